This design comes from an exercise in tuning for a short achievable clock period and few clock cycles on the open sky130 flow, not from production work.
The RTL was checked by simulation tests, not by an equivalence proof against the original design.
The runs stand in the order in which they began. Some may have run side by side, so a run need not build on the results above it, and the first need not be the original design.
The series may have gaps, and a smaller design here may also do less where the tests do not look.
Power figures rest on the tool's default switching activity, not on a simulated workload.

--- flow/design.v ---
`timescale 1ns / 1ps
module control(
    input [5:0] OP,
    input [5:0]FUNC,
    output wire  [3:0]ALU_OP,
    output wire  Memtoreg, Memwrite, Alu_src, Regwrite, Syscall, Signedext, Regdst, Beq, Bne, Jr, Jmp, Jal, Shift,  Bgtz, 
    output wire[1:0]Mode
    );
    reg SLL, SRA, SRL, ADD, ADDU, SUB, AND, OR, NOR, SLT, SLTU, JR, SYSCALL, SRLV, SUBU;
    reg R_type;
	wire J,JAL,BEQ,BNE,BGTZ,ADDI,ADDIU,SLTI,ANDI,ORI,LW,SW,SB;
	assign  Mode = (SB)? 2'b00 : 2'b10;
	assign  Memtoreg = LW ;
    assign  Memwrite = SW || SB;
    assign  Alu_src = ADDI || ANDI || ADDIU || SLTI || ORI || LW || SW || SB;
    assign  Regwrite = R_type || JAL || ADDI || ANDI || ADDIU || SLTI || ORI || LW;
    assign  Syscall = SYSCALL;
    assign  Signedext = ADDI || ADDIU || SLTI || LW || SW || SB || BNE || Beq || SUBU || BGTZ;
    assign  Regdst = R_type;
    assign  Beq = BEQ;
    assign  Bne = BNE;
    assign  Jr = JR;
    assign  Jmp = J;
    assign  Jal = JAL;
    assign  Shift = SRLV ;
    assign  Bgtz = BGTZ;
	assign  ALU_OP = (ADD || ADDU || ADDI || ADDIU || LW || SW ||SB) ? 5 :
                (SLL) ? 0 :
                (SRA ) ? 1 :
                (SRL || SRLV) ? 2 :
                (SUB || SUBU) ? 6 :
                (AND || ANDI) ? 7 :
                (OR || ORI) ? 8 :
                (SLT || SLTI) ? 11 :
                (SLTU) ? 12 : 
                NOR ? 10 : 13;
    assign  J = (OP == 2);
    assign  JAL = (OP == 3);
    assign  BEQ = (OP == 4);
    assign  BNE = (OP == 5);
    assign  BGTZ = (OP == 7);
    assign  ADDI = (OP == 8);
    assign  ADDIU = (OP == 9);
    assign  SLTI = (OP == 10);
    assign  ANDI = (OP == 12);
    assign  ORI = (OP == 13);
    assign  LW = (OP == 35);
    assign  SB = (OP == 40);
    assign  SW = (OP == 43);
	always @(*) begin	
        if (OP == 0 && SYSCALL == 0)begin
            R_type = 1;
        end
        else R_type = 0;
	end
	always @(*) begin
		if(OP!=0)begin
			SLL = 0;
			SRA = 0;
			SRL = 0;
			ADD = 0;
			ADDU = 0;
			SUB = 0;
			AND = 0;
			OR = 0;
			NOR = 0;
			SLT = 0;
			SLTU = 0;
			JR = 0;
			SYSCALL = 0;
			SRLV = 0;
			SUBU = 0;
		end		
		else begin
		SLL = (FUNC == 0);
		SRL = (FUNC == 2);
		SRA = (FUNC == 3);
		SRLV = (FUNC == 6);
		JR = (FUNC == 8);
		SYSCALL = (FUNC == 12);
		ADD = (FUNC == 32);
		SUB = (FUNC == 34);
		ADDU = (FUNC == 33);
		SUBU = (FUNC == 35);
		AND = (FUNC == 36);
		OR = (FUNC == 37);
		NOR = (FUNC == 39);
		SLT = (FUNC == 42);
		SLTU = (FUNC == 43);
		end
	end
endmodule
`timescale 1ns / 1ps
module ALU(
	input [31:0] x,
	input [31:0] y,
	input [3:0] aluop,
	input [4:0] shamt,
	output reg [31:0] res1,
	output reg equ
    );
always @(*)
	begin
	equ = (x == y);
	case(aluop)
	0: res1 = y << shamt;
	1: res1 = $signed(y) >>> shamt;
	2: res1 = y >> shamt;
	5: res1 = x + y;
	6: res1 = x - y;
	7: res1 = x & y;
	8: res1 = x | y;
	9: res1 = x ^ y;
	10: res1 = ~(x | y);
	11: res1 = ($signed(x) < $signed(y)) ? 32'd1 : 32'd0;
	12: res1 = (x < y) ? 32'd1 : 32'd0;
	default: res1 = 0;
	endcase  
end
endmodule
`timescale 1ns / 1ps
module DataRelate(
	input [5:0] OP, F,
	input [4:0] EX_WriteNo, MEM_WriteNo, ID_R1No, ID_R2No,
	input EX_Write, MEM_Write,
	output R1_EX, R1_MEM, R2_EX, R2_MEM
    );
wire R1_Used, R2_Used;
assign R1_Used = ~OP[5] & ~OP[4] & ~OP[3] & ~OP[2] & ~OP[1] & ~OP[0] &  F[5] & ~F[4] & ~F[3] & ~F[2] & ~F[1] & ~F[0] |
~OP[5] & ~OP[4] & ~OP[3] & ~OP[2] & ~OP[1] & ~OP[0] &  F[5] & ~F[4] & ~F[3] & ~F[2] & ~F[1] &  F[0] |
~OP[5] & ~OP[4] & ~OP[3] & ~OP[2] & ~OP[1] & ~OP[0] &  F[5] & ~F[4] & ~F[3] & ~F[2] &  F[1] & ~F[0] |
~OP[5] & ~OP[4] & ~OP[3] & ~OP[2] & ~OP[1] & ~OP[0] &  F[5] & ~F[4] & ~F[3] &  F[2] & ~F[1] & ~F[0] |
~OP[5] & ~OP[4] & ~OP[3] & ~OP[2] & ~OP[1] & ~OP[0] &  F[5] & ~F[4] & ~F[3] &  F[2] & ~F[1] &  F[0] |
~OP[5] & ~OP[4] & ~OP[3] & ~OP[2] & ~OP[1] & ~OP[0] &  F[5] & ~F[4] & ~F[3] &  F[2] &  F[1] &  F[0] |
~OP[5] & ~OP[4] & ~OP[3] & ~OP[2] & ~OP[1] & ~OP[0] &  F[5] & ~F[4] &  F[3] & ~F[2] &  F[1] & ~F[0] |
~OP[5] & ~OP[4] & ~OP[3] & ~OP[2] & ~OP[1] & ~OP[0] &  F[5] & ~F[4] &  F[3] & ~F[2] &  F[1] &  F[0] |
~OP[5] & ~OP[4] & ~OP[3] & ~OP[2] & ~OP[1] & ~OP[0] & ~F[5] & ~F[4] &  F[3] & ~F[2] & ~F[1] & ~F[0] |
~OP[5] & ~OP[4] & ~OP[3] & ~OP[2] & ~OP[1] & ~OP[0] & ~F[5] & ~F[4] &  F[3] &  F[2] & ~F[1] & ~F[0] |
~OP[5] & ~OP[4] & ~OP[3] &  OP[2] & ~OP[1] & ~OP[0] |
~OP[5] & ~OP[4] & ~OP[3] &  OP[2] & ~OP[1] &  OP[0] |
~OP[5] & ~OP[4] &  OP[3] & ~OP[2] & ~OP[1] & ~OP[0] |
~OP[5] & ~OP[4] &  OP[3] &  OP[2] & ~OP[1] & ~OP[0] |
~OP[5] & ~OP[4] &  OP[3] & ~OP[2] & ~OP[1] &  OP[0] |
~OP[5] & ~OP[4] &  OP[3] & ~OP[2] &  OP[1] & ~OP[0] |
~OP[5] & ~OP[4] &  OP[3] &  OP[2] & ~OP[1] &  OP[0] |
 OP[5] & ~OP[4] & ~OP[3] & ~OP[2] &  OP[1] &  OP[0] |
 OP[5] & ~OP[4] &  OP[3] & ~OP[2] &  OP[1] &  OP[0] |
~OP[5] & ~OP[4] & ~OP[3] & ~OP[2] & ~OP[1] & ~OP[0] & ~F[5] & ~F[4] & ~F[3] &  F[2] &  F[1] & ~F[0] |
~OP[5] & ~OP[4] & ~OP[3] & ~OP[2] & ~OP[1] & ~OP[0] &  F[5] & ~F[4] & ~F[3] & ~F[2] &  F[1] &  F[0] |
 OP[5] & ~OP[4] &  OP[3] & ~OP[2] & ~OP[1] & ~OP[0] |
~OP[5] & ~OP[4] & ~OP[3] &  OP[2] &  OP[1] &  OP[0];
assign R2_Used = ~OP[5] & ~OP[4] & ~OP[3] & ~OP[2] & ~OP[1] & ~OP[0] & ~F[5] & ~F[4] & ~F[3] & ~F[2] & ~F[1] & ~F[0] |
~OP[5] & ~OP[4] & ~OP[3] & ~OP[2] & ~OP[1] & ~OP[0] & ~F[5] & ~F[4] & ~F[3] & ~F[2] &  F[1] &  F[0] |
~OP[5] & ~OP[4] & ~OP[3] & ~OP[2] & ~OP[1] & ~OP[0] & ~F[5] & ~F[4] & ~F[3] & ~F[2] &  F[1] & ~F[0] |
~OP[5] & ~OP[4] & ~OP[3] & ~OP[2] & ~OP[1] & ~OP[0] &  F[5] & ~F[4] & ~F[3] & ~F[2] & ~F[1] & ~F[0] |
~OP[5] & ~OP[4] & ~OP[3] & ~OP[2] & ~OP[1] & ~OP[0] &  F[5] & ~F[4] & ~F[3] & ~F[2] & ~F[1] &  F[0] |
~OP[5] & ~OP[4] & ~OP[3] & ~OP[2] & ~OP[1] & ~OP[0] &  F[5] & ~F[4] & ~F[3] & ~F[2] &  F[1] & ~F[0] |
~OP[5] & ~OP[4] & ~OP[3] & ~OP[2] & ~OP[1] & ~OP[0] &  F[5] & ~F[4] & ~F[3] &  F[2] & ~F[1] & ~F[0] |
~OP[5] & ~OP[4] & ~OP[3] & ~OP[2] & ~OP[1] & ~OP[0] &  F[5] & ~F[4] & ~F[3] &  F[2] & ~F[1] &  F[0] |
~OP[5] & ~OP[4] & ~OP[3] & ~OP[2] & ~OP[1] & ~OP[0] &  F[5] & ~F[4] & ~F[3] &  F[2] &  F[1] &  F[0] |
~OP[5] & ~OP[4] & ~OP[3] & ~OP[2] & ~OP[1] & ~OP[0] &  F[5] & ~F[4] &  F[3] & ~F[2] &  F[1] & ~F[0] |
~OP[5] & ~OP[4] & ~OP[3] & ~OP[2] & ~OP[1] & ~OP[0] &  F[5] & ~F[4] &  F[3] & ~F[2] &  F[1] &  F[0] |
~OP[5] & ~OP[4] & ~OP[3] & ~OP[2] & ~OP[1] & ~OP[0] & ~F[5] & ~F[4] &  F[3] &  F[2] & ~F[1] & ~F[0] |
~OP[5] & ~OP[4] & ~OP[3] &  OP[2] & ~OP[1] & ~OP[0] |
~OP[5] & ~OP[4] & ~OP[3] &  OP[2] & ~OP[1] &  OP[0] |
 OP[5] & ~OP[4] &  OP[3] & ~OP[2] &  OP[1] &  OP[0] |
~OP[5] & ~OP[4] & ~OP[3] & ~OP[2] & ~OP[1] & ~OP[0] & ~F[5] & ~F[4] & ~F[3] &  F[2] &  F[1] & ~F[0] |
~OP[5] & ~OP[4] & ~OP[3] & ~OP[2] & ~OP[1] & ~OP[0] &  F[5] & ~F[4] & ~F[3] & ~F[2] &  F[1] &  F[0] |
 OP[5] & ~OP[4] &  OP[3] & ~OP[2] & ~OP[1] & ~OP[0];
assign R1_EX = (ID_R1No != 5'h0) & ((ID_R1No == EX_WriteNo) & R1_Used & EX_Write);
assign R1_MEM = (ID_R1No != 5'h0) & ((ID_R1No == MEM_WriteNo) & R1_Used & MEM_Write);
assign R2_EX = (ID_R2No != 5'h0) & ((ID_R2No == EX_WriteNo) & R2_Used & EX_Write);
assign R2_MEM = (ID_R2No != 5'h0) & ((ID_R2No == MEM_WriteNo) & R2_Used & MEM_Write);
endmodule
`timescale 1ns / 1ps
module IF_ID(
	input clk,
	input rst,
	input en,
	input bubble,
	input [31:0] I_PC,
	input [31:0]I_IR,
	output reg [31:0]O_PC,
	output reg [31:0]O_IR
    );
always @(posedge clk or posedge rst)
begin
	if(rst)
	begin
		O_PC <= 0;
		O_IR <= 0;
	end
	else if(bubble)
	begin
		O_PC <= 0;
		O_IR <= 0;
	end
	else if(~en)
	begin
		O_PC <= I_PC;
		O_IR <= I_IR;
	end
end
endmodule
`timescale 1ns / 1ps
module ID_EX(
	input clk,
	input rst,
	input en,
	input bubble,
	input [31:0] I_PC, I_IR,
	input I_RegWrite, I_MemtoReg, I_MemWrite, 
	input [1:0] I_Mode,
	input I_ALU_SRC, I_BEQ, I_BNE, I_JR, I_JMP, I_JAL, I_BGTZ, I_Shamt,
	input [3:0] I_ALU_OP,
	input I_syscall, 
	input [4:0] I_Wnum,
	input [31:0] I_R1, I_R2, I_Imm,
	input I_R1_EX, I_R1_MEM, I_R2_EX, I_R2_MEM,
	output reg [31:0] O_PC, O_IR,
	output reg O_RegWrite, O_MemtoReg, O_MemWrite,
	output reg [1:0] O_Mode,
	output reg O_ALU_SRC, O_BEQ, O_BNE, O_JR, O_JMP, O_JAL, O_BGTZ, O_Shamt,
	output reg [3:0] O_ALU_OP,
	output reg O_syscall, 
	output reg [4:0] O_Wnum,
	output reg [31:0] O_R1, O_R2, O_Imm,
	output reg R1_EX, R1_MEM, R2_EX, R2_MEM
	);
always @(posedge clk or posedge rst)
begin
	if(rst)
	begin
		O_PC <= 0; O_IR <= 0;
		O_RegWrite <= 0; O_MemtoReg <= 0; O_MemWrite <= 0; O_Mode <= 0;
		O_ALU_SRC <= 0; O_BEQ <= 0; O_BNE <= 0; O_JR <= 0; O_JMP <= 0; O_JAL <= 0; O_BGTZ <= 0; O_Shamt <= 0;
		O_ALU_OP <= 0;
		O_syscall <= 0; 
		O_Wnum <= 0;
		O_R1 <= 0; O_R2 <= 0; O_Imm <= 0;	
		R1_EX <= 0; R1_MEM <= 0; R2_EX <= 0; R2_MEM <= 0;
	end
	else if(bubble)
	begin
		O_PC <= 0; O_IR <= 0;
		O_RegWrite <= 0; O_MemtoReg <= 0; O_MemWrite <= 0; O_Mode <= 0;
		O_ALU_SRC <= 0; O_BEQ <= 0; O_BNE <= 0; O_JR <= 0; O_JMP <= 0; O_JAL <= 0; O_BGTZ <= 0; O_Shamt <= 0;
		O_ALU_OP <= 0;
		O_syscall <= 0; 
		O_Wnum <= 0;
		O_R1 <= 0; O_R2 <= 0; O_Imm <= 0;
		R1_EX <= 0; R1_MEM <= 0; R2_EX <= 0; R2_MEM <= 0;
	end
	else if(~en)
	begin
		O_PC <= I_PC; O_IR <= I_IR;
		O_RegWrite <= I_RegWrite; O_MemtoReg <= I_MemtoReg; O_MemWrite <= I_MemWrite; O_Mode <= I_Mode;
		O_ALU_SRC <= I_ALU_SRC; O_BEQ <= I_BEQ; O_BNE <= I_BNE; O_JR <= I_JR; O_JMP <= I_JMP; O_JAL <= I_JAL; O_BGTZ <= I_BGTZ; O_Shamt <= I_Shamt;
		O_ALU_OP <= I_ALU_OP;
		O_syscall <= I_syscall; 
		O_Wnum <= I_Wnum;
		O_R1 <= I_R1; O_R2 <= I_R2; O_Imm <= I_Imm;
		R1_EX <= I_R1_EX; R1_MEM <= I_R1_MEM; R2_EX <= I_R2_EX; R2_MEM <= I_R2_MEM;
	end
end
endmodule
`timescale 1ns / 1ps
module EX_MEM(
	input clk,
	input rst,
	input en,
	input bubble,
	input [31:0] I_PC, I_IR,
	input I_RegWrite, I_MemtoReg, I_MemWrite, I_JAL, I_Halt,
	input [31:0] I_res1, I_mem_din,
	input [4:0] I_Wnum,
	input [1:0] I_mode,
	output reg [31:0] O_PC, O_IR, 
	output reg O_RegWrite, O_MemtoReg, O_MemWrite, O_JAL, O_Halt,
	output reg [31:0] O_res1, O_mem_din,
	output reg [4:0] O_Wnum,
	output reg [1:0] O_mode
    );
always @(posedge clk or posedge rst)
begin
	if(rst)
	begin
	O_PC <= 0; O_IR <= 0; 
	O_RegWrite <= 0; O_MemtoReg <= 0; O_MemWrite <= 0; O_JAL <= 0; O_Halt <= 0; 
	O_res1 <= 0; O_mem_din <= 0; 
	O_Wnum <= 0; 
	O_mode <= 0; 
	end
	else if(bubble)
	begin
	O_PC <= 0; O_IR <= 0; 
	O_RegWrite <= 0; O_MemtoReg <= 0; O_MemWrite <= 0; O_JAL <= 0; O_Halt <= 0; 
	O_res1 <= 0; O_mem_din <= 0; 
	O_Wnum <= 0; 
	O_mode <= 0; 
	end
	else if(~en)
	begin
	O_PC <= I_PC; O_IR <= I_IR; 
	O_RegWrite <= I_RegWrite; O_MemtoReg <= I_MemtoReg; O_MemWrite <= I_MemWrite; O_JAL <= I_JAL; O_Halt <= I_Halt; 
	O_res1 <= I_res1; O_mem_din <= I_mem_din; 
	O_Wnum <= I_Wnum; 
	O_mode <= I_mode; 
	end
end
endmodule
`timescale 1ns / 1ps
module MEM_WB(
	input clk,
	input rst,
	input en,
	input bubble,
	input [31:0] I_PC, I_IR,
	input I_RegWrite, I_MemtoReg, I_jal, 
	input [31:0] I_res1, I_MemOut,
	input [4:0] I_Wnum,
	output reg [31:0] O_PC, O_IR,
	output reg O_RegWrite, O_MemtoReg, O_jal, 
	output reg [31:0] O_res1, O_MemOut,
	output reg [4:0] O_Wnum
    );
always @(posedge clk or posedge rst)
begin
	if(rst)
	begin
	O_PC <= 0; O_IR <= 0;
	O_RegWrite <= 0; O_MemtoReg <= 0; O_jal <= 0; 
	O_res1 <= 0; O_MemOut <= 0;
	O_Wnum <= 0;
	end
	else if(bubble)
	begin
	O_PC <= 0; O_IR <= 0;
	O_RegWrite <= 0; O_MemtoReg <= 0; O_jal <= 0; 
	O_res1 <= 0; O_MemOut <= 0;
	O_Wnum <= 0;
	end
	else if(~en)
	begin
	O_PC <= I_PC; O_IR <= I_IR;
	O_RegWrite <= I_RegWrite; O_MemtoReg <= I_MemtoReg; O_jal <= I_jal; 
	O_res1 <= I_res1; O_MemOut <= I_MemOut;
	O_Wnum <= I_Wnum;
	end
end
endmodule
`timescale 1ns / 1ps
module RegFile(
	input [4:0] R1_num,
	input [4:0] R2_num,
	input [4:0] W_num,
	input [31:0] Din,
	input WE,
	input clk,
	output [31:0] R1_data,
	output [31:0] R2_data
    );
reg [31:0] Reg [1:31];
always @(posedge clk)
begin
	if(WE && W_num != 5'd0) Reg[W_num] <= Din;
end
assign R1_data = (R1_num == 5'd0) ? 32'd0 :
                 (WE && W_num == R1_num) ? Din : Reg[R1_num];
assign R2_data = (R2_num == 5'd0) ? 32'd0 :
                 (WE && W_num == R2_num) ? Din : Reg[R2_num];
endmodule
`timescale 1ns / 1ps
module LedData(Syscall, R1, R2, clk, clr, data);
    input Syscall, clk, clr;
    input [31:0] R1, R2;
    output reg [31:0]data;
    wire show;
    assign show = Syscall & (R1 == 34);
    always @(posedge clr or posedge clk) begin
		if(clr == 1) begin
			data <= 0;
		end
		else if(show == 1) begin
			data <= R2;
		end
	end
endmodule
`timescale 1ns / 1ps
module Counter(running, clk, clr, count);
    input running,clk,clr;
    output reg [31:0] count;
    always @(posedge clk) begin
     if(clr) count <= 0;
      else  if(running) count <= count+1;
    end
endmodule
`timescale 1ns / 1ps
module RAM
    (Addr, data_in, Mode, memWrite,  clk, clr, data_out,mem_probe,probe);
    parameter
        byte_mode       = 2'b00,
        dbyte_mode      = 2'b01,
        word_mode       = 2'b10,
        Addr_Width      = 7;
    input [31:0] data_in;
    input [Addr_Width - 1 : 0] Addr;
    input [1:0] Mode;
    input memWrite,  clk, clr;
    output wire [31:0] data_out;
    output wire [31:0] mem_probe ;
    input  wire [Addr_Width - 3:0] probe;
    wire [31:0] words [0:2**(Addr_Width - 2)-1];
    wire [31:0] select;
    wire [Addr_Width - 3:0]index;
    assign index = Addr[Addr_Width - 1:2];
    assign select = words[index];
    assign mem_probe = words[probe];
    reg [31:0] merged;
    always @(*) begin
        merged = select;
        case(Mode)
            dbyte_mode: begin
                if(Addr[1:1]==0) merged[15:0] = data_in[15:0];
                else merged[31:16] = data_in[15:0];
            end
            word_mode: merged = data_in;
            byte_mode: begin
                case(Addr[1:0])
                    2'd0: merged[7:0] = data_in[7:0];
                    2'd1: merged[15:8] = data_in[7:0];
                    2'd2: merged[23:16] = data_in[7:0];
                    default: merged[31:24] = data_in[7:0];
                endcase
            end
            default: merged = select;
        endcase
    end
    genvar w;
    generate
        for (w = 0; w < 2**(Addr_Width - 2); w = w + 1) begin : g_word
            reg [31:0] word;
            always @(posedge clk or posedge clr) begin
                if(clr) word <= 32'h0;
                else if(memWrite && index == w) word <= merged;
            end
            assign words[w] = word;
        end
    endgenerate
    wire [15:0] out_31_16;
    wire [7:0] out_7_0, out_15_8;
    assign out_7_0 = (Mode == byte_mode)?(
                 (Addr[1:0] == 2'b00)?select[7:0]:
                            ((Addr[1:0] == 2'b01)?select[15:8]:
                                ((Addr[1:0] == 2'b10)?select[23:16]:select[31:24]))):
                            ((Mode == dbyte_mode)?
                            ((Addr[1] == 0)?select[7:0]:select[23:16]):select[7:0]);
    assign out_15_8 = (Mode == byte_mode)?(8'b0):
                            ((Mode == dbyte_mode)?
                            ((Addr[1] == 1)?select[31:24]:select[15:8]):select[15:8]);
    assign out_31_16 = (Mode == word_mode)?select[31:16]:16'b0;
    assign data_out = {out_31_16, out_15_8, out_7_0};
endmodule
`timescale 1ns / 1ps
module MIPS_CPU(
	input rst, Go, clk,
	output [31:0] Leddata, Count_cycle, Count_branch, Count_jmp,
	input [4:0] probe,
	output [31:0] mem_probe,
	output [9:0] imem_addr,
	input [31:0] imem_data,
	output halted
    );
wire Memtoreg, Memwrite, Alu_src, Regwrite, Syscall, Signedext,
 Regdst, Beq, Bne, Jr, Jmp, Jal, Shift,  Bgtz;
reg [31:0] PC;
wire [31:0] ID_PC, EX_PC, MEM_PC, WB_PC;
wire [31:0] ID_IR, EX_IR, MEM_IR, WB_IR;
wire [5:0] OP, Func;
wire [3:0] ALU_OP;
wire [31:0] instr;
wire [1:0] Mode;
assign OP = ID_IR[31:26];
assign Func = ID_IR[5:0];
control control1(OP, Func, ALU_OP, Memtoreg, Memwrite, Alu_src, 
	Regwrite, Syscall, Signedext, Regdst, Beq, Bne, Jr, Jmp, 
    Jal, Shift, Bgtz, Mode);
wire [15:0]high = ID_IR[15] ? 16'hFFFF : 16'h0;
wire [31:0]imm = (Signedext) ? {high, ID_IR[15:0]} : {16'h0, ID_IR[15:0]};
wire LoadUse;
wire branch;
reg run;
wire EN1, EN2, EN3, EN4;
assign EN1 = LoadUse | ~run;
assign EN2 = ~run;
assign EN3 = ~run;
assign EN4 = ~run;
wire bubble1, bubble2, bubble3, bubble4;
assign bubble1 = branch;
assign bubble2 = branch | LoadUse;
assign bubble3 = 0;
assign bubble4 = 0;
assign imem_addr = PC[11:2];
assign instr = imem_data;
IF_ID IF_ID1(clk, rst, EN1, bubble1, PC, instr, ID_PC, ID_IR);
wire [4:0] R1_in, R2_in, W_in;
wire [31:0] R1_out, R2_out, Din;
assign R1_in = (Syscall == 1) ? 5'b00010 : ID_IR[25:21];
assign R2_in = (Syscall == 1) ? 5'b00100 : ID_IR[20:16];
assign W_in = (Jal == 1) ? 5'b11111 : 
			  (Regdst == 0) ? ID_IR[20:16] : ID_IR[15:11];
wire EX_RegWrite, EX_MemtoReg, EX_MemWrite;
wire [1:0]EX_Mode;
wire EX_ALU_SRC, EX_BEQ, EX_BNE, EX_JR, EX_JMP, EX_JAL, EX_BGTZ;
wire [3:0] EX_ALU_OP;
wire EX_syscall, EX_Shamt;
wire [4:0] EX_Wnum;
wire [31:0] EX_R1, EX_R2, EX_Imm;
wire R1_EX, R1_MEM, R2_EX, R2_MEM;
wire I_R1_EX, I_R1_MEM, I_R2_EX, I_R2_MEM;
assign LoadUse = (I_R1_EX | I_R2_EX) & EX_MemtoReg & ~EX_JAL;
ID_EX ID_EX1(clk, rst, EN2, bubble2, ID_PC, ID_IR, Regwrite, 
	Memtoreg, Memwrite, Mode, Alu_src, Beq, Bne, Jr, Jmp, Jal, 
	Bgtz, Shift, ALU_OP, Syscall, W_in, R1_out, R2_out, imm, 
	I_R1_EX, I_R1_MEM, I_R2_EX, I_R2_MEM,
	EX_PC, EX_IR, EX_RegWrite, EX_MemtoReg, EX_MemWrite, EX_Mode,
	EX_ALU_SRC, EX_BEQ, EX_BNE, EX_JR, EX_JMP, EX_JAL, EX_BGTZ, 
	EX_Shamt, EX_ALU_OP, EX_syscall, EX_Wnum, EX_R1, EX_R2, EX_Imm,
	R1_EX, R1_MEM, R2_EX, R2_MEM);
wire [31:0] EX_O_R1, EX_O_R2;
wire [31:0] X, Y;
wire [4:0] shamt;
wire [31:0] EX_res1;
wire equal;
assign X = EX_O_R1;
assign Y = EX_ALU_SRC ? EX_Imm : EX_O_R2;
assign shamt = (EX_Shamt == 1) ? EX_O_R1 : EX_IR[10:6];
ALU alu1 (X, Y, EX_ALU_OP, shamt, EX_res1, equal);
LedData led(EX_syscall, EX_O_R1, EX_O_R2, clk, rst, Leddata);
wire EX_Halt = EX_syscall & (EX_O_R1 != 32'h22);
wire MEM_RegWrite, MEM_MemtoReg, MEM_MemWrite, MEM_JAL, MEM_Halt;
wire [31:0] MEM_res1, MEM_MemDin;
wire [4:0] MEM_Wnum;
wire [1:0] MEM_mode;
wire [31:0] EX_MemDin = EX_O_R2;
EX_MEM EX_MEM1(
	clk, rst, EN3, bubble3, EX_PC, EX_IR, EX_RegWrite, EX_MemtoReg,
	EX_MemWrite, EX_JAL, EX_Halt, EX_res1, EX_MemDin, 
	EX_Wnum, EX_Mode,
	MEM_PC, MEM_IR, 
	MEM_RegWrite, MEM_MemtoReg, MEM_MemWrite, MEM_JAL, MEM_Halt,
	MEM_res1, MEM_MemDin,
	MEM_Wnum, 
	MEM_mode
	);
assign halted = ~run;
always @(posedge clk or posedge rst) begin : proc_run
	if(rst) begin
		run <= 1;
	end else if(Go) begin
		run <= 1;
	end else if(MEM_Halt) begin
		run <= 0;
	end 
end
wire [31:0]MEM_MemOut;
parameter RAM_Width = 7;
RAM RAM1(MEM_res1[RAM_Width - 1:0], MEM_MemDin, MEM_mode, 
	MEM_MemWrite, clk, rst, MEM_MemOut, mem_probe, probe);
wire WB_RegWrite, WB_MemtoReg, WB_jal; 
wire [31:0] WB_res1, WB_MemOut;
wire [4:0] WB_Wnum;
MEM_WB MEM_WB1(
	clk, rst, EN4, bubble4, MEM_PC, MEM_IR,
	MEM_RegWrite,  MEM_MemtoReg, MEM_JAL, 
	MEM_res1, MEM_MemOut, MEM_Wnum,
	WB_PC, WB_IR,
	WB_RegWrite, WB_MemtoReg, WB_jal, 
	WB_res1, WB_MemOut,
	WB_Wnum
	);
wire [31:0] WB_NPC;
assign WB_NPC = WB_PC + 4;
assign Din = (WB_jal == 1) ? WB_NPC : 
			  (WB_MemtoReg == 1) ? WB_MemOut : WB_res1;
RegFile regFile1(R1_in, R2_in, WB_Wnum, Din, WB_RegWrite, clk,
	R1_out, R2_out);
DataRelate DataRelate1(OP, Func, EX_Wnum, MEM_Wnum, R1_in, R2_in, 
	EX_RegWrite, MEM_RegWrite, I_R1_EX, I_R1_MEM, I_R2_EX, I_R2_MEM);
wire Branch_Rel = (EX_BNE & ~equal) | (EX_BEQ & equal) | 
	(EX_BGTZ & ~EX_O_R1[31] & (EX_O_R1 != 0));
wire Branch_Abs = EX_JMP | EX_JAL;
wire Branch_Reg = EX_JR;
assign branch = Branch_Rel | Branch_Abs | Branch_Reg;
wire [31:0]RelateAddr = EX_PC + 32'h4 + (EX_Imm << 2);
wire [31:0]AbsoluteAddr = {EX_PC[31:28], EX_IR[25:0], 2'b00};
wire [31:0]RegAddr = EX_O_R1;
assign EX_O_R1 = R1_EX ? MEM_res1 : R1_MEM ? Din : EX_R1;
assign EX_O_R2 = R2_EX ? MEM_res1 : R2_MEM ? Din : EX_R2;
always @(posedge clk or posedge rst) begin : proc_PC
	if(rst) begin
		PC <= 0;
	end else if(run & ~LoadUse) begin
		PC <= Branch_Reg ? RegAddr : 
			  Branch_Abs ? AbsoluteAddr : 
			  Branch_Rel ? RelateAddr : PC + 4;
	end
end
Counter count1(run, clk, rst, Count_cycle);
Counter count2(run & Branch_Rel, clk, rst, Count_branch);
Counter count3(run & (Branch_Abs | Branch_Reg), 
				clk, rst, Count_jmp);
endmodule
--- flow/run.sh ---
#!/bin/bash
# synth_recipe.tcl (not shown) runs the flow's synth.tcl, then flattens the netlist and writes it again
# the make line also repeats each setting of config.mk as NAME=value (left out here)
make -C /OpenROAD-flow-scripts/flow DESIGN_CONFIG=/design/flow/config.mk WORK_HOME=/design/flow/orfs CLKGATE_MAP_FILE= SYNTH_SCRIPT=/design/flow/synth_recipe.tcl finish
--- flow/config.mk ---
export PLATFORM = sky130hd
export DESIGN_NAME = MIPS_CPU
export DESIGN_NICKNAME = MIPS_CPU
export VERILOG_FILES = /design/flow/design.v
export SDC_FILE = /design/flow/constraint.sdc
export NUM_CORES = 8
export LEC_CHECK = 0
export CAP_MARGIN = 20
export CORE_MARGIN = 2
export CORE_UTILIZATION = 40
export PLACE_DENSITY = 0.6
export SLEW_MARGIN = 20
--- flow/constraint.sdc ---
create_clock -name core_clock -period 10.0 [get_ports {clk}]
set_input_delay 2.0000 -clock core_clock [delete_from_list [all_inputs] [get_ports {clk}]]
set_output_delay 2.0000 -clock core_clock [all_outputs]
set_load 0.01 [all_outputs]
==> results of run 1 <==
==> Yosys cell counts, types with 76 or more instances <==
cell,count
a22oi_1,689
nor3_1,192
buf_1,114
mux2_2,306
clkbuf_1,1081
inv_1,174
a21oi_1,634
nor2b_1,198
o22ai_1,117
a311oi_1,140
a22o_1,294
a211oi_1,228
mux2i_1,434
nor4_1,76
o21ai_0,1357
a31oi_1,126
nor2_1,681
and3_1,76
ha_1,158
a221oi_1,281
edfxtp_1,992
nand3_1,300
o211ai_1,139
dfrtp_1,1512
nand4_1,153
dfxtp_1,96
nand2_1,2448
==> metal layers <==
layer	track usage	vias to the layer above	part of all wire
li1	-	52400	-
met1	0.487	61900	0.39
met2	0.503	9919	0.40
met3	0.122	2482	0.14
met4	0.200	36	0.069
met5	0.000958	-	0.00043
==> kinds of logic (layout without fill, tap and decap cells) <==
family,count (synthesis),in the layout
flip-flops,2601,2601
adder cells (fa/ha/maj),161,161
XOR/XNOR,141,141
multiplexers,743,743
buffers and inverters,1445,1335
AO/OA/AOI/OAI,4677,4677
other,0,34
AND/OR/NAND/NOR,4435,4435
==> worst max-delay path, cell delays in order (launching register included) <==
cell and delay (ns):
dfrtp_1 0.56, ha_1 0.57, nand4_1 0.59, mux2_2 0.50
and2_1 0.14, buf_4 0.26, mux2i_1 0.21, nor2_1 0.07
a21oi_1 0.83, ha_1 0.53, or4_1 0.51, or2_1 0.27
nor2_1 0.34, nand3_1 0.37, mux2i_1 0.30, nand3_1 0.09
or3_4 0.46, o21ai_4 0.24, and4_4 0.97, a22o_1 0.27
==> worst min-delay path by stage <==
| stage | from | to | slack, ns | cells after the start |
|---|---|---|---|---|
| floorplan | EX_MEM1.O_PC[25] | MEM_WB1.O_PC[25] | 0.45 | 2 |
| detailed placement | EX_MEM1.O_PC[28] | MEM_WB1.O_PC[28] | 0.47 | 2 |
| finish | IF_ID1.O_IR[8] | ID_EX1.O_Imm[8] | 0.48 | 1 |
| CTS | IF_ID1.O_IR[8] | ID_EX1.O_Imm[8] | 0.48 | 1 |
| global placement | count2.count[31] | count2.count[31] | 0.46 | 2 |
| global route | IF_ID1.O_PC[7] | ID_EX1.O_PC[7] | 0.50 | 1 |
==> area by class of cell <==
cell class | instances | area (µm²) | area share
Multi-Input combinational cell | 10200 | 64000 | 0.410
Clock inverter | 139 | 1810 | 0.0116
Clock buffer | 395 | 8530 | 0.0547
Timing Repair Buffer | 621 | 5600 | 0.0359
Antenna cell | 34 | 85.1 | 0.000545
Inverter | 180 | 682 | 0.00437
Tap cell | 4557 | 5700 | 0.0366
Sequential cell | 2601 | 69600 | 0.446
==> cells in the final DEF (no fill, tap or decap), types with 61 or more instances in the layout <==
| cell | Yosys | routed |
|---|---|---|
| nand2_1 | 2448 | 2405 |
| dfrtp_1 | 1512 | 1497 |
| o21ai_0 | 1357 | 1350 |
| edfxtp_1 | 992 | 992 |
| a22oi_1 | 689 | 689 |
| a21oi_1 | 634 | 601 |
| nor2_1 | 681 | 576 |
| mux2i_1 | 434 | 422 |
| buf_4 | 18 | 380 |
| clkbuf_16 | 0 | 317 |
| mux2_2 | 306 | 306 |
| nand3_1 | 300 | 299 |
| a22o_1 | 294 | 294 |
| a221oi_1 | 281 | 279 |
| a211oi_1 | 228 | 228 |
| clkdlybuf4s50_1 | 0 | 209 |
| nor2b_1 | 198 | 197 |
| nor3_1 | 192 | 188 |
| inv_1 | 174 | 172 |
| ha_1 | 158 | 158 |
| nand4_1 | 153 | 153 |
| a311oi_1 | 140 | 140 |
| o211ai_1 | 139 | 139 |
| a31oi_1 | 126 | 120 |
| o22ai_1 | 117 | 115 |
| nor2_4 | 0 | 97 |
| dfxtp_1 | 96 | 96 |
| and3_1 | 76 | 76 |
| nor4_1 | 76 | 73 |
| xor2_1 | 71 | 71 |
| xnor2_1 | 70 | 70 |
| o31ai_1 | 74 | 70 |
| or3_1 | 69 | 69 |
| a2bb2oi_1 | 61 | 61 |
==> report_power, final <==
part | internal [mW] | switching, mW | leakage [nW]
clock network | 7.00 | 4.81 | 5.02
registers | 12.0 | 1.06 | 30.3
logic | 2.42 | 5.71 | 25.9
total | 21.4 | 11.6 | 61.1
==> impl_metrics.py, run 1 <==
metrics = {
    "status": {
        "outcome": "timing/DRC/antenna clean",
    },
    "finish": {
        "final_cells": 18700,
        "final_util": 0.456,
        "largest_register_ffs": 1024,
        "drive_above_1_share": 0.108,
        "area_delta_synth_final_pct": 13.5,
        "finalInstanceArea_um2": 156000,
        "final_nets": 14100,
        "fill_cells": 32200,
    },
    "floorplan": {
        "rows": 215,
        "initial_core_util": 0.401,
        "fp.dieH_um": 590,
        "ios": 211,
        "core_area_um2": 342000,
        "die_w_um": 590,
        "die-area_um2": 348000,
    },
    "synthesis": {
        "synthMuxAreaShare": 0.0572,
        "synth_ff_type": "dfrtp_1",
        "synth_area_per_cell_um2": 9.67,
        "synthArstFlopShare": 0.582,
        "yosys.area.top_type": "dfrtp_1",
        "synth_edf_count": 992,
        "synth_cell_type_count": 101,
        "synth_area_leaders": "dfrtp_1 28%, edfxtp_1 22%, nand2_1 6.7%",
        "yosysSeqAreaShare": 0.506,
        "synth-compound-area-share": 0.229,
        "yosysTopAreaCellShare": 0.275,
        "synth_seq_cells": 2601,
        "syn-cell-area_um2": 137000,
        "synth-adder-area-share": 0.0148,
        "ys_warn_count": 11,
        "synth-simple-area-share": 0.143,
        "synth_xor_xnor_area_share": 0.00899,
        "synthCells": 14200,
        "synth_top_family_by_area": "compound AO/OA/AOI/OAI gates",
    },
    "drt": {
        "first_iter_violations": 20900,
        "via_per_inst": 6.78,
        "antenna_left": 0,
        "wl_per_cell_um": 34.9,
        "drtPass1Iterations": 8,
        "vias": 127000,
        "wirelength_um": 651000,
        "route.detailed.drc": 0,
    },
    "critical_path": {
        "timing.rr.end": "ID_EX1.O_PC[17]",
        "path_class": "register to register",
        "reg2reg_slack_ns": 1.78,
        "crit_start": "MEM_WB1.O_PC[2]",
        "critical_path.max_fanout": 81,
        "startpoint_type": "register",
        "cp.arrival_ns": 9.05,
        "crit_path_end_kind": "register",
        "crit-reg2reg-launch": "MEM_WB1.O_PC[2]",
        "worstPathRequired_ns": 10.83,
        "r2r_cells": 19,
        "cp-endpoint": "ID_EX1.O_PC[17]",
    },
    "global_routing": {
        "grt_max_degree": 155,
        "grt_antenna_before_repair": 52,
        "grt_pass1_wl_um": 905000,
        "grt_pass1_vias": 117000,
        "track_usage": 0.360,
        "grt-ovfl-total": 0,
    },
    "placement": {
        "dp_slack_ns": 2.22,
        "dpl_cell_area_um2": 145000,
        "port_buffers": 210,
        "dpl.hpwl_um": 398000,
        "finalWeightedCongestion": 1.02,
        "dp_cells": 18100,
    },
    "sta": {
        "slew_headroom": 0.135,
        "worstMarginPinSlew_ns": 1.29,
        "hold_viol": 0,
        "finalMaxSlewViolations": 0,
        "setup_ws_ns": 1.78,
        "rsz0062_at_grt": "no",
        "holdWs_ns": 0.478,
        "setup_viol": 0,
        "fmax_ghz": 0.122,
        "post-route-min-period_ns": 8.22,
        "setup_tns_ns": 0,
        "post-route-period-util": 0.822,
        "finClkSkew_ns": 0.115,
    },
    "pwr": {
        "vdd_drop_max_v": 0.000156,
        "powerDensity_nw_per_um2": 212,
        "p_total_mw": 33.0,
        "leakagePower_nw": 61.1,
    },
    "cts": {
        "cts_setup_buffers": 0,
        "cts_tree": "built",
        "clk_latency_ns": 0.98,
        "cts-resized-gates": 0,
        "clock-root-buffer": "clkbuf_16",
        "cts_hold_buf": 0,
        "cts_max_level": 5,
        "cts.sinks": 2601,
        "clk_pin_slew_ns": 0.07,
        "cts_buffer_depth": 4,
        "cts_buffers": 300,
    },
    "job": {
        "max_cap_violations": 0,
    },
    "hold_path": {
        "hp-class": "register to register",
    },
}
Testbench counts, summed over its fixed seeds: cycles 108,070.
==> inputs of run 2 (changes only) <==
==> flow/design.v (replaced) <==
`timescale 1ns / 1ps
module control(
    input  [31:0] ir,
    output [3:0]  alu_op,
    output        memtoreg, memwrite, sb, alu_src, regwrite, syscall, signext,
    output        beq, bne, bgtz, jr, j, jal, srlv,
    output [4:0]  wnum
    );
    wire [5:0] op = ir[31:26];
    wire [5:0] fn = ir[5:0];
    wire rt0 = (op == 6'd0);
    wire SLL  = rt0 & (fn == 6'd0);
    wire SRL  = rt0 & (fn == 6'd2);
    wire SRA  = rt0 & (fn == 6'd3);
    wire SRLV = rt0 & (fn == 6'd6);
    wire JR   = rt0 & (fn == 6'd8);
    wire SYSC = rt0 & (fn == 6'd12);
    wire ADD  = rt0 & (fn == 6'd32);
    wire ADDU = rt0 & (fn == 6'd33);
    wire SUB  = rt0 & (fn == 6'd34);
    wire SUBU = rt0 & (fn == 6'd35);
    wire AND  = rt0 & (fn == 6'd36);
    wire OR   = rt0 & (fn == 6'd37);
    wire NOR  = rt0 & (fn == 6'd39);
    wire SLT  = rt0 & (fn == 6'd42);
    wire SLTU = rt0 & (fn == 6'd43);
    wire RT   = rt0 & ~SYSC;
    wire J     = (op == 6'd2);
    wire JAL   = (op == 6'd3);
    wire BEQ   = (op == 6'd4);
    wire BNE   = (op == 6'd5);
    wire BGTZ  = (op == 6'd7);
    wire ADDI  = (op == 6'd8);
    wire ADDIU = (op == 6'd9);
    wire SLTI  = (op == 6'd10);
    wire ANDI  = (op == 6'd12);
    wire ORI   = (op == 6'd13);
    wire LW    = (op == 6'd35);
    wire SB    = (op == 6'd40);
    wire SW    = (op == 6'd43);
    assign memtoreg = LW;
    assign memwrite = SW | SB;
    assign sb       = SB;
    assign alu_src  = ADDI | ANDI | ADDIU | SLTI | ORI | LW | SW | SB;
    assign regwrite = RT | JAL | ADDI | ANDI | ADDIU | SLTI | ORI | LW;
    assign syscall  = SYSC;
    assign signext  = ~(ANDI | ORI);
    assign beq = BEQ; assign bne = BNE; assign bgtz = BGTZ;
    assign jr = JR; assign j = J; assign jal = JAL; assign srlv = SRLV;
    assign wnum = JAL ? 5'd31 : RT ? ir[15:11] : ir[20:16];
    assign alu_op = (ADD | ADDU | ADDI | ADDIU | LW | SW | SB) ? 4'd5 :
                    SLL ? 4'd0 :
                    SRA ? 4'd1 :
                    (SRL | SRLV) ? 4'd2 :
                    (SUB | SUBU) ? 4'd6 :
                    (AND | ANDI) ? 4'd7 :
                    (OR | ORI) ? 4'd8 :
                    (SLT | SLTI) ? 4'd11 :
                    SLTU ? 4'd12 :
                    NOR ? 4'd10 : 4'd13;
endmodule
`timescale 1ns / 1ps
module ALU(
	input [31:0] x,
	input [31:0] y,
	input [3:0] aluop,
	input [4:0] shamt,
	output reg [31:0] res1
    );
always @(*)
	begin
	case(aluop)
	0: res1 = y << shamt;
	1: res1 = $signed(y) >>> shamt;
	2: res1 = y >> shamt;
	5: res1 = x + y;
	6: res1 = x - y;
	7: res1 = x & y;
	8: res1 = x | y;
	9: res1 = x ^ y;
	10: res1 = ~(x | y);
	11: res1 = ($signed(x) < $signed(y)) ? 32'd1 : 32'd0;
	12: res1 = (x < y) ? 32'd1 : 32'd0;
	default: res1 = 0;
	endcase  
end
endmodule
`timescale 1ns / 1ps
module RegFile(
	input [4:0] R1_num,
	input [4:0] R2_num,
	input [4:0] W_num,
	input [31:0] Din,
	input WE,
	input clk,
	output [31:0] R1_data,
	output [31:0] R2_data,
	output [31:0] V0_data,
	output [31:0] A0_data
    );
reg [31:0] Reg [1:31];
always @(posedge clk)
begin
	if(WE && W_num != 5'd0) Reg[W_num] <= Din;
end
assign R1_data = (R1_num == 5'd0) ? 32'd0 : Reg[R1_num];
assign R2_data = (R2_num == 5'd0) ? 32'd0 : Reg[R2_num];
assign V0_data = Reg[2];
assign A0_data = Reg[4];
endmodule
`timescale 1ns / 1ps
module LedData(show, R2, clk, clr, data);
    input show, clk, clr;
    input [31:0] R2;
    output reg [31:0]data;
    always @(posedge clr or posedge clk) begin
		if(clr == 1) begin
			data <= 0;
		end
		else if(show == 1) begin
			data <= R2;
		end
	end
endmodule
`timescale 1ns / 1ps
module Counter(running, clk, clr, count);
    input running,clk,clr;
    output reg [31:0] count;
    always @(posedge clk) begin
     if(clr) count <= 0;
      else  if(running) count <= count+1;
    end
endmodule
`timescale 1ns / 1ps
module RAM(Addr, data_in, sb, memWrite, clk, clr, data_out, mem_probe, probe);
    input [6:0] Addr;
    input [31:0] data_in;
    input sb, memWrite, clk, clr;
    output wire [31:0] data_out;
    output wire [31:0] mem_probe;
    input wire [4:0] probe;
    wire [31:0] words [0:31];
    wire [4:0] index = Addr[6:2];
    assign data_out = words[index];
    assign mem_probe = words[probe];
    genvar w, b;
    generate
        for (w = 0; w < 32; w = w + 1) begin : g_word
            for (b = 0; b < 4; b = b + 1) begin : g_byte
                reg [7:0] byte_q;
                always @(posedge clk or posedge clr) begin
                    if(clr) byte_q <= 8'h0;
                    else if(memWrite && index == w && (!sb || Addr[1:0] == b))
                        byte_q <= sb ? data_in[7:0] : data_in[8*b+7:8*b];
                end
                assign words[w][8*b+7:8*b] = byte_q;
            end
        end
    endgenerate
endmodule
`timescale 1ns / 1ps
module MIPS_CPU(
	input rst, Go, clk,
	output [31:0] Leddata, Count_cycle, Count_branch, Count_jmp,
	input [4:0] probe,
	output [31:0] mem_probe,
	output [9:0] imem_addr,
	input [31:0] imem_data,
	output halted
    );
reg run;
reg [31:0] PC;
assign imem_addr = PC[11:2];
assign halted = ~run;
wire [31:0] IR = imem_data;
wire [3:0] alu_op;
wire memtoreg, memwrite, sb, alu_src, regwrite, syscall, signext;
wire beq, bne, bgtz, jr, j, jal, srlv;
wire [4:0] wnum;
control ctl(IR, alu_op, memtoreg, memwrite, sb, alu_src, regwrite, syscall, signext,
	beq, bne, bgtz, jr, j, jal, srlv, wnum);
wire [4:0] rs = IR[25:21];
wire [4:0] rt = IR[20:16];
wire [31:0] imm = {{16{signext & IR[15]}}, IR[15:0]};
reg        B_regwrite, B_memtoreg, B_memwrite, B_sb, B_jal;
reg [4:0]  B_wnum;
reg [3:0]  B_aluop;
reg [4:0]  B_shamt;
reg [31:0] B_x, B_y, B_sd, B_pc4;
wire [31:0] B_din;
wire B_fwd_ok = B_regwrite & (B_wnum != 5'd0);
wire [31:0] rf_a, rf_b, rf_v0, rf_a0;
RegFile regFile1(rs, rt, B_wnum, B_din, B_regwrite, clk, rf_a, rf_b, rf_v0, rf_a0);
wire [31:0] A = (B_fwd_ok && B_wnum == rs) ? B_din : rf_a;
wire [31:0] Bv = (B_fwd_ok && B_wnum == rt) ? B_din : rf_b;
wire [31:0] V0 = (B_fwd_ok && B_wnum == 5'd2) ? B_din : rf_v0;
wire [31:0] A0 = (B_fwd_ok && B_wnum == 5'd4) ? B_din : rf_a0;
wire show = syscall & (V0 == 32'd34);
wire halt = syscall & (V0 != 32'd34);
wire equal = (A == Bv);
wire br_taken = (beq & equal) | (bne & ~equal) | (bgtz & ~A[31] & (A != 32'd0));
wire [31:0] PC4 = PC + 32'd4;
wire [31:0] br_target = PC4 + {imm[29:0], 2'b00};
wire [31:0] j_target = {PC[31:28], IR[25:0], 2'b00};
wire [31:0] nextPC = jr ? A : (j | jal) ? j_target : br_taken ? br_target : PC4;
always @(posedge clk or posedge rst) begin
	if (rst) run <= 1'b1;
	else if (Go) run <= 1'b1;
	else if (run & halt) run <= 1'b0;
end
always @(posedge clk or posedge rst) begin
	if (rst) PC <= 32'd0;
	else if (run) PC <= nextPC;
end
always @(posedge clk or posedge rst) begin
	if (rst) begin
		B_regwrite <= 1'b0; B_memwrite <= 1'b0;
	end else if (run) begin
		B_regwrite <= regwrite; B_memwrite <= memwrite;
	end else begin
		B_regwrite <= 1'b0; B_memwrite <= 1'b0;
	end
end
always @(posedge clk) begin
	if (run) begin
		B_memtoreg <= memtoreg; B_sb <= sb; B_jal <= jal;
		B_wnum <= wnum; B_aluop <= alu_op;
		B_shamt <= srlv ? A[4:0] : IR[10:6];
		B_x <= A;
		B_y <= alu_src ? imm : Bv;
		B_sd <= Bv;
		B_pc4 <= PC4;
	end
end
LedData led(run & show, A0, clk, rst, Leddata);
wire [31:0] alu_res;
ALU alu1(B_x, B_y, B_aluop, B_shamt, alu_res);
wire [31:0] mem_out;
RAM RAM1(alu_res[6:0], B_sd, B_sb, B_memwrite, clk, rst, mem_out, mem_probe, probe);
assign B_din = B_jal ? B_pc4 : B_memtoreg ? mem_out : alu_res;
Counter count1(run, clk, rst, Count_cycle);
Counter count2(run & br_taken, clk, rst, Count_branch);
Counter count3(run & (j | jal | jr), clk, rst, Count_jmp);
endmodule
--- a/flow/config.mk
+++ b/flow/config.mk
@@ -5,8 +5,11 @@
 export SDC_FILE = /design/flow/constraint.sdc
 export NUM_CORES = 8
 export LEC_CHECK = 0
+export ABC_CLOCK_PERIOD_IN_PS = 5000
 export CAP_MARGIN = 20
 export CORE_MARGIN = 2
 export CORE_UTILIZATION = 40
 export PLACE_DENSITY = 0.6
+export SETUP_SLACK_MARGIN = 4.5
 export SLEW_MARGIN = 20
+export TNS_END_PERCENT = 100
==> run 2 against run 1 <==
Non-clock buffer count rose by 856; still clean; sequential power fell by 12%; critical endpoint is now count2.count[30]; synthesized cell count fell by 24%; fmax rose by 7.6%; clock power fell by 12%; critical path type unchanged; combinational power fell by 2%.
==> impl_metrics.py, run 2 <==
metrics = {
    "sta": {
        "worstMarginPinSlew_ns": 1.38,
        "post-route-period-util": 0.764,
        "rsz0062_at_grt": "yes",
        "slew_headroom": 0.0757,
        "finClkSkew_ns": 0.111,
        "finalMaxSlewViolations": 0,
        "setup_ws_ns": 2.36,
        "post-route-min-period_ns": 7.64,
        "setup_tns_ns": 0,
        "hold_viol": 0,
        "fmax_ghz": 0.131,
        "setup_viol": 0,
    },
    "placement": {
        "dpl_cell_area_um2": 134000,
        "dp_cells": 14800,
        "dpl.hpwl_um": 420000,
        "dp_slack_ns": 0.784,
        "finalWeightedCongestion": 1.06,
        "port_buffers": 210,
    },
    "cts": {
        "clk_pin_slew_ns": 0.06,
        "clock-root-buffer": "clkbuf_16",
        "clk_latency_ns": 0.99,
        "cts_buffer_depth": 4,
        "cts.sinks": 2324,
        "cts_buffers": 273,
        "cts_max_level": 5,
        "cts_tree": "built",
        "cts_hold_buf": 0,
    },
    "global_routing": {
        "grt-ovfl-total": 0,
        "grt_pass1_wl_um": 922000,
        "grt_pass1_vias": 108000,
        "grt_antenna_before_repair": 77,
        "grt_max_degree": 166,
        "track_usage": 0.423,
    },
    "synthesis": {
        "yosysTopAreaCellShare": 0.275,
        "synth_cell_type_count": 115,
        "synth_area_leaders": "edfxtp_1 28%, dfrtp_1 22%, mux4_2 9.9%",
        "synth_area_per_cell_um2": 11.4,
        "yosys.area.top_type": "edfxtp_1",
        "syn-cell-area_um2": 124000,
        "synth_ff_type": "edfxtp_1",
        "synth.most_common_cell": "nor2_1",
        "synth_seq_cells": 2324,
        "yosysSeqAreaShare": 0.511,
        "synthTopCellsByCount": "1,189 x nor2_1, 1,137 x edfxtp_1, 1,090 x dfrtp_1",
        "synth_edf_count": 1137,
        "synthArstFlopShare": 0.469,
        "synthCells": 10900,
        "ys_warn_count": 6,
    },
    "finish": {
        "final_cells": 16100,
        "drive_above_1_share": 0.300,
        "final_nets": 11900,
        "final_cell_mix": "1,137 x edfxtp_1, 1,089 x dfrtp_1, 1,023 x nor2_1",
        "largest_register_ffs": 1024,
        "finalInstanceArea_um2": 159000,
        "mostFrequentLayoutCell": "edfxtp_1",
        "area_delta_synth_final_pct": 27.8,
        "fill_cells": 26600,
    },
    "floorplan": {
        "core_area_um2": 309000,
        "initial_core_util": 0.402,
        "fp.dieH_um": 561,
        "die-area_um2": 315000,
        "die_w_um": 561,
        "ios": 211,
        "rows": 204,
    },
    "pwr": {
        "vdd_drop_max_v": 0.000145,
        "powerDensity_nw_per_um2": 189,
        "leakagePower_nw": 61.4,
        "p_total_mw": 29.9,
    },
    "critical_path": {
        "crit_path_end_kind": "register",
        "critical_path.max_fanout": 7,
        "path_class": "register to register",
        "startpoint_type": "register",
        "cp.arrival_ns": 8.43,
        "crit_slowest_cell": "a222oi_1",
        "worstPathRequired_ns": 10.80,
        "crit_path_frequent_cell": "buf_12",
        "slowest_delay_ns": 0.60,
    },
    "drt": {
        "via_per_inst": 7.24,
        "route.detailed.drc": 0,
        "vias": 117000,
        "first_iter_violations": 21400,
        "antenna_left": 0,
        "wl_per_cell_um": 43.1,
        "wirelength_um": 695000,
        "drtPass1Iterations": 12,
    },
    "job": {
        "max_cap_violations": 0,
    },
    "status": {
        "outcome": "timing/DRC/antenna clean",
    },
    "hold_path": {
        "hp-class": "register to register",
    },
}
run 2: stage by stage:
stage	hold WS (ns)	util
after floorplan	0.425	-
after global placement	0.473	0.433
after detailed placement	0.469	0.434
after CTS	0.483	0.498
after global routing	0.530	0.513
final	0.493	0.514
run 2: kinds of logic after synthesis:
| logic type | Yosys count | synth area share |
|---|---|---|
| AO/OA/AOI/OAI | 3176 | 0.175 |
| AND/OR/NAND/NOR | 2798 | 0.102 |
| flip-flops | 2324 | 0.511 |
| multiplexers | 1187 | 0.154 |
| buffers and inverters | 1090 | 0.0352 |
| XOR/XNOR | 150 | 0.0106 |
| adder cells (fa/ha/maj) | 133 | 0.0136 |
run 2: routing by layer:
layer  up-vias  part of all wire  wire, µm  global-route usage
met5         -            0.0016      1140              0.0143
met4        60             0.095     66300               0.311
met3      3339              0.15    107000               0.194
met2     11000              0.40    278000               0.582
met1     58300              0.35    243000               0.518
li1      44000                 -         -                   -
run 2: report_power, final:
part | internal (mW) | switching, mW
Combinational | 2.79 | 5.22
Sequential | 10.7 | 0.849
Clock | 5.96 | 4.44
run 2: worst paths after layout:
| check | slack, ns | start | end | depth (start not counted) |
|---|---|---|---|---|
| max | 2.36 | B_x[1] | count2.count[30] | 29 |
| min | 0.49 | count3.count[31] | count3.count[31] | 2 |
| max reg2reg | 2.36 | B_x[1] | count2.count[30] | 29 |
| min reg2reg | 0.49 | count3.count[31] | count3.count[31] | 2 |
| max in group asynchronous | 6.32 | rst | RAM1.g_word[2].g_byte[3].byte_q[5] | 4 |
| min in group asynchronous | 1.18 | rst | RAM1.g_word[23].g_byte[2].byte_q[4] | 2 |
run 2: area by class of cell:
cell class / count / area (µm²) / share of cell area
repair inverters: 12 / 91.3 / 0.000576
repair buffers: 1477 / 17200 / 0.109
inverters: 176 / 733 / 0.00462
flip-flops and latches: 2324 / 63400 / 0.400
clock inverters: 127 / 1350 / 0.00849
diodes: 70 / 175 / 0.00110
multi-input cells: 7449 / 62800 / 0.396
clock buffers: 365 / 7730 / 0.0487
well taps: 4120 / 5150 / 0.0325
run 2: timing repair:
item,4_1_cts,5_1_grt
buffers inserted,473,182
cloned,67,22
pin swaps,294,331
resized for setup,1185,600
setup endpoints to repair,2273,1584
run 2: critical path: cells and delay by family (launching register included):
family	cells	cell delay, ns
DFF	1	0.55
muxes	2	0.45
AOI/OAI and AO/OA	8	2.01
adders and majority gates	1	0.42
buffers and inverters	8	1.37
and+or+nand+nor	10	2.56
Testbench counts for the RTL of run 2, summed over its fixed seeds: cycles 81,580.
==> inputs of run 3 (changes only) <==
--- a/flow/design.v
+++ b/flow/design.v
@@ -93,20 +93,33 @@
 	input [31:0] Din,
 	input WE,
 	input clk,
-	output [31:0] R1_data,
-	output [31:0] R2_data,
+	output reg [31:0] R1_data,
+	output reg [31:0] R2_data,
 	output [31:0] V0_data,
 	output [31:0] A0_data
     );
-reg [31:0] Reg [1:31];
-always @(posedge clk)
-begin
-	if(WE && W_num != 5'd0) Reg[W_num] <= Din;
-end
-assign R1_data = (R1_num == 5'd0) ? 32'd0 : Reg[R1_num];
-assign R2_data = (R2_num == 5'd0) ? 32'd0 : Reg[R2_num];
-assign V0_data = Reg[2];
-assign A0_data = Reg[4];
+wire [31:0] q [0:31];
+assign q[0] = 32'd0;
+genvar k;
+generate
+	for (k = 1; k < 32; k = k + 1) begin : g_reg
+		reg [31:0] r;
+		always @(posedge clk)
+			if (WE && W_num == k) r <= Din;
+		assign q[k] = r;
+	end
+endgenerate
+integer i;
+always @(*) begin
+	R1_data = 32'd0;
+	R2_data = 32'd0;
+	for (i = 1; i < 32; i = i + 1) begin
+		R1_data = R1_data | ({32{R1_num == i}} & q[i]);
+		R2_data = R2_data | ({32{R2_num == i}} & q[i]);
+	end
+end
+assign V0_data = q[2];
+assign A0_data = q[4];
 endmodule
 `timescale 1ns / 1ps
 module LedData(show, R2, clk, clr, data);
@@ -132,17 +145,24 @@
     end
 endmodule
 `timescale 1ns / 1ps
-module RAM(Addr, data_in, sb, memWrite, clk, clr, data_out, mem_probe, probe);
-    input [6:0] Addr;
+module RAM(wsel, lane, data_in, sb, memWrite, clk, clr, data_out, mem_probe, probe);
+    input [31:0] wsel;
+    input [1:0] lane;
     input [31:0] data_in;
     input sb, memWrite, clk, clr;
-    output wire [31:0] data_out;
-    output wire [31:0] mem_probe;
+    output reg [31:0] data_out;
+    output reg [31:0] mem_probe;
     input wire [4:0] probe;
     wire [31:0] words [0:31];
-    wire [4:0] index = Addr[6:2];
-    assign data_out = words[index];
-    assign mem_probe = words[probe];
+    integer i;
+    always @(*) begin
+        data_out = 32'd0;
+        mem_probe = 32'd0;
+        for (i = 0; i < 32; i = i + 1) begin
+            data_out = data_out | ({32{wsel[i]}} & words[i]);
+            mem_probe = mem_probe | ({32{probe == i}} & words[i]);
+        end
+    end
     genvar w, b;
     generate
         for (w = 0; w < 32; w = w + 1) begin : g_word
@@ -150,7 +170,7 @@
                 reg [7:0] byte_q;
                 always @(posedge clk or posedge clr) begin
                     if(clr) byte_q <= 8'h0;
-                    else if(memWrite && index == w && (!sb || Addr[1:0] == b))
+                    else if(memWrite && wsel[w] && (!sb || lane == b))
                         byte_q <= sb ? data_in[7:0] : data_in[8*b+7:8*b];
                 end
                 assign words[w][8*b+7:8*b] = byte_q;
@@ -191,18 +211,35 @@
 wire B_fwd_ok = B_regwrite & (B_wnum != 5'd0);
 wire [31:0] rf_a, rf_b, rf_v0, rf_a0;
 RegFile regFile1(rs, rt, B_wnum, B_din, B_regwrite, clk, rf_a, rf_b, rf_v0, rf_a0);
-wire [31:0] A = (B_fwd_ok && B_wnum == rs) ? B_din : rf_a;
-wire [31:0] Bv = (B_fwd_ok && B_wnum == rt) ? B_din : rf_b;
+wire fa  = B_fwd_ok & (B_wnum == rs);
+wire fb  = B_fwd_ok & (B_wnum == rt);
+wire [31:0] A  = fa ? B_din : rf_a;
+wire [31:0] Bv = fb ? B_din : rf_b;
 wire [31:0] V0 = (B_fwd_ok && B_wnum == 5'd2) ? B_din : rf_v0;
 wire [31:0] A0 = (B_fwd_ok && B_wnum == 5'd4) ? B_din : rf_a0;
 wire show = syscall & (V0 == 32'd34);
 wire halt = syscall & (V0 != 32'd34);
-wire equal = (A == Bv);
-wire br_taken = (beq & equal) | (bne & ~equal) | (bgtz & ~A[31] & (A != 32'd0));
+wire eq_rr = (rf_a == rf_b);
+wire eq_dr = (B_din == rf_b);
+wire eq_rd = (rf_a == B_din);
+wire equal = fa ? (fb ? 1'b1 : eq_dr) : (fb ? eq_rd : eq_rr);
+wire gtz_r = ~rf_a[31] & (rf_a != 32'd0);
+wire gtz_d = ~B_din[31] & (B_din != 32'd0);
+wire gtz = fa ? gtz_d : gtz_r;
+wire br_taken = (beq & equal) | (bne & ~equal) | (bgtz & gtz);
 wire [31:0] PC4 = PC + 32'd4;
 wire [31:0] br_target = PC4 + {imm[29:0], 2'b00};
 wire [31:0] j_target = {PC[31:28], IR[25:0], 2'b00};
-wire [31:0] nextPC = jr ? A : (j | jal) ? j_target : br_taken ? br_target : PC4;
+wire [31:0] seqPC = jr ? A : (j | jal) ? j_target : PC4;
+wire [31:0] nextPC = br_taken ? br_target : seqPC;
+wire [6:0] addr7 = A[6:0] + imm[6:0];
+wire [31:0] wsel;
+genvar gi;
+generate
+	for (gi = 0; gi < 32; gi = gi + 1) begin : g_wsel
+		assign wsel[gi] = (addr7[6:2] == gi);
+	end
+endgenerate
 always @(posedge clk or posedge rst) begin
 	if (rst) run <= 1'b1;
 	else if (Go) run <= 1'b1;
@@ -212,6 +249,8 @@
 	if (rst) PC <= 32'd0;
 	else if (run) PC <= nextPC;
 end
+reg [31:0] B_wsel;
+reg [1:0]  B_lane;
 always @(posedge clk or posedge rst) begin
 	if (rst) begin
 		B_regwrite <= 1'b0; B_memwrite <= 1'b0;
@@ -230,15 +269,22 @@
 		B_y <= alu_src ? imm : Bv;
 		B_sd <= Bv;
 		B_pc4 <= PC4;
+		B_wsel <= wsel;
+		B_lane <= addr7[1:0];
 	end
 end
 LedData led(run & show, A0, clk, rst, Leddata);
 wire [31:0] alu_res;
 ALU alu1(B_x, B_y, B_aluop, B_shamt, alu_res);
 wire [31:0] mem_out;
-RAM RAM1(alu_res[6:0], B_sd, B_sb, B_memwrite, clk, rst, mem_out, mem_probe, probe);
+RAM RAM1(B_wsel, B_lane, B_sd, B_sb, B_memwrite, clk, rst, mem_out, mem_probe, probe);
 assign B_din = B_jal ? B_pc4 : B_memtoreg ? mem_out : alu_res;
 Counter count1(run, clk, rst, Count_cycle);
-Counter count2(run & br_taken, clk, rst, Count_branch);
-Counter count3(run & (j | jal | jr), clk, rst, Count_jmp);
-endmodule
+reg br_pend, jmp_pend;
+always @(posedge clk or posedge rst) begin
+	if (rst) begin br_pend <= 1'b0; jmp_pend <= 1'b0; end
+	else begin br_pend <= run & br_taken; jmp_pend <= run & (j | jal | jr); end
+end
+Counter count2(br_pend, clk, rst, Count_branch);
+Counter count3(jmp_pend, clk, rst, Count_jmp);
+endmodule
==> run 3 against run 2 <==
Still clean; worst hold slack got worse by 0.044 ns; combinational power fell by 12%; worst setup slack improved by 0.77 ns; first-iteration DRC count rose by 17%; area after synthesis fell by 1.8%; largest cell class unchanged; sequential cell count rose by 36; clock skew fell by 0.031 ns.
==> impl_metrics.py, run 3 <==
metrics = {
    "status": {
        "outcome": "timing/DRC/antenna clean",
    },
    "critical_path": {
        "worstPathRequired_ns": 10.79,
        "cp_cell_sequence": "buf_16 -> buf_4 -> nor2_1 -> a21oi_1 -> o32a_1 -> nand4_1 -> or4_4 -> mux2i_1 -> or4_4 -> a2111oi_4 -> nand4_1 -> nor4b_2 -> nand4_1 -> or4_1 -> or4_4 -> a31o_4 -> o211ai_1 -> bufbuf_16 -> mux2i_1 -> mux2_4",
        "crit_slowest_cell": "nor2_1",
        "cp.arrival_ns": 7.66,
        "path_class": "input port to register",
        "crit_path_end_kind": "register",
        "crit_start": "imem_data[17]",
        "startpoint_type": "input port",
        "critical_path.max_fanout": 8,
        "slowest_delay_ns": 0.81,
        "crit-reg2reg-launch": "B_wsel[9]",
    },
    "floorplan": {
        "ios": 211,
        "rows": 202,
        "die-area_um2": 309000,
        "fp.dieH_um": 556,
        "initial_core_util": 0.402,
        "core_area_um2": 303000,
        "die_w_um": 556,
    },
    "drt": {
        "vias": 125000,
        "via_per_inst": 7.56,
        "first_iter_violations": 25000,
        "antenna_left": 0,
        "route.detailed.drc": 0,
        "wirelength_um": 743000,
        "drtPass1Iterations": 19,
        "wl_per_cell_um": 44.9,
    },
    "sta": {
        "post-route-period-util": 0.687,
        "worstMarginPinSlew_ns": 1.30,
        "finClkSkew_ns": 0.0805,
        "fmax_ghz": 0.146,
        "rsz0062_at_grt": "yes",
        "slew_headroom": 0.131,
        "holdWs_ns": 0.449,
        "finalMaxSlewViolations": 0,
        "setup_tns_ns": 0,
        "setup_viol": 0,
        "post-route-min-period_ns": 6.87,
        "hold_viol": 0,
    },
    "cts": {
        "clk_latency_ns": 0.95,
        "cts.sinks": 2360,
        "clock-root-buffer": "clkbuf_16",
        "cts_hold_buf": 0,
        "cts_buffers": 274,
        "clk_pin_slew_ns": 0.06,
        "cts_buffer_depth": 4,
        "cts_max_level": 5,
        "cts_tree": "built",
    },
    "hold_path": {
        "hp-class": "register to register",
        "min_from": "PC[1]",
    },
    "global_routing": {
        "track_usage": 0.461,
        "grt_antenna_before_repair": 69,
        "grt-ovfl-total": 0,
        "grt_max_degree": 181,
        "grt_pass1_vias": 115000,
        "grt_pass1_wl_um": 986000,
    },
    "synthesis": {
        "synth.most_common_cell": "edfxtp_1",
        "synthArstFlopShare": 0.463,
        "syn-cell-area_um2": 122000,
        "synth_area_leaders": "edfxtp_1 29%, dfrtp_1 22%, a22oi_1 7.0%",
        "synth_seq_cells": 2360,
        "synth_edf_count": 1171,
        "yosys.area.top_type": "edfxtp_1",
        "synth_area_per_cell_um2": 10.6,
        "synth_ff_type": "edfxtp_1",
        "synthTopCellsByCount": "1,171 x edfxtp_1, 1,139 x a22oi_1, 1,137 x nor2_1",
        "yosysSeqAreaShare": 0.529,
        "yosysTopAreaCellShare": 0.289,
        "synth_cell_type_count": 104,
        "ys_warn_count": 6,
        "synthCells": 11500,
    },
    "placement": {
        "dpl_cell_area_um2": 131000,
        "dp_cells": 15300,
        "finalWeightedCongestion": 1.05,
        "port_buffers": 210,
        "dpl.hpwl_um": 460000,
    },
    "pwr": {
        "vdd_drop_max_v": 0.000147,
        "p_total_mw": 29.9,
        "powerDensity_nw_per_um2": 195,
        "leakagePower_nw": 61.0,
    },
    "finish": {
        "mostFrequentLayoutCell": "edfxtp_1",
        "final_cells": 16500,
        "final_cell_mix": "1,171 x edfxtp_1, 1,105 x a22oi_1, 1,091 x dfrtp_1",
        "final_nets": 12500,
        "finalInstanceArea_um2": 153000,
        "drive_above_1_share": 0.240,
        "area_delta_synth_final_pct": 26.0,
        "largest_register_ffs": 1024,
    },
    "job": {
        "max_cap_violations": 0,
    },
}
## run 3: cell types whose count changed after synthesis, moves of 96 or more
cell       delta
a22oi_1     +805
mux4_2      -471
and3_1      +324
a21oi_1     -272
mux2i_1     -209
nand4_1     +200
nand2_1     +108
clkbuf_1    +102
a2111oi_0    +96
## run 3: worst paths after layout
| check | end | slack (ns) | depth (start not counted) |
|---|---|---|---|
| worst max-delay path | PC[15] | 3.13 | 20 |
| worst min-delay path | B_pc4[1] | 0.45 | 0 |
| worst max register to register | PC[15] | 3.16 | 20 |
| worst min register to register | B_pc4[1] | 0.45 | 0 |
| max in group asynchronous | RAM1.g_word[25].g_byte[3].byte_q[1] | 6.13 | 4 |
| min in group asynchronous | RAM1.g_word[10].g_byte[0].byte_q[4] | 1.62 | 2 |
## run 3: report_power, final
| part | internal [mW] | switching (mW) | leakage [nW] |
|---|---|---|---|
| registers | 11.3 | 1.06 | 26.8 |
| logic | 2.42 | 4.66 | 29.7 |
| clock network | 5.98 | 4.44 | 4.47 |
| total | 19.7 | 10.2 | 61.0 |
## run 3: layout make-up
class / instances / area, µm²
timing repair inverter: 3 / 18.8
tap: 3978 / 4980
clock inverter: 128 / 1430
inverter: 162 / 674
antenna: 65 / 163
timing repair buffer: 1450 / 15400
multi-input combinational: 8034 / 58600
sequential: 2360 / 64400
fill: 26500 / 149000
clock buffer: 367 / 7710
## run 3: per-layer routing
layer / vias to the layer above / GRT usage / routed length [µm]
li1: 46200 / - / -
met1: 61100 / 0.567 / 256000
met5: - / 0.00609 / 985
met2: 13600 / 0.619 / 285000
met3: 4248 / 0.218 / 126000
met4: 42 / 0.351 / 74500
## run 3: cells by family (layout without fill, tap and decap cells)
| logic type | Yosys count | after routing | synth area share |
|---|---|---|---|
| mux | 537 | 537 | 0.0553 |
| other cells | 0 | 65 | 0 |
| fa+ha+maj | 139 | 139 | 0.0145 |
| xor+xnor | 234 | 234 | 0.0168 |
| flops | 2360 | 2360 | 0.529 |
| buf+inv | 1120 | 2110 | 0.0361 |
| simple gates | 3609 | 3614 | 0.144 |
| compound gates | 3509 | 3510 | 0.204 |
## run 3: stage by stage
stage | worst slack (ns) | utilization
after global routing | 3.21 | 0.506
after floorplan | -7.56 | -
after global placement | 0.940 | 0.433
after detailed placement | 0.940 | 0.434
final | 3.13 | 0.507
after CTS | 3.49 | 0.498
## run 3: repair_timing
action | CTS | global route
pin swaps | 290 | 125
setup buffers | 547 | 97
gates cloned | 48 | 2
setup endpoints to repair | 372 | 130
gates resized for setup | 1196 | 257
## run 3: worst max-delay path: cells and delay by family
kind                   cells  cell delay (ns)
buffers and inverters      3             0.63
AOI/OAI and AO/OA          5             1.40
muxes                      3             0.46
and+or+nand+nor            9             3.12
Testbench counts for the RTL of run 3, summed over its fixed seeds: cycles 81,580.
==> inputs of run 4 (changes only) <==
--- a/flow/design.v
+++ b/flow/design.v
@@ -4,7 +4,8 @@
     output [3:0]  alu_op,
     output        memtoreg, memwrite, sb, alu_src, regwrite, syscall, signext,
     output        beq, bne, bgtz, jr, j, jal, srlv,
-    output [4:0]  wnum
+    output [4:0]  wnum,
+    output        use_rs, use_rt, is_mem, is_jump
     );
     wire [5:0] op = ir[31:26];
     wire [5:0] fn = ir[5:0];
@@ -48,6 +49,10 @@
     assign beq = BEQ; assign bne = BNE; assign bgtz = BGTZ;
     assign jr = JR; assign j = J; assign jal = JAL; assign srlv = SRLV;
     assign wnum = JAL ? 5'd31 : RT ? ir[15:11] : ir[20:16];
+    assign use_rs = ~(SLL | SRL | SRA | J | JAL);
+    assign use_rt = rt0 | BEQ | BNE | SW | SB;
+    assign is_mem = LW | SW | SB;
+    assign is_jump = J | JAL | JR;
     assign alu_op = (ADD | ADDU | ADDI | ADDIU | LW | SW | SB) ? 4'd5 :
                     SLL ? 4'd0 :
                     SRA ? 4'd1 :
@@ -87,14 +92,12 @@
 endmodule
 `timescale 1ns / 1ps
 module RegFile(
-	input [4:0] R1_num,
-	input [4:0] R2_num,
-	input [4:0] W_num,
-	input [31:0] Din,
-	input WE,
+	input [4:0] Ra0, Rb0, Ra1, Rb1,
+	input [4:0] W0_num, W1_num,
+	input [31:0] Din0, Din1,
+	input WE0, WE1,
 	input clk,
-	output reg [31:0] R1_data,
-	output reg [31:0] R2_data,
+	output reg [31:0] Qa0, Qb0, Qa1, Qb1,
 	output [31:0] V0_data,
 	output [31:0] A0_data
     );
@@ -105,17 +108,19 @@
 	for (k = 1; k < 32; k = k + 1) begin : g_reg
 		reg [31:0] r;
 		always @(posedge clk)
-			if (WE && W_num == k) r <= Din;
+			if (WE1 && W1_num == k) r <= Din1;
+			else if (WE0 && W0_num == k) r <= Din0;
 		assign q[k] = r;
 	end
 endgenerate
 integer i;
 always @(*) begin
-	R1_data = 32'd0;
-	R2_data = 32'd0;
+	Qa0 = 32'd0; Qb0 = 32'd0; Qa1 = 32'd0; Qb1 = 32'd0;
 	for (i = 1; i < 32; i = i + 1) begin
-		R1_data = R1_data | ({32{R1_num == i}} & q[i]);
-		R2_data = R2_data | ({32{R2_num == i}} & q[i]);
+		Qa0 = Qa0 | ({32{Ra0 == i}} & q[i]);
+		Qb0 = Qb0 | ({32{Rb0 == i}} & q[i]);
+		Qa1 = Qa1 | ({32{Ra1 == i}} & q[i]);
+		Qb1 = Qb1 | ({32{Rb1 == i}} & q[i]);
 	end
 end
 assign V0_data = q[2];
@@ -192,54 +197,105 @@
 reg [31:0] PC;
 assign imem_addr = PC[11:2];
 assign halted = ~run;
-wire [31:0] IR = imem_data;
-wire [3:0] alu_op;
-wire memtoreg, memwrite, sb, alu_src, regwrite, syscall, signext;
-wire beq, bne, bgtz, jr, j, jal, srlv;
-wire [4:0] wnum;
-control ctl(IR, alu_op, memtoreg, memwrite, sb, alu_src, regwrite, syscall, signext,
-	beq, bne, bgtz, jr, j, jal, srlv, wnum);
-wire [4:0] rs = IR[25:21];
-wire [4:0] rt = IR[20:16];
-wire [31:0] imm = {{16{signext & IR[15]}}, IR[15:0]};
-reg        B_regwrite, B_memtoreg, B_memwrite, B_sb, B_jal;
-reg [4:0]  B_wnum;
-reg [3:0]  B_aluop;
-reg [4:0]  B_shamt;
-reg [31:0] B_x, B_y, B_sd, B_pc4;
-wire [31:0] B_din;
-wire B_fwd_ok = B_regwrite & (B_wnum != 5'd0);
-wire [31:0] rf_a, rf_b, rf_v0, rf_a0;
-RegFile regFile1(rs, rt, B_wnum, B_din, B_regwrite, clk, rf_a, rf_b, rf_v0, rf_a0);
-wire fa  = B_fwd_ok & (B_wnum == rs);
-wire fb  = B_fwd_ok & (B_wnum == rt);
-wire [31:0] A  = fa ? B_din : rf_a;
-wire [31:0] Bv = fb ? B_din : rf_b;
-wire [31:0] V0 = (B_fwd_ok && B_wnum == 5'd2) ? B_din : rf_v0;
-wire [31:0] A0 = (B_fwd_ok && B_wnum == 5'd4) ? B_din : rf_a0;
-wire show = syscall & (V0 == 32'd34);
-wire halt = syscall & (V0 != 32'd34);
-wire eq_rr = (rf_a == rf_b);
-wire eq_dr = (B_din == rf_b);
-wire eq_rd = (rf_a == B_din);
-wire equal = fa ? (fb ? 1'b1 : eq_dr) : (fb ? eq_rd : eq_rr);
-wire gtz_r = ~rf_a[31] & (rf_a != 32'd0);
-wire gtz_d = ~B_din[31] & (B_din != 32'd0);
-wire gtz = fa ? gtz_d : gtz_r;
-wire br_taken = (beq & equal) | (bne & ~equal) | (bgtz & gtz);
+localparam NE = 16;
+reg [NE-1:0] c_valid;
+reg [25:0]   c_tag  [0:NE-1];
+reg [31:0]   c_word [0:NE-1];
+wire [3:0]   c_idx = PC[5:2];
+wire         c_hit = c_valid[c_idx] && (c_tag[c_idx] == PC[31:6]);
+wire [31:0]  IR1 = c_word[c_idx];
+wire [31:0]  IR0 = imem_data;
+wire [3:0] alu_op0, alu_op1;
+wire memtoreg0, memwrite0, sb0, alu_src0, regwrite0, syscall0, signext0;
+wire beq0, bne0, bgtz0, jr0, j0, jal0, srlv0;
+wire [4:0] wnum0;
+wire use_rs0, use_rt0, is_mem0, is_jump0;
+control ctl0(IR0, alu_op0, memtoreg0, memwrite0, sb0, alu_src0, regwrite0, syscall0, signext0,
+	beq0, bne0, bgtz0, jr0, j0, jal0, srlv0, wnum0, use_rs0, use_rt0, is_mem0, is_jump0);
+wire memtoreg1, memwrite1, sb1, alu_src1, regwrite1, syscall1, signext1;
+wire beq1, bne1, bgtz1, jr1, j1, jal1, srlv1;
+wire [4:0] wnum1;
+wire use_rs1, use_rt1, is_mem1, is_jump1;
+control ctl1(IR1, alu_op1, memtoreg1, memwrite1, sb1, alu_src1, regwrite1, syscall1, signext1,
+	beq1, bne1, bgtz1, jr1, j1, jal1, srlv1, wnum1, use_rs1, use_rt1, is_mem1, is_jump1);
+wire [4:0] rs0 = IR0[25:21], rt0 = IR0[20:16];
+wire [4:0] rs1 = IR1[25:21], rt1 = IR1[20:16];
+wire [31:0] imm0 = {{16{signext0 & IR0[15]}}, IR0[15:0]};
+wire [31:0] imm1 = {{16{signext1 & IR1[15]}}, IR1[15:0]};
+reg        B0_regwrite, B1_regwrite, B_memwrite;
+reg        B0_memtoreg, B1_memtoreg, B0_jal, B1_jal, B_sb;
+reg [4:0]  B0_wnum, B1_wnum;
+reg [3:0]  B0_aluop, B1_aluop;
+reg [4:0]  B0_shamt, B1_shamt;
+reg [31:0] B0_x, B0_y, B1_x, B1_y, B_sd, B0_pc4, B1_pc4;
+reg [31:0] B_wsel;
+reg [1:0]  B_lane;
+wire [31:0] B0_din, B1_din;
+wire B0_ok = B0_regwrite & (B0_wnum != 5'd0);
+wire B1_ok = B1_regwrite & (B1_wnum != 5'd0);
+wire [31:0] rf_a0, rf_b0, rf_a1, rf_b1, rf_v0, rf_a0r;
+RegFile regFile1(rs0, rt0, rs1, rt1, B0_wnum, B1_wnum, B0_din, B1_din,
+	B0_regwrite, B1_regwrite, clk, rf_a0, rf_b0, rf_a1, rf_b1, rf_v0, rf_a0r);
+function [31:0] fwd;
+	input [4:0] r;
+	input [31:0] rf;
+	input b1ok, b0ok;
+	input [4:0] w1, w0;
+	input [31:0] d1, d0;
+	begin
+		fwd = (b1ok && w1 == r) ? d1 : (b0ok && w0 == r) ? d0 : rf;
+	end
+endfunction
+wire [31:0] A0 = fwd(rs0, rf_a0, B1_ok, B0_ok, B1_wnum, B0_wnum, B1_din, B0_din);
+wire [31:0] Bv0 = fwd(rt0, rf_b0, B1_ok, B0_ok, B1_wnum, B0_wnum, B1_din, B0_din);
+wire [31:0] A1 = fwd(rs1, rf_a1, B1_ok, B0_ok, B1_wnum, B0_wnum, B1_din, B0_din);
+wire [31:0] Bv1 = fwd(rt1, rf_b1, B1_ok, B0_ok, B1_wnum, B0_wnum, B1_din, B0_din);
+wire [31:0] V0 = fwd(5'd2, rf_v0, B1_ok, B0_ok, B1_wnum, B0_wnum, B1_din, B0_din);
+wire [31:0] A0r = fwd(5'd4, rf_a0r, B1_ok, B0_ok, B1_wnum, B0_wnum, B1_din, B0_din);
+wire show = syscall0 & (V0 == 32'd34);
+wire halt = syscall0 & (V0 != 32'd34);
+wire eq0 = (A0 == Bv0);
+wire taken0 = (beq0 & eq0) | (bne0 & ~eq0) | (bgtz0 & ~A0[31] & (A0 != 32'd0));
+wire eq1 = (A1 == Bv1);
+wire taken1 = (beq1 & eq1) | (bne1 & ~eq1) | (bgtz1 & ~A1[31] & (A1 != 32'd0));
+wire dep = regwrite0 & (wnum0 != 5'd0) &
+	((use_rs1 & (rs1 == wnum0)) | (use_rt1 & (rt1 == wnum0)));
+wire pair = c_hit & ~syscall0 & ~is_jump0 & ~syscall1 & ~(is_mem0 & is_mem1) & ~dep;
+wire ex1 = pair & ~taken0;    
 wire [31:0] PC4 = PC + 32'd4;
-wire [31:0] br_target = PC4 + {imm[29:0], 2'b00};
-wire [31:0] j_target = {PC[31:28], IR[25:0], 2'b00};
-wire [31:0] seqPC = jr ? A : (j | jal) ? j_target : PC4;
-wire [31:0] nextPC = br_taken ? br_target : seqPC;
-wire [6:0] addr7 = A[6:0] + imm[6:0];
-wire [31:0] wsel;
-genvar gi;
-generate
-	for (gi = 0; gi < 32; gi = gi + 1) begin : g_wsel
-		assign wsel[gi] = (addr7[6:2] == gi);
+wire [31:0] PC8 = PC + 32'd8;
+wire [31:0] bt0 = PC4 + {imm0[29:0], 2'b00};
+wire [31:0] bt1 = PC8 + {imm1[29:0], 2'b00};
+wire [31:0] jt0 = {PC[31:28], IR0[25:0], 2'b00};
+wire [31:0] jt1 = {PC4[31:28], IR1[25:0], 2'b00};
+wire [31:0] seq0 = jr0 ? A0 : (j0 | jal0) ? jt0 : PC4;
+wire [31:0] seq1 = jr1 ? A1 : (j1 | jal1) ? jt1 : taken1 ? bt1 : PC8;
+wire [31:0] nextPC = taken0 ? bt0 : pair ? seq1 : seq0;
+reg        f_seq;
+reg [31:0] f_addr;
+wire [3:0] f_idx = f_addr[5:2];
+integer ci;
+always @(posedge clk or posedge rst) begin
+	if (rst) begin
+		c_valid <= {NE{1'b0}};
+		f_seq <= 1'b0;
+	end else if (run) begin
+		if (halt) c_valid <= {NE{1'b0}};
+		else if (f_seq) c_valid[f_idx] <= 1'b1;
+		f_seq <= ~halt & ~taken0 & ~is_jump0 & (~pair | (~taken1 & ~is_jump1));
+	end else begin
+		f_seq <= 1'b0;
 	end
-endgenerate
+end
+always @(posedge clk) begin
+	if (run) begin
+		if (f_seq) begin
+			c_tag[f_idx] <= f_addr[31:6];
+			c_word[f_idx] <= IR0;
+		end
+		f_addr <= pair ? PC4 : PC;
+	end
+end
 always @(posedge clk or posedge rst) begin
 	if (rst) run <= 1'b1;
 	else if (Go) run <= 1'b1;
@@ -249,42 +305,64 @@
 	if (rst) PC <= 32'd0;
 	else if (run) PC <= nextPC;
 end
-reg [31:0] B_wsel;
-reg [1:0]  B_lane;
+wire [6:0] addr0 = A0[6:0] + imm0[6:0];
+wire [6:0] addr1 = A1[6:0] + imm1[6:0];
+wire [6:0] addr7 = is_mem0 ? addr0 : addr1;
+wire [31:0] wsel;
+genvar gi;
+generate
+	for (gi = 0; gi < 32; gi = gi + 1) begin : g_wsel
+		assign wsel[gi] = (addr7[6:2] == gi);
+	end
+endgenerate
 always @(posedge clk or posedge rst) begin
 	if (rst) begin
-		B_regwrite <= 1'b0; B_memwrite <= 1'b0;
+		B0_regwrite <= 1'b0; B1_regwrite <= 1'b0; B_memwrite <= 1'b0;
 	end else if (run) begin
-		B_regwrite <= regwrite; B_memwrite <= memwrite;
+		B0_regwrite <= regwrite0;
+		B1_regwrite <= ex1 & regwrite1;
+		B_memwrite <= memwrite0 | (ex1 & memwrite1);
 	end else begin
-		B_regwrite <= 1'b0; B_memwrite <= 1'b0;
+		B0_regwrite <= 1'b0; B1_regwrite <= 1'b0; B_memwrite <= 1'b0;
 	end
 end
 always @(posedge clk) begin
 	if (run) begin
-		B_memtoreg <= memtoreg; B_sb <= sb; B_jal <= jal;
-		B_wnum <= wnum; B_aluop <= alu_op;
-		B_shamt <= srlv ? A[4:0] : IR[10:6];
-		B_x <= A;
-		B_y <= alu_src ? imm : Bv;
-		B_sd <= Bv;
-		B_pc4 <= PC4;
+		B0_memtoreg <= memtoreg0; B0_jal <= jal0;
+		B0_wnum <= wnum0; B0_aluop <= alu_op0;
+		B0_shamt <= srlv0 ? A0[4:0] : IR0[10:6];
+		B0_x <= A0;
+		B0_y <= alu_src0 ? imm0 : Bv0;
+		B0_pc4 <= PC4;
+		B1_memtoreg <= memtoreg1; B1_jal <= jal1;
+		B1_wnum <= wnum1; B1_aluop <= alu_op1;
+		B1_shamt <= srlv1 ? A1[4:0] : IR1[10:6];
+		B1_x <= A1;
+		B1_y <= alu_src1 ? imm1 : Bv1;
+		B1_pc4 <= PC8;
+		B_sb <= is_mem0 ? sb0 : sb1;
+		B_sd <= is_mem0 ? Bv0 : Bv1;
 		B_wsel <= wsel;
 		B_lane <= addr7[1:0];
 	end
 end
-LedData led(run & show, A0, clk, rst, Leddata);
-wire [31:0] alu_res;
-ALU alu1(B_x, B_y, B_aluop, B_shamt, alu_res);
+LedData led(run & show, A0r, clk, rst, Leddata);
+wire [31:0] alu0, alu1;
+ALU alu_0(B0_x, B0_y, B0_aluop, B0_shamt, alu0);
+ALU alu_1(B1_x, B1_y, B1_aluop, B1_shamt, alu1);
 wire [31:0] mem_out;
 RAM RAM1(B_wsel, B_lane, B_sd, B_sb, B_memwrite, clk, rst, mem_out, mem_probe, probe);
-assign B_din = B_jal ? B_pc4 : B_memtoreg ? mem_out : alu_res;
-Counter count1(run, clk, rst, Count_cycle);
+assign B0_din = B0_jal ? B0_pc4 : B0_memtoreg ? mem_out : alu0;
+assign B1_din = B1_jal ? B1_pc4 : B1_memtoreg ? mem_out : alu1;
 reg br_pend, jmp_pend;
 always @(posedge clk or posedge rst) begin
 	if (rst) begin br_pend <= 1'b0; jmp_pend <= 1'b0; end
-	else begin br_pend <= run & br_taken; jmp_pend <= run & (j | jal | jr); end
+	else begin
+		br_pend <= run & (taken0 | (ex1 & taken1));
+		jmp_pend <= run & (is_jump0 | (ex1 & is_jump1));
+	end
 end
+Counter count1(run, clk, rst, Count_cycle);
 Counter count2(br_pend, clk, rst, Count_branch);
 Counter count3(jmp_pend, clk, rst, Count_jmp);
 endmodule
==> run 4 against run 3 <==
Synthesized cell count grew 82%; the run now fails in 5_1_grt; area after synthesis grew 72%.
==> impl_metrics.py, run 4 <==
metrics = {
    "status": {
        "outcome": "aborted with a tool error",
        "stop_stage": "5_1_grt",
        "toolErrorMsg": "[ERROR GRT-0116] Global routing finished with congestion. Check the congestion regions in the DRC Viewer.",
    },
    "synthesis": {
        "yosysSeqAreaShare": 0.463,
        "yosysTopAreaCellShare": 0.321,
        "synthArstFlopShare": 0.322,
        "synth_cell_type_count": 127,
        "synth_edf_count": 2239,
        "ys_warn_count": 6,
        "synthCells": 21000,
        "synth_seq_cells": 3446,
        "synth.most_common_cell": "edfxtp_1",
        "synth_area_per_cell_um2": 9.99,
        "synthTopCellsByCount": "2,239 x edfxtp_1, 2,023 x nand2_1, 1,816 x a22oi_1",
        "synth_ff_type": "edfxtp_1",
        "synth_area_leaders": "edfxtp_1 32%, dfrtp_1 13%, a22oi_1 6.5%",
        "yosys.area.top_type": "edfxtp_1",
        "syn-cell-area_um2": 209000,
    },
    "cts": {
        "cts.sinks": 3446,
        "cts_max_level": 5,
        "cts_hold_buf": 0,
        "cts_buffers": 376,
        "clock-root-buffer": "clkbuf_16",
        "cts_buffer_depth": 4,
    },
    "placement": {
        "dp_slack_ns": 0.143,
        "port_buffers": 210,
        "dpl.hpwl_um": 1400000,
        "finalWeightedCongestion": 1.26,
    },
    "global_routing": {
        "grt_pass1_vias": 263000,
        "grt_max_degree": 182,
        "track_usage": 0.820,
        "grt-ovfl-total": 2348,
        "grt_pass1_wl_um": 2900000,
    },
    "floorplan": {
        "die_w_um": 727,
        "initial_core_util": 0.402,
        "rows": 265,
        "fp.dieH_um": 727,
        "ios": 211,
    },
}
## run 4: how the worst min path moves through the flow
stage / from / endpoint / slack [ns]
after CTS: led.data[23] / led.data[23] / 0.48
after floorplan: PC[0] / B0_pc4[0] / 0.42
after detailed placement: led.data[23] / led.data[23] / 0.47
after global placement: led.data[23] / led.data[23] / 0.47
## run 4: kinds of logic after synthesis
group	Yosys count	synth area share
compound gates	6976	0.229
simple gates	6220	0.139
flops	3446	0.463
buf+inv	2240	0.0423
mux	1410	0.0932
xor+xnor	376	0.0157
fa+ha+maj	283	0.0172
## run 4: metal layers
layer  track usage  overflow
met4         0.764       757
met2         0.925      1093
met1         0.844       235
met5         0.512        17
met3         0.720       246
## run 4: stage by stage
stage	instances	hold slack (ns)	setup TNS (ns)	cell area, µm²
after detailed placement	28100	0.469	0	232000
after CTS	29800	0.482	0	265000
after global placement	28000	0.466	-17.86	231000
after floorplan	21000	0.421	-8670.11	209000
## run 4: repair_timing
item	in CTS
buffers inserted	981
cloned	60
setup endpoints to repair	598
resized for setup	2155
pin swaps	537
Testbench counts for the RTL of run 4, summed over its fixed seeds: cycles 65,765.
==> inputs of run 5 (changes only) <==
==> flow/design.v: back to that of run 3 <==
--- a/flow/config.mk
+++ b/flow/config.mk
@@ -5,11 +5,12 @@
 export SDC_FILE = /design/flow/constraint.sdc
 export NUM_CORES = 8
 export LEC_CHECK = 0
-export ABC_CLOCK_PERIOD_IN_PS = 5000
 export CAP_MARGIN = 20
 export CORE_MARGIN = 2
 export CORE_UTILIZATION = 40
 export PLACE_DENSITY = 0.6
 export SETUP_SLACK_MARGIN = 4.5
 export SLEW_MARGIN = 20
+export SYNTH_HIERARCHICAL = 1
+export SYNTH_MINIMUM_KEEP_SIZE = 0
 export TNS_END_PERCENT = 100
==> run 5 against run 4 <==
The run now finishes clean; area after synthesis is 42% lower; synthesized cell count is 44% lower.
==> impl_metrics.py, run 5 <==
metrics = {
    "finish": {
        "area_delta_synth_final_pct": 23.7,
        "largest_register_ffs": 1024,
        "final_nets": 12500,
        "mostFrequentLayoutCell": "a22oi_1",
        "final_cell_mix": "1,213 x a22oi_1, 1,171 x edfxtp_1, 1,091 x dfrtp_1",
        "regArea_um2": 64400,
        "multi_input_comb_area_um2": 58000,
        "final_util": 0.496,
        "fill_cells": 27100,
        "drive_above_1_share": 0.223,
        "finalInstanceArea_um2": 151000,
    },
    "placement": {
        "dpl_cell_area_um2": 131000,
        "dpl.hpwl_um": 467000,
        "port_buffers": 210,
        "finalWeightedCongestion": 1.05,
    },
    "synthesis": {
        "synth_cell_type_count": 131,
        "synth.most_common_cell": "a22oi_1",
        "synth_area_per_cell_um2": 10.5,
        "ys_warn_count": 12,
        "synth_ff_type": "edfxtp_1",
        "synth_edf_count": 1171,
        "yosysTopAreaCellShare": 0.287,
        "yosys.area.top_type": "edfxtp_1",
        "synthArstFlopShare": 0.463,
        "synthCells": 11700,
        "yosysSeqAreaShare": 0.527,
        "synth_seq_cells": 2360,
        "syn-cell-area_um2": 122000,
        "synth_area_leaders": "edfxtp_1 29%, dfrtp_1 22%, a22oi_1 7.6%",
        "synthTopCellsByCount": "1,232 x a22oi_1, 1,171 x edfxtp_1, 1,092 x dfrtp_1",
    },
    "floorplan": {
        "core_area_um2": 305000,
        "die-area_um2": 310000,
        "ios": 211,
        "die_w_um": 557,
        "fp.dieH_um": 557,
        "initial_core_util": 0.401,
        "rows": 203,
    },
    "drt": {
        "wl_per_cell_um": 45.2,
        "via_per_inst": 7.45,
        "first_iter_violations": 25200,
        "wirelength_um": 754000,
        "vias": 124000,
        "drtPass1Iterations": 17,
        "route.detailed.drc": 0,
        "antenna_left": 0,
    },
    "critical_path": {
        "cp-endpoint": "mem_probe[2]",
        "crit_slowest_cell": "or4_4",
        "cp.depth": 10,
        "slowest_delay_ns": 0.69,
        "path_class": "input port to primary output",
        "timing.rr.end": "PC[23]",
        "critical_path.max_fanout": 7,
        "cpLargestDelayFamily": "simple AND/OR/NAND/NOR gates",
        "cp_cell_sequence": "buf_16 -> buf_8 -> and3b_4 -> buf_12 -> buf_8 -> and3_4 -> a2111oi_4 -> nand4_1 -> or4_4 -> buf_6",
        "worstPathRequired_ns": 8.00,
        "crit_path_end_kind": "primary output",
        "cp.arrival_ns": 4.37,
        "r2r_cells": 19,
        "reg2reg_slack_ns": 3.76,
        "startpoint_type": "input port",
        "crit_start": "probe[4]",
        "crit-reg2reg-launch": "B_wsel[3]",
        "crit_path_frequent_cell": "buf_8",
        "crit_buf_inv": 5,
    },
    "sta": {
        "rsz0062_at_grt": "yes",
        "fmax_ghz": 0.157,
        "post-route-min-period_ns": 6.37,
        "finalMaxSlewViolations": 0,
        "setup_tns_ns": 0,
        "setup_viol": 0,
        "finClkSkew_ns": 0.0815,
        "hold_viol": 0,
        "slew_headroom": 0.109,
        "worstMarginPinSlew_ns": 1.33,
        "post-route-period-util": 0.637,
    },
    "global_routing": {
        "grt-ovfl-total": 0,
        "grt_pass1_vias": 114000,
        "grt_max_degree": 175,
        "grt_pass1_wl_um": 995000,
        "grt_antenna_before_repair": 90,
        "track_usage": 0.469,
    },
    "pwr": {
        "leakagePower_nw": 60.6,
        "vdd_drop_max_v": 0.000132,
        "powerDensity_nw_per_um2": 204,
        "p_total_mw": 30.8,
    },
    "cts": {
        "cts.sinks": 2360,
        "clock-root-buffer": "clkbuf_16",
        "clk_latency_ns": 0.98,
        "cts_tree": "built",
        "cts_max_level": 5,
        "cts_buffer_depth": 4,
        "clk_pin_slew_ns": 0.06,
        "cts_buffers": 274,
    },
    "job": {
        "max_cap_violations": 0,
    },
    "hold_path": {
        "hp-class": "register to register",
        "whs_path_depth": 0,
    },
    "status": {
        "outcome": "timing/DRC/antenna clean",
    },
}
[run 5: how the worst min path moves through the flow]
stage,start,end
2_1_floorplan,PC[0],B_pc4[0]
3_3_place_gp,PC[0],B_pc4[0]
3_5_place_dp,PC[1],B_pc4[1]
4_1_cts,PC[1],B_pc4[1]
5_1_grt,PC[1],B_pc4[1]
6_report,PC[1],B_pc4[1]
[run 5: cell type report]
| cell class | count | area share |
|---|---|---|
| Antenna cell | 103 | 0.00170 |
| Clock buffer | 360 | 0.0505 |
| Clock inverter | 134 | 0.0113 |
| Inverter | 205 | 0.00547 |
| Multi-Input combinational cell | 8142 | 0.384 |
| Sequential cell | 2360 | 0.426 |
| Tap cell | 4100 | 0.0339 |
| Timing Repair Buffer | 1297 | 0.0878 |
| Timing Repair inverter | 1 | 0.0000331 |
[run 5: power by group]
group | leakage [nW] | switching, mW | internal (mW) | total, mW
sequential | 26.9 | 0.959 | 11.4 | 12.3
clock | 4.56 | 4.53 | 6.20 | 10.7
combinational | 29.1 | 5.32 | 2.46 | 7.78
total | 60.6 | 10.8 | 20.0 | 30.8
[run 5: cells by family (layout without fill, tap and decap cells)]
logic type,Yosys count,count (layout),synth area share
other cells,0,103,0
buf+inv,1198,1997,0.0396
xor+xnor,153,153,0.0109
mux,580,581,0.0552
compound gates,3476,3476,0.196
flops,2360,2360,0.527
simple gates,3769,3783,0.156
fa+ha+maj,149,149,0.0155
[run 5: worst register-to-register path: cells and delay by family (launching register included)]
kind	cells	cell delay, ns
compound gates	6	1.77
mux	1	0.39
flops	1	0.61
buf+inv	7	1.89
simple gates	5	1.45
[run 5: modules after synthesis, one instance, submodules excluded]
| module | flops+latches | times used | cells inside | area (µm²) |
|---|---|---|---|---|
| RAM | 1024 | 1 | 5075 | 49300 |
| ALU | 0 | 1 | 1354 | 9190 |
| Counter | 32 | 3 | 174 | 1490 |
| MIPS_CPU | 216 | 1 | 1466 | 14300 |
| LedData | 32 | 1 | 69 | 1350 |
| control | 0 | 1 | 98 | 607 |
| RegFile | 992 | 1 | 3101 | 43200 |
[run 5: routing by layer]
| metal | routed length (µm) | track usage |
|---|---|---|
| met1 | 256000 | 0.563 |
| met2 | 296000 | 0.641 |
| met3 | 115000 | 0.201 |
| met4 | 86600 | 0.400 |
| met5 | 757 | 0.00617 |
[run 5: what timing repair did]
| action | 4_1_cts | 5_1_grt |
|---|---|---|
| buffers inserted | 335 | 147 |
| hold buffers | 0 | 0 |
| gates resized for setup | 1022 | 331 |
| setup endpoints to repair | 307 | 130 |
| cloned | 44 | 8 |
| pin swaps | 212 | 190 |
[run 5: stage by stage]
step	setup WS, ns	hold slack [ns]	instances
floorplan	-6.11	0.425	11700
global placement	1.22	0.445	15600
detailed placement	1.21	0.440	15600
CTS	3.79	0.454	16400
global route	3.68	0.471	16600
finish	3.63	0.459	16700
Testbench counts for the RTL of run 5, summed over its fixed seeds: cycles 81,580.
==> inputs of run 6 (changes only) <==
--- a/flow/design.v
+++ b/flow/design.v
@@ -4,7 +4,8 @@
     output [3:0]  alu_op,
     output        memtoreg, memwrite, sb, alu_src, regwrite, syscall, signext,
     output        beq, bne, bgtz, jr, j, jal, srlv,
-    output [4:0]  wnum
+    output [4:0]  wnum,
+    output        use_rs, use_rt, is_mem, is_jump
     );
     wire [5:0] op = ir[31:26];
     wire [5:0] fn = ir[5:0];
@@ -48,6 +49,10 @@
     assign beq = BEQ; assign bne = BNE; assign bgtz = BGTZ;
     assign jr = JR; assign j = J; assign jal = JAL; assign srlv = SRLV;
     assign wnum = JAL ? 5'd31 : RT ? ir[15:11] : ir[20:16];
+    assign use_rs = ~(SLL | SRL | SRA | J | JAL);
+    assign use_rt = rt0 | BEQ | BNE | SW | SB;
+    assign is_mem = LW | SW | SB;
+    assign is_jump = J | JAL | JR;
     assign alu_op = (ADD | ADDU | ADDI | ADDIU | LW | SW | SB) ? 4'd5 :
                     SLL ? 4'd0 :
                     SRA ? 4'd1 :
@@ -86,15 +91,70 @@
 end
 endmodule
 `timescale 1ns / 1ps
+module BrUnit(
+	input [31:0] ra, rb, d0, d1,
+	input [2:0] sa, sb,
+	input beq, bne, bgtz,
+	output taken
+    );
+wire eq_rr = (ra == rb);
+wire eq_r0 = (ra == d0);
+wire eq_r1 = (ra == d1);
+wire eq_0r = (d0 == rb);
+wire eq_1r = (d1 == rb);
+wire eq_01 = (d0 == d1);
+wire equal = (sa[0] & sb[0] & eq_rr) | (sa[0] & sb[1] & eq_r0) | (sa[0] & sb[2] & eq_r1) |
+             (sa[1] & sb[0] & eq_0r) | (sa[2] & sb[0] & eq_1r) |
+             (sa[1] & sb[1]) | (sa[2] & sb[2]) | (((sa[1] & sb[2]) | (sa[2] & sb[1])) & eq_01);
+wire gtz = (sa[0] & ~ra[31] & (ra != 32'd0)) | (sa[1] & ~d0[31] & (d0 != 32'd0)) |
+           (sa[2] & ~d1[31] & (d1 != 32'd0));
+assign taken = (beq & equal) | (bne & ~equal) | (bgtz & gtz);
+endmodule
+`timescale 1ns / 1ps
+module SuccCache(
+	input clk, rst, clear,
+	input we,
+	input [31:0] wkey,
+	input [31:0] wword,
+	input [31:0] k0, k1, k2, k3, k4, k5,
+	output h0, h1, h2, h3, h4, h5,
+	output [31:0] w0, w1, w2, w3, w4, w5
+    );
+reg [15:0] valid;
+reg [25:0] tag  [0:15];
+reg [31:0] word [0:15];
+always @(posedge clk or posedge rst) begin
+	if (rst) valid <= 16'd0;
+	else if (clear) valid <= 16'd0;
+	else if (we) valid[wkey[5:2]] <= 1'b1;
+end
+always @(posedge clk) begin
+	if (we) begin
+		tag[wkey[5:2]] <= wkey[31:6];
+		word[wkey[5:2]] <= wword;
+	end
+end
+assign h0 = valid[k0[5:2]] & (tag[k0[5:2]] == k0[31:6]);
+assign h1 = valid[k1[5:2]] & (tag[k1[5:2]] == k1[31:6]);
+assign h2 = valid[k2[5:2]] & (tag[k2[5:2]] == k2[31:6]);
+assign h3 = valid[k3[5:2]] & (tag[k3[5:2]] == k3[31:6]);
+assign h4 = valid[k4[5:2]] & (tag[k4[5:2]] == k4[31:6]);
+assign h5 = valid[k5[5:2]] & (tag[k5[5:2]] == k5[31:6]);
+assign w0 = word[k0[5:2]];
+assign w1 = word[k1[5:2]];
+assign w2 = word[k2[5:2]];
+assign w3 = word[k3[5:2]];
+assign w4 = word[k4[5:2]];
+assign w5 = word[k5[5:2]];
+endmodule
+`timescale 1ns / 1ps
 module RegFile(
-	input [4:0] R1_num,
-	input [4:0] R2_num,
-	input [4:0] W_num,
-	input [31:0] Din,
-	input WE,
+	input [4:0] Ra0, Rb0, Ra1, Rb1,
+	input [4:0] W0_num, W1_num,
+	input [31:0] Din0, Din1,
+	input WE0, WE1,
 	input clk,
-	output reg [31:0] R1_data,
-	output reg [31:0] R2_data,
+	output reg [31:0] Qa0, Qb0, Qa1, Qb1,
 	output [31:0] V0_data,
 	output [31:0] A0_data
     );
@@ -105,17 +165,19 @@
 	for (k = 1; k < 32; k = k + 1) begin : g_reg
 		reg [31:0] r;
 		always @(posedge clk)
-			if (WE && W_num == k) r <= Din;
+			if (WE1 && W1_num == k) r <= Din1;
+			else if (WE0 && W0_num == k) r <= Din0;
 		assign q[k] = r;
 	end
 endgenerate
 integer i;
 always @(*) begin
-	R1_data = 32'd0;
-	R2_data = 32'd0;
+	Qa0 = 32'd0; Qb0 = 32'd0; Qa1 = 32'd0; Qb1 = 32'd0;
 	for (i = 1; i < 32; i = i + 1) begin
-		R1_data = R1_data | ({32{R1_num == i}} & q[i]);
-		R2_data = R2_data | ({32{R2_num == i}} & q[i]);
+		Qa0 = Qa0 | ({32{Ra0 == i}} & q[i]);
+		Qb0 = Qb0 | ({32{Rb0 == i}} & q[i]);
+		Qa1 = Qa1 | ({32{Ra1 == i}} & q[i]);
+		Qb1 = Qb1 | ({32{Rb1 == i}} & q[i]);
 	end
 end
 assign V0_data = q[2];
@@ -192,54 +254,121 @@
 reg [31:0] PC;
 assign imem_addr = PC[11:2];
 assign halted = ~run;
-wire [31:0] IR = imem_data;
-wire [3:0] alu_op;
-wire memtoreg, memwrite, sb, alu_src, regwrite, syscall, signext;
-wire beq, bne, bgtz, jr, j, jal, srlv;
-wire [4:0] wnum;
-control ctl(IR, alu_op, memtoreg, memwrite, sb, alu_src, regwrite, syscall, signext,
-	beq, bne, bgtz, jr, j, jal, srlv, wnum);
-wire [4:0] rs = IR[25:21];
-wire [4:0] rt = IR[20:16];
-wire [31:0] imm = {{16{signext & IR[15]}}, IR[15:0]};
-reg        B_regwrite, B_memtoreg, B_memwrite, B_sb, B_jal;
-reg [4:0]  B_wnum;
-reg [3:0]  B_aluop;
-reg [4:0]  B_shamt;
-reg [31:0] B_x, B_y, B_sd, B_pc4;
-wire [31:0] B_din;
-wire B_fwd_ok = B_regwrite & (B_wnum != 5'd0);
-wire [31:0] rf_a, rf_b, rf_v0, rf_a0;
-RegFile regFile1(rs, rt, B_wnum, B_din, B_regwrite, clk, rf_a, rf_b, rf_v0, rf_a0);
-wire fa  = B_fwd_ok & (B_wnum == rs);
-wire fb  = B_fwd_ok & (B_wnum == rt);
-wire [31:0] A  = fa ? B_din : rf_a;
-wire [31:0] Bv = fb ? B_din : rf_b;
-wire [31:0] V0 = (B_fwd_ok && B_wnum == 5'd2) ? B_din : rf_v0;
-wire [31:0] A0 = (B_fwd_ok && B_wnum == 5'd4) ? B_din : rf_a0;
-wire show = syscall & (V0 == 32'd34);
-wire halt = syscall & (V0 != 32'd34);
-wire eq_rr = (rf_a == rf_b);
-wire eq_dr = (B_din == rf_b);
-wire eq_rd = (rf_a == B_din);
-wire equal = fa ? (fb ? 1'b1 : eq_dr) : (fb ? eq_rd : eq_rr);
-wire gtz_r = ~rf_a[31] & (rf_a != 32'd0);
-wire gtz_d = ~B_din[31] & (B_din != 32'd0);
-wire gtz = fa ? gtz_d : gtz_r;
-wire br_taken = (beq & equal) | (bne & ~equal) | (bgtz & gtz);
+reg        I1_valid;
+reg [31:0] I1_word;
+wire [31:0] IR0 = imem_data;
+wire [31:0] IR1 = I1_word;
+wire [3:0] alu_op0, alu_op1;
+wire memtoreg0, memwrite0, sb0, alu_src0, regwrite0, syscall0, signext0;
+wire beq0, bne0, bgtz0, jr0, j0, jal0, srlv0;
+wire [4:0] wnum0;
+wire use_rs0, use_rt0, is_mem0, is_jump0;
+control ctl0(IR0, alu_op0, memtoreg0, memwrite0, sb0, alu_src0, regwrite0, syscall0, signext0,
+	beq0, bne0, bgtz0, jr0, j0, jal0, srlv0, wnum0, use_rs0, use_rt0, is_mem0, is_jump0);
+wire memtoreg1, memwrite1, sb1, alu_src1, regwrite1, syscall1, signext1;
+wire beq1, bne1, bgtz1, jr1, j1, jal1, srlv1;
+wire [4:0] wnum1;
+wire use_rs1, use_rt1, is_mem1, is_jump1;
+control ctl1(IR1, alu_op1, memtoreg1, memwrite1, sb1, alu_src1, regwrite1, syscall1, signext1,
+	beq1, bne1, bgtz1, jr1, j1, jal1, srlv1, wnum1, use_rs1, use_rt1, is_mem1, is_jump1);
+wire [4:0] rs0 = IR0[25:21], rt0 = IR0[20:16];
+wire [4:0] rs1 = IR1[25:21], rt1 = IR1[20:16];
+wire [31:0] imm0 = {{16{signext0 & IR0[15]}}, IR0[15:0]};
+wire [31:0] imm1 = {{16{signext1 & IR1[15]}}, IR1[15:0]};
+reg        B0_regwrite, B1_regwrite, B_memwrite;
+reg        B0_memtoreg, B1_memtoreg, B0_jal, B1_jal, B_sb;
+reg [4:0]  B0_wnum, B1_wnum;
+reg [3:0]  B0_aluop, B1_aluop;
+reg [4:0]  B0_shamt, B1_shamt;
+reg [31:0] B0_x, B0_y, B1_x, B1_y, B_sd, B0_pc4, B1_pc4;
+reg [31:0] B_wsel;
+reg [1:0]  B_lane;
+wire [31:0] B0_din, B1_din;
+wire B0_ok = B0_regwrite & (B0_wnum != 5'd0);
+wire B1_ok = B1_regwrite & (B1_wnum != 5'd0);
+wire [31:0] rf_a0, rf_b0, rf_a1, rf_b1, rf_v0, rf_a0r;
+RegFile regFile1(rs0, rt0, rs1, rt1, B0_wnum, B1_wnum, B0_din, B1_din,
+	B0_regwrite, B1_regwrite, clk, rf_a0, rf_b0, rf_a1, rf_b1, rf_v0, rf_a0r);
+function [2:0] srcsel;
+	input [4:0] r;
+	input b1ok, b0ok;
+	input [4:0] w1, w0;
+	reg m1, m0;
+	begin
+		m1 = b1ok & (w1 == r);
+		m0 = b0ok & (w0 == r);
+		srcsel = {m1, ~m1 & m0, ~m1 & ~m0};
+	end
+endfunction
+function [31:0] pick;
+	input [2:0] s;
+	input [31:0] rf, d0, d1;
+	begin
+		pick = ({32{s[0]}} & rf) | ({32{s[1]}} & d0) | ({32{s[2]}} & d1);
+	end
+endfunction
+wire [2:0] sa0 = srcsel(rs0, B1_ok, B0_ok, B1_wnum, B0_wnum);
+wire [2:0] tb0 = srcsel(rt0, B1_ok, B0_ok, B1_wnum, B0_wnum);
+wire [2:0] sa1 = srcsel(rs1, B1_ok, B0_ok, B1_wnum, B0_wnum);
+wire [2:0] tb1 = srcsel(rt1, B1_ok, B0_ok, B1_wnum, B0_wnum);
+wire [2:0] sv0 = srcsel(5'd2, B1_ok, B0_ok, B1_wnum, B0_wnum);
+wire [2:0] sa0r = srcsel(5'd4, B1_ok, B0_ok, B1_wnum, B0_wnum);
+wire [31:0] A0  = pick(sa0, rf_a0, B0_din, B1_din);
+wire [31:0] Bv0 = pick(tb0, rf_b0, B0_din, B1_din);
+wire [31:0] A1  = pick(sa1, rf_a1, B0_din, B1_din);
+wire [31:0] Bv1 = pick(tb1, rf_b1, B0_din, B1_din);
+wire [31:0] V0  = pick(sv0, rf_v0, B0_din, B1_din);
+wire [31:0] A0r = pick(sa0r, rf_a0r, B0_din, B1_din);
+wire show = syscall0 & (V0 == 32'd34);
+wire halt = syscall0 & (V0 != 32'd34);
+wire taken0, taken1;
+BrUnit bru0(rf_a0, rf_b0, B0_din, B1_din, sa0, tb0, beq0, bne0, bgtz0, taken0);
+BrUnit bru1(rf_a1, rf_b1, B0_din, B1_din, sa1, tb1, beq1, bne1, bgtz1, taken1);
+wire dep = regwrite0 & (wnum0 != 5'd0) &
+	((use_rs1 & (rs1 == wnum0)) | (use_rt1 & (rt1 == wnum0)));
+wire pair = I1_valid & ~syscall0 & ~is_jump0 & ~syscall1 & ~(is_mem0 & is_mem1) & ~dep;
+wire ex1 = pair & ~taken0;    
 wire [31:0] PC4 = PC + 32'd4;
-wire [31:0] br_target = PC4 + {imm[29:0], 2'b00};
-wire [31:0] j_target = {PC[31:28], IR[25:0], 2'b00};
-wire [31:0] seqPC = jr ? A : (j | jal) ? j_target : PC4;
-wire [31:0] nextPC = br_taken ? br_target : seqPC;
-wire [6:0] addr7 = A[6:0] + imm[6:0];
-wire [31:0] wsel;
-genvar gi;
-generate
-	for (gi = 0; gi < 32; gi = gi + 1) begin : g_wsel
-		assign wsel[gi] = (addr7[6:2] == gi);
+wire [31:0] PC8 = PC + 32'd8;
+wire [31:0] bt0 = PC4 + {imm0[29:0], 2'b00};
+wire [31:0] bt1 = PC8 + {imm1[29:0], 2'b00};
+wire [31:0] jt0 = {PC[31:28], IR0[25:0], 2'b00};
+wire [31:0] jt1 = {PC4[31:28], IR1[25:0], 2'b00};
+wire [31:0] seq0 = jr0 ? A0 : (j0 | jal0) ? jt0 : PC4;
+wire [31:0] seq1 = jr1 ? A1 : (j1 | jal1) ? jt1 : taken1 ? bt1 : PC8;
+wire [31:0] nextPC = taken0 ? bt0 : pair ? seq1 : seq0;
+reg        f_seq;
+reg [31:0] f_addr;
+wire hp4, hp8, hbt0, hjt0, hbt1, hjt1;
+wire [31:0] wp4, wp8, wbt0, wjt0, wbt1, wjt1;
+SuccCache cache(clk, rst, run & halt, run & f_seq, f_addr, IR0,
+	PC4, PC8, bt0, jt0, bt1, jt1,
+	hp4, hp8, hbt0, hjt0, hbt1, hjt1,
+	wp4, wp8, wbt0, wjt0, wbt1, wjt1);
+wire        n1_v0 = ~jr0 & ((j0 | jal0) ? hjt0 : hp4);
+wire [31:0] n1_w0 = (j0 | jal0) ? wjt0 : wp4;
+wire        n1_v1 = ~jr1 & ((j1 | jal1) ? hjt1 : taken1 ? hbt1 : hp8);
+wire [31:0] n1_w1 = (j1 | jal1) ? wjt1 : taken1 ? wbt1 : wp8;
+wire        n1_v = taken0 ? hbt0 : pair ? n1_v1 : n1_v0;
+wire [31:0] n1_w = taken0 ? wbt0 : pair ? n1_w1 : n1_w0;
+always @(posedge clk or posedge rst) begin
+	if (rst) begin
+		f_seq <= 1'b0;
+		I1_valid <= 1'b0;
+	end else if (run) begin
+		f_seq <= ~halt & ~taken0 & ~is_jump0 & (~pair | (~taken1 & ~is_jump1));
+		I1_valid <= ~halt & n1_v;
+	end else begin
+		f_seq <= 1'b0;
+		I1_valid <= 1'b0;
 	end
-endgenerate
+end
+always @(posedge clk) begin
+	if (run) begin
+		f_addr <= pair ? PC4 : PC;
+		I1_word <= n1_w;
+	end
+end
 always @(posedge clk or posedge rst) begin
 	if (rst) run <= 1'b1;
 	else if (Go) run <= 1'b1;
@@ -249,42 +378,64 @@
 	if (rst) PC <= 32'd0;
 	else if (run) PC <= nextPC;
 end
-reg [31:0] B_wsel;
-reg [1:0]  B_lane;
+wire [6:0] addr0 = A0[6:0] + imm0[6:0];
+wire [6:0] addr1 = A1[6:0] + imm1[6:0];
+wire [6:0] addr7 = is_mem0 ? addr0 : addr1;
+wire [31:0] wsel;
+genvar gi;
+generate
+	for (gi = 0; gi < 32; gi = gi + 1) begin : g_wsel
+		assign wsel[gi] = (addr7[6:2] == gi);
+	end
+endgenerate
 always @(posedge clk or posedge rst) begin
 	if (rst) begin
-		B_regwrite <= 1'b0; B_memwrite <= 1'b0;
+		B0_regwrite <= 1'b0; B1_regwrite <= 1'b0; B_memwrite <= 1'b0;
 	end else if (run) begin
-		B_regwrite <= regwrite; B_memwrite <= memwrite;
+		B0_regwrite <= regwrite0;
+		B1_regwrite <= ex1 & regwrite1;
+		B_memwrite <= memwrite0 | (ex1 & memwrite1);
 	end else begin
-		B_regwrite <= 1'b0; B_memwrite <= 1'b0;
+		B0_regwrite <= 1'b0; B1_regwrite <= 1'b0; B_memwrite <= 1'b0;
 	end
 end
 always @(posedge clk) begin
 	if (run) begin
-		B_memtoreg <= memtoreg; B_sb <= sb; B_jal <= jal;
-		B_wnum <= wnum; B_aluop <= alu_op;
-		B_shamt <= srlv ? A[4:0] : IR[10:6];
-		B_x <= A;
-		B_y <= alu_src ? imm : Bv;
-		B_sd <= Bv;
-		B_pc4 <= PC4;
+		B0_memtoreg <= memtoreg0; B0_jal <= jal0;
+		B0_wnum <= wnum0; B0_aluop <= alu_op0;
+		B0_shamt <= srlv0 ? A0[4:0] : IR0[10:6];
+		B0_x <= A0;
+		B0_y <= alu_src0 ? imm0 : Bv0;
+		B0_pc4 <= PC4;
+		B1_memtoreg <= memtoreg1; B1_jal <= jal1;
+		B1_wnum <= wnum1; B1_aluop <= alu_op1;
+		B1_shamt <= srlv1 ? A1[4:0] : IR1[10:6];
+		B1_x <= A1;
+		B1_y <= alu_src1 ? imm1 : Bv1;
+		B1_pc4 <= PC8;
+		B_sb <= is_mem0 ? sb0 : sb1;
+		B_sd <= is_mem0 ? Bv0 : Bv1;
 		B_wsel <= wsel;
 		B_lane <= addr7[1:0];
 	end
 end
-LedData led(run & show, A0, clk, rst, Leddata);
-wire [31:0] alu_res;
-ALU alu1(B_x, B_y, B_aluop, B_shamt, alu_res);
+LedData led(run & show, A0r, clk, rst, Leddata);
+wire [31:0] alu0, alu1;
+ALU alu_0(B0_x, B0_y, B0_aluop, B0_shamt, alu0);
+ALU alu_1(B1_x, B1_y, B1_aluop, B1_shamt, alu1);
 wire [31:0] mem_out;
 RAM RAM1(B_wsel, B_lane, B_sd, B_sb, B_memwrite, clk, rst, mem_out, mem_probe, probe);
-assign B_din = B_jal ? B_pc4 : B_memtoreg ? mem_out : alu_res;
-Counter count1(run, clk, rst, Count_cycle);
+assign B0_din = B0_jal ? B0_pc4 : B0_memtoreg ? mem_out : alu0;
+assign B1_din = B1_jal ? B1_pc4 : B1_memtoreg ? mem_out : alu1;
 reg br_pend, jmp_pend;
 always @(posedge clk or posedge rst) begin
 	if (rst) begin br_pend <= 1'b0; jmp_pend <= 1'b0; end
-	else begin br_pend <= run & br_taken; jmp_pend <= run & (j | jal | jr); end
+	else begin
+		br_pend <= run & (taken0 | (ex1 & taken1));
+		jmp_pend <= run & (is_jump0 | (ex1 & is_jump1));
+	end
 end
+Counter count1(run, clk, rst, Count_cycle);
 Counter count2(br_pend, clk, rst, Count_branch);
 Counter count3(jmp_pend, clk, rst, Count_jmp);
 endmodule
--- a/flow/config.mk
+++ b/flow/config.mk
@@ -7,8 +7,8 @@
 export LEC_CHECK = 0
 export CAP_MARGIN = 20
 export CORE_MARGIN = 2
-export CORE_UTILIZATION = 40
-export PLACE_DENSITY = 0.6
+export CORE_UTILIZATION = 30
+export PLACE_DENSITY = 0.5
 export SETUP_SLACK_MARGIN = 4.5
 export SLEW_MARGIN = 20
 export SYNTH_HIERARCHICAL = 1
==> run 6 against run 5 <==
Still clean; sequential share of layout area shrank 10 points; via count grew 110%; sequential power grew 68%; cell count grew 110%; area after synthesis grew 110%; largest cell class is now multi-input gates.
==> impl_metrics.py, run 6 <==
metrics = {
    "status": {
        "outcome": "timing/DRC/antenna clean",
    },
    "finish": {
        "regArea_um2": 98000,
        "multi_input_comb_area_um2": 151000,
        "mostFrequentLayoutCell": "edfxtp_1",
        "fill_cells": 82300,
        "finalInstanceArea_um2": 302000,
        "area_delta_synth_final_pct": 19.8,
        "final_cell_mix": "2,271 x edfxtp_1, 1,632 x a22oi_1, 1,602 x mux4_2",
        "drive_above_1_share": 0.297,
        "largest_register_ffs": 1024,
        "final_nets": 23800,
    },
    "drt": {
        "routed-wl-met2_um": 698000,
        "route.detailed.drc": 0,
        "via_per_inst": 7.28,
        "wl_met3_um": 272000,
        "vias": 257000,
        "drtPass1Iterations": 17,
        "antenna_left": 0,
        "met1_length_um": 622000,
        "first_iter_violations": 50400,
        "top_layer": "met5",
        "wl_per_cell_um": 50.5,
        "wirelength_um": 1780000,
    },
    "sta": {
        "worstMarginPinSlew_ns": 1.37,
        "finClkSkew_ns": 0.140,
        "post-route-period-util": 0.750,
        "rsz0062_at_grt": "yes",
        "fmax_ghz": 0.133,
        "hold_viol": 0,
        "setup_viol": 0,
        "finalMaxSlewViolations": 0,
        "post-route-min-period_ns": 7.50,
        "slew_headroom": 0.0817,
        "setup_ws_ns": 2.50,
    },
    "hold_path": {
        "min_from": "PC[0]",
        "hold_end": "B0_pc4[0]",
        "hp-class": "register to register",
        "whs_path_depth": 0,
    },
    "floorplan": {
        "fp.dieH_um": 920,
        "core_area_um2": 837000,
        "ios": 211,
        "initial_core_util": 0.301,
        "die_w_um": 920,
        "die-area_um2": 846000,
        "rows": 336,
    },
    "cts": {
        "cts_buffer_depth": 4,
        "clk_latency_ns": 1.19,
        "clk_pin_slew_ns": 0.06,
        "cts.sinks": 3479,
        "cts_max_level": 5,
        "cts_tree": "built",
        "clock-root-buffer": "clkbuf_16",
        "cts_buffers": 429,
    },
    "global_routing": {
        "grt_max_degree": 168,
        "grt-ovfl-total": 0,
        "grt_pass1_vias": 231000,
        "track_usage": 0.399,
        "grt_antenna_before_repair": 243,
        "grt_pass1_wl_um": 2290000,
    },
    "critical_path": {
        "crit_path_end_kind": "register",
        "worstPathRequired_ns": 10.81,
        "path_class": "register to register",
        "timing.rr.end": "I1_word[26]",
        "r2r_cells": 23,
        "startpoint_type": "register",
        "cp.arrival_ns": 8.32,
        "crit-reg2reg-launch": "I1_word[17]",
        "critical_path.max_fanout": 28,
        "reg2reg_slack_ns": 2.50,
    },
    "job": {
        "max_cap_violations": 0,
    },
    "synthesis": {
        "synthCells": 23100,
        "ys_warn_count": 13,
        "synth_area_per_cell_um2": 10.9,
        "syn-cell-area_um2": 252000,
    },
    "placement": {
        "dpl.hpwl_um": 1180000,
        "finalWeightedCongestion": 1.12,
        "port_buffers": 210,
        "dp_slack_ns": 0.584,
        "dpl_cell_area_um2": 272000,
    },
    "pwr": {
        "powerDensity_nw_per_um2": 364,
        "vdd_drop_max_v": 0.000650,
        "leakagePower_nw": 110,
        "p_total_mw": 110,
    },
}
-- run 6: per-stage QoR --
stage | cells | utilization | TNS [ns] | hold slack, ns
after detailed placement | 33500 | 0.325 | 0 | 0.449
after floorplan | 23100 | - | -6260.67 | 0.419
final | 35200 | 0.360 | 0 | 0.465
after global placement | 33500 | 0.325 | 0 | 0.446
after global routing | 35000 | 0.360 | 0 | 0.468
after CTS | 34800 | 0.354 | 0 | 0.464
-- run 6: routing by layer --
metal,global-route usage,up-vias
li1,-,92800
met5,0.0162,-
met2,0.545,26300
met3,0.188,8137
met1,0.478,129000
met4,0.315,126
-- run 6: critical path: stages, from the launching register on --
cell and delay (ns):
edfxtp_1 0.38, buf_4 0.26, nor2_4 0.65, buf_4 0.59, and2_4 0.77, buf_4 0.51
a22oi_1 0.17, nand3_1 0.13, or4_1 0.73, xor2_1 0.15, nor4_1 0.36, nand4_1 0.25
nor4_2 0.34, a41oi_1 0.14, and4_4 0.22, mux2i_4 0.19, buf_6 0.13, buf_12 0.17
buf_16 0.19, buf_16 0.20, mux2i_1 0.20, o21ai_0 0.08, a21oi_1 0.18, o21ai_1 0.09
-- run 6: where the power goes --
| part | switching [mW] | leakage [nW] | internal (mW) |
|---|---|---|---|
| registers | 2.57 | 37.3 | 18.1 |
| clock network | 7.30 | 7.12 | 9.54 |
| logic | 48.0 | 66.0 | 24.2 |
| total | 57.9 | 110 | 51.9 |
-- run 6: cell type report --
class                           count  share of cell area
Multi-Input combinational cell  17000               0.500
Sequential cell                  3479               0.325
Timing Repair Buffer             2178              0.0729
Tap cell                        11200              0.0463
Clock buffer                      554              0.0389
Clock inverter                    247             0.00966
Inverter                          369             0.00480
Antenna cell                      243             0.00202
Timing Repair inverter              1           0.0000249
-- run 6: worst max path at each step --
| stage | endpoint | cells after the start | start |
|---|---|---|---|
| floorplan | RAM1.g_word[0].g_byte[0].byte_q[0] | 1 | rst |
| global placement | PC[19] | 22 | imem_data[25] |
| detailed placement | PC[19] | 22 | imem_data[25] |
| CTS | PC[19] | 28 | B1_y[0] |
| global route | PC[4] | 32 | B1_x[0] |
| finish | I1_word[26] | 23 | I1_word[17] |
-- run 6: timing repair --
item	CTS	global route
gates cloned	31	20
setup endpoints to repair	781	254
hold buffers	0	0
pin swaps	321	287
buffers inserted	480	163
resized for setup	1255	556
Testbench counts for the RTL of run 6, summed over its fixed seeds: cycles 65,854.
==> inputs of run 7 (changes only) <==
--- a/flow/design.v
+++ b/flow/design.v
@@ -68,60 +68,46 @@
 module ALU(
 	input [31:0] x,
 	input [31:0] y,
-	input [3:0] aluop,
+	input [9:0] op,
 	input [4:0] shamt,
-	output reg [31:0] res1
+	output [31:0] res1
     );
-always @(*)
-	begin
-	case(aluop)
-	0: res1 = y << shamt;
-	1: res1 = $signed(y) >>> shamt;
-	2: res1 = y >> shamt;
-	5: res1 = x + y;
-	6: res1 = x - y;
-	7: res1 = x & y;
-	8: res1 = x | y;
-	9: res1 = x ^ y;
-	10: res1 = ~(x | y);
-	11: res1 = ($signed(x) < $signed(y)) ? 32'd1 : 32'd0;
-	12: res1 = (x < y) ? 32'd1 : 32'd0;
-	default: res1 = 0;
-	endcase  
-end
+wire sub = op[1] | op[5] | op[6];
+wire [32:0] sum = {1'b0, x} + {1'b0, y ^ {32{sub}}} + {32'd0, sub};
+wire slt  = (x[31] ^ y[31]) ? x[31] : sum[31];
+wire sltu = ~sum[32];
+wire [31:0] sra = $signed(y) >>> shamt;
+assign res1 = ({32{op[0] | op[1]}} & sum[31:0]) |
+              ({32{op[2]}} & (x & y)) |
+              ({32{op[3]}} & (x | y)) |
+              ({32{op[4]}} & ~(x | y)) |
+              {31'd0, (op[5] & slt) | (op[6] & sltu)} |
+              ({32{op[7]}} & (y << shamt)) |
+              ({32{op[8]}} & (y >> shamt)) |
+              ({32{op[9]}} & sra);
 endmodule
 `timescale 1ns / 1ps
 module BrUnit(
-	input [31:0] ra, rb, d0, d1,
-	input [2:0] sa, sb,
-	input beq, bne, bgtz,
+	input [31:0] x, y,
+	input [2:0] op,
 	output taken
     );
-wire eq_rr = (ra == rb);
-wire eq_r0 = (ra == d0);
-wire eq_r1 = (ra == d1);
-wire eq_0r = (d0 == rb);
-wire eq_1r = (d1 == rb);
-wire eq_01 = (d0 == d1);
-wire equal = (sa[0] & sb[0] & eq_rr) | (sa[0] & sb[1] & eq_r0) | (sa[0] & sb[2] & eq_r1) |
-             (sa[1] & sb[0] & eq_0r) | (sa[2] & sb[0] & eq_1r) |
-             (sa[1] & sb[1]) | (sa[2] & sb[2]) | (((sa[1] & sb[2]) | (sa[2] & sb[1])) & eq_01);
-wire gtz = (sa[0] & ~ra[31] & (ra != 32'd0)) | (sa[1] & ~d0[31] & (d0 != 32'd0)) |
-           (sa[2] & ~d1[31] & (d1 != 32'd0));
-assign taken = (beq & equal) | (bne & ~equal) | (bgtz & gtz);
+wire equal = (x == y);
+wire gtz = ~x[31] & (x != 32'd0);
+assign taken = (op[0] & equal) | (op[1] & ~equal) | (op[2] & gtz);
 endmodule
 `timescale 1ns / 1ps
 module SuccCache(
 	input clk, rst, clear,
 	input we,
-	input [31:0] wkey,
+	input [11:2] wkey,
 	input [31:0] wword,
-	input [31:0] k0, k1, k2, k3, k4, k5,
-	output h0, h1, h2, h3, h4, h5,
-	output [31:0] w0, w1, w2, w3, w4, w5
+	input [11:2] k0, k1, k2, k3, k4, k5, k6, k7,
+	output h0, h1, h2, h3, h4, h5, h6, h7,
+	output [31:0] w0, w1, w2, w3, w4, w5, w6, w7
     );
 reg [15:0] valid;
-reg [25:0] tag  [0:15];
+reg [5:0]  tag  [0:15];
 reg [31:0] word [0:15];
 always @(posedge clk or posedge rst) begin
 	if (rst) valid <= 16'd0;
@@ -130,22 +116,84 @@
 end
 always @(posedge clk) begin
 	if (we) begin
-		tag[wkey[5:2]] <= wkey[31:6];
+		tag[wkey[5:2]] <= wkey[11:6];
 		word[wkey[5:2]] <= wword;
 	end
 end
-assign h0 = valid[k0[5:2]] & (tag[k0[5:2]] == k0[31:6]);
-assign h1 = valid[k1[5:2]] & (tag[k1[5:2]] == k1[31:6]);
-assign h2 = valid[k2[5:2]] & (tag[k2[5:2]] == k2[31:6]);
-assign h3 = valid[k3[5:2]] & (tag[k3[5:2]] == k3[31:6]);
-assign h4 = valid[k4[5:2]] & (tag[k4[5:2]] == k4[31:6]);
-assign h5 = valid[k5[5:2]] & (tag[k5[5:2]] == k5[31:6]);
+assign h0 = valid[k0[5:2]] & (tag[k0[5:2]] == k0[11:6]);
+assign h1 = valid[k1[5:2]] & (tag[k1[5:2]] == k1[11:6]);
+assign h2 = valid[k2[5:2]] & (tag[k2[5:2]] == k2[11:6]);
+assign h3 = valid[k3[5:2]] & (tag[k3[5:2]] == k3[11:6]);
+assign h4 = valid[k4[5:2]] & (tag[k4[5:2]] == k4[11:6]);
+assign h5 = valid[k5[5:2]] & (tag[k5[5:2]] == k5[11:6]);
+assign h6 = valid[k6[5:2]] & (tag[k6[5:2]] == k6[11:6]);
+assign h7 = valid[k7[5:2]] & (tag[k7[5:2]] == k7[11:6]);
 assign w0 = word[k0[5:2]];
 assign w1 = word[k1[5:2]];
 assign w2 = word[k2[5:2]];
 assign w3 = word[k3[5:2]];
 assign w4 = word[k4[5:2]];
 assign w5 = word[k5[5:2]];
+assign w6 = word[k6[5:2]];
+assign w7 = word[k7[5:2]];
+endmodule
+`timescale 1ns / 1ps
+module g_a22oi(input a1, a2, b1, b2, output y); assign y = ~((a1 & a2) | (b1 & b2)); endmodule
+module g_nand4(input a, b, c, d, output y); assign y = ~(a & b & c & d); endmodule
+module g_nor2(input a, b, output y); assign y = ~(a | b); endmodule
+module g_nand2(input a, b, output y); assign y = ~(a & b); endmodule
+module g_and2(input a, b, output y); assign y = a & b; endmodule
+module g_nor3(input a, b, c, output y); assign y = ~(a | b | c); endmodule
+module sel32(input [31:0] sel, input [1023:0] d, output [31:0] y);
+genvar b, k;
+generate for (b = 0; b < 32; b = b + 1) begin : g_bit
+	wire [15:0] t;
+	wire [3:0] u;
+	wire [1:0] v;
+	for (k = 0; k < 16; k = k + 1) begin : g_t
+		g_a22oi x(sel[2*k], d[32*(2*k)+b], sel[2*k+1], d[32*(2*k+1)+b], t[k]);
+	end
+	for (k = 0; k < 4; k = k + 1) begin : g_u
+		g_nand4 x(t[4*k], t[4*k+1], t[4*k+2], t[4*k+3], u[k]);
+	end
+	g_nor2 x0(u[0], u[1], v[0]);
+	g_nor2 x1(u[2], u[3], v[1]);
+	g_nand2 x2(v[0], v[1], y[b]);
+end endgenerate
+endmodule
+module dec32(input [4:0] a, output [31:0] y);
+wire [3:0] lo; wire [7:0] hi;
+genvar i;
+generate
+	for (i = 0; i < 4; i = i + 1) begin : g_lo
+		g_nor2 x(a[0] ^ i[0], a[1] ^ i[1], lo[i]);
+	end
+	for (i = 0; i < 8; i = i + 1) begin : g_hi
+		g_nor3 x(a[2] ^ i[0], a[3] ^ i[1], a[4] ^ i[2], hi[i]);
+	end
+	for (i = 0; i < 32; i = i + 1) begin : g_y
+		g_and2 x(lo[i % 4], hi[i / 4], y[i]);
+	end
+endgenerate
+endmodule
+module psel8(input [4:0] p, input [255:0] d, output [7:0] y);
+wire [31:0] s;
+dec32 dd(p, s);
+genvar b, k;
+generate for (b = 0; b < 8; b = b + 1) begin : g_bit
+	wire [15:0] t;
+	wire [3:0] u;
+	wire [1:0] v;
+	for (k = 0; k < 16; k = k + 1) begin : g_t
+		g_a22oi x(s[2*k], d[8*(2*k)+b], s[2*k+1], d[8*(2*k+1)+b], t[k]);
+	end
+	for (k = 0; k < 4; k = k + 1) begin : g_u
+		g_nand4 x(t[4*k], t[4*k+1], t[4*k+2], t[4*k+3], u[k]);
+	end
+	g_nor2 x0(u[0], u[1], v[0]);
+	g_nor2 x1(u[2], u[3], v[1]);
+	g_nand2 x2(v[0], v[1], y[b]);
+end endgenerate
 endmodule
 `timescale 1ns / 1ps
 module RegFile(
@@ -154,9 +202,10 @@
 	input [31:0] Din0, Din1,
 	input WE0, WE1,
 	input clk,
-	output reg [31:0] Qa0, Qb0, Qa1, Qb1,
+	output [31:0] Qa0, Qb0, Qa1, Qb1,
 	output [31:0] V0_data,
-	output [31:0] A0_data
+	output [31:0] A0_data,
+	output GZa0, GZa1         
     );
 wire [31:0] q [0:31];
 assign q[0] = 32'd0;
@@ -170,16 +219,28 @@
 		assign q[k] = r;
 	end
 endgenerate
-integer i;
-always @(*) begin
-	Qa0 = 32'd0; Qb0 = 32'd0; Qa1 = 32'd0; Qb1 = 32'd0;
-	for (i = 1; i < 32; i = i + 1) begin
-		Qa0 = Qa0 | ({32{Ra0 == i}} & q[i]);
-		Qb0 = Qb0 | ({32{Rb0 == i}} & q[i]);
-		Qa1 = Qa1 | ({32{Ra1 == i}} & q[i]);
-		Qb1 = Qb1 | ({32{Rb1 == i}} & q[i]);
-	end
-end
+wire [1023:0] flat;
+genvar f;
+generate for (f = 0; f < 32; f = f + 1) begin : g_flat
+	assign flat[32*f+31:32*f] = q[f];
+end endgenerate
+wire [31:0] da0, db0, da1, db1;
+dec32 dA0(Ra0, da0);
+dec32 dB0(Rb0, db0);
+dec32 dA1(Ra1, da1);
+dec32 dB1(Rb1, db1);
+sel32 sA0(da0, flat, Qa0);
+sel32 sB0(db0, flat, Qb0);
+sel32 sA1(da1, flat, Qa1);
+sel32 sB1(db1, flat, Qb1);
+wire [31:0] gz;
+assign gz[0] = 1'b0;
+genvar z;
+generate for (z = 1; z < 32; z = z + 1) begin : g_gz
+	assign gz[z] = ~q[z][31] & (q[z] != 32'd0);
+end endgenerate
+assign GZa0 = |(da0 & gz);
+assign GZa1 = |(da1 & gz);
 assign V0_data = q[2];
 assign A0_data = q[4];
 endmodule
@@ -213,16 +274,22 @@
     input [31:0] data_in;
     input sb, memWrite, clk, clr;
     output reg [31:0] data_out;
-    output reg [31:0] mem_probe;
+    output [31:0] mem_probe;
     input wire [4:0] probe;
     wire [31:0] words [0:31];
+    genvar fw, sl;
+    generate for (sl = 0; sl < 4; sl = sl + 1) begin : g_sl
+        wire [255:0] flat;
+        for (fw = 0; fw < 32; fw = fw + 1) begin : g_flat
+            assign flat[8*fw+7:8*fw] = words[fw][8*sl+7:8*sl];
+        end
+        psel8 pm(probe, flat, mem_probe[8*sl+7:8*sl]);
+    end endgenerate
     integer i;
     always @(*) begin
         data_out = 32'd0;
-        mem_probe = 32'd0;
         for (i = 0; i < 32; i = i + 1) begin
             data_out = data_out | ({32{wsel[i]}} & words[i]);
-            mem_probe = mem_probe | ({32{probe == i}} & words[i]);
         end
     end
     genvar w, b;
@@ -278,17 +345,22 @@
 reg        B0_regwrite, B1_regwrite, B_memwrite;
 reg        B0_memtoreg, B1_memtoreg, B0_jal, B1_jal, B_sb;
 reg [4:0]  B0_wnum, B1_wnum;
-reg [3:0]  B0_aluop, B1_aluop;
+reg [9:0]  B0_aluop, B1_aluop;
 reg [4:0]  B0_shamt, B1_shamt;
 reg [31:0] B0_x, B0_y, B1_x, B1_y, B_sd, B0_pc4, B1_pc4;
-reg [31:0] B_wsel;
-reg [1:0]  B_lane;
+reg [6:0]  B_mx, B_my;        
+reg        B_mslot;           
+reg        B0_cb, B1_cb, B0_pt, B1_pt, B0_jmp, B1_jmp;
+reg [2:0]  B0_bop, B1_bop;    
+reg [31:0] B0_alt, B1_alt;    
 wire [31:0] B0_din, B1_din;
 wire B0_ok = B0_regwrite & (B0_wnum != 5'd0);
 wire B1_ok = B1_regwrite & (B1_wnum != 5'd0);
 wire [31:0] rf_a0, rf_b0, rf_a1, rf_b1, rf_v0, rf_a0r;
+wire rf_gz0, rf_gz1;
 RegFile regFile1(rs0, rt0, rs1, rt1, B0_wnum, B1_wnum, B0_din, B1_din,
-	B0_regwrite, B1_regwrite, clk, rf_a0, rf_b0, rf_a1, rf_b1, rf_v0, rf_a0r);
+	B0_regwrite, B1_we, clk, rf_a0, rf_b0, rf_a1, rf_b1, rf_v0, rf_a0r,
+	rf_gz0, rf_gz1);
 function [2:0] srcsel;
 	input [4:0] r;
 	input b1ok, b0ok;
@@ -319,15 +391,44 @@
 wire [31:0] Bv1 = pick(tb1, rf_b1, B0_din, B1_din);
 wire [31:0] V0  = pick(sv0, rf_v0, B0_din, B1_din);
 wire [31:0] A0r = pick(sa0r, rf_a0r, B0_din, B1_din);
-wire show = syscall0 & (V0 == 32'd34);
-wire halt = syscall0 & (V0 != 32'd34);
-wire taken0, taken1;
-BrUnit bru0(rf_a0, rf_b0, B0_din, B1_din, sa0, tb0, beq0, bne0, bgtz0, taken0);
-BrUnit bru1(rf_a1, rf_b1, B0_din, B1_din, sa1, tb1, beq1, bne1, bgtz1, taken1);
+wire show = syscall0 & (V0 == 32'd34) & ~mis;
+wire halt = syscall0 & (V0 != 32'd34) & ~mis;
+function [9:0] aluoh;
+	input [3:0] c;
+	begin
+		case (c)
+			4'd5:  aluoh = 10'b0000000001;
+			4'd6:  aluoh = 10'b0000000010;
+			4'd7:  aluoh = 10'b0000000100;
+			4'd8:  aluoh = 10'b0000001000;
+			4'd10: aluoh = 10'b0000010000;
+			4'd11: aluoh = 10'b0000100000;
+			4'd12: aluoh = 10'b0001000000;
+			4'd0:  aluoh = 10'b0010000000;
+			4'd2:  aluoh = 10'b0100000000;
+			4'd1:  aluoh = 10'b1000000000;
+			default: aluoh = 10'b0000000000;
+		endcase
+	end
+endfunction
+wire cb0 = beq0 | bne0 | bgtz0;
+wire cb1 = beq1 | bne1 | bgtz1;
+wire gzd0 = ~B0_din[31] & (B0_din != 32'd0);
+wire gzd1 = ~B1_din[31] & (B1_din != 32'd0);
+wire gz0 = (sa0[0] & rf_gz0) | (sa0[1] & gzd0) | (sa0[2] & gzd1);
+wire gz1 = (sa1[0] & rf_gz1) | (sa1[1] & gzd0) | (sa1[2] & gzd1);
+wire pt0 = bne0 | (beq0 & IR0[15]) | (bgtz0 & gz0);    
+wire pt1 = bne1 | (beq1 & IR1[15]) | (bgtz1 & gz1);
+wire taken0 = cb0 & pt0;
+wire taken1 = cb1 & pt1;
+wire mis;                   
+wire mis0;
+wire [31:0] redirect;
 wire dep = regwrite0 & (wnum0 != 5'd0) &
 	((use_rs1 & (rs1 == wnum0)) | (use_rt1 & (rt1 == wnum0)));
 wire pair = I1_valid & ~syscall0 & ~is_jump0 & ~syscall1 & ~(is_mem0 & is_mem1) & ~dep;
-wire ex1 = pair & ~taken0;    
+wire ex0 = ~mis;             
+wire ex1 = pair & ~taken0 & ~mis;    
 wire [31:0] PC4 = PC + 32'd4;
 wire [31:0] PC8 = PC + 32'd8;
 wire [31:0] bt0 = PC4 + {imm0[29:0], 2'b00};
@@ -336,27 +437,34 @@
 wire [31:0] jt1 = {PC4[31:28], IR1[25:0], 2'b00};
 wire [31:0] seq0 = jr0 ? A0 : (j0 | jal0) ? jt0 : PC4;
 wire [31:0] seq1 = jr1 ? A1 : (j1 | jal1) ? jt1 : taken1 ? bt1 : PC8;
-wire [31:0] nextPC = taken0 ? bt0 : pair ? seq1 : seq0;
+wire [31:0] nextA = taken0 ? bt0 : pair ? seq1 : seq0;
+wire [31:0] nextPC = mis ? redirect : nextA;
 reg        f_seq;
-reg [31:0] f_addr;
-wire hp4, hp8, hbt0, hjt0, hbt1, hjt1;
-wire [31:0] wp4, wp8, wbt0, wjt0, wbt1, wjt1;
+reg [11:2] f_addr;
+wire [11:2] kp4  = PC[11:2] + 10'd1;
+wire [11:2] kp8  = PC[11:2] + 10'd2;
+wire [11:2] kbt0 = PC[11:2] + 10'd1 + imm0[9:0];
+wire [11:2] kbt1 = PC[11:2] + 10'd2 + imm1[9:0];
+wire hp4, hp8, hbt0, hjt0, hbt1, hjt1, hra0, hra1;
+wire [31:0] wp4, wp8, wbt0, wjt0, wbt1, wjt1, wra0, wra1;
 SuccCache cache(clk, rst, run & halt, run & f_seq, f_addr, IR0,
-	PC4, PC8, bt0, jt0, bt1, jt1,
-	hp4, hp8, hbt0, hjt0, hbt1, hjt1,
-	wp4, wp8, wbt0, wjt0, wbt1, wjt1);
+	kp4, kp8, kbt0, IR0[9:0], kbt1, IR1[9:0], B0_alt[11:2], B1_alt[11:2],
+	hp4, hp8, hbt0, hjt0, hbt1, hjt1, hra0, hra1,
+	wp4, wp8, wbt0, wjt0, wbt1, wjt1, wra0, wra1);
+wire        hrd = mis0 ? hra0 : hra1;
+wire [31:0] wrd = mis0 ? wra0 : wra1;
 wire        n1_v0 = ~jr0 & ((j0 | jal0) ? hjt0 : hp4);
 wire [31:0] n1_w0 = (j0 | jal0) ? wjt0 : wp4;
 wire        n1_v1 = ~jr1 & ((j1 | jal1) ? hjt1 : taken1 ? hbt1 : hp8);
 wire [31:0] n1_w1 = (j1 | jal1) ? wjt1 : taken1 ? wbt1 : wp8;
-wire        n1_v = taken0 ? hbt0 : pair ? n1_v1 : n1_v0;
-wire [31:0] n1_w = taken0 ? wbt0 : pair ? n1_w1 : n1_w0;
+wire        n1_v = mis ? hrd : taken0 ? hbt0 : pair ? n1_v1 : n1_v0;
+wire [31:0] n1_w = mis ? wrd : taken0 ? wbt0 : pair ? n1_w1 : n1_w0;
 always @(posedge clk or posedge rst) begin
 	if (rst) begin
 		f_seq <= 1'b0;
 		I1_valid <= 1'b0;
 	end else if (run) begin
-		f_seq <= ~halt & ~taken0 & ~is_jump0 & (~pair | (~taken1 & ~is_jump1));
+		f_seq <= ~halt & ~mis & ~taken0 & ~is_jump0 & (~pair | (~taken1 & ~is_jump1));
 		I1_valid <= ~halt & n1_v;
 	end else begin
 		f_seq <= 1'b0;
@@ -365,7 +473,7 @@
 end
 always @(posedge clk) begin
 	if (run) begin
-		f_addr <= pair ? PC4 : PC;
+		f_addr <= pair ? kp4 : PC[11:2];
 		I1_word <= n1_w;
 	end
 end
@@ -377,65 +485,75 @@
 always @(posedge clk or posedge rst) begin
 	if (rst) PC <= 32'd0;
 	else if (run) PC <= nextPC;
+	else if (IR0 == 32'd0) PC <= PC4;
 end
-wire [6:0] addr0 = A0[6:0] + imm0[6:0];
-wire [6:0] addr1 = A1[6:0] + imm1[6:0];
-wire [6:0] addr7 = is_mem0 ? addr0 : addr1;
-wire [31:0] wsel;
-genvar gi;
-generate
-	for (gi = 0; gi < 32; gi = gi + 1) begin : g_wsel
-		assign wsel[gi] = (addr7[6:2] == gi);
-	end
-endgenerate
 always @(posedge clk or posedge rst) begin
 	if (rst) begin
 		B0_regwrite <= 1'b0; B1_regwrite <= 1'b0; B_memwrite <= 1'b0;
+		B0_cb <= 1'b0; B1_cb <= 1'b0; B0_jmp <= 1'b0; B1_jmp <= 1'b0;
 	end else if (run) begin
-		B0_regwrite <= regwrite0;
+		B0_regwrite <= ex0 & regwrite0;
 		B1_regwrite <= ex1 & regwrite1;
-		B_memwrite <= memwrite0 | (ex1 & memwrite1);
+		B_memwrite <= (ex0 & memwrite0) | (ex1 & memwrite1);
+		B0_cb <= ex0 & cb0;
+		B1_cb <= ex1 & cb1;
+		B0_jmp <= ex0 & is_jump0;
+		B1_jmp <= ex1 & is_jump1;
 	end else begin
 		B0_regwrite <= 1'b0; B1_regwrite <= 1'b0; B_memwrite <= 1'b0;
+		B0_cb <= 1'b0; B1_cb <= 1'b0; B0_jmp <= 1'b0; B1_jmp <= 1'b0;
 	end
 end
 always @(posedge clk) begin
 	if (run) begin
 		B0_memtoreg <= memtoreg0; B0_jal <= jal0;
-		B0_wnum <= wnum0; B0_aluop <= alu_op0;
+		B0_wnum <= wnum0; B0_aluop <= memtoreg0 ? 10'd0 : aluoh(alu_op0);
 		B0_shamt <= srlv0 ? A0[4:0] : IR0[10:6];
 		B0_x <= A0;
 		B0_y <= alu_src0 ? imm0 : Bv0;
 		B0_pc4 <= PC4;
+		B0_pt <= pt0; B0_bop <= {bgtz0, bne0, beq0};
+		B0_alt <= pt0 ? PC4 : bt0;
 		B1_memtoreg <= memtoreg1; B1_jal <= jal1;
-		B1_wnum <= wnum1; B1_aluop <= alu_op1;
+		B1_wnum <= wnum1; B1_aluop <= memtoreg1 ? 10'd0 : aluoh(alu_op1);
 		B1_shamt <= srlv1 ? A1[4:0] : IR1[10:6];
 		B1_x <= A1;
 		B1_y <= alu_src1 ? imm1 : Bv1;
 		B1_pc4 <= PC8;
+		B1_pt <= pt1; B1_bop <= {bgtz1, bne1, beq1};
+		B1_alt <= pt1 ? PC8 : bt1;
 		B_sb <= is_mem0 ? sb0 : sb1;
 		B_sd <= is_mem0 ? Bv0 : Bv1;
-		B_wsel <= wsel;
-		B_lane <= addr7[1:0];
+		B_mslot <= ~is_mem0;
+		B_mx <= is_mem0 ? A0[6:0] : A1[6:0];
+		B_my <= is_mem0 ? imm0[6:0] : imm1[6:0];
 	end
 end
+wire act0, act1;
+BrUnit bru0(B0_x, B0_y, B0_bop, act0);
+BrUnit bru1(B1_x, B1_y, B1_bop, act1);
+assign mis0 = B0_cb & (act0 != B0_pt);
+wire mis1 = B1_cb & (act1 != B1_pt) & ~mis0;
+assign mis = mis0 | mis1;
+assign redirect = mis0 ? B0_alt : B1_alt;
+wire B1_live = ~mis0;       
+wire B1_we = B1_regwrite & B1_live;
+wire B_mwe = B_memwrite & (~B_mslot | B1_live);
 LedData led(run & show, A0r, clk, rst, Leddata);
 wire [31:0] alu0, alu1;
 ALU alu_0(B0_x, B0_y, B0_aluop, B0_shamt, alu0);
 ALU alu_1(B1_x, B1_y, B1_aluop, B1_shamt, alu1);
+wire [6:0] maddr = B_mx + B_my;
+wire [31:0] B_wsel;
+dec32 mdec(maddr[6:2], B_wsel);
+wire [1:0] B_lane = maddr[1:0];
 wire [31:0] mem_out;
-RAM RAM1(B_wsel, B_lane, B_sd, B_sb, B_memwrite, clk, rst, mem_out, mem_probe, probe);
-assign B0_din = B0_jal ? B0_pc4 : B0_memtoreg ? mem_out : alu0;
-assign B1_din = B1_jal ? B1_pc4 : B1_memtoreg ? mem_out : alu1;
-reg br_pend, jmp_pend;
-always @(posedge clk or posedge rst) begin
-	if (rst) begin br_pend <= 1'b0; jmp_pend <= 1'b0; end
-	else begin
-		br_pend <= run & (taken0 | (ex1 & taken1));
-		jmp_pend <= run & (is_jump0 | (ex1 & is_jump1));
-	end
-end
+RAM RAM1(B_wsel, B_lane, B_sd, B_sb, B_mwe, clk, rst, mem_out, mem_probe, probe);
+assign B0_din = ({32{B0_jal}} & B0_pc4) | ({32{B0_memtoreg}} & mem_out) | alu0;
+assign B1_din = ({32{B1_jal}} & B1_pc4) | ({32{B1_memtoreg}} & mem_out) | alu1;
+wire br_cnt = (B0_cb & act0) | (B1_cb & act1 & B1_live);
+wire jmp_cnt = B0_jmp | (B1_jmp & B1_live);
 Counter count1(run, clk, rst, Count_cycle);
-Counter count2(br_pend, clk, rst, Count_branch);
-Counter count3(jmp_pend, clk, rst, Count_jmp);
+Counter count2(br_cnt, clk, rst, Count_branch);
+Counter count3(jmp_cnt, clk, rst, Count_jmp);
 endmodule
--- a/flow/config.mk
+++ b/flow/config.mk
@@ -5,12 +5,12 @@
 export SDC_FILE = /design/flow/constraint.sdc
 export NUM_CORES = 8
 export LEC_CHECK = 0
-export CAP_MARGIN = 20
+export CAP_MARGIN = 40
 export CORE_MARGIN = 2
 export CORE_UTILIZATION = 30
 export PLACE_DENSITY = 0.5
 export SETUP_SLACK_MARGIN = 4.5
-export SLEW_MARGIN = 20
+export SLEW_MARGIN = 40
 export SYNTH_HIERARCHICAL = 1
 export SYNTH_MINIMUM_KEEP_SIZE = 0
 export TNS_END_PERCENT = 100
==> run 7 against run 6 <==
Global-route usage decreased by 8.3 points; synthesized cell count decreased by 15%; largest cell class unchanged; critical path depth increased by 5; clock skew decreased by 0.020 ns; count of clock-buffer cells in the layout decreased by 30; die area decreased by 3.3%; non-clock buffer count decreased by 536; sequential power increased by 13%; fmax increased by 14%; register-to-register slack improved by 0.90 ns; total power decreased by 14%; sequential share of layout area decreased by 1.3 points.
==> impl_metrics.py, run 7 <==
metrics = {
    "critical_path": {
        "cp.arrival_ns": 7.60,
        "worstPathRequired_ns": 11.00,
        "startpoint_type": "register",
        "crit_slowest_cell": "or4_4",
        "path_class": "register to register",
        "crit_path_end_kind": "register",
        "r2r_cells": 28,
        "critical_path.max_fanout": 8,
        "crit-reg2reg-launch": "B_mx[1]",
        "slowest_delay_ns": 0.80,
        "reg2reg_slack_ns": 3.40,
        "timing.rr.end": "I1_valid",
    },
    "sta": {
        "post-route-min-period_ns": 6.60,
        "hold_viol": 0,
        "rsz0062_at_grt": "yes",
        "holdWs_ns": 0.447,
        "setup_ws_ns": 3.40,
        "finClkSkew_ns": 0.120,
        "fmax_ghz": 0.152,
        "setup_tns_ns": 0,
        "slew_headroom": 0.252,
        "finalMaxSlewViolations": 0,
        "setup_viol": 0,
        "worstMarginPinSlew_ns": 1.11,
        "post-route-period-util": 0.660,
    },
    "global_routing": {
        "grt_pass1_vias": 200000,
        "track_usage": 0.316,
        "grt_antenna_before_repair": 101,
        "grt_max_degree": 156,
        "grt-ovfl-total": 0,
        "grt_pass1_wl_um": 1820000,
    },
    "cts": {
        "cts_tree": "built",
        "cts_buffers": 400,
        "clock-root-buffer": "clkbuf_16",
        "cts_max_level": 5,
        "cts_hold_buf": 0,
        "cts.sinks": 3202,
        "cts_buffer_depth": 4,
        "clk_latency_ns": 1.15,
        "clk_pin_slew_ns": 0.06,
    },
    "floorplan": {
        "ios": 211,
        "die_w_um": 905,
        "rows": 330,
        "initial_core_util": 0.301,
        "die-area_um2": 818000,
        "core_area_um2": 808000,
        "fp.dieH_um": 905,
    },
    "pwr": {
        "power_frac_comb": 0.590,
        "switchingPower_mw": 46.9,
        "vdd_drop_max_v": 0.000787,
        "power_frac_clock": 0.162,
        "internal_power_mw": 47.4,
        "leakagePower_nw": 98.1,
        "seqPwrFrac": 0.248,
        "switching_share": 0.498,
        "powerDensity_nw_per_um2": 328,
    },
    "finish": {
        "mostFrequentLayoutCell": "a22oi_2",
        "final_cell_mix": "2,608 x a22oi_2, 1,992 x edfxtp_1, 1,624 x mux4_2",
        "largest_register_ffs": 1024,
        "finalInstanceArea_um2": 287000,
        "final_nets": 20600,
        "drive_above_1_share": 0.462,
        "final_util": 0.355,
        "area_delta_synth_final_pct": 18.0,
    },
    "drt": {
        "wl_per_cell_um": 43.1,
        "vias": 215000,
        "drtPass1Iterations": 10,
        "route.detailed.drc": 0,
        "first_iter_violations": 36700,
        "antenna_left": 0,
        "wirelength_um": 1360000,
        "via_per_inst": 6.82,
    },
    "hold_path": {
        "hp-class": "register to register",
        "whs_path_depth": 0,
        "hold_end": "B0_pc4[1]",
        "min_from": "PC[1]",
    },
    "placement": {
        "finalWeightedCongestion": 1.03,
        "dp_slack_ns": 0.743,
        "dpl.hpwl_um": 924000,
        "port_buffers": 210,
        "dpl_cell_area_um2": 261000,
    },
    "synthesis": {
        "ys_warn_count": 12,
        "syn-cell-area_um2": 243000,
        "synth_area_per_cell_um2": 12.3,
        "synthCells": 19700,
    },
    "job": {
        "max_cap_violations": 0,
    },
    "status": {
        "outcome": "timing/DRC/antenna clean",
    },
}
run 7: through the flow:
stage / total power, mW / std cells
after global placement: 72.2 / 30100
final: 94.3 / 31600
after CTS: 90.8 / 31300
after floorplan: 50.4 / 19900
after detailed placement: 72.5 / 30100
after global routing: 95.3 / 31500
run 7: final cells by class:
type | count | area [µm²]
Multi-Input combinational cell | 14800 | 152000
Fill cell | 78900 | 521000
Inverter | 310 | 1370
Clock buffer | 524 | 10900
Sequential cell | 3202 | 89600
Antenna cell | 62 | 155
Timing Repair Buffer | 1642 | 16700
Tap cell | 10800 | 13500
Clock inverter | 215 | 2490
Timing Repair inverter | 13 | 246
run 7: what timing repair did:
action | 4_1_cts | 5_1_grt
pin swaps | 382 | 336
cloned | 59 | 9
endpoints found under the hold margin | 0 | 0
endpoints found under the setup margin | 2927 | 536
setup buffers | 414 | 150
gates resized for setup | 1177 | 419
run 7: worst max-delay path: cells and delay by family (launching register included):
family	cells	cell delay, ns
compound gates	11	2.30
simple gates	8	2.14
buf+inv	7	1.08
flops	1	0.39
fa+ha+maj	1	0.31
xor+xnor	1	0.21
run 7: routing by layer:
metal	global-route usage	share of wire	vias up
li1	-	-	82100
met3	0.0898	0.12	4409
met5	0.000694	0.00041	-
met1	0.406	0.37	111000
met4	0.227	0.093	68
met2	0.454	0.41	18000
run 7: worst max-delay path by stage:
stage,slack (ns),to,cells after the start,start
after floorplan,-6.11,RAM1.g_word[0].g_byte[0].byte_q[0],1,rst
after global placement,0.64,PC[29],25,B_mx[0]
after detailed placement,0.74,PC[29],26,B_my[0]
after CTS,3.55,I1_word[30],32,B_my[0]
after global routing,3.37,I1_valid,26,B0_aluop[6]
final,3.40,I1_valid,28,B_mx[1]
run 7: power groups by stage:
stage | clock network [mW] | logic, mW | registers, mW
4_1_cts | 15.4 | 52.3 | 23.0
3_5_place_dp | 0 | 49.3 | 23.2
2_1_floorplan | 0 | 30.4 | 20.0
3_3_place_gp | 0 | 48.8 | 23.4
5_1_grt | 15.8 | 56.1 | 23.4
6_report | 15.3 | 55.6 | 23.4
Testbench counts for the RTL of run 7, summed over its fixed seeds: cycles 65,707.
==> inputs of run 8 (changes only) <==
--- a/flow/design.v
+++ b/flow/design.v
@@ -268,12 +268,12 @@
     end
 endmodule
 `timescale 1ns / 1ps
-module RAM(wsel, lane, data_in, sb, memWrite, clk, clr, data_out, mem_probe, probe);
-    input [31:0] wsel;
+module RAM(rsel0, rsel1, wsel, lane, data_in, sb, memWrite, clk, clr, data_out, data_out1, mem_probe, probe);
+    input [31:0] rsel0, rsel1, wsel;
     input [1:0] lane;
     input [31:0] data_in;
     input sb, memWrite, clk, clr;
-    output reg [31:0] data_out;
+    output reg [31:0] data_out, data_out1;
     output [31:0] mem_probe;
     input wire [4:0] probe;
     wire [31:0] words [0:31];
@@ -288,8 +288,10 @@
     integer i;
     always @(*) begin
         data_out = 32'd0;
+        data_out1 = 32'd0;
         for (i = 0; i < 32; i = i + 1) begin
-            data_out = data_out | ({32{wsel[i]}} & words[i]);
+            data_out = data_out | ({32{rsel0[i]}} & words[i]);
+            data_out1 = data_out1 | ({32{rsel1[i]}} & words[i]);
         end
     end
     genvar w, b;
@@ -348,12 +350,14 @@
 reg [9:0]  B0_aluop, B1_aluop;
 reg [4:0]  B0_shamt, B1_shamt;
 reg [31:0] B0_x, B0_y, B1_x, B1_y, B_sd, B0_pc4, B1_pc4;
-reg [6:0]  B_mx, B_my;        
+reg [6:0]  B0_mx, B0_my, B1_mx, B1_my;   
 reg        B_mslot;           
 reg        B0_cb, B1_cb, B0_pt, B1_pt, B0_jmp, B1_jmp;
+reg        B1_chain;           
 reg [2:0]  B0_bop, B1_bop;    
 reg [31:0] B0_alt, B1_alt;    
 wire [31:0] B0_din, B1_din;
+wire [31:0] alu0, alu1;
 wire B0_ok = B0_regwrite & (B0_wnum != 5'd0);
 wire B1_ok = B1_regwrite & (B1_wnum != 5'd0);
 wire [31:0] rf_a0, rf_b0, rf_a1, rf_b1, rf_v0, rf_a0r;
@@ -418,15 +422,16 @@
 wire gz0 = (sa0[0] & rf_gz0) | (sa0[1] & gzd0) | (sa0[2] & gzd1);
 wire gz1 = (sa1[0] & rf_gz1) | (sa1[1] & gzd0) | (sa1[2] & gzd1);
 wire pt0 = bne0 | (beq0 & IR0[15]) | (bgtz0 & gz0);    
-wire pt1 = bne1 | (beq1 & IR1[15]) | (bgtz1 & gz1);
+wire dep = regwrite0 & (wnum0 != 5'd0) &
+	((use_rs1 & (rs1 == wnum0)) | (use_rt1 & (rt1 == wnum0)));
+wire chain = dep & bgtz1 & ~memtoreg0 & ~jal0;
+wire pt1 = bne1 | (beq1 & IR1[15]) | (bgtz1 & (chain ? IR1[15] : gz1));
 wire taken0 = cb0 & pt0;
 wire taken1 = cb1 & pt1;
 wire mis;                   
 wire mis0;
 wire [31:0] redirect;
-wire dep = regwrite0 & (wnum0 != 5'd0) &
-	((use_rs1 & (rs1 == wnum0)) | (use_rt1 & (rt1 == wnum0)));
-wire pair = I1_valid & ~syscall0 & ~is_jump0 & ~syscall1 & ~(is_mem0 & is_mem1) & ~dep;
+wire pair = I1_valid & ~syscall0 & ~is_jump0 & ~syscall1 & ~(memwrite0 & is_mem1) & (~dep | chain);    
 wire ex0 = ~mis;             
 wire ex1 = pair & ~taken0 & ~mis;    
 wire [31:0] PC4 = PC + 32'd4;
@@ -521,17 +526,19 @@
 		B1_y <= alu_src1 ? imm1 : Bv1;
 		B1_pc4 <= PC8;
 		B1_pt <= pt1; B1_bop <= {bgtz1, bne1, beq1};
+		B1_chain <= chain;
 		B1_alt <= pt1 ? PC8 : bt1;
-		B_sb <= is_mem0 ? sb0 : sb1;
-		B_sd <= is_mem0 ? Bv0 : Bv1;
-		B_mslot <= ~is_mem0;
-		B_mx <= is_mem0 ? A0[6:0] : A1[6:0];
-		B_my <= is_mem0 ? imm0[6:0] : imm1[6:0];
+		B_sb <= memwrite0 ? sb0 : sb1;
+		B_sd <= memwrite0 ? Bv0 : Bv1;
+		B_mslot <= ~memwrite0;
+		B0_mx <= A0[6:0]; B0_my <= imm0[6:0];
+		B1_mx <= A1[6:0]; B1_my <= imm1[6:0];
 	end
 end
 wire act0, act1;
 BrUnit bru0(B0_x, B0_y, B0_bop, act0);
-BrUnit bru1(B1_x, B1_y, B1_bop, act1);
+wire [31:0] B1_bx = B1_chain ? alu0 : B1_x;
+BrUnit bru1(B1_bx, B1_y, B1_bop, act1);
 assign mis0 = B0_cb & (act0 != B0_pt);
 wire mis1 = B1_cb & (act1 != B1_pt) & ~mis0;
 assign mis = mis0 | mis1;
@@ -540,17 +547,19 @@
 wire B1_we = B1_regwrite & B1_live;
 wire B_mwe = B_memwrite & (~B_mslot | B1_live);
 LedData led(run & show, A0r, clk, rst, Leddata);
-wire [31:0] alu0, alu1;
 ALU alu_0(B0_x, B0_y, B0_aluop, B0_shamt, alu0);
 ALU alu_1(B1_x, B1_y, B1_aluop, B1_shamt, alu1);
-wire [6:0] maddr = B_mx + B_my;
-wire [31:0] B_wsel;
-dec32 mdec(maddr[6:2], B_wsel);
-wire [1:0] B_lane = maddr[1:0];
-wire [31:0] mem_out;
-RAM RAM1(B_wsel, B_lane, B_sd, B_sb, B_mwe, clk, rst, mem_out, mem_probe, probe);
-assign B0_din = ({32{B0_jal}} & B0_pc4) | ({32{B0_memtoreg}} & mem_out) | alu0;
-assign B1_din = ({32{B1_jal}} & B1_pc4) | ({32{B1_memtoreg}} & mem_out) | alu1;
+wire [6:0] maddr0 = B0_mx + B0_my;
+wire [6:0] maddr1 = B1_mx + B1_my;
+wire [31:0] wsel0, wsel1;
+dec32 mdec0(maddr0[6:2], wsel0);
+dec32 mdec1(maddr1[6:2], wsel1);
+wire [31:0] B_wsel = B_mslot ? wsel1 : wsel0;       
+wire [1:0]  B_lane = B_mslot ? maddr1[1:0] : maddr0[1:0];
+wire [31:0] mem_out0, mem_out1;
+RAM RAM1(wsel0, wsel1, B_wsel, B_lane, B_sd, B_sb, B_mwe, clk, rst, mem_out0, mem_out1, mem_probe, probe);
+assign B0_din = ({32{B0_jal}} & B0_pc4) | ({32{B0_memtoreg}} & mem_out0) | alu0;
+assign B1_din = ({32{B1_jal}} & B1_pc4) | ({32{B1_memtoreg}} & mem_out1) | alu1;
 wire br_cnt = (B0_cb & act0) | (B1_cb & act1 & B1_live);
 wire jmp_cnt = B0_jmp | (B1_jmp & B1_live);
 Counter count1(run, clk, rst, Count_cycle);
==> run 8 against run 7 <==
Final area is 4.0% higher; global-route usage is 5.4 points higher; non-clock buffer count is 346 higher; still clean on timing, DRC and antenna; cell count is 4.1% higher; critical path depth is 2 lower; worst setup slack worse by 0.38 ns; register-to-register slack worse by 0.38 ns; die area is 2.4% higher; highest routed layer unchanged; via count is 6.7% higher; first-iteration DRC count is 0.17% higher.
==> impl_metrics.py, run 8 <==
metrics = {
    "status": {
        "outcome": "timing/DRC/antenna clean",
    },
    "synthesis": {
        "synth_area_per_cell_um2": 12.1,
        "syn-cell-area_um2": 249000,
        "ys_warn_count": 12,
        "synthCells": 20600,
    },
    "finish": {
        "drive_above_1_share": 0.468,
        "final_nets": 21700,
        "largest_register_ffs": 1024,
        "finalInstanceArea_um2": 298000,
        "final_cells": 32800,
        "mostFrequentLayoutCell": "a22oi_2",
        "area_delta_synth_final_pct": 19.8,
        "fill_cells": 80700,
        "final_cell_mix": "2,627 x a22oi_2, 1,993 x edfxtp_1, 1,633 x mux2_2",
    },
    "cts": {
        "cts_max_level": 5,
        "clk_pin_slew_ns": 0.09,
        "cts.sinks": 3203,
        "clock-root-buffer": "clkbuf_16",
        "cts_buffers": 408,
        "clk_latency_ns": 1.19,
        "cts_tree": "built",
        "cts_buffer_depth": 4,
    },
    "sta": {
        "post-route-period-util": 0.698,
        "post-route-min-period_ns": 6.98,
        "setup_ws_ns": 3.02,
        "fmax_ghz": 0.143,
        "finClkSkew_ns": 0.137,
        "worstMarginPinSlew_ns": 1.14,
        "holdWs_ns": 0.498,
        "slew_headroom": 0.237,
        "hold_viol": 0,
        "rsz0062_at_grt": "yes",
        "setup_viol": 0,
        "finalMaxSlewViolations": 0,
    },
    "placement": {
        "dpl.hpwl_um": 1140000,
        "dp_cells": 31200,
        "finalWeightedCongestion": 1.05,
        "port_buffers": 210,
        "dp_slack_ns": 1.34,
        "dpl_cell_area_um2": 269000,
    },
    "critical_path": {
        "crit-reg2reg-launch": "B1_mx[1]",
        "cp.arrival_ns": 8.02,
        "crit_path_end_kind": "register",
        "worstPathRequired_ns": 11.04,
        "critical_path.max_fanout": 13,
        "path_class": "register to register",
        "crit_start": "B1_mx[1]",
        "startpoint_type": "register",
    },
    "floorplan": {
        "ios": 211,
        "core_area_um2": 827000,
        "rows": 334,
        "initial_core_util": 0.301,
        "die-area_um2": 838000,
        "die_w_um": 915,
        "fp.dieH_um": 915,
    },
    "global_routing": {
        "grt_antenna_before_repair": 149,
        "grt_pass1_vias": 212000,
        "grt_pass1_wl_um": 2120000,
        "grt_max_degree": 160,
        "grt-ovfl-total": 0,
        "track_usage": 0.370,
    },
    "drt": {
        "first_iter_violations": 36800,
        "route.detailed.drc": 0,
        "vias": 230000,
        "wirelength_um": 1630000,
        "drtPass1Iterations": 8,
        "antenna_left": 0,
        "wl_per_cell_um": 49.7,
        "via_per_inst": 6.99,
    },
    "pwr": {
        "vdd_drop_max_v": 0.000647,
        "powerDensity_nw_per_um2": 333,
        "leakagePower_nw": 103,
        "p_total_mw": 99.5,
    },
    "hold_path": {
        "min_from": "count1.count[22]",
        "hp-class": "register to register",
    },
    "job": {
        "max_cap_violations": 0,
    },
}
[run 8: layout make-up]
class	instances	area, µm²	area share
Sequential cell	3203	89700	0.300
Inverter	315	1370	0.00460
Multi-Input combinational cell	15600	159000	0.532
Timing Repair Buffer	1988	20800	0.0698
Timing Repair inverter	3	52.6	0.000176
Tap cell	10900	13700	0.0458
Clock buffer	511	11000	0.0370
Antenna cell	94	235	0.000788
Clock inverter	248	2880	0.00966
[run 8: power breakdown]
| group | total (mW) | internal, mW | switching (mW) | leakage (nW) |
|---|---|---|---|---|
| clock | 15.9 | 9.03 | 6.90 | 6.74 |
| sequential | 24.8 | 17.6 | 7.18 | 35.1 |
| combinational | 58.8 | 21.4 | 37.5 | 60.7 |
[run 8: timing repair]
action | in CTS | in global routing
buffers inserted | 405 | 265
setup endpoints to repair | 1871 | 1583
pin swaps | 390 | 377
hold endpoints to repair | 0 | 0
cloned | 40 | 20
hold buffers | 0 | 0
gates resized for setup | 1412 | 644
[run 8: critical path, stage by stage, from the launching register on]
cell and delay (ns):
edfxtp_1 0.48, ha_1 0.33, a21o_1 0.22, a21oi_4 0.20, o21bai_1 0.10, a21oi_1 0.18
xnor2_1 0.18, buf_6 0.23, nor3_2 0.09, and2_4 0.29, buf_4 0.29, a22oi_1 0.23
nand4_1 0.27, or4_4 0.73, a221oi_2 0.27, buf_4 0.31, nand4_1 0.23, nor4_4 0.35
a21oi_4 0.18, o22ai_4 0.23, o21a_4 0.23, buf_12 0.18, buf_12 0.13, clkbuf_16 0.16
mux2i_1 0.20, a211oi_1 0.09, o311a_1 0.37
[run 8: path summary, 6_finish.rpt]
check,end,slack [ns],depth (start not counted)
max in group asynchronous,RAM1.g_word[2].g_byte[0].byte_q[1],6.96,6
hold / removal,count1.count[22],0.50,2
hold reg to reg,count1.count[22],0.50,2
setup reg to reg,I1_valid,3.02,26
setup / recovery,I1_valid,3.02,26
min in group asynchronous,RAM1.g_word[26].g_byte[1].byte_q[5],1.26,3
[run 8: stage by stage]
stage          setup TNS [ns]  utilization
6_report                    0        0.361
5_1_grt                     0        0.360
4_1_cts                     0        0.353
3_5_place_dp                0        0.326
3_3_place_gp                0        0.324
2_1_floorplan        -6260.67            -
[run 8: per-layer routing]
metal  track usage  wire length, µm
met5       0.00351              786
met4         0.266           156000
met3         0.116           190000
met2         0.545           684000
met1         0.458           601000
Testbench counts for the RTL of run 8, summed over its fixed seeds: cycles 62,213.
==> inputs of run 9 (changes only) <==
--- a/flow/design.v
+++ b/flow/design.v
@@ -273,7 +273,7 @@
     input [1:0] lane;
     input [31:0] data_in;
     input sb, memWrite, clk, clr;
-    output reg [31:0] data_out, data_out1;
+    output [31:0] data_out, data_out1;
     output [31:0] mem_probe;
     input wire [4:0] probe;
     wire [31:0] words [0:31];
@@ -285,15 +285,13 @@
         end
         psel8 pm(probe, flat, mem_probe[8*sl+7:8*sl]);
     end endgenerate
-    integer i;
-    always @(*) begin
-        data_out = 32'd0;
-        data_out1 = 32'd0;
-        for (i = 0; i < 32; i = i + 1) begin
-            data_out = data_out | ({32{rsel0[i]}} & words[i]);
-            data_out1 = data_out1 | ({32{rsel1[i]}} & words[i]);
-        end
-    end
+    wire [1023:0] flatw;
+    genvar fx;
+    generate for (fx = 0; fx < 32; fx = fx + 1) begin : g_flatw
+        assign flatw[32*fx+31:32*fx] = words[fx];
+    end endgenerate
+    sel32 rd0(rsel0, flatw, data_out);
+    sel32 rd1(rsel1, flatw, data_out1);
     genvar w, b;
     generate
         for (w = 0; w < 32; w = w + 1) begin : g_word
@@ -417,10 +415,8 @@
 endfunction
 wire cb0 = beq0 | bne0 | bgtz0;
 wire cb1 = beq1 | bne1 | bgtz1;
-wire gzd0 = ~B0_din[31] & (B0_din != 32'd0);
-wire gzd1 = ~B1_din[31] & (B1_din != 32'd0);
-wire gz0 = (sa0[0] & rf_gz0) | (sa0[1] & gzd0) | (sa0[2] & gzd1);
-wire gz1 = (sa1[0] & rf_gz1) | (sa1[1] & gzd0) | (sa1[2] & gzd1);
+wire gz0 = sa0[0] ? rf_gz0 : IR0[15];
+wire gz1 = sa1[0] ? rf_gz1 : IR1[15];
 wire pt0 = bne0 | (beq0 & IR0[15]) | (bgtz0 & gz0);    
 wire dep = regwrite0 & (wnum0 != 5'd0) &
 	((use_rs1 & (rs1 == wnum0)) | (use_rt1 & (rt1 == wnum0)));
==> run 9 against run 8 <==
Synthesized cell count is 0.18% higher; area after synthesis grew 2.2%; critical path type unchanged; non-clock buffer count is 147 lower; core utilization fell by 0.42 points; highest routed layer unchanged; sequential cell count unchanged; sequential share of layout area decreased by 0.33 points; die area is 2.2% higher; via count fell by 3.6%; still clean; sequential power down 8.9%; routed wire length decreased by 14%; combinational power fell by 4.6%; final area up 1.1%.
==> impl_metrics.py, run 9 <==
metrics = {
    "status": {
        "outcome": "timing/DRC/antenna clean",
    },
    "finish": {
        "mostFrequentLayoutCell": "a22oi_2",
        "final_nets": 21700,
        "drive_above_1_share": 0.507,
        "regArea_um2": 89700,
        "multi_input_comb_area_um2": 165000,
        "area_delta_synth_final_pct": 18.5,
        "largest_register_ffs": 1024,
        "fill_cells": 82600,
        "final_cell_mix": "3,587 x a22oi_2, 1,993 x edfxtp_1, 1,624 x mux4_2",
    },
    "hold_path": {
        "whs_path_depth": 0,
        "hp-class": "register to register",
        "min_from": "PC[0]",
    },
    "critical_path": {
        "timing.rr.end": "led.data[23]",
        "reg2reg_slack_ns": 3.48,
        "cp-endpoint": "led.data[23]",
        "crit_path_frequent_cell": "buf_12",
        "r2r_cells": 29,
        "critical_path.max_fanout": 8,
        "crit-reg2reg-launch": "B0_mx[0]",
        "slowest_delay_ns": 0.39,
        "path_class": "register to register",
        "crit_path_end_kind": "register",
        "startpoint_type": "register",
        "cp.arrival_ns": 7.42,
        "worstPathRequired_ns": 10.90,
        "crit_slowest_cell": "fa_2",
        "crit_start": "B0_mx[0]",
    },
    "global_routing": {
        "track_usage": 0.309,
        "grt_max_degree": 144,
        "grt-ovfl-total": 0,
        "grt_pass1_vias": 209000,
        "grt_pass1_wl_um": 1870000,
        "grt_antenna_before_repair": 124,
    },
    "cts": {
        "clk_pin_slew_ns": 0.07,
        "clock-root-buffer": "clkbuf_16",
        "cts_buffers": 403,
        "cts_hold_buf": 0,
        "clk_latency_ns": 1.17,
        "cts.sinks": 3203,
        "cts_buffer_depth": 4,
        "cts_tree": "built",
        "cts_max_level": 5,
    },
    "floorplan": {
        "initial_core_util": 0.301,
        "core_area_um2": 847000,
        "fp.dieH_um": 925,
        "die_w_um": 925,
        "ios": 211,
        "die-area_um2": 856000,
        "rows": 338,
    },
    "sta": {
        "setup_ws_ns": 3.48,
        "setup_viol": 0,
        "slew_headroom": 0.232,
        "worstMarginPinSlew_ns": 1.13,
        "holdWs_ns": 0.456,
        "finalMaxSlewViolations": 0,
        "hold_viol": 0,
        "rsz0062_at_grt": "yes",
        "fmax_ghz": 0.153,
        "finClkSkew_ns": 0.156,
        "post-route-period-util": 0.652,
        "post-route-min-period_ns": 6.52,
    },
    "drt": {
        "antenna_left": 0,
        "drtPass1Iterations": 7,
        "wirelength_um": 1400000,
        "via_per_inst": 6.68,
        "top_layer": "met5",
        "wl_met3_um": 169000,
        "wl_per_cell_um": 42.1,
        "route.detailed.drc": 0,
        "first_iter_violations": 33300,
        "met1_length_um": 520000,
        "routed-wl-met2_um": 585000,
        "vias": 221000,
    },
    "job": {
        "max_cap_violations": 0,
    },
    "synthesis": {
        "synthCells": 20600,
        "syn-cell-area_um2": 255000,
        "ys_warn_count": 12,
        "synth_area_per_cell_um2": 12.4,
    },
    "placement": {
        "dp_slack_ns": 2.02,
        "port_buffers": 210,
        "finalWeightedCongestion": 1.04,
        "dpl.hpwl_um": 941000,
    },
    "pwr": {
        "internal_power_mw": 47.4,
        "power_frac_comb": 0.594,
        "switchingPower_mw": 47.0,
        "powerDensity_nw_per_um2": 313,
        "seqPwrFrac": 0.239,
        "power_frac_clock": 0.167,
        "vdd_drop_max_v": 0.000676,
        "switching_share": 0.498,
        "leakagePower_nw": 102,
    },
}
[run 9: power groups by stage]
stage	sequential, mW	clock [mW]	combinational (mW)
6_report	22.6	15.7	56.1
5_1_grt	22.9	16.3	56.7
4_1_cts	22.4	15.9	52.7
3_5_place_dp	22.7	0	51.0
3_3_place_gp	22.7	0	50.4
2_1_floorplan	20.6	0	31.4
[run 9: final cells by class]
cell class / instances / share of cell area
Clock buffer: 517 / 0.0367
Antenna cell: 47 / 0.000390
Sequential cell: 3203 / 0.297
Timing Repair Buffer: 1841 / 0.0605
Tap cell: 11200 / 0.0465
Inverter: 333 / 0.00475
Clock inverter: 227 / 0.00886
Multi-Input combinational cell: 15700 / 0.545
[run 9: worst min-delay path by stage]
stage | slack (ns) | endpoint
floorplan | 0.42 | B0_alt[0]
global placement | 0.44 | B0_alt[0]
detailed placement | 0.44 | B0_alt[0]
CTS | 0.46 | B0_alt[0]
global route | 0.46 | B0_alt[0]
finish | 0.46 | B0_alt[0]
[run 9: timing repair]
action | 4_1_cts | 5_1_grt
cloned | 30 | 10
setup endpoints to repair | 2719 | 1364
pin swaps | 369 | 320
gates resized for setup | 1501 | 417
setup buffers | 470 | 223
[run 9: layer usage]
metal,vias up,global-route usage
met1,114000,0.390
met4,46,0.205
met3,3901,0.100
met2,16500,0.453
li1,86600,-
met5,-,0.00238
[run 9: through the flow]
step / area, µm² / TNS [ns] / power [mW] / std cells / util
finish: 302000 / 0 / 94.5 / 33100 / 0.357
global route: 302000 / 0 / 95.9 / 33100 / 0.356
CTS: 297000 / 0 / 91.0 / 32800 / 0.351
detailed placement: 274000 / 0 / 73.7 / 31600 / 0.324
global placement: 273000 / 0 / 73.1 / 31500 / 0.322
floorplan: 255000 / -6260.67 / 52.0 / 20700 / -
[run 9: worst max-delay path, delay by kind of cell, from the launching register on]
kind | cells | cell delay, ns
AND/OR/NAND/NOR | 8 | 2.03
AO/OA/AOI/OAI | 8 | 1.45
buffers and inverters | 9 | 1.35
adder cells (fa/ha/maj) | 2 | 0.59
flip-flops | 1 | 0.38
multiplexers | 1 | 0.30
XOR/XNOR | 1 | 0.19
Testbench counts for the RTL of run 9, summed over its fixed seeds: cycles 62,667.
==> inputs of run 10 (changes only) <==
--- a/flow/design.v
+++ b/flow/design.v
@@ -393,8 +393,10 @@
 wire [31:0] Bv1 = pick(tb1, rf_b1, B0_din, B1_din);
 wire [31:0] V0  = pick(sv0, rf_v0, B0_din, B1_din);
 wire [31:0] A0r = pick(sa0r, rf_a0r, B0_din, B1_din);
-wire show = syscall0 & (V0 == 32'd34) & ~mis;
-wire halt = syscall0 & (V0 != 32'd34) & ~mis;
+reg        B_sys;
+reg [31:0] B_v0, B_a0;
+wire show = B_sys & (B_v0 == 32'd34);
+wire halt = B_sys & (B_v0 != 32'd34);
 function [9:0] aluoh;
 	input [3:0] c;
 	begin
@@ -425,11 +427,12 @@
 wire taken0 = cb0 & pt0;
 wire taken1 = cb1 & pt1;
 wire mis;                   
+wire misx;                  
 wire mis0;
 wire [31:0] redirect;
 wire pair = I1_valid & ~syscall0 & ~is_jump0 & ~syscall1 & ~(memwrite0 & is_mem1) & (~dep | chain);    
-wire ex0 = ~mis;             
-wire ex1 = pair & ~taken0 & ~mis;    
+wire ex0 = ~misx;            
+wire ex1 = pair & ~taken0 & ~misx;   
 wire [31:0] PC4 = PC + 32'd4;
 wire [31:0] PC8 = PC + 32'd8;
 wire [31:0] bt0 = PC4 + {imm0[29:0], 2'b00};
@@ -439,7 +442,7 @@
 wire [31:0] seq0 = jr0 ? A0 : (j0 | jal0) ? jt0 : PC4;
 wire [31:0] seq1 = jr1 ? A1 : (j1 | jal1) ? jt1 : taken1 ? bt1 : PC8;
 wire [31:0] nextA = taken0 ? bt0 : pair ? seq1 : seq0;
-wire [31:0] nextPC = mis ? redirect : nextA;
+wire [31:0] nextPC = halt ? B0_pc4 : mis ? redirect : nextA;
 reg        f_seq;
 reg [11:2] f_addr;
 wire [11:2] kp4  = PC[11:2] + 10'd1;
@@ -465,7 +468,7 @@
 		f_seq <= 1'b0;
 		I1_valid <= 1'b0;
 	end else if (run) begin
-		f_seq <= ~halt & ~mis & ~taken0 & ~is_jump0 & (~pair | (~taken1 & ~is_jump1));
+		f_seq <= ~misx & ~taken0 & ~is_jump0 & (~pair | (~taken1 & ~is_jump1));
 		I1_valid <= ~halt & n1_v;
 	end else begin
 		f_seq <= 1'b0;
@@ -492,17 +495,20 @@
 	if (rst) begin
 		B0_regwrite <= 1'b0; B1_regwrite <= 1'b0; B_memwrite <= 1'b0;
 		B0_cb <= 1'b0; B1_cb <= 1'b0; B0_jmp <= 1'b0; B1_jmp <= 1'b0;
+		B_sys <= 1'b0;
 	end else if (run) begin
 		B0_regwrite <= ex0 & regwrite0;
 		B1_regwrite <= ex1 & regwrite1;
 		B_memwrite <= (ex0 & memwrite0) | (ex1 & memwrite1);
 		B0_cb <= ex0 & cb0;
+		B_sys <= ex0 & syscall0;
 		B1_cb <= ex1 & cb1;
 		B0_jmp <= ex0 & is_jump0;
 		B1_jmp <= ex1 & is_jump1;
 	end else begin
 		B0_regwrite <= 1'b0; B1_regwrite <= 1'b0; B_memwrite <= 1'b0;
 		B0_cb <= 1'b0; B1_cb <= 1'b0; B0_jmp <= 1'b0; B1_jmp <= 1'b0;
+		B_sys <= 1'b0;
 	end
 end
 always @(posedge clk) begin
@@ -514,6 +520,7 @@
 		B0_y <= alu_src0 ? imm0 : Bv0;
 		B0_pc4 <= PC4;
 		B0_pt <= pt0; B0_bop <= {bgtz0, bne0, beq0};
+		B_v0 <= V0; B_a0 <= A0r;
 		B0_alt <= pt0 ? PC4 : bt0;
 		B1_memtoreg <= memtoreg1; B1_jal <= jal1;
 		B1_wnum <= wnum1; B1_aluop <= memtoreg1 ? 10'd0 : aluoh(alu_op1);
@@ -538,11 +545,12 @@
 assign mis0 = B0_cb & (act0 != B0_pt);
 wire mis1 = B1_cb & (act1 != B1_pt) & ~mis0;
 assign mis = mis0 | mis1;
+assign misx = mis | halt;
 assign redirect = mis0 ? B0_alt : B1_alt;
 wire B1_live = ~mis0;       
 wire B1_we = B1_regwrite & B1_live;
 wire B_mwe = B_memwrite & (~B_mslot | B1_live);
-LedData led(run & show, A0r, clk, rst, Leddata);
+LedData led(run & show, B_a0, clk, rst, Leddata);
 ALU alu_0(B0_x, B0_y, B0_aluop, B0_shamt, alu0);
 ALU alu_1(B1_x, B1_y, B1_aluop, B1_shamt, alu1);
 wire [6:0] maddr0 = B0_mx + B0_my;
==> run 10 against run 9 <==
Still clean; clock skew up 0.017 ns; global-route usage down 0.76 points; via count up 0.51%; die area up 1.0%; largest cell class unchanged.
==> impl_metrics.py, run 10 <==
metrics = {
    "synthesis": {
        "synthCells": 20700,
        "ys_warn_count": 12,
        "syn-cell-area_um2": 257000,
        "synth_area_per_cell_um2": 12.4,
    },
    "pwr": {
        "vdd_drop_max_v": 0.000557,
        "leakagePower_nw": 104,
        "p_total_mw": 97.0,
        "power_frac_comb": 0.594,
        "switchingPower_mw": 47.7,
        "seqPwrFrac": 0.237,
        "power_frac_clock": 0.169,
        "switching_share": 0.491,
        "internal_power_mw": 49.3,
        "powerDensity_nw_per_um2": 313,
    },
    "sta": {
        "finClkSkew_ns": 0.173,
        "setup_viol": 0,
        "fmax_ghz": 0.148,
        "post-route-period-util": 0.678,
        "rsz0062_at_grt": "yes",
        "hold_viol": 0,
        "finalMaxSlewViolations": 0,
        "slew_headroom": 0.254,
        "post-route-min-period_ns": 6.78,
        "worstMarginPinSlew_ns": 1.11,
        "setup_tns_ns": 0,
    },
    "floorplan": {
        "initial_core_util": 0.301,
        "fp.dieH_um": 930,
        "die-area_um2": 865000,
        "ios": 211,
        "core_area_um2": 856000,
        "rows": 340,
        "die_w_um": 930,
    },
    "finish": {
        "largest_register_ffs": 1024,
        "final_nets": 22000,
        "final_cell_mix": "3,584 x a22oi_2, 2,057 x edfxtp_1, 1,612 x mux4_2",
        "final_util": 0.362,
        "drive_above_1_share": 0.517,
        "mostFrequentLayoutCell": "a22oi_2",
        "area_delta_synth_final_pct": 20.4,
    },
    "global_routing": {
        "track_usage": 0.302,
        "grt-ovfl-total": 0,
        "grt_max_degree": 147,
        "grt_antenna_before_repair": 97,
        "grt_pass1_vias": 208000,
        "grt_pass1_wl_um": 1840000,
    },
    "critical_path": {
        "crit-reg2reg-launch": "B0_aluop[6]",
        "slowest_delay_ns": 0.44,
        "cp.arrival_ns": 7.73,
        "reg2reg_slack_ns": 3.22,
        "r2r_cells": 29,
        "worstPathRequired_ns": 10.95,
        "critical_path.max_fanout": 6,
        "crit_slowest_cell": "edfxtp_1",
        "path_class": "register to register",
        "timing.rr.end": "count2.count[31]",
        "startpoint_type": "register",
        "crit_buf_inv": 7,
        "crit_path_end_kind": "register",
        "cpLargestDelayFamily": "simple AND/OR/NAND/NOR gates",
        "crit_path_frequent_cell": "buf_6",
    },
    "placement": {
        "port_buffers": 210,
        "finalWeightedCongestion": 1.03,
        "dpl.hpwl_um": 934000,
    },
    "drt": {
        "wirelength_um": 1380000,
        "antenna_left": 0,
        "routed-wl-met2_um": 574000,
        "via_per_inst": 6.61,
        "route.detailed.drc": 0,
        "drtPass1Iterations": 6,
        "first_iter_violations": 33600,
        "vias": 222000,
        "wl_per_cell_um": 41.0,
        "wl_met3_um": 165000,
        "met1_length_um": 520000,
        "top_layer": "met5",
    },
    "hold_path": {
        "whs_path_depth": 0,
        "min_from": "PC[1]",
        "hold_end": "B0_alt[1]",
        "hp-class": "register to register",
    },
    "cts": {
        "clock-root-buffer": "clkbuf_16",
        "clk_pin_slew_ns": 0.06,
        "cts_hold_buf": 0,
        "clk_latency_ns": 1.14,
        "cts.sinks": 3268,
        "cts_tree": "built",
        "cts_max_level": 5,
        "cts_buffers": 411,
        "cts_buffer_depth": 4,
    },
    "status": {
        "outcome": "timing/DRC/antenna clean",
    },
    "job": {
        "max_cap_violations": 0,
    },
}
==> run 10: routing by layer <==
layer / vias to the layer above / GRT usage
met5: - / 0
met3: 3784 / 0.0939
met4: 38 / 0.204
met2: 16200 / 0.438
li1: 87500 / -
met1: 115000 / 0.385
==> run 10: power by group through the flow <==
stage,Combinational (mW),Sequential (mW),Clock (mW)
after floorplan,31.4,21.0,0
after global placement,50.2,23.0,0
after detailed placement,50.9,23.1,0
after CTS,53.6,22.9,16.5
after global routing,58.3,23.4,17.0
final,57.6,23.0,16.4
==> run 10: area by class of cell <==
cell class	instances	area, µm²
Timing Repair Buffer	2018	21200
Fill cell	83200	546000
Antenna cell	81	203
Inverter	291	1330
Tap cell	11500	14300
Sequential cell	3268	91600
Multi-Input combinational cell	15800	167000
Clock inverter	247	3130
Timing Repair inverter	2	17.5
Clock buffer	528	11200
==> run 10: worst max path at each step <==
stage / slack (ns) / startpoint / to / cells after the start
after floorplan: -6.11 / rst / RAM1.g_word[0].g_byte[0].byte_q[0] / 1
after global placement: 0.93 / B0_aluop[6] / PC[25] / 29
after detailed placement: 1.28 / B0_aluop[6] / PC[25] / 29
after CTS: 3.38 / B0_aluop[6] / PC[30] / 30
after global routing: 2.99 / B0_aluop[5] / count2.count[27] / 29
final: 3.22 / B0_aluop[6] / count2.count[31] / 29
==> run 10: through the flow <==
step / setup slack, ns / std cells / area (µm²) / hold WS, ns
4_1_cts: 3.38 / 33200 / 302000 / 0.456
3_5_place_dp: 1.28 / 31800 / 277000 / 0.442
6_report: 3.22 / 33700 / 310000 / 0.455
5_1_grt: 2.99 / 33600 / 310000 / 0.461
3_3_place_gp: 0.933 / 31800 / 275000 / 0.435
2_1_floorplan: -6.11 / 20800 / 258000 / 0.425
==> run 10: what timing repair did <==
item                       4_1_cts  5_1_grt
gates cloned                    21       28
pin swaps                      355      412
setup buffers                  534      398
setup endpoints to repair     2709     1422
resized for setup             1678      868
Testbench counts for the RTL of run 10, summed over its fixed seeds: cycles 63,050.
==> inputs of run 11 (changes only) <==
--- a/flow/design.v
+++ b/flow/design.v
@@ -102,9 +102,9 @@
 	input we,
 	input [11:2] wkey,
 	input [31:0] wword,
-	input [11:2] k0, k1, k2, k3, k4, k5, k6, k7,
-	output h0, h1, h2, h3, h4, h5, h6, h7,
-	output [31:0] w0, w1, w2, w3, w4, w5, w6, w7
+	input [11:2] k0, k1, k2, k3, k4, k5, k6, k7, k8,
+	output h0, h1, h2, h3, h4, h5, h6, h7, h8,
+	output [31:0] w0, w1, w2, w3, w4, w5, w6, w7, w8
     );
 reg [15:0] valid;
 reg [5:0]  tag  [0:15];
@@ -128,6 +128,7 @@
 assign h5 = valid[k5[5:2]] & (tag[k5[5:2]] == k5[11:6]);
 assign h6 = valid[k6[5:2]] & (tag[k6[5:2]] == k6[11:6]);
 assign h7 = valid[k7[5:2]] & (tag[k7[5:2]] == k7[11:6]);
+assign h8 = valid[k8[5:2]] & (tag[k8[5:2]] == k8[11:6]);
 assign w0 = word[k0[5:2]];
 assign w1 = word[k1[5:2]];
 assign w2 = word[k2[5:2]];
@@ -136,6 +137,7 @@
 assign w5 = word[k5[5:2]];
 assign w6 = word[k6[5:2]];
 assign w7 = word[k7[5:2]];
+assign w8 = word[k8[5:2]];
 endmodule
 `timescale 1ns / 1ps
 module g_a22oi(input a1, a2, b1, b2, output y); assign y = ~((a1 & a2) | (b1 & b2)); endmodule
@@ -209,14 +211,24 @@
     );
 wire [31:0] q [0:31];
 assign q[0] = 32'd0;
+function gtz32;
+	input [31:0] v;
+	gtz32 = ~v[31] & (v != 32'd0);
+endfunction
+wire gz1 = gtz32(Din1);
+wire gz0 = gtz32(Din0);
+wire [31:0] gz;
+assign gz[0] = 1'b0;
 genvar k;
 generate
 	for (k = 1; k < 32; k = k + 1) begin : g_reg
 		reg [31:0] r;
+		reg gzq;
 		always @(posedge clk)
-			if (WE1 && W1_num == k) r <= Din1;
-			else if (WE0 && W0_num == k) r <= Din0;
+			if (WE1 && W1_num == k) begin r <= Din1; gzq <= gz1; end
+			else if (WE0 && W0_num == k) begin r <= Din0; gzq <= gz0; end
 		assign q[k] = r;
+		assign gz[k] = gzq;
 	end
 endgenerate
 wire [1023:0] flat;
@@ -233,12 +245,6 @@
 sel32 sB0(db0, flat, Qb0);
 sel32 sA1(da1, flat, Qa1);
 sel32 sB1(db1, flat, Qb1);
-wire [31:0] gz;
-assign gz[0] = 1'b0;
-genvar z;
-generate for (z = 1; z < 32; z = z + 1) begin : g_gz
-	assign gz[z] = ~q[z][31] & (q[z] != 32'd0);
-end endgenerate
 assign GZa0 = |(da0 & gz);
 assign GZa1 = |(da1 & gz);
 assign V0_data = q[2];
@@ -267,6 +273,15 @@
       else  if(running) count <= count+1;
     end
 endmodule
+module Counter2(inc, clk, clr, count);
+    input [1:0] inc;
+    input clk, clr;
+    output reg [31:0] count;
+    always @(posedge clk) begin
+     if(clr) count <= 0;
+      else  if(inc != 2'd0) count <= count + {30'd0, inc};
+    end
+endmodule
 `timescale 1ns / 1ps
 module RAM(rsel0, rsel1, wsel, lane, data_in, sb, memWrite, clk, clr, data_out, data_out1, mem_probe, probe);
     input [31:0] rsel0, rsel1, wsel;
@@ -361,7 +376,7 @@
 wire [31:0] rf_a0, rf_b0, rf_a1, rf_b1, rf_v0, rf_a0r;
 wire rf_gz0, rf_gz1;
 RegFile regFile1(rs0, rt0, rs1, rt1, B0_wnum, B1_wnum, B0_din, B1_din,
-	B0_regwrite, B1_we, clk, rf_a0, rf_b0, rf_a1, rf_b1, rf_v0, rf_a0r,
+	B0_we, B1_we, clk, rf_a0, rf_b0, rf_a1, rf_b1, rf_v0, rf_a0r,
 	rf_gz0, rf_gz1);
 function [2:0] srcsel;
 	input [4:0] r;
@@ -395,8 +410,11 @@
 wire [31:0] A0r = pick(sa0r, rf_a0r, B0_din, B1_din);
 reg        B_sys;
 reg [31:0] B_v0, B_a0;
-wire show = B_sys & (B_v0 == 32'd34);
-wire halt = B_sys & (B_v0 != 32'd34);
+reg        C_v, C_pt, C_act;
+reg [31:0] C_alt;
+wire misC = C_v & (C_act != C_pt);
+wire show = B_sys & (B_v0 == 32'd34) & ~misC;
+wire halt = B_sys & (B_v0 != 32'd34) & ~misC;
 function [9:0] aluoh;
 	input [3:0] c;
 	begin
@@ -442,27 +460,27 @@
 wire [31:0] seq0 = jr0 ? A0 : (j0 | jal0) ? jt0 : PC4;
 wire [31:0] seq1 = jr1 ? A1 : (j1 | jal1) ? jt1 : taken1 ? bt1 : PC8;
 wire [31:0] nextA = taken0 ? bt0 : pair ? seq1 : seq0;
-wire [31:0] nextPC = halt ? B0_pc4 : mis ? redirect : nextA;
+wire [31:0] nextPC = misC ? C_alt : halt ? B0_pc4 : mis ? redirect : nextA;
 reg        f_seq;
 reg [11:2] f_addr;
 wire [11:2] kp4  = PC[11:2] + 10'd1;
 wire [11:2] kp8  = PC[11:2] + 10'd2;
 wire [11:2] kbt0 = PC[11:2] + 10'd1 + imm0[9:0];
 wire [11:2] kbt1 = PC[11:2] + 10'd2 + imm1[9:0];
-wire hp4, hp8, hbt0, hjt0, hbt1, hjt1, hra0, hra1;
-wire [31:0] wp4, wp8, wbt0, wjt0, wbt1, wjt1, wra0, wra1;
+wire hp4, hp8, hbt0, hjt0, hbt1, hjt1, hra0, hra1, hrc;
+wire [31:0] wp4, wp8, wbt0, wjt0, wbt1, wjt1, wra0, wra1, wrc;
 SuccCache cache(clk, rst, run & halt, run & f_seq, f_addr, IR0,
-	kp4, kp8, kbt0, IR0[9:0], kbt1, IR1[9:0], B0_alt[11:2], B1_alt[11:2],
-	hp4, hp8, hbt0, hjt0, hbt1, hjt1, hra0, hra1,
-	wp4, wp8, wbt0, wjt0, wbt1, wjt1, wra0, wra1);
+	kp4, kp8, kbt0, IR0[9:0], kbt1, IR1[9:0], B0_alt[11:2], B1_alt[11:2], C_alt[11:2],
+	hp4, hp8, hbt0, hjt0, hbt1, hjt1, hra0, hra1, hrc,
+	wp4, wp8, wbt0, wjt0, wbt1, wjt1, wra0, wra1, wrc);
 wire        hrd = mis0 ? hra0 : hra1;
 wire [31:0] wrd = mis0 ? wra0 : wra1;
 wire        n1_v0 = ~jr0 & ((j0 | jal0) ? hjt0 : hp4);
 wire [31:0] n1_w0 = (j0 | jal0) ? wjt0 : wp4;
 wire        n1_v1 = ~jr1 & ((j1 | jal1) ? hjt1 : taken1 ? hbt1 : hp8);
 wire [31:0] n1_w1 = (j1 | jal1) ? wjt1 : taken1 ? wbt1 : wp8;
-wire        n1_v = mis ? hrd : taken0 ? hbt0 : pair ? n1_v1 : n1_v0;
-wire [31:0] n1_w = mis ? wrd : taken0 ? wbt0 : pair ? n1_w1 : n1_w0;
+wire        n1_v = misC ? hrc : mis ? hrd : taken0 ? hbt0 : pair ? n1_v1 : n1_v0;
+wire [31:0] n1_w = misC ? wrc : mis ? wrd : taken0 ? wbt0 : pair ? n1_w1 : n1_w0;
 always @(posedge clk or posedge rst) begin
 	if (rst) begin
 		f_seq <= 1'b0;
@@ -540,16 +558,26 @@
 end
 wire act0, act1;
 BrUnit bru0(B0_x, B0_y, B0_bop, act0);
-wire [31:0] B1_bx = B1_chain ? alu0 : B1_x;
-BrUnit bru1(B1_bx, B1_y, B1_bop, act1);
-assign mis0 = B0_cb & (act0 != B0_pt);
-wire mis1 = B1_cb & (act1 != B1_pt) & ~mis0;
+BrUnit bru1(B1_x, B1_y, B1_bop, act1);
+assign mis0 = B0_cb & (act0 != B0_pt) & ~misC;
+wire mis1 = B1_cb & ~B1_chain & (act1 != B1_pt) & ~mis0 & ~misC;
 assign mis = mis0 | mis1;
-assign misx = mis | halt;
+assign misx = mis | halt | misC;
 assign redirect = mis0 ? B0_alt : B1_alt;
 wire B1_live = ~mis0;       
-wire B1_we = B1_regwrite & B1_live;
-wire B_mwe = B_memwrite & (~B_mslot | B1_live);
+wire B0_we = B0_regwrite & ~misC;
+wire B1_we = B1_regwrite & B1_live & ~misC;
+wire B_mwe = B_memwrite & (~B_mslot | B1_live) & ~misC;
+wire C_next = B1_cb & B1_chain & B1_live & ~misC;
+always @(posedge clk or posedge rst) begin
+	if (rst) C_v <= 1'b0;
+	else C_v <= C_next;
+end
+always @(posedge clk) begin
+	C_act <= ~alu0[31] & (alu0 != 32'd0);
+	C_pt <= B1_pt;
+	C_alt <= B1_alt;
+end
 LedData led(run & show, B_a0, clk, rst, Leddata);
 ALU alu_0(B0_x, B0_y, B0_aluop, B0_shamt, alu0);
 ALU alu_1(B1_x, B1_y, B1_aluop, B1_shamt, alu1);
@@ -564,9 +592,10 @@
 RAM RAM1(wsel0, wsel1, B_wsel, B_lane, B_sd, B_sb, B_mwe, clk, rst, mem_out0, mem_out1, mem_probe, probe);
 assign B0_din = ({32{B0_jal}} & B0_pc4) | ({32{B0_memtoreg}} & mem_out0) | alu0;
 assign B1_din = ({32{B1_jal}} & B1_pc4) | ({32{B1_memtoreg}} & mem_out1) | alu1;
-wire br_cnt = (B0_cb & act0) | (B1_cb & act1 & B1_live);
-wire jmp_cnt = B0_jmp | (B1_jmp & B1_live);
+wire br_cntB = ((B0_cb & act0) | (B1_cb & ~B1_chain & act1 & B1_live)) & ~misC;
+wire br_cntC = C_v & C_act;
+wire jmp_cnt = (B0_jmp | (B1_jmp & B1_live)) & ~misC;
 Counter count1(run, clk, rst, Count_cycle);
-Counter count2(br_cnt, clk, rst, Count_branch);
+Counter2 count2({br_cntB & br_cntC, br_cntB ^ br_cntC}, clk, rst, Count_branch);
 Counter count3(jmp_cnt, clk, rst, Count_jmp);
 endmodule
==> run 11 against run 10 <==
Critical path depth down 15; critical endpoint is now mem_probe[29]; die area increased by 1.4%; first-iteration DRC count shrank 7.8%; largest power group unchanged; largest cell class unchanged; register-to-register slack better by 0.83 ns; still clean on timing, DRC and antenna; worst setup slack improved by 0.79 ns; count of clock-buffer cells in the layout fell by 19.
==> impl_metrics.py, run 11 <==
metrics = {
    "global_routing": {
        "grt_pass1_vias": 213000,
        "grt_max_degree": 155,
        "track_usage": 0.305,
        "grt_antenna_before_repair": 98,
        "grt-ovfl-total": 0,
        "grt_pass1_wl_um": 1880000,
    },
    "hold_path": {
        "hp-class": "register to register",
    },
    "synthesis": {
        "ys_warn_count": 13,
        "synthCells": 20600,
        "synth_area_per_cell_um2": 12.6,
        "syn-cell-area_um2": 261000,
    },
    "cts": {
        "clk_pin_slew_ns": 0.06,
        "clk_latency_ns": 1.19,
        "cts_buffer_depth": 4,
        "cts.sinks": 3334,
        "clock-root-buffer": "clkbuf_16",
        "cts_max_level": 5,
        "cts_buffers": 408,
        "cts_hold_buf": 0,
        "cts_tree": "built",
    },
    "placement": {
        "port_buffers": 210,
        "finalWeightedCongestion": 1.01,
        "dpl_cell_area_um2": 282000,
        "dpl.hpwl_um": 939000,
    },
    "floorplan": {
        "core_area_um2": 867000,
        "initial_core_util": 0.301,
        "rows": 342,
        "ios": 211,
        "fp.dieH_um": 936,
        "die_w_um": 936,
        "die-area_um2": 877000,
    },
    "job": {
        "max_cap_violations": 0,
    },
    "finish": {
        "drive_above_1_share": 0.513,
        "finalInstanceArea_um2": 309000,
        "area_delta_synth_final_pct": 18.4,
        "mostFrequentLayoutCell": "a22oi_2",
        "largest_register_ffs": 1024,
        "final_nets": 21800,
        "final_cell_mix": "3,588 x a22oi_2, 2,088 x edfxtp_1, 1,840 x mux4_2",
        "fill_cells": 84500,
    },
    "drt": {
        "vias": 222000,
        "drtPass1Iterations": 10,
        "wl_per_cell_um": 41.8,
        "route.detailed.drc": 0,
        "wirelength_um": 1400000,
        "antenna_left": 0,
        "first_iter_violations": 31000,
        "via_per_inst": 6.63,
    },
    "sta": {
        "setup_tns_ns": 0,
        "post-route-min-period_ns": 5.99,
        "hold_viol": 0,
        "rsz0062_at_grt": "yes",
        "post-route-period-util": 0.599,
        "worstMarginPinSlew_ns": 1.14,
        "fmax_ghz": 0.167,
        "setup_viol": 0,
        "finalMaxSlewViolations": 0,
        "slew_headroom": 0.234,
        "finClkSkew_ns": 0.166,
    },
    "critical_path": {
        "crit_path_frequent_cell": "buf_6",
        "worstPathRequired_ns": 8.00,
        "critical_path.max_fanout": 5,
        "crit_slowest_cell": "nor2_4",
        "slowest_delay_ns": 0.27,
        "cp.arrival_ns": 3.99,
        "path_class": "input port to primary output",
        "crit_path_end_kind": "primary output",
        "startpoint_type": "input port",
        "cp_cell_sequence": "buf_16 -> buf_4 -> clkinvlp_4 -> nor3_4 -> and2_4 -> buf_6 -> buf_6 -> buf_6 -> buf_6 -> a22oi_2 -> nand4_1 -> nor2_4 -> nand2_2 -> buf_6",
    },
    "pwr": {
        "leakagePower_nw": 104,
        "vdd_drop_max_v": 0.000582,
        "powerDensity_nw_per_um2": 324,
    },
    "status": {
        "outcome": "timing/DRC/antenna clean",
    },
}
[run 11: path summary, 6_finish.rpt]
kind | startpoint | endpoint | slack (ns) | depth (start not counted)
min reg2reg | B1_alt[19] | C_alt[19] | 0.35 | 0
min | B1_alt[19] | C_alt[19] | 0.35 | 0
max in group asynchronous | rst | RAM1.g_word[8].g_byte[2].byte_q[7] | 6.79 | 6
min in group asynchronous | rst | RAM1.g_word[5].g_byte[0].byte_q[5] | 1.16 | 2
max reg2reg | B0_mx[0] | regFile1.g_reg[8].gzq | 4.05 | 30
max | probe[2] | mem_probe[29] | 4.01 | 14
[run 11: per-stage QoR]
stage | hold slack (ns) | power, mW | cells | util | setup slack (ns)
finish | 0.349 | 100 | 33500 | 0.356 | 4.01
global route | 0.360 | 102 | 33500 | 0.356 | 3.97
CTS | 0.346 | 95.9 | 33200 | 0.351 | 4.00
detailed placement | 0.357 | 76.9 | 32000 | 0.325 | 2.22
global placement | 0.353 | 76.3 | 31900 | 0.323 | 1.94
floorplan | 0.348 | 54.2 | 20800 | - | -6.11
[run 11: repair_timing]
action / in CTS / in global routing
endpoints found under the setup margin: 2485 / 743
setup buffers: 403 / 262
cloned: 37 / 14
pin swaps: 318 / 368
resized for setup: 1413 / 424
[run 11: layout make-up]
type,count,area [µm²],share of cell area
Inverter,294,1350,0.00437
Multi-Input combinational cell,15600,167000,0.540
Tap cell,11500,14400,0.0467
Clock buffer,509,10900,0.0354
Clock inverter,254,3000,0.00972
Antenna cell,71,178,0.000575
Sequential cell,3334,93300,0.302
Timing Repair Buffer,1895,18900,0.0613
Timing Repair inverter,2,20.0,0.0000648
[run 11: power by group]
group          switching, mW  leakage (nW)  internal [mW]
combinational           37.1          60.6           23.1
sequential              5.44          36.4           18.2
clock                   6.96          6.77           9.13
total                   49.5           104           50.5
[run 11: routing by layer]
layer	wire length (µm)	vias up	track usage	part of all wire
li1	-	87100	-	-
met1	509000	115000	0.370	0.36
met2	594000	15900	0.451	0.42
met3	163000	4234	0.0993	0.12
met4	133000	60	0.227	0.095
met5	1180	-	0.00474	0.00085
[run 11: worst max-delay path: cells and delay by family]
| kind | cells | cell delay, ns |
|---|---|---|
| AOI/OAI and AO/OA | 1 | 0.17 |
| and+or+nand+nor | 5 | 0.86 |
| buffers and inverters | 8 | 0.93 |
Testbench counts for the RTL of run 11, summed over its fixed seeds: cycles 63,517.
==> inputs of run 12 (changes only) <==
==> flow/design.v (replaced) <==
`timescale 1ns / 1ps
module control(
    input  [31:0] ir,
    output [3:0]  alu_op,
    output        memtoreg, memwrite, sb, alu_src, regwrite, syscall, signext,
    output        beq, bne, bgtz, jr, j, jal, srlv,
    output [4:0]  wnum,
    output        use_rs, use_rt, is_mem, is_jump
    );
    wire [5:0] op = ir[31:26];
    wire [5:0] fn = ir[5:0];
    wire rt0 = (op == 6'd0);
    wire SLL  = rt0 & (fn == 6'd0);
    wire SRL  = rt0 & (fn == 6'd2);
    wire SRA  = rt0 & (fn == 6'd3);
    wire SRLV = rt0 & (fn == 6'd6);
    wire JR   = rt0 & (fn == 6'd8);
    wire SYSC = rt0 & (fn == 6'd12);
    wire ADD  = rt0 & (fn == 6'd32);
    wire ADDU = rt0 & (fn == 6'd33);
    wire SUB  = rt0 & (fn == 6'd34);
    wire SUBU = rt0 & (fn == 6'd35);
    wire AND  = rt0 & (fn == 6'd36);
    wire OR   = rt0 & (fn == 6'd37);
    wire NOR  = rt0 & (fn == 6'd39);
    wire SLT  = rt0 & (fn == 6'd42);
    wire SLTU = rt0 & (fn == 6'd43);
    wire RT   = rt0 & ~SYSC;
    wire J     = (op == 6'd2);
    wire JAL   = (op == 6'd3);
    wire BEQ   = (op == 6'd4);
    wire BNE   = (op == 6'd5);
    wire BGTZ  = (op == 6'd7);
    wire ADDI  = (op == 6'd8);
    wire ADDIU = (op == 6'd9);
    wire SLTI  = (op == 6'd10);
    wire ANDI  = (op == 6'd12);
    wire ORI   = (op == 6'd13);
    wire LW    = (op == 6'd35);
    wire SB    = (op == 6'd40);
    wire SW    = (op == 6'd43);
    assign memtoreg = LW;
    assign memwrite = SW | SB;
    assign sb       = SB;
    assign alu_src  = ADDI | ANDI | ADDIU | SLTI | ORI | LW | SW | SB;
    assign regwrite = RT | JAL | ADDI | ANDI | ADDIU | SLTI | ORI | LW;
    assign syscall  = SYSC;
    assign signext  = ~(ANDI | ORI);
    assign beq = BEQ; assign bne = BNE; assign bgtz = BGTZ;
    assign jr = JR; assign j = J; assign jal = JAL; assign srlv = SRLV;
    assign wnum = JAL ? 5'd31 : RT ? ir[15:11] : ir[20:16];
    assign use_rs = ~(SLL | SRL | SRA | J | JAL);
    assign use_rt = rt0 | BEQ | BNE | SW | SB;
    assign is_mem = LW | SW | SB;
    assign is_jump = J | JAL | JR;
    assign alu_op = (ADD | ADDU | ADDI | ADDIU | LW | SW | SB) ? 4'd5 :
                    SLL ? 4'd0 :
                    SRA ? 4'd1 :
                    (SRL | SRLV) ? 4'd2 :
                    (SUB | SUBU) ? 4'd6 :
                    (AND | ANDI) ? 4'd7 :
                    (OR | ORI) ? 4'd8 :
                    (SLT | SLTI) ? 4'd11 :
                    SLTU ? 4'd12 :
                    NOR ? 4'd10 : 4'd13;
endmodule
`timescale 1ns / 1ps
module ALU(
	input [31:0] x,
	input [31:0] y,
	input [9:0] op,
	input [4:0] shamt,
	output [31:0] res1
    );
wire sub = op[1] | op[5] | op[6];
wire [32:0] sum = {1'b0, x} + {1'b0, y ^ {32{sub}}} + {32'd0, sub};
wire slt  = (x[31] ^ y[31]) ? x[31] : sum[31];
wire sltu = ~sum[32];
wire [31:0] sra = $signed(y) >>> shamt;
assign res1 = ({32{op[0] | op[1]}} & sum[31:0]) |
              ({32{op[2]}} & (x & y)) |
              ({32{op[3]}} & (x | y)) |
              ({32{op[4]}} & ~(x | y)) |
              {31'd0, (op[5] & slt) | (op[6] & sltu)} |
              ({32{op[7]}} & (y << shamt)) |
              ({32{op[8]}} & (y >> shamt)) |
              ({32{op[9]}} & sra);
endmodule
`timescale 1ns / 1ps
module BrUnit(
	input [31:0] x, y,
	input [2:0] op,
	output taken
    );
wire equal = (x == y);
wire gtz = ~x[31] & (x != 32'd0);
assign taken = (op[0] & equal) | (op[1] & ~equal) | (op[2] & gtz);
endmodule
`timescale 1ns / 1ps
module WordCache #(parameter NP = 15) (
	input clk, rst,
	input [9:0] wkey,
	input [31:0] wword,
	input [10*NP-1:0] keys,
	output [NP-1:0] hits,
	output [32*NP-1:0] words
    );
reg [31:0] valid;
reg [4:0]  tag  [0:31];
reg [31:0] word [0:31];
always @(posedge clk or posedge rst) begin
	if (rst) valid <= 32'd0;
	else valid[wkey[4:0]] <= 1'b1;
end
always @(posedge clk) begin
	tag[wkey[4:0]] <= wkey[9:5];
	word[wkey[4:0]] <= wword;
end
genvar i;
generate for (i = 0; i < NP; i = i + 1) begin : g_port
	wire [9:0] k = keys[10*i+9:10*i];
	assign hits[i] = valid[k[4:0]] & (tag[k[4:0]] == k[9:5]);
	assign words[32*i+31:32*i] = word[k[4:0]];
end endgenerate
endmodule
`timescale 1ns / 1ps
module g_a22oi(input a1, a2, b1, b2, output y); assign y = ~((a1 & a2) | (b1 & b2)); endmodule
module g_nand4(input a, b, c, d, output y); assign y = ~(a & b & c & d); endmodule
module g_nor2(input a, b, output y); assign y = ~(a | b); endmodule
module g_nand2(input a, b, output y); assign y = ~(a & b); endmodule
module g_and2(input a, b, output y); assign y = a & b; endmodule
module g_nor3(input a, b, c, output y); assign y = ~(a | b | c); endmodule
module sel32(input [31:0] sel, input [1023:0] d, output [31:0] y);
genvar b, k;
generate for (b = 0; b < 32; b = b + 1) begin : g_bit
	wire [15:0] t;
	wire [3:0] u;
	wire [1:0] v;
	for (k = 0; k < 16; k = k + 1) begin : g_t
		g_a22oi x(sel[2*k], d[32*(2*k)+b], sel[2*k+1], d[32*(2*k+1)+b], t[k]);
	end
	for (k = 0; k < 4; k = k + 1) begin : g_u
		g_nand4 x(t[4*k], t[4*k+1], t[4*k+2], t[4*k+3], u[k]);
	end
	g_nor2 x0(u[0], u[1], v[0]);
	g_nor2 x1(u[2], u[3], v[1]);
	g_nand2 x2(v[0], v[1], y[b]);
end endgenerate
endmodule
module dec32(input [4:0] a, output [31:0] y);
wire [3:0] lo; wire [7:0] hi;
genvar i;
generate
	for (i = 0; i < 4; i = i + 1) begin : g_lo
		g_nor2 x(a[0] ^ i[0], a[1] ^ i[1], lo[i]);
	end
	for (i = 0; i < 8; i = i + 1) begin : g_hi
		g_nor3 x(a[2] ^ i[0], a[3] ^ i[1], a[4] ^ i[2], hi[i]);
	end
	for (i = 0; i < 32; i = i + 1) begin : g_y
		g_and2 x(lo[i % 4], hi[i / 4], y[i]);
	end
endgenerate
endmodule
module psel8(input [4:0] p, input [255:0] d, output [7:0] y);
wire [31:0] s;
dec32 dd(p, s);
genvar b, k;
generate for (b = 0; b < 8; b = b + 1) begin : g_bit
	wire [15:0] t;
	wire [3:0] u;
	wire [1:0] v;
	for (k = 0; k < 16; k = k + 1) begin : g_t
		g_a22oi x(s[2*k], d[8*(2*k)+b], s[2*k+1], d[8*(2*k+1)+b], t[k]);
	end
	for (k = 0; k < 4; k = k + 1) begin : g_u
		g_nand4 x(t[4*k], t[4*k+1], t[4*k+2], t[4*k+3], u[k]);
	end
	g_nor2 x0(u[0], u[1], v[0]);
	g_nor2 x1(u[2], u[3], v[1]);
	g_nand2 x2(v[0], v[1], y[b]);
end endgenerate
endmodule
`timescale 1ns / 1ps
module RegFile(
	input [14:0] Ra,           
	input [14:0] Rb,           
	input [14:0] W_num,
	input [95:0] Din,
	input [2:0] WE,
	input clk,
	output [95:0] Qa, Qb,
	output [2:0] GZa,
	output [31:0] V0_data,
	output [31:0] A0_data
    );
wire [31:0] q [0:31];
assign q[0] = 32'd0;
function gtz32;
	input [31:0] v;
	gtz32 = ~v[31] & (v != 32'd0);
endfunction
wire [2:0] gzw = {gtz32(Din[95:64]), gtz32(Din[63:32]), gtz32(Din[31:0])};
wire [31:0] gz;
assign gz[0] = 1'b0;
genvar k;
generate
	for (k = 1; k < 32; k = k + 1) begin : g_reg
		reg [31:0] r;
		reg gzq;
		always @(posedge clk)
			if (WE[2] && W_num[14:10] == k) begin r <= Din[95:64]; gzq <= gzw[2]; end
			else if (WE[1] && W_num[9:5] == k) begin r <= Din[63:32]; gzq <= gzw[1]; end
			else if (WE[0] && W_num[4:0] == k) begin r <= Din[31:0]; gzq <= gzw[0]; end
		assign q[k] = r;
		assign gz[k] = gzq;
	end
endgenerate
wire [1023:0] flat;
genvar f;
generate for (f = 0; f < 32; f = f + 1) begin : g_flat
	assign flat[32*f+31:32*f] = q[f];
end endgenerate
genvar p;
generate for (p = 0; p < 3; p = p + 1) begin : g_port
	wire [31:0] da, db;
	dec32 dA(Ra[5*p+4:5*p], da);
	dec32 dB(Rb[5*p+4:5*p], db);
	sel32 sA(da, flat, Qa[32*p+31:32*p]);
	sel32 sB(db, flat, Qb[32*p+31:32*p]);
	assign GZa[p] = |(da & gz);
end endgenerate
assign V0_data = q[2];
assign A0_data = q[4];
endmodule
`timescale 1ns / 1ps
module LedData(show, R2, clk, clr, data);
    input show, clk, clr;
    input [31:0] R2;
    output reg [31:0]data;
    always @(posedge clr or posedge clk) begin
		if(clr == 1) begin
			data <= 0;
		end
		else if(show == 1) begin
			data <= R2;
		end
	end
endmodule
`timescale 1ns / 1ps
module Counter(running, clk, clr, count);
    input running,clk,clr;
    output reg [31:0] count;
    always @(posedge clk) begin
     if(clr) count <= 0;
      else  if(running) count <= count+1;
    end
endmodule
module Counter2(inc, clk, clr, count);
    input [1:0] inc;
    input clk, clr;
    output reg [31:0] count;
    always @(posedge clk) begin
     if(clr) count <= 0;
      else  if(inc != 2'd0) count <= count + {30'd0, inc};
    end
endmodule
`timescale 1ns / 1ps
module RAM(rsel0, rsel1, rsel2, wsel, lane, data_in, sb, memWrite, clk, clr, data_out, data_out1, data_out2, mem_probe, probe);
    input [31:0] rsel0, rsel1, rsel2, wsel;
    input [1:0] lane;
    input [31:0] data_in;
    input sb, memWrite, clk, clr;
    output [31:0] data_out, data_out1, data_out2;
    output [31:0] mem_probe;
    input wire [4:0] probe;
    wire [31:0] words [0:31];
    genvar fw, sl;
    generate for (sl = 0; sl < 4; sl = sl + 1) begin : g_sl
        wire [255:0] flat;
        for (fw = 0; fw < 32; fw = fw + 1) begin : g_flat
            assign flat[8*fw+7:8*fw] = words[fw][8*sl+7:8*sl];
        end
        psel8 pm(probe, flat, mem_probe[8*sl+7:8*sl]);
    end endgenerate
    wire [1023:0] flatw;
    genvar fx;
    generate for (fx = 0; fx < 32; fx = fx + 1) begin : g_flatw
        assign flatw[32*fx+31:32*fx] = words[fx];
    end endgenerate
    sel32 rd0(rsel0, flatw, data_out);
    sel32 rd1(rsel1, flatw, data_out1);
    sel32 rd2(rsel2, flatw, data_out2);
    genvar w, b;
    generate
        for (w = 0; w < 32; w = w + 1) begin : g_word
            for (b = 0; b < 4; b = b + 1) begin : g_byte
                reg [7:0] byte_q;
                always @(posedge clk or posedge clr) begin
                    if(clr) byte_q <= 8'h0;
                    else if(memWrite && wsel[w] && (!sb || lane == b))
                        byte_q <= sb ? data_in[7:0] : data_in[8*b+7:8*b];
                end
                assign words[w][8*b+7:8*b] = byte_q;
            end
        end
    endgenerate
endmodule
`timescale 1ns / 1ps
module MIPS_CPU(
	input rst, Go, clk,
	output [31:0] Leddata, Count_cycle, Count_branch, Count_jmp,
	input [4:0] probe,
	output [31:0] mem_probe,
	output [9:0] imem_addr,
	input [31:0] imem_data,
	output halted
    );
reg run;
reg [31:0] PC;
reg [9:0] FA;                 
reg       fa_pf;              
reg [9:0] PF;                 
assign imem_addr = FA;
assign halted = ~run;
reg        I0_valid, I1_valid, I2_valid;
reg [31:0] I0_word, I1_word, I2_word;
wire [31:0] IR [0:2];
assign IR[0] = I0_valid ? I0_word : imem_data;
assign IR[1] = I1_word;
assign IR[2] = I2_word;
wire [31:0] PCs [0:3];        
assign PCs[0] = PC;
assign PCs[1] = PC + 32'd4;
assign PCs[2] = PC + 32'd8;
assign PCs[3] = PC + 32'd12;
reg  [2:0]  B_regwrite, B_memtoreg, B_jal, B_cb, B_pt, B_jmp, B_chain;
reg  [4:0]  B_wnum [0:2];
reg  [9:0]  B_aluop [0:2];
reg  [4:0]  B_shamt [0:2];
reg  [31:0] B_x [0:2];
reg  [31:0] B_y [0:2];
reg  [31:0] B_pc4 [0:2];
reg  [2:0]  B_bop [0:2];
reg  [31:0] B_alt [0:2];
reg  [6:0]  B_mx [0:2];
reg  [6:0]  B_my [0:2];
reg         B_memwrite, B_sb;
reg  [1:0]  B_mslot;           
reg  [31:0] B_sd;
wire [31:0] B_din [0:2];
wire [31:0] alu [0:2];
wire [31:0] B_dnl [0:2];
wire [2:0]  B_ok;
genvar gs;
generate for (gs = 0; gs < 3; gs = gs + 1) begin : g_bok
	assign B_ok[gs] = B_regwrite[gs] & (B_wnum[gs] != 5'd0);
end endgenerate
wire mis, mis0, mis1, mis2;   
wire [2:0] live;              
wire [3:0] alu_op [0:2];
wire [2:0] memtoreg, memwrite, sb, alu_src, regwrite, syscall, signext;
wire [2:0] beq, bne, bgtz, jr, j, jal, srlv, use_rs, use_rt, is_mem, is_jump;
wire [4:0] wnum [0:2];
wire [4:0] rs [0:2];
wire [4:0] rt [0:2];
wire [31:0] imm [0:2];
generate for (gs = 0; gs < 3; gs = gs + 1) begin : g_dec
	control ctl(IR[gs], alu_op[gs], memtoreg[gs], memwrite[gs], sb[gs], alu_src[gs],
		regwrite[gs], syscall[gs], signext[gs], beq[gs], bne[gs], bgtz[gs], jr[gs], j[gs],
		jal[gs], srlv[gs], wnum[gs], use_rs[gs], use_rt[gs], is_mem[gs], is_jump[gs]);
	assign rs[gs] = IR[gs][25:21];
	assign rt[gs] = IR[gs][20:16];
	assign imm[gs] = {{16{signext[gs] & IR[gs][15]}}, IR[gs][15:0]};
end endgenerate
wire [95:0] rfa, rfb;
wire [2:0]  rf_gz;
wire [31:0] rf_v0, rf_a0r;
RegFile regFile1({rs[2], rs[1], rs[0]}, {rt[2], rt[1], rt[0]},
	{B_wnum[2], B_wnum[1], B_wnum[0]}, {B_din[2], B_din[1], B_din[0]},
	B_regwrite & live, clk, rfa, rfb, rf_gz, rf_v0, rf_a0r);
function [3:0] srcsel;
	input [4:0] r;
	input [2:0] ok;
	input [4:0] w0, w1, w2;
	reg m2, m1, m0;
	begin
		m2 = ok[2] & (w2 == r);
		m1 = ok[1] & (w1 == r);
		m0 = ok[0] & (w0 == r);
		srcsel = {m2, ~m2 & m1, ~m2 & ~m1 & m0, ~m2 & ~m1 & ~m0};
	end
endfunction
function [31:0] pick;
	input [3:0] s;
	input [31:0] rf, d0, d1, d2;
	begin
		pick = ({32{s[0]}} & rf) | ({32{s[1]}} & d0) | ({32{s[2]}} & d1) | ({32{s[3]}} & d2);
	end
endfunction
wire [3:0]  sa [0:2];
wire [31:0] A [0:2];
wire [31:0] Ajr [0:2];        
wire [2:0]  jr_ld;            
wire [31:0] Bv [0:2];
generate for (gs = 0; gs < 3; gs = gs + 1) begin : g_op
	wire [3:0] sb_ = srcsel(rt[gs], B_ok, B_wnum[0], B_wnum[1], B_wnum[2]);
	assign sa[gs] = srcsel(rs[gs], B_ok, B_wnum[0], B_wnum[1], B_wnum[2]);
	assign A[gs]  = pick(sa[gs], rfa[32*gs+31:32*gs], B_din[0], B_din[1], B_din[2]);
	assign Ajr[gs] = pick(sa[gs], rfa[32*gs+31:32*gs], B_dnl[0], B_dnl[1], B_dnl[2]);
	assign jr_ld[gs] = jr[gs] & |(sa[gs][3:1] & B_memtoreg);
	assign Bv[gs] = pick(sb_, rfb[32*gs+31:32*gs], B_din[0], B_din[1], B_din[2]);
end endgenerate
wire [31:0] V0  = pick(srcsel(5'd2, B_ok, B_wnum[0], B_wnum[1], B_wnum[2]), rf_v0, B_din[0], B_din[1], B_din[2]);
wire [31:0] A0r = pick(srcsel(5'd4, B_ok, B_wnum[0], B_wnum[1], B_wnum[2]), rf_a0r, B_din[0], B_din[1], B_din[2]);
wire [31:0] redirect;
reg        B_sys;
reg [31:0] B_v0, B_a0;
reg        C_v, C_pt, C_act;
reg [31:0] C_alt;
wire misC = C_v & (C_act != C_pt);
wire show = B_sys & (B_v0 == 32'd34) & ~misC;
wire halt = B_sys & (B_v0 != 32'd34) & ~misC;
wire misx = mis | halt | misC;    
wire bub = jr_ld[0] & ~misx;      
function dep;                 
	input rw_i;
	input [4:0] w_i;
	input urs_j, urt_j;
	input [4:0] rs_j, rt_j;
	begin
		dep = rw_i & (w_i != 5'd0) & ((urs_j & (rs_j == w_i)) | (urt_j & (rt_j == w_i)));
	end
endfunction
wire dep01 = dep(regwrite[0], wnum[0], use_rs[1], use_rt[1], rs[1], rt[1]);
wire dep02 = dep(regwrite[0], wnum[0], use_rs[2], use_rt[2], rs[2], rt[2]);
wire dep12 = dep(regwrite[1], wnum[1], use_rs[2], use_rt[2], rs[2], rt[2]);
wire chain1 = dep01 & bgtz[1] & ~memtoreg[0] & ~jal[0];
wire chain2 = dep12 & ~dep02 & bgtz[2] & ~memtoreg[1] & ~jal[1];
wire [2:0] cb, pt, taken, endg;
generate for (gs = 0; gs < 3; gs = gs + 1) begin : g_pred
	wire ch = (gs == 1) ? chain1 : (gs == 2) ? chain2 : 1'b0;
	wire gz = (sa[gs][0] & ~ch) ? rf_gz[gs] : IR[gs][15];
	assign cb[gs] = beq[gs] | bne[gs] | bgtz[gs];
	assign pt[gs] = bne[gs] | (beq[gs] & IR[gs][15]) | (bgtz[gs] & gz);    
	assign taken[gs] = cb[gs] & pt[gs];
	assign endg[gs] = syscall[gs] | is_jump[gs] | taken[gs];    
end endgenerate
wire iss1 = I1_valid & ~jr_ld[1] & ~endg[0] & ~syscall[1] & ~(memwrite[0] & is_mem[1]) & (~dep01 | chain1);
wire iss2 = iss1 & ~jr_ld[2] & ~chain1 & I2_valid & ~endg[1] & ~syscall[2] &
	~((memwrite[0] | memwrite[1]) & is_mem[2]) & ~dep02 & (~dep12 | chain2);
wire [2:0] ex = {iss2, iss1, 1'b1} & {3{~misx & ~bub}};
wire [31:0] bt [0:2];
wire [31:0] seq [0:2];
generate for (gs = 0; gs < 3; gs = gs + 1) begin : g_npc
	assign bt[gs] = PCs[gs+1] + {imm[gs][29:0], 2'b00};
	wire [31:0] jt = {PCs[gs][31:28], IR[gs][25:0], 2'b00};
	assign seq[gs] = jr[gs] ? Ajr[gs] : (j[gs] | jal[gs]) ? jt : taken[gs] ? bt[gs] : PCs[gs+1];
end endgenerate
wire [31:0] nextA = iss2 ? seq[2] : iss1 ? seq[1] : seq[0];
wire [31:0] nextPC = misC ? C_alt : halt ? B_pc4[0] : mis ? redirect : bub ? PC : nextA;
wire [9:0] pcw = PC[11:2];
wire [9:0] kbt0 = pcw + 10'd1 + imm[0][9:0];
wire [9:0] kbt1 = pcw + 10'd2 + imm[1][9:0];
wire [9:0] kbt2 = pcw + 10'd3 + imm[2][9:0];
wire [149:0] keys = {pcw,
	kbt2 + 10'd2, kbt2 + 10'd1, kbt2, kbt1 + 10'd2, kbt1 + 10'd1, kbt1,
	kbt0 + 10'd2, kbt0 + 10'd1, kbt0,
	pcw + 10'd5, pcw + 10'd4, pcw + 10'd3, pcw + 10'd2, pcw + 10'd1};
wire [14:0]  ch_hit;
wire [479:0] ch_word;
WordCache #(15) cache(clk, rst, FA, imem_data, keys, ch_hit, ch_word);
wire [31:0] cw [0:14];
generate for (gs = 0; gs < 15; gs = gs + 1) begin : g_cw
	assign cw[gs] = ch_word[32*gs+31:32*gs];
end endgenerate
reg        n0_v, n1_v, n2_v;
reg [31:0] n0_w, n1_w, n2_w;
task sel3;
	input integer p;
	begin
		n0_v = ch_hit[p]; n0_w = cw[p];
		n1_v = ch_hit[p+1]; n1_w = cw[p+1];
		n2_v = ch_hit[p+2]; n2_w = cw[p+2];
	end
endtask
wire redir = misx;
always @(*) begin
	n0_v = 1'b0; n1_v = 1'b0; n2_v = 1'b0;
	n0_w = cw[0]; n1_w = cw[1]; n2_w = cw[2];
	if (!run || bub) begin
		n0_v = ch_hit[14]; n0_w = cw[14]; n1_v = ch_hit[0]; n1_w = cw[0]; n2_v = ch_hit[1]; n2_w = cw[1];
	end else if (redir) begin
		n0_v = 1'b0; n1_v = 1'b0; n2_v = 1'b0;
	end else if (iss2) begin
		if (taken[2]) sel3(11);
		else if (~is_jump[2]) sel3(2);
	end else if (iss1) begin
		if (taken[1]) sel3(8);
		else if (~is_jump[1]) sel3(1);
	end else begin
		if (taken[0]) sel3(5);
		else if (~is_jump[0]) sel3(0);
	end
end
always @(posedge clk or posedge rst) begin
	if (rst) begin
		I0_valid <= 1'b0; I1_valid <= 1'b0; I2_valid <= 1'b0;
	end else begin
		I0_valid <= n0_v;
		I1_valid <= n1_v;
		I2_valid <= n1_v & n2_v;
	end
end
always @(posedge clk) begin
	I0_word <= n0_w;
	I1_word <= n1_w;
	I2_word <= n2_w;
end
wire [9:0] pf_base = run ? pcw + 10'd3 : pcw;
wire [9:0] pf_diff = PF - pf_base;
wire pf_reset = pf_diff[9] | (pf_diff > 10'd40);
wire [9:0] PF_next = pf_reset ? pf_base : (fa_pf & (pf_diff < (run ? 10'd20 : 10'd31))) ? PF + 10'd1 : PF;
wire go_now = run | Go;         
always @(posedge clk or posedge rst) begin
	if (rst) begin
		PF <= 10'd0; FA <= 10'd0; fa_pf <= 1'b0;
	end else begin
		PF <= PF_next;
		fa_pf <= ~go_now | n0_v;
		FA <= (~go_now | n0_v) ? PF_next : (run ? nextPC[11:2] : pcw);
	end
end
always @(posedge clk or posedge rst) begin
	if (rst) run <= 1'b1;
	else if (Go) run <= 1'b1;
	else if (run & halt) run <= 1'b0;
end
always @(posedge clk or posedge rst) begin
	if (rst) PC <= 32'd0;
	else if (run) PC <= nextPC;
	else if (ch_hit[14] && cw[14] == 32'd0) PC <= PCs[1];
end
function [9:0] aluoh;
	input [3:0] c;
	begin
		case (c)
			4'd5:  aluoh = 10'b0000000001;
			4'd6:  aluoh = 10'b0000000010;
			4'd7:  aluoh = 10'b0000000100;
			4'd8:  aluoh = 10'b0000001000;
			4'd10: aluoh = 10'b0000010000;
			4'd11: aluoh = 10'b0000100000;
			4'd12: aluoh = 10'b0001000000;
			4'd0:  aluoh = 10'b0010000000;
			4'd2:  aluoh = 10'b0100000000;
			4'd1:  aluoh = 10'b1000000000;
			default: aluoh = 10'b0000000000;
		endcase
	end
endfunction
always @(posedge clk or posedge rst) begin
	if (rst) begin
		B_regwrite <= 3'd0; B_memwrite <= 1'b0; B_cb <= 3'd0; B_jmp <= 3'd0;
		B_sys <= 1'b0;
	end else if (run) begin
		B_sys <= ex[0] & syscall[0];
		B_regwrite <= ex & regwrite;
		B_memwrite <= |(ex & memwrite);
		B_cb <= ex & cb;
		B_jmp <= ex & is_jump;
	end else begin
		B_regwrite <= 3'd0; B_memwrite <= 1'b0; B_cb <= 3'd0; B_jmp <= 3'd0;
		B_sys <= 1'b0;
	end
end
integer bs;
always @(posedge clk) begin
	if (run) begin
		for (bs = 0; bs < 3; bs = bs + 1) begin
			B_memtoreg[bs] <= memtoreg[bs];
			B_jal[bs] <= jal[bs];
			B_wnum[bs] <= wnum[bs];
			B_aluop[bs] <= memtoreg[bs] ? 10'd0 : aluoh(alu_op[bs]);
			B_shamt[bs] <= srlv[bs] ? A[bs][4:0] : IR[bs][10:6];
			B_x[bs] <= A[bs];
			B_y[bs] <= alu_src[bs] ? imm[bs] : Bv[bs];
			B_pc4[bs] <= PCs[bs+1];
			B_pt[bs] <= pt[bs];
			B_bop[bs] <= {bgtz[bs], bne[bs], beq[bs]};
			B_alt[bs] <= pt[bs] ? PCs[bs+1] : bt[bs];
			B_mx[bs] <= A[bs][6:0];
			B_my[bs] <= imm[bs][6:0];
		end
		B_chain <= {chain2, chain1, 1'b0};
		B_v0 <= V0; B_a0 <= A0r;
		B_sb <= memwrite[0] ? sb[0] : memwrite[1] ? sb[1] : sb[2];
		B_sd <= memwrite[0] ? Bv[0] : memwrite[1] ? Bv[1] : Bv[2];
		B_mslot <= memwrite[0] ? 2'd0 : memwrite[1] ? 2'd1 : 2'd2;
	end
end
LedData led(run & show, B_a0, clk, rst, Leddata);
generate for (gs = 0; gs < 3; gs = gs + 1) begin : g_alu
	ALU alu_s(B_x[gs], B_y[gs], B_aluop[gs], B_shamt[gs], alu[gs]);
end endgenerate
wire [2:0] act;
generate for (gs = 0; gs < 3; gs = gs + 1) begin : g_br
	BrUnit bru(B_x[gs], B_y[gs], B_bop[gs], act[gs]);
end endgenerate
wire [2:0] bres = B_cb & ~B_chain;      
assign mis0 = bres[0] & (act[0] != B_pt[0]) & ~misC;
assign mis1 = bres[1] & (act[1] != B_pt[1]) & ~mis0 & ~misC;
assign mis2 = bres[2] & (act[2] != B_pt[2]) & ~mis0 & ~mis1 & ~misC;
assign mis = mis0 | mis1 | mis2;
assign redirect = mis0 ? B_alt[0] : mis1 ? B_alt[1] : B_alt[2];
assign live = {~mis0 & ~mis1, ~mis0, 1'b1} & {3{~misC}};
wire C_next = |(B_cb & B_chain & live);
always @(posedge clk or posedge rst) begin
	if (rst) C_v <= 1'b0;
	else C_v <= C_next;
end
wire [31:0] C_src = B_chain[1] ? alu[0] : alu[1];
always @(posedge clk) begin
	C_act <= ~C_src[31] & (C_src != 32'd0);
	C_pt <= B_chain[1] ? B_pt[1] : B_pt[2];
	C_alt <= B_chain[1] ? B_alt[1] : B_alt[2];
end
wire [6:0]  maddr [0:2];
wire [31:0] rsel [0:2];
generate for (gs = 0; gs < 3; gs = gs + 1) begin : g_ma
	assign maddr[gs] = B_mx[gs] + B_my[gs];
	dec32 mdec(maddr[gs][6:2], rsel[gs]);
end endgenerate
wire [31:0] B_wsel = (B_mslot == 2'd0) ? rsel[0] : (B_mslot == 2'd1) ? rsel[1] : rsel[2];
wire [1:0]  B_lane = (B_mslot == 2'd0) ? maddr[0][1:0] : (B_mslot == 2'd1) ? maddr[1][1:0] : maddr[2][1:0];
wire B_mwe = B_memwrite & (((B_mslot == 2'd0) & live[0]) | ((B_mslot == 2'd1) & live[1]) | ((B_mslot == 2'd2) & live[2]));
wire [31:0] mem_out [0:2];
RAM RAM1(rsel[0], rsel[1], rsel[2], B_wsel, B_lane, B_sd, B_sb, B_mwe, clk, rst,
	mem_out[0], mem_out[1], mem_out[2], mem_probe, probe);
generate for (gs = 0; gs < 3; gs = gs + 1) begin : g_din
	assign B_dnl[gs] = ({32{B_jal[gs]}} & B_pc4[gs]) | alu[gs];
	assign B_din[gs] = ({32{B_memtoreg[gs]}} & mem_out[gs]) | B_dnl[gs];
end endgenerate
wire br_cntB = |(bres & act & live);
wire br_cntC = C_v & C_act;
wire jmp_cnt = |(B_jmp & live);
Counter count1(run, clk, rst, Count_cycle);
Counter2 count2({br_cntB & br_cntC, br_cntB ^ br_cntC}, clk, rst, Count_branch);
Counter count3(jmp_cnt, clk, rst, Count_jmp);
endmodule
--- a/flow/config.mk
+++ b/flow/config.mk
@@ -7,8 +7,8 @@
 export LEC_CHECK = 0
 export CAP_MARGIN = 40
 export CORE_MARGIN = 2
-export CORE_UTILIZATION = 30
-export PLACE_DENSITY = 0.5
+export CORE_UTILIZATION = 25
+export PLACE_DENSITY = 0.45
 export SETUP_SLACK_MARGIN = 4.5
 export SLEW_MARGIN = 40
 export SYNTH_HIERARCHICAL = 1
==> run 12 against run 11 <==
Still clean; count of clock-buffer cells in the layout increased by 233; sequential cell count increased by 829; global-route usage increased by 4.5 points; register-to-register slack got worse by 0.83 ns; routed wire length increased by 140%; sequential share of layout area decreased by 9.1 points; first-iteration DRC count increased to 2.6 times the previous value; non-clock buffer count increased by 2630; synthesized cell count increased by 87%; critical path type is now register to register.
==> impl_metrics.py, run 12 <==
metrics = {
    "status": {
        "outcome": "timing/DRC/antenna clean",
    },
    "drt": {
        "wl_per_cell_um": 52.3,
        "wirelength_um": 3370000,
        "route.detailed.drc": 0,
        "vias": 452000,
        "antenna_left": 0,
        "via_per_inst": 7.03,
        "first_iter_violations": 80100,
        "drtPass1Iterations": 10,
    },
    "global_routing": {
        "grt_pass1_vias": 413000,
        "grt_pass1_wl_um": 4290000,
        "grt_antenna_before_repair": 381,
        "grt-ovfl-total": 0,
        "grt_max_degree": 187,
        "track_usage": 0.350,
    },
    "critical_path": {
        "crit_path_frequent_cell": "nor2_1",
        "slowest_delay_ns": 1.09,
        "cp.arrival_ns": 7.88,
        "cpLargestDelayFamily": "simple AND/OR/NAND/NOR gates",
        "critical_path.max_fanout": 13,
        "crit_slowest_cell": "nand2_1",
        "crit_buf_inv": 1,
        "crit_path_end_kind": "register",
        "path_class": "register to register",
        "startpoint_type": "register",
        "worstPathRequired_ns": 11.10,
        "cp_cell_sequence": "nor2_1 -> and2_2 -> buf_4 -> a22oi_2 -> nand4_1 -> nor2_1 -> nand2_1 -> nor2_1 -> a211oi_1 -> o21ai_0 -> o21ai_0 -> a221oi_1 -> o211ai_1 -> a311o_1",
    },
    "sta": {
        "setup_tns_ns": 0,
        "slew_headroom": 0.0663,
        "worstMarginPinSlew_ns": 1.40,
        "setup_ws_ns": 3.22,
        "finalMaxSlewViolations": 0,
        "post-route-period-util": 0.678,
        "holdWs_ns": 0.435,
        "setup_viol": 0,
        "rsz0062_at_grt": "yes",
        "post-route-min-period_ns": 6.78,
        "finClkSkew_ns": 0.221,
        "hold_viol": 0,
        "fmax_ghz": 0.148,
    },
    "finish": {
        "drive_above_1_share": 0.515,
        "mostFrequentLayoutCell": "mux4_2",
        "final_cell_mix": "5,472 x mux4_2, 5,138 x a22oi_2, 2,780 x edfxtp_1",
        "final_nets": 39800,
        "area_delta_synth_final_pct": 23.2,
        "final_cells": 64300,
    },
    "floorplan": {
        "die_w_um": 1350,
        "ios": 211,
        "rows": 493,
        "die-area_um2": 1820000,
        "fp.dieH_um": 1350,
        "initial_core_util": 0.251,
        "core_area_um2": 1800000,
    },
    "cts": {
        "cts_buffer_depth": 5,
        "cts_tree": "built",
        "cts_buffers": 596,
        "cts_max_level": 6,
        "clk_pin_slew_ns": 0.07,
        "clock-root-buffer": "clkbuf_16",
        "clk_latency_ns": 1.38,
        "cts.sinks": 4163,
    },
    "placement": {
        "dp_cells": 60700,
        "port_buffers": 210,
        "finalWeightedCongestion": 1.07,
        "dpl.hpwl_um": 2150000,
        "dp_slack_ns": 0.667,
    },
    "synthesis": {
        "synthCells": 38600,
        "syn-cell-area_um2": 451000,
        "ys_warn_count": 33,
        "synth_area_per_cell_um2": 11.7,
    },
    "hold_path": {
        "hp-class": "register to register",
    },
    "job": {
        "max_cap_violations": 0,
    },
}
## run 12: metal layers
metal	track usage	routed length, µm
met5	0.0129	5380
met4	0.294	365000
met2	0.481	1340000
met1	0.407	1160000
met3	0.168	499000
## run 12: area by class of cell
class                   instances  area [µm²]
well taps                   24000       30000
repair buffers               4525       54100
fillers                    181000     1240000
flip-flops and latches       4163      117000
multi-input cells           29700      331000
clock inverters               341        3790
clock buffers                 742       16000
inverters                     451        3160
diodes                        365         913
repair inverters               17         173
## run 12: worst register-to-register path: cells and delay by family, from the launching register on
family,cells,cell delay [ns]
compound gates,7,1.61
flops,1,0.79
simple gates,6,3.80
buf+inv,1,0.41
## run 12: path summary, 6_finish.rpt
check                                                     endpoint  slack (ns)  cells after the start        start
worst max-delay path                                        PC[30]        3.22                     14  I1_word[21]
worst min-delay path                                   led.data[3]        0.44                      1      B_a0[3]
worst max register to register                              PC[30]        3.22                     14  I1_word[21]
worst min register to register                         led.data[3]        0.44                      1      B_a0[3]
max in group asynchronous       RAM1.g_word[0].g_byte[3].byte_q[5]        6.97                      6          rst
min in group asynchronous                             led.data[11]        0.71                      2          rst
## run 12: repair_timing
action | CTS | global route
setup endpoints to repair | 3349 | 1824
pin swaps | 880 | 1085
endpoints found under the hold margin | 0 | 0
resized for setup | 4003 | 1852
buffers inserted | 1312 | 592
hold buffers | 0 | 0
gates cloned | 182 | 60
## run 12: through the flow
stage | cell area, µm² | util
4_1_cts | 540000 | 0.300
3_5_place_dp | 489000 | 0.271
3_3_place_gp | 485000 | 0.270
2_1_floorplan | 452000 | -
6_report | 556000 | 0.309
5_1_grt | 555000 | 0.308
Testbench counts for the RTL of run 12, summed over its fixed seeds: cycles 52,554.
Power of run 12 is not shown: default switching activity piles up to over one toggle a cycle in this logic, so the estimate is an artifact.
==> inputs of run 13 (changes only) <==
--- a/flow/design.v
+++ b/flow/design.v
@@ -105,22 +105,22 @@
 	output [NP-1:0] hits,
 	output [32*NP-1:0] words
     );
-reg [31:0] valid;
-reg [4:0]  tag  [0:31];
-reg [31:0] word [0:31];
+reg [63:0] valid;
+reg [3:0]  tag  [0:63];
+reg [31:0] word [0:63];
 always @(posedge clk or posedge rst) begin
-	if (rst) valid <= 32'd0;
-	else valid[wkey[4:0]] <= 1'b1;
+	if (rst) valid <= 64'd0;
+	else valid[wkey[5:0]] <= 1'b1;
 end
 always @(posedge clk) begin
-	tag[wkey[4:0]] <= wkey[9:5];
-	word[wkey[4:0]] <= wword;
+	tag[wkey[5:0]] <= wkey[9:6];
+	word[wkey[5:0]] <= wword;
 end
 genvar i;
 generate for (i = 0; i < NP; i = i + 1) begin : g_port
 	wire [9:0] k = keys[10*i+9:10*i];
-	assign hits[i] = valid[k[4:0]] & (tag[k[4:0]] == k[9:5]);
-	assign words[32*i+31:32*i] = word[k[4:0]];
+	assign hits[i] = valid[k[5:0]] & (tag[k[5:0]] == k[9:6]);
+	assign words[32*i+31:32*i] = word[k[5:0]];
 end endgenerate
 endmodule
 `timescale 1ns / 1ps
@@ -519,8 +519,8 @@
 end
 wire [9:0] pf_base = run ? pcw + 10'd3 : pcw;
 wire [9:0] pf_diff = PF - pf_base;
-wire pf_reset = pf_diff[9] | (pf_diff > 10'd40);
-wire [9:0] PF_next = pf_reset ? pf_base : (fa_pf & (pf_diff < (run ? 10'd20 : 10'd31))) ? PF + 10'd1 : PF;
+wire pf_reset = pf_diff[9] | (pf_diff > 10'd80);
+wire [9:0] PF_next = pf_reset ? pf_base : (fa_pf & (pf_diff < (run ? 10'd44 : 10'd63))) ? PF + 10'd1 : PF;
 wire go_now = run | Go;         
 always @(posedge clk or posedge rst) begin
 	if (rst) begin
==> run 13 against run 12 <==
Fmax decreased by 3.3%; core utilization down 1.3 points; final area up 33%; critical path type unchanged; still clean; die area grew 39%.
==> impl_metrics.py, run 13 <==
metrics = {
    "finish": {
        "largest_register_ffs": 2048,
        "finalInstanceArea_um2": 739000,
        "final_util": 0.295,
        "mostFrequentLayoutCell": "mux4_2",
        "final_nets": 47700,
        "area_delta_synth_final_pct": 18.0,
        "drive_above_1_share": 0.554,
        "final_cell_mix": "11,200 x mux4_2, 5,121 x a22oi_2, 3,900 x edfxtp_1",
    },
    "global_routing": {
        "track_usage": 0.328,
        "grt_max_degree": 144,
        "grt_antenna_before_repair": 554,
        "grt_pass1_wl_um": 5570000,
        "grt-ovfl-total": 0,
        "grt_pass1_vias": 533000,
    },
    "sta": {
        "finalMaxSlewViolations": 0,
        "post-route-min-period_ns": 7.01,
        "worstMarginPinSlew_ns": 1.37,
        "slew_headroom": 0.0891,
        "setup_viol": 0,
        "fmax_ghz": 0.143,
        "setup_tns_ns": 0,
        "finClkSkew_ns": 0.137,
        "rsz0062_at_grt": "yes",
        "post-route-period-util": 0.701,
        "setup_ws_ns": 2.99,
        "hold_viol": 0,
    },
    "critical_path": {
        "crit_slowest_cell": "a311oi_1",
        "crit_path_end_kind": "register",
        "critical_path.max_fanout": 26,
        "cp.arrival_ns": 8.43,
        "startpoint_type": "register",
        "cp_cell_sequence": "buf_4 -> buf_4 -> buf_12 -> buf_6 -> inv_8 -> ha_1 -> bufinv_16 -> buf_4 -> nor2b_1 -> a311oi_1 -> a211oi_2 -> or3_1 -> a21oi_1 -> and4_1 -> nand3_1 -> a21oi_1 -> o21ai_0 -> a21oi_1 -> o21a_1",
        "path_class": "register to register",
        "slowest_delay_ns": 0.77,
        "worstPathRequired_ns": 11.42,
    },
    "placement": {
        "port_buffers": 210,
        "finalWeightedCongestion": 1.04,
        "dpl.hpwl_um": 2780000,
        "dpl_cell_area_um2": 673000,
        "dp_slack_ns": 0.720,
    },
    "drt": {
        "vias": 596000,
        "via_per_inst": 7.27,
        "route.detailed.drc": 0,
        "wirelength_um": 4350000,
        "wl_per_cell_um": 53.0,
        "drtPass1Iterations": 10,
        "antenna_left": 0,
        "first_iter_violations": 109000,
    },
    "cts": {
        "cts_hold_buf": 0,
        "cts_buffers": 736,
        "clk_pin_slew_ns": 0.08,
        "cts.sinks": 5315,
        "cts_tree": "built",
        "clock-root-buffer": "clkbuf_16",
        "cts_buffer_depth": 6,
        "cts_max_level": 6,
        "clk_latency_ns": 1.47,
    },
    "synthesis": {
        "synthCells": 48500,
        "syn-cell-area_um2": 626000,
        "synth_area_per_cell_um2": 12.9,
        "ys_warn_count": 33,
    },
    "floorplan": {
        "die-area_um2": 2520000,
        "ios": 211,
        "rows": 581,
        "initial_core_util": 0.250,
        "fp.dieH_um": 1590,
        "die_w_um": 1590,
        "core_area_um2": 2500000,
    },
    "hold_path": {
        "hp-class": "register to register",
    },
    "status": {
        "outcome": "timing/DRC/antenna clean",
    },
    "job": {
        "max_cap_violations": 0,
    },
}
## run 13: cell count changes in the layout (fill, tap and decap cells not counted), moves of 69 or more
cell,change
a211oi_1,+86
a21oi_1,-70
buf_4,+582
buf_6,-154
clkbuf_16,+128
diode_2,+500
edfxtp_1,+1120
mux2_2,-311
mux4_2,+5704
nand2_1,+165
nor2_2,-100
o21ai_0,+652
o21ai_1,-174
o21ai_2,+69
## run 13: area by class of cell
type	instances	area, µm²
fill	251000	1760000
antenna	865	2160
timing repair buffer	4956	57100
timing repair inverter	19	185
inverter	451	2520
clock buffer	927	19900
sequential	5315	152000
tap	33200	41600
clock inverter	370	4000
multi-input combinational	35900	460000
## run 13: metrics by stage
step                hold WS [ns]  std cells
CTS                        0.436      80500
floorplan                  0.425      48700
global route               0.447      81400
detailed placement         0.433      78000
global placement           0.434      77900
finish                     0.430      82100
## run 13: critical path: cells and delay by family (launching register included)
family | cells | cell delay [ns]
buffers and inverters | 7 | 2.48
DFF | 1 | 0.44
adders and majority gates | 1 | 0.40
and+or+nand+nor | 4 | 1.21
AOI/OAI and AO/OA | 7 | 2.18
## run 13: per-layer routing
layer	wire, µm	track usage
met3	713000	0.180
met1	1520000	0.394
met5	5700	0.0131
met2	1690000	0.428
met4	421000	0.259
## run 13: worst paths after layout
| kind | start | to | slack, ns | depth (start not counted) |
|---|---|---|---|---|
| max in group asynchronous | rst | RAM1.g_word[20].g_byte[1].byte_q[2] | 7.01 | 6 |
| min reg2reg | PC[0] | B_pc4[0][0] | 0.43 | 0 |
| min in group asynchronous | rst | RAM1.g_word[17].g_byte[0].byte_q[4] | 0.91 | 2 |
| max | PC[4] | I2_valid | 2.99 | 19 |
| max reg2reg | PC[4] | I2_valid | 2.99 | 19 |
| min | PC[0] | B_pc4[0][0] | 0.43 | 0 |
## run 13: repair_timing
item / 4_1_cts / 5_1_grt
setup endpoints to repair: 3642 / 1519
pin swaps: 784 / 699
setup buffers: 942 / 642
gates resized for setup: 3468 / 1218
cloned: 187 / 38
hold endpoints to repair: 0 / 0
Testbench counts for the RTL of run 13, summed over its fixed seeds: cycles 50,089.
Power of run 13 is left out for the same reason.
==> inputs of run 14 (changes only) <==
--- a/flow/design.v
+++ b/flow/design.v
@@ -105,22 +105,22 @@
 	output [NP-1:0] hits,
 	output [32*NP-1:0] words
     );
-reg [63:0] valid;
-reg [3:0]  tag  [0:63];
-reg [31:0] word [0:63];
+reg [31:0] valid;
+reg [4:0]  tag  [0:31];
+reg [31:0] word [0:31];
 always @(posedge clk or posedge rst) begin
-	if (rst) valid <= 64'd0;
-	else valid[wkey[5:0]] <= 1'b1;
+	if (rst) valid <= 32'd0;
+	else valid[wkey[4:0]] <= 1'b1;
 end
 always @(posedge clk) begin
-	tag[wkey[5:0]] <= wkey[9:6];
-	word[wkey[5:0]] <= wword;
+	tag[wkey[4:0]] <= wkey[9:5];
+	word[wkey[4:0]] <= wword;
 end
 genvar i;
 generate for (i = 0; i < NP; i = i + 1) begin : g_port
 	wire [9:0] k = keys[10*i+9:10*i];
-	assign hits[i] = valid[k[5:0]] & (tag[k[5:0]] == k[9:6]);
-	assign words[32*i+31:32*i] = word[k[5:0]];
+	assign hits[i] = valid[k[4:0]] & (tag[k[4:0]] == k[9:5]);
+	assign words[32*i+31:32*i] = word[k[4:0]];
 end endgenerate
 endmodule
 `timescale 1ns / 1ps
@@ -162,16 +162,16 @@
 	end
 endgenerate
 endmodule
-module psel8(input [4:0] p, input [255:0] d, output [7:0] y);
+module psel4(input [4:0] p, input [127:0] d, output [3:0] y);
 wire [31:0] s;
 dec32 dd(p, s);
 genvar b, k;
-generate for (b = 0; b < 8; b = b + 1) begin : g_bit
+generate for (b = 0; b < 4; b = b + 1) begin : g_bit
 	wire [15:0] t;
 	wire [3:0] u;
 	wire [1:0] v;
 	for (k = 0; k < 16; k = k + 1) begin : g_t
-		g_a22oi x(s[2*k], d[8*(2*k)+b], s[2*k+1], d[8*(2*k+1)+b], t[k]);
+		g_a22oi x(s[2*k], d[4*(2*k)+b], s[2*k+1], d[4*(2*k+1)+b], t[k]);
 	end
 	for (k = 0; k < 4; k = k + 1) begin : g_u
 		g_nand4 x(t[4*k], t[4*k+1], t[4*k+2], t[4*k+3], u[k]);
@@ -188,9 +188,11 @@
 	input [14:0] W_num,
 	input [95:0] Din,
 	input [2:0] WE,
+	input [2:0] GZin, G1in,    
 	input clk,
 	output [95:0] Qa, Qb,
 	output [2:0] GZa,
+	output [2:0] G1a,          
 	output [31:0] V0_data,
 	output [31:0] A0_data
     );
@@ -200,20 +202,28 @@
 	input [31:0] v;
 	gtz32 = ~v[31] & (v != 32'd0);
 endfunction
-wire [2:0] gzw = {gtz32(Din[95:64]), gtz32(Din[63:32]), gtz32(Din[31:0])};
+wire [2:0] gzw = GZin;
+function g1f;
+	input [31:0] v;
+	g1f = (~v[31] & (v[30:1] != 30'd0)) | (v[31] & (v[30:0] == 31'd0));
+endfunction
+wire [2:0] g1w = G1in;
+wire [31:0] g1;
+assign g1[0] = 1'b0;
 wire [31:0] gz;
 assign gz[0] = 1'b0;
 genvar k;
 generate
 	for (k = 1; k < 32; k = k + 1) begin : g_reg
 		reg [31:0] r;
-		reg gzq;
+		reg gzq, g1q;
 		always @(posedge clk)
-			if (WE[2] && W_num[14:10] == k) begin r <= Din[95:64]; gzq <= gzw[2]; end
-			else if (WE[1] && W_num[9:5] == k) begin r <= Din[63:32]; gzq <= gzw[1]; end
-			else if (WE[0] && W_num[4:0] == k) begin r <= Din[31:0]; gzq <= gzw[0]; end
+			if (WE[2] && W_num[14:10] == k) begin r <= Din[95:64]; gzq <= gzw[2]; g1q <= g1w[2]; end
+			else if (WE[1] && W_num[9:5] == k) begin r <= Din[63:32]; gzq <= gzw[1]; g1q <= g1w[1]; end
+			else if (WE[0] && W_num[4:0] == k) begin r <= Din[31:0]; gzq <= gzw[0]; g1q <= g1w[0]; end
 		assign q[k] = r;
 		assign gz[k] = gzq;
+		assign g1[k] = g1q;
 	end
 endgenerate
 wire [1023:0] flat;
@@ -229,6 +239,7 @@
 	sel32 sA(da, flat, Qa[32*p+31:32*p]);
 	sel32 sB(db, flat, Qb[32*p+31:32*p]);
 	assign GZa[p] = |(da & gz);
+	assign G1a[p] = |(da & g1);
 end endgenerate
 assign V0_data = q[2];
 assign A0_data = q[4];
@@ -266,22 +277,23 @@
     end
 endmodule
 `timescale 1ns / 1ps
-module RAM(rsel0, rsel1, rsel2, wsel, lane, data_in, sb, memWrite, clk, clr, data_out, data_out1, data_out2, mem_probe, probe);
+module RAM(rsel0, rsel1, rsel2, wsel, lane, data_in, sb, memWrite, clk, clr, data_out, data_out1, data_out2, mem_probe, probe, gz, g1);
     input [31:0] rsel0, rsel1, rsel2, wsel;
     input [1:0] lane;
     input [31:0] data_in;
     input sb, memWrite, clk, clr;
     output [31:0] data_out, data_out1, data_out2;
+    output [2:0] gz, g1;       
     output [31:0] mem_probe;
     input wire [4:0] probe;
     wire [31:0] words [0:31];
     genvar fw, sl;
-    generate for (sl = 0; sl < 4; sl = sl + 1) begin : g_sl
-        wire [255:0] flat;
+    generate for (sl = 0; sl < 8; sl = sl + 1) begin : g_sl
+        wire [127:0] flat;
         for (fw = 0; fw < 32; fw = fw + 1) begin : g_flat
-            assign flat[8*fw+7:8*fw] = words[fw][8*sl+7:8*sl];
+            assign flat[4*fw+3:4*fw] = words[fw][4*sl+3:4*sl];
         end
-        psel8 pm(probe, flat, mem_probe[8*sl+7:8*sl]);
+        psel4 pm(probe, flat, mem_probe[4*sl+3:4*sl]);
     end endgenerate
     wire [1023:0] flatw;
     genvar fx;
@@ -291,6 +303,13 @@
     sel32 rd0(rsel0, flatw, data_out);
     sel32 rd1(rsel1, flatw, data_out1);
     sel32 rd2(rsel2, flatw, data_out2);
+    wire [31:0] wgz, wg1;
+    generate for (fx = 0; fx < 32; fx = fx + 1) begin : g_wt
+        assign wgz[fx] = ~words[fx][31] & (words[fx] != 32'd0);
+        assign wg1[fx] = (~words[fx][31] & (words[fx][30:1] != 30'd0)) | (words[fx][31] & (words[fx][30:0] == 31'd0));
+    end endgenerate
+    assign gz = {|(rsel2 & wgz), |(rsel1 & wgz), |(rsel0 & wgz)};
+    assign g1 = {|(rsel2 & wg1), |(rsel1 & wg1), |(rsel0 & wg1)};
     genvar w, b;
     generate
         for (w = 0; w < 32; w = w + 1) begin : g_word
@@ -334,7 +353,7 @@
 assign PCs[1] = PC + 32'd4;
 assign PCs[2] = PC + 32'd8;
 assign PCs[3] = PC + 32'd12;
-reg  [2:0]  B_regwrite, B_memtoreg, B_jal, B_cb, B_pt, B_jmp, B_chain;
+reg  [2:0]  B_regwrite, B_memtoreg, B_jal, B_cb, B_pt, B_jmp, B_chain, B_cbA, B_jrv, B_rs31;
 reg  [4:0]  B_wnum [0:2];
 reg  [9:0]  B_aluop [0:2];
 reg  [4:0]  B_shamt [0:2];
@@ -343,6 +362,7 @@
 reg  [31:0] B_pc4 [0:2];
 reg  [2:0]  B_bop [0:2];
 reg  [31:0] B_alt [0:2];
+reg  [31:0] B_jrt [0:2];      
 reg  [6:0]  B_mx [0:2];
 reg  [6:0]  B_my [0:2];
 reg         B_memwrite, B_sb;
@@ -374,11 +394,12 @@
 	assign imm[gs] = {{16{signext[gs] & IR[gs][15]}}, IR[gs][15:0]};
 end endgenerate
 wire [95:0] rfa, rfb;
-wire [2:0]  rf_gz;
+wire [2:0]  rf_gz, rf_g1;
+wire [2:0]  wgz_in, wg1_in;    
 wire [31:0] rf_v0, rf_a0r;
 RegFile regFile1({rs[2], rs[1], rs[0]}, {rt[2], rt[1], rt[0]},
 	{B_wnum[2], B_wnum[1], B_wnum[0]}, {B_din[2], B_din[1], B_din[0]},
-	B_regwrite & live, clk, rfa, rfb, rf_gz, rf_v0, rf_a0r);
+	B_regwrite & live, wgz_in, wg1_in, clk, rfa, rfb, rf_gz, rf_g1, rf_v0, rf_a0r);
 function [3:0] srcsel;
 	input [4:0] r;
 	input [2:0] ok;
@@ -400,15 +421,11 @@
 endfunction
 wire [3:0]  sa [0:2];
 wire [31:0] A [0:2];
-wire [31:0] Ajr [0:2];        
-wire [2:0]  jr_ld;            
 wire [31:0] Bv [0:2];
 generate for (gs = 0; gs < 3; gs = gs + 1) begin : g_op
 	wire [3:0] sb_ = srcsel(rt[gs], B_ok, B_wnum[0], B_wnum[1], B_wnum[2]);
 	assign sa[gs] = srcsel(rs[gs], B_ok, B_wnum[0], B_wnum[1], B_wnum[2]);
 	assign A[gs]  = pick(sa[gs], rfa[32*gs+31:32*gs], B_din[0], B_din[1], B_din[2]);
-	assign Ajr[gs] = pick(sa[gs], rfa[32*gs+31:32*gs], B_dnl[0], B_dnl[1], B_dnl[2]);
-	assign jr_ld[gs] = jr[gs] & |(sa[gs][3:1] & B_memtoreg);
 	assign Bv[gs] = pick(sb_, rfb[32*gs+31:32*gs], B_din[0], B_din[1], B_din[2]);
 end endgenerate
 wire [31:0] V0  = pick(srcsel(5'd2, B_ok, B_wnum[0], B_wnum[1], B_wnum[2]), rf_v0, B_din[0], B_din[1], B_din[2]);
@@ -422,7 +439,6 @@
 wire show = B_sys & (B_v0 == 32'd34) & ~misC;
 wire halt = B_sys & (B_v0 != 32'd34) & ~misC;
 wire misx = mis | halt | misC;    
-wire bub = jr_ld[0] & ~misx;      
 function dep;                 
 	input rw_i;
 	input [4:0] w_i;
@@ -437,28 +453,61 @@
 wire dep12 = dep(regwrite[1], wnum[1], use_rs[2], use_rt[2], rs[2], rt[2]);
 wire chain1 = dep01 & bgtz[1] & ~memtoreg[0] & ~jal[0];
 wire chain2 = dep12 & ~dep02 & bgtz[2] & ~memtoreg[1] & ~jal[1];
+wire [2:0] dec1;
+generate for (gs = 0; gs < 3; gs = gs + 1) begin : g_dec1
+	assign dec1[gs] = (IR[gs][31:27] == 5'b00100) & (IR[gs][15:0] == 16'hffff) & sa[gs][0];
+end endgenerate
+wire resA1 = chain1 & dec1[0];
+wire resA2 = chain2 & dec1[1];
 wire [2:0] cb, pt, taken, endg;
 generate for (gs = 0; gs < 3; gs = gs + 1) begin : g_pred
 	wire ch = (gs == 1) ? chain1 : (gs == 2) ? chain2 : 1'b0;
-	wire gz = (sa[gs][0] & ~ch) ? rf_gz[gs] : IR[gs][15];
+	wire ra = (gs == 1) ? resA1 : (gs == 2) ? resA2 : 1'b0;
+	wire g1 = (gs == 1) ? rf_g1[0] : rf_g1[(gs == 2) ? 1 : 0];
+	wire gz = ra ? g1 : (sa[gs][0] & ~ch) ? rf_gz[gs] : IR[gs][15];
 	assign cb[gs] = beq[gs] | bne[gs] | bgtz[gs];
 	assign pt[gs] = bne[gs] | (beq[gs] & IR[gs][15]) | (bgtz[gs] & gz);    
 	assign taken[gs] = cb[gs] & pt[gs];
 	assign endg[gs] = syscall[gs] | is_jump[gs] | taken[gs];    
 end endgenerate
-wire iss1 = I1_valid & ~jr_ld[1] & ~endg[0] & ~syscall[1] & ~(memwrite[0] & is_mem[1]) & (~dep01 | chain1);
-wire iss2 = iss1 & ~jr_ld[2] & ~chain1 & I2_valid & ~endg[1] & ~syscall[2] &
+wire iss1 = I1_valid & ~endg[0] & ~syscall[1] & ~(memwrite[0] & is_mem[1]) & (~dep01 | chain1);
+wire iss2 = iss1 & ~chain1 & I2_valid & ~endg[1] & ~syscall[2] &
 	~((memwrite[0] | memwrite[1]) & is_mem[2]) & ~dep02 & (~dep12 | chain2);
-wire [2:0] ex = {iss2, iss1, 1'b1} & {3{~misx & ~bub}};
+wire [2:0] ex = {iss2, iss1, 1'b1} & {3{~misx}};
+reg        ras_v, jb_v;
+reg [31:0] ras;
+reg [9:0]  jb_pc;             
+reg [31:0] jb_t;
+wire [31:0] jrp [0:2];
 wire [31:0] bt [0:2];
 wire [31:0] seq [0:2];
 generate for (gs = 0; gs < 3; gs = gs + 1) begin : g_npc
 	assign bt[gs] = PCs[gs+1] + {imm[gs][29:0], 2'b00};
 	wire [31:0] jt = {PCs[gs][31:28], IR[gs][25:0], 2'b00};
-	assign seq[gs] = jr[gs] ? Ajr[gs] : (j[gs] | jal[gs]) ? jt : taken[gs] ? bt[gs] : PCs[gs+1];
+	assign jrp[gs] = (ras_v & (rs[gs] == 5'd31)) ? ras :
+	                 (jb_v & (jb_pc == PCs[gs][11:2])) ? jb_t : PCs[gs+1];
+	assign seq[gs] = jr[gs] ? jrp[gs] : (j[gs] | jal[gs]) ? jt : taken[gs] ? bt[gs] : PCs[gs+1];
 end endgenerate
 wire [31:0] nextA = iss2 ? seq[2] : iss1 ? seq[1] : seq[0];
-wire [31:0] nextPC = misC ? C_alt : halt ? B_pc4[0] : mis ? redirect : bub ? PC : nextA;
+wire [31:0] nextPC = misC ? C_alt : halt ? B_pc4[0] : mis ? redirect : nextA;
+always @(posedge clk or posedge rst) begin
+	if (rst) begin ras_v <= 1'b0; jb_v <= 1'b0; end
+	else begin
+		if (run & |(ex & jal)) ras_v <= 1'b1;
+		if (jbw) jb_v <= 1'b1;
+	end
+end
+wire [2:0] jb_s = B_jrv & ~B_rs31 & live;
+wire jbw = |jb_s & ~misC;
+always @(posedge clk) begin
+	if (jbw) begin
+		jb_pc <= jb_s[0] ? B_pc4[0][11:2] - 10'd1 : jb_s[1] ? B_pc4[1][11:2] - 10'd1 : B_pc4[2][11:2] - 10'd1;
+		jb_t <= jb_s[0] ? B_alt[0] : jb_s[1] ? B_alt[1] : B_alt[2];
+	end
+end
+always @(posedge clk) begin
+	if (run & |(ex & jal)) ras <= (ex[2] & jal[2]) ? PCs[3] : (ex[1] & jal[1]) ? PCs[2] : PCs[1];
+end
 wire [9:0] pcw = PC[11:2];
 wire [9:0] kbt0 = pcw + 10'd1 + imm[0][9:0];
 wire [9:0] kbt1 = pcw + 10'd2 + imm[1][9:0];
@@ -488,7 +537,7 @@
 always @(*) begin
 	n0_v = 1'b0; n1_v = 1'b0; n2_v = 1'b0;
 	n0_w = cw[0]; n1_w = cw[1]; n2_w = cw[2];
-	if (!run || bub) begin
+	if (!run) begin
 		n0_v = ch_hit[14]; n0_w = cw[14]; n1_v = ch_hit[0]; n1_w = cw[0]; n2_v = ch_hit[1]; n2_w = cw[1];
 	end else if (redir) begin
 		n0_v = 1'b0; n1_v = 1'b0; n2_v = 1'b0;
@@ -519,8 +568,8 @@
 end
 wire [9:0] pf_base = run ? pcw + 10'd3 : pcw;
 wire [9:0] pf_diff = PF - pf_base;
-wire pf_reset = pf_diff[9] | (pf_diff > 10'd80);
-wire [9:0] PF_next = pf_reset ? pf_base : (fa_pf & (pf_diff < (run ? 10'd44 : 10'd63))) ? PF + 10'd1 : PF;
+wire pf_reset = pf_diff[9] | (pf_diff > 10'd40);
+wire [9:0] PF_next = pf_reset ? pf_base : (fa_pf & (pf_diff < (run ? 10'd20 : 10'd31))) ? PF + 10'd1 : PF;
 wire go_now = run | Go;         
 always @(posedge clk or posedge rst) begin
 	if (rst) begin
@@ -562,16 +611,18 @@
 always @(posedge clk or posedge rst) begin
 	if (rst) begin
 		B_regwrite <= 3'd0; B_memwrite <= 1'b0; B_cb <= 3'd0; B_jmp <= 3'd0;
-		B_sys <= 1'b0;
+		B_sys <= 1'b0; B_cbA <= 3'd0; B_jrv <= 3'd0;
 	end else if (run) begin
 		B_sys <= ex[0] & syscall[0];
 		B_regwrite <= ex & regwrite;
 		B_memwrite <= |(ex & memwrite);
-		B_cb <= ex & cb;
+		B_cb <= ex & cb & ~{resA2, resA1, 1'b0};
+		B_jrv <= ex & jr;
+		B_cbA <= ex & {resA2, resA1, 1'b0};
 		B_jmp <= ex & is_jump;
 	end else begin
 		B_regwrite <= 3'd0; B_memwrite <= 1'b0; B_cb <= 3'd0; B_jmp <= 3'd0;
-		B_sys <= 1'b0;
+		B_sys <= 1'b0; B_cbA <= 3'd0; B_jrv <= 3'd0;
 	end
 end
 integer bs;
@@ -588,11 +639,13 @@
 			B_pc4[bs] <= PCs[bs+1];
 			B_pt[bs] <= pt[bs];
 			B_bop[bs] <= {bgtz[bs], bne[bs], beq[bs]};
-			B_alt[bs] <= pt[bs] ? PCs[bs+1] : bt[bs];
+			B_alt[bs] <= jr[bs] ? A[bs] : pt[bs] ? PCs[bs+1] : bt[bs];
+			B_jrt[bs] <= jrp[bs];
+			B_rs31[bs] <= (rs[bs] == 5'd31);
 			B_mx[bs] <= A[bs][6:0];
 			B_my[bs] <= imm[bs][6:0];
 		end
-		B_chain <= {chain2, chain1, 1'b0};
+		B_chain <= {chain2 & ~resA2, chain1 & ~resA1, 1'b0};
 		B_v0 <= V0; B_a0 <= A0r;
 		B_sb <= memwrite[0] ? sb[0] : memwrite[1] ? sb[1] : sb[2];
 		B_sd <= memwrite[0] ? Bv[0] : memwrite[1] ? Bv[1] : Bv[2];
@@ -608,9 +661,13 @@
 	BrUnit bru(B_x[gs], B_y[gs], B_bop[gs], act[gs]);
 end endgenerate
 wire [2:0] bres = B_cb & ~B_chain;      
-assign mis0 = bres[0] & (act[0] != B_pt[0]) & ~misC;
-assign mis1 = bres[1] & (act[1] != B_pt[1]) & ~mis0 & ~misC;
-assign mis2 = bres[2] & (act[2] != B_pt[2]) & ~mis0 & ~mis1 & ~misC;
+wire [2:0] jmis;                
+generate for (gs = 0; gs < 3; gs = gs + 1) begin : g_jmis
+	assign jmis[gs] = B_jrv[gs] & (B_alt[gs] != B_jrt[gs]);
+end endgenerate
+assign mis0 = ((bres[0] & (act[0] != B_pt[0])) | jmis[0]) & ~misC;
+assign mis1 = ((bres[1] & (act[1] != B_pt[1])) | jmis[1]) & ~mis0 & ~misC;
+assign mis2 = ((bres[2] & (act[2] != B_pt[2])) | jmis[2]) & ~mis0 & ~mis1 & ~misC;
 assign mis = mis0 | mis1 | mis2;
 assign redirect = mis0 ? B_alt[0] : mis1 ? B_alt[1] : B_alt[2];
 assign live = {~mis0 & ~mis1, ~mis0, 1'b1} & {3{~misC}};
@@ -635,13 +692,18 @@
 wire [1:0]  B_lane = (B_mslot == 2'd0) ? maddr[0][1:0] : (B_mslot == 2'd1) ? maddr[1][1:0] : maddr[2][1:0];
 wire B_mwe = B_memwrite & (((B_mslot == 2'd0) & live[0]) | ((B_mslot == 2'd1) & live[1]) | ((B_mslot == 2'd2) & live[2]));
 wire [31:0] mem_out [0:2];
+wire [2:0] mgz, mg1;
 RAM RAM1(rsel[0], rsel[1], rsel[2], B_wsel, B_lane, B_sd, B_sb, B_mwe, clk, rst,
-	mem_out[0], mem_out[1], mem_out[2], mem_probe, probe);
+	mem_out[0], mem_out[1], mem_out[2], mem_probe, probe, mgz, mg1);
 generate for (gs = 0; gs < 3; gs = gs + 1) begin : g_din
 	assign B_dnl[gs] = ({32{B_jal[gs]}} & B_pc4[gs]) | alu[gs];
 	assign B_din[gs] = ({32{B_memtoreg[gs]}} & mem_out[gs]) | B_dnl[gs];
+	assign wgz_in[gs] = B_memtoreg[gs] ? mgz[gs] :
+		(~B_dnl[gs][31] & (B_dnl[gs] != 32'd0));
+	assign wg1_in[gs] = B_memtoreg[gs] ? mg1[gs] :
+		((~B_dnl[gs][31] & (B_dnl[gs][30:1] != 30'd0)) | (B_dnl[gs][31] & (B_dnl[gs][30:0] == 31'd0)));
 end endgenerate
-wire br_cntB = |(bres & act & live);
+wire br_cntB = |(((bres & act) | (B_cbA & B_pt)) & live);
 wire br_cntC = C_v & C_act;
 wire jmp_cnt = |(B_jmp & live);
 Counter count1(run, clk, rst, Count_cycle);
==> run 14 against run 13 <==
Now fails the layout checks on antenna violations, max-slew violations; register-to-register slack improved by 0.72 ns; sequential cell count fell by 935; final area fell by 23%; global-route usage rose by 2.0 points; clock skew rose by 0.11 ns; area after synthesis fell by 26%; core utilization rose by 1.2 points.
==> impl_metrics.py, run 14 <==
metrics = {
    "sta": {
        "rsz0062_at_grt": "yes",
        "post-route-period-util": 0.629,
        "setup_ws_ns": 3.71,
        "fmax_ghz": 0.159,
        "hold_viol": 0,
        "setup_viol": 0,
        "finalMaxSlewViolations": 16,
        "finClkSkew_ns": 0.252,
        "holdWs_ns": 0.474,
        "post-route-min-period_ns": 6.29,
        "worstMarginPinSlew_ns": 1.50,
        "slew_headroom": -0.00233,
    },
    "drt": {
        "vias": 485000,
        "route.detailed.drc": 0,
        "drtPass1Iterations": 15,
        "via_per_inst": 6.99,
        "wl_per_cell_um": 50.2,
        "wirelength_um": 3480000,
        "antenna_left": 2,
        "first_iter_violations": 89500,
    },
    "job": {
        "max_cap_violations": 0,
    },
    "critical_path": {
        "reg2reg_slack_ns": 3.71,
        "worstPathRequired_ns": 11.14,
        "path_class": "register to register",
        "crit_path_end_kind": "register",
        "critical_path.max_fanout": 16,
        "crit_start": "I1_word[24]",
        "cp.arrival_ns": 7.43,
        "startpoint_type": "register",
        "crit-reg2reg-launch": "I1_word[24]",
    },
    "finish": {
        "final_cells": 69400,
        "multi_input_comb_area_um2": 341000,
        "regArea_um2": 124000,
        "mostFrequentLayoutCell": "mux4_2",
        "final_cell_mix": "5,172 x mux4_2, 5,140 x a22oi_2, 4,510 x nand2_1",
        "final_nets": 44200,
        "finalInstanceArea_um2": 572000,
        "fill_cells": 189000,
        "drive_above_1_share": 0.450,
        "area_delta_synth_final_pct": 22.8,
    },
    "global_routing": {
        "grt_max_degree": 139,
        "grt-ovfl-total": 0,
        "track_usage": 0.348,
        "grt_antenna_before_repair": 342,
        "grt_pass1_vias": 430000,
        "grt_pass1_wl_um": 4410000,
    },
    "floorplan": {
        "rows": 501,
        "die_w_um": 1370,
        "ios": 211,
        "die-area_um2": 1870000,
        "core_area_um2": 1860000,
        "fp.dieH_um": 1370,
        "initial_core_util": 0.250,
    },
    "synthesis": {
        "ys_warn_count": 35,
        "synthCells": 43300,
        "syn-cell-area_um2": 466000,
        "synth_area_per_cell_um2": 10.8,
    },
    "hold_path": {
        "hp-class": "register to register",
        "min_from": "B_a0[31]",
    },
    "cts": {
        "cts_tree": "built",
        "cts_max_level": 6,
        "cts_buffers": 607,
        "clk_latency_ns": 1.45,
        "cts.sinks": 4380,
        "clk_pin_slew_ns": 0.06,
        "cts_buffer_depth": 5,
        "clock-root-buffer": "clkbuf_16",
    },
    "status": {
        "outcome": "finished with violations",
        "failed_checks": "antenna violations, max-slew violations",
    },
    "placement": {
        "dpl_cell_area_um2": 506000,
        "dpl.hpwl_um": 2240000,
        "dp_slack_ns": 0.153,
        "port_buffers": 210,
        "dp_cells": 65900,
        "finalWeightedCongestion": 1.07,
    },
}
-- run 14: final timing paths --
| check | cells after the start | endpoint |
|---|---|---|
| hold / removal | 1 | led.data[31] |
| hold reg to reg | 1 | led.data[31] |
| min in group asynchronous | 2 | RAM1.g_word[8].g_byte[2].byte_q[7] |
| max in group asynchronous | 6 | RAM1.g_word[16].g_byte[1].byte_q[0] |
| setup / recovery | 20 | FA[4] |
| setup reg to reg | 20 | FA[4] |
-- run 14: metal layers --
metal / up-vias / wire length [µm] / GRT usage / part of all wire
li1: 175000 / - / - / -
met1: 248000 / 1200000 / 0.408 / 0.34
met2: 48800 / 1320000 / 0.456 / 0.38
met3: 12700 / 573000 / 0.184 / 0.16
met4: 234 / 391000 / 0.302 / 0.11
met5: - / 7450 / 0.0219 / 0.0021
-- run 14: cell type report --
type                    instances  area share
repair inverters               14    0.000219
flip-flops and latches       4380       0.216
clock inverters               342     0.00743
repair buffers               4486      0.0915
clock buffers                 765      0.0286
inverters                     490     0.00528
multi-input cells           33900       0.595
well taps                   24600      0.0539
diodes                        395     0.00173
-- run 14: worst max-delay path, cell delays in order (launching register included) --
cell and delay, ns:
dfxtp_2 0.31, buf_4 0.53, inv_1 0.30, nor3_2 0.49
and2_2 0.76, a22o_1 0.23, a221oi_1 0.05, nand3_1 0.16
or4_4 0.29, nand4b_1 0.57, a31o_4 0.49, buf_12 0.15
and2_4 0.19, buf_6 0.12, buf_6 0.12, nand3_4 0.18
o221ai_4 0.14, o31ai_4 0.34, buf_4 0.17, o21ai_0 0.07
mux2_4 0.28
-- run 14: metrics by stage --
stage               setup TNS [ns]   util
detailed placement               0  0.272
global placement            -0.101  0.270
floorplan                 -6260.67      -
global route                     0  0.307
CTS                              0  0.297
finish                           0  0.308
-- run 14: what timing repair did --
action | in CTS | in global routing
setup endpoints to repair | 3898 | 1575
pin swaps | 939 | 1092
hold buffers | 0 | 0
endpoints found under the hold margin | 0 | 0
gates cloned | 189 | 91
buffers inserted | 968 | 688
resized for setup | 3362 | 2333
Testbench counts for the RTL of run 14, summed over its fixed seeds: cycles 51,789.
Power of run 14 is left out for the same reason.
==> inputs of run 15 (changes only) <==
--- a/flow/design.v
+++ b/flow/design.v
@@ -471,7 +471,7 @@
 	assign endg[gs] = syscall[gs] | is_jump[gs] | taken[gs];    
 end endgenerate
 wire iss1 = I1_valid & ~endg[0] & ~syscall[1] & ~(memwrite[0] & is_mem[1]) & (~dep01 | chain1);
-wire iss2 = iss1 & ~chain1 & I2_valid & ~endg[1] & ~syscall[2] &
+wire iss2 = 1'b0 & iss1 & ~chain1 & I2_valid & ~endg[1] & ~syscall[2] &
 	~((memwrite[0] | memwrite[1]) & is_mem[2]) & ~dep02 & (~dep12 | chain2);
 wire [2:0] ex = {iss2, iss1, 1'b1} & {3{~misx}};
 reg        ras_v, jb_v;
@@ -558,7 +558,7 @@
 	end else begin
 		I0_valid <= n0_v;
 		I1_valid <= n1_v;
-		I2_valid <= n1_v & n2_v;
+		I2_valid <= 1'b0;
 	end
 end
 always @(posedge clk) begin
==> run 15 against run 14 <==
Critical path depth is 5 higher; critical path type unchanged; register-to-register slack better by 0.06 ns; fmax is 0.96% higher; synthesized cell count is 12% lower; count of clock-buffer cells in the layout increased by 13; fails the layout checks on max-slew violations; die area shrank 12%; global-route usage is 0.93 points higher; via count fell by 13%; routed wire length shrank 10%.
==> impl_metrics.py, run 15 <==
metrics = {
    "cts": {
        "cts_buffer_depth": 5,
        "cts_max_level": 6,
        "clk_latency_ns": 1.30,
        "cts_tree": "built",
        "cts.sinks": 4337,
        "clock-root-buffer": "clkbuf_16",
        "cts_hold_buf": 0,
        "cts_buffers": 619,
        "clk_pin_slew_ns": 0.06,
    },
    "synthesis": {
        "synth_area_per_cell_um2": 10.8,
        "ys_warn_count": 35,
        "synthCells": 37900,
        "syn-cell-area_um2": 410000,
    },
    "floorplan": {
        "initial_core_util": 0.251,
        "ios": 211,
        "fp.dieH_um": 1280,
        "rows": 470,
        "die_w_um": 1280,
        "core_area_um2": 1640000,
        "die-area_um2": 1650000,
    },
    "global_routing": {
        "track_usage": 0.357,
        "grt_antenna_before_repair": 310,
        "grt_max_degree": 140,
        "grt_pass1_vias": 384000,
        "grt-ovfl-total": 0,
        "grt_pass1_wl_um": 3980000,
    },
    "placement": {
        "dp_slack_ns": 0.735,
        "finalWeightedCongestion": 1.05,
        "dpl.hpwl_um": 2050000,
        "port_buffers": 210,
    },
    "sta": {
        "fmax_ghz": 0.160,
        "finClkSkew_ns": 0.140,
        "slew_headroom": -2.51,
        "setup_viol": 0,
        "post-route-period-util": 0.623,
        "holdWs_ns": 0.479,
        "hold_viol": 0,
        "finalMaxSlewViolations": 2170,
        "setup_tns_ns": 0,
        "setup_ws_ns": 3.77,
        "worstMarginPinSlew_ns": 5.26,
        "post-route-min-period_ns": 6.23,
        "rsz0062_at_grt": "yes",
    },
    "hold_path": {
        "whs_path_depth": 1,
        "hp-class": "register to register",
    },
    "critical_path": {
        "crit_path_end_kind": "register",
        "r2r_cells": 25,
        "cp.arrival_ns": 7.15,
        "critical_path.max_fanout": 9,
        "worstPathRequired_ns": 10.92,
        "path_class": "register to register",
        "startpoint_type": "register",
    },
    "drt": {
        "drtPass1Iterations": 10,
        "wl_per_cell_um": 51.4,
        "vias": 420000,
        "route.detailed.drc": 0,
        "first_iter_violations": 72800,
        "via_per_inst": 6.90,
        "antenna_left": 0,
        "wirelength_um": 3130000,
    },
    "finish": {
        "final_cell_mix": "5,124 x a22oi_2, 3,898 x mux4_2, 3,128 x nand2_1",
        "drive_above_1_share": 0.473,
        "fill_cells": 165000,
        "mostFrequentLayoutCell": "a22oi_2",
        "area_delta_synth_final_pct": 24.3,
        "final_nets": 38700,
    },
    "status": {
        "failed_checks": "max-slew violations",
        "outcome": "finished with violations",
    },
    "job": {
        "max_cap_violations": 0,
    },
}
-- run 15: path summary, 6_finish.rpt --
check,start,end,slack (ns)
setup / recovery,B_my[0][0],regFile1.g_reg[26].r[14],3.77
hold / removal,B_a0[5],led.data[5],0.48
setup reg to reg,B_my[0][0],regFile1.g_reg[26].r[14],3.77
hold reg to reg,B_a0[5],led.data[5],0.48
max in group asynchronous,rst,RAM1.g_word[7].g_byte[3].byte_q[2],6.88
min in group asynchronous,rst,RAM1.g_word[29].g_byte[1].byte_q[5],1.08
-- run 15: through the flow --
step                area (µm²)   util  cells
finish                  510000  0.312  60900
global route            510000  0.311  60700
CTS                     494000  0.302  60100
detailed placement      446000  0.273  57800
global placement        442000  0.270  57700
floorplan               411000      -  38100
-- run 15: routing by layer --
layer	share of wire	vias to the layer above	wire (µm)	global-route usage
li1	-	153000	-	-
met1	0.35	216000	1100000	0.423
met2	0.39	40300	1230000	0.491
met3	0.15	10600	459000	0.163
met4	0.11	166	331000	0.296
met5	0.0012	-	3840	0.00652
-- run 15: cell type report --
type | instances | area (µm²) | share of cell area
Timing Repair inverter | 14 | 203 | 0.000397
Tap cell | 21700 | 27200 | 0.0533
Timing Repair Buffer | 3735 | 44600 | 0.0875
Sequential cell | 4337 | 122000 | 0.240
Multi-Input combinational cell | 29100 | 291000 | 0.571
Inverter | 582 | 2850 | 0.00559
Clock buffer | 778 | 16700 | 0.0328
Antenna cell | 245 | 613 | 0.00120
Clock inverter | 349 | 4210 | 0.00825
-- run 15: repair_timing --
item	CTS	global route
setup buffers	980	461
hold endpoints to repair	0	0
resized for setup	3926	2227
pin swaps	1030	1167
setup endpoints to repair	3864	2454
gates cloned	151	53
-- run 15: critical path, cell delays in order, from the launching register on --
cell	delay, ns
edfxtp_1	0.60
ha_2	0.29
inv_2	0.04
fa_2	0.34
buf_4	0.14
buf_4	0.14
xnor2_4	0.44
nor2_2	0.30
and2_4	0.29
buf_6	0.12
buf_6	0.11
buf_12	0.12
buf_8	0.13
a22oi_2	0.15
nand4_1	0.35
nor2_4	0.48
nand2_8	0.18
a221oi_4	0.35
buf_12	0.21
buf_12	0.12
buf_12	0.13
clkinvlp_4	0.16
buf_12	0.21
clkbuf_16	0.19
nand2_2	0.06
a31oi_1	0.11
Testbench counts for the RTL of run 15, summed over its fixed seeds: cycles 58,555.
Power of run 15 is not shown: the default activity estimate is doubtful for this run.
==> inputs of run 16 (changes only) <==
--- a/flow/design.v
+++ b/flow/design.v
@@ -471,7 +471,7 @@
 	assign endg[gs] = syscall[gs] | is_jump[gs] | taken[gs];    
 end endgenerate
 wire iss1 = I1_valid & ~endg[0] & ~syscall[1] & ~(memwrite[0] & is_mem[1]) & (~dep01 | chain1);
-wire iss2 = 1'b0 & iss1 & ~chain1 & I2_valid & ~endg[1] & ~syscall[2] &
+wire iss2 = iss1 & ~chain1 & I2_valid & ~endg[1] & ~syscall[2] &
 	~((memwrite[0] | memwrite[1]) & is_mem[2]) & ~dep02 & (~dep12 | chain2);
 wire [2:0] ex = {iss2, iss1, 1'b1} & {3{~misx}};
 reg        ras_v, jb_v;
@@ -558,7 +558,7 @@
 	end else begin
 		I0_valid <= n0_v;
 		I1_valid <= n1_v;
-		I2_valid <= 1'b0;
+		I2_valid <= n1_v & n2_v;
 	end
 end
 always @(posedge clk) begin
--- a/flow/config.mk
+++ b/flow/config.mk
@@ -5,12 +5,12 @@
 export SDC_FILE = /design/flow/constraint.sdc
 export NUM_CORES = 8
 export LEC_CHECK = 0
-export CAP_MARGIN = 40
+export CAP_MARGIN = 50
 export CORE_MARGIN = 2
 export CORE_UTILIZATION = 25
 export PLACE_DENSITY = 0.45
 export SETUP_SLACK_MARGIN = 4.5
-export SLEW_MARGIN = 40
+export SLEW_MARGIN = 70
 export SYNTH_HIERARCHICAL = 1
 export SYNTH_MINIMUM_KEEP_SIZE = 0
 export TNS_END_PERCENT = 100
==> run 16 against run 15 <==
The run now finishes clean; final area grew 20%; routed wire length rose by 9.6%; sequential cell count increased by 43; non-clock buffer count up 3842; first-iteration DRC count increased by 23%; clock skew up 0.11 ns; critical path depth shrank 2; critical endpoint is now ras[9]; worst hold slack worse by 0.0074 ns.
==> impl_metrics.py, run 16 <==
metrics = {
    "sta": {
        "finalMaxSlewViolations": 0,
        "worstMarginPinSlew_ns": 0.621,
        "finClkSkew_ns": 0.251,
        "fmax_ghz": 0.161,
        "slew_headroom": 0.586,
        "rsz0062_at_grt": "yes",
        "hold_viol": 0,
        "holdWs_ns": 0.472,
        "post-route-min-period_ns": 6.21,
        "setup_viol": 0,
        "setup_tns_ns": 0,
        "post-route-period-util": 0.621,
    },
    "drt": {
        "met1_length_um": 1190000,
        "first_iter_violations": 89700,
        "drtPass1Iterations": 17,
        "routed-wl-met2_um": 1310000,
        "route.detailed.drc": 0,
        "wl_per_cell_um": 47.4,
        "via_per_inst": 6.82,
        "wirelength_um": 3430000,
        "wl_met3_um": 552000,
        "antenna_left": 0,
        "vias": 493000,
        "top_layer": "met5",
    },
    "hold_path": {
        "whs_path_depth": 1,
        "hold_end": "led.data[31]",
        "min_from": "B_a0[31]",
        "hp-class": "register to register",
    },
    "job": {
        "max_cap_violations": 0,
    },
    "cts": {
        "cts.sinks": 4380,
        "cts_buffer_depth": 5,
        "cts_max_level": 6,
        "clk_pin_slew_ns": 0.06,
        "cts_hold_buf": 0,
        "cts_buffers": 602,
        "cts_tree": "built",
        "clock-root-buffer": "clkbuf_16",
        "clk_latency_ns": 1.44,
    },
    "critical_path": {
        "cp.arrival_ns": 7.22,
        "cp_cell_sequence": "buf_12 -> nand2b_4 -> and2_4 -> clkinvlp_4 -> or4b_4 -> o311ai_4 -> buf_6 -> mux2i_2 -> nand2_2 -> or4_4 -> o21ai_4 -> buf_6 -> o311ai_4 -> buf_6 -> buf_12 -> buf_6 -> a311oi_4 -> buf_4 -> buf_6 -> and3_4 -> buf_12 -> mux2i_1 -> a21oi_1",
        "crit_slowest_cell": "or4b_4",
        "reg2reg_slack_ns": 3.84,
        "cpLargestDelayFamily": "simple AND/OR/NAND/NOR gates",
        "startpoint_type": "input port",
        "worstPathRequired_ns": 11.02,
        "crit-reg2reg-launch": "I0_valid",
        "crit_path_frequent_cell": "buf_6",
        "crit_buf_inv": 10,
        "timing.rr.end": "ras[9]",
        "r2r_cells": 23,
        "critical_path.max_fanout": 8,
        "slowest_delay_ns": 0.56,
        "crit_path_end_kind": "register",
        "path_class": "input port to register",
    },
    "finish": {
        "final_nets": 47300,
        "final_cell_mix": "5,172 x mux4_2, 5,145 x a22oi_2, 4,402 x nand2_1",
        "mostFrequentLayoutCell": "mux4_2",
        "final_cells": 72300,
        "area_delta_synth_final_pct": 31.5,
        "drive_above_1_share": 0.504,
    },
    "floorplan": {
        "rows": 501,
        "core_area_um2": 1860000,
        "ios": 211,
        "initial_core_util": 0.250,
        "fp.dieH_um": 1370,
        "die-area_um2": 1870000,
        "die_w_um": 1370,
    },
    "placement": {
        "port_buffers": 210,
        "finalWeightedCongestion": 1.07,
        "dpl.hpwl_um": 2460000,
        "dp_cells": 69100,
    },
    "synthesis": {
        "ys_warn_count": 35,
        "syn-cell-area_um2": 466000,
        "synthCells": 43300,
        "synth_area_per_cell_um2": 10.8,
    },
    "global_routing": {
        "grt-ovfl-total": 0,
        "grt_max_degree": 65,
        "grt_pass1_wl_um": 4420000,
        "grt_pass1_vias": 445000,
        "track_usage": 0.345,
        "grt_antenna_before_repair": 281,
    },
    "status": {
        "outcome": "timing/DRC/antenna clean",
    },
}
## run 16: per-stage QoR
stage	setup slack [ns]	cell area, µm²	util
after floorplan	-6.11	467000	-
after global placement	-0.101	501000	0.270
after detailed placement	1.43	553000	0.297
after CTS	4.02	592000	0.319
after global routing	3.79	612000	0.329
final	3.79	612000	0.329
## run 16: final cells by class
class	instances	area, µm²
fillers	186000	1250000
multi-input cells	33900	346000
flip-flops and latches	4380	124000
repair buffers	7577	88500
well taps	24600	30800
clock buffers	765	16300
clock inverters	332	3590
inverters	490	3090
diodes	256	641
repair inverters	7	63.8
## run 16: timing repair
action	4_1_cts	5_1_grt
resized for setup	2317	2101
endpoints found under the hold margin	0	0
setup buffers	840	590
cloned	142	71
endpoints found under the setup margin	2125	1425
pin swaps	917	1164
## run 16: worst max path at each step
stage	from	endpoint	slack [ns]	cells past startpoint
6_report	imem_data[1]	ras[9]	3.79	23
5_1_grt	imem_data[1]	I2_valid	3.79	25
4_1_cts	imem_data[1]	I2_word[30]	4.02	23
3_5_place_dp	imem_data[0]	FA[8]	1.43	19
3_3_place_gp	imem_data[25]	FA[4]	-0.10	21
2_1_floorplan	rst	RAM1.g_word[0].g_byte[0].byte_q[0]	-6.11	1
## run 16: metal layers
layer / vias to the layer above / GRT usage
met5: - / 0.0163
met4: 200 / 0.285
met2: 47600 / 0.460
li1: 181000 / -
met1: 252000 / 0.409
met3: 12300 / 0.175
Testbench counts for the RTL of run 16, summed over its fixed seeds: cycles 51,789.
Power of run 16 is not shown: default switching activity piles up to over one toggle a cycle in this logic, so the estimate is an artifact.
==> inputs of run 17 (changes only) <==
--- a/flow/design.v
+++ b/flow/design.v
@@ -238,8 +238,10 @@
 	dec32 dB(Rb[5*p+4:5*p], db);
 	sel32 sA(da, flat, Qa[32*p+31:32*p]);
 	sel32 sB(db, flat, Qb[32*p+31:32*p]);
-	assign GZa[p] = |(da & gz);
-	assign G1a[p] = |(da & g1);
+	wire [31:0] dg;
+	dec32 dG(Ra[5*p+4:5*p], dg);
+	assign GZa[p] = |(dg & gz);
+	assign G1a[p] = |(dg & g1);
 end endgenerate
 assign V0_data = q[2];
 assign A0_data = q[4];
@@ -475,7 +477,9 @@
 	~((memwrite[0] | memwrite[1]) & is_mem[2]) & ~dep02 & (~dep12 | chain2);
 wire [2:0] ex = {iss2, iss1, 1'b1} & {3{~misx}};
 reg        ras_v, jb_v;
-reg [31:0] ras;
+reg [31:0] ras;               
+wire       jal_B;             
+wire [31:0] ret_B;
 reg [9:0]  jb_pc;             
 reg [31:0] jb_t;
 wire [31:0] jrp [0:2];
@@ -484,7 +488,7 @@
 generate for (gs = 0; gs < 3; gs = gs + 1) begin : g_npc
 	assign bt[gs] = PCs[gs+1] + {imm[gs][29:0], 2'b00};
 	wire [31:0] jt = {PCs[gs][31:28], IR[gs][25:0], 2'b00};
-	assign jrp[gs] = (ras_v & (rs[gs] == 5'd31)) ? ras :
+	assign jrp[gs] = (rs[gs] == 5'd31) ? (jal_B ? ret_B : ras_v ? ras : PCs[gs+1]) :
 	                 (jb_v & (jb_pc == PCs[gs][11:2])) ? jb_t : PCs[gs+1];
 	assign seq[gs] = jr[gs] ? jrp[gs] : (j[gs] | jal[gs]) ? jt : taken[gs] ? bt[gs] : PCs[gs+1];
 end endgenerate
@@ -493,12 +497,15 @@
 always @(posedge clk or posedge rst) begin
 	if (rst) begin ras_v <= 1'b0; jb_v <= 1'b0; end
 	else begin
-		if (run & |(ex & jal)) ras_v <= 1'b1;
+		if (jal_B) ras_v <= 1'b1;
 		if (jbw) jb_v <= 1'b1;
 	end
 end
 wire [2:0] jb_s = B_jrv & ~B_rs31 & live;
 wire jbw = |jb_s & ~misC;
+wire [2:0] jal_s = B_jal & live & {3{~misC}};
+assign jal_B = |jal_s;
+assign ret_B = jal_s[2] ? B_pc4[2] : jal_s[1] ? B_pc4[1] : B_pc4[0];
 always @(posedge clk) begin
 	if (jbw) begin
 		jb_pc <= jb_s[0] ? B_pc4[0][11:2] - 10'd1 : jb_s[1] ? B_pc4[1][11:2] - 10'd1 : B_pc4[2][11:2] - 10'd1;
@@ -506,7 +513,7 @@
 	end
 end
 always @(posedge clk) begin
-	if (run & |(ex & jal)) ras <= (ex[2] & jal[2]) ? PCs[3] : (ex[1] & jal[1]) ? PCs[2] : PCs[1];
+	if (jal_B) ras <= ret_B;
 end
 wire [9:0] pcw = PC[11:2];
 wire [9:0] kbt0 = pcw + 10'd1 + imm[0][9:0];
==> run 17 against run 16 <==
Worst setup slack worse by 0.35 ns; final area is 0.39% lower; synthesized cell count is 0.49% higher; die area up 0.46%; largest cell class unchanged; critical endpoint is now I1_word[25]; sequential share of layout area is 0.090 points higher; register-to-register slack worse by 0.39 ns; sequential cell count did not move.
==> impl_metrics.py, run 17 <==
metrics = {
    "status": {
        "outcome": "timing/DRC/antenna clean",
    },
    "critical_path": {
        "cp.arrival_ns": 7.71,
        "crit_path_frequent_cell": "buf_16",
        "cp_cell_sequence": "buf_16 -> buf_12 -> mux2_4 -> or4b_4 -> o311ai_4 -> buf_6 -> mux2i_2 -> nand2_2 -> or4_4 -> o21a_4 -> nor2b_4 -> a221o_4 -> nand2b_4 -> or3_4 -> or3_4 -> nor2_4 -> buf_6 -> buf_12 -> buf_16 -> buf_16 -> a221oi_4 -> a31oi_1 -> mux2_4",
        "timing.rr.end": "I1_word[25]",
        "crit_path_end_kind": "register",
        "cpLargestDelayFamily": "simple AND/OR/NAND/NOR gates",
        "path_class": "register to register",
        "startpoint_type": "register",
        "critical_path.max_fanout": 7,
        "worstPathRequired_ns": 11.15,
        "crit-reg2reg-launch": "I0_valid",
        "crit_slowest_cell": "or4b_4",
        "reg2reg_slack_ns": 3.45,
        "slowest_delay_ns": 0.67,
        "crit_buf_inv": 7,
        "r2r_cells": 23,
    },
    "sta": {
        "post-route-min-period_ns": 6.55,
        "finClkSkew_ns": 0.196,
        "post-route-period-util": 0.655,
        "rsz0062_at_grt": "yes",
        "setup_ws_ns": 3.45,
        "setup_tns_ns": 0,
        "holdWs_ns": 0.480,
        "setup_viol": 0,
        "worstMarginPinSlew_ns": 0.550,
        "hold_viol": 0,
        "finalMaxSlewViolations": 0,
        "slew_headroom": 0.623,
        "fmax_ghz": 0.153,
    },
    "drt": {
        "antenna_left": 0,
        "route.detailed.drc": 0,
        "vias": 492000,
        "via_per_inst": 6.77,
        "wl_per_cell_um": 47.6,
        "first_iter_violations": 87500,
        "wirelength_um": 3460000,
        "drtPass1Iterations": 15,
    },
    "synthesis": {
        "synth_area_per_cell_um2": 10.8,
        "synthCells": 43500,
        "ys_warn_count": 35,
        "syn-cell-area_um2": 468000,
    },
    "global_routing": {
        "grt_max_degree": 66,
        "grt_pass1_vias": 447000,
        "grt_pass1_wl_um": 4460000,
        "track_usage": 0.349,
        "grt_antenna_before_repair": 303,
        "grt-ovfl-total": 0,
    },
    "cts": {
        "cts.sinks": 4380,
        "cts_buffers": 615,
        "cts_tree": "built",
        "clk_pin_slew_ns": 0.07,
        "clock-root-buffer": "clkbuf_16",
        "cts_buffer_depth": 5,
        "clk_latency_ns": 1.41,
        "cts_max_level": 6,
    },
    "finish": {
        "mostFrequentLayoutCell": "a22oi_2",
        "final_cells": 72600,
        "final_cell_mix": "5,191 x a22oi_2, 5,172 x mux4_2, 4,304 x nand2_1",
        "final_nets": 47200,
        "area_delta_synth_final_pct": 30.4,
        "fill_cells": 187000,
        "drive_above_1_share": 0.502,
    },
    "hold_path": {
        "hp-class": "register to register",
        "min_from": "B_a0[4]",
        "hold_end": "led.data[4]",
        "whs_path_depth": 1,
    },
    "floorplan": {
        "fp.dieH_um": 1370,
        "initial_core_util": 0.251,
        "die_w_um": 1370,
        "rows": 502,
        "ios": 211,
        "die-area_um2": 1880000,
        "core_area_um2": 1870000,
    },
    "placement": {
        "port_buffers": 210,
        "dp_cells": 69700,
        "dp_slack_ns": 0.975,
        "dpl.hpwl_um": 2520000,
        "finalWeightedCongestion": 1.06,
    },
    "job": {
        "max_cap_violations": 0,
    },
}
-- run 17: routing by layer --
metal,GRT usage,wire (µm),vias up
met5,0.0111,4890,-
met4,0.291,371000,176
met3,0.164,528000,12300
met2,0.471,1340000,47100
met1,0.416,1210000,250000
li1,-,-,182000
-- run 17: repair_timing --
item / CTS / global route
hold buffers: 0 / 0
setup buffers: 797 / 335
pin swaps: 890 / 886
endpoints found under the setup margin: 2498 / 1148
gates resized for setup: 2635 / 1420
cloned: 88 / 42
-- run 17: how the worst max path moves through the flow --
stage / startpoint / endpoint / slack [ns] / depth (start not counted)
after detailed placement: imem_data[0] / FA[5] / 0.97 / 20
after CTS: I0_valid / FA[5] / 3.67 / 22
final: I0_valid / I1_word[25] / 3.45 / 23
after floorplan: rst / RAM1.g_word[0].g_byte[0].byte_q[0] / -6.11 / 1
after global routing: I0_valid / I1_word[21] / 3.47 / 23
after global placement: imem_data[0] / FA[1] / 0.56 / 17
-- run 17: layout make-up --
type,instances,area [µm²],area share
Sequential cell,4380,124000,0.203
Clock buffer,786,16700,0.0274
Multi-Input combinational cell,34100,347000,0.569
Tap cell,24900,31200,0.0512
Timing Repair inverter,9,110,0.000180
Antenna cell,268,671,0.00110
Clock inverter,342,4140,0.00679
Inverter,512,3340,0.00548
Timing Repair Buffer,7305,82800,0.136
-- run 17: metrics by stage --
step	cell area, µm²	util
after floorplan	469000	-
after global placement	505000	0.270
after detailed placement	556000	0.298
after CTS	596000	0.319
after global routing	610000	0.326
final	610000	0.327
Testbench counts for the RTL of run 17, summed over its fixed seeds: cycles 51,948.
Power of run 17 is left out for the same reason.
==> inputs of run 18 (changes only) <==
--- a/flow/design.v
+++ b/flow/design.v
@@ -198,15 +198,7 @@
     );
 wire [31:0] q [0:31];
 assign q[0] = 32'd0;
-function gtz32;
-	input [31:0] v;
-	gtz32 = ~v[31] & (v != 32'd0);
-endfunction
 wire [2:0] gzw = GZin;
-function g1f;
-	input [31:0] v;
-	g1f = (~v[31] & (v[30:1] != 30'd0)) | (v[31] & (v[30:0] == 31'd0));
-endfunction
 wire [2:0] g1w = G1in;
 wire [31:0] g1;
 assign g1[0] = 1'b0;
@@ -279,13 +271,13 @@
     end
 endmodule
 `timescale 1ns / 1ps
-module RAM(rsel0, rsel1, rsel2, wsel, lane, data_in, sb, memWrite, clk, clr, data_out, data_out1, data_out2, mem_probe, probe, gz, g1);
-    input [31:0] rsel0, rsel1, rsel2, wsel;
+module RAM(rsel0, rsel1, wsel, lane, data_in, sb, memWrite, clk, clr, data_out, data_out1, mem_probe, probe, gz, g1);
+    input [31:0] rsel0, rsel1, wsel;
     input [1:0] lane;
     input [31:0] data_in;
     input sb, memWrite, clk, clr;
-    output [31:0] data_out, data_out1, data_out2;
-    output [2:0] gz, g1;       
+    output [31:0] data_out, data_out1;
+    output [1:0] gz, g1;       
     output [31:0] mem_probe;
     input wire [4:0] probe;
     wire [31:0] words [0:31];
@@ -304,14 +296,13 @@
     end endgenerate
     sel32 rd0(rsel0, flatw, data_out);
     sel32 rd1(rsel1, flatw, data_out1);
-    sel32 rd2(rsel2, flatw, data_out2);
     wire [31:0] wgz, wg1;
     generate for (fx = 0; fx < 32; fx = fx + 1) begin : g_wt
         assign wgz[fx] = ~words[fx][31] & (words[fx] != 32'd0);
         assign wg1[fx] = (~words[fx][31] & (words[fx][30:1] != 30'd0)) | (words[fx][31] & (words[fx][30:0] == 31'd0));
     end endgenerate
-    assign gz = {|(rsel2 & wgz), |(rsel1 & wgz), |(rsel0 & wgz)};
-    assign g1 = {|(rsel2 & wg1), |(rsel1 & wg1), |(rsel0 & wg1)};
+    assign gz = {|(rsel1 & wgz), |(rsel0 & wgz)};
+    assign g1 = {|(rsel1 & wg1), |(rsel0 & wg1)};
     genvar w, b;
     generate
         for (w = 0; w < 32; w = w + 1) begin : g_word
@@ -365,8 +356,9 @@
 reg  [2:0]  B_bop [0:2];
 reg  [31:0] B_alt [0:2];
 reg  [31:0] B_jrt [0:2];      
-reg  [6:0]  B_mx [0:2];
-reg  [6:0]  B_my [0:2];
+reg  [6:0]  B_ax [0:1];        
+reg  [6:0]  B_ay [0:1];        
+reg  [6:0]  B_sx, B_sy;        
 reg         B_memwrite, B_sb;
 reg  [1:0]  B_mslot;           
 reg  [31:0] B_sd;
@@ -474,7 +466,7 @@
 end endgenerate
 wire iss1 = I1_valid & ~endg[0] & ~syscall[1] & ~(memwrite[0] & is_mem[1]) & (~dep01 | chain1);
 wire iss2 = iss1 & ~chain1 & I2_valid & ~endg[1] & ~syscall[2] &
-	~((memwrite[0] | memwrite[1]) & is_mem[2]) & ~dep02 & (~dep12 | chain2);
+	~((memwrite[0] | memwrite[1]) & is_mem[2]) & ~(memtoreg[1] & memtoreg[2]) & ~dep02 & (~dep12 | chain2);
 wire [2:0] ex = {iss2, iss1, 1'b1} & {3{~misx}};
 reg        ras_v, jb_v;
 reg [31:0] ras;               
@@ -649,14 +641,17 @@
 			B_alt[bs] <= jr[bs] ? A[bs] : pt[bs] ? PCs[bs+1] : bt[bs];
 			B_jrt[bs] <= jrp[bs];
 			B_rs31[bs] <= (rs[bs] == 5'd31);
-			B_mx[bs] <= A[bs][6:0];
-			B_my[bs] <= imm[bs][6:0];
 		end
 		B_chain <= {chain2 & ~resA2, chain1 & ~resA1, 1'b0};
 		B_v0 <= V0; B_a0 <= A0r;
 		B_sb <= memwrite[0] ? sb[0] : memwrite[1] ? sb[1] : sb[2];
 		B_sd <= memwrite[0] ? Bv[0] : memwrite[1] ? Bv[1] : Bv[2];
 		B_mslot <= memwrite[0] ? 2'd0 : memwrite[1] ? 2'd1 : 2'd2;
+		B_ax[0] <= A[0][6:0]; B_ay[0] <= imm[0][6:0];
+		B_ax[1] <= memtoreg[1] ? A[1][6:0] : A[2][6:0];
+		B_ay[1] <= memtoreg[1] ? imm[1][6:0] : imm[2][6:0];
+		B_sx <= memwrite[0] ? A[0][6:0] : memwrite[1] ? A[1][6:0] : A[2][6:0];
+		B_sy <= memwrite[0] ? imm[0][6:0] : memwrite[1] ? imm[1][6:0] : imm[2][6:0];
 	end
 end
 LedData led(run & show, B_a0, clk, rst, Leddata);
@@ -689,19 +684,24 @@
 	C_pt <= B_chain[1] ? B_pt[1] : B_pt[2];
 	C_alt <= B_chain[1] ? B_alt[1] : B_alt[2];
 end
-wire [6:0]  maddr [0:2];
-wire [31:0] rsel [0:2];
-generate for (gs = 0; gs < 3; gs = gs + 1) begin : g_ma
-	assign maddr[gs] = B_mx[gs] + B_my[gs];
+wire [6:0]  maddr [0:1];
+wire [31:0] rsel [0:1];
+generate for (gs = 0; gs < 2; gs = gs + 1) begin : g_ma
+	assign maddr[gs] = B_ax[gs] + B_ay[gs];
 	dec32 mdec(maddr[gs][6:2], rsel[gs]);
 end endgenerate
-wire [31:0] B_wsel = (B_mslot == 2'd0) ? rsel[0] : (B_mslot == 2'd1) ? rsel[1] : rsel[2];
-wire [1:0]  B_lane = (B_mslot == 2'd0) ? maddr[0][1:0] : (B_mslot == 2'd1) ? maddr[1][1:0] : maddr[2][1:0];
+wire [6:0]  saddr = B_sx + B_sy;
+wire [31:0] B_wsel;
+dec32 sdec(saddr[6:2], B_wsel);
+wire [1:0]  B_lane = saddr[1:0];
 wire B_mwe = B_memwrite & (((B_mslot == 2'd0) & live[0]) | ((B_mslot == 2'd1) & live[1]) | ((B_mslot == 2'd2) & live[2]));
 wire [31:0] mem_out [0:2];
 wire [2:0] mgz, mg1;
-RAM RAM1(rsel[0], rsel[1], rsel[2], B_wsel, B_lane, B_sd, B_sb, B_mwe, clk, rst,
-	mem_out[0], mem_out[1], mem_out[2], mem_probe, probe, mgz, mg1);
+RAM RAM1(rsel[0], rsel[1], B_wsel, B_lane, B_sd, B_sb, B_mwe, clk, rst,
+	mem_out[0], mem_out[1], mem_probe, probe, mgz[1:0], mg1[1:0]);
+assign mem_out[2] = mem_out[1];
+assign mgz[2] = mgz[1];
+assign mg1[2] = mg1[1];
 generate for (gs = 0; gs < 3; gs = gs + 1) begin : g_din
 	assign B_dnl[gs] = ({32{B_jal[gs]}} & B_pc4[gs]) | alu[gs];
 	assign B_din[gs] = ({32{B_memtoreg[gs]}} & mem_out[gs]) | B_dnl[gs];
--- a/flow/config.mk
+++ b/flow/config.mk
@@ -8,7 +8,7 @@
 export CAP_MARGIN = 50
 export CORE_MARGIN = 2
 export CORE_UTILIZATION = 25
-export PLACE_DENSITY = 0.45
+export PLACE_DENSITY = 0.55
 export SETUP_SLACK_MARGIN = 4.5
 export SLEW_MARGIN = 70
 export SYNTH_HIERARCHICAL = 1
==> run 18 against run 17 <==
Count of clock-buffer cells in the layout down 46; worst setup slack better by 0.14 ns; critical endpoint is now FA[6]; fmax up 2.1%; critical path depth up 1; synthesized cell count down 2.2%; non-clock buffer count down 562; core utilization down 0.29 points; sequential cell count up 14; clock skew down 0.024 ns.
==> impl_metrics.py, run 18 <==
metrics = {
    "floorplan": {
        "die-area_um2": 1850000,
        "ios": 211,
        "core_area_um2": 1830000,
        "die_w_um": 1360,
        "fp.dieH_um": 1360,
        "initial_core_util": 0.251,
        "rows": 497,
    },
    "critical_path": {
        "startpoint_type": "register",
        "worstPathRequired_ns": 11.13,
        "crit_start": "I0_valid",
        "critical_path.max_fanout": 5,
        "crit-reg2reg-launch": "I0_valid",
        "reg2reg_slack_ns": 3.58,
        "timing.rr.end": "FA[6]",
        "crit_path_end_kind": "register",
        "r2r_cells": 24,
        "path_class": "register to register",
        "cp.arrival_ns": 7.55,
    },
    "synthesis": {
        "synth_area_per_cell_um2": 10.8,
        "synthCells": 42600,
        "syn-cell-area_um2": 459000,
        "ys_warn_count": 35,
    },
    "sta": {
        "setup_viol": 0,
        "hold_viol": 0,
        "slew_headroom": 0.475,
        "holdWs_ns": 0.480,
        "rsz0062_at_grt": "yes",
        "finalMaxSlewViolations": 0,
        "finClkSkew_ns": 0.172,
        "worstMarginPinSlew_ns": 0.785,
        "fmax_ghz": 0.156,
        "post-route-period-util": 0.642,
        "post-route-min-period_ns": 6.42,
    },
    "cts": {
        "cts_max_level": 6,
        "cts_buffers": 585,
        "cts_buffer_depth": 5,
        "clock-root-buffer": "clkbuf_16",
        "cts_hold_buf": 0,
        "clk_latency_ns": 1.34,
        "cts.sinks": 4394,
        "cts_tree": "built",
        "clk_pin_slew_ns": 0.07,
    },
    "placement": {
        "finalWeightedCongestion": 1.10,
        "port_buffers": 210,
        "dpl.hpwl_um": 2180000,
        "dpl_cell_area_um2": 539000,
    },
    "drt": {
        "via_per_inst": 6.96,
        "drtPass1Iterations": 17,
        "antenna_left": 0,
        "first_iter_violations": 99200,
        "route.detailed.drc": 0,
        "wl_per_cell_um": 44.0,
        "vias": 491000,
        "wirelength_um": 3100000,
    },
    "finish": {
        "final_nets": 45700,
        "finalInstanceArea_um2": 593000,
        "drive_above_1_share": 0.483,
        "mostFrequentLayoutCell": "mux4_2",
        "area_delta_synth_final_pct": 29.2,
        "final_cell_mix": "5,172 x mux4_2, 4,684 x a22oi_2, 4,488 x nand2_1",
        "fill_cells": 182000,
    },
    "global_routing": {
        "track_usage": 0.316,
        "grt_pass1_vias": 439000,
        "grt_max_degree": 90,
        "grt_antenna_before_repair": 292,
        "grt_pass1_wl_um": 4050000,
        "grt-ovfl-total": 0,
    },
    "hold_path": {
        "min_from": "B_a0[5]",
        "whs_path_depth": 1,
        "hp-class": "register to register",
        "hold_end": "led.data[5]",
    },
    "status": {
        "outcome": "timing/DRC/antenna clean",
    },
    "job": {
        "max_cap_violations": 0,
    },
}
==> run 18: cell types whose count changed in the layout (fill, tap and decap cells not counted), sizes merged, moves of 57 or more <==
cell	before	now
nor3	399	528
buf	7019	6402
nand4	1499	1382
and3	171	97
diode	268	344
o211ai	406	209
nand2	5004	4858
inv	523	580
o21ai	1202	1378
a22oi	5720	5217
a221oi	274	180
nand3	381	302
a211oi	353	452
nor2	3831	3724
==> run 18: metrics by stage <==
step           utilization  setup TNS, ns  std cells  setup slack (ns)
6_report             0.324              0      70600              3.58
5_1_grt              0.324              0      70400              3.60
4_1_cts              0.315              0      69500              3.89
3_5_place_dp         0.295              0      67600              1.25
3_3_place_gp         0.269              0      64600             0.364
2_1_floorplan            -       -6260.67      42800             -6.11
==> run 18: how the worst max path moves through the flow <==
stage | end | slack (ns) | cells after the start
floorplan | RAM1.g_word[0].g_byte[0].byte_q[0] | -6.11 | 1
global placement | I1_word[4] | 0.36 | 18
detailed placement | FA[5] | 1.25 | 23
CTS | FA[0] | 3.89 | 26
global route | I1_word[31] | 3.60 | 25
finish | FA[6] | 3.58 | 24
==> run 18: area by class of cell <==
class	count	area (µm²)	area share
diodes	344	861	0.00145
clock buffers	740	15800	0.0267
clock inverters	319	3750	0.00632
inverters	583	3050	0.00515
multi-input cells	33000	336000	0.567
flip-flops and latches	4394	124000	0.209
well taps	24500	30600	0.0516
repair buffers	6743	78600	0.133
repair inverters	10	140	0.000236
==> run 18: timing repair <==
item / in CTS / in global routing
buffers inserted: 683 / 519
setup endpoints to repair: 1812 / 892
cloned: 129 / 53
pin swaps: 798 / 881
resized for setup: 2450 / 1364
==> run 18: layer usage <==
layer,global-route usage,routed length [µm],vias up,part of all wire
li1,-,-,176000,-
met5,0.0330,9410,-,0.0030
met3,0.191,573000,16600,0.18
met1,0.357,1000000,242000,0.32
met2,0.412,1160000,56000,0.37
met4,0.272,360000,271,0.12
==> run 18: critical path: stages (launching register included) <==
cell      delay [ns]
dfrtp_4         0.57
buf_16          0.18
buf_12          0.14
mux2_4          0.32
or4b_4          0.74
o311ai_4        0.48
buf_6           0.19
mux2i_2         0.22
nand2_2         0.15
or4_4           0.58
o21ai_4         0.28
nor2_2          0.10
a221oi_4        0.26
buf_4           0.17
buf_12          0.10
and2_1          0.17
o311ai_4        0.13
buf_6           0.18
a311oi_4        0.39
a311oi_4        0.10
nor3_4          0.31
inv_4           0.08
buf_6           0.13
and2_4          0.13
a31o_1          0.18
Testbench counts for the RTL of run 18, summed over its fixed seeds: cycles 52,048.
Power of run 18 is left out for the same reason.
==> inputs of run 19 (changes only) <==
--- a/flow/config.mk
+++ b/flow/config.mk
@@ -8,7 +8,7 @@
 export CAP_MARGIN = 50
 export CORE_MARGIN = 2
 export CORE_UTILIZATION = 25
-export PLACE_DENSITY = 0.55
+export PLACE_DENSITY = 0.4
 export SETUP_SLACK_MARGIN = 4.5
 export SLEW_MARGIN = 70
 export SYNTH_HIERARCHICAL = 1
==> run 19 against run 18 <==
Count of clock-buffer cells in the layout is 62 higher; clock skew is 0.012 ns higher; cell count is 1.2% higher; area after synthesis stayed put; critical path depth is 7 higher; sequential share of layout area is 0.60 points lower.
==> impl_metrics.py, run 19 <==
metrics = {
    "drt": {
        "drtPass1Iterations": 10,
        "first_iter_violations": 84200,
        "vias": 482000,
        "wirelength_um": 3420000,
        "route.detailed.drc": 0,
        "via_per_inst": 6.74,
        "antenna_left": 0,
        "wl_per_cell_um": 47.9,
    },
    "critical_path": {
        "timing.rr.end": "I0_word[8]",
        "path_class": "register to register",
        "critical_path.max_fanout": 6,
        "crit_buf_inv": 14,
        "crit_path_frequent_cell": "buf_16",
        "crit_slowest_cell": "or4b_4",
        "cpLargestDelayFamily": "buffers and inverters",
        "crit_path_end_kind": "register",
        "r2r_cells": 31,
        "worstPathRequired_ns": 11.13,
        "slowest_delay_ns": 0.58,
        "crit-reg2reg-launch": "I0_valid",
        "reg2reg_slack_ns": 3.58,
        "cp.arrival_ns": 7.55,
        "startpoint_type": "register",
    },
    "hold_path": {
        "min_from": "B_a0[26]",
        "hp-class": "register to register",
        "whs_path_depth": 1,
        "hold_end": "led.data[26]",
    },
    "synthesis": {
        "ys_warn_count": 35,
        "syn-cell-area_um2": 459000,
        "synthCells": 42600,
        "synth_area_per_cell_um2": 10.8,
    },
    "global_routing": {
        "grt_max_degree": 75,
        "grt-ovfl-total": 0,
        "grt_pass1_vias": 447000,
        "track_usage": 0.352,
        "grt_pass1_wl_um": 4430000,
        "grt_antenna_before_repair": 227,
    },
    "sta": {
        "setup_viol": 0,
        "post-route-min-period_ns": 6.42,
        "finClkSkew_ns": 0.184,
        "rsz0062_at_grt": "yes",
        "setup_tns_ns": 0,
        "finalMaxSlewViolations": 0,
        "slew_headroom": 0.543,
        "hold_viol": 0,
        "worstMarginPinSlew_ns": 0.685,
        "fmax_ghz": 0.156,
        "post-route-period-util": 0.642,
    },
    "job": {
        "max_cap_violations": 0,
    },
    "floorplan": {
        "core_area_um2": 1830000,
        "rows": 497,
        "die-area_um2": 1850000,
        "ios": 211,
        "die_w_um": 1360,
        "fp.dieH_um": 1360,
        "initial_core_util": 0.251,
    },
    "status": {
        "outcome": "timing/DRC/antenna clean",
    },
    "cts": {
        "cts_tree": "built",
        "clock-root-buffer": "clkbuf_16",
        "clk_latency_ns": 1.40,
        "cts_hold_buf": 0,
        "cts_buffer_depth": 5,
        "clk_pin_slew_ns": 0.06,
        "cts.sinks": 4394,
        "cts_max_level": 6,
        "cts_buffers": 626,
    },
    "finish": {
        "final_nets": 46600,
        "drive_above_1_share": 0.510,
        "area_delta_synth_final_pct": 33.0,
        "final_cell_mix": "5,172 x mux4_2, 4,686 x a22oi_2, 3,985 x nand2_1",
        "fill_cells": 181000,
        "mostFrequentLayoutCell": "mux4_2",
        "final_util": 0.333,
    },
    "placement": {
        "dpl.hpwl_um": 2470000,
        "finalWeightedCongestion": 1.05,
        "port_buffers": 210,
    },
}
-- run 19: per-stage QoR --
stage	setup WS [ns]	hold slack (ns)	cells	instance area [µm²]
2_1_floorplan	-6.11	0.454	42800	460000
3_3_place_gp	0.216	0.463	64900	495000
3_5_place_dp	1.60	0.472	68300	547000
4_1_cts	3.74	0.482	70600	593000
5_1_grt	3.50	0.504	71300	610000
6_report	3.58	0.478	71500	611000
-- run 19: how the worst max path moves through the flow --
stage,endpoint,slack (ns),from,cells past startpoint
2_1_floorplan,RAM1.g_word[0].g_byte[0].byte_q[0],-6.11,rst,1
3_5_place_dp,I1_word[7],1.60,imem_data[5],23
3_3_place_gp,B_alt[1][19],0.22,B_x[0][1],23
4_1_cts,FA[5],3.74,I0_valid,26
6_report,I0_word[8],3.58,I0_valid,31
5_1_grt,I0_word[23],3.50,I0_valid,30
-- run 19: repair_timing --
item / CTS / global route
gates resized for setup: 3377 / 1960
pin swaps: 1192 / 1031
setup buffers: 964 / 382
cloned: 188 / 52
setup endpoints to repair: 3243 / 1639
-- run 19: cell type report --
class	count	area, µm²	area share
Multi-Input combinational cell	33000	341000	0.558
Sequential cell	4394	124000	0.203
Timing Repair Buffer	7658	89800	0.147
Tap cell	24500	30600	0.0501
Clock buffer	802	17200	0.0282
Clock inverter	338	4070	0.00666
Inverter	583	3280	0.00537
Antenna cell	215	538	0.000881
Timing Repair inverter	16	228	0.000373
-- run 19: routing by layer --
layer  part of all wire  vias to the layer above  wire [µm]  track usage
li1                   -                   178000          -            -
met1               0.36                   248000    1230000        0.432
met2               0.40                    45100    1360000        0.490
met3               0.14                    11000     490000        0.145
met4              0.099                      140     340000        0.266
met5            0.00064                        -       2190     0.000206
Power of run 19 is left out for the same reason.
==> inputs of run 20 (changes only) <==
--- a/flow/design.v
+++ b/flow/design.v
@@ -188,7 +188,6 @@
 	input [14:0] W_num,
 	input [95:0] Din,
 	input [2:0] WE,
-	input [2:0] GZin, G1in,    
 	input clk,
 	output [95:0] Qa, Qb,
 	output [2:0] GZa,
@@ -198,8 +197,6 @@
     );
 wire [31:0] q [0:31];
 assign q[0] = 32'd0;
-wire [2:0] gzw = GZin;
-wire [2:0] g1w = G1in;
 wire [31:0] g1;
 assign g1[0] = 1'b0;
 wire [31:0] gz;
@@ -208,14 +205,12 @@
 generate
 	for (k = 1; k < 32; k = k + 1) begin : g_reg
 		reg [31:0] r;
-		reg gzq, g1q;
 		always @(posedge clk)
-			if (WE[2] && W_num[14:10] == k) begin r <= Din[95:64]; gzq <= gzw[2]; g1q <= g1w[2]; end
-			else if (WE[1] && W_num[9:5] == k) begin r <= Din[63:32]; gzq <= gzw[1]; g1q <= g1w[1]; end
-			else if (WE[0] && W_num[4:0] == k) begin r <= Din[31:0]; gzq <= gzw[0]; g1q <= g1w[0]; end
+			if (WE[2] && W_num[14:10] == k) r <= Din[95:64];
+			else if (WE[1] && W_num[9:5] == k) r <= Din[63:32];
+			else if (WE[0] && W_num[4:0] == k) r <= Din[31:0];
 		assign q[k] = r;
-		assign gz[k] = gzq;
-		assign g1[k] = g1q;
+		sgn s(r, gz[k], g1[k]);
 	end
 endgenerate
 wire [1023:0] flat;
@@ -238,6 +233,11 @@
 assign V0_data = q[2];
 assign A0_data = q[4];
 endmodule
+module sgn(input [31:0] v, output gz, output g1);
+wire z30 = (v[30:1] == 30'd0);
+assign gz = ~v[31] & ~(z30 & ~v[0]);
+assign g1 = (~v[31] & ~z30) | (v[31] & z30 & ~v[0]);
+endmodule
 `timescale 1ns / 1ps
 module LedData(show, R2, clk, clr, data);
     input show, clk, clr;
@@ -271,13 +271,12 @@
     end
 endmodule
 `timescale 1ns / 1ps
-module RAM(rsel0, rsel1, wsel, lane, data_in, sb, memWrite, clk, clr, data_out, data_out1, mem_probe, probe, gz, g1);
+module RAM(rsel0, rsel1, wsel, lane, data_in, sb, memWrite, clk, clr, data_out, data_out1, mem_probe, probe);
     input [31:0] rsel0, rsel1, wsel;
     input [1:0] lane;
     input [31:0] data_in;
     input sb, memWrite, clk, clr;
     output [31:0] data_out, data_out1;
-    output [1:0] gz, g1;       
     output [31:0] mem_probe;
     input wire [4:0] probe;
     wire [31:0] words [0:31];
@@ -296,13 +295,6 @@
     end endgenerate
     sel32 rd0(rsel0, flatw, data_out);
     sel32 rd1(rsel1, flatw, data_out1);
-    wire [31:0] wgz, wg1;
-    generate for (fx = 0; fx < 32; fx = fx + 1) begin : g_wt
-        assign wgz[fx] = ~words[fx][31] & (words[fx] != 32'd0);
-        assign wg1[fx] = (~words[fx][31] & (words[fx][30:1] != 30'd0)) | (words[fx][31] & (words[fx][30:0] == 31'd0));
-    end endgenerate
-    assign gz = {|(rsel1 & wgz), |(rsel0 & wgz)};
-    assign g1 = {|(rsel1 & wg1), |(rsel0 & wg1)};
     genvar w, b;
     generate
         for (w = 0; w < 32; w = w + 1) begin : g_word
@@ -389,11 +381,10 @@
 end endgenerate
 wire [95:0] rfa, rfb;
 wire [2:0]  rf_gz, rf_g1;
-wire [2:0]  wgz_in, wg1_in;    
 wire [31:0] rf_v0, rf_a0r;
 RegFile regFile1({rs[2], rs[1], rs[0]}, {rt[2], rt[1], rt[0]},
 	{B_wnum[2], B_wnum[1], B_wnum[0]}, {B_din[2], B_din[1], B_din[0]},
-	B_regwrite & live, wgz_in, wg1_in, clk, rfa, rfb, rf_gz, rf_g1, rf_v0, rf_a0r);
+	B_regwrite & live, clk, rfa, rfb, rf_gz, rf_g1, rf_v0, rf_a0r);
 function [3:0] srcsel;
 	input [4:0] r;
 	input [2:0] ok;
@@ -696,19 +687,12 @@
 wire [1:0]  B_lane = saddr[1:0];
 wire B_mwe = B_memwrite & (((B_mslot == 2'd0) & live[0]) | ((B_mslot == 2'd1) & live[1]) | ((B_mslot == 2'd2) & live[2]));
 wire [31:0] mem_out [0:2];
-wire [2:0] mgz, mg1;
 RAM RAM1(rsel[0], rsel[1], B_wsel, B_lane, B_sd, B_sb, B_mwe, clk, rst,
-	mem_out[0], mem_out[1], mem_probe, probe, mgz[1:0], mg1[1:0]);
+	mem_out[0], mem_out[1], mem_probe, probe);
 assign mem_out[2] = mem_out[1];
-assign mgz[2] = mgz[1];
-assign mg1[2] = mg1[1];
 generate for (gs = 0; gs < 3; gs = gs + 1) begin : g_din
 	assign B_dnl[gs] = ({32{B_jal[gs]}} & B_pc4[gs]) | alu[gs];
 	assign B_din[gs] = ({32{B_memtoreg[gs]}} & mem_out[gs]) | B_dnl[gs];
-	assign wgz_in[gs] = B_memtoreg[gs] ? mgz[gs] :
-		(~B_dnl[gs][31] & (B_dnl[gs] != 32'd0));
-	assign wg1_in[gs] = B_memtoreg[gs] ? mg1[gs] :
-		((~B_dnl[gs][31] & (B_dnl[gs][30:1] != 30'd0)) | (B_dnl[gs][31] & (B_dnl[gs][30:0] == 31'd0)));
 end endgenerate
 wire br_cntB = |(((bres & act) | (B_cbA & B_pt)) & live);
 wire br_cntC = C_v & C_act;
--- a/flow/config.mk
+++ b/flow/config.mk
@@ -8,7 +8,7 @@
 export CAP_MARGIN = 50
 export CORE_MARGIN = 2
 export CORE_UTILIZATION = 25
-export PLACE_DENSITY = 0.4
+export PLACE_DENSITY = 0.55
 export SETUP_SLACK_MARGIN = 4.5
 export SLEW_MARGIN = 70
 export SYNTH_HIERARCHICAL = 1
==> run 20 against run 19 <==
The run now fails in 5_2_route; global-route usage shrank 3.9 points; area after synthesis shrank 0.25%; synthesized cell count shrank 4.1%.
==> impl_metrics.py, run 20 <==
metrics = {
    "global_routing": {
        "track_usage": 0.313,
        "grt_max_degree": 72,
        "grt_antenna_before_repair": 265,
        "grt-ovfl-total": 0,
        "grt_pass1_wl_um": 3990000,
        "grt_pass1_vias": 429000,
    },
    "floorplan": {
        "rows": 497,
        "die_w_um": 1360,
        "ios": 211,
        "fp.dieH_um": 1360,
        "initial_core_util": 0.250,
    },
    "cts": {
        "cts_buffers": 588,
        "cts.sinks": 4332,
        "cts_max_level": 6,
        "cts_buffer_depth": 5,
        "clock-root-buffer": "clkbuf_16",
    },
    "synthesis": {
        "synthCells": 40800,
        "ys_warn_count": 35,
        "synth_area_per_cell_um2": 11.2,
        "syn-cell-area_um2": 458000,
    },
    "placement": {
        "dpl.hpwl_um": 2200000,
        "finalWeightedCongestion": 1.13,
        "port_buffers": 210,
    },
    "status": {
        "outcome": "aborted with a tool error",
        "stop_stage": "5_2_route",
        "toolErrorMsg": "Error: net5026 1 pin not visited #guides = 42",
    },
    "sta": {
        "worst-ep-kind": "register input",
        "crit_endpoint": "PC[21]$_DFFE_PP0P_/D",
    },
}
[run 20: stage by stage]
stage	util	worst slack, ns	hold WS (ns)	std cells	instance area (µm²)
2_1_floorplan	-	-6.11	0.454	41000	459000
3_3_place_gp	0.269	0.727	0.460	63100	492000
3_5_place_dp	0.295	1.24	0.465	66600	540000
5_1_grt	0.323	3.75	0.474	69500	591000
4_1_cts	0.314	3.95	0.439	68400	574000
[run 20: worst max path at each step]
stage	startpoint	endpoint	slack [ns]	cells past startpoint
global route	imem_data[1]	PC[21]	3.75	25
CTS	imem_data[1]	FA[6]	3.95	23
detailed placement	imem_data[0]	FA[0]	1.24	22
global placement	imem_data[1]	I1_word[22]	0.73	21
floorplan	rst	RAM1.g_word[0].g_byte[0].byte_q[0]	-6.11	1
[run 20: repair_timing]
action,4_1_cts,5_1_grt
cloned,96,56
pin swaps,623,733
gates resized for setup,1897,1450
hold buffers,0,0
endpoints found under the setup margin,2526,1015
setup buffers,603,542
[run 20: layer usage]
metal and track usage:
met1 0.348, met2 0.419, met3 0.178, met4 0.278
met5 0.0256
Testbench counts for the RTL of run 20, summed over its fixed seeds: cycles 52,048.
==> inputs of run 21 (changes only) <==
--- a/flow/config.mk
+++ b/flow/config.mk
@@ -8,8 +8,8 @@
 export CAP_MARGIN = 50
 export CORE_MARGIN = 2
 export CORE_UTILIZATION = 25
-export PLACE_DENSITY = 0.55
-export SETUP_SLACK_MARGIN = 4.5
+export PLACE_DENSITY = 0.45
+export SETUP_SLACK_MARGIN = 5
 export SLEW_MARGIN = 70
 export SYNTH_HIERARCHICAL = 1
 export SYNTH_MINIMUM_KEEP_SIZE = 0
==> run 21 against run 20 <==
Global-route usage up 4.7 points; synthesized cell count did not move; area after synthesis unchanged; now clean on timing, DRC and antenna.
==> impl_metrics.py, run 21 <==
metrics = {
    "sta": {
        "setup_ws_ns": 3.76,
        "slew_headroom": 0.291,
        "finalMaxSlewViolations": 0,
        "hold_viol": 0,
        "worstMarginPinSlew_ns": 1.06,
        "rsz0062_at_grt": "yes",
        "post-route-min-period_ns": 6.24,
        "setup_viol": 0,
        "setup_tns_ns": 0,
        "post-route-period-util": 0.624,
        "finClkSkew_ns": 0.272,
        "fmax_ghz": 0.160,
    },
    "placement": {
        "port_buffers": 210,
        "dpl.hpwl_um": 2500000,
        "dpl_cell_area_um2": 552000,
        "dp_slack_ns": 1.55,
        "finalWeightedCongestion": 1.07,
    },
    "floorplan": {
        "die_w_um": 1360,
        "die-area_um2": 1840000,
        "rows": 497,
        "initial_core_util": 0.250,
        "core_area_um2": 1830000,
        "fp.dieH_um": 1360,
        "ios": 211,
    },
    "finish": {
        "final_cell_mix": "5,486 x mux4_2, 4,731 x a22oi_2, 2,942 x edfxtp_1",
        "fill_cells": 178000,
        "drive_above_1_share": 0.586,
        "mostFrequentLayoutCell": "mux4_2",
        "final_util": 0.347,
        "area_delta_synth_final_pct": 38.4,
        "final_nets": 46400,
        "finalInstanceArea_um2": 634000,
    },
    "drt": {
        "top_layer": "met5",
        "wirelength_um": 3510000,
        "first_iter_violations": 89400,
        "wl_met3_um": 571000,
        "drtPass1Iterations": 14,
        "routed-wl-met2_um": 1340000,
        "vias": 492000,
        "route.detailed.drc": 0,
        "wl_per_cell_um": 49.1,
        "antenna_left": 0,
        "via_per_inst": 6.90,
        "met1_length_um": 1200000,
    },
    "synthesis": {
        "synthCells": 40800,
        "syn-cell-area_um2": 458000,
        "synth_area_per_cell_um2": 11.2,
        "ys_warn_count": 35,
    },
    "critical_path": {
        "path_class": "register to register",
        "crit-reg2reg-launch": "regFile1.g_reg[13].r[25]",
        "worstPathRequired_ns": 11.09,
        "critical_path.max_fanout": 26,
        "reg2reg_slack_ns": 3.76,
        "crit_path_end_kind": "register",
        "startpoint_type": "register",
        "crit_start": "regFile1.g_reg[13].r[25]",
        "r2r_cells": 22,
        "cp.arrival_ns": 7.33,
        "timing.rr.end": "I2_word[8]",
    },
    "global_routing": {
        "grt-ovfl-total": 0,
        "grt_pass1_vias": 452000,
        "grt_max_degree": 78,
        "grt_pass1_wl_um": 4500000,
        "grt_antenna_before_repair": 283,
        "track_usage": 0.360,
    },
    "hold_path": {
        "whs_path_depth": 1,
        "min_from": "B_a0[21]",
        "hold_end": "led.data[21]",
        "hp-class": "register to register",
    },
    "status": {
        "outcome": "timing/DRC/antenna clean",
    },
    "job": {
        "max_cap_violations": 0,
    },
    "cts": {
        "clk_latency_ns": 1.43,
        "clk_pin_slew_ns": 0.06,
        "cts_buffers": 623,
        "cts_buffer_depth": 5,
        "cts_max_level": 6,
        "cts.sinks": 4332,
        "clock-root-buffer": "clkbuf_16",
        "cts_tree": "built",
    },
}
[run 21: stage by stage]
| step | cells | hold slack, ns |
|---|---|---|
| finish | 71300 | 0.478 |
| global route | 71100 | 0.487 |
| CTS | 70000 | 0.479 |
| detailed placement | 67300 | 0.466 |
| global placement | 63000 | 0.465 |
| floorplan | 41000 | 0.454 |
[run 21: metal layers]
| layer | global-route usage | vias to the layer above |
|---|---|---|
| met4 | 0.307 | 242 |
| li1 | - | 176000 |
| met2 | 0.478 | 51100 |
| met1 | 0.418 | 251000 |
| met3 | 0.191 | 13700 |
| met5 | 0.0261 | - |
[run 21: what timing repair did]
action | CTS | global route
gates resized for setup | 4897 | 2690
pin swaps | 1568 | 1395
setup buffers | 1319 | 588
setup endpoints to repair | 3264 | 2454
gates cloned | 238 | 41
hold buffers | 0 | 0
[run 21: worst max-delay path, stage by stage (launching register included)]
cell	delay (ns)
edfxtp_1	0.54
buf_2	0.25
nor4_2	0.33
buf_1	0.23
nand4_1	0.27
buf_4	0.28
nor3_2	0.30
nor2_2	0.08
buf_4	0.23
a22oi_1	0.19
nand4_1	0.14
or4_4	0.58
nand2_1	0.16
or4_4	0.19
and3_4	0.31
inv_16	0.10
buf_12	0.18
buf_12	0.20
buf_16	0.20
buf_16	0.28
a221oi_2	0.30
o21ai_1	0.13
a22o_1	0.20
[run 21: final cells by class]
class,instances,area (µm²),share of cell area
repair inverters,13,138,0.000217
clock buffers,770,16800,0.0265
inverters,478,3480,0.00550
clock inverters,364,4340,0.00684
multi-input cells,31600,348000,0.549
repair buffers,9066,108000,0.170
diodes,316,791,0.00125
well taps,24500,30600,0.0483
flip-flops and latches,4332,122000,0.193
[run 21: worst max path at each step]
stage,to,slack (ns),cells after the start
after floorplan,RAM1.g_word[0].g_byte[0].byte_q[0],-6.11,1
after global placement,B_sd[2],0.84,24
after detailed placement,PC[4],1.55,22
after CTS,PC[31],3.97,24
after global routing,PC[6],3.76,25
final,I2_word[8],3.76,22
Power of run 21 is left out for the same reason.
==> inputs of run 22 (changes only) <==
--- a/flow/config.mk
+++ b/flow/config.mk
@@ -8,8 +8,8 @@
 export CAP_MARGIN = 50
 export CORE_MARGIN = 2
 export CORE_UTILIZATION = 25
-export PLACE_DENSITY = 0.45
-export SETUP_SLACK_MARGIN = 5
+export PLACE_DENSITY = 0.4
+export SETUP_SLACK_MARGIN = 4.5
 export SLEW_MARGIN = 70
 export SYNTH_HIERARCHICAL = 1
 export SYNTH_MINIMUM_KEEP_SIZE = 0
==> run 22 against run 21 <==
Routed wire length is 2.4% lower; highest routed layer unchanged; still clean; fmax rose by 3.0%; clock skew fell by 0.046 ns; synthesized cell count unchanged; cell count shrank 1.0%; critical path type unchanged; non-clock buffer count is 641 lower; worst hold slack worse by 0.027 ns; count of clock-buffer cells in the layout rose by 15; sequential cell count stayed put; global-route usage decreased by 0.57 points; die area stayed put.
==> impl_metrics.py, run 22 <==
metrics = {
    "drt": {
        "first_iter_violations": 80300,
        "drtPass1Iterations": 8,
        "wl_per_cell_um": 48.5,
        "vias": 474000,
        "antenna_left": 0,
        "route.detailed.drc": 0,
        "wirelength_um": 3420000,
        "via_per_inst": 6.72,
    },
    "cts": {
        "cts_max_level": 6,
        "clk_latency_ns": 1.38,
        "cts_tree": "built",
        "cts_buffer_depth": 5,
        "cts_buffers": 621,
        "clk_pin_slew_ns": 0.06,
        "cts.sinks": 4332,
        "clock-root-buffer": "clkbuf_16",
    },
    "finish": {
        "drive_above_1_share": 0.537,
        "final_cell_mix": "5,486 x mux4_2, 4,697 x a22oi_2, 4,022 x nand2_1",
        "final_util": 0.332,
        "regArea_um2": 122000,
        "final_nets": 45700,
        "multi_input_comb_area_um2": 337000,
        "area_delta_synth_final_pct": 32.6,
        "mostFrequentLayoutCell": "mux4_2",
        "fill_cells": 181000,
    },
    "sta": {
        "holdWs_ns": 0.450,
        "fmax_ghz": 0.165,
        "worstMarginPinSlew_ns": 0.759,
        "setup_ws_ns": 3.94,
        "hold_viol": 0,
        "post-route-period-util": 0.606,
        "post-route-min-period_ns": 6.06,
        "slew_headroom": 0.494,
        "rsz0062_at_grt": "yes",
        "finClkSkew_ns": 0.226,
        "setup_viol": 0,
        "finalMaxSlewViolations": 0,
    },
    "synthesis": {
        "synth_area_per_cell_um2": 11.2,
        "synthCells": 40800,
        "ys_warn_count": 35,
        "syn-cell-area_um2": 458000,
    },
    "global_routing": {
        "track_usage": 0.354,
        "grt_pass1_vias": 442000,
        "grt_antenna_before_repair": 277,
        "grt.met2_usage": 0.493,
        "grt-ovfl-total": 0,
        "grt_pass1_wl_um": 4430000,
        "grt_max_degree": 83,
        "grt_busiest_layer": "met2",
        "grt_use_met3": 0.156,
        "gr-usage-met1": 0.426,
    },
    "floorplan": {
        "ios": 211,
        "fp.dieH_um": 1360,
        "die-area_um2": 1840000,
        "rows": 497,
        "core_area_um2": 1830000,
        "die_w_um": 1360,
        "initial_core_util": 0.250,
    },
    "critical_path": {
        "cp.arrival_ns": 7.12,
        "startpoint_type": "register",
        "crit_slowest_cell": "or4_4",
        "critical_path.max_fanout": 13,
        "path_class": "register to register",
        "crit_path_end_kind": "register",
        "slowest_delay_ns": 0.68,
        "cp_cell_sequence": "buf_2 -> nor4_2 -> nand4_1 -> buf_4 -> buf_6 -> o21bai_1 -> a21bo_1 -> a22o_1 -> a221oi_1 -> nand3_1 -> or4_4 -> a2111oi_2 -> or2_4 -> buf_12 -> inv_16 -> buf_12 -> bufbuf_16 -> nand2_1 -> o21ai_1 -> a221oi_2 -> o21ai_2 -> a22o_1",
        "worstPathRequired_ns": 11.07,
    },
    "status": {
        "outcome": "timing/DRC/antenna clean",
    },
    "job": {
        "max_cap_violations": 0,
    },
    "placement": {
        "finalWeightedCongestion": 1.07,
        "dpl.hpwl_um": 2520000,
        "port_buffers": 210,
        "dp_slack_ns": 1.16,
    },
    "hold_path": {
        "hp-class": "register to register",
    },
}
## run 22: final cells by class
class                           instances  share of cell area
Sequential cell                      4332               0.201
Tap cell                            24500              0.0504
Clock buffer                          785              0.0279
Multi-Input combinational cell      31500               0.555
Antenna cell                          214            0.000882
Inverter                              478             0.00467
Clock inverter                        353             0.00733
Timing Repair inverter                 15            0.000330
Timing Repair Buffer                 8425               0.152
## run 22: final timing paths
check                                                       to                     from  slack (ns)  cells after the start
max in group asynchronous   RAM1.g_word[5].g_byte[3].byte_q[6]                      rst        6.93                     10
min                                               led.data[28]                 B_a0[28]        0.45                      1
min reg2reg                                       led.data[28]                 B_a0[28]        0.45                      1
max                                                I2_word[11]  regFile1.g_reg[5].r[24]        3.94                     22
max reg2reg                                        I2_word[11]  regFile1.g_reg[5].r[24]        3.94                     22
min in group asynchronous  RAM1.g_word[11].g_byte[1].byte_q[7]                      rst        0.73                      2
## run 22: worst max-delay path: cells and delay by family, from the launching register on
kind,cells,cell delay [ns]
AND/OR/NAND/NOR,6,1.88
buffers and inverters,7,1.35
flip-flops,1,0.50
AO/OA/AOI/OAI,9,2.04
## run 22: timing repair
| item | 4_1_cts | 5_1_grt |
|---|---|---|
| pin swaps | 801 | 644 |
| hold buffers | 0 | 0 |
| endpoints found under the setup margin | 2116 | 1496 |
| gates resized for setup | 2441 | 1007 |
| buffers inserted | 836 | 364 |
| cloned | 134 | 35 |
## run 22: per-stage QoR
| stage | instance area, µm² | TNS, ns | instances |
|---|---|---|---|
| after detailed placement | 552000 | 0 | 67500 |
| after global placement | 493000 | 0 | 63100 |
| final | 607000 | 0 | 70600 |
| after global routing | 607000 | 0 | 70400 |
| after floorplan | 459000 | -6260.67 | 41000 |
| after CTS | 594000 | 0 | 69700 |
## run 22: metal layers
layer  vias up  wire length [µm]  share of wire
met1    245000           1220000           0.36
met3     10600            493000           0.14
li1     175000                 -              -
met2     44000           1370000           0.40
met5         -              1690        0.00049
met4       162            340000          0.099
Power of run 22 is left out for the same reason.
==> inputs of run 23 (changes only) <==
--- a/flow/config.mk
+++ b/flow/config.mk
@@ -7,8 +7,8 @@
 export LEC_CHECK = 0
 export CAP_MARGIN = 50
 export CORE_MARGIN = 2
-export CORE_UTILIZATION = 25
-export PLACE_DENSITY = 0.4
+export CORE_UTILIZATION = 22
+export PLACE_DENSITY = 0.45
 export SETUP_SLACK_MARGIN = 4.5
 export SLEW_MARGIN = 70
 export SYNTH_HIERARCHICAL = 1
==> run 23 against run 22 <==
Clock skew fell by 0.058 ns; sequential share of layout area about the same; routed wire length is 4.4% lower; global-route usage fell by 6.0 points; first-iteration DRC count rose by 1.5%; count of clock-buffer cells in the layout fell by 25; final area about the same; sequential cell count unchanged; worst hold slack improved by 0.032 ns; area after synthesis did not move; critical path type is now input port to register; highest routed layer unchanged.
==> impl_metrics.py, run 23 <==
metrics = {
    "drt": {
        "first_iter_violations": 81500,
        "wl_per_cell_um": 44.6,
        "drtPass1Iterations": 17,
        "via_per_inst": 6.40,
        "vias": 469000,
        "route.detailed.drc": 0,
        "wirelength_um": 3270000,
        "antenna_left": 0,
    },
    "global_routing": {
        "grt_pass1_vias": 429000,
        "track_usage": 0.294,
        "grt_max_degree": 66,
        "grt_antenna_before_repair": 263,
        "grt_pass1_wl_um": 4210000,
        "grt-ovfl-total": 0,
    },
    "sta": {
        "post-route-period-util": 0.635,
        "worstMarginPinSlew_ns": 0.689,
        "slew_headroom": 0.540,
        "setup_ws_ns": 3.65,
        "fmax_ghz": 0.158,
        "finClkSkew_ns": 0.167,
        "finalMaxSlewViolations": 0,
        "rsz0062_at_grt": "yes",
        "post-route-min-period_ns": 6.35,
        "setup_viol": 0,
        "holdWs_ns": 0.482,
        "hold_viol": 0,
        "setup_tns_ns": 0,
    },
    "synthesis": {
        "syn-cell-area_um2": 458000,
        "ys_warn_count": 35,
        "synth_area_per_cell_um2": 11.2,
        "synthCells": 40800,
    },
    "critical_path": {
        "worstPathRequired_ns": 11.14,
        "reg2reg_slack_ns": 3.70,
        "timing.rr.end": "PC[17]",
        "critical_path.max_fanout": 5,
        "startpoint_type": "input port",
        "crit-reg2reg-launch": "I0_valid",
        "r2r_cells": 25,
        "crit_path_end_kind": "register",
        "cp.arrival_ns": 7.49,
        "path_class": "input port to register",
    },
    "cts": {
        "clock-root-buffer": "clkbuf_16",
        "cts_tree": "built",
        "cts_buffer_depth": 5,
        "cts_max_level": 6,
        "clk_latency_ns": 1.31,
        "cts.sinks": 4332,
        "cts_buffers": 597,
        "clk_pin_slew_ns": 0.06,
    },
    "floorplan": {
        "fp.dieH_um": 1450,
        "die_w_um": 1450,
        "core_area_um2": 2080000,
        "die-area_um2": 2090000,
        "ios": 211,
        "rows": 530,
        "initial_core_util": 0.220,
    },
    "placement": {
        "finalWeightedCongestion": 1.08,
        "dp_slack_ns": 1.51,
        "dpl.hpwl_um": 2390000,
        "port_buffers": 210,
    },
    "hold_path": {
        "min_from": "B_a0[30]",
        "whs_path_depth": 1,
        "hold_end": "led.data[30]",
        "hp-class": "register to register",
    },
    "finish": {
        "final_util": 0.292,
        "area_delta_synth_final_pct": 32.7,
        "final_cell_mix": "5,486 x mux4_2, 4,716 x a22oi_2, 3,624 x nand2_1",
        "mostFrequentLayoutCell": "mux4_2",
        "final_nets": 45300,
        "drive_above_1_share": 0.547,
    },
    "job": {
        "max_cap_violations": 0,
    },
    "status": {
        "outcome": "timing/DRC/antenna clean",
    },
}
run 23: cell count changes in the layout (fill, tap and decap cells not counted), sizes merged, moves of 8 or more:
| cell | change |
|---|---|
| buf | -409 |
| bufbuf | -37 |
| bufinv | -26 |
| clkinvlp | -22 |
| clkinv | +21 |
| inv | +14 |
| clkbuf | -8 |
run 23: worst max-delay path by stage:
| stage | startpoint | to | slack (ns) |
|---|---|---|---|
| 2_1_floorplan | rst | RAM1.g_word[0].g_byte[0].byte_q[0] | -6.11 |
| 3_3_place_gp | imem_data[1] | FA[0] | 0.91 |
| 3_5_place_dp | imem_data[30] | I2_word[19] | 1.51 |
| 4_1_cts | imem_data[1] | PC[1] | 3.84 |
| 5_1_grt | imem_data[1] | PC[6] | 3.66 |
| 6_report | imem_data[3] | PC[17] | 3.65 |
run 23: metrics by stage:
stage	cell area [µm²]	std cells
2_1_floorplan	459000	41000
3_3_place_gp	497000	66300
3_5_place_dp	551000	70400
4_1_cts	589000	72300
5_1_grt	607000	73200
6_report	608000	73300
run 23: critical path, cell delays in order:
cell and delay [ns]:
buf_4 0.26, mux2_2 0.38, or4b_4 0.55, o311ai_4 0.27, buf_6 0.19, buf_8 0.13, mux2i_2 0.23, nand2_2 0.08
or4_4 0.60, o21ai_4 0.26, nor2_2 0.08, a221o_4 0.45, nor2b_4 0.16, nand3_4 0.12, buf_6 0.16, or4_4 0.54
buf_12 0.17, nor3_4 0.25, o2111ai_2 0.21, nor3b_2 0.22, o311a_1 0.11
run 23: per-layer routing:
layer / wire [µm] / part of all wire / GRT usage
met1: 1140000 / 0.35 / 0.348
met2: 1290000 / 0.39 / 0.407
met3: 483000 / 0.15 / 0.131
met4: 359000 / 0.11 / 0.244
met5: 2830 / 0.00087 / 0.00431
run 23: cell type report:
| cell class | count | area (µm²) |
|---|---|---|
| antenna | 210 | 526 |
| clock buffer | 760 | 16200 |
| clock inverter | 329 | 3650 |
| fill | 211000 | 1470000 |
| inverter | 478 | 3260 |
| multi-input combinational | 31500 | 340000 |
| sequential | 4332 | 122000 |
| tap | 27700 | 34600 |
| timing repair buffer | 7998 | 87000 |
| timing repair inverter | 26 | 332 |
run 23: timing repair:
item                                     CTS  global route
buffers inserted                         767           390
endpoints found under the setup margin  2457          1660
pin swaps                                839           980
endpoints found under the hold margin      0             0
resized for setup                       2566          2220
hold buffers                               0             0
gates cloned                              88            75
Power of run 23 is left out for the same reason.

==> afterwards: timing with drivers on the ports <==
No port has a modelled driver above. Below, the same layouts with a new extraction and two added sets of constraints. Step 1 assumes that a clkbuf_16 drives the clock port and a buf_2 every other input. Step 2 also shifts input and output timing later by t, the mid clock arrival at the registers, as if the neighbouring blocks saw the same clock. a / b / c = ideal ports / drivers / drivers and shift; a / b = the first two.
run	shift t [ns]	setup slack, ns	worst setup path at the end	slew at the worst register clock pin (ns)	worst slew at a driven data input, ns
run 1	1.032	1.782 / 1.782 / 1.782	register to register	0.08 / 0.08	0.10
run 2	1.052	2.361 / 2.361 / 1.618	input to register	0.08 / 0.08	0.07
run 3	1.019	3.135 / 3.012 / 1.993	input to register	0.07 / 0.07	0.31
run 5	1.055	3.631 / 3.314 / 2.710	input to register	0.07 / 0.07	0.48
run 6	1.274	2.498 / 2.498 / 1.342	input to register	0.08 / 0.08	0.42
run 7	1.247	3.401 / 3.401 / 2.684	input to register	0.08 / 0.08	0.21
run 8	1.284	3.020 / 3.020 / 2.345	input to register	0.09 / 0.09	0.30
run 9	1.230	3.482 / 3.482 / 2.758	input to register	0.07 / 0.07	0.21
run 10	1.200	3.221 / 3.221 / 2.554	input to register	0.07 / 0.07	0.18
run 11	1.250	4.013 / 3.748 / 3.073	input to register	0.08 / 0.08	0.41
run 12	1.468	3.222 / 3.222 / 2.118	input to register	0.08 / 0.08	0.35
run 13	1.638	2.990 / 2.990 / 1.622	input to register	0.09 / 0.09	0.96
run 14	1.527	3.709 / 3.478 / 2.365	input to register	0.08 / 0.08	0.68
run 15	1.401	3.769 / 3.557 / 2.530	input to register	0.08 / 0.08	0.47
run 16	1.519	3.794 / 3.475 / 2.319	input to register	0.08 / 0.08	0.54
run 17	1.507	3.446 / 3.357 / 1.850	input to register	0.08 / 0.08	0.57
run 18	1.443	3.582 / 3.582 / 2.141	input to register	0.08 / 0.08	0.53
run 19	1.497	3.578 / 3.525 / 2.310	input to register	0.08 / 0.08	0.39
run 21	1.527	3.760 / 3.760 / 2.388	input to register	0.08 / 0.08	0.38
run 22	1.438	3.943 / 3.829 / 2.496	input to register	0.09 / 0.09	0.55
run 23	1.423	3.654 / 3.611 / 2.188	input to register	0.09 / 0.09	0.63
The setup slack of run 17, which loses most, moves by -0.089 ns with the drivers and by -1.596 ns with both steps.
